What follows belongs to an exercise in optimizing a design on an open flow for small area; a production flow would make more cautious choices.
Where RTL was checked, it was by simulation tests only, not by an equivalence proof against the original.
The runs stand in the order in which they began. Some may have run side by side, so a run need not build on the results above it, and the first need not be the original design.
The series may have gaps, and a smaller design here may also do less where the tests do not look.
Only the layout flow was run in run 5; the RTL was not checked for function there.
Power and IR drop assume default switching activity.

==> flow/design.v <==
module ROM_16x32(input wire [4:0] g, input wire [4:0] row, input wire [3:0] col, output wire bit_o);
  wire new_n16, new_n17, new_n18, new_n19, new_n20, new_n21, new_n22,
    new_n23, new_n24, new_n25, new_n26, new_n27, new_n28, new_n29, new_n30,
    new_n31, new_n32, new_n33, new_n34, new_n35, new_n36, new_n37, new_n38,
    new_n39, new_n40, new_n41, new_n42, new_n43, new_n44, new_n45, new_n46,
    new_n47, new_n48, new_n49, new_n50, new_n51, new_n52, new_n53, new_n54,
    new_n55, new_n56, new_n57, new_n58, new_n59, new_n60, new_n61, new_n62,
    new_n63, new_n64, new_n65, new_n66, new_n67, new_n68, new_n69, new_n70,
    new_n71, new_n72, new_n73, new_n74, new_n75, new_n76, new_n77, new_n78,
    new_n79, new_n80, new_n81, new_n82, new_n83, new_n84, new_n85, new_n86,
    new_n87, new_n88, new_n89, new_n90, new_n91, new_n92, new_n93, new_n94,
    new_n95, new_n96, new_n97, new_n98, new_n99, new_n100, new_n101,
    new_n102, new_n103, new_n104, new_n105, new_n106, new_n107, new_n108,
    new_n109, new_n110, new_n111, new_n112, new_n113, new_n114, new_n115,
    new_n116, new_n117, new_n118, new_n119, new_n120, new_n121, new_n122,
    new_n123, new_n124, new_n125, new_n126, new_n127, new_n128, new_n129,
    new_n130, new_n131, new_n132, new_n133, new_n134, new_n135, new_n136,
    new_n137, new_n138, new_n139, new_n140, new_n141, new_n142, new_n143,
    new_n144, new_n145, new_n146, new_n147, new_n148, new_n149, new_n150,
    new_n151, new_n152, new_n153, new_n154, new_n155, new_n156, new_n157,
    new_n158, new_n159, new_n160, new_n161, new_n162, new_n163, new_n164,
    new_n165, new_n166, new_n167, new_n168, new_n169, new_n170, new_n171,
    new_n172, new_n173, new_n174, new_n175, new_n176, new_n177, new_n178,
    new_n179, new_n180, new_n181, new_n182, new_n183, new_n184, new_n185,
    new_n186, new_n187, new_n188, new_n189, new_n190, new_n191, new_n192,
    new_n193, new_n194, new_n195, new_n196, new_n197, new_n198, new_n199,
    new_n200, new_n201, new_n202, new_n203, new_n204, new_n205, new_n206,
    new_n207, new_n208, new_n209, new_n210, new_n211, new_n212, new_n213,
    new_n214, new_n215, new_n216, new_n217, new_n218, new_n219, new_n220,
    new_n221, new_n222, new_n223, new_n224, new_n225, new_n226, new_n227,
    new_n228, new_n229, new_n230, new_n231, new_n232, new_n233, new_n234,
    new_n235, new_n236, new_n237, new_n238, new_n239, new_n240, new_n241,
    new_n242, new_n243, new_n244, new_n245, new_n246, new_n247, new_n248,
    new_n249, new_n250, new_n251, new_n252, new_n253, new_n254, new_n255,
    new_n256, new_n257, new_n258, new_n259, new_n260, new_n261, new_n262,
    new_n263, new_n264, new_n265, new_n266, new_n267, new_n268, new_n269,
    new_n270, new_n271, new_n272, new_n273, new_n274, new_n275, new_n276,
    new_n277, new_n278, new_n279, new_n280, new_n281, new_n282, new_n283,
    new_n284, new_n285, new_n286, new_n287, new_n288, new_n289, new_n290,
    new_n291, new_n292, new_n293, new_n294, new_n295, new_n296, new_n297,
    new_n298, new_n299, new_n300, new_n301, new_n302, new_n303, new_n304,
    new_n305, new_n306, new_n307, new_n308, new_n309, new_n310, new_n311,
    new_n312, new_n313, new_n314, new_n315, new_n316, new_n317, new_n318,
    new_n319, new_n320, new_n321, new_n322, new_n323, new_n324, new_n325,
    new_n326, new_n327, new_n328, new_n329, new_n330, new_n331, new_n332,
    new_n333, new_n334, new_n335, new_n336, new_n337, new_n338, new_n339,
    new_n340, new_n341, new_n342, new_n343, new_n344, new_n345, new_n346,
    new_n347, new_n348, new_n349, new_n350, new_n351, new_n352, new_n353,
    new_n354, new_n355, new_n356, new_n357, new_n358, new_n359, new_n360,
    new_n361, new_n362, new_n363, new_n364, new_n365, new_n366, new_n367,
    new_n368, new_n369, new_n370, new_n371, new_n372, new_n373, new_n374,
    new_n375, new_n376, new_n377, new_n378, new_n379, new_n380, new_n381,
    new_n382, new_n383, new_n384, new_n385, new_n386, new_n387, new_n388,
    new_n389, new_n390, new_n391, new_n392, new_n393, new_n394, new_n395,
    new_n396, new_n397, new_n398, new_n399, new_n400, new_n401, new_n402,
    new_n403, new_n404, new_n405, new_n406, new_n407, new_n408, new_n409,
    new_n410, new_n411, new_n412, new_n413, new_n414, new_n415, new_n416,
    new_n417, new_n418, new_n419, new_n420, new_n421, new_n422, new_n423,
    new_n424, new_n425, new_n426, new_n427, new_n428, new_n429, new_n430,
    new_n431, new_n432, new_n433, new_n434, new_n435, new_n436, new_n437,
    new_n438, new_n439, new_n440, new_n441, new_n442, new_n443, new_n444,
    new_n445, new_n446, new_n447, new_n448, new_n449, new_n450, new_n451,
    new_n452, new_n453, new_n454, new_n455, new_n456, new_n457, new_n458,
    new_n459, new_n460, new_n461, new_n462, new_n463, new_n464, new_n465,
    new_n466, new_n467, new_n468, new_n469, new_n470, new_n471, new_n472,
    new_n473, new_n474, new_n475, new_n476, new_n477, new_n478, new_n479,
    new_n480, new_n481, new_n482, new_n483, new_n484, new_n485, new_n486,
    new_n487, new_n488, new_n489, new_n490, new_n491, new_n492, new_n493,
    new_n494, new_n495, new_n496, new_n497, new_n498, new_n499, new_n500,
    new_n501, new_n502, new_n503, new_n504, new_n505, new_n506, new_n507,
    new_n508, new_n509, new_n510, new_n511, new_n512, new_n513, new_n514,
    new_n515, new_n516, new_n517, new_n518;
  assign new_n16 = row[0] & col[0];
  assign new_n17 = ~row[1] & ~new_n16;
  assign new_n18 = row[2] & ~new_n17;
  assign new_n19 = ~row[4] & row[3];
  assign new_n20 = g[1] & new_n19;
  assign new_n21 = ~g[4] & ~g[3];
  assign new_n22 = g[2] & ~g[0];
  assign new_n23 = new_n21 & ~new_n22;
  assign new_n24 = new_n20 & new_n23;
  assign new_n25 = ~new_n18 & new_n24;
  assign new_n26 = g[0] & new_n21;
  assign new_n27 = ~g[4] & ~g[2];
  assign new_n28 = ~g[1] & new_n27;
  assign new_n29 = ~new_n26 & new_n28;
  assign new_n30 = ~g[1] & g[0];
  assign new_n31 = g[1] & ~g[0];
  assign new_n32 = ~new_n30 & ~new_n31;
  assign new_n33 = g[2] & ~new_n32;
  assign new_n34 = new_n21 & new_n33;
  assign new_n35 = ~new_n29 & ~new_n34;
  assign new_n36 = row[4] & ~row[3];
  assign new_n37 = ~row[1] & ~row[0];
  assign new_n38 = ~row[2] & new_n37;
  assign new_n39 = new_n32 & new_n38;
  assign new_n40 = new_n36 & ~new_n39;
  assign new_n41 = ~new_n35 & new_n40;
  assign new_n42 = ~new_n25 & ~new_n41;
  assign new_n43 = ~g[3] & ~g[2];
  assign new_n44 = new_n30 & new_n43;
  assign new_n45 = ~g[0] & new_n19;
  assign new_n46 = g[0] & new_n36;
  assign new_n47 = ~new_n45 & ~new_n46;
  assign new_n48 = ~new_n44 & ~new_n47;
  assign new_n49 = new_n36 & new_n43;
  assign new_n50 = new_n48 & new_n49;
  assign new_n51 = col[1] & ~new_n50;
  assign new_n52 = ~g[3] & new_n27;
  assign new_n53 = new_n35 & ~new_n52;
  assign new_n54 = ~row[4] & row[2];
  assign new_n55 = ~new_n37 & new_n54;
  assign new_n56 = g[1] & ~row[3];
  assign new_n57 = new_n21 & new_n56;
  assign new_n58 = new_n55 & new_n57;
  assign new_n59 = new_n53 & new_n58;
  assign new_n60 = ~row[3] & ~new_n38;
  assign new_n61 = row[1] & row[0];
  assign new_n62 = row[3] & ~row[2];
  assign new_n63 = ~new_n61 & new_n62;
  assign new_n64 = ~new_n60 & ~new_n63;
  assign new_n65 = g[1] & ~new_n64;
  assign new_n66 = new_n55 & ~new_n61;
  assign new_n67 = new_n33 & ~new_n66;
  assign new_n68 = new_n26 & ~new_n67;
  assign new_n69 = ~new_n65 & new_n68;
  assign new_n70 = ~row[2] & ~new_n61;
  assign new_n71 = row[4] & ~new_n37;
  assign new_n72 = new_n70 & new_n71;
  assign new_n73 = row[3] & new_n72;
  assign new_n74 = new_n69 & new_n73;
  assign new_n75 = col[2] & ~new_n74;
  assign new_n76 = ~new_n59 & new_n75;
  assign new_n77 = ~new_n51 & ~new_n76;
  assign new_n78 = new_n42 & ~new_n77;
  assign new_n79 = g[3] & new_n28;
  assign new_n80 = row[2] & row[1];
  assign new_n81 = ~row[0] & ~col[0];
  assign new_n82 = row[0] & ~col[3];
  assign new_n83 = ~new_n81 & ~new_n82;
  assign new_n84 = new_n80 & ~new_n83;
  assign new_n85 = new_n79 & new_n84;
  assign new_n86 = row[2] & new_n37;
  assign new_n87 = ~g[2] & ~col[3];
  assign new_n88 = new_n26 & new_n87;
  assign new_n89 = new_n86 & new_n88;
  assign new_n90 = ~new_n85 & ~new_n89;
  assign new_n91 = new_n19 & ~new_n90;
  assign new_n92 = new_n78 & new_n91;
  assign new_n93 = col[3] & ~new_n78;
  assign new_n94 = col[3] & ~col[0];
  assign new_n95 = row[0] & new_n94;
  assign new_n96 = ~g[4] & ~new_n95;
  assign new_n97 = ~row[2] & ~new_n96;
  assign new_n98 = new_n50 & new_n97;
  assign new_n99 = ~new_n93 & ~new_n98;
  assign new_n100 = ~new_n92 & new_n99;
  assign new_n101 = new_n48 & new_n53;
  assign new_n102 = ~g[2] & ~g[0];
  assign new_n103 = ~g[4] & new_n102;
  assign new_n104 = ~new_n55 & new_n103;
  assign new_n105 = new_n101 & new_n104;
  assign new_n106 = col[0] & new_n37;
  assign new_n107 = new_n105 & ~new_n106;
  assign new_n108 = row[1] & new_n54;
  assign new_n109 = ~row[2] & ~row[1];
  assign new_n110 = row[4] & new_n109;
  assign new_n111 = ~new_n19 & ~new_n36;
  assign new_n112 = ~new_n110 & new_n111;
  assign new_n113 = ~new_n20 & ~new_n112;
  assign new_n114 = ~new_n108 & ~new_n113;
  assign new_n115 = new_n69 & ~new_n114;
  assign new_n116 = ~g[0] & new_n49;
  assign new_n117 = ~g[1] & ~new_n81;
  assign new_n118 = ~row[1] & col[1];
  assign new_n119 = ~new_n16 & ~new_n118;
  assign new_n120 = ~new_n117 & new_n119;
  assign new_n121 = new_n116 & new_n120;
  assign new_n122 = new_n109 & new_n121;
  assign new_n123 = col[2] & col[1];
  assign new_n124 = ~col[2] & ~col[1];
  assign new_n125 = ~new_n123 & ~new_n124;
  assign new_n126 = new_n19 & new_n44;
  assign new_n127 = ~new_n109 & new_n126;
  assign new_n128 = ~new_n125 & ~new_n127;
  assign new_n129 = ~new_n122 & new_n128;
  assign new_n130 = ~new_n115 & new_n129;
  assign new_n131 = ~new_n107 & new_n130;
  assign new_n132 = ~new_n100 & ~new_n131;
  assign new_n133 = ~col[2] & col[1];
  assign new_n134 = col[3] & col[2];
  assign new_n135 = ~col[3] & ~col[2];
  assign new_n136 = ~new_n134 & ~new_n135;
  assign new_n137 = ~col[1] & ~new_n80;
  assign new_n138 = ~new_n136 & new_n137;
  assign new_n139 = ~new_n133 & ~new_n138;
  assign new_n140 = ~new_n19 & ~new_n108;
  assign new_n141 = ~new_n139 & ~new_n140;
  assign new_n142 = ~row[4] & ~col[1];
  assign new_n143 = ~g[2] & ~new_n142;
  assign new_n144 = col[3] & ~col[1];
  assign new_n145 = new_n143 & new_n144;
  assign new_n146 = ~col[2] & ~new_n109;
  assign new_n147 = ~col[2] & col[0];
  assign new_n148 = new_n109 & ~new_n147;
  assign new_n149 = ~new_n146 & ~new_n148;
  assign new_n150 = new_n145 & new_n149;
  assign new_n151 = ~new_n141 & ~new_n150;
  assign new_n152 = new_n56 & ~new_n151;
  assign new_n153 = ~col[1] & ~col[0];
  assign new_n154 = ~col[2] & new_n153;
  assign new_n155 = col[2] & ~new_n153;
  assign new_n156 = ~new_n154 & ~new_n155;
  assign new_n157 = new_n136 & ~new_n156;
  assign new_n158 = ~new_n54 & ~new_n157;
  assign new_n159 = ~new_n64 & ~new_n158;
  assign new_n160 = g[1] & ~new_n159;
  assign new_n161 = g[1] & row[4];
  assign new_n162 = row[0] & new_n80;
  assign new_n163 = ~new_n19 & ~new_n162;
  assign new_n164 = ~col[2] & ~new_n163;
  assign new_n165 = ~new_n66 & ~new_n164;
  assign new_n166 = ~row[3] & ~new_n162;
  assign new_n167 = col[3] & ~new_n166;
  assign new_n168 = col[1] & new_n134;
  assign new_n169 = row[3] & new_n162;
  assign new_n170 = ~new_n168 & ~new_n169;
  assign new_n171 = ~new_n167 & new_n170;
  assign new_n172 = ~new_n165 & new_n171;
  assign new_n173 = ~new_n161 & ~new_n172;
  assign new_n174 = g[2] & ~new_n173;
  assign new_n175 = ~new_n160 & new_n174;
  assign new_n176 = ~new_n152 & ~new_n175;
  assign new_n177 = g[0] & ~new_n176;
  assign new_n178 = row[1] & new_n16;
  assign new_n179 = ~col[1] & ~new_n178;
  assign new_n180 = ~new_n17 & ~new_n179;
  assign new_n181 = new_n54 & new_n180;
  assign new_n182 = ~new_n112 & new_n181;
  assign new_n183 = g[2] & col[3];
  assign new_n184 = ~new_n182 & ~new_n183;
  assign new_n185 = new_n112 & ~new_n181;
  assign new_n186 = ~g[1] & ~g[0];
  assign new_n187 = ~col[2] & new_n186;
  assign new_n188 = ~new_n185 & new_n187;
  assign new_n189 = ~new_n184 & new_n188;
  assign new_n190 = col[1] & ~col[0];
  assign new_n191 = row[2] & new_n190;
  assign new_n192 = col[1] & col[0];
  assign new_n193 = ~col[3] & ~new_n192;
  assign new_n194 = ~row[0] & ~new_n193;
  assign new_n195 = ~new_n191 & ~new_n194;
  assign new_n196 = ~new_n136 & ~new_n153;
  assign new_n197 = ~row[4] & col[2];
  assign new_n198 = g[2] & ~row[3];
  assign new_n199 = ~new_n197 & ~new_n198;
  assign new_n200 = ~new_n44 & new_n199;
  assign new_n201 = ~new_n196 & new_n200;
  assign new_n202 = ~new_n22 & ~new_n55;
  assign new_n203 = ~g[1] & ~row[2];
  assign new_n204 = row[1] & new_n203;
  assign new_n205 = new_n22 & ~new_n204;
  assign new_n206 = ~new_n202 & ~new_n205;
  assign new_n207 = new_n201 & new_n206;
  assign new_n208 = ~new_n195 & new_n207;
  assign new_n209 = ~new_n189 & ~new_n208;
  assign new_n210 = ~new_n177 & new_n209;
  assign new_n211 = new_n21 & ~new_n210;
  assign new_n212 = new_n86 & new_n153;
  assign new_n213 = ~row[0] & col[0];
  assign new_n214 = ~new_n61 & ~new_n213;
  assign new_n215 = col[1] & ~new_n214;
  assign new_n216 = ~row[1] & new_n153;
  assign new_n217 = new_n203 & ~new_n216;
  assign new_n218 = ~new_n215 & new_n217;
  assign new_n219 = ~new_n212 & ~new_n218;
  assign new_n220 = new_n134 & ~new_n219;
  assign new_n221 = ~col[3] & ~new_n118;
  assign new_n222 = new_n86 & ~new_n221;
  assign new_n223 = ~g[0] & row[2];
  assign new_n224 = ~new_n70 & new_n125;
  assign new_n225 = ~new_n223 & ~new_n224;
  assign new_n226 = new_n135 & new_n153;
  assign new_n227 = ~new_n225 & ~new_n226;
  assign new_n228 = ~new_n222 & ~new_n227;
  assign new_n229 = ~g[0] & row[1];
  assign new_n230 = ~new_n16 & new_n229;
  assign new_n231 = col[3] & ~new_n230;
  assign new_n232 = ~new_n223 & new_n231;
  assign new_n233 = ~g[1] & ~new_n232;
  assign new_n234 = ~new_n228 & ~new_n233;
  assign new_n235 = g[0] & ~new_n80;
  assign new_n236 = ~new_n30 & ~new_n235;
  assign new_n237 = row[1] & ~new_n236;
  assign new_n238 = ~new_n234 & ~new_n237;
  assign new_n239 = ~new_n153 & ~new_n192;
  assign new_n240 = new_n37 & ~new_n125;
  assign new_n241 = ~new_n239 & new_n240;
  assign new_n242 = ~new_n238 & ~new_n241;
  assign new_n243 = ~new_n220 & ~new_n242;
  assign new_n244 = col[3] & ~col[2];
  assign new_n245 = ~col[1] & new_n244;
  assign new_n246 = ~new_n192 & ~new_n196;
  assign new_n247 = ~new_n244 & ~new_n246;
  assign new_n248 = ~new_n245 & ~new_n247;
  assign new_n249 = new_n31 & ~new_n248;
  assign new_n250 = row[1] & ~new_n81;
  assign new_n251 = new_n223 & new_n250;
  assign new_n252 = ~row[2] & ~new_n95;
  assign new_n253 = ~col[3] & col[2];
  assign new_n254 = ~g[1] & ~col[1];
  assign new_n255 = ~new_n253 & new_n254;
  assign new_n256 = ~new_n123 & ~new_n255;
  assign new_n257 = ~new_n252 & new_n256;
  assign new_n258 = ~row[0] & ~new_n123;
  assign new_n259 = ~new_n203 & new_n258;
  assign new_n260 = ~col[3] & ~new_n153;
  assign new_n261 = ~new_n259 & new_n260;
  assign new_n262 = ~col[3] & new_n192;
  assign new_n263 = g[1] & ~col[2];
  assign new_n264 = ~new_n82 & new_n263;
  assign new_n265 = ~new_n262 & new_n264;
  assign new_n266 = g[0] & ~new_n265;
  assign new_n267 = ~new_n261 & new_n266;
  assign new_n268 = ~new_n257 & new_n267;
  assign new_n269 = ~new_n251 & ~new_n268;
  assign new_n270 = ~new_n249 & ~new_n269;
  assign new_n271 = new_n19 & ~new_n270;
  assign new_n272 = ~new_n243 & new_n271;
  assign new_n273 = g[0] & new_n37;
  assign new_n274 = ~row[2] & ~new_n178;
  assign new_n275 = ~new_n251 & ~new_n274;
  assign new_n276 = ~new_n273 & ~new_n275;
  assign new_n277 = g[0] & col[2];
  assign new_n278 = new_n153 & new_n277;
  assign new_n279 = ~new_n86 & new_n278;
  assign new_n280 = ~new_n133 & ~new_n279;
  assign new_n281 = ~col[3] & ~new_n280;
  assign new_n282 = ~new_n276 & new_n281;
  assign new_n283 = row[2] & row[0];
  assign new_n284 = ~new_n38 & ~new_n283;
  assign new_n285 = new_n262 & ~new_n284;
  assign new_n286 = col[2] & ~new_n80;
  assign new_n287 = ~new_n168 & ~new_n286;
  assign new_n288 = ~new_n285 & ~new_n287;
  assign new_n289 = ~col[1] & ~new_n16;
  assign new_n290 = ~col[3] & col[0];
  assign new_n291 = new_n80 & ~new_n94;
  assign new_n292 = ~new_n290 & new_n291;
  assign new_n293 = new_n289 & new_n292;
  assign new_n294 = ~col[2] & ~new_n192;
  assign new_n295 = new_n162 & new_n294;
  assign new_n296 = new_n30 & ~new_n295;
  assign new_n297 = ~new_n293 & new_n296;
  assign new_n298 = ~new_n288 & new_n297;
  assign new_n299 = ~new_n282 & ~new_n298;
  assign new_n300 = ~new_n249 & new_n299;
  assign new_n301 = new_n36 & ~new_n300;
  assign new_n302 = ~new_n125 & ~new_n283;
  assign new_n303 = ~row[3] & ~new_n190;
  assign new_n304 = ~col[3] & new_n161;
  assign new_n305 = new_n235 & new_n304;
  assign new_n306 = ~new_n303 & new_n305;
  assign new_n307 = ~new_n302 & new_n306;
  assign new_n308 = ~new_n301 & ~new_n307;
  assign new_n309 = ~new_n272 & new_n308;
  assign new_n310 = g[4] & new_n43;
  assign new_n311 = ~new_n309 & new_n310;
  assign new_n312 = ~row[4] & new_n192;
  assign new_n313 = ~new_n143 & ~new_n312;
  assign new_n314 = new_n162 & ~new_n313;
  assign new_n315 = new_n42 & ~new_n314;
  assign new_n316 = new_n57 & ~new_n315;
  assign new_n317 = new_n36 & new_n103;
  assign new_n318 = ~new_n20 & ~new_n317;
  assign new_n319 = ~new_n35 & ~new_n318;
  assign new_n320 = new_n18 & new_n254;
  assign new_n321 = new_n116 & new_n320;
  assign new_n322 = ~new_n319 & ~new_n321;
  assign new_n323 = ~new_n109 & ~new_n322;
  assign new_n324 = ~new_n316 & ~new_n323;
  assign new_n325 = new_n135 & ~new_n324;
  assign new_n326 = new_n46 & new_n155;
  assign new_n327 = ~g[0] & ~new_n156;
  assign new_n328 = new_n19 & ~new_n277;
  assign new_n329 = ~new_n327 & new_n328;
  assign new_n330 = ~new_n326 & ~new_n329;
  assign new_n331 = ~row[0] & new_n21;
  assign new_n332 = ~new_n330 & new_n331;
  assign new_n333 = new_n53 & ~new_n332;
  assign new_n334 = ~col[2] & new_n181;
  assign new_n335 = col[3] & ~new_n125;
  assign new_n336 = ~col[0] & new_n108;
  assign new_n337 = new_n166 & ~new_n336;
  assign new_n338 = ~new_n335 & ~new_n337;
  assign new_n339 = ~new_n334 & ~new_n338;
  assign new_n340 = row[2] & ~new_n213;
  assign new_n341 = ~col[2] & ~new_n340;
  assign new_n342 = ~col[3] & ~new_n341;
  assign new_n343 = ~row[4] & new_n37;
  assign new_n344 = new_n102 & ~new_n343;
  assign new_n345 = ~new_n342 & new_n344;
  assign new_n346 = new_n65 & new_n345;
  assign new_n347 = ~new_n339 & new_n346;
  assign new_n348 = g[1] & new_n87;
  assign new_n349 = ~new_n183 & ~new_n348;
  assign new_n350 = col[0] & ~new_n349;
  assign new_n351 = col[1] & new_n87;
  assign new_n352 = col[2] & new_n183;
  assign new_n353 = g[0] & ~new_n352;
  assign new_n354 = ~new_n351 & new_n353;
  assign new_n355 = ~new_n350 & new_n354;
  assign new_n356 = ~g[3] & new_n136;
  assign new_n357 = ~row[0] & ~new_n356;
  assign new_n358 = ~g[1] & col[1];
  assign new_n359 = new_n102 & ~new_n358;
  assign new_n360 = ~new_n196 & ~new_n359;
  assign new_n361 = ~new_n44 & ~new_n108;
  assign new_n362 = ~new_n112 & ~new_n361;
  assign new_n363 = new_n360 & new_n362;
  assign new_n364 = ~new_n357 & new_n363;
  assign new_n365 = ~new_n355 & new_n364;
  assign new_n366 = new_n111 & new_n156;
  assign new_n367 = ~g[3] & ~new_n32;
  assign new_n368 = ~new_n284 & ~new_n367;
  assign new_n369 = new_n366 & new_n368;
  assign new_n370 = ~new_n114 & new_n369;
  assign new_n371 = ~new_n365 & ~new_n370;
  assign new_n372 = ~new_n347 & new_n371;
  assign new_n373 = ~new_n333 & ~new_n372;
  assign new_n374 = ~row[1] & col[0];
  assign new_n375 = new_n22 & new_n190;
  assign new_n376 = ~new_n374 & ~new_n375;
  assign new_n377 = col[2] & ~new_n376;
  assign new_n378 = ~col[2] & ~col[0];
  assign new_n379 = g[2] & ~new_n378;
  assign new_n380 = ~new_n133 & ~new_n379;
  assign new_n381 = ~g[0] & ~new_n380;
  assign new_n382 = ~row[1] & ~new_n381;
  assign new_n383 = ~new_n377 & ~new_n382;
  assign new_n384 = new_n58 & ~new_n383;
  assign new_n385 = ~row[4] & new_n16;
  assign new_n386 = ~new_n118 & new_n385;
  assign new_n387 = new_n44 & new_n386;
  assign new_n388 = ~new_n72 & ~new_n387;
  assign new_n389 = row[2] & ~new_n125;
  assign new_n390 = ~new_n62 & ~new_n389;
  assign new_n391 = ~new_n388 & ~new_n390;
  assign new_n392 = ~new_n53 & new_n391;
  assign new_n393 = ~new_n384 & ~new_n392;
  assign new_n394 = new_n136 & ~new_n192;
  assign new_n395 = ~new_n262 & ~new_n394;
  assign new_n396 = ~new_n393 & ~new_n395;
  assign new_n397 = new_n74 & new_n133;
  assign new_n398 = new_n147 & ~new_n162;
  assign new_n399 = ~new_n231 & new_n398;
  assign new_n400 = new_n162 & new_n244;
  assign new_n401 = g[3] & ~new_n277;
  assign new_n402 = ~col[1] & ~new_n253;
  assign new_n403 = ~new_n401 & new_n402;
  assign new_n404 = new_n94 & new_n133;
  assign new_n405 = ~g[3] & ~col[3];
  assign new_n406 = new_n16 & new_n405;
  assign new_n407 = ~new_n404 & ~new_n406;
  assign new_n408 = ~new_n403 & new_n407;
  assign new_n409 = ~new_n400 & new_n408;
  assign new_n410 = ~new_n399 & new_n409;
  assign new_n411 = ~new_n80 & new_n221;
  assign new_n412 = new_n19 & ~new_n274;
  assign new_n413 = ~row[1] & ~col[2];
  assign new_n414 = new_n55 & new_n413;
  assign new_n415 = ~new_n412 & ~new_n414;
  assign new_n416 = ~new_n411 & ~new_n415;
  assign new_n417 = ~new_n410 & new_n416;
  assign new_n418 = ~new_n141 & ~new_n417;
  assign new_n419 = new_n29 & ~new_n418;
  assign new_n420 = ~new_n397 & ~new_n419;
  assign new_n421 = ~new_n396 & new_n420;
  assign new_n422 = ~new_n373 & new_n421;
  assign new_n423 = ~new_n325 & new_n422;
  assign new_n424 = ~new_n311 & new_n423;
  assign new_n425 = ~new_n211 & new_n424;
  assign new_n426 = row[1] & new_n253;
  assign new_n427 = col[1] & ~new_n244;
  assign new_n428 = ~new_n250 & ~new_n427;
  assign new_n429 = ~new_n426 & ~new_n428;
  assign new_n430 = col[2] & ~new_n16;
  assign new_n431 = col[1] & ~new_n430;
  assign new_n432 = ~row[3] & col[2];
  assign new_n433 = ~new_n431 & ~new_n432;
  assign new_n434 = ~new_n429 & ~new_n433;
  assign new_n435 = ~new_n17 & new_n245;
  assign new_n436 = ~new_n434 & ~new_n435;
  assign new_n437 = new_n43 & new_n101;
  assign new_n438 = ~new_n24 & ~new_n437;
  assign new_n439 = ~new_n436 & ~new_n438;
  assign new_n440 = ~new_n245 & ~new_n405;
  assign new_n441 = ~new_n157 & new_n440;
  assign new_n442 = g[1] & new_n317;
  assign new_n443 = ~new_n441 & new_n442;
  assign new_n444 = row[1] & new_n357;
  assign new_n445 = new_n443 & new_n444;
  assign new_n446 = ~new_n109 & ~new_n445;
  assign new_n447 = ~new_n439 & new_n446;
  assign new_n448 = g[4] & g[1];
  assign new_n449 = new_n116 & ~new_n448;
  assign new_n450 = ~new_n126 & ~new_n449;
  assign new_n451 = ~new_n80 & ~new_n450;
  assign new_n452 = ~g[0] & new_n58;
  assign new_n453 = ~new_n451 & ~new_n452;
  assign new_n454 = row[1] & ~col[1];
  assign new_n455 = ~new_n121 & ~new_n454;
  assign new_n456 = ~new_n453 & ~new_n455;
  assign new_n457 = new_n447 & new_n456;
  assign new_n458 = new_n109 & new_n449;
  assign new_n459 = ~new_n105 & ~new_n458;
  assign new_n460 = col[0] & new_n454;
  assign new_n461 = new_n289 & ~new_n460;
  assign new_n462 = ~new_n459 & ~new_n461;
  assign new_n463 = ~row[2] & new_n180;
  assign new_n464 = new_n86 & new_n190;
  assign new_n465 = ~g[0] & ~new_n137;
  assign new_n466 = ~col[1] & ~new_n223;
  assign new_n467 = ~new_n465 & ~new_n466;
  assign new_n468 = ~new_n464 & ~new_n467;
  assign new_n469 = ~new_n463 & new_n468;
  assign new_n470 = new_n21 & ~new_n469;
  assign new_n471 = new_n101 & new_n470;
  assign new_n472 = ~row[3] & new_n66;
  assign new_n473 = g[2] & row[0];
  assign new_n474 = ~new_n44 & ~new_n473;
  assign new_n475 = new_n472 & new_n474;
  assign new_n476 = ~new_n53 & new_n475;
  assign new_n477 = ~new_n471 & ~new_n476;
  assign new_n478 = ~new_n462 & new_n477;
  assign new_n479 = ~new_n457 & new_n478;
  assign new_n480 = new_n253 & ~new_n479;
  assign new_n481 = ~new_n356 & ~new_n460;
  assign new_n482 = new_n443 & new_n481;
  assign new_n483 = ~new_n456 & new_n482;
  assign new_n484 = new_n447 & new_n483;
  assign new_n485 = new_n156 & new_n316;
  assign new_n486 = new_n79 & new_n136;
  assign new_n487 = ~new_n485 & ~new_n486;
  assign new_n488 = ~col[1] & new_n472;
  assign new_n489 = new_n36 & new_n38;
  assign new_n490 = ~new_n488 & ~new_n489;
  assign new_n491 = ~new_n487 & ~new_n490;
  assign new_n492 = new_n332 & new_n348;
  assign new_n493 = row[0] & ~col[1];
  assign new_n494 = ~g[2] & ~row[0];
  assign new_n495 = row[4] & row[3];
  assign new_n496 = ~new_n494 & new_n495;
  assign new_n497 = ~new_n493 & new_n496;
  assign new_n498 = new_n156 & new_n497;
  assign new_n499 = ~new_n53 & new_n498;
  assign new_n500 = ~new_n135 & ~new_n289;
  assign new_n501 = ~new_n253 & new_n289;
  assign new_n502 = ~new_n500 & ~new_n501;
  assign new_n503 = new_n319 & new_n502;
  assign new_n504 = new_n21 & new_n186;
  assign new_n505 = ~new_n335 & new_n504;
  assign new_n506 = new_n133 & new_n213;
  assign new_n507 = new_n79 & new_n506;
  assign new_n508 = ~new_n505 & ~new_n507;
  assign new_n509 = new_n36 & ~new_n508;
  assign new_n510 = ~row[2] & ~new_n509;
  assign new_n511 = ~new_n503 & new_n510;
  assign new_n512 = ~new_n499 & new_n511;
  assign new_n513 = ~new_n492 & new_n512;
  assign new_n514 = ~new_n447 & ~new_n513;
  assign new_n515 = ~new_n491 & ~new_n514;
  assign new_n516 = ~new_n484 & new_n515;
  assign new_n517 = ~new_n480 & new_n516;
  assign new_n518 = new_n425 & new_n517;
  assign bit_o = new_n132 | ~new_n518;
endmodule
`timescale 1ns / 1ps
module Controlador_VGA(
input wire clock, reset,
input wire [7:0] out_seg_hora,out_min_hora,out_hora_hora,
input wire [7:0] out_dia_fecha,out_mes_fecha,out_jahr_fecha,
input wire [7:0] out_seg_timer,out_min_timer,out_hora_timer,
input wire [1:0] out_banderas_config,
input wire AM_PM,
input wire [1:0] config_mode, cursor_location,
output reg alarma_sonora,
output wire hsync, vsync,
output wire [11:0] RGB
);
function ge10(input [9:0] v, input [9:0] k);
	integer i; reg r;
	begin r = 1'b1; for (i = 0; i < 10; i = i + 1) r = k[i] ? (v[i] & r) : (v[i] | r); ge10 = r; end
endfunction
function le10(input [9:0] v, input [9:0] k);
	integer i; reg r;
	begin r = 1'b1; for (i = 0; i < 10; i = i + 1) r = k[i] ? (~v[i] | r) : (~v[i] & r); le10 = r; end
endfunction
reg [1:0] ph;
always @(posedge clock, posedge reset)
	if (reset) ph <= 2'd0; else ph <= ph + 2'd1;
wire tick_fall = ph[1] & ph[0];
reg [9:0] hx, vy;
wire h_end = hx[9] & hx[8] & (&hx[4:0]);    
wire v_end = vy[9] & vy[3] & vy[2];           
always @(posedge clock, posedge reset)
	if (reset) begin hx <= 10'd0; vy <= 10'd0; end
	else if (tick_fall) begin
		hx <= h_end ? 10'd0 : hx + 10'd1;
		if (h_end) vy <= v_end ? 10'd0 : vy + 10'd1;
	end
reg hs_reg, vs_reg;
always @(posedge clock, posedge reset)
	if (reset) begin hs_reg <= 1'b0; vs_reg <= 1'b0; end
	else if (ph != 2'd0) begin
		hs_reg <= (hx >= 10'd656) && (hx <= 10'd751);
		vs_reg <= (vy >= 10'd513) && (vy <= 10'd514);
	end
assign hsync = ~hs_reg;
assign vsync = ~vs_reg;
reg [19:0] al;
reg blink;
wire al_t = (al == 20'b01010100001000100011);
always @(posedge clock, posedge reset)
	if (reset) begin al <= 20'b10101000010001000111; blink <= 1'b0; end
	else begin
		al <= {al[18:0], ~(al[19] ^ al[16]) ^ al_t};
		blink <= blink ^ al_t;
	end
always @* alarma_sonora = out_banderas_config[0] & blink;
reg [9:0] cl;
reg blink_cursor;
wire hl_end = tick_fall & hx[8] & (&hx[3:0]) & ((hx[7] & ~hx[6] & ~hx[5] & ~hx[4]) | (hx[9] & hx[4]));  
wire cl_t = (cl == 10'b0010110000);
always @(posedge clock, posedge reset)
	if (reset) begin cl <= 10'b0101100000; blink_cursor <= 1'b0; end
	else if (hl_end) begin
		cl <= {cl[8:0], ~(cl[9] ^ cl[6]) ^ cl_t};
		blink_cursor <= blink_cursor ^ cl_t;
	end
wire [5:0] xc = hx[9:4];
wire [4:0] yc = vy[9:5];
wire hora_on  = (yc == 5'd3)  && (xc >= 6'd16) && (xc <= 6'd23);
wire fecha_on = (yc == 5'd7)  && (xc >= 6'd5)  && (xc <= 6'd12);
wire timer_on = (yc == 5'd11) && (xc >= 6'd5)  && (xc <= 6'd12);
wire ampm_on  = (yc == 5'd1)  && (xc >= 6'd26) && (xc <= 6'd27);
wire [7:0] d;   
assign d[0] = hx[6:4] == 3'd0; assign d[1] = hx[6:4] == 3'd1;
assign d[2] = hx[6:4] == 3'd2; assign d[3] = hx[6:4] == 3'd3;
assign d[4] = hx[6:4] == 3'd4; assign d[5] = hx[6:4] == 3'd5;
assign d[6] = hx[6:4] == 3'd6; assign d[7] = hx[6:4] == 3'd7;
wire rh = vy[6] & ~vy[7] & ~vy[8];    
wire rf = vy[6] & vy[7];              
wire rt = vy[6] & vy[8];              
wire ra = ~vy[6];                     
wire [3:0] n =
	({4{rh & d[0]}} & out_hora_hora[7:4]) | ({4{rh & d[1]}} & out_hora_hora[3:0]) |
	({4{rh & d[3]}} & out_min_hora[7:4])  | ({4{rh & d[4]}} & out_min_hora[3:0]) |
	({4{rh & d[6]}} & out_seg_hora[7:4])  | ({4{rh & d[7]}} & out_seg_hora[3:0]) |
	({4{rf & d[5]}} & out_dia_fecha[7:4]) | ({4{rf & d[6]}} & out_dia_fecha[3:0]) |
	({4{rf & d[0]}} & out_mes_fecha[7:4]) | ({4{rf & d[1]}} & out_mes_fecha[3:0]) |
	({4{rf & d[3]}} & out_jahr_fecha[7:4]) | ({4{rf & d[4]}} & out_jahr_fecha[3:0]) |
	({4{rt & d[5]}} & out_hora_timer[7:4]) | ({4{rt & d[6]}} & out_hora_timer[3:0]) |
	({4{rt & d[0]}} & out_min_timer[7:4])  | ({4{rt & d[1]}} & out_min_timer[3:0]) |
	({4{rt & d[3]}} & out_seg_timer[7:4])  | ({4{rt & d[4]}} & out_seg_timer[3:0]) |
	({4{(rh & (d[2] | d[5])) | (rt & (d[7] | d[2]))}} & 4'ha) |
	({4{ra}} & {2'b00, hx[4] | AM_PM, ~hx[4]});
wire [4:0] g = {ra | (rf & (d[7] | d[2])), n};
wire fbit;
ROM_16x32 font (.g(g), .row(vy[4:0]), .col(hx[3:0]), .bit_o(fbit));
reg fb;
always @(posedge clock) fb <= fbit;
wire cl2 = cursor_location == 2'd2, cl1 = cursor_location == 2'd1, cl0 = cursor_location == 2'd0;
wire cur_h = (cl2 & (d[0] | d[1])) | (cl1 & (d[3] | d[4])) | (cl0 & (d[6] | d[7]));
wire cur_ft = (cl2 & (d[5] | d[6])) | (cl1 & (d[0] | d[1])) | (cl0 & (d[3] | d[4]));
wire cur_on = blink_cursor & ((hora_on & (config_mode == 2'd1) & cur_h) |
              (((fecha_on & (config_mode == 2'd2)) | (timer_on & (config_mode == 2'd3))) & cur_ft));
wire text_on = hora_on | fecha_on | timer_on;
wire white = text_on & (fb | cur_on);
wire amg = ampm_on & out_banderas_config[1] & fb;
wire [9:0] x = hx, y = vy;
wire xF = ge10(x, 10'd1) && le10(x, 10'd639);
wire xa = ge10(x, 10'd1) && le10(x, 10'd11);
wire xb = ge10(x, 10'd270) && le10(x, 10'd280);
wire xc3 = ge10(x, 10'd281) && le10(x, 10'd290);
wire xd = ge10(x, 10'd628) && le10(x, 10'd638);
wire xL = ge10(x, 10'd1) && le10(x, 10'd280);
wire xR = ge10(x, 10'd281) && le10(x, 10'd639);
wire red = ((ge10(y, 10'd1) && le10(y, 10'd11)) || (ge10(y, 10'd140) && le10(y, 10'd150))) && xF ||
           (ge10(y, 10'd12) && le10(y, 10'd139)) && (xa || xd);
wire blue = ((ge10(y, 10'd151) && le10(y, 10'd160)) || (ge10(y, 10'd270) && le10(y, 10'd280))) && xL ||
            (ge10(y, 10'd161) && le10(y, 10'd269)) && (xa || xb);
wire green = ((ge10(y, 10'd281) && le10(y, 10'd290)) || (ge10(y, 10'd468) && le10(y, 10'd478))) && xL ||
             (ge10(y, 10'd291) && le10(y, 10'd467)) && (xa || xb);
wire cyan = ((ge10(y, 10'd151) && le10(y, 10'd160)) || (ge10(y, 10'd468) && le10(y, 10'd478))) && xR ||
            (ge10(y, 10'd161) && le10(y, 10'd467)) && (xc3 || xd);
wire box = !text_on && !ampm_on;
reg ca, cb, cc;
always @(posedge clock, posedge reset)
	if (reset) {ca, cb, cc} <= 3'd0;
	else if (ph[1]) begin
		ca <= white | amg | (box & (green | cyan));
		cb <= white | (box & (blue | cyan));
		cc <= white | amg | (box & red);
	end
wire r11 = cc & (cb | ~ca);
wire r10 = (~cb & (ca ^ cc)) | (ca & cb & cc);
wire b1 = cb | (ca & cc);
assign RGB = {r11, r10, cc, r11, ca, ca, ca, ca, cb, cb, b1, cb};
endmodule
==> flow/run.sh <==
#!/bin/bash
# synth_recipe.tcl (not shown) runs the flow's synth.tcl, then flattens the netlist and writes it again
# the make line also repeats each setting of config.mk as NAME=value (left out here)
make -C /OpenROAD-flow-scripts/flow DESIGN_CONFIG=/design/flow/config.mk WORK_HOME=/design/flow/orfs CLKGATE_MAP_FILE= SYNTH_SCRIPT=/design/flow/synth_recipe.tcl finish
==> flow/config.mk <==
export PLATFORM = sky130hd
export DESIGN_NAME = Controlador_VGA
export DESIGN_NICKNAME = Controlador_VGA
export VERILOG_FILES = /design/flow/design.v
export SDC_FILE = /design/flow/constraint.sdc
export NUM_CORES = 4
export LEC_CHECK = 0
export CAP_MARGIN = 20
export CORE_MARGIN = 2
export CORE_UTILIZATION = 40
export SLEW_MARGIN = 20
==> flow/constraint.sdc <==
create_clock -name core_clock -period 10.0 [get_ports {clock}]
set_input_delay 2.0000 -clock core_clock [delete_from_list [all_inputs] [get_ports {clock}]]
set_output_delay 2.0000 -clock core_clock [all_outputs]
set_load 0.01 [all_outputs]
==> impl_metrics.ini, run 1 <==
[outcome]
outcome = timing/DRC/antenna clean

[route]
drc = 0
drtAntennaViolNets = 0
vias = 7132
firstDrtPassIters = 6
viasPerCell = 6.56
wl_per_cell_microns = 23.4
wl_met1_mm = 11.0
wl_met2_mm = 11.0
wl_met3_mm = 2.49
drt-initial-drc-count = 937
routed_wirelength_mm = 25.4
highest_layer = met5

[clock_network]
insertion_delay_ns = 0.34
cts_hold_buf = 0
cts_max_path_buffers = 2
cts_resized = 0
cts_buffers = 9
ctsHtreeMaxLevel = 3
cts.clk_slew.worst_paths_ns = 0.07
clock_sinks = 60
cts_tree = built
root_buffer = clkbuf_16
post_cts_buffers = 0

[logic_synthesis]
yosys.cell_types.count = 93
synth_top_cell_by_area = dfrtp_1
syn_inst = 826
ys_ff_latch = 60
yosys-top-cells-area = dfrtp_1, ha_1, dfstp_2
yosysSeqAreaShare_pct = 23.6
synth_top_area_share_pct = 18.8
synth_common_cells = nor2_1, nand2_1, a21oi_1, o21ai_0, dfrtp_1
ys_warn_count = 1
synthFlopType = dfrtp_1
yosysMostFrequentCell = nor2_1
synth_edf_count = 0
syn_avg_cell_area_sq_um = 7.74
synthArstFlopShare_pct = 98.3
syn_area_sq_um = 6390

[cells_and_area]
largest-register = al
final_core_util_pct = 48.0
multiInputGateArea_sq_um = 4330
largest_reg_flops = 20
drive_gt1_share_pct = 7.81
seq_area_sq_um = 1510
diodes = 0
fill_cells = 1617
final_net_count = 979
area_delta_synth_final_pct = 18.3

[sta]
slew_violations = 0
rsz0062_at_grt = false
worstMarginPinSlew_ns = 1.08
slew_headroom_pct = 27.3
hold_ws_ns = 0.348
min_period_over_period_pct = 57.4
setup_ws_ns = 4.26
hold_violations = 0
min_period_ns = 5.74
clock_skew_ns = 0.0166
setup-tns-final_ns = 0
setup_viol_count_final = 0
max_freq_ghz = 0.174

[worst_setup_path]
required_ns = 10.23
cp-end-kind = flip-flop
worst-r2r-cell-count = 13
path_max_fanout = 15
crit_type = primary input to flip-flop
startpoint_type = primary input
arrival_ns = 5.96

[floorplanning]
die_y_microns = 130
dieArea_sq_um = 17000
num_rows = 46
core_sq_um = 15800
start_util_pct = 40.5
die_w_microns = 130
io_pins = 96

[placed_design]
pre_cts_ws_ns = 3.98
gp_congestion = 0.994
portBuffers = 95
dp_hpwl_mm = 18.2

[worst_hold_path]
hold_path.class = flip-flop to flip-flop
whs_path_depth = 0

[global_route]
grt_pass1_wl_mm = 39.6
grt_pass1_vias = 6931
antenna_found_initial = 1
grt_max_degree = 53
grt_usage_pct = 30.3
gr-total-overflow = 0

[job]
maxCapViolCount = 0
[layout by cell type (no fill, tap or decap), types with 11 or more instances in the layout]
cell | synthesis | routed
clkdlybuf4s50_1 | 0 | 95
nor2_1 | 74 | 74
nand2_1 | 72 | 72
o21ai_0 | 56 | 56
a21oi_1 | 56 | 56
dfrtp_1 | 48 | 48
nand3_1 | 33 | 33
ha_1 | 32 | 32
inv_1 | 30 | 29
nor3_1 | 23 | 23
mux2i_1 | 20 | 20
nor4_1 | 18 | 18
and3_1 | 14 | 14
nand4_1 | 13 | 13
o22ai_1 | 13 | 13
nand3b_1 | 11 | 11
dfstp_2 | 11 | 11
[through the flow]
| step | instances | instance area, sq um |
|---|---|---|
| finish | 1087 | 7560 |
| global route | 1087 | 7560 |
| CTS | 1087 | 7560 |
| detailed placement | 1071 | 7260 |
| global placement | 1071 | 7260 |
| floorplan | 826 | 6390 |
[per-layer routing]
metal | track usage (%) | vias up
met4 | 11.1 | 2
met2 | 46.9 | 465
met1 | 41.8 | 3404
met5 | 0 | -
li1 | - | 3175
met3 | 6.51 | 86
[logic make-up (layout without fill, tap and decap cells)]
group,count (synthesis),in the layout,share of synthesized area (%)
AO/OA/AOI/OAI,242,242,25.6
XOR/XNOR,13,13,1.78
multiplexers,31,31,5.13
adder cells (fa/ha/maj),34,34,6.58
AND/OR/NAND/NOR,335,335,28.5
flip-flops,60,60,23.6
buffers and inverters,111,156,8.81
[path summary, 6_finish.rpt]
check | startpoint | to | slack, ns
max | out_seg_hora[5] | fb | 4.26
min | al[1] | al[2] | 0.35
max reg2reg | hx[5] | fb | 4.99
min reg2reg | al[1] | al[2] | 0.35
min in group asynchronous | reset | al[9] | 2.01
max in group asynchronous | reset | cl[8] | 7.10
[critical path: stages]
cell	delay (ns)
clkdlybuf4s50_1	0.40
and4b_1	0.20
o31ai_1	0.24
o221a_1	0.23
nand4_2	0.47
inv_2	0.48
ha_1	0.38
inv_1	0.16
nor3_4	0.32
nand2_2	0.11
a21oi_2	0.15
o21ai_1	0.09
mux2_4	0.30
a2111o_1	0.42
[final cells by class]
cell class	instances	share of cell area, %
well taps	216	3.57
clock inverters	7	0.993
clock buffers	9	2.98
inverters	36	1.79
flip-flops and latches	60	20.0
multi-input cells	655	57.2
repair buffers	104	13.5
Power of run 1 is not shown: the default activity estimate is doubtful for this run.
==> run 2: changes to the inputs <==
==> flow/flow/run.sh (new file) <==
#!/bin/bash
# Own layout flow: the standard ORFS flow (standard.sh) with one change to
# synthesis: ABC maps for area (no delay-driven restructuring, buffering or
# upsizing; the 10 ns clock has ample slack) and Yosys does not extract
# half/full adders, so ABC sees all of the logic. Every other script is ORFS's
# own, unchanged. Each tool's output goes to a log file in this folder.
set -euo pipefail
cp -r "$FLOW_HOME/scripts" scripts_area
cp flow/abc_area_map.script scripts_area/abc_speed.script
bash standard.sh SCRIPTS_DIR="$PWD/scripts_area" ADDER_MAP_FILE= synth > synth.log 2>&1
bash standard.sh SCRIPTS_DIR="$PWD/scripts_area" ADDER_MAP_FILE= finish > layout.log 2>&1
test -s out/final.def
==> flow/flow/abc_area_map.script (new file) <==
strash
&get -n
&st
&dch
&nf -R 1000
&put
topo
stime -c
==> flow/standard.sh (new file) <==
#!/bin/bash
# synth_recipe.tcl (not shown) runs the flow's synth.tcl, then flattens the netlist and writes it again
# the make line also repeats each setting of config.mk as NAME=value (left out here)
make -C /OpenROAD-flow-scripts/flow DESIGN_CONFIG=/design/flow/config.mk WORK_HOME=/design/flow/orfs CLKGATE_MAP_FILE= SYNTH_SCRIPT=/design/flow/synth_recipe.tcl "${@:-finish}"
removed: flow/run.sh
==> impl_metrics.ini, run 2 <==
[sta]
max_freq_ghz = 0.143
setup_ws_ns = 3.00
worstMarginPinSlew_ns = 1.14
hold_violations = 0
clock_skew_ns = 0.00527
min_period_ns = 7.00
rsz0062_at_grt = false
min_period_over_period_pct = 70.0
setup_viol_count_final = 0
setup-tns-final_ns = 0
slew_headroom_pct = 22.9
slew_violations = 0

[clock_network]
clock_sinks = 60
root_buffer = clkbuf_16
cts_hold_buf = 0
cts_buffers = 9
cts_tree = built
ctsHtreeMaxLevel = 3
insertion_delay_ns = 0.32
cts_resized = 0
cts.clk_slew.worst_paths_ns = 0.05
post_cts_buffers = 0
cts_max_path_buffers = 2

[worst_setup_path]
path_max_fanout = 16
required_ns = 10.19
cpMostUsedCell = a221o_1
cp-end-kind = flip-flop
arrival_ns = 7.18
crit_type = primary input to flip-flop
critPathSlowestCell = clkdlybuf4s50_1
startpoint_type = primary input
crit_chain = clkdlybuf4s50_1, a222oi_1, nand3_1, a221o_1, a221o_1, a221o_1, a221o_1, a221o_1, a221o_1, a211oi_1, o21ai_0, buf_4, nor2_1, nand2b_1, nand2_1, o31ai_1, a21o_1, nand2b_1, o31ai_1, o21ai_0, nand2_1, mux2_1, a21oi_1, nand4_1
max_stage_delay_ns = 0.41

[logic_synthesis]
synth_common_cells = nor2_1, nand2_1, o21ai_0
syn_area_sq_um = 4960
ys_warn_count = 1
yosys.cell_types.count = 57
syn_inst = 677
synth_edf_count = 0
yosysMostFrequentCell = nor2_1
synth_top_area_share_pct = 24.2
syn_avg_cell_area_sq_um = 7.33
yosysSeqAreaShare_pct = 30.4
yosys-top-cells-area = dfrtp_1, nor2_1, nand2_1
synth_top_cell_by_area = dfrtp_1
synthArstFlopShare_pct = 98.3
synthFlopType = dfrtp_1
ys_ff_latch = 60

[placed_design]
portBuffers = 95
pre_cts_ws_ns = 2.81
dp_hpwl_mm = 14.9
gp_congestion = 1.01

[floorplanning]
dieArea_sq_um = 13300
num_rows = 40
die_w_microns = 115
die_y_microns = 115
start_util_pct = 41.2
core_sq_um = 12100
io_pins = 96

[route]
wl_per_cell_microns = 21.1
drc = 0
drtAntennaViolNets = 0
viasPerCell = 6.55
drt-initial-drc-count = 985
vias = 6235
firstDrtPassIters = 6
routed_wirelength_mm = 20.1

[worst_hold_path]
hold_path.class = flip-flop to flip-flop

[cells_and_area]
drive_gt1_share_pct = 4.72
final_net_count = 860
area_delta_synth_final_pct = 29.8
fill_cells = 1163
largest-register = al
diodes = 0
final_common_cell = nor2_1
mostFrequentLayoutCells = nor2_1, nand2_1, clkdlybuf4s50_1
largest_reg_flops = 20

[global_route]
grt_pass1_vias = 5876
grt_pass1_wl_mm = 31.4
grt_usage_pct = 30.0
gr-total-overflow = 0
grt_max_degree = 60
antenna_found_initial = 0

[outcome]
outcome = timing/DRC/antenna clean

[job]
maxCapViolCount = 0
run 2: cell count changes in the layout (fill, tap and decap cells not counted), moves of 9 or more:
cell / before / now
mux2_2: 10 / 0
ha_1: 32 / 0
clkinv_1: 3 / 19
inv_1: 29 / 0
mux2_1: 0 / 10
nand2_1: 72 / 95
nor3_1: 23 / 32
a31oi_1: 6 / 15
nand3b_1: 11 / 2
nor2_1: 74 / 97
mux2i_1: 20 / 1
run 2: final timing paths:
path,endpoint,slack [ns],cells after the start,start
max in group asynchronous,hx[6],7.33,3,reset
worst min-delay path,al[2],0.37,0,al[1]
worst min register to register,al[2],0.37,0,al[1]
min in group asynchronous,vs_reg,2.20,3,reset
worst max-delay path,fb,3.00,24,out_hora_hora[5]
worst max register to register,fb,3.81,25,hx[6]
run 2: stage by stage:
step           util (%)  hold slack (ns)  cells  instance area, sq um
5_1_grt            53.4            0.383    952                  6440
3_3_place_gp       50.6            0.356    936                  6100
6_report           53.4            0.373    952                  6440
2_1_floorplan         -            0.347    677                  4960
3_5_place_dp       50.6            0.360    936                  6100
4_1_cts            53.4            0.370    952                  6440
run 2: final cells by class:
cell class	instances	area, sq um	area share, %
inverters	20	75.1	1.17
clock buffers	13	270	4.19
flip-flops and latches	60	1510	23.4
repair buffers	103	1010	15.7
multi-input cells	585	3300	51.2
well taps	168	210	3.26
clock inverters	3	67.6	1.05
run 2: per-layer routing:
metal	part of all wire, %	track usage, %	vias to the layer above
met5	0	0	-
met4	3.2	11.3	0
met3	10	4.86	66
met2	46	48.0	440
met1	41	40.8	2918
li1	-	-	2811
run 2: cells by family after synthesis:
| kind of cell | count (synthesis) | synth area share, % |
|---|---|---|
| buf+inv | 32 | 3.33 |
| mux | 11 | 2.47 |
| simple gates | 335 | 31.7 |
| xor+xnor | 11 | 1.94 |
| flops | 60 | 30.4 |
| compound gates | 228 | 30.1 |
run 2: critical path, delay by kind of cell:
kind,cells,cell delay [ns]
buffers and inverters,2,0.64
multiplexers,1,0.31
AO/OA/AOI/OAI,14,3.21
AND/OR/NAND/NOR,7,1.03
Power of run 2 is not shown: the default activity estimate is doubtful for this run.
==> run 3: changes to the inputs <==
==> flow/flow/run.sh (replaced) <==
#!/bin/bash
# Own layout flow: the standard ORFS flow (standard.sh) with these changes:
#  - synthesis: ABC maps for area (no delay-driven restructuring, buffering or
#    upsizing; the 10 ns clock has ample slack), and Yosys does not extract
#    half/full adders, so ABC sees all of the logic;
#  - every input and output port still gets its own buffer, but the smallest
#    one (buf_1) instead of the clkdlybuf4s50_1 that buffer_ports picks;
#  - clock tree built from clkbuf_4 cells.
# Every ORFS script is used unchanged. Each tool's output goes to a log file
# in this folder.
set -euo pipefail
cp -r "$FLOW_HOME/scripts" scripts_area
cp flow/abc_area_map.script scripts_area/abc_speed.script
KNOBS=(SCRIPTS_DIR="$PWD/scripts_area" ADDER_MAP_FILE=
       "BUFFER_PORTS_ARGS=-buffer_cell sky130_fd_sc_hd__buf_1"
       CTS_BUF_LIST=sky130_fd_sc_hd__clkbuf_4)
bash standard.sh "${KNOBS[@]}" synth > synth.log 2>&1
bash standard.sh "${KNOBS[@]}" finish > layout.log 2>&1
test -s out/final.def
==> impl_metrics.ini, run 3 <==
[outcome]
outcome = timing/DRC/antenna clean

[logic_synthesis]
yosys.cell_types.count = 57
yosysSeqAreaShare_pct = 30.4
ys_ff_latch = 60
synth_common_cells = nor2_1, nand2_1, o21ai_0
syn_inst = 677
syn_avg_cell_area_sq_um = 7.33
synthArstFlopShare_pct = 98.3
yosys-top-cells-area = dfrtp_1, nor2_1, nand2_1
synth_top_cell_by_area = dfrtp_1
synth_edf_count = 0
syn_area_sq_um = 4960
ys_warn_count = 1
synth_top_area_share_pct = 24.2
synthFlopType = dfrtp_1
yosysMostFrequentCell = nor2_1

[route]
drc = 0
routed_wirelength_mm = 19.8
drt-initial-drc-count = 919
wl_per_cell_microns = 20.7
viasPerCell = 6.45
firstDrtPassIters = 5
drtAntennaViolNets = 0
vias = 6171

[floorplanning]
dieArea_sq_um = 13300
core_sq_um = 12100
start_util_pct = 41.2
num_rows = 40
die_w_microns = 115
io_pins = 96
die_y_microns = 115

[placed_design]
dp_hpwl_mm = 14.7
portBuffers = 95
gp_congestion = 1.01

[sta]
hold_violations = 0
slew_headroom_pct = 31.8
max_freq_ghz = 0.155
clock_skew_ns = 0.0105
min_period_ns = 6.46
rsz0062_at_grt = false
setup_viol_count_final = 0
setup-tns-final_ns = 0
slew_violations = 0
min_period_over_period_pct = 64.6
worstMarginPinSlew_ns = 1.02

[clock_network]
clock_sinks = 60
cts.clk_slew.worst_paths_ns = 0.10
insertion_delay_ns = 0.44
cts_resized = 0
cts_max_path_buffers = 2
cts_tree = built
cts_hold_buf = 0
root_buffer = clkbuf_4
ctsHtreeMaxLevel = 3
cts_buffers = 9
post_cts_buffers = 0

[worst_setup_path]
startpoint_type = primary input
cp-end-kind = flip-flop
critPathSlowestCell = o31ai_1
cpMostUsedCell = a221o_1
crit_buf_inv = 2
max_stage_delay_ns = 0.31
crit_type = primary input to flip-flop
arrival_ns = 6.78
required_ns = 10.32
crit_chain = buf_1, a222oi_1, nand3_1, a221o_1, a221o_1, a221o_1, a221o_1, a221o_1, a221o_1, a211oi_1, o21ai_0, buf_4, nor2_1, nand2b_1, nand2_1, o31ai_1, a21o_1, nand2b_1, o31ai_1, o21ai_0, nand2_1, mux2_1, a21oi_1, nand4_1
cpLargestDelayFamily = compound AO/OA/AOI/OAI gates
path_max_fanout = 16

[cells_and_area]
mostFrequentLayoutCells = nor2_1, nand2_1, buf_1
drive_gt1_share_pct = 5.08
area_delta_synth_final_pct = 14.8
largest-register = al
final_common_cell = nor2_1
fill_cells = 1206
largest_reg_flops = 20
final_net_count = 864

[global_route]
grt_pass1_vias = 5676
gr-total-overflow = 0
grt_pass1_wl_mm = 30.3
grt_usage_pct = 29.3
grt_max_degree = 60
antenna_found_initial = 0

[worst_hold_path]
hold_path.class = flip-flop to flip-flop

[job]
maxCapViolCount = 0
==> run 3: cell counts after synthesis <==
Identical to the previous run, type by type.
==> run 3: path summary, 6_finish.rpt <==
| path | cells past startpoint | endpoint | slack [ns] | startpoint |
|---|---|---|---|---|
| worst max register to register | 25 | fb | 3.89 | hx[6] |
| worst min register to register | 0 | al[1] | 0.37 | al[0] |
| worst max-delay path | 24 | fb | 3.54 | out_hora_hora[5] |
| worst min-delay path | 0 | al[1] | 0.37 | al[0] |
| min in group asynchronous | 3 | vy[5] | 1.74 | reset |
| max in group asynchronous | 3 | hx[7] | 7.80 | reset |
==> run 3: through the flow <==
step | util [%] | area [sq um] | instances | hold WS (ns) | worst slack (ns)
after floorplan | - | 4960 | 677 | 0.347 | 3.49
after global placement | 45.9 | 5540 | 940 | 0.353 | 3.28
after detailed placement | 45.9 | 5540 | 940 | 0.360 | 3.17
after CTS | 47.2 | 5700 | 956 | 0.380 | 3.60
after global routing | 47.2 | 5700 | 956 | 0.391 | 3.11
final | 47.2 | 5700 | 957 | 0.375 | 3.54
==> run 3: cell families after synthesis <==
family / synth area share (%)
mux: 2.47
compound gates: 30.1
flops: 30.4
simple gates: 31.7
xor+xnor: 1.94
buf+inv: 3.33
==> run 3: layout make-up <==
cell class / instances / area, sq um / share of cell area [%]
Antenna cell: 1 / 2.50 / 0.0439
Clock buffer: 11 / 82.6 / 1.45
Clock inverter: 5 / 76.3 / 1.34
Inverter: 20 / 75.1 / 1.32
Multi-Input combinational cell: 585 / 3290 / 57.8
Sequential cell: 60 / 1510 / 26.5
Tap cell: 168 / 210 / 3.69
Timing Repair Buffer: 107 / 447 / 7.84
==> run 3: metal layers <==
metal | wire [microns] | part of all wire [%] | vias up | GRT usage, %
met4 | 1080 | 5.5 | 0 | 14.8
met3 | 2000 | 10 | 88 | 5.49
met1 | 8160 | 41 | 2866 | 39.4
met5 | 0 | 0 | - | 0
met2 | 8530 | 43 | 413 | 45.0
li1 | - | - | 2804 | -
Power of run 3 is not shown: the default activity estimate is doubtful for this run.
==> run 4: changes to the inputs <==
--- a/flow/flow/run.sh
+++ b/flow/flow/run.sh
@@ -5,7 +5,8 @@
 #    half/full adders, so ABC sees all of the logic;
 #  - every input and output port still gets its own buffer, but the smallest
 #    one (buf_1) instead of the clkdlybuf4s50_1 that buffer_ports picks;
-#  - clock tree built from clkbuf_4 cells.
+#  - clock tree built from clkbuf_4 cells in clusters of up to 20 registers,
+#    without dummy load cells.
 # Every ORFS script is used unchanged. Each tool's output goes to a log file
 # in this folder.
 set -euo pipefail
@@ -13,7 +14,8 @@
 cp flow/abc_area_map.script scripts_area/abc_speed.script
 KNOBS=(SCRIPTS_DIR="$PWD/scripts_area" ADDER_MAP_FILE=
        "BUFFER_PORTS_ARGS=-buffer_cell sky130_fd_sc_hd__buf_1"
-       CTS_BUF_LIST=sky130_fd_sc_hd__clkbuf_4)
+       CTS_BUF_LIST=sky130_fd_sc_hd__clkbuf_4
+       "CTS_ARGS=-sink_clustering_enable -repair_clock_nets -buf_list sky130_fd_sc_hd__clkbuf_4 -sink_clustering_size 20 -sink_clustering_max_diameter 100 -dont_use_dummy_load")
 bash standard.sh "${KNOBS[@]}" synth > synth.log 2>&1
 bash standard.sh "${KNOBS[@]}" finish > layout.log 2>&1
 test -s out/final.def
==> impl_metrics.ini, run 4 <==
[outcome]
outcome = timing/DRC/antenna clean

[logic_synthesis]
synthFlopType = dfrtp_1
yosysSeqAreaShare_pct = 30.4
yosys.area_share.simple_pct = 31.7
yosys.cell_types.count = 57
synth_edf_count = 0
synth_compound_area_share_pct = 30.1
synthAdderAreaFrac_pct = 0
synth_top_cell_by_area = dfrtp_1
syn_avg_cell_area_sq_um = 7.33
yosys-top-cells-area = dfrtp_1, nor2_1, nand2_1
synthArstFlopShare_pct = 98.3
yosysMostFrequentCell = nor2_1
synth_top_area_share_pct = 24.2
ys_warn_count = 1
syn_inst = 677
synth_top_family_by_area = simple AND/OR/NAND/NOR gates
synthMuxAreaShare_pct = 2.47
ys_ff_latch = 60
synth_common_cells = nor2_1, nand2_1, o21ai_0
synth_xor_area_share_pct = 1.94
syn_area_sq_um = 4960

[cells_and_area]
area_delta_synth_final_pct = 12.9
drive_gt1_share_pct = 4.35
final_common_cell = nor2_1
largest-register = al
mostFrequentLayoutCells = nor2_1, nand2_1, buf_1
largest_reg_flops = 20
final_net_count = 864
fill_cells = 1213

[route]
drtAntennaViolNets = 0
drt-initial-drc-count = 851
drc = 0
routed_wirelength_mm = 19.7
firstDrtPassIters = 7
viasPerCell = 6.51
vias = 6182
wl_per_cell_microns = 20.7

[worst_setup_path]
cp-end-kind = flip-flop
path_max_fanout = 16
startpoint_type = primary input
arrival_ns = 6.81
crit_type = primary input to flip-flop
required_ns = 10.29

[global_route]
grt_use_met2_pct = 44.9
grt_max_degree = 60
use_met3_pct = 5.49
grt_pass1_vias = 5649
grt.busiest_layer = met2
grtUsageMet1_pct = 39.4
grt_pass1_wl_mm = 30.2
antenna_found_initial = 0
grt_usage_pct = 29.2
gr-total-overflow = 0

[clock_network]
insertion_delay_ns = 0.41
cts_buffers = 9
cts.clk_slew.worst_paths_ns = 0.09
cts_max_path_buffers = 2
clock_sinks = 60
ctsHtreeMaxLevel = 3
cts_tree = built
post_cts_buffers = 0
cts_hold_buf = 0
root_buffer = clkbuf_4
cts_resized = 0

[placed_design]
portBuffers = 95
gp_congestion = 1.01
dp_hpwl_mm = 14.7

[sta]
slew_headroom_pct = 31.7
hold_violations = 0
slew_violations = 0
setup-tns-final_ns = 0
min_period_ns = 6.51
setup_viol_count_final = 0
clock_skew_ns = 0.0228
rsz0062_at_grt = false
max_freq_ghz = 0.154
worstMarginPinSlew_ns = 1.02
min_period_over_period_pct = 65.1

[floorplanning]
io_pins = 96
die_y_microns = 115
die_w_microns = 115
dieArea_sq_um = 13300
start_util_pct = 41.2
core_sq_um = 12100
num_rows = 40

[worst_hold_path]
hold_path.class = flip-flop to flip-flop

[job]
maxCapViolCount = 0
## run 4: final timing paths
| kind | from | to | slack, ns | cells after the start |
|---|---|---|---|---|
| setup reg to reg | hx[6] | fb | 3.86 | 25 |
| hold reg to reg | al[7] | al[8] | 0.37 | 0 |
| max in group asynchronous | reset | hx[7] | 7.75 | 3 |
| setup / recovery | out_hora_hora[5] | fb | 3.49 | 24 |
| hold / removal | al[7] | al[8] | 0.37 | 0 |
| min in group asynchronous | reset | vs_reg | 1.77 | 3 |
## run 4: layout make-up
class	count	area (sq um)	area share, %
Clock buffer	9	67.6	1.21
Multi-Input combinational cell	585	3290	58.8
Sequential cell	60	1510	26.9
Antenna cell	1	2.50	0.0446
Inverter	20	75.1	1.34
Timing Repair Buffer	107	447	7.97
Tap cell	168	210	3.75
## run 4: critical path: stages
cell      delay [ns]
buf_1           0.07
a222oi_1        0.30
nand3_1         0.14
a221o_1         0.28
a221o_1         0.27
a221o_1         0.26
a221o_1         0.27
a221o_1         0.26
a221o_1         0.25
a211oi_1        0.21
o21ai_0         0.12
buf_4           0.23
nor2_1          0.24
nand2b_1        0.20
nand2_1         0.09
o31ai_1         0.31
a21o_1          0.25
nand2b_1        0.20
o31ai_1         0.09
o21ai_0         0.14
nand2_1         0.08
mux2_1          0.31
a21oi_1         0.13
nand4_1         0.09
## run 4: per-stage QoR
stage | cell area, sq um | hold WS [ns] | utilization [%] | instances | setup slack, ns
4_1_cts | 5600 | 0.373 | 46.5 | 949 | 3.58
3_5_place_dp | 5540 | 0.360 | 45.9 | 940 | 3.17
6_report | 5610 | 0.366 | 46.5 | 950 | 3.49
5_1_grt | 5600 | 0.385 | 46.5 | 949 | 3.09
2_1_floorplan | 4960 | 0.347 | - | 677 | 3.49
3_3_place_gp | 5540 | 0.353 | 45.9 | 940 | 3.28
## run 4: cell families after synthesis
logic type	Yosys count
simple gates	335
compound gates	228
flops	60
buf+inv	32
xor+xnor	11
mux	11
## run 4: layer usage
| layer | vias up | routed length (microns) |
|---|---|---|
| met5 | - | 0 |
| met4 | 0 | 960 |
| met3 | 77 | 1930 |
| met2 | 464 | 8560 |
| met1 | 2843 | 8230 |
| li1 | 2798 | - |
Power of run 4 is not shown: the default activity estimate is doubtful for this run.
==> run 5: changes to the inputs <==
--- a/flow/design.v
+++ b/flow/design.v
@@ -694,14 +694,13 @@
              (ge10(y, 10'd291) && le10(y, 10'd467)) && (xa || xb);
 wire cyan = ((ge10(y, 10'd151) && le10(y, 10'd160)) || (ge10(y, 10'd468) && le10(y, 10'd478))) && xR ||
             (ge10(y, 10'd161) && le10(y, 10'd467)) && (xc3 || xd);
-wire box = !text_on && !ampm_on;
 reg ca, cb, cc;
 always @(posedge clock, posedge reset)
 	if (reset) {ca, cb, cc} <= 3'd0;
 	else if (ph[1]) begin
-		ca <= white | amg | (box & (green | cyan));
-		cb <= white | (box & (blue | cyan));
-		cc <= white | amg | (box & red);
+		ca <= white | amg | green | cyan;
+		cb <= white | blue | cyan;
+		cc <= white | amg | red;
 	end
 wire r11 = cc & (cb | ~ca);
 wire r10 = (~cb & (ca ^ cc)) | (ca & cb & cc);
--- a/flow/flow/run.sh
+++ b/flow/flow/run.sh
@@ -1,8 +1,5 @@
 #!/bin/bash
 # Own layout flow: the standard ORFS flow (standard.sh) with these changes:
-#  - synthesis: ABC maps for area (no delay-driven restructuring, buffering or
-#    upsizing; the 10 ns clock has ample slack), and Yosys does not extract
-#    half/full adders, so ABC sees all of the logic;
 #  - every input and output port still gets its own buffer, but the smallest
 #    one (buf_1) instead of the clkdlybuf4s50_1 that buffer_ports picks;
 #  - clock tree built from clkbuf_4 cells in clusters of up to 20 registers,
==> flow/flow/abc_area_map.script (replaced) <==
strash
dc2
&get -n
&deepsyn -T 600
&dch
&nf -R 1000 -E 100 -F 10
&put
topo
stime -c
==> impl_metrics.ini, run 5 <==
[clock_network]
ctsHtreeMaxLevel = 3
clock_sinks = 60
cts_tree = built
cts_max_path_buffers = 2
cts_hold_buf = 0
root_buffer = clkbuf_4
cts.clk_slew.worst_paths_ns = 0.11
cts_buffers = 9
cts_resized = 0
post_cts_buffers = 0
insertion_delay_ns = 0.40

[route]
drt-initial-drc-count = 935
drtAntennaViolNets = 0
viasPerCell = 6.69
drc = 0
vias = 5962
firstDrtPassIters = 6
wl_per_cell_microns = 21.9
routed_wirelength_mm = 19.5

[logic_synthesis]
synth_top_area_share_pct = 25.1
synth_edf_count = 0
synthArstFlopShare_pct = 98.3
yosysMostFrequentCell = nand2_1
yosys-top-cells-area = dfrtp_1, nand2_1, nor2_1
ys_ff_latch = 60
synth_common_cells = nand2_1, nor2_1, a21oi_1
yosysSeqAreaShare_pct = 31.6
yosys.cell_types.count = 59
syn_avg_cell_area_sq_um = 7.43
syn_inst = 643
synthFlopType = dfrtp_1
synth_top_cell_by_area = dfrtp_1
syn_area_sq_um = 4780
ys_warn_count = 1

[sta]
hold_violations = 0
worstMarginPinSlew_ns = 0.973
setup_viol_count_final = 0
slew_headroom_pct = 34.9
setup-tns-final_ns = 0
clock_skew_ns = 0.0456
slew_violations = 0
min_period_ns = 5.46
max_freq_ghz = 0.183
min_period_over_period_pct = 54.6
rsz0062_at_grt = false

[cells_and_area]
fill_cells = 1184
final_common_cell = buf_1
final_net_count = 830
drive_gt1_share_pct = 4.42
area_delta_synth_final_pct = 12.7
largest_reg_flops = 20
largest-register = al
mostFrequentLayoutCells = buf_1, nand2_1, nor2_1
final_core_util_pct = 46.8

[worst_setup_path]
arrival_ns = 5.70
cp-end-kind = flip-flop
critPathSlowestCell = a31oi_1
crit_buf_inv = 2
startpoint_type = primary input
cpLargestDelayFamily = compound AO/OA/AOI/OAI gates
max_stage_delay_ns = 0.50
crit_type = primary input to flip-flop
path_max_fanout = 13
required_ns = 10.24
crit_chain = buf_1, a32oi_1, nand3_1, a31oi_1, o22ai_1, a31oi_1, o21ai_0, buf_4, nand3_1, and2_0, o21ai_0, or3_1, a311oi_1, a311oi_1, nor3b_1, o22ai_1, o2111ai_1

[placed_design]
portBuffers = 95
dp_hpwl_mm = 14.0
gp_congestion = 1.07

[floorplanning]
core_sq_um = 11500
die_w_microns = 113
start_util_pct = 41.5
dieArea_sq_um = 12800
io_pins = 96
num_rows = 39
die_y_microns = 113

[job]
maxCapViolCount = 0

[global_route]
grt_pass1_wl_mm = 31.3
grt_pass1_vias = 5717
antenna_found_initial = 1
grt_max_degree = 60
gr-total-overflow = 0
grt_usage_pct = 30.7

[outcome]
outcome = timing/DRC/antenna clean

[power]
powerDensity_nw_per_um2 = 71.8
max-vdd-ir-drop_mv = 0.0427
leakagePower_nw = 1.85

[worst_hold_path]
hold_path.class = flip-flop to flip-flop
-- run 5: cell types whose count changed after synthesis, moves of 8 or more --
cell / previous run / this run
clkinv_1: 20 / 32
o21ai_0: 58 / 45
nand2_1: 95 / 85
a221o_1: 10 / 2
a21oi_1: 52 / 61
nor2_1: 97 / 84
-- run 5: worst paths after layout --
kind                             startpoint  endpoint  slack (ns)  cells after the start
setup / recovery           out_dia_fecha[5]        fb        4.54                     17
hold / removal                        al[0]     al[1]        0.34                      0
setup reg to reg                      hx[5]        fb        4.61                     18
hold reg to reg                       al[0]     al[1]        0.34                      0
max in group asynchronous             reset     cl[7]        7.73                      3
min in group asynchronous             reset    al[13]        1.78                      3
-- run 5: power by group --
| group | switching, mW | total [mW] | internal [mW] |
|---|---|---|---|
| Combinational | 0.0162 | 0.0278 | 0.0116 |
| Sequential | 0 | 0.243 | 0.243 |
| Clock | 0.0742 | 0.116 | 0.0417 |
-- run 5: stage by stage --
step	instances	area, sq um	hold WS [ns]	power, mW	setup WS [ns]
2_1_floorplan	643	4780	0.347	0.258	4.92
3_3_place_gp	881	5320	0.351	0.274	4.23
3_5_place_dp	881	5320	0.363	0.275	4.31
4_1_cts	890	5380	0.337	0.390	4.73
5_1_grt	891	5390	0.339	0.405	4.32
6_report	891	5390	0.335	0.386	4.54
-- run 5: final cells by class --
class | instances | area (sq um) | area share (%)
well taps | 143 | 179 | 3.32
multi-input cells | 539 | 3060 | 56.8
repair buffers | 107 | 447 | 8.29
inverters | 32 | 120 | 2.23
clock buffers | 9 | 67.6 | 1.25
diodes | 1 | 2.50 | 0.0465
flip-flops and latches | 60 | 1510 | 28.0
-- run 5: routing by layer --
| metal | track usage [%] | vias to the layer above | part of all wire [%] |
|---|---|---|---|
| li1 | - | 2681 | - |
| met1 | 43.4 | 2820 | 42 |
| met2 | 46.1 | 387 | 44 |
| met3 | 3.64 | 74 | 9.1 |
| met4 | 16.1 | 0 | 4.3 |
| met5 | 0 | - | 0 |
-- run 5: cells by family (layout without fill, tap and decap cells) --
group / Yosys count / in the layout / synth area share (%)
adder cells (fa/ha/maj): 2 / 2 / 0.419
buffers and inverters: 44 / 148 / 4.40
multiplexers: 9 / 9 / 2.12
AO/OA/AOI/OAI: 233 / 233 / 32.1
XOR/XNOR: 9 / 9 / 1.65
other: 0 / 1 / 0
flip-flops: 60 / 60 / 31.6
AND/OR/NAND/NOR: 286 / 286 / 27.7
==> run 6: changes to the inputs <==
--- a/flow/design.v
+++ b/flow/design.v
@@ -694,13 +694,14 @@
              (ge10(y, 10'd291) && le10(y, 10'd467)) && (xa || xb);
 wire cyan = ((ge10(y, 10'd151) && le10(y, 10'd160)) || (ge10(y, 10'd468) && le10(y, 10'd478))) && xR ||
             (ge10(y, 10'd161) && le10(y, 10'd467)) && (xc3 || xd);
+wire box = !text_on && !ampm_on;
 reg ca, cb, cc;
 always @(posedge clock, posedge reset)
 	if (reset) {ca, cb, cc} <= 3'd0;
 	else if (ph[1]) begin
-		ca <= white | amg | green | cyan;
-		cb <= white | blue | cyan;
-		cc <= white | amg | red;
+		ca <= white | amg | (box & (green | cyan));
+		cb <= white | (box & (blue | cyan));
+		cc <= white | amg | (box & red);
 	end
 wire r11 = cc & (cb | ~ca);
 wire r10 = (~cb & (ca ^ cc)) | (ca & cb & cc);
==> flow/flow/run.sh (replaced) <==
#!/bin/bash
# Own layout flow: the standard ORFS flow (standard.sh) with these changes:
#  - synthesis: ABC maps for area (no delay-driven restructuring, buffering or
#    upsizing; the 10 ns clock has ample slack), and Yosys does not extract
#    half/full adders, so ABC sees all of the logic;
#  - every input and output port still gets its own buffer, but the smallest
#    one (buf_1) instead of the clkdlybuf4s50_1 that buffer_ports picks;
#  - clock tree built from clkbuf_4 cells in clusters of up to 20 registers,
#    without dummy load cells.
# Every ORFS script is used unchanged. Each tool's output goes to a log file
# in this folder.
set -euo pipefail
cp -r "$FLOW_HOME/scripts" scripts_area
cp flow/abc_area_map.script scripts_area/abc_speed.script
KNOBS=(SCRIPTS_DIR="$PWD/scripts_area" ADDER_MAP_FILE=
       "BUFFER_PORTS_ARGS=-buffer_cell sky130_fd_sc_hd__buf_1"
       CTS_BUF_LIST=sky130_fd_sc_hd__clkbuf_8
       "CTS_ARGS=-sink_clustering_enable -repair_clock_nets -buf_list sky130_fd_sc_hd__clkbuf_8 -sink_clustering_size 30 -sink_clustering_max_diameter 200 -dont_use_dummy_load")
bash standard.sh "${KNOBS[@]}" synth > synth.log 2>&1
bash standard.sh "${KNOBS[@]}" finish > layout.log 2>&1
test -s out/final.def
==> flow/flow/abc_area_map.script (replaced) <==
strash
&get -n
&st
&dch
&nf -R 1000
&put
topo
stime -c
==> impl_metrics.ini, run 6 <==
[cells_and_area]
drive_gt1_share_pct = 4.35
fin_cells = 949
largest_reg_flops = 20
final_net_count = 864
mostFrequentLayoutCells = nor2_1, nand2_1, buf_1
diodes = 0
largest-register = al
final_common_cell = nor2_1
area_delta_synth_final_pct = 14.0

[route]
viasPerCell = 6.49
wl_per_cell_microns = 20.8
vias = 6158
routed_wirelength_mm = 19.7
drtAntennaViolNets = 0
drc = 0
firstDrtPassIters = 6
drt-initial-drc-count = 885

[worst_setup_path]
path_max_fanout = 16
max_stage_delay_ns = 0.31
cp-end-kind = flip-flop
cpMostUsedCell = a221o_1
crit_type = primary input to flip-flop
crit_buf_inv = 2
cpLargestDelayFamily = compound AO/OA/AOI/OAI gates
required_ns = 10.21
crit_chain = buf_1, a222oi_1, nand3_1, a221o_1, a221o_1, a221o_1, a221o_1, a221o_1, a221o_1, a211oi_1, o21ai_0, buf_4, nor2_1, nand2b_1, nand2_1, o31ai_1, a21o_1, nand2b_1, o31ai_1, o21ai_0, nand2_1, mux2_1, a21oi_1, nand4_1
critPathSlowestCell = o31ai_1
arrival_ns = 6.81
startpoint_type = primary input

[logic_synthesis]
synth_common_cells = nor2_1, nand2_1, o21ai_0
yosys.cell_types.count = 57
syn_area_sq_um = 4960
syn_inst = 677
synthArstFlopShare_pct = 98.3
synth_xor_area_share_pct = 1.94
synth_top_family_by_area = simple AND/OR/NAND/NOR gates
syn_avg_cell_area_sq_um = 7.33
yosys-top-cells-area = dfrtp_1, nor2_1, nand2_1
ys_warn_count = 1
synth_top_cell_by_area = dfrtp_1
yosysSeqAreaShare_pct = 30.4
synthMuxAreaShare_pct = 2.47
synthAdderAreaFrac_pct = 0
synth_edf_count = 0
yosysMostFrequentCell = nor2_1
yosys.area_share.simple_pct = 31.7
synth_top_area_share_pct = 24.2
synthFlopType = dfrtp_1
synth_compound_area_share_pct = 30.1
ys_ff_latch = 60

[clock_network]
cts_tree = built
cts.clk_slew.worst_paths_ns = 0.06
root_buffer = clkbuf_8
cts_resized = 0
post_cts_buffers = 0
cts_max_path_buffers = 2
cts_hold_buf = 0
ctsHtreeMaxLevel = 3
cts_buffers = 9
clock_sinks = 60
insertion_delay_ns = 0.34

[global_route]
grtUsageMet1_pct = 39.6
grt_use_met2_pct = 44.8
grt_pass1_wl_mm = 30.4
grt_pass1_vias = 5660
gr-total-overflow = 0
grt_max_degree = 60
grt_usage_pct = 29.3
grt.busiest_layer = met2
use_met3_pct = 5.54
antenna_found_initial = 0

[floorplanning]
die_w_microns = 115
dieArea_sq_um = 13300
core_sq_um = 12100
num_rows = 40
start_util_pct = 41.2
die_y_microns = 115
io_pins = 96

[sta]
hold_violations = 0
worstMarginPinSlew_ns = 1.02
slew_headroom_pct = 31.9
setup_viol_count_final = 0
clock_skew_ns = 0.0205
rsz0062_at_grt = false
min_period_over_period_pct = 66.0
setup-tns-final_ns = 0
max_freq_ghz = 0.152
min_period_ns = 6.60
slew_violations = 0

[job]
maxCapViolCount = 0

[outcome]
outcome = timing/DRC/antenna clean

[placed_design]
portBuffers = 95
dp.cells = 940
dp_hpwl_mm = 14.7
gp_congestion = 1.01

[worst_hold_path]
hold_path.class = flip-flop to flip-flop
-- run 6: cell types whose count changed in the layout (fill, tap and decap cells not counted), sizes merged, moves of 8 or more --
cell    previous run  this run
nor2              84        97
o21ai             45        58
clkinv            31        19
nand2             85        95
a21oi             61        52
a221o              2        10
-- run 6: path summary, 6_finish.rpt --
kind                            slack (ns)              from  depth (start not counted)      to
max in group asynchronous             7.68             reset                          3   hx[7]
min in group asynchronous             1.84             reset                          3  vs_reg
worst max-delay path                  3.40  out_hora_hora[5]                         24      fb
worst min-delay path                  0.37             al[7]                          0   al[8]
worst min register to register        0.37             al[7]                          0   al[8]
worst max register to register        3.87             hx[6]                         25      fb
-- run 6: per-layer routing --
| layer | routed length, microns | up-vias |
|---|---|---|
| li1 | - | 2797 |
| met1 | 8100 | 2836 |
| met2 | 8700 | 453 |
| met3 | 2010 | 72 |
| met4 | 926 | 0 |
| met5 | 0 | - |
-- run 6: cell type report --
type / instances / area (sq um)
fill: 1207 / 6400
multi-input combinational: 585 / 3290
sequential: 60 / 1510
timing repair buffer: 107 / 447
tap: 168 / 210
clock buffer: 9 / 124
inverter: 20 / 75.1
-- run 6: worst register-to-register path, delay by kind of cell (launching register included) --
kind,cells,cell delay [ns]
compound gates,14,3.18
buf+inv,1,0.23
flops,1,0.74
mux,1,0.31
simple gates,9,1.56
-- run 6: kinds of logic after synthesis --
kind of cell	count (synthesis)
buffers and inverters	32
AND/OR/NAND/NOR	335
XOR/XNOR	11
AO/OA/AOI/OAI	228
multiplexers	11
flip-flops	60
-- run 6: through the flow --
stage	instance area [sq um]	utilization (%)	setup WS (ns)	hold WS, ns
2_1_floorplan	4960	-	3.49	0.347
3_5_place_dp	5540	45.9	3.17	0.360
5_1_grt	5660	46.9	3.01	0.379
6_report	5660	46.9	3.40	0.369
4_1_cts	5660	46.9	3.50	0.372
3_3_place_gp	5540	45.9	3.28	0.353
Power of run 6 is not shown: the default activity estimate is doubtful for this run.
==> run 7: changes to the inputs <==
--- a/flow/flow/run.sh
+++ b/flow/flow/run.sh
@@ -14,8 +14,8 @@
 cp flow/abc_area_map.script scripts_area/abc_speed.script
 KNOBS=(SCRIPTS_DIR="$PWD/scripts_area" ADDER_MAP_FILE=
        "BUFFER_PORTS_ARGS=-buffer_cell sky130_fd_sc_hd__buf_1"
-       CTS_BUF_LIST=sky130_fd_sc_hd__clkbuf_8
-       "CTS_ARGS=-sink_clustering_enable -repair_clock_nets -buf_list sky130_fd_sc_hd__clkbuf_8 -sink_clustering_size 30 -sink_clustering_max_diameter 200 -dont_use_dummy_load")
+       CTS_BUF_LIST=sky130_fd_sc_hd__clkbuf_16
+       "CTS_ARGS=-sink_clustering_enable -repair_clock_nets -buf_list sky130_fd_sc_hd__clkbuf_16 -sink_clustering_size 60 -sink_clustering_max_diameter 500 -dont_use_dummy_load")
 bash standard.sh "${KNOBS[@]}" synth > synth.log 2>&1
 bash standard.sh "${KNOBS[@]}" finish > layout.log 2>&1
 test -s out/final.def
==> impl_metrics.ini, run 7 <==
[sta]
min_period_over_period_pct = 65.8
slew_headroom_pct = 32.3
setup-tns-final_ns = 0
worstMarginPinSlew_ns = 1.02
setup_viol_count_final = 0
rsz0062_at_grt = false
hold_violations = 0
clock_skew_ns = 0.0140
min_period_ns = 6.58
setup_ws_ns = 3.42
max_freq_ghz = 0.152
slew_violations = 0
hold_ws_ns = 0.368

[worst_hold_path]
hold_path.class = flip-flop to flip-flop
whs_path_depth = 0
holdPathEnd = al[8]
worstHoldStart = al[7]

[logic_synthesis]
syn_avg_cell_area_sq_um = 7.33
synthArstFlopShare_pct = 98.3
yosys.cell_types.count = 57
synth_top_cell_by_area = dfrtp_1
synth_common_cells = nor2_1, nand2_1, o21ai_0
ys_warn_count = 1
ys_ff_latch = 60
synth_top_area_share_pct = 24.2
yosysMostFrequentCell = nor2_1
synthFlopType = dfrtp_1
syn_area_sq_um = 4960
yosys-top-cells-area = dfrtp_1, nor2_1, nand2_1
syn_inst = 677
synth_edf_count = 0
yosysSeqAreaShare_pct = 30.4

[worst_setup_path]
startpoint_type = primary input
cp-end-kind = flip-flop
required_ns = 10.21
r2r_end = fb
crit_type = primary input to flip-flop
rr_startpoint = hx[6]
r2r_slack_ns = 3.87
path_max_fanout = 16
arrival_ns = 6.79
worst-r2r-cell-count = 25

[floorplanning]
io_pins = 96
start_util_pct = 41.2
core_sq_um = 12100
die_w_microns = 115
dieArea_sq_um = 13300
num_rows = 40
die_y_microns = 115

[global_route]
antenna_found_initial = 0
grt_usage_pct = 29.5
use_met3_pct = 6.12
grt_use_met2_pct = 45.1
grt_pass1_wl_mm = 30.5
grtUsageMet1_pct = 39.7
grt_pass1_vias = 5663
gr-total-overflow = 0
grt.busiest_layer = met2
grt_max_degree = 60

[placed_design]
dp_hpwl_mm = 14.7
pre_cts_ws_ns = 3.17
portBuffers = 95
gp_congestion = 1.01

[route]
viasPerCell = 6.50
drc = 0
drt-initial-drc-count = 930
wl_per_cell_microns = 20.9
vias = 6168
routed_wirelength_mm = 19.9
firstDrtPassIters = 6
drtAntennaViolNets = 0

[cells_and_area]
final_net_count = 864
largest-register = al
mostFrequentLayoutCells = nor2_1, nand2_1, buf_1
largest_reg_flops = 20
final_common_cell = nor2_1
fill_cells = 1199
diodes = 0
drive_gt1_share_pct = 4.35
area_delta_synth_final_pct = 16.1
final_core_util_pct = 47.8

[clock_network]
clock_sinks = 60
cts_resized = 0
cts_hold_buf = 0
cts_buffers = 9
root_buffer = clkbuf_16
cts_tree = built
cts.clk_slew.worst_paths_ns = 0.05
cts_max_path_buffers = 2
insertion_delay_ns = 0.33
post_cts_buffers = 0
ctsHtreeMaxLevel = 3

[outcome]
outcome = timing/DRC/antenna clean

[job]
maxCapViolCount = 0
-- run 7: cell counts after synthesis --
No cell type changed its count.
-- run 7: routing by layer --
| layer | share of wire, % | vias up |
|---|---|---|
| met5 | 0 | - |
| met1 | 42 | 2889 |
| li1 | - | 2797 |
| met3 | 9.3 | 69 |
| met4 | 4.6 | 0 |
| met2 | 44 | 413 |
-- run 7: through the flow --
stage / instance area [sq um] / cells
final: 5760 / 949
after global routing: 5760 / 949
after global placement: 5540 / 940
after floorplan: 4960 / 677
after CTS: 5760 / 949
after detailed placement: 5540 / 940
-- run 7: cell families (layout without fill, tap and decap cells) --
group,count (synthesis),after routing,share of synthesized area (%)
and+or+nand+nor,335,335,31.7
AOI/OAI and AO/OA,228,228,30.1
DFF,60,60,30.4
buffers and inverters,32,136,3.33
xor gates and xnor gates,11,11,1.94
muxes,11,11,2.47
-- run 7: layout make-up --
class                           instances  area, sq um  share of cell area (%)
Multi-Input combinational cell        585         3290                    57.2
Sequential cell                        60         1510                    26.2
Timing Repair Buffer                  107          447                    7.75
Clock buffer                            9          225                    3.91
Tap cell                              168          210                    3.65
Inverter                               20         75.1                    1.30
-- run 7: critical path: stages --
cell      delay, ns
buf_1          0.07
a222oi_1       0.30
nand3_1        0.14
a221o_1        0.28
a221o_1        0.27
a221o_1        0.26
a221o_1        0.27
a221o_1        0.26
a221o_1        0.25
a211oi_1       0.21
o21ai_0        0.12
buf_4          0.23
nor2_1         0.23
nand2b_1       0.20
nand2_1        0.09
o31ai_1        0.31
a21o_1         0.24
nand2b_1       0.19
o31ai_1        0.09
o21ai_0        0.14
nand2_1        0.08
mux2_1         0.32
a21oi_1        0.14
nand4_1        0.09
-- run 7: worst max path at each step --
stage | slack (ns) | to | startpoint | depth (start not counted)
floorplan | 3.49 | fb | out_hora_hora[5] | 22
global placement | 3.28 | fb | out_hora_hora[5] | 24
detailed placement | 3.17 | fb | out_hora_hora[5] | 24
CTS | 3.48 | fb | out_hora_hora[5] | 24
global route | 2.99 | fb | out_hora_hora[5] | 24
finish | 3.42 | fb | out_hora_hora[5] | 24
Power of run 7 is not shown: the default activity estimate is doubtful for this run.
==> run 8: changes to the inputs <==
==> flow/design.v (replaced) <==
module ROM_16x32(input wire [4:0] g, input wire [4:0] row, input wire [3:0] col, output wire bit_o);
  wire new_n16, new_n17, new_n18, new_n19, new_n20, new_n21, new_n22,
    new_n23, new_n24, new_n25, new_n26, new_n27, new_n28, new_n29, new_n30,
    new_n31, new_n32, new_n33, new_n34, new_n35, new_n36, new_n37, new_n38,
    new_n39, new_n40, new_n41, new_n42, new_n43, new_n44, new_n45, new_n46,
    new_n47, new_n48, new_n49, new_n50, new_n51, new_n52, new_n53, new_n54,
    new_n55, new_n56, new_n57, new_n58, new_n59, new_n60, new_n61, new_n62,
    new_n63, new_n64, new_n65, new_n66, new_n67, new_n68, new_n69, new_n70,
    new_n71, new_n72, new_n73, new_n74, new_n75, new_n76, new_n77, new_n78,
    new_n79, new_n80, new_n81, new_n82, new_n83, new_n84, new_n85, new_n86,
    new_n87, new_n88, new_n89, new_n90, new_n91, new_n92, new_n93, new_n94,
    new_n95, new_n96, new_n97, new_n98, new_n99, new_n100, new_n101,
    new_n102, new_n103, new_n104, new_n105, new_n106, new_n107, new_n108,
    new_n109, new_n110, new_n111, new_n112, new_n113, new_n114, new_n115,
    new_n116, new_n117, new_n118, new_n119, new_n120, new_n121, new_n122,
    new_n123, new_n124, new_n125, new_n126, new_n127, new_n128, new_n129,
    new_n130, new_n131, new_n132, new_n133, new_n134, new_n135, new_n136,
    new_n137, new_n138, new_n139, new_n140, new_n141, new_n142, new_n143,
    new_n144, new_n145, new_n146, new_n147, new_n148, new_n149, new_n150,
    new_n151, new_n152, new_n153, new_n154, new_n155, new_n156, new_n157,
    new_n158, new_n159, new_n160, new_n161, new_n162, new_n163, new_n164,
    new_n165, new_n166, new_n167, new_n168, new_n169, new_n170, new_n171,
    new_n172, new_n173, new_n174, new_n175, new_n176, new_n177, new_n178,
    new_n179, new_n180, new_n181, new_n182, new_n183, new_n184, new_n185,
    new_n186, new_n187, new_n188, new_n189, new_n190, new_n191, new_n192,
    new_n193, new_n194, new_n195, new_n196, new_n197, new_n198, new_n199,
    new_n200, new_n201, new_n202, new_n203, new_n204, new_n205, new_n206,
    new_n207, new_n208, new_n209, new_n210, new_n211, new_n212, new_n213,
    new_n214, new_n215, new_n216, new_n217, new_n218, new_n219, new_n220,
    new_n221, new_n222, new_n223, new_n224, new_n225, new_n226, new_n227,
    new_n228, new_n229, new_n230, new_n231, new_n232, new_n233, new_n234,
    new_n235, new_n236, new_n237, new_n238, new_n239, new_n240, new_n241,
    new_n242, new_n243, new_n244, new_n245, new_n246, new_n247, new_n248,
    new_n249, new_n250, new_n251, new_n252, new_n253, new_n254, new_n255,
    new_n256, new_n257, new_n258, new_n259, new_n260, new_n261, new_n262,
    new_n263, new_n264, new_n265, new_n266, new_n267, new_n268, new_n269,
    new_n270, new_n271, new_n272, new_n273, new_n274, new_n275, new_n276,
    new_n277, new_n278, new_n279, new_n280, new_n281, new_n282, new_n283,
    new_n284, new_n285, new_n286, new_n287, new_n288, new_n289, new_n290,
    new_n291, new_n292, new_n293, new_n294, new_n295, new_n296, new_n297,
    new_n298, new_n299, new_n300, new_n301, new_n302, new_n303, new_n304,
    new_n305, new_n306, new_n307, new_n308, new_n309, new_n310, new_n311,
    new_n312, new_n313, new_n314, new_n315, new_n316, new_n317, new_n318,
    new_n319, new_n320, new_n321, new_n322, new_n323, new_n324, new_n325,
    new_n326, new_n327, new_n328, new_n329, new_n330, new_n331, new_n332,
    new_n333, new_n334, new_n335, new_n336, new_n337, new_n338, new_n339,
    new_n340, new_n341, new_n342, new_n343, new_n344, new_n345, new_n346,
    new_n347, new_n348, new_n349, new_n350, new_n351, new_n352, new_n353,
    new_n354, new_n355, new_n356, new_n357, new_n358, new_n359, new_n360,
    new_n361, new_n362, new_n363, new_n364, new_n365, new_n366, new_n367,
    new_n368, new_n369, new_n370, new_n371, new_n372, new_n373, new_n374,
    new_n375, new_n376, new_n377, new_n378, new_n379, new_n380, new_n381,
    new_n382, new_n383, new_n384, new_n385, new_n386, new_n387, new_n388,
    new_n389, new_n390, new_n391, new_n392, new_n393, new_n394, new_n395,
    new_n396, new_n397, new_n398, new_n399, new_n400, new_n401, new_n402,
    new_n403, new_n404, new_n405, new_n406, new_n407, new_n408, new_n409,
    new_n410, new_n411, new_n412, new_n413, new_n414, new_n415, new_n416,
    new_n417, new_n418, new_n419, new_n420, new_n421, new_n422, new_n423,
    new_n424, new_n425, new_n426, new_n427, new_n428, new_n429, new_n430,
    new_n431, new_n432, new_n433, new_n434, new_n435, new_n436, new_n437,
    new_n438, new_n439, new_n440, new_n441, new_n442, new_n443, new_n444,
    new_n445, new_n446, new_n447, new_n448, new_n449, new_n450, new_n451,
    new_n452, new_n453, new_n454, new_n455, new_n456, new_n457, new_n458,
    new_n459, new_n460, new_n461, new_n462, new_n463, new_n464;
  assign new_n16 = ~row[4] & row[3];
  assign new_n17 = ~row[2] & col[0];
  assign new_n18 = row[3] & ~row[0];
  assign new_n19 = new_n17 & new_n18;
  assign new_n20 = ~new_n16 & ~new_n19;
  assign new_n21 = col[1] & ~new_n20;
  assign new_n22 = ~col[2] & ~col[1];
  assign new_n23 = col[2] & col[1];
  assign new_n24 = ~new_n22 & ~new_n23;
  assign new_n25 = row[4] & ~row[3];
  assign new_n26 = row[1] & row[0];
  assign new_n27 = ~row[2] & ~new_n26;
  assign new_n28 = new_n25 & ~new_n27;
  assign new_n29 = row[2] & row[1];
  assign new_n30 = row[2] & row[0];
  assign new_n31 = ~new_n29 & ~new_n30;
  assign new_n32 = new_n16 & new_n31;
  assign new_n33 = ~new_n28 & ~new_n32;
  assign new_n34 = col[1] & col[0];
  assign new_n35 = col[3] & col[0];
  assign new_n36 = ~col[3] & col[1];
  assign new_n37 = ~new_n35 & ~new_n36;
  assign new_n38 = ~new_n34 & ~new_n37;
  assign new_n39 = ~new_n33 & new_n38;
  assign new_n40 = ~new_n24 & ~new_n39;
  assign new_n41 = row[2] & ~new_n40;
  assign new_n42 = row[0] & col[0];
  assign new_n43 = ~row[1] & ~new_n42;
  assign new_n44 = ~col[3] & col[2];
  assign new_n45 = new_n43 & ~new_n44;
  assign new_n46 = new_n41 & ~new_n45;
  assign new_n47 = ~row[2] & ~row[1];
  assign new_n48 = ~new_n29 & ~new_n47;
  assign new_n49 = ~new_n42 & ~new_n48;
  assign new_n50 = col[2] & ~new_n49;
  assign new_n51 = ~col[3] & new_n50;
  assign new_n52 = ~row[2] & new_n51;
  assign new_n53 = ~new_n46 & ~new_n52;
  assign new_n54 = new_n21 & ~new_n53;
  assign new_n55 = ~row[0] & new_n47;
  assign new_n56 = row[4] & row[3];
  assign new_n57 = new_n27 & new_n56;
  assign new_n58 = ~new_n55 & new_n57;
  assign new_n59 = ~row[0] & ~col[0];
  assign new_n60 = col[3] & new_n59;
  assign new_n61 = ~col[1] & new_n60;
  assign new_n62 = new_n58 & new_n61;
  assign new_n63 = ~g[0] & ~new_n62;
  assign new_n64 = ~new_n54 & new_n63;
  assign new_n65 = ~row[4] & ~row[3];
  assign new_n66 = ~new_n26 & new_n65;
  assign new_n67 = ~new_n31 & new_n66;
  assign new_n68 = col[3] & ~col[2];
  assign new_n69 = ~new_n44 & ~new_n68;
  assign new_n70 = g[1] & new_n69;
  assign new_n71 = ~g[2] & new_n44;
  assign new_n72 = ~col[1] & ~new_n71;
  assign new_n73 = ~new_n70 & new_n72;
  assign new_n74 = ~new_n67 & ~new_n73;
  assign new_n75 = g[1] & new_n25;
  assign new_n76 = ~col[0] & new_n47;
  assign new_n77 = new_n75 & new_n76;
  assign new_n78 = new_n16 & new_n29;
  assign new_n79 = ~new_n44 & ~new_n78;
  assign new_n80 = ~new_n77 & new_n79;
  assign new_n81 = row[1] & ~new_n17;
  assign new_n82 = ~new_n27 & ~new_n81;
  assign new_n83 = ~g[1] & new_n16;
  assign new_n84 = new_n82 & new_n83;
  assign new_n85 = g[2] & ~new_n84;
  assign new_n86 = ~new_n80 & ~new_n85;
  assign new_n87 = ~new_n74 & new_n86;
  assign new_n88 = new_n64 & new_n87;
  assign new_n89 = ~g[2] & ~g[1];
  assign new_n90 = ~g[3] & g[0];
  assign new_n91 = new_n89 & ~new_n90;
  assign new_n92 = new_n24 & new_n91;
  assign new_n93 = row[2] & ~col[2];
  assign new_n94 = ~row[2] & col[2];
  assign new_n95 = ~new_n93 & ~new_n94;
  assign new_n96 = ~col[1] & ~new_n43;
  assign new_n97 = ~row[0] & col[0];
  assign new_n98 = col[1] & ~new_n26;
  assign new_n99 = ~new_n97 & new_n98;
  assign new_n100 = ~new_n96 & ~new_n99;
  assign new_n101 = ~new_n95 & ~new_n100;
  assign new_n102 = row[2] & ~row[1];
  assign new_n103 = ~col[1] & ~new_n59;
  assign new_n104 = new_n102 & ~new_n103;
  assign new_n105 = ~col[2] & ~new_n26;
  assign new_n106 = new_n17 & ~new_n105;
  assign new_n107 = ~new_n104 & ~new_n106;
  assign new_n108 = new_n24 & ~new_n107;
  assign new_n109 = ~new_n101 & ~new_n108;
  assign new_n110 = g[4] & g[3];
  assign new_n111 = g[1] & g[0];
  assign new_n112 = new_n110 & new_n111;
  assign new_n113 = ~g[2] & new_n112;
  assign new_n114 = ~new_n109 & new_n113;
  assign new_n115 = ~new_n92 & ~new_n114;
  assign new_n116 = col[3] & new_n16;
  assign new_n117 = ~new_n115 & new_n116;
  assign new_n118 = ~new_n88 & new_n117;
  assign new_n119 = col[0] & new_n22;
  assign new_n120 = ~col[1] & col[0];
  assign new_n121 = new_n24 & ~new_n120;
  assign new_n122 = ~new_n119 & ~new_n121;
  assign new_n123 = ~g[3] & g[2];
  assign new_n124 = new_n111 & new_n123;
  assign new_n125 = ~new_n69 & new_n124;
  assign new_n126 = new_n122 & new_n125;
  assign new_n127 = row[4] & new_n126;
  assign new_n128 = ~new_n24 & ~new_n69;
  assign new_n129 = g[2] & g[1];
  assign new_n130 = ~g[3] & ~new_n129;
  assign new_n131 = g[1] & ~g[0];
  assign new_n132 = ~new_n23 & new_n131;
  assign new_n133 = new_n130 & new_n132;
  assign new_n134 = ~new_n128 & new_n133;
  assign new_n135 = ~row[4] & ~row[1];
  assign new_n136 = new_n59 & new_n135;
  assign new_n137 = new_n44 & ~new_n136;
  assign new_n138 = new_n22 & new_n136;
  assign new_n139 = ~new_n137 & ~new_n138;
  assign new_n140 = new_n134 & new_n139;
  assign new_n141 = ~new_n127 & ~new_n140;
  assign new_n142 = new_n27 & ~new_n141;
  assign new_n143 = new_n42 & new_n71;
  assign new_n144 = g[2] & new_n110;
  assign new_n145 = ~g[1] & g[0];
  assign new_n146 = new_n59 & new_n145;
  assign new_n147 = new_n144 & new_n146;
  assign new_n148 = ~new_n143 & ~new_n147;
  assign new_n149 = ~g[1] & row[2];
  assign new_n150 = g[3] & ~g[2];
  assign new_n151 = new_n149 & ~new_n150;
  assign new_n152 = g[4] & g[0];
  assign new_n153 = new_n29 & new_n152;
  assign new_n154 = ~new_n151 & ~new_n153;
  assign new_n155 = ~new_n148 & ~new_n154;
  assign new_n156 = ~col[3] & ~col[2];
  assign new_n157 = new_n131 & new_n156;
  assign new_n158 = new_n123 & new_n157;
  assign new_n159 = ~new_n155 & ~new_n158;
  assign new_n160 = new_n21 & ~new_n159;
  assign new_n161 = ~new_n25 & ~new_n160;
  assign new_n162 = ~new_n142 & new_n161;
  assign new_n163 = ~new_n118 & new_n162;
  assign new_n164 = row[0] & new_n29;
  assign new_n165 = ~g[3] & g[1];
  assign new_n166 = new_n164 & new_n165;
  assign new_n167 = ~col[3] & ~new_n166;
  assign new_n168 = ~col[2] & ~new_n167;
  assign new_n169 = ~col[3] & ~new_n55;
  assign new_n170 = col[0] & new_n165;
  assign new_n171 = ~row[0] & ~col[1];
  assign new_n172 = g[4] & ~col[0];
  assign new_n173 = new_n171 & new_n172;
  assign new_n174 = ~new_n170 & ~new_n173;
  assign new_n175 = g[0] & new_n47;
  assign new_n176 = ~new_n174 & new_n175;
  assign new_n177 = ~new_n169 & ~new_n176;
  assign new_n178 = new_n109 & ~new_n177;
  assign new_n179 = ~g[3] & ~col[3];
  assign new_n180 = g[0] & ~new_n55;
  assign new_n181 = new_n179 & ~new_n180;
  assign new_n182 = ~new_n112 & ~new_n181;
  assign new_n183 = ~new_n178 & ~new_n182;
  assign new_n184 = ~new_n168 & ~new_n183;
  assign new_n185 = col[1] & ~new_n95;
  assign new_n186 = col[2] & ~col[1];
  assign new_n187 = new_n102 & new_n186;
  assign new_n188 = ~new_n185 & ~new_n187;
  assign new_n189 = ~col[3] & ~new_n188;
  assign new_n190 = new_n177 & ~new_n189;
  assign new_n191 = ~new_n184 & ~new_n190;
  assign new_n192 = col[3] & ~new_n186;
  assign new_n193 = ~g[1] & ~g[0];
  assign new_n194 = new_n47 & new_n193;
  assign new_n195 = ~new_n192 & new_n194;
  assign new_n196 = ~new_n122 & ~new_n171;
  assign new_n197 = new_n195 & new_n196;
  assign new_n198 = ~new_n191 & ~new_n197;
  assign new_n199 = ~g[2] & ~new_n198;
  assign new_n200 = new_n126 & ~new_n191;
  assign new_n201 = ~g[3] & new_n195;
  assign new_n202 = ~row[3] & ~new_n158;
  assign new_n203 = ~new_n201 & new_n202;
  assign new_n204 = ~new_n200 & new_n203;
  assign new_n205 = ~new_n199 & new_n204;
  assign new_n206 = ~new_n163 & ~new_n205;
  assign new_n207 = ~g[3] & new_n88;
  assign new_n208 = ~col[2] & ~new_n34;
  assign new_n209 = col[3] & ~new_n208;
  assign new_n210 = ~new_n34 & new_n156;
  assign new_n211 = ~new_n209 & ~new_n210;
  assign new_n212 = g[2] & ~new_n23;
  assign new_n213 = ~new_n211 & ~new_n212;
  assign new_n214 = ~g[3] & ~new_n122;
  assign new_n215 = new_n25 & new_n55;
  assign new_n216 = ~new_n214 & new_n215;
  assign new_n217 = new_n29 & new_n83;
  assign new_n218 = row[0] & new_n217;
  assign new_n219 = ~new_n216 & ~new_n218;
  assign new_n220 = g[2] & new_n122;
  assign new_n221 = ~new_n179 & ~new_n220;
  assign new_n222 = ~new_n219 & new_n221;
  assign new_n223 = new_n30 & new_n65;
  assign new_n224 = new_n70 & new_n223;
  assign new_n225 = ~new_n67 & ~new_n224;
  assign new_n226 = ~new_n222 & new_n225;
  assign new_n227 = ~new_n213 & ~new_n226;
  assign new_n228 = col[3] & new_n24;
  assign new_n229 = new_n25 & new_n228;
  assign new_n230 = row[4] & new_n55;
  assign new_n231 = ~new_n122 & new_n230;
  assign new_n232 = ~new_n229 & ~new_n231;
  assign new_n233 = g[1] & col[0];
  assign new_n234 = row[0] & ~new_n233;
  assign new_n235 = ~row[3] & new_n47;
  assign new_n236 = ~new_n234 & new_n235;
  assign new_n237 = ~new_n232 & ~new_n236;
  assign new_n238 = ~new_n16 & ~new_n164;
  assign new_n239 = row[3] & row[1];
  assign new_n240 = row[2] & new_n239;
  assign new_n241 = new_n156 & ~new_n240;
  assign new_n242 = ~new_n238 & new_n241;
  assign new_n243 = ~new_n229 & ~new_n242;
  assign new_n244 = ~col[2] & new_n55;
  assign new_n245 = ~new_n243 & new_n244;
  assign new_n246 = ~row[4] & new_n29;
  assign new_n247 = ~row[3] & new_n246;
  assign new_n248 = new_n196 & new_n247;
  assign new_n249 = ~g[0] & new_n25;
  assign new_n250 = row[2] & ~col[1];
  assign new_n251 = new_n16 & ~new_n250;
  assign new_n252 = ~new_n249 & ~new_n251;
  assign new_n253 = ~new_n47 & new_n156;
  assign new_n254 = ~new_n252 & new_n253;
  assign new_n255 = ~new_n90 & ~new_n254;
  assign new_n256 = ~g[1] & ~new_n255;
  assign new_n257 = ~new_n248 & ~new_n256;
  assign new_n258 = ~new_n245 & new_n257;
  assign new_n259 = ~new_n237 & new_n258;
  assign new_n260 = ~g[2] & ~new_n259;
  assign new_n261 = ~new_n227 & ~new_n260;
  assign new_n262 = ~col[3] & new_n82;
  assign new_n263 = row[3] & ~new_n262;
  assign new_n264 = ~new_n65 & ~new_n263;
  assign new_n265 = ~new_n40 & new_n264;
  assign new_n266 = ~new_n51 & ~new_n265;
  assign new_n267 = new_n16 & ~new_n30;
  assign new_n268 = ~new_n266 & new_n267;
  assign new_n269 = col[0] & new_n26;
  assign new_n270 = ~new_n96 & ~new_n269;
  assign new_n271 = row[2] & ~new_n270;
  assign new_n272 = new_n65 & ~new_n271;
  assign new_n273 = ~new_n27 & new_n56;
  assign new_n274 = new_n128 & ~new_n273;
  assign new_n275 = ~new_n272 & new_n274;
  assign new_n276 = new_n24 & new_n58;
  assign new_n277 = new_n89 & ~new_n276;
  assign new_n278 = ~new_n275 & new_n277;
  assign new_n279 = ~new_n268 & new_n278;
  assign new_n280 = new_n164 & ~new_n232;
  assign new_n281 = ~g[0] & ~new_n280;
  assign new_n282 = ~g[3] & ~new_n281;
  assign new_n283 = ~new_n279 & new_n282;
  assign new_n284 = ~new_n91 & ~new_n283;
  assign new_n285 = ~new_n261 & ~new_n284;
  assign new_n286 = new_n29 & new_n75;
  assign new_n287 = new_n16 & new_n149;
  assign new_n288 = ~new_n286 & ~new_n287;
  assign new_n289 = ~g[2] & col[0];
  assign new_n290 = new_n239 & new_n289;
  assign new_n291 = ~new_n144 & ~new_n290;
  assign new_n292 = ~new_n288 & ~new_n291;
  assign new_n293 = ~g[2] & ~new_n67;
  assign new_n294 = ~new_n84 & new_n293;
  assign new_n295 = ~col[1] & ~new_n42;
  assign new_n296 = new_n29 & ~new_n295;
  assign new_n297 = ~g[1] & new_n65;
  assign new_n298 = ~new_n296 & new_n297;
  assign new_n299 = new_n130 & ~new_n273;
  assign new_n300 = ~new_n298 & new_n299;
  assign new_n301 = ~new_n294 & new_n300;
  assign new_n302 = ~new_n292 & ~new_n301;
  assign new_n303 = new_n168 & ~new_n302;
  assign new_n304 = ~new_n35 & ~new_n109;
  assign new_n305 = ~col[1] & new_n164;
  assign new_n306 = ~col[1] & ~col[0];
  assign new_n307 = new_n29 & new_n306;
  assign new_n308 = col[2] & ~new_n307;
  assign new_n309 = ~new_n305 & new_n308;
  assign new_n310 = ~new_n304 & ~new_n309;
  assign new_n311 = row[4] & ~new_n42;
  assign new_n312 = ~new_n310 & ~new_n311;
  assign new_n313 = ~new_n189 & ~new_n246;
  assign new_n314 = ~g[2] & new_n165;
  assign new_n315 = ~row[3] & new_n314;
  assign new_n316 = ~new_n313 & new_n315;
  assign new_n317 = ~new_n312 & new_n316;
  assign new_n318 = ~new_n303 & ~new_n317;
  assign new_n319 = ~g[0] & ~new_n318;
  assign new_n320 = ~new_n25 & ~new_n271;
  assign new_n321 = ~new_n128 & ~new_n320;
  assign new_n322 = ~new_n228 & new_n320;
  assign new_n323 = ~new_n124 & ~new_n314;
  assign new_n324 = ~new_n16 & ~new_n215;
  assign new_n325 = ~new_n323 & ~new_n324;
  assign new_n326 = ~new_n322 & new_n325;
  assign new_n327 = ~new_n321 & new_n326;
  assign new_n328 = g[3] & ~new_n89;
  assign new_n329 = ~row[0] & ~new_n211;
  assign new_n330 = ~new_n131 & ~new_n145;
  assign new_n331 = g[2] & new_n330;
  assign new_n332 = ~new_n36 & new_n69;
  assign new_n333 = ~new_n331 & ~new_n332;
  assign new_n334 = new_n58 & new_n333;
  assign new_n335 = ~new_n329 & new_n334;
  assign new_n336 = new_n24 & new_n59;
  assign new_n337 = g[2] & ~col[3];
  assign new_n338 = ~g[3] & ~new_n337;
  assign new_n339 = new_n336 & ~new_n338;
  assign new_n340 = new_n217 & new_n339;
  assign new_n341 = ~new_n335 & ~new_n340;
  assign new_n342 = ~new_n328 & ~new_n341;
  assign new_n343 = new_n91 & new_n156;
  assign new_n344 = ~new_n29 & ~new_n145;
  assign new_n345 = ~new_n31 & new_n123;
  assign new_n346 = ~new_n344 & new_n345;
  assign new_n347 = new_n211 & new_n346;
  assign new_n348 = ~new_n343 & ~new_n347;
  assign new_n349 = ~row[1] & new_n16;
  assign new_n350 = ~new_n348 & new_n349;
  assign new_n351 = ~new_n342 & ~new_n350;
  assign new_n352 = ~new_n327 & new_n351;
  assign new_n353 = ~new_n319 & new_n352;
  assign new_n354 = ~new_n285 & new_n353;
  assign new_n355 = ~new_n207 & new_n354;
  assign new_n356 = ~new_n206 & new_n355;
  assign new_n357 = g[0] & new_n243;
  assign new_n358 = ~g[1] & ~new_n357;
  assign new_n359 = ~new_n64 & new_n358;
  assign new_n360 = new_n55 & new_n359;
  assign new_n361 = ~new_n18 & ~new_n26;
  assign new_n362 = new_n120 & ~new_n239;
  assign new_n363 = ~new_n361 & new_n362;
  assign new_n364 = ~new_n33 & ~new_n363;
  assign new_n365 = new_n44 & ~new_n306;
  assign new_n366 = ~new_n128 & ~new_n365;
  assign new_n367 = new_n131 & ~new_n366;
  assign new_n368 = new_n364 & new_n367;
  assign new_n369 = ~g[1] & ~new_n42;
  assign new_n370 = col[0] & new_n156;
  assign new_n371 = new_n369 & new_n370;
  assign new_n372 = g[3] & ~new_n371;
  assign new_n373 = new_n78 & ~new_n372;
  assign new_n374 = ~new_n368 & ~new_n373;
  assign new_n375 = ~new_n360 & new_n374;
  assign new_n376 = ~g[0] & new_n171;
  assign new_n377 = new_n330 & ~new_n376;
  assign new_n378 = ~new_n366 & new_n377;
  assign new_n379 = ~g[3] & ~new_n378;
  assign new_n380 = ~g[2] & ~new_n379;
  assign new_n381 = ~new_n375 & new_n380;
  assign new_n382 = ~g[0] & row[1];
  assign new_n383 = col[2] & ~new_n196;
  assign new_n384 = ~col[3] & ~new_n59;
  assign new_n385 = g[1] & ~new_n384;
  assign new_n386 = ~new_n383 & new_n385;
  assign new_n387 = ~new_n119 & ~new_n128;
  assign new_n388 = ~new_n386 & new_n387;
  assign new_n389 = ~row[2] & ~new_n388;
  assign new_n390 = ~g[1] & ~new_n22;
  assign new_n391 = ~col[3] & new_n390;
  assign new_n392 = ~new_n60 & new_n208;
  assign new_n393 = col[1] & new_n392;
  assign new_n394 = ~new_n391 & ~new_n393;
  assign new_n395 = ~new_n389 & new_n394;
  assign new_n396 = new_n382 & ~new_n395;
  assign new_n397 = new_n149 & ~new_n364;
  assign new_n398 = ~new_n41 & ~new_n397;
  assign new_n399 = new_n29 & new_n392;
  assign new_n400 = new_n193 & ~new_n399;
  assign new_n401 = ~g[0] & ~new_n369;
  assign new_n402 = ~new_n68 & new_n306;
  assign new_n403 = new_n145 & ~new_n402;
  assign new_n404 = new_n31 & ~new_n55;
  assign new_n405 = ~g[0] & ~col[3];
  assign new_n406 = ~new_n22 & new_n405;
  assign new_n407 = ~new_n404 & new_n406;
  assign new_n408 = ~new_n403 & ~new_n407;
  assign new_n409 = ~g[1] & new_n34;
  assign new_n410 = new_n365 & ~new_n382;
  assign new_n411 = ~new_n409 & new_n410;
  assign new_n412 = col[1] & new_n68;
  assign new_n413 = ~new_n411 & ~new_n412;
  assign new_n414 = ~new_n408 & new_n413;
  assign new_n415 = ~new_n401 & ~new_n414;
  assign new_n416 = ~new_n400 & ~new_n415;
  assign new_n417 = ~new_n398 & new_n416;
  assign new_n418 = ~new_n396 & ~new_n417;
  assign new_n419 = new_n16 & ~new_n418;
  assign new_n420 = ~col[3] & ~new_n29;
  assign new_n421 = new_n56 & new_n420;
  assign new_n422 = ~new_n265 & ~new_n421;
  assign new_n423 = new_n131 & ~new_n422;
  assign new_n424 = g[0] & new_n16;
  assign new_n425 = ~new_n27 & new_n424;
  assign new_n426 = new_n390 & new_n425;
  assign new_n427 = ~new_n423 & ~new_n426;
  assign new_n428 = ~new_n24 & ~new_n30;
  assign new_n429 = ~new_n29 & ~new_n428;
  assign new_n430 = ~new_n336 & ~new_n429;
  assign new_n431 = ~new_n427 & ~new_n430;
  assign new_n432 = ~new_n309 & new_n400;
  assign new_n433 = ~new_n371 & ~new_n414;
  assign new_n434 = ~new_n432 & new_n433;
  assign new_n435 = new_n25 & ~new_n434;
  assign new_n436 = ~new_n431 & ~new_n435;
  assign new_n437 = ~new_n419 & new_n436;
  assign new_n438 = new_n144 & ~new_n437;
  assign new_n439 = col[3] & new_n383;
  assign new_n440 = new_n223 & ~new_n366;
  assign new_n441 = ~new_n275 & new_n440;
  assign new_n442 = ~new_n78 & ~new_n441;
  assign new_n443 = ~new_n439 & ~new_n442;
  assign new_n444 = new_n232 & ~new_n443;
  assign new_n445 = g[0] & ~new_n18;
  assign new_n446 = ~new_n330 & ~new_n445;
  assign new_n447 = ~new_n444 & new_n446;
  assign new_n448 = row[3] & ~col[1];
  assign new_n449 = new_n348 & ~new_n448;
  assign new_n450 = ~col[2] & new_n49;
  assign new_n451 = ~row[4] & new_n405;
  assign new_n452 = ~new_n50 & new_n451;
  assign new_n453 = ~new_n450 & new_n452;
  assign new_n454 = ~new_n400 & new_n453;
  assign new_n455 = ~new_n449 & new_n454;
  assign new_n456 = ~new_n369 & new_n412;
  assign new_n457 = new_n223 & new_n330;
  assign new_n458 = new_n456 & new_n457;
  assign new_n459 = ~new_n455 & ~new_n458;
  assign new_n460 = ~new_n359 & new_n459;
  assign new_n461 = ~new_n447 & new_n460;
  assign new_n462 = new_n123 & ~new_n461;
  assign new_n463 = ~new_n438 & ~new_n462;
  assign new_n464 = ~new_n381 & new_n463;
  assign bit_o = ~new_n356 | ~new_n464;
endmodule
`timescale 1ns / 1ps
module Controlador_VGA(
input wire clock, reset,
input wire [7:0] out_seg_hora,out_min_hora,out_hora_hora,
input wire [7:0] out_dia_fecha,out_mes_fecha,out_jahr_fecha,
input wire [7:0] out_seg_timer,out_min_timer,out_hora_timer,
input wire [1:0] out_banderas_config,
input wire AM_PM,
input wire [1:0] config_mode, cursor_location,
output reg alarma_sonora,
output wire hsync, vsync,
output wire [11:0] RGB
);
function ge10(input [9:0] v, input [9:0] k);
	integer i; reg r;
	begin r = 1'b1; for (i = 0; i < 10; i = i + 1) r = k[i] ? (v[i] & r) : (v[i] | r); ge10 = r; end
endfunction
function le10(input [9:0] v, input [9:0] k);
	integer i; reg r;
	begin r = 1'b1; for (i = 0; i < 10; i = i + 1) r = k[i] ? (~v[i] | r) : (~v[i] & r); le10 = r; end
endfunction
reg [1:0] ph;
always @(posedge clock, posedge reset)
	if (reset) ph <= 2'd0; else ph <= ph + 2'd1;
wire tick_fall = ph[1] & ph[0];
reg [9:0] hx, vy;
wire h_end = hx[9] & hx[8] & (&hx[4:0]);    
wire v_end = vy[9] & vy[3] & vy[2];           
always @(posedge clock, posedge reset)
	if (reset) begin hx <= 10'd0; vy <= 10'd0; end
	else if (tick_fall) begin
		hx <= h_end ? 10'd0 : hx + 10'd1;
		if (h_end) vy <= v_end ? 10'd0 : vy + 10'd1;
	end
reg hs_reg, vs_reg;
always @(posedge clock, posedge reset)
	if (reset) begin hs_reg <= 1'b0; vs_reg <= 1'b0; end
	else if (ph != 2'd0) begin
		hs_reg <= (hx >= 10'd656) && (hx <= 10'd751);
		vs_reg <= (vy >= 10'd513) && (vy <= 10'd514);
	end
assign hsync = ~hs_reg;
assign vsync = ~vs_reg;
reg [19:0] al;
reg blink;
wire al_t = (al == 20'b01010100001000100011);
always @(posedge clock, posedge reset)
	if (reset) begin al <= 20'b10101000010001000111; blink <= 1'b0; end
	else begin
		al <= {al[18:0], ~(al[19] ^ al[16]) ^ al_t};
		blink <= blink ^ al_t;
	end
always @* alarma_sonora = out_banderas_config[0] & blink;
reg [9:0] cl;
reg blink_cursor;
wire hl_end = tick_fall & hx[8] & (&hx[3:0]) & ((hx[7] & ~hx[6] & ~hx[5] & ~hx[4]) | (hx[9] & hx[4]));  
wire cl_t = (cl == 10'b0010110000);
always @(posedge clock, posedge reset)
	if (reset) begin cl <= 10'b0101100000; blink_cursor <= 1'b0; end
	else if (hl_end) begin
		cl <= {cl[8:0], ~(cl[9] ^ cl[6]) ^ cl_t};
		blink_cursor <= blink_cursor ^ cl_t;
	end
wire [5:0] xc = hx[9:4];
wire [4:0] yc = vy[9:5];
wire hora_on  = (yc == 5'd3)  && (xc >= 6'd16) && (xc <= 6'd23);
wire fecha_on = (yc == 5'd7)  && (xc >= 6'd5)  && (xc <= 6'd12);
wire timer_on = (yc == 5'd11) && (xc >= 6'd5)  && (xc <= 6'd12);
wire ampm_on  = (yc == 5'd1)  && (xc >= 6'd26) && (xc <= 6'd27);
wire [7:0] d;   
assign d[0] = hx[6:4] == 3'd0; assign d[1] = hx[6:4] == 3'd1;
assign d[2] = hx[6:4] == 3'd2; assign d[3] = hx[6:4] == 3'd3;
assign d[4] = hx[6:4] == 3'd4; assign d[5] = hx[6:4] == 3'd5;
assign d[6] = hx[6:4] == 3'd6; assign d[7] = hx[6:4] == 3'd7;
wire rh = vy[6] & ~vy[7] & ~vy[8];    
wire rf = vy[6] & vy[7];              
wire rt = vy[6] & vy[8];              
wire ra = ~vy[6];                     
wire colon = (rh & (d[2] | d[5])) | (rt & (d[7] | d[2]));
wire slash = rf & (d[7] | d[2]);
wire [3:0] n =
	({4{rh & d[0]}} & out_hora_hora[7:4]) | ({4{rh & d[1]}} & out_hora_hora[3:0]) |
	({4{rh & d[3]}} & out_min_hora[7:4])  | ({4{rh & d[4]}} & out_min_hora[3:0]) |
	({4{rh & d[6]}} & out_seg_hora[7:4])  | ({4{rh & d[7]}} & out_seg_hora[3:0]) |
	({4{rf & d[5]}} & out_dia_fecha[7:4]) | ({4{rf & d[6]}} & out_dia_fecha[3:0]) |
	({4{rf & d[0]}} & out_mes_fecha[7:4]) | ({4{rf & d[1]}} & out_mes_fecha[3:0]) |
	({4{rf & d[3]}} & out_jahr_fecha[7:4]) | ({4{rf & d[4]}} & out_jahr_fecha[3:0]) |
	({4{rt & d[5]}} & out_hora_timer[7:4]) | ({4{rt & d[6]}} & out_hora_timer[3:0]) |
	({4{rt & d[0]}} & out_min_timer[7:4])  | ({4{rt & d[1]}} & out_min_timer[3:0]) |
	({4{rt & d[3]}} & out_seg_timer[7:4])  | ({4{rt & d[4]}} & out_seg_timer[3:0]) |
	({4{colon | slash}} & 4'ha) | {3'b000, slash} |
	({4{ra}} & {2'b11, ~hx[4] & AM_PM, hx[4]});
wire [4:0] g = {ra | slash, n};
wire fbit;
ROM_16x32 font (.g(g), .row(vy[4:0]), .col(hx[3:0]), .bit_o(fbit));
reg fb;
always @(posedge clock) fb <= fbit;
wire cl2 = cursor_location == 2'd2, cl1 = cursor_location == 2'd1, cl0 = cursor_location == 2'd0;
wire cur_h = (cl2 & (d[0] | d[1])) | (cl1 & (d[3] | d[4])) | (cl0 & (d[6] | d[7]));
wire cur_ft = (cl2 & (d[5] | d[6])) | (cl1 & (d[0] | d[1])) | (cl0 & (d[3] | d[4]));
wire cur_on = blink_cursor & ((hora_on & (config_mode == 2'd1) & cur_h) |
              (((fecha_on & (config_mode == 2'd2)) | (timer_on & (config_mode == 2'd3))) & cur_ft));
wire text_on = hora_on | fecha_on | timer_on;
wire white = text_on & (fb | cur_on);
wire amg = ampm_on & out_banderas_config[1] & fb;
wire [9:0] x = hx, y = vy;
wire xF = ge10(x, 10'd1) && le10(x, 10'd639);
wire xa = ge10(x, 10'd1) && le10(x, 10'd11);
wire xb = ge10(x, 10'd270) && le10(x, 10'd280);
wire xc3 = ge10(x, 10'd281) && le10(x, 10'd290);
wire xd = ge10(x, 10'd628) && le10(x, 10'd638);
wire xL = ge10(x, 10'd1) && le10(x, 10'd280);
wire xR = ge10(x, 10'd281) && le10(x, 10'd639);
wire red = ((ge10(y, 10'd1) && le10(y, 10'd11)) || (ge10(y, 10'd140) && le10(y, 10'd150))) && xF ||
           (ge10(y, 10'd12) && le10(y, 10'd139)) && (xa || xd);
wire blue = ((ge10(y, 10'd151) && le10(y, 10'd160)) || (ge10(y, 10'd270) && le10(y, 10'd280))) && xL ||
            (ge10(y, 10'd161) && le10(y, 10'd269)) && (xa || xb);
wire green = ((ge10(y, 10'd281) && le10(y, 10'd290)) || (ge10(y, 10'd468) && le10(y, 10'd478))) && xL ||
             (ge10(y, 10'd291) && le10(y, 10'd467)) && (xa || xb);
wire cyan = ((ge10(y, 10'd151) && le10(y, 10'd160)) || (ge10(y, 10'd468) && le10(y, 10'd478))) && xR ||
            (ge10(y, 10'd161) && le10(y, 10'd467)) && (xc3 || xd);
reg ca, cb, cc;
always @(posedge clock, posedge reset)
	if (reset) {ca, cb, cc} <= 3'd0;
	else if (ph[1]) begin
		ca <= white | amg | green | cyan;
		cb <= white | blue | cyan;
		cc <= white | amg | red;
	end
wire r11 = cc & (cb | ~ca);
wire r10 = (~cb & (ca ^ cc)) | (ca & cb & cc);
wire b1 = cb | (ca & cc);
assign RGB = {r11, r10, cc, r11, ca, ca, ca, ca, cb, cb, b1, cb};
endmodule
==> flow/flow/run.sh (replaced) <==
#!/bin/bash
# Own layout flow: the standard ORFS flow (standard.sh) with these changes:
#  - every input and output port still gets its own buffer, but the smallest
#    one (buf_1) instead of the clkdlybuf4s50_1 that buffer_ports picks;
#  - clock tree built from clkbuf_4 cells in clusters of up to 20 registers,
#    without dummy load cells.
# Every ORFS script is used unchanged. Each tool's output goes to a log file
# in this folder.
set -euo pipefail
cp -r "$FLOW_HOME/scripts" scripts_area
cp flow/abc_area_map.script scripts_area/abc_speed.script
KNOBS=(SCRIPTS_DIR="$PWD/scripts_area" ADDER_MAP_FILE=
       "BUFFER_PORTS_ARGS=-buffer_cell sky130_fd_sc_hd__buf_1"
       CTS_BUF_LIST=sky130_fd_sc_hd__clkbuf_4
       "CTS_ARGS=-sink_clustering_enable -repair_clock_nets -buf_list sky130_fd_sc_hd__clkbuf_4 -sink_clustering_size 20 -sink_clustering_max_diameter 100 -dont_use_dummy_load")
bash standard.sh "${KNOBS[@]}" synth > synth.log 2>&1
bash standard.sh "${KNOBS[@]}" finish > layout.log 2>&1
test -s out/final.def
==> flow/flow/abc_area_map.script (replaced) <==
strash
dc2
&get -n
&deepsyn -T 600
&dch
&nf -R 1000 -E 100 -F 10
&put
topo
stime -c
==> impl_metrics.ini, run 8 <==
[route]
wl_per_cell_microns = 21.8
drtAntennaViolNets = 0
drt-initial-drc-count = 787
vias = 5652
firstDrtPassIters = 8
drc = 0
viasPerCell = 6.63
routed_wirelength_mm = 18.6

[worst_setup_path]
arrival_ns = 5.35
cp-end-kind = flip-flop
crit_type = primary input to flip-flop
required_ns = 10.28
startpoint_type = primary input
path_max_fanout = 15

[clock_network]
ctsHtreeMaxLevel = 3
cts_resized = 0
post_cts_buffers = 0
clock_sinks = 60
cts_tree = built
cts_max_path_buffers = 2
cts.clk_slew.worst_paths_ns = 0.10
root_buffer = clkbuf_4
insertion_delay_ns = 0.41
cts_hold_buf = 0
cts_buffers = 9

[logic_synthesis]
yosysMostFrequentCell = nor2_1
yosysSeqAreaShare_pct = 32.3
synth_common_cells = nor2_1, nand2_1, a21oi_1
syn_avg_cell_area_sq_um = 7.70
synth_edf_count = 0
synth_top_cell_by_area = dfrtp_1
synthFlopType = dfrtp_1
ys_warn_count = 1
syn_inst = 607
yosys.cell_types.count = 58
syn_area_sq_um = 4670
synthArstFlopShare_pct = 98.3
synth_top_area_share_pct = 25.7
ys_ff_latch = 60
yosys-top-cells-area = dfrtp_1, nor2_1, dfstp_2

[cells_and_area]
largest_reg_flops = 20
area_delta_synth_final_pct = 12.6
final_net_count = 792
diodes = 0
largest-register = al
drive_gt1_share_pct = 4.37
mostFrequentLayoutCells = buf_1, nor2_1, nand2_1
final_common_cell = buf_1
final_core_util_pct = 46.1

[power]
leakagePower_nw = 1.87
max-vdd-ir-drop_mv = 0.0775
powerDensity_nw_per_um2 = 73.5

[global_route]
grt_pass1_wl_mm = 29.6
gr-total-overflow = 0
grt_max_degree = 59
grt_usage_pct = 29.7
antenna_found_initial = 0
grt_pass1_vias = 5423

[job]
maxCapViolCount = 0

[outcome]
outcome = timing/DRC/antenna clean

[floorplanning]
core_sq_um = 11400
num_rows = 39
die_w_microns = 112
dieArea_sq_um = 12600
start_util_pct = 40.9
die_y_microns = 112
io_pins = 96

[sta]
hold_ws_ns = 0.372
slew_headroom_pct = 29.7
setup_viol_count_final = 0
rsz0062_at_grt = false
hold_violations = 0
slew_violations = 0
min_period_over_period_pct = 50.8
setup-tns-final_ns = 0
min_period_ns = 5.08
clock_skew_ns = 0.0353
worstMarginPinSlew_ns = 1.05
max_freq_ghz = 0.197

[placed_design]
portBuffers = 95
gp_congestion = 0.973
dp_hpwl_mm = 13.5

[worst_hold_path]
hold_path.class = flip-flop to flip-flop
==> run 8: changes by cell type in the layout (fill, tap and decap cells not counted), moves of 6 or more <==
cell       before  now
a222oi_1        4   12
nor3_1         32   21
nor4_1         15    5
nor2_1         97   78
nand3_1        30   24
clkbuf_4        0    9
a221o_1        10    1
o21ai_0        58   44
clkbuf_16       9    0
nand2_1        95   71
==> run 8: cell type report <==
cell class                      count  area (sq um)
Clock buffer                        9          67.6
Multi-Input combinational cell    513          2990
Tap cell                          143           179
Fill cell                        1211          6160
Sequential cell                    60          1510
Inverter                           22          82.6
Timing Repair Buffer              105           432
==> run 8: path summary, 6_finish.rpt <==
check / start / end / slack [ns] / depth (start not counted)
setup / recovery: out_hora_hora[0] / fb / 4.92 / 13
hold / removal: al[1] / al[2] / 0.37 / 0
setup reg to reg: hx[4] / fb / 5.26 / 19
hold reg to reg: al[1] / al[2] / 0.37 / 0
max in group asynchronous: reset / hx[1] / 7.71 / 3
min in group asynchronous: reset / blink_cursor / 1.43 / 2
==> run 8: per-layer routing <==
metal | wire, microns | track usage [%]
met1 | 7970 | 43.1
met2 | 8210 | 43.6
met3 | 1830 | 5.51
met4 | 534 | 12.6
met5 | 0 | 0
==> run 8: worst max-delay path: stages <==
cell      delay [ns]
buf_1           0.07
a222oi_1        0.34
o21ai_0         0.12
a311oi_1        0.20
o21ai_0         0.25
nor2_1          0.79
clkinv_1        0.32
a21oi_1         0.34
o32ai_1         0.13
a32oi_1         0.22
a21oi_1         0.09
nor4b_1         0.30
o311ai_0        0.17
==> run 8: cells by family after synthesis <==
family | synth area share (%)
xor+xnor | 1.87
buf+inv | 3.70
compound gates | 34.0
flops | 32.3
simple gates | 26.0
mux | 2.14
==> run 8: through the flow <==
step	cells	worst slack [ns]	power (mW)	cell area [sq um]
floorplan	607	5.33	0.257	4670
global placement	843	4.71	0.272	5190
detailed placement	843	4.53	0.273	5190
CTS	852	4.98	0.392	5260
global route	852	4.60	0.404	5260
finish	852	4.92	0.387	5260
==> run 8: power by group <==
part           internal [mW]  switching [mW]
registers              0.243               0
logic                 0.0114          0.0140
clock network         0.0417          0.0768
total                  0.296          0.0908
==> run 9: changes to the inputs <==
==> flow/design.v (replaced) <==
module ROM_16x32(input wire [4:0] g, input wire [4:0] row, input wire [3:0] col, output wire bit_o);
  wire new_n16, new_n17, new_n18, new_n19, new_n20, new_n21, new_n22,
    new_n23, new_n24, new_n25, new_n26, new_n27, new_n28, new_n29, new_n30,
    new_n31, new_n32, new_n33, new_n34, new_n35, new_n36, new_n37, new_n38,
    new_n39, new_n40, new_n41, new_n42, new_n43, new_n44, new_n45, new_n46,
    new_n47, new_n48, new_n49, new_n50, new_n51, new_n52, new_n53, new_n54,
    new_n55, new_n56, new_n57, new_n58, new_n59, new_n60, new_n61, new_n62,
    new_n63, new_n64, new_n65, new_n66, new_n67, new_n68, new_n69, new_n70,
    new_n71, new_n72, new_n73, new_n74, new_n75, new_n76, new_n77, new_n78,
    new_n79, new_n80, new_n81, new_n82, new_n83, new_n84, new_n85, new_n86,
    new_n87, new_n88, new_n89, new_n90, new_n91, new_n92, new_n93, new_n94,
    new_n95, new_n96, new_n97, new_n98, new_n99, new_n100, new_n101,
    new_n102, new_n103, new_n104, new_n105, new_n106, new_n107, new_n108,
    new_n109, new_n110, new_n111, new_n112, new_n113, new_n114, new_n115,
    new_n116, new_n117, new_n118, new_n119, new_n120, new_n121, new_n122,
    new_n123, new_n124, new_n125, new_n126, new_n127, new_n128, new_n129,
    new_n130, new_n131, new_n132, new_n133, new_n134, new_n135, new_n136,
    new_n137, new_n138, new_n139, new_n140, new_n141, new_n142, new_n143,
    new_n144, new_n145, new_n146, new_n147, new_n148, new_n149, new_n150,
    new_n151, new_n152, new_n153, new_n154, new_n155, new_n156, new_n157,
    new_n158, new_n159, new_n160, new_n161, new_n162, new_n163, new_n164,
    new_n165, new_n166, new_n167, new_n168, new_n169, new_n170, new_n171,
    new_n172, new_n173, new_n174, new_n175, new_n176, new_n177, new_n178,
    new_n179, new_n180, new_n181, new_n182, new_n183, new_n184, new_n185,
    new_n186, new_n187, new_n188, new_n189, new_n190, new_n191, new_n192,
    new_n193, new_n194, new_n195, new_n196, new_n197, new_n198, new_n199,
    new_n200, new_n201, new_n202, new_n203, new_n204, new_n205, new_n206,
    new_n207, new_n208, new_n209, new_n210, new_n211, new_n212, new_n213,
    new_n214, new_n215, new_n216, new_n217, new_n218, new_n219, new_n220,
    new_n221, new_n222, new_n223, new_n224, new_n225, new_n226, new_n227,
    new_n228, new_n229, new_n230, new_n231, new_n232, new_n233, new_n234,
    new_n235, new_n236, new_n237, new_n238, new_n239, new_n240, new_n241,
    new_n242, new_n243, new_n244, new_n245, new_n246, new_n247, new_n248,
    new_n249, new_n250, new_n251, new_n252, new_n253, new_n254, new_n255,
    new_n256, new_n257, new_n258, new_n259, new_n260, new_n261, new_n262,
    new_n263, new_n264, new_n265, new_n266, new_n267, new_n268, new_n269,
    new_n270, new_n271, new_n272, new_n273, new_n274, new_n275, new_n276,
    new_n277, new_n278, new_n279, new_n280, new_n281, new_n282, new_n283,
    new_n284, new_n285, new_n286, new_n287, new_n288, new_n289, new_n290,
    new_n291, new_n292, new_n293, new_n294, new_n295, new_n296, new_n297,
    new_n298, new_n299, new_n300, new_n301, new_n302, new_n303, new_n304,
    new_n305, new_n306, new_n307, new_n308, new_n309, new_n310, new_n311,
    new_n312, new_n313, new_n314, new_n315, new_n316, new_n317, new_n318,
    new_n319, new_n320, new_n321, new_n322, new_n323, new_n324, new_n325,
    new_n326, new_n327, new_n328, new_n329, new_n330, new_n331, new_n332,
    new_n333, new_n334, new_n335, new_n336, new_n337, new_n338, new_n339,
    new_n340, new_n341, new_n342, new_n343, new_n344, new_n345, new_n346,
    new_n347, new_n348, new_n349, new_n350, new_n351, new_n352, new_n353,
    new_n354, new_n355, new_n356, new_n357, new_n358, new_n359, new_n360,
    new_n361, new_n362, new_n363, new_n364, new_n365, new_n366, new_n367,
    new_n368, new_n369, new_n370, new_n371, new_n372, new_n373, new_n374,
    new_n375, new_n376, new_n377, new_n378, new_n379, new_n380, new_n381,
    new_n382, new_n383, new_n384, new_n385, new_n386, new_n387, new_n388,
    new_n389, new_n390, new_n391, new_n392, new_n393, new_n394, new_n395,
    new_n396, new_n397, new_n398, new_n399, new_n400, new_n401, new_n402,
    new_n403, new_n404, new_n405, new_n406, new_n407;
  assign new_n16 = row[1] & row[0];
  assign new_n17 = ~row[2] & ~new_n16;
  assign new_n18 = row[4] & row[3];
  assign new_n19 = ~row[1] & ~row[0];
  assign new_n20 = new_n18 & ~new_n19;
  assign new_n21 = new_n17 & new_n20;
  assign new_n22 = row[4] & ~row[3];
  assign new_n23 = ~col[2] & col[1];
  assign new_n24 = col[2] & ~col[1];
  assign new_n25 = ~new_n23 & ~new_n24;
  assign new_n26 = col[3] & ~new_n25;
  assign new_n27 = new_n22 & new_n26;
  assign new_n28 = ~col[1] & ~col[0];
  assign new_n29 = ~col[2] & ~new_n28;
  assign new_n30 = col[2] & new_n28;
  assign new_n31 = ~new_n29 & ~new_n30;
  assign new_n32 = ~row[2] & ~row[1];
  assign new_n33 = ~row[0] & new_n32;
  assign new_n34 = row[4] & new_n33;
  assign new_n35 = ~new_n31 & new_n34;
  assign new_n36 = ~new_n27 & ~new_n35;
  assign new_n37 = col[3] & col[2];
  assign new_n38 = ~row[0] & ~col[1];
  assign new_n39 = ~new_n31 & ~new_n38;
  assign new_n40 = new_n37 & ~new_n39;
  assign new_n41 = row[2] & row[1];
  assign new_n42 = ~row[4] & row[3];
  assign new_n43 = new_n41 & new_n42;
  assign new_n44 = ~new_n40 & new_n43;
  assign new_n45 = new_n36 & ~new_n44;
  assign new_n46 = g[1] & g[0];
  assign new_n47 = new_n31 & new_n46;
  assign new_n48 = ~new_n45 & new_n47;
  assign new_n49 = ~new_n21 & ~new_n48;
  assign new_n50 = col[1] & col[0];
  assign new_n51 = ~col[3] & ~col[2];
  assign new_n52 = new_n50 & new_n51;
  assign new_n53 = ~new_n37 & ~new_n51;
  assign new_n54 = ~new_n50 & ~new_n51;
  assign new_n55 = new_n29 & ~new_n54;
  assign new_n56 = new_n53 & ~new_n55;
  assign new_n57 = ~new_n52 & ~new_n56;
  assign new_n58 = ~row[1] & new_n23;
  assign new_n59 = new_n57 & ~new_n58;
  assign new_n60 = ~new_n49 & ~new_n59;
  assign new_n61 = row[0] & col[0];
  assign new_n62 = ~new_n32 & ~new_n41;
  assign new_n63 = ~new_n61 & ~new_n62;
  assign new_n64 = col[2] & ~new_n63;
  assign new_n65 = ~new_n41 & ~new_n61;
  assign new_n66 = row[2] & ~new_n65;
  assign new_n67 = ~new_n64 & ~new_n66;
  assign new_n68 = ~row[0] & ~col[0];
  assign new_n69 = ~row[1] & new_n68;
  assign new_n70 = col[2] & ~new_n69;
  assign new_n71 = row[2] & new_n70;
  assign new_n72 = ~new_n67 & ~new_n71;
  assign new_n73 = ~col[1] & new_n72;
  assign new_n74 = new_n41 & ~new_n68;
  assign new_n75 = row[1] & new_n61;
  assign new_n76 = ~row[2] & ~new_n75;
  assign new_n77 = ~new_n74 & ~new_n76;
  assign new_n78 = new_n23 & new_n77;
  assign new_n79 = ~new_n28 & ~new_n50;
  assign new_n80 = ~new_n61 & ~new_n79;
  assign new_n81 = col[2] & new_n17;
  assign new_n82 = ~new_n80 & new_n81;
  assign new_n83 = ~new_n78 & ~new_n82;
  assign new_n84 = ~new_n73 & new_n83;
  assign new_n85 = row[2] & row[0];
  assign new_n86 = ~new_n41 & ~new_n85;
  assign new_n87 = new_n42 & new_n86;
  assign new_n88 = ~col[3] & ~new_n63;
  assign new_n89 = new_n87 & new_n88;
  assign new_n90 = ~new_n84 & new_n89;
  assign new_n91 = new_n21 & ~new_n25;
  assign new_n92 = ~new_n25 & ~new_n89;
  assign new_n93 = ~row[4] & ~row[3];
  assign new_n94 = col[1] & ~new_n75;
  assign new_n95 = new_n66 & ~new_n94;
  assign new_n96 = new_n93 & ~new_n95;
  assign new_n97 = ~new_n17 & new_n18;
  assign new_n98 = new_n53 & ~new_n97;
  assign new_n99 = ~new_n96 & new_n98;
  assign new_n100 = ~new_n92 & new_n99;
  assign new_n101 = ~new_n91 & ~new_n100;
  assign new_n102 = ~new_n90 & new_n101;
  assign new_n103 = row[3] & new_n95;
  assign new_n104 = ~g[0] & ~col[0];
  assign new_n105 = row[0] & ~new_n104;
  assign new_n106 = ~row[3] & new_n32;
  assign new_n107 = ~new_n105 & new_n106;
  assign new_n108 = ~new_n103 & ~new_n107;
  assign new_n109 = ~new_n102 & ~new_n108;
  assign new_n110 = g[1] & ~new_n109;
  assign new_n111 = ~g[1] & ~g[0];
  assign new_n112 = ~col[3] & ~new_n41;
  assign new_n113 = ~col[2] & ~new_n112;
  assign new_n114 = row[2] & new_n113;
  assign new_n115 = new_n111 & ~new_n114;
  assign new_n116 = row[3] & new_n112;
  assign new_n117 = ~new_n23 & ~new_n54;
  assign new_n118 = new_n22 & ~new_n117;
  assign new_n119 = ~new_n116 & ~new_n118;
  assign new_n120 = ~g[0] & ~new_n74;
  assign new_n121 = ~new_n119 & new_n120;
  assign new_n122 = ~new_n42 & ~new_n121;
  assign new_n123 = ~new_n115 & ~new_n122;
  assign new_n124 = ~new_n23 & ~new_n53;
  assign new_n125 = g[1] & new_n41;
  assign new_n126 = ~new_n124 & new_n125;
  assign new_n127 = ~new_n123 & ~new_n126;
  assign new_n128 = ~row[4] & ~new_n127;
  assign new_n129 = new_n26 & ~new_n103;
  assign new_n130 = new_n128 & new_n129;
  assign new_n131 = new_n110 & ~new_n130;
  assign new_n132 = row[2] & col[1];
  assign new_n133 = new_n65 & ~new_n132;
  assign new_n134 = ~col[3] & col[2];
  assign new_n135 = row[4] & new_n134;
  assign new_n136 = new_n133 & new_n135;
  assign new_n137 = ~row[0] & col[0];
  assign new_n138 = row[1] & ~col[1];
  assign new_n139 = ~new_n137 & new_n138;
  assign new_n140 = ~new_n55 & ~new_n139;
  assign new_n141 = ~col[2] & new_n139;
  assign new_n142 = ~new_n140 & ~new_n141;
  assign new_n143 = ~row[4] & ~new_n133;
  assign new_n144 = new_n142 & new_n143;
  assign new_n145 = ~new_n136 & ~new_n144;
  assign new_n146 = new_n84 & ~new_n145;
  assign new_n147 = new_n131 & new_n146;
  assign new_n148 = g[1] & ~new_n53;
  assign new_n149 = new_n16 & ~new_n148;
  assign new_n150 = ~row[4] & ~new_n86;
  assign new_n151 = ~new_n149 & new_n150;
  assign new_n152 = ~new_n34 & ~new_n151;
  assign new_n153 = new_n53 & ~new_n152;
  assign new_n154 = g[0] & col[0];
  assign new_n155 = new_n32 & new_n154;
  assign new_n156 = col[3] & ~new_n155;
  assign new_n157 = new_n113 & ~new_n156;
  assign new_n158 = new_n152 & new_n157;
  assign new_n159 = ~new_n153 & ~new_n158;
  assign new_n160 = ~new_n147 & new_n159;
  assign new_n161 = ~g[2] & ~new_n32;
  assign new_n162 = col[3] & new_n25;
  assign new_n163 = col[3] & col[1];
  assign new_n164 = ~new_n28 & ~new_n163;
  assign new_n165 = ~new_n162 & ~new_n164;
  assign new_n166 = new_n53 & ~new_n165;
  assign new_n167 = ~g[0] & ~new_n166;
  assign new_n168 = col[3] & new_n39;
  assign new_n169 = new_n85 & ~new_n168;
  assign new_n170 = ~new_n167 & new_n169;
  assign new_n171 = ~new_n161 & ~new_n170;
  assign new_n172 = ~row[3] & ~new_n171;
  assign new_n173 = ~new_n160 & new_n172;
  assign new_n174 = ~new_n60 & ~new_n173;
  assign new_n175 = ~g[0] & ~new_n131;
  assign new_n176 = g[0] & new_n131;
  assign new_n177 = ~new_n175 & ~new_n176;
  assign new_n178 = ~new_n174 & new_n177;
  assign new_n179 = ~col[3] & ~new_n84;
  assign new_n180 = ~col[3] & ~col[1];
  assign new_n181 = new_n33 & ~new_n180;
  assign new_n182 = new_n53 & new_n181;
  assign new_n183 = ~new_n179 & ~new_n182;
  assign new_n184 = ~g[3] & g[0];
  assign new_n185 = ~col[1] & col[0];
  assign new_n186 = ~new_n23 & ~new_n185;
  assign new_n187 = new_n33 & ~new_n186;
  assign new_n188 = ~new_n184 & new_n187;
  assign new_n189 = g[4] & g[3];
  assign new_n190 = new_n46 & new_n189;
  assign new_n191 = ~g[3] & ~g[0];
  assign new_n192 = ~new_n190 & ~new_n191;
  assign new_n193 = ~new_n187 & new_n192;
  assign new_n194 = ~new_n188 & ~new_n193;
  assign new_n195 = ~new_n183 & new_n194;
  assign new_n196 = ~g[3] & row[0];
  assign new_n197 = new_n157 & new_n196;
  assign new_n198 = ~row[3] & ~new_n197;
  assign new_n199 = ~new_n195 & new_n198;
  assign new_n200 = g[1] & ~g[0];
  assign new_n201 = ~g[3] & new_n200;
  assign new_n202 = new_n17 & new_n201;
  assign new_n203 = ~new_n134 & new_n202;
  assign new_n204 = ~new_n162 & new_n203;
  assign new_n205 = new_n18 & ~new_n204;
  assign new_n206 = ~new_n199 & ~new_n205;
  assign new_n207 = new_n39 & new_n41;
  assign new_n208 = new_n93 & ~new_n207;
  assign new_n209 = new_n99 & ~new_n208;
  assign new_n210 = new_n47 & new_n209;
  assign new_n211 = ~new_n206 & new_n210;
  assign new_n212 = ~row[4] & ~col[2];
  assign new_n213 = new_n102 & ~new_n212;
  assign new_n214 = row[4] & ~new_n83;
  assign new_n215 = ~row[3] & ~new_n163;
  assign new_n216 = new_n111 & ~new_n180;
  assign new_n217 = ~new_n215 & new_n216;
  assign new_n218 = new_n72 & new_n217;
  assign new_n219 = ~new_n214 & new_n218;
  assign new_n220 = ~new_n213 & new_n219;
  assign new_n221 = row[3] & ~new_n152;
  assign new_n222 = ~g[1] & ~new_n221;
  assign new_n223 = ~new_n45 & ~new_n222;
  assign new_n224 = ~new_n46 & ~new_n111;
  assign new_n225 = new_n223 & new_n224;
  assign new_n226 = ~row[1] & col[1];
  assign new_n227 = new_n63 & ~new_n226;
  assign new_n228 = col[2] & ~new_n227;
  assign new_n229 = ~col[2] & new_n227;
  assign new_n230 = ~g[0] & ~col[3];
  assign new_n231 = ~new_n229 & new_n230;
  assign new_n232 = ~new_n228 & new_n231;
  assign new_n233 = new_n128 & new_n232;
  assign new_n234 = ~new_n225 & ~new_n233;
  assign new_n235 = ~new_n220 & new_n234;
  assign new_n236 = ~new_n211 & new_n235;
  assign new_n237 = g[2] & ~new_n236;
  assign new_n238 = new_n43 & ~new_n162;
  assign new_n239 = new_n111 & ~new_n238;
  assign new_n240 = ~col[3] & new_n41;
  assign new_n241 = ~new_n25 & new_n240;
  assign new_n242 = ~new_n239 & ~new_n241;
  assign new_n243 = g[2] & ~col[2];
  assign new_n244 = row[3] & ~col[1];
  assign new_n245 = new_n77 & new_n244;
  assign new_n246 = ~new_n243 & ~new_n245;
  assign new_n247 = new_n209 & ~new_n246;
  assign new_n248 = g[1] & ~new_n33;
  assign new_n249 = new_n42 & ~new_n248;
  assign new_n250 = ~g[0] & new_n22;
  assign new_n251 = ~new_n32 & new_n250;
  assign new_n252 = ~new_n249 & ~new_n251;
  assign new_n253 = new_n41 & new_n244;
  assign new_n254 = new_n51 & ~new_n253;
  assign new_n255 = ~new_n252 & new_n254;
  assign new_n256 = g[2] & ~new_n46;
  assign new_n257 = ~new_n27 & new_n256;
  assign new_n258 = ~new_n255 & new_n257;
  assign new_n259 = ~col[3] & ~new_n258;
  assign new_n260 = new_n247 & ~new_n259;
  assign new_n261 = ~new_n242 & ~new_n260;
  assign new_n262 = new_n242 & new_n258;
  assign new_n263 = ~new_n261 & ~new_n262;
  assign new_n264 = ~new_n131 & new_n263;
  assign new_n265 = ~new_n237 & ~new_n264;
  assign new_n266 = ~new_n178 & new_n265;
  assign new_n267 = ~g[3] & ~new_n266;
  assign new_n268 = row[2] & new_n196;
  assign new_n269 = new_n50 & new_n268;
  assign new_n270 = g[4] & g[1];
  assign new_n271 = ~col[3] & ~new_n270;
  assign new_n272 = ~new_n269 & new_n271;
  assign new_n273 = ~g[0] & row[1];
  assign new_n274 = row[2] & new_n273;
  assign new_n275 = ~new_n162 & ~new_n274;
  assign new_n276 = ~new_n272 & new_n275;
  assign new_n277 = ~new_n110 & new_n276;
  assign new_n278 = col[3] & new_n190;
  assign new_n279 = ~new_n84 & new_n278;
  assign new_n280 = new_n19 & new_n31;
  assign new_n281 = ~col[3] & ~new_n70;
  assign new_n282 = new_n202 & new_n281;
  assign new_n283 = ~new_n280 & new_n282;
  assign new_n284 = ~row[4] & ~new_n283;
  assign new_n285 = ~new_n279 & new_n284;
  assign new_n286 = ~new_n277 & new_n285;
  assign new_n287 = new_n206 & ~new_n286;
  assign new_n288 = row[2] & col[3];
  assign new_n289 = new_n16 & new_n288;
  assign new_n290 = new_n200 & ~new_n289;
  assign new_n291 = new_n93 & new_n207;
  assign new_n292 = ~new_n33 & ~new_n155;
  assign new_n293 = ~row[3] & ~new_n292;
  assign new_n294 = ~new_n36 & ~new_n293;
  assign new_n295 = ~new_n291 & ~new_n294;
  assign new_n296 = ~new_n255 & new_n295;
  assign new_n297 = ~new_n290 & ~new_n296;
  assign new_n298 = new_n16 & new_n185;
  assign new_n299 = ~new_n17 & new_n22;
  assign new_n300 = ~new_n298 & new_n299;
  assign new_n301 = ~new_n87 & ~new_n300;
  assign new_n302 = ~new_n297 & ~new_n301;
  assign new_n303 = g[3] & g[1];
  assign new_n304 = ~new_n302 & new_n303;
  assign new_n305 = new_n142 & new_n221;
  assign new_n306 = ~row[4] & ~row[0];
  assign new_n307 = ~row[1] & new_n185;
  assign new_n308 = new_n306 & new_n307;
  assign new_n309 = ~new_n27 & ~new_n200;
  assign new_n310 = ~new_n308 & ~new_n309;
  assign new_n311 = ~new_n167 & new_n310;
  assign new_n312 = ~new_n305 & ~new_n311;
  assign new_n313 = g[3] & ~new_n312;
  assign new_n314 = ~new_n60 & ~new_n297;
  assign new_n315 = ~new_n313 & new_n314;
  assign new_n316 = ~new_n304 & ~new_n315;
  assign new_n317 = ~new_n287 & ~new_n316;
  assign new_n318 = ~g[2] & ~new_n317;
  assign new_n319 = new_n28 & new_n51;
  assign new_n320 = ~g[1] & ~new_n319;
  assign new_n321 = ~col[2] & ~new_n41;
  assign new_n322 = ~new_n134 & ~new_n321;
  assign new_n323 = row[0] & ~col[0];
  assign new_n324 = new_n163 & ~new_n323;
  assign new_n325 = ~new_n322 & ~new_n324;
  assign new_n326 = new_n320 & new_n325;
  assign new_n327 = ~new_n24 & ~new_n52;
  assign new_n328 = ~row[0] & ~new_n327;
  assign new_n329 = new_n180 & new_n323;
  assign new_n330 = g[1] & ~row[2];
  assign new_n331 = ~new_n329 & new_n330;
  assign new_n332 = ~new_n328 & new_n331;
  assign new_n333 = ~new_n326 & ~new_n332;
  assign new_n334 = ~new_n220 & new_n333;
  assign new_n335 = ~new_n247 & new_n288;
  assign new_n336 = ~new_n152 & new_n184;
  assign new_n337 = g[2] & new_n189;
  assign new_n338 = new_n273 & new_n337;
  assign new_n339 = ~new_n336 & ~new_n338;
  assign new_n340 = ~new_n335 & new_n339;
  assign new_n341 = ~new_n40 & new_n42;
  assign new_n342 = ~new_n340 & new_n341;
  assign new_n343 = ~new_n334 & new_n342;
  assign new_n344 = ~new_n50 & new_n134;
  assign new_n345 = ~g[1] & ~new_n344;
  assign new_n346 = ~new_n165 & new_n345;
  assign new_n347 = ~new_n126 & ~new_n346;
  assign new_n348 = new_n224 & ~new_n347;
  assign new_n349 = ~new_n142 & new_n322;
  assign new_n350 = ~new_n33 & ~new_n85;
  assign new_n351 = ~new_n79 & ~new_n350;
  assign new_n352 = col[2] & ~new_n41;
  assign new_n353 = ~new_n351 & new_n352;
  assign new_n354 = new_n111 & ~new_n353;
  assign new_n355 = ~new_n349 & new_n354;
  assign new_n356 = ~new_n348 & ~new_n355;
  assign new_n357 = new_n22 & ~new_n356;
  assign new_n358 = ~row[1] & ~new_n79;
  assign new_n359 = new_n306 & ~new_n358;
  assign new_n360 = ~new_n111 & ~new_n359;
  assign new_n361 = ~new_n167 & ~new_n360;
  assign new_n362 = new_n25 & ~new_n85;
  assign new_n363 = ~new_n361 & new_n362;
  assign new_n364 = ~col[0] & new_n162;
  assign new_n365 = ~new_n19 & new_n25;
  assign new_n366 = ~g[0] & row[2];
  assign new_n367 = ~new_n365 & new_n366;
  assign new_n368 = ~row[4] & ~new_n367;
  assign new_n369 = ~new_n364 & ~new_n368;
  assign new_n370 = ~new_n74 & new_n320;
  assign new_n371 = ~new_n346 & ~new_n370;
  assign new_n372 = ~new_n17 & ~new_n371;
  assign new_n373 = ~new_n369 & ~new_n372;
  assign new_n374 = new_n123 & ~new_n373;
  assign new_n375 = ~new_n363 & new_n374;
  assign new_n376 = ~new_n357 & ~new_n375;
  assign new_n377 = new_n337 & ~new_n376;
  assign new_n378 = ~row[3] & ~new_n152;
  assign new_n379 = new_n45 & ~new_n378;
  assign new_n380 = ~g[2] & ~g[1];
  assign new_n381 = ~new_n184 & ~new_n380;
  assign new_n382 = ~g[2] & new_n57;
  assign new_n383 = ~new_n381 & ~new_n382;
  assign new_n384 = ~new_n379 & new_n383;
  assign new_n385 = ~new_n223 & new_n384;
  assign new_n386 = ~new_n377 & ~new_n385;
  assign new_n387 = ~g[2] & ~col[3];
  assign new_n388 = ~new_n39 & new_n387;
  assign new_n389 = row[2] & new_n215;
  assign new_n390 = ~g[3] & ~new_n389;
  assign new_n391 = ~new_n168 & new_n390;
  assign new_n392 = ~new_n388 & new_n391;
  assign new_n393 = ~new_n386 & ~new_n392;
  assign new_n394 = new_n39 & new_n380;
  assign new_n395 = g[1] & ~new_n243;
  assign new_n396 = ~g[3] & ~new_n395;
  assign new_n397 = ~new_n394 & ~new_n396;
  assign new_n398 = ~g[1] & ~new_n32;
  assign new_n399 = new_n250 & ~new_n398;
  assign new_n400 = ~new_n162 & new_n399;
  assign new_n401 = ~new_n397 & new_n400;
  assign new_n402 = ~new_n393 & ~new_n401;
  assign new_n403 = ~new_n343 & new_n402;
  assign new_n404 = ~new_n318 & new_n403;
  assign new_n405 = ~new_n267 & new_n404;
  assign new_n406 = new_n184 & new_n380;
  assign new_n407 = new_n102 & new_n406;
  assign bit_o = ~new_n405 & ~new_n407;
endmodule
`timescale 1ns / 1ps
module Controlador_VGA(
input wire clock, reset,
input wire [7:0] out_seg_hora,out_min_hora,out_hora_hora,
input wire [7:0] out_dia_fecha,out_mes_fecha,out_jahr_fecha,
input wire [7:0] out_seg_timer,out_min_timer,out_hora_timer,
input wire [1:0] out_banderas_config,
input wire AM_PM,
input wire [1:0] config_mode, cursor_location,
output reg alarma_sonora,
output wire hsync, vsync,
output wire [11:0] RGB
);
function ge10(input [9:0] v, input [9:0] k);
	integer i; reg r;
	begin r = 1'b1; for (i = 0; i < 10; i = i + 1) r = k[i] ? (v[i] & r) : (v[i] | r); ge10 = r; end
endfunction
function le10(input [9:0] v, input [9:0] k);
	integer i; reg r;
	begin r = 1'b1; for (i = 0; i < 10; i = i + 1) r = k[i] ? (~v[i] | r) : (~v[i] & r); le10 = r; end
endfunction
reg [1:0] ph;
always @(posedge clock, posedge reset)
	if (reset) ph <= 2'd0; else ph <= ph + 2'd1;
wire tick_fall = ph[1] & ph[0];
reg [9:0] hx, vy;
wire h_end = hx[9] & hx[8] & (&hx[4:0]);    
wire v_end = vy[9] & vy[3] & vy[2];           
wire [9:0] hx_inc = hx + 10'd1;
wire [9:0] vy_inc = vy + 10'd1;
always @(posedge clock, posedge reset)
	if (reset) begin hx <= 10'd0; vy <= 10'd0; end
	else if (tick_fall) begin
		hx <= {hx_inc[9:8] & {2{~h_end}}, hx_inc[7:6], hx_inc[5] & ~h_end, hx_inc[4:0]};
		if (h_end) vy <= {vy_inc[9] & ~v_end, vy_inc[8:4], vy_inc[3:2] & {2{~v_end}}, vy_inc[1], vy_inc[0] & ~v_end};
	end
reg hs_reg, vs_reg;
always @(posedge clock, posedge reset)
	if (reset) begin hs_reg <= 1'b0; vs_reg <= 1'b0; end
	else if (ph != 2'd0) begin
		hs_reg <= (hx >= 10'd656) && (hx <= 10'd751);
		vs_reg <= (vy >= 10'd513) && (vy <= 10'd514);
	end
assign hsync = ~hs_reg;
assign vsync = ~vs_reg;
reg [19:0] al;
reg blink;
wire al_t = (al == 20'b01010100001000100011);
always @(posedge clock, posedge reset)
	if (reset) begin al <= 20'b10101000010001000111; blink <= 1'b0; end
	else begin
		al <= {al[18:0], ~(al[19] ^ al[16]) ^ al_t};
		blink <= blink ^ al_t;
	end
always @* alarma_sonora = out_banderas_config[0] & blink;
reg [9:0] cl;
reg blink_cursor;
wire hl_end = tick_fall & hx[8] & (&hx[3:0]) & ((hx[7] & ~hx[6] & ~hx[5] & ~hx[4]) | (hx[9] & hx[4]));  
wire cl_t = (cl == 10'b0010110000);
always @(posedge clock, posedge reset)
	if (reset) begin cl <= 10'b0101100000; blink_cursor <= 1'b0; end
	else if (hl_end) begin
		cl <= {cl[8:0], ~(cl[9] ^ cl[6]) ^ cl_t};
		blink_cursor <= blink_cursor ^ cl_t;
	end
wire [5:0] xc = hx[9:4];
wire [4:0] yc = vy[9:5];
wire hora_on  = (yc == 5'd3)  && (xc >= 6'd16) && (xc <= 6'd23);
wire fecha_on = (yc == 5'd7)  && (xc >= 6'd5)  && (xc <= 6'd12);
wire timer_on = (yc == 5'd11) && (xc >= 6'd5)  && (xc <= 6'd12);
wire ampm_on  = (yc == 5'd1)  && (xc >= 6'd26) && (xc <= 6'd27);
wire [7:0] d;   
assign d[0] = hx[6:4] == 3'd0; assign d[1] = hx[6:4] == 3'd1;
assign d[2] = hx[6:4] == 3'd2; assign d[3] = hx[6:4] == 3'd3;
assign d[4] = hx[6:4] == 3'd4; assign d[5] = hx[6:4] == 3'd5;
assign d[6] = hx[6:4] == 3'd6; assign d[7] = hx[6:4] == 3'd7;
wire rh = vy[6] & ~vy[7] & ~vy[8];    
wire rf = vy[6] & vy[7];              
wire rt = vy[6] & vy[8];              
wire ra = ~vy[6];                     
wire colon = (rh & (d[2] | d[5])) | (rt & (d[7] | d[2]));
wire slash = rf & (d[7] | d[2]);
wire [3:0] n =
	({4{rh & d[0]}} & out_hora_hora[7:4]) | ({4{rh & d[1]}} & out_hora_hora[3:0]) |
	({4{rh & d[3]}} & out_min_hora[7:4])  | ({4{rh & d[4]}} & out_min_hora[3:0]) |
	({4{rh & d[6]}} & out_seg_hora[7:4])  | ({4{rh & d[7]}} & out_seg_hora[3:0]) |
	({4{rf & d[5]}} & out_dia_fecha[7:4]) | ({4{rf & d[6]}} & out_dia_fecha[3:0]) |
	({4{rf & d[0]}} & out_mes_fecha[7:4]) | ({4{rf & d[1]}} & out_mes_fecha[3:0]) |
	({4{rf & d[3]}} & out_jahr_fecha[7:4]) | ({4{rf & d[4]}} & out_jahr_fecha[3:0]) |
	({4{rt & d[5]}} & out_hora_timer[7:4]) | ({4{rt & d[6]}} & out_hora_timer[3:0]) |
	({4{rt & d[0]}} & out_min_timer[7:4])  | ({4{rt & d[1]}} & out_min_timer[3:0]) |
	({4{rt & d[3]}} & out_seg_timer[7:4])  | ({4{rt & d[4]}} & out_seg_timer[3:0]) |
	({4{colon | slash}} & 4'ha) | {3'b000, slash} |
	({4{ra}} & {2'b11, ~hx[4] & AM_PM, hx[4]});
wire [4:0] g = {ra | slash, n};
wire fbit;
ROM_16x32 font (.g(g), .row(vy[4:0]), .col(hx[3:0]), .bit_o(fbit));
reg fb;
always @(posedge clock) fb <= fbit;
wire cl2 = cursor_location == 2'd2, cl1 = cursor_location == 2'd1, cl0 = cursor_location == 2'd0;
wire cur_h = (cl2 & (d[0] | d[1])) | (cl1 & (d[3] | d[4])) | (cl0 & (d[6] | d[7]));
wire cur_ft = (cl2 & (d[5] | d[6])) | (cl1 & (d[0] | d[1])) | (cl0 & (d[3] | d[4]));
wire cur_on = blink_cursor & ((hora_on & (config_mode == 2'd1) & cur_h) |
              (((fecha_on & (config_mode == 2'd2)) | (timer_on & (config_mode == 2'd3))) & cur_ft));
wire text_on = hora_on | fecha_on | timer_on;
wire white = text_on & (fb | cur_on);
wire amg = ampm_on & out_banderas_config[1] & fb;
wire [9:0] x = hx, y = vy;
wire xF = ge10(x, 10'd1) && le10(x, 10'd639);
wire xa = ge10(x, 10'd1) && le10(x, 10'd11);
wire xb = ge10(x, 10'd270) && le10(x, 10'd280);
wire xc3 = ge10(x, 10'd281) && le10(x, 10'd290);
wire xd = ge10(x, 10'd628) && le10(x, 10'd638);
wire xL = ge10(x, 10'd1) && le10(x, 10'd280);
wire xR = ge10(x, 10'd281) && le10(x, 10'd639);
wire red = ((ge10(y, 10'd1) && le10(y, 10'd11)) || (ge10(y, 10'd140) && le10(y, 10'd150))) && xF ||
           (ge10(y, 10'd12) && le10(y, 10'd139)) && (xa || xd);
wire blue = ((ge10(y, 10'd151) && le10(y, 10'd160)) || (ge10(y, 10'd270) && le10(y, 10'd280))) && xL ||
            (ge10(y, 10'd161) && le10(y, 10'd269)) && (xa || xb);
wire green = ((ge10(y, 10'd281) && le10(y, 10'd290)) || (ge10(y, 10'd468) && le10(y, 10'd478))) && xL ||
             (ge10(y, 10'd291) && le10(y, 10'd467)) && (xa || xb);
wire cyan = ((ge10(y, 10'd151) && le10(y, 10'd160)) || (ge10(y, 10'd468) && le10(y, 10'd478))) && xR ||
            (ge10(y, 10'd161) && le10(y, 10'd467)) && (xc3 || xd);
reg ca, cb, cc;
always @(posedge clock, posedge reset)
	if (reset) {ca, cb, cc} <= 3'd0;
	else if (ph[1]) begin
		ca <= white | amg | green | cyan;
		cb <= white | blue | cyan;
		cc <= white | amg | red;
	end
wire r11 = cc & (cb | ~ca);
wire r10 = (~cb & (ca ^ cc)) | (ca & cb & cc);
wire b1 = cb | (ca & cc);
assign RGB = {r11, r10, cc, r11, ca, ca, ca, ca, cb, cb, b1, cb};
endmodule
==> flow/flow/abc_area_map.script (replaced) <==
strash
dc2
&get -n
&deepsyn -T 1500
&dch -f
&nf -R 1000 -E 100 -F 10
&put
topo
stime -c
==> impl_metrics.ini, run 9 <==
[logic_synthesis]
yosysMostFrequentCell = nand2_1
synthArstFlopShare_pct = 98.3
yosys-top-cells-area = dfrtp_1, dfstp_2, nand2_1
synth_top_cell_by_area = dfrtp_1
syn_avg_cell_area_sq_um = 7.97
ys_warn_count = 1
synth_common_cells = nand2_1, nor2_1, dfrtp_1
yosysSeqAreaShare_pct = 33.0
syn_inst = 574
synth_top_area_share_pct = 26.3
yosys.cell_types.count = 60
syn_area_sq_um = 4570
ys_ff_latch = 60
synthFlopType = dfrtp_1
synth_edf_count = 0

[sta]
clock_skew_ns = 0.0333
min_period_ns = 4.98
hold_ws_ns = 0.343
slew_headroom_pct = 43.7
setup_viol_count_final = 0
max_freq_ghz = 0.201
slew_violations = 0
min_period_over_period_pct = 49.8
rsz0062_at_grt = false
worstMarginPinSlew_ns = 0.844
setup_ws_ns = 5.02
hold_violations = 0
setup-tns-final_ns = 0

[cells_and_area]
final_net_count = 761
final_core_util_pct = 46.1
drive_gt1_share_pct = 5.16
fin_area_sq_um = 5190
largest-register = al
fin_cells = 822
area_delta_synth_final_pct = 13.5
final_common_cell = buf_1
mostFrequentLayoutCells = buf_1, nand2_1, nor2_1
largest_reg_flops = 20

[global_route]
grt_pass1_vias = 4980
grt_max_degree = 60
antenna_found_initial = 1
grt_usage_pct = 26.4
gr-total-overflow = 0
grt_pass1_wl_mm = 26.6

[job]
maxCapViolCount = 0

[power]
leakagePower_nw = 1.85
power_mw = 0.385
max-vdd-ir-drop_mv = 0.0544
powerDensity_nw_per_um2 = 74.2

[worst_hold_path]
whs_path_depth = 0
hold_path.class = flip-flop to flip-flop
worstHoldStart = al[14]
holdPathEnd = al[15]

[placed_design]
dp_hpwl_mm = 12.0
pre_cts_ws_ns = 4.33
gp_congestion = 0.995
portBuffers = 95
placed_area_sq_um = 5120
dp.cells = 812

[clock_network]
insertion_delay_ns = 0.39
cts_buffers = 9
cts_resized = 0
cts_max_path_buffers = 2
post_cts_buffers = 0
cts_tree = built
clock_sinks = 60
ctsHtreeMaxLevel = 3
cts.clk_slew.worst_paths_ns = 0.11
root_buffer = clkbuf_4
cts_hold_buf = 0

[floorplanning]
start_util_pct = 40.6
dieArea_sq_um = 12300
num_rows = 39
core_sq_um = 11300
die_w_microns = 111
die_y_microns = 111
io_pins = 96

[worst_setup_path]
arrival_ns = 5.25
rr_startpoint = vy[7]
cp-end-kind = flip-flop
worst-r2r-cell-count = 19
crit_type = primary input to flip-flop
required_ns = 10.27
startpoint_type = primary input
r2r_end = fb
r2r_slack_ns = 5.47
path_max_fanout = 13

[route]
drt-initial-drc-count = 524
drc = 0
vias = 5283
drtAntennaViolNets = 0
wl_per_cell_microns = 19.9
viasPerCell = 6.43
routed_wirelength_mm = 16.3
firstDrtPassIters = 8

[outcome]
outcome = timing/DRC/antenna clean
run 9: cell types whose count changed in the layout (fill, tap and decap cells not counted), moves of 5 or more:
cell      delta
a222oi_1    -11
nor2_1      -20
nor2b_1      +6
nand4_1      +8
o32ai_1      -6
nand3_1      -6
o41ai_1      -5
or2_0        +5
a221oi_1     +9
a21oi_1     -15
a31oi_1      -6
o31ai_1      +5
run 9: report_power, final:
| part | switching (mW) | internal [mW] | total (mW) |
|---|---|---|---|
| combinational | 0.0136 | 0.0103 | 0.0238 |
| clock | 0.0767 | 0.0418 | 0.119 |
| sequential | 0 | 0.243 | 0.243 |
| total | 0.0902 | 0.295 | 0.385 |
run 9: cells by family (layout without fill, tap and decap cells):
family	count (synthesis)	count (layout)	share of synthesized area (%)
AOI/OAI and AO/OA	214	214	31.7
other	0	1	0
and+or+nand+nor	243	243	26.1
xor gates and xnor gates	16	16	3.06
DFF	60	60	33.0
buffers and inverters	30	134	3.45
muxes	11	11	2.65
run 9: critical path: stages:
cell and delay [ns]:
buf_1 0.07, nand2_1 0.05, nand2_1 0.05, a221oi_1 0.23
o311ai_0 0.16, a31oi_1 0.18, nor4_1 0.07, a21oi_1 0.29
a21boi_2 0.62, and2_0 0.27, o21ai_0 0.11, a21oi_1 0.23
o22ai_1 0.13, a211oi_1 0.27, a31oi_1 0.07, a21oi_1 0.15
o2111ai_1 0.12, o32a_1 0.19
run 9: final cells by class:
class / instances / area (sq um)
antenna: 1 / 2.50
tap: 143 / 179
multi-input combinational: 484 / 2920
timing repair buffer: 107 / 447
clock buffer: 9 / 67.6
sequential: 60 / 1510
inverter: 18 / 67.6
fill: 1146 / 6080
run 9: worst max-delay path by stage:
stage,startpoint,end,slack [ns]
floorplan,out_jahr_fecha[0],fb,4.94
global placement,out_jahr_fecha[0],fb,4.40
detailed placement,out_jahr_fecha[0],fb,4.33
CTS,out_jahr_fecha[0],fb,4.72
global route,out_jahr_fecha[0],fb,4.57
finish,out_jahr_fecha[0],fb,5.02
run 9: metal layers:
layer	share of wire, %	track usage, %	up-vias
li1	-	-	2445
met1	44	37.6	2476
met2	44	40.2	331
met3	9.7	4.98	31
met4	2.1	9.08	0
met5	0	0	-
==> run 10: changes to the inputs <==
--- a/flow/flow/run.sh
+++ b/flow/flow/run.sh
@@ -11,7 +11,7 @@
 cp flow/abc_area_map.script scripts_area/abc_speed.script
 KNOBS=(SCRIPTS_DIR="$PWD/scripts_area" ADDER_MAP_FILE=
        "BUFFER_PORTS_ARGS=-buffer_cell sky130_fd_sc_hd__buf_1"
-       CTS_BUF_LIST=sky130_fd_sc_hd__clkbuf_4
+       CTS_BUF_LIST=sky130_fd_sc_hd__clkbuf_4 SLEW_MARGIN=0 CAP_MARGIN=0 GPL_TIMING_DRIVEN=0
        "CTS_ARGS=-sink_clustering_enable -repair_clock_nets -buf_list sky130_fd_sc_hd__clkbuf_4 -sink_clustering_size 20 -sink_clustering_max_diameter 100 -dont_use_dummy_load")
 bash standard.sh "${KNOBS[@]}" synth > synth.log 2>&1
 bash standard.sh "${KNOBS[@]}" finish > layout.log 2>&1
==> flow/flow/abc_area_map.script (replaced) <==
strash
dc2
&get -n
&deepsyn -T 60
&dch -f
&nf -R 1000 -E 100 -F 10
&put
topo
stime -c
==> impl_metrics.ini, run 10 <==
[worst_setup_path]
crit_buf_inv = 2
crit_chain = buf_1, a222oi_1, o311ai_0, a2111oi_0, nor2_1, clkinv_1, o21ai_0, a222oi_1, nand2b_1, o32ai_1, a211o_1, a22oi_1, nor2_1, nor3_1, a31oi_1
rr_startpoint = hx[4]
max_stage_delay_ns = 0.80
required_ns = 10.27
startpoint_type = primary input
r2r_slack_ns = 4.27
cpLargestDelayFamily = compound AO/OA/AOI/OAI gates
crit_type = primary input to flip-flop
worst-r2r-cell-count = 15
cp-end-kind = flip-flop
path_max_fanout = 11
arrival_ns = 6.16
r2r_end = fb
critPathSlowestCell = a2111oi_0

[global_route]
grt_pass1_vias = 5149
gr-total-overflow = 0
grt_usage_pct = 25.7
grt_max_degree = 42
antenna_found_initial = 1
grt_pass1_wl_mm = 26.1

[sta]
clock_skew_ns = 0.0351
slew_headroom_pct = 14.0
max_freq_ghz = 0.170
slew_violations = 0
setup_viol_count_final = 0
worstMarginPinSlew_ns = 1.28
min_period_over_period_pct = 58.9
min_period_ns = 5.89
hold_violations = 0
setup-tns-final_ns = 0
rsz0062_at_grt = false

[floorplanning]
num_rows = 39
dieArea_sq_um = 12400
start_util_pct = 40.6
die_y_microns = 111
core_sq_um = 11300
die_w_microns = 111
io_pins = 96

[power]
switching_power_mw = 0.0881
intPower_mw = 0.297
power_mw = 0.385
leakagePower_nw = 1.95
p_seq_share_pct = 63.1
switching_share_pct = 22.9
combPwrFrac_pct = 7.1
pwr-share-clk_pct = 29.8
max-vdd-ir-drop_mv = 0.0791
powerDensity_nw_per_um2 = 73.7

[route]
drtAntennaViolNets = 0
viasPerCell = 6.48
drt-initial-drc-count = 633
routed_wirelength_mm = 16.0
drc = 0
wl_per_cell_microns = 19.3
firstDrtPassIters = 6
vias = 5362

[logic_synthesis]
synth_edf_count = 0
syn_inst = 579
syn_avg_cell_area_sq_um = 7.94
ys_warn_count = 1
synth_common_cells = nor2_1, nand2_1, dfrtp_1
ys_ff_latch = 60
synthFlopType = dfrtp_1
yosysMostFrequentCell = nor2_1
synth_top_cell_by_area = dfrtp_1
synth_top_area_share_pct = 26.1
synthArstFlopShare_pct = 98.3
yosys.cell_types.count = 58
syn_area_sq_um = 4600
yosys-top-cells-area = dfrtp_1, dfstp_2, nor2_1
yosysSeqAreaShare_pct = 32.9

[cells_and_area]
seq_area_sq_um = 1510
largest-register = al
fill_cells = 1180
multiInputGateArea_sq_um = 2930
mostFrequentLayoutCells = buf_1, nor2_1, nand2_1
final_common_cell = buf_1
drive_gt1_share_pct = 4.97
area_delta_synth_final_pct = 13.6
final_net_count = 767
largest_reg_flops = 20

[clock_network]
cts_max_path_buffers = 2
insertion_delay_ns = 0.42
cts_buffers = 9
cts.clk_slew.worst_paths_ns = 0.10
cts_hold_buf = 0
cts_resized = 0
post_cts_buffers = 0
clock_sinks = 60
root_buffer = clkbuf_4
cts_tree = built
ctsHtreeMaxLevel = 3

[worst_hold_path]
holdPathEnd = al[2]
worstHoldStart = al[1]
whs_path_depth = 0
hold_path.class = flip-flop to flip-flop

[placed_design]
portBuffers = 95
gp_congestion = 1.01
dp_hpwl_mm = 11.6

[job]
maxCapViolCount = 0

[outcome]
outcome = timing/DRC/antenna clean
[run 10: area by class of cell]
class	count	share of cell area, %
buffer	12	1.72
inverter	17	1.25
multi-input combinational	490	56.1
sequential	60	28.9
tap	143	3.43
timing repair buffer	96	7.21
clock buffer	9	1.29
antenna	1	0.0479
[run 10: through the flow]
step	utilization (%)	hold WS [ns]	instances	worst slack (ns)	cell area (sq um)
after floorplan	-	0.347	579	5.02	4600
after global placement	45.3	0.358	817	3.78	5130
after detailed placement	45.5	0.353	818	3.83	5150
after CTS	46.1	0.358	827	4.30	5220
after global routing	46.1	0.365	828	3.91	5220
final	46.1	0.360	828	4.11	5220
[run 10: how the worst max path moves through the flow]
stage | start | depth (start not counted) | end
5_1_grt | out_min_timer[5] | 18 | fb
3_3_place_gp | out_min_timer[5] | 15 | fb
3_5_place_dp | out_min_timer[5] | 15 | fb
2_1_floorplan | out_min_timer[5] | 17 | fb
6_report | out_seg_timer[5] | 15 | fb
4_1_cts | out_min_timer[5] | 15 | fb
[run 10: cell families (layout without fill, tap and decap cells)]
kind of cell / after synthesis / in the layout / share of synthesized area [%]
multiplexers: 9 / 9 / 2.21
other: 0 / 1 / 0
XOR/XNOR: 16 / 16 / 3.05
AND/OR/NAND/NOR: 250 / 250 / 26.5
flip-flops: 60 / 60 / 32.9
buffers and inverters: 29 / 134 / 3.35
AO/OA/AOI/OAI: 215 / 215 / 32.1
[run 10: per-layer routing]
layer	wire, microns	part of all wire (%)	global-route usage, %
met4	622	3.9	11.8
met5	0	0	0
met3	1490	9.3	4.81
met1	6850	43	35.1
met2	7050	44	39.4
[run 10: power groups by stage]
stage | Combinational [mW] | Clock [mW] | Sequential [mW]
finish | 0.0275 | 0.115 | 0.243
global route | 0.0312 | 0.129 | 0.243
CTS | 0.0277 | 0.121 | 0.243
detailed placement | 0.0277 | 0 | 0.247
global placement | 0.0263 | 0 | 0.247
floorplan | 0.0113 | 0 | 0.247
==> run 11: changes to the inputs <==
--- a/flow/flow/run.sh
+++ b/flow/flow/run.sh
@@ -11,7 +11,7 @@
 cp flow/abc_area_map.script scripts_area/abc_speed.script
 KNOBS=(SCRIPTS_DIR="$PWD/scripts_area" ADDER_MAP_FILE=
        "BUFFER_PORTS_ARGS=-buffer_cell sky130_fd_sc_hd__buf_1"
-       CTS_BUF_LIST=sky130_fd_sc_hd__clkbuf_4 SLEW_MARGIN=0 CAP_MARGIN=0 GPL_TIMING_DRIVEN=0
+       CTS_BUF_LIST=sky130_fd_sc_hd__clkbuf_4 SLEW_MARGIN=0 CAP_MARGIN=0
        "CTS_ARGS=-sink_clustering_enable -repair_clock_nets -buf_list sky130_fd_sc_hd__clkbuf_4 -sink_clustering_size 20 -sink_clustering_max_diameter 100 -dont_use_dummy_load")
 bash standard.sh "${KNOBS[@]}" synth > synth.log 2>&1
 bash standard.sh "${KNOBS[@]}" finish > layout.log 2>&1
==> impl_metrics.ini, run 11 <==
[outcome]
outcome = timing/DRC/antenna clean

[cells_and_area]
area_delta_synth_final_pct = 13.2
fin_area_sq_um = 5200
fill_cells = 1191
final_core_util_pct = 45.9
final_net_count = 766
largest_reg_flops = 20
final_common_cell = buf_1
largest-register = al
drive_gt1_share_pct = 4.83
mostFrequentLayoutCells = buf_1, nor2_1, nand2_1

[placed_design]
placed_area_sq_um = 5130
portBuffers = 95
gp_congestion = 0.954
dp_hpwl_mm = 12.9

[floorplanning]
core_sq_um = 11300
die_y_microns = 111
io_pins = 96
start_util_pct = 40.6
num_rows = 39
die_w_microns = 111
dieArea_sq_um = 12400

[logic_synthesis]
synth_edf_count = 0
synth_top_area_share_pct = 26.1
syn_inst = 579
synthArstFlopShare_pct = 98.3
yosysSeqAreaShare_pct = 32.9
synth_top_cell_by_area = dfrtp_1
yosysMostFrequentCell = nor2_1
synth_common_cells = nor2_1, nand2_1, dfrtp_1
ys_warn_count = 1
syn_area_sq_um = 4600
yosys-top-cells-area = dfrtp_1, dfstp_2, nor2_1
yosys.cell_types.count = 58
synthFlopType = dfrtp_1
ys_ff_latch = 60
syn_avg_cell_area_sq_um = 7.94

[route]
firstDrtPassIters = 8
drt-initial-drc-count = 606
viasPerCell = 6.54
routed_wirelength_mm = 17.3
drtAntennaViolNets = 0
wl_per_cell_microns = 20.9
drc = 0
vias = 5411

[job]
maxCapViolCount = 0

[worst_setup_path]
path_max_fanout = 11
arrival_ns = 5.69
cp-end-kind = flip-flop
crit_type = primary input to flip-flop
required_ns = 10.26
startpoint_type = primary input
worst-r2r-cell-count = 15
r2r_slack_ns = 4.98

[sta]
worstMarginPinSlew_ns = 1.13
hold_ws_ns = 0.371
slew_violations = 0
min_period_over_period_pct = 54.3
max_freq_ghz = 0.184
rsz0062_at_grt = false
setup_viol_count_final = 0
slew_headroom_pct = 23.4
setup-tns-final_ns = 0
hold_violations = 0
min_period_ns = 5.43
clock_skew_ns = 0.0153

[global_route]
grt_max_degree = 60
grt_pass1_vias = 5080
grt_usage_pct = 27.3
gr-total-overflow = 0
antenna_found_initial = 1
grt_pass1_wl_mm = 27.3

[clock_network]
insertion_delay_ns = 0.39
cts_max_path_buffers = 2
post_cts_buffers = 0
root_buffer = clkbuf_4
cts_tree = built
cts_buffers = 9
cts_resized = 0
cts_hold_buf = 0
cts.clk_slew.worst_paths_ns = 0.09
ctsHtreeMaxLevel = 3
clock_sinks = 60

[power]
powerDensity_nw_per_um2 = 74.2
max-vdd-ir-drop_mv = 0.0791
leakagePower_nw = 1.93
power_mw = 0.386

[worst_hold_path]
whs_path_depth = 0
hold_path.class = flip-flop to flip-flop
run 11: cell types whose count changed in the layout (fill, tap and decap cells not counted):
cell | before | now
buf_12 | 1 | 0
inv_2 | 0 | 1
clkinv_2 | 1 | 0
run 11: critical path: stages:
cell and delay (ns):
buf_1 0.07, a222oi_1 0.29, o311ai_0 0.19, a2111oi_0 0.71, nor2_1 0.37, clkinv_1 0.24, o21ai_0 0.10, a222oi_1 0.57
nand2b_1 0.23, o32ai_1 0.10, a211o_1 0.31, a22oi_1 0.16, nor2_1 0.06, nor3_1 0.20, a31oi_1 0.07
run 11: where the power goes:
| group | internal, mW | switching, mW |
|---|---|---|
| Sequential | 0.243 | 0 |
| Clock | 0.0418 | 0.0749 |
| Combinational | 0.0119 | 0.0148 |
run 11: per-stage QoR:
step           instances  setup WS, ns
6_report             827          4.57
5_1_grt              827          4.26
4_1_cts              826          4.67
3_5_place_dp         817          4.24
3_3_place_gp         817          4.31
2_1_floorplan        579          5.02
run 11: cell type report:
| class | instances | area, sq um | area share, % |
|---|---|---|---|
| Tap cell | 143 | 179 | 3.44 |
| Timing Repair Buffer | 107 | 447 | 8.59 |
| Sequential cell | 60 | 1510 | 29.0 |
| Multi-Input combinational cell | 490 | 2930 | 56.4 |
| Antenna cell | 1 | 2.50 | 0.0481 |
| Inverter | 17 | 63.8 | 1.23 |
| Clock buffer | 9 | 67.6 | 1.30 |
run 11: kinds of logic (layout without fill, tap and decap cells):
family | count (synthesis) | count (layout) | synth area share, %
xor+xnor | 16 | 16 | 3.05
buf+inv | 29 | 133 | 3.35
mux | 9 | 9 | 2.21
flops | 60 | 60 | 32.9
other cells | 0 | 1 | 0
compound gates | 215 | 215 | 32.1
simple gates | 250 | 250 | 26.5
run 11: per-layer routing:
| layer | vias to the layer above | part of all wire (%) | track usage (%) |
|---|---|---|---|
| li1 | 2459 | - | - |
| met1 | 2593 | 43 | 37.0 |
| met2 | 307 | 46 | 43.0 |
| met3 | 52 | 7.5 | 3.88 |
| met4 | 0 | 4.0 | 13.2 |
| met5 | - | 0 | 0 |
run 11: final timing paths:
path                             startpoint     to
max in group asynchronous             reset  ph[0]
hold / removal                        al[0]  al[1]
hold reg to reg                       al[0]  al[1]
setup reg to reg                      hx[6]     fb
setup / recovery           out_min_timer[5]     fb
min in group asynchronous             reset  hx[6]
==> run 12: changes to the inputs <==
--- a/flow/flow/run.sh
+++ b/flow/flow/run.sh
@@ -11,7 +11,7 @@
 cp flow/abc_area_map.script scripts_area/abc_speed.script
 KNOBS=(SCRIPTS_DIR="$PWD/scripts_area" ADDER_MAP_FILE=
        "BUFFER_PORTS_ARGS=-buffer_cell sky130_fd_sc_hd__buf_1"
-       CTS_BUF_LIST=sky130_fd_sc_hd__clkbuf_4 SLEW_MARGIN=0 CAP_MARGIN=0
+       CTS_BUF_LIST=sky130_fd_sc_hd__clkbuf_4 SLEW_MARGIN=10 CAP_MARGIN=10 GPL_TIMING_DRIVEN=0 REMOVE_ABC_BUFFERS=1
        "CTS_ARGS=-sink_clustering_enable -repair_clock_nets -buf_list sky130_fd_sc_hd__clkbuf_4 -sink_clustering_size 20 -sink_clustering_max_diameter 100 -dont_use_dummy_load")
 bash standard.sh "${KNOBS[@]}" synth > synth.log 2>&1
 bash standard.sh "${KNOBS[@]}" finish > layout.log 2>&1
==> impl_metrics.ini, run 12 <==
[outcome]
outcome = timing/DRC/antenna clean

[power]
combPwrFrac_pct = 7.3
max-vdd-ir-drop_mv = 0.0848
switching_share_pct = 22.8
leakagePower_nw = 1.88
pwr-share-clk_pct = 29.6
powerDensity_nw_per_um2 = 74.8
p_seq_share_pct = 63.1
intPower_mw = 0.297
switching_power_mw = 0.0878

[logic_synthesis]
syn_inst = 579
synth_top_cell_by_area = dfrtp_1
yosysMostFrequentCell = nor2_1
syn_area_sq_um = 4600
synth_top_area_share_pct = 26.1
synth_edf_count = 0
synthArstFlopShare_pct = 98.3
syn_avg_cell_area_sq_um = 7.94
synthFlopType = dfrtp_1
ys_warn_count = 1
yosys.cell_types.count = 58
yosys-top-cells-area = dfrtp_1, dfstp_2, nor2_1
synth_common_cells = nor2_1, nand2_1, dfrtp_1
ys_ff_latch = 60
yosysSeqAreaShare_pct = 32.9

[route]
wl_per_cell_microns = 21.1
drt-initial-drc-count = 540
vias = 5405
routed_wirelength_mm = 17.2
firstDrtPassIters = 6
drc = 0
drtAntennaViolNets = 0
viasPerCell = 6.63

[global_route]
gr-total-overflow = 0
antenna_found_initial = 0
grt_pass1_wl_mm = 27.7
grt_pass1_vias = 5154
grt_usage_pct = 27.7
grt_max_degree = 36

[floorplanning]
die_w_microns = 111
num_rows = 39
core_sq_um = 11300
dieArea_sq_um = 12400
die_y_microns = 111
io_pins = 96
start_util_pct = 40.6

[sta]
hold_violations = 0
min_period_over_period_pct = 60.5
clock_skew_ns = 0.0417
max_freq_ghz = 0.165
slew_headroom_pct = 26.8
hold_ws_ns = 0.350
worstMarginPinSlew_ns = 1.09
rsz0062_at_grt = false
setup_viol_count_final = 0
setup-tns-final_ns = 0
min_period_ns = 6.05
slew_violations = 0

[clock_network]
insertion_delay_ns = 0.41
cts_buffers = 9
clock_sinks = 60
cts.clk_slew.worst_paths_ns = 0.10
cts_hold_buf = 0
cts_tree = built
post_cts_buffers = 0
cts_resized = 0
cts_max_path_buffers = 2
root_buffer = clkbuf_4
ctsHtreeMaxLevel = 3

[job]
maxCapViolCount = 0

[worst_setup_path]
crit_type = primary input to flip-flop
path_max_fanout = 11
required_ns = 10.27
arrival_ns = 6.31
startpoint_type = primary input
cp-end-kind = flip-flop

[cells_and_area]
mostFrequentLayoutCells = buf_1, nor2_1, nand2_1
final_common_cell = buf_1
final_net_count = 755
diodes = 0
area_delta_synth_final_pct = 11.9
largest-register = al
final_core_util_pct = 45.4
drive_gt1_share_pct = 3.57
fin_cells = 815
largest_reg_flops = 20

[placed_design]
dp_hpwl_mm = 12.5
dp.cells = 806
gp_congestion = 0.952
portBuffers = 95

[worst_hold_path]
hold_path.class = flip-flop to flip-flop
[run 12: changes by cell type in the layout (fill, tap and decap cells not counted)]
cell      previous run  this run
buf_4               12         0
a41oi_1              3         2
a41oi_2              0         1
buf_12               0         1
clkinv_2             0         1
diode_2              1         0
inv_2                1         0
nor3_1              28        27
nor3_2               0         1
[run 12: worst paths after layout]
kind	startpoint	end	slack [ns]	cells after the start
worst min register to register	al[1]	al[2]	0.35	0
worst max-delay path	out_min_timer[5]	fb	3.95	18
worst max register to register	hx[4]	fb	4.15	18
worst min-delay path	al[1]	al[2]	0.35	0
max in group asynchronous	reset	al[1]	7.85	3
min in group asynchronous	reset	vy[8]	1.56	2
[run 12: critical path: stages]
cell,delay [ns]
buf_1,0.09
a222oi_1,0.29
o311ai_0,0.21
a2111oi_0,0.86
nor2_1,0.44
clkinv_1,0.29
nand2_1,0.19
nor2_1,0.17
nor2_1,0.07
a31oi_1,0.25
nor2_1,0.11
a31o_1,0.31
o31a_1,0.31
nor3_1,0.16
o21ai_0,0.11
a21oi_1,0.13
nor3_1,0.07
a31oi_1,0.25
[run 12: stage by stage]
stage	worst slack, ns	cell area, sq um	power, mW
3_3_place_gp	3.61	5040	0.274
4_1_cts	4.10	5130	0.392
2_1_floorplan	5.02	4510	0.259
5_1_grt	3.70	5140	0.405
6_report	3.95	5140	0.384
3_5_place_dp	3.70	5060	0.275
[run 12: final cells by class]
type / count / area, sq um
Tap cell: 143 / 179
Clock buffer: 9 / 67.6
Sequential cell: 60 / 1510
Fill cell: 1148 / 6180
Timing Repair Buffer: 96 / 377
Inverter: 17 / 65.1
Multi-Input combinational cell: 490 / 2940
[run 12: cells by family (layout without fill, tap and decap cells)]
kind of cell | Yosys count | count (layout) | share of synthesized area [%]
AND/OR/NAND/NOR | 250 | 250 | 26.5
AO/OA/AOI/OAI | 215 | 215 | 32.1
flip-flops | 60 | 60 | 32.9
buffers and inverters | 29 | 122 | 3.35
XOR/XNOR | 16 | 16 | 3.05
multiplexers | 9 | 9 | 2.21
[run 12: power groups by stage]
stage	clock network (mW)	registers, mW	logic (mW)
after floorplan	0	0.247	0.0113
after global placement	0	0.247	0.0266
after detailed placement	0	0.247	0.0281
after CTS	0.121	0.243	0.0283
after global routing	0.131	0.243	0.0315
final	0.114	0.243	0.0281
[run 12: routing by layer]
metal / wire length [microns] / GRT usage [%]
met3: 1250 / 4.32
met2: 7900 / 43.9
met1: 7440 / 38.5
met4: 573 / 9.96
met5: 0 / 0
==> run 13: changes to the inputs <==
--- a/flow/flow/run.sh
+++ b/flow/flow/run.sh
@@ -11,7 +11,7 @@
 cp flow/abc_area_map.script scripts_area/abc_speed.script
 KNOBS=(SCRIPTS_DIR="$PWD/scripts_area" ADDER_MAP_FILE=
        "BUFFER_PORTS_ARGS=-buffer_cell sky130_fd_sc_hd__buf_1"
-       CTS_BUF_LIST=sky130_fd_sc_hd__clkbuf_4 SLEW_MARGIN=10 CAP_MARGIN=10 GPL_TIMING_DRIVEN=0 REMOVE_ABC_BUFFERS=1
+       CTS_BUF_LIST=sky130_fd_sc_hd__clkbuf_4 GPL_TIMING_DRIVEN=0 REMOVE_ABC_BUFFERS=1
        "CTS_ARGS=-sink_clustering_enable -repair_clock_nets -buf_list sky130_fd_sc_hd__clkbuf_4 -sink_clustering_size 20 -sink_clustering_max_diameter 100 -dont_use_dummy_load")
 bash standard.sh "${KNOBS[@]}" synth > synth.log 2>&1
 bash standard.sh "${KNOBS[@]}" finish > layout.log 2>&1
==> impl_metrics.ini, run 13 <==
[logic_synthesis]
yosys-top-cells-area = dfrtp_1, dfstp_2, nor2_1
synth_common_cells = nor2_1, nand2_1, dfrtp_1
synthMuxAreaShare_pct = 2.21
synth_compound_area_share_pct = 32.1
ys_ff_latch = 60
synth_xor_area_share_pct = 3.05
synthAdderAreaFrac_pct = 0
yosys.area_share.simple_pct = 26.5
synthFlopType = dfrtp_1
syn_area_sq_um = 4600
yosysMostFrequentCell = nor2_1
synth_top_area_share_pct = 26.1
synth_top_cell_by_area = dfrtp_1
synthArstFlopShare_pct = 98.3
yosysSeqAreaShare_pct = 32.9
synth_top_family_by_area = compound AO/OA/AOI/OAI gates
yosys.cell_types.count = 58
ys_warn_count = 1
syn_avg_cell_area_sq_um = 7.94
synth_edf_count = 0
syn_inst = 579

[route]
drtAntennaViolNets = 0
vias = 5465
drt-initial-drc-count = 505
firstDrtPassIters = 5
routed_wirelength_mm = 17.2
drc = 0
viasPerCell = 6.71
wl_per_cell_microns = 21.1

[global_route]
grt_usage_pct = 28.0
gr-total-overflow = 0
grt_pass1_wl_mm = 27.9
grt_max_degree = 36
antenna_found_initial = 0
grt_pass1_vias = 5152

[clock_network]
post_cts_buffers = 0
ctsHtreeMaxLevel = 3
root_buffer = clkbuf_4
cts_max_path_buffers = 2
clock_sinks = 60
cts_hold_buf = 0
cts_resized = 0
cts_buffers = 9
cts.clk_slew.worst_paths_ns = 0.09
insertion_delay_ns = 0.40
cts_tree = built

[worst_setup_path]
path_max_fanout = 11
startpoint_type = primary input
cpLargestDelayFamily = compound AO/OA/AOI/OAI gates
crit_chain = buf_1, a222oi_1, o311ai_0, a2111oi_0, nor2_1, clkinv_1, o21ai_0, a222oi_1, nand2b_1, a21oi_1, a31oi_1, nand3_1, a22oi_1, a21oi_1, nor3_1, a31oi_1
required_ns = 10.21
critPathSlowestCell = a2111oi_0
rr_startpoint = hx[4]
crit_type = primary input to flip-flop
r2r_end = fb
crit_buf_inv = 2
cp.depth = 16
cp-startpoint = out_min_timer[5]
worst-r2r-cell-count = 19
max_stage_delay_ns = 0.78
r2r_slack_ns = 4.11
arrival_ns = 6.20
endpoint = fb
cp-end-kind = flip-flop

[cells_and_area]
final_net_count = 755
fill_cells = 1179
largest_reg_flops = 20
fin_cells = 815
diodes = 0
mostFrequentLayoutCells = buf_1, nor2_1, nand2_1
final_core_util_pct = 45.4
largest-register = al
drive_gt1_share_pct = 3.57
final_common_cell = buf_1
area_delta_synth_final_pct = 11.9

[sta]
setup_ws_ns = 4.02
worstMarginPinSlew_ns = 1.06
slew_headroom_pct = 29.4
clock_skew_ns = 0.0302
rsz0062_at_grt = false
slew_violations = 0
max_freq_ghz = 0.167
setup_viol_count_final = 0
min_period_ns = 5.98
hold_violations = 0
setup-tns-final_ns = 0
min_period_over_period_pct = 59.8

[placed_design]
dp.cells = 806
dp_hpwl_mm = 12.6
pre_cts_ws_ns = 3.68
portBuffers = 95
gp_congestion = 0.952

[floorplanning]
num_rows = 39
dieArea_sq_um = 12400
die_y_microns = 111
die_w_microns = 111
start_util_pct = 40.6
io_pins = 96
core_sq_um = 11300

[power]
powerDensity_nw_per_um2 = 74.8
max-vdd-ir-drop_mv = 0.0799
leakagePower_nw = 1.88
power_mw = 0.384

[worst_hold_path]
hold_path.class = flip-flop to flip-flop

[outcome]
outcome = timing/DRC/antenna clean

[job]
maxCapViolCount = 0
-- run 13: layer usage --
metal	global-route usage [%]	up-vias	part of all wire (%)
li1	-	2451	-
met1	39.0	2649	43
met2	43.4	308	45
met3	4.81	57	7.8
met4	11.4	0	3.7
met5	0	-	0
-- run 13: final cells by class --
cell class | count | area (sq um) | share of cell area [%]
Inverter | 17 | 65.1 | 1.27
Tap cell | 143 | 179 | 3.48
Sequential cell | 60 | 1510 | 29.4
Multi-Input combinational cell | 490 | 2940 | 57.3
Timing Repair Buffer | 96 | 377 | 7.32
Clock buffer | 9 | 67.6 | 1.31
-- run 13: cell families (layout without fill, tap and decap cells) --
logic type / Yosys count / after routing
simple gates: 250 / 250
xor+xnor: 16 / 16
buf+inv: 29 / 122
flops: 60 / 60
mux: 9 / 9
compound gates: 215 / 215
-- run 13: worst min-delay path by stage --
stage	from	to	slack, ns	cells after the start
after floorplan	al[9]	al[10]	0.35	0
after global placement	al[0]	al[1]	0.36	0
after detailed placement	al[0]	al[1]	0.36	0
after CTS	al[0]	al[1]	0.37	0
after global routing	al[7]	al[8]	0.38	0
final	al[0]	al[1]	0.37	0
-- run 13: report_power, final --
part	leakage, nW	switching, mW	internal, mW
clock network	0.0414	0.0721	0.0416
registers	0.743	0	0.243
logic	1.10	0.0155	0.0125
-- run 13: metrics by stage --
stage	hold WS (ns)	instance area [sq um]
after detailed placement	0.359	5070
after global routing	0.382	5140
final	0.371	5140
after global placement	0.358	5040
after floorplan	0.347	4510
after CTS	0.373	5130
==> run 14: changes to the inputs <==
--- a/flow/flow/run.sh
+++ b/flow/flow/run.sh
@@ -3,7 +3,12 @@
 #  - every input and output port still gets its own buffer, but the smallest
 #    one (buf_1) instead of the clkdlybuf4s50_1 that buffer_ports picks;
 #  - clock tree built from clkbuf_4 cells in clusters of up to 20 registers,
-#    without dummy load cells.
+#    without dummy load cells;
+#  - the buffers synthesis puts on outputs that share a net are removed at
+#    floorplan (REMOVE_ABC_BUFFERS), and global placement is not timing-driven
+#    (its repair_design would buffer high-fanout nets the 10 ns clock does not
+#    need buffered); the ordinary repair_design after placement still fixes
+#    every slew and capacitance limit with ORFS's default margins.
 # Every ORFS script is used unchanged. Each tool's output goes to a log file
 # in this folder.
 set -euo pipefail
==> flow/flow/abc_area_map.script (replaced) <==
strash
dc2
&get -n
&deepsyn -T 600
&dch -f
&nf -R 1000 -E 100 -F 10
&put
topo
stime -c
==> impl_metrics.ini, run 14 <==
[job]
maxCapViolCount = 0

[power]
pwr-share-clk_pct = 30.5
combPwrFrac_pct = 6.3
max-vdd-ir-drop_mv = 0.0608
p_seq_share_pct = 63.3
powerDensity_nw_per_um2 = 74.5
switching_share_pct = 23.1
intPower_mw = 0.295
leakagePower_nw = 1.81
switching_power_mw = 0.0885

[clock_network]
post_cts_buffers = 0
clock_sinks = 60
cts_max_path_buffers = 2
cts_tree = built
ctsHtreeMaxLevel = 3
cts.clk_slew.worst_paths_ns = 0.10
cts_buffers = 9
cts_hold_buf = 0
insertion_delay_ns = 0.39
root_buffer = clkbuf_4
cts_resized = 0

[cells_and_area]
final_common_cell = buf_1
final_net_count = 752
diodes = 0
drive_gt1_share_pct = 4.48
area_delta_synth_final_pct = 12.5
fill_cells = 1145
final_core_util_pct = 45.7
mostFrequentLayoutCells = buf_1, nand2_1, nor2_1
largest_reg_flops = 20
largest-register = al

[worst_setup_path]
cp-end-kind = flip-flop
required_ns = 10.25
crit_type = primary input to flip-flop
max_stage_delay_ns = 0.53
crit_chain = buf_1, nand2_1, nand2_1, a221oi_1, o311ai_0, a31oi_1, nor4_1, a21oi_1, a21boi_1, or2_0, clkinv_1, o21ai_0, or3_1, a31oi_1, a31oi_1, nor3_1, o21ai_0, a21oi_1, o32a_1
path_max_fanout = 6
cpMostUsedCell = a31oi_1
startpoint_type = primary input
critPathSlowestCell = a21boi_1
arrival_ns = 5.67

[route]
drtAntennaViolNets = 0
wl_per_cell_microns = 19.0
drt-initial-drc-count = 756
wl_met3_mm = 1.46
routed_wirelength_mm = 15.4
wl_met1_mm = 6.38
drc = 0
vias = 5304
viasPerCell = 6.53
wl_met2_mm = 7.06
highest_layer = met4
firstDrtPassIters = 6

[logic_synthesis]
synthFlopType = dfrtp_1
ys_warn_count = 1
yosys.cell_types.count = 60
synth_common_cells = nand2_1, nor2_1, dfrtp_1
syn_inst = 574
syn_area_sq_um = 4570
synthArstFlopShare_pct = 98.3
synth_edf_count = 0
yosys-top-cells-area = dfrtp_1, dfstp_2, nand2_1
yosysSeqAreaShare_pct = 33.0
synth_top_area_share_pct = 26.3
ys_ff_latch = 60
syn_avg_cell_area_sq_um = 7.97
yosysMostFrequentCell = nand2_1
synth_top_cell_by_area = dfrtp_1

[floorplanning]
die_y_microns = 111
die_w_microns = 111
core_sq_um = 11300
start_util_pct = 40.6
num_rows = 39
io_pins = 96
dieArea_sq_um = 12300

[global_route]
grt_pass1_wl_mm = 25.5
antenna_found_initial = 0
grt_usage_pct = 24.9
grt_max_degree = 39
grt_pass1_vias = 5092
gr-total-overflow = 0

[sta]
min_period_over_period_pct = 54.2
max_freq_ghz = 0.185
slew_headroom_pct = 29.8
setup-tns-final_ns = 0
setup_viol_count_final = 0
hold_violations = 0
min_period_ns = 5.42
rsz0062_at_grt = false
slew_violations = 0
clock_skew_ns = 0.0306
worstMarginPinSlew_ns = 1.04

[outcome]
outcome = timing/DRC/antenna clean

[placed_design]
portBuffers = 95
dp_hpwl_mm = 11.1
gp_congestion = 0.991

[worst_hold_path]
hold_path.class = flip-flop to flip-flop
[run 14: cell types whose count changed in the layout (fill, tap and decap cells not counted), sizes merged, moves of 7 or more]
cell    previous run  this run
a31oi             24        13
nor3              28        20
and2              11         3
nand4              3        14
nor2b              9        16
o21ai             35        45
nor2              67        58
a221oi             4        14
a22oi             17         7
nand2             59        68
[run 14: area by class of cell]
class | instances | area (sq um) | share of cell area, %
clock buffer | 9 | 67.6 | 1.31
inverter | 18 | 68.8 | 1.34
multi-input combinational | 484 | 2930 | 56.9
sequential | 60 | 1510 | 29.4
tap | 143 | 179 | 3.48
timing repair buffer | 98 | 392 | 7.61
[run 14: path summary, 6_finish.rpt]
kind                            slack [ns]  cells after the start              start  endpoint
worst max-delay path                  4.58                     19  out_jahr_fecha[0]        fb
worst min-delay path                  0.37                      0              al[7]     al[8]
worst max register to register        5.13                     18              hx[6]        fb
worst min register to register        0.37                      0              al[7]     al[8]
max in group asynchronous             7.86                      3              reset     cl[5]
min in group asynchronous             1.56                      2              reset     al[9]
[run 14: through the flow]
step	power (mW)	setup slack (ns)	cells	instance area (sq um)	hold slack (ns)
finish	0.384	4.58	812	5150	0.367
global route	0.403	4.33	812	5150	0.371
CTS	0.392	4.59	812	5140	0.370
detailed placement	0.271	4.26	803	5070	0.358
global placement	0.270	3.23	800	5020	0.358
floorplan	0.256	4.94	562	4480	0.347
[run 14: worst max-delay path, delay by kind of cell]
| kind | cells | cell delay (ns) |
|---|---|---|
| buf+inv | 2 | 0.15 |
| simple gates | 6 | 0.73 |
| compound gates | 11 | 2.79 |
[run 14: kinds of logic after synthesis]
group                  Yosys count  synth area share [%]
AO/OA/AOI/OAI                  214                  31.7
XOR/XNOR                        16                  3.06
buffers and inverters           30                  3.45
flip-flops                      60                  33.0
multiplexers                    11                  2.65
AND/OR/NAND/NOR                243                  26.1
[run 14: routing by layer]
metal,GRT usage [%],up-vias
li1,-,2416
met1,33.0,2474
met2,40.4,363
met3,4.76,51
met4,9.58,0
met5,0,-
[run 14: power by group through the flow]
stage                     clock network (mW)  registers [mW]  logic (mW)
after floorplan                            0           0.247     0.00868
after global placement                     0           0.247      0.0228
after detailed placement                   0           0.247      0.0242
after CTS                              0.125           0.243      0.0242
after global routing                   0.133           0.243      0.0274
final                                  0.117           0.243      0.0241
==> run 15: changes to the inputs <==
==> flow/design.v (replaced) <==
module ROM_16x32(input wire [4:0] g, input wire [4:0] row, input wire [3:0] col, output wire bit_o);
  wire new_n16, new_n17, new_n18, new_n19, new_n20, new_n21, new_n22,
    new_n23, new_n24, new_n25, new_n26, new_n27, new_n28, new_n29, new_n30,
    new_n31, new_n32, new_n33, new_n34, new_n35, new_n36, new_n37, new_n38,
    new_n39, new_n40, new_n41, new_n42, new_n43, new_n44, new_n45, new_n46,
    new_n47, new_n48, new_n49, new_n50, new_n51, new_n52, new_n53, new_n54,
    new_n55, new_n56, new_n57, new_n58, new_n59, new_n60, new_n61, new_n62,
    new_n63, new_n64, new_n65, new_n66, new_n67, new_n68, new_n69, new_n70,
    new_n71, new_n72, new_n73, new_n74, new_n75, new_n76, new_n77, new_n78,
    new_n79, new_n80, new_n81, new_n82, new_n83, new_n84, new_n85, new_n86,
    new_n87, new_n88, new_n89, new_n90, new_n91, new_n92, new_n93, new_n94,
    new_n95, new_n96, new_n97, new_n98, new_n99, new_n100, new_n101,
    new_n102, new_n103, new_n104, new_n105, new_n106, new_n107, new_n108,
    new_n109, new_n110, new_n111, new_n112, new_n113, new_n114, new_n115,
    new_n116, new_n117, new_n118, new_n119, new_n120, new_n121, new_n122,
    new_n123, new_n124, new_n125, new_n126, new_n127, new_n128, new_n129,
    new_n130, new_n131, new_n132, new_n133, new_n134, new_n135, new_n136,
    new_n137, new_n138, new_n139, new_n140, new_n141, new_n142, new_n143,
    new_n144, new_n145, new_n146, new_n147, new_n148, new_n149, new_n150,
    new_n151, new_n152, new_n153, new_n154, new_n155, new_n156, new_n157,
    new_n158, new_n159, new_n160, new_n161, new_n162, new_n163, new_n164,
    new_n165, new_n166, new_n167, new_n168, new_n169, new_n170, new_n171,
    new_n172, new_n173, new_n174, new_n175, new_n176, new_n177, new_n178,
    new_n179, new_n180, new_n181, new_n182, new_n183, new_n184, new_n185,
    new_n186, new_n187, new_n188, new_n189, new_n190, new_n191, new_n192,
    new_n193, new_n194, new_n195, new_n196, new_n197, new_n198, new_n199,
    new_n200, new_n201, new_n202, new_n203, new_n204, new_n205, new_n206,
    new_n207, new_n208, new_n209, new_n210, new_n211, new_n212, new_n213,
    new_n214, new_n215, new_n216, new_n217, new_n218, new_n219, new_n220,
    new_n221, new_n222, new_n223, new_n224, new_n225, new_n226, new_n227,
    new_n228, new_n229, new_n230, new_n231, new_n232, new_n233, new_n234,
    new_n235, new_n236, new_n237, new_n238, new_n239, new_n240, new_n241,
    new_n242, new_n243, new_n244, new_n245, new_n246, new_n247, new_n248,
    new_n249, new_n250, new_n251, new_n252, new_n253, new_n254, new_n255,
    new_n256, new_n257, new_n258, new_n259, new_n260, new_n261, new_n262,
    new_n263, new_n264, new_n265, new_n266, new_n267, new_n268, new_n269,
    new_n270, new_n271, new_n272, new_n273, new_n274, new_n275, new_n276,
    new_n277, new_n278, new_n279, new_n280, new_n281, new_n282, new_n283,
    new_n284, new_n285, new_n286, new_n287, new_n288, new_n289, new_n290,
    new_n291, new_n292, new_n293, new_n294, new_n295, new_n296, new_n297,
    new_n298, new_n299, new_n300, new_n301, new_n302, new_n303, new_n304,
    new_n305, new_n306, new_n307, new_n308, new_n309, new_n310, new_n311,
    new_n312, new_n313, new_n314, new_n315, new_n316, new_n317, new_n318,
    new_n319, new_n320, new_n321, new_n322, new_n323, new_n324, new_n325,
    new_n326, new_n327, new_n328, new_n329, new_n330, new_n331, new_n332,
    new_n333, new_n334, new_n335, new_n336, new_n337, new_n338, new_n339,
    new_n340, new_n341, new_n342, new_n343, new_n344, new_n345, new_n346,
    new_n347, new_n348, new_n349, new_n350, new_n351, new_n352, new_n353,
    new_n354, new_n355, new_n356, new_n357, new_n358, new_n359, new_n360,
    new_n361, new_n362, new_n363, new_n364, new_n365, new_n366, new_n367,
    new_n368, new_n369, new_n370, new_n371, new_n372, new_n373, new_n374,
    new_n375, new_n376, new_n377, new_n378, new_n379, new_n380, new_n381,
    new_n382, new_n383, new_n384, new_n385, new_n386, new_n387, new_n388,
    new_n389, new_n390, new_n391, new_n392, new_n393, new_n394, new_n395,
    new_n396, new_n397, new_n398, new_n399, new_n400, new_n401, new_n402;
  assign new_n16 = row[2] & row[1];
  assign new_n17 = ~col[3] & ~col[2];
  assign new_n18 = ~row[4] & row[3];
  assign new_n19 = ~row[2] & ~row[1];
  assign new_n20 = ~row[0] & new_n19;
  assign new_n21 = g[1] & ~new_n20;
  assign new_n22 = new_n18 & ~new_n21;
  assign new_n23 = row[4] & ~row[3];
  assign new_n24 = ~g[0] & new_n23;
  assign new_n25 = ~new_n19 & new_n24;
  assign new_n26 = ~new_n22 & ~new_n25;
  assign new_n27 = new_n17 & ~new_n26;
  assign new_n28 = ~new_n16 & new_n27;
  assign new_n29 = ~g[1] & ~g[0];
  assign new_n30 = g[1] & g[0];
  assign new_n31 = ~new_n29 & ~new_n30;
  assign new_n32 = ~col[2] & col[1];
  assign new_n33 = col[2] & ~col[1];
  assign new_n34 = ~new_n32 & ~new_n33;
  assign new_n35 = col[3] & ~new_n34;
  assign new_n36 = new_n23 & new_n35;
  assign new_n37 = new_n31 & ~new_n36;
  assign new_n38 = ~new_n28 & new_n37;
  assign new_n39 = new_n16 & new_n18;
  assign new_n40 = ~col[1] & ~col[0];
  assign new_n41 = col[2] & ~new_n40;
  assign new_n42 = ~col[2] & new_n40;
  assign new_n43 = ~new_n41 & ~new_n42;
  assign new_n44 = new_n30 & ~new_n43;
  assign new_n45 = new_n39 & new_n44;
  assign new_n46 = row[1] & row[0];
  assign new_n47 = ~row[2] & ~new_n46;
  assign new_n48 = row[4] & row[3];
  assign new_n49 = ~row[1] & ~row[0];
  assign new_n50 = new_n48 & ~new_n49;
  assign new_n51 = new_n47 & new_n50;
  assign new_n52 = ~new_n45 & ~new_n51;
  assign new_n53 = ~row[0] & ~col[1];
  assign new_n54 = col[1] & col[0];
  assign new_n55 = ~new_n40 & ~new_n54;
  assign new_n56 = ~row[1] & new_n55;
  assign new_n57 = new_n53 & new_n56;
  assign new_n58 = new_n19 & new_n32;
  assign new_n59 = ~new_n57 & ~new_n58;
  assign new_n60 = ~col[3] & col[2];
  assign new_n61 = col[3] & ~col[2];
  assign new_n62 = ~new_n60 & ~new_n61;
  assign new_n63 = ~col[2] & new_n54;
  assign new_n64 = ~new_n62 & ~new_n63;
  assign new_n65 = new_n17 & new_n54;
  assign new_n66 = ~new_n64 & ~new_n65;
  assign new_n67 = new_n59 & new_n66;
  assign new_n68 = ~new_n52 & ~new_n67;
  assign new_n69 = ~row[4] & ~new_n16;
  assign new_n70 = row[0] & col[0];
  assign new_n71 = ~row[1] & ~new_n70;
  assign new_n72 = row[2] & ~new_n71;
  assign new_n73 = ~col[2] & new_n72;
  assign new_n74 = ~col[1] & new_n73;
  assign new_n75 = row[1] & new_n70;
  assign new_n76 = ~row[2] & ~new_n75;
  assign new_n77 = row[2] & new_n46;
  assign new_n78 = col[0] & new_n16;
  assign new_n79 = ~new_n77 & ~new_n78;
  assign new_n80 = ~new_n76 & new_n79;
  assign new_n81 = new_n32 & new_n80;
  assign new_n82 = new_n40 & new_n49;
  assign new_n83 = row[2] & col[2];
  assign new_n84 = new_n82 & new_n83;
  assign new_n85 = ~new_n40 & ~new_n46;
  assign new_n86 = row[1] & ~col[1];
  assign new_n87 = ~new_n85 & ~new_n86;
  assign new_n88 = ~row[2] & col[2];
  assign new_n89 = ~row[0] & new_n54;
  assign new_n90 = new_n88 & ~new_n89;
  assign new_n91 = ~new_n87 & new_n90;
  assign new_n92 = ~new_n84 & ~new_n91;
  assign new_n93 = ~new_n81 & new_n92;
  assign new_n94 = ~new_n74 & new_n93;
  assign new_n95 = ~col[3] & ~new_n94;
  assign new_n96 = new_n20 & ~new_n33;
  assign new_n97 = ~new_n62 & new_n96;
  assign new_n98 = ~new_n95 & ~new_n97;
  assign new_n99 = ~new_n85 & new_n86;
  assign new_n100 = col[3] & ~new_n63;
  assign new_n101 = ~new_n99 & new_n100;
  assign new_n102 = ~g[0] & ~new_n101;
  assign new_n103 = ~new_n16 & ~new_n70;
  assign new_n104 = row[4] & ~new_n103;
  assign new_n105 = new_n34 & ~new_n88;
  assign new_n106 = ~new_n104 & ~new_n105;
  assign new_n107 = new_n102 & new_n106;
  assign new_n108 = new_n98 & new_n107;
  assign new_n109 = ~new_n69 & new_n108;
  assign new_n110 = row[4] & new_n20;
  assign new_n111 = row[2] & ~new_n49;
  assign new_n112 = g[1] & new_n62;
  assign new_n113 = new_n46 & ~new_n112;
  assign new_n114 = new_n111 & ~new_n113;
  assign new_n115 = ~row[4] & new_n114;
  assign new_n116 = ~new_n110 & ~new_n115;
  assign new_n117 = ~new_n62 & ~new_n116;
  assign new_n118 = new_n16 & new_n17;
  assign new_n119 = new_n116 & new_n118;
  assign new_n120 = ~new_n117 & ~new_n119;
  assign new_n121 = ~new_n109 & new_n120;
  assign new_n122 = g[0] & row[0];
  assign new_n123 = ~row[2] & ~new_n122;
  assign new_n124 = new_n71 & new_n123;
  assign new_n125 = ~row[3] & ~new_n124;
  assign new_n126 = ~row[4] & ~row[3];
  assign new_n127 = col[1] & ~new_n75;
  assign new_n128 = new_n72 & ~new_n127;
  assign new_n129 = new_n126 & ~new_n128;
  assign new_n130 = ~new_n47 & new_n48;
  assign new_n131 = ~new_n62 & ~new_n130;
  assign new_n132 = new_n34 & ~new_n131;
  assign new_n133 = col[2] & ~new_n71;
  assign new_n134 = ~new_n80 & ~new_n133;
  assign new_n135 = ~row[4] & ~col[3];
  assign new_n136 = ~new_n111 & new_n135;
  assign new_n137 = ~new_n134 & new_n136;
  assign new_n138 = ~new_n51 & ~new_n137;
  assign new_n139 = ~new_n34 & new_n138;
  assign new_n140 = ~new_n132 & ~new_n139;
  assign new_n141 = ~new_n129 & new_n140;
  assign new_n142 = col[3] & new_n34;
  assign new_n143 = ~col[3] & ~new_n40;
  assign new_n144 = ~new_n41 & ~new_n143;
  assign new_n145 = ~new_n142 & new_n144;
  assign new_n146 = ~new_n62 & ~new_n145;
  assign new_n147 = ~g[0] & ~new_n146;
  assign new_n148 = row[0] & ~new_n147;
  assign new_n149 = ~new_n141 & new_n148;
  assign new_n150 = g[2] & ~new_n149;
  assign new_n151 = new_n125 & ~new_n150;
  assign new_n152 = ~new_n121 & new_n151;
  assign new_n153 = ~new_n68 & ~new_n152;
  assign new_n154 = new_n38 & ~new_n153;
  assign new_n155 = g[2] & new_n38;
  assign new_n156 = ~new_n23 & ~new_n128;
  assign new_n157 = ~new_n125 & ~new_n156;
  assign new_n158 = new_n140 & new_n157;
  assign new_n159 = new_n43 & ~new_n53;
  assign new_n160 = new_n16 & new_n159;
  assign new_n161 = new_n126 & new_n160;
  assign new_n162 = new_n18 & ~new_n128;
  assign new_n163 = ~new_n161 & ~new_n162;
  assign new_n164 = new_n35 & ~new_n163;
  assign new_n165 = g[1] & ~new_n164;
  assign new_n166 = ~new_n158 & new_n165;
  assign new_n167 = ~new_n155 & ~new_n166;
  assign new_n168 = ~new_n154 & ~new_n167;
  assign new_n169 = new_n126 & ~new_n160;
  assign new_n170 = new_n131 & ~new_n169;
  assign new_n171 = g[2] & ~col[2];
  assign new_n172 = ~g[2] & col[2];
  assign new_n173 = row[3] & ~col[1];
  assign new_n174 = ~new_n172 & new_n173;
  assign new_n175 = new_n80 & new_n174;
  assign new_n176 = ~new_n171 & ~new_n175;
  assign new_n177 = new_n170 & ~new_n176;
  assign new_n178 = ~col[3] & ~new_n34;
  assign new_n179 = new_n39 & ~new_n142;
  assign new_n180 = ~new_n178 & new_n179;
  assign new_n181 = ~g[2] & new_n180;
  assign new_n182 = new_n29 & ~new_n181;
  assign new_n183 = ~new_n177 & new_n182;
  assign new_n184 = ~new_n168 & ~new_n183;
  assign new_n185 = ~new_n60 & new_n94;
  assign new_n186 = ~new_n159 & new_n185;
  assign new_n187 = new_n39 & ~new_n186;
  assign new_n188 = new_n43 & new_n110;
  assign new_n189 = ~new_n36 & ~new_n188;
  assign new_n190 = ~new_n187 & new_n189;
  assign new_n191 = new_n116 & new_n190;
  assign new_n192 = row[3] & ~new_n116;
  assign new_n193 = g[1] & ~new_n190;
  assign new_n194 = ~new_n192 & ~new_n193;
  assign new_n195 = ~new_n191 & new_n194;
  assign new_n196 = new_n31 & ~new_n190;
  assign new_n197 = ~new_n195 & new_n196;
  assign new_n198 = g[4] & g[3];
  assign new_n199 = new_n30 & new_n198;
  assign new_n200 = ~g[3] & ~g[0];
  assign new_n201 = ~new_n199 & ~new_n200;
  assign new_n202 = new_n59 & new_n201;
  assign new_n203 = ~g[3] & g[0];
  assign new_n204 = ~new_n59 & ~new_n203;
  assign new_n205 = ~new_n202 & ~new_n204;
  assign new_n206 = ~new_n98 & new_n205;
  assign new_n207 = g[0] & col[0];
  assign new_n208 = new_n19 & new_n207;
  assign new_n209 = new_n61 & new_n208;
  assign new_n210 = ~col[2] & new_n16;
  assign new_n211 = row[0] & ~col[3];
  assign new_n212 = new_n210 & new_n211;
  assign new_n213 = ~new_n209 & ~new_n212;
  assign new_n214 = ~g[3] & ~new_n213;
  assign new_n215 = ~row[3] & ~new_n214;
  assign new_n216 = ~new_n206 & new_n215;
  assign new_n217 = g[1] & ~g[0];
  assign new_n218 = ~g[3] & new_n217;
  assign new_n219 = new_n47 & new_n218;
  assign new_n220 = ~new_n60 & ~new_n142;
  assign new_n221 = new_n219 & new_n220;
  assign new_n222 = new_n48 & ~new_n221;
  assign new_n223 = ~new_n216 & ~new_n222;
  assign new_n224 = new_n44 & new_n170;
  assign new_n225 = ~new_n223 & new_n224;
  assign new_n226 = col[2] & ~new_n138;
  assign new_n227 = ~new_n73 & ~new_n226;
  assign new_n228 = ~new_n18 & ~new_n108;
  assign new_n229 = row[3] & col[1];
  assign new_n230 = ~col[3] & ~new_n229;
  assign new_n231 = col[0] & new_n83;
  assign new_n232 = new_n29 & ~new_n231;
  assign new_n233 = ~new_n230 & new_n232;
  assign new_n234 = ~new_n228 & new_n233;
  assign new_n235 = ~new_n227 & new_n234;
  assign new_n236 = ~new_n32 & new_n62;
  assign new_n237 = ~g[0] & new_n16;
  assign new_n238 = g[1] & new_n237;
  assign new_n239 = ~new_n236 & new_n238;
  assign new_n240 = ~row[4] & new_n239;
  assign new_n241 = row[2] & new_n61;
  assign new_n242 = new_n29 & ~new_n210;
  assign new_n243 = ~new_n241 & new_n242;
  assign new_n244 = new_n18 & ~new_n243;
  assign new_n245 = ~new_n240 & ~new_n244;
  assign new_n246 = ~col[1] & new_n19;
  assign new_n247 = ~new_n16 & ~new_n246;
  assign new_n248 = ~new_n70 & ~new_n247;
  assign new_n249 = ~new_n60 & new_n248;
  assign new_n250 = ~new_n17 & ~new_n248;
  assign new_n251 = ~g[0] & ~new_n250;
  assign new_n252 = ~new_n249 & new_n251;
  assign new_n253 = ~new_n245 & new_n252;
  assign new_n254 = ~new_n235 & ~new_n253;
  assign new_n255 = ~new_n225 & new_n254;
  assign new_n256 = ~new_n197 & new_n255;
  assign new_n257 = g[2] & ~new_n256;
  assign new_n258 = ~new_n184 & ~new_n257;
  assign new_n259 = ~g[3] & ~new_n258;
  assign new_n260 = ~new_n36 & ~new_n217;
  assign new_n261 = ~new_n147 & ~new_n260;
  assign new_n262 = row[1] & new_n43;
  assign new_n263 = new_n192 & new_n262;
  assign new_n264 = ~new_n140 & new_n263;
  assign new_n265 = ~new_n261 & ~new_n264;
  assign new_n266 = ~row[4] & ~new_n59;
  assign new_n267 = g[3] & ~new_n266;
  assign new_n268 = ~new_n265 & new_n267;
  assign new_n269 = new_n27 & ~new_n180;
  assign new_n270 = new_n189 & ~new_n269;
  assign new_n271 = ~new_n20 & ~new_n208;
  assign new_n272 = ~row[3] & ~new_n271;
  assign new_n273 = ~new_n270 & ~new_n272;
  assign new_n274 = ~new_n161 & ~new_n273;
  assign new_n275 = col[3] & new_n77;
  assign new_n276 = new_n217 & ~new_n275;
  assign new_n277 = ~new_n274 & ~new_n276;
  assign new_n278 = ~new_n68 & ~new_n277;
  assign new_n279 = ~new_n268 & new_n278;
  assign new_n280 = new_n18 & ~new_n111;
  assign new_n281 = ~col[1] & new_n75;
  assign new_n282 = new_n23 & ~new_n47;
  assign new_n283 = ~new_n281 & new_n282;
  assign new_n284 = ~new_n280 & ~new_n283;
  assign new_n285 = ~new_n277 & ~new_n284;
  assign new_n286 = g[3] & g[1];
  assign new_n287 = ~new_n285 & new_n286;
  assign new_n288 = ~new_n279 & ~new_n287;
  assign new_n289 = new_n78 & new_n234;
  assign new_n290 = ~new_n185 & new_n199;
  assign new_n291 = ~g[1] & ~new_n237;
  assign new_n292 = ~new_n142 & new_n291;
  assign new_n293 = ~new_n290 & ~new_n292;
  assign new_n294 = row[2] & row[0];
  assign new_n295 = g[3] & ~row[1];
  assign new_n296 = new_n54 & ~new_n295;
  assign new_n297 = new_n294 & new_n296;
  assign new_n298 = ~col[3] & ~new_n297;
  assign new_n299 = ~new_n293 & ~new_n298;
  assign new_n300 = ~new_n17 & ~new_n82;
  assign new_n301 = ~new_n60 & new_n82;
  assign new_n302 = new_n219 & ~new_n301;
  assign new_n303 = ~new_n300 & new_n302;
  assign new_n304 = ~row[4] & ~new_n303;
  assign new_n305 = ~new_n299 & new_n304;
  assign new_n306 = new_n223 & ~new_n305;
  assign new_n307 = ~new_n289 & ~new_n306;
  assign new_n308 = ~new_n288 & new_n307;
  assign new_n309 = ~g[2] & ~new_n308;
  assign new_n310 = col[3] & col[1];
  assign new_n311 = ~row[3] & ~new_n310;
  assign new_n312 = ~g[2] & ~new_n159;
  assign new_n313 = ~new_n311 & ~new_n312;
  assign new_n314 = row[2] & ~new_n313;
  assign new_n315 = col[3] & new_n159;
  assign new_n316 = ~g[3] & ~new_n315;
  assign new_n317 = ~new_n314 & new_n316;
  assign new_n318 = ~g[2] & new_n66;
  assign new_n319 = ~g[2] & ~g[1];
  assign new_n320 = ~new_n203 & ~new_n319;
  assign new_n321 = ~new_n318 & ~new_n320;
  assign new_n322 = ~new_n317 & new_n321;
  assign new_n323 = new_n195 & new_n322;
  assign new_n324 = ~row[1] & ~new_n55;
  assign new_n325 = ~row[4] & ~row[0];
  assign new_n326 = ~new_n324 & new_n325;
  assign new_n327 = ~new_n29 & ~new_n326;
  assign new_n328 = ~new_n147 & ~new_n327;
  assign new_n329 = row[4] & col[3];
  assign new_n330 = ~col[0] & new_n329;
  assign new_n331 = new_n294 & ~new_n330;
  assign new_n332 = new_n34 & ~new_n331;
  assign new_n333 = ~new_n328 & new_n332;
  assign new_n334 = ~col[1] & new_n17;
  assign new_n335 = new_n79 & ~new_n334;
  assign new_n336 = g[1] & ~new_n54;
  assign new_n337 = col[2] & ~new_n336;
  assign new_n338 = new_n24 & ~new_n337;
  assign new_n339 = new_n335 & new_n338;
  assign new_n340 = row[3] & ~col[3];
  assign new_n341 = ~new_n16 & new_n340;
  assign new_n342 = new_n217 & new_n341;
  assign new_n343 = ~new_n244 & ~new_n342;
  assign new_n344 = ~new_n339 & new_n343;
  assign new_n345 = ~new_n333 & ~new_n344;
  assign new_n346 = ~new_n54 & new_n60;
  assign new_n347 = ~new_n145 & ~new_n346;
  assign new_n348 = g[0] & new_n347;
  assign new_n349 = ~new_n20 & ~new_n111;
  assign new_n350 = ~new_n56 & ~new_n349;
  assign new_n351 = col[2] & ~new_n350;
  assign new_n352 = new_n99 & new_n210;
  assign new_n353 = new_n102 & ~new_n352;
  assign new_n354 = ~new_n351 & new_n353;
  assign new_n355 = ~new_n348 & ~new_n354;
  assign new_n356 = ~g[1] & ~new_n355;
  assign new_n357 = ~new_n239 & ~new_n356;
  assign new_n358 = new_n23 & ~new_n357;
  assign new_n359 = ~new_n345 & ~new_n358;
  assign new_n360 = g[2] & new_n198;
  assign new_n361 = ~new_n335 & ~new_n347;
  assign new_n362 = ~g[1] & ~new_n47;
  assign new_n363 = ~new_n361 & new_n362;
  assign new_n364 = new_n34 & ~new_n49;
  assign new_n365 = ~g[0] & row[2];
  assign new_n366 = ~new_n364 & new_n365;
  assign new_n367 = ~row[4] & ~new_n366;
  assign new_n368 = ~new_n363 & new_n367;
  assign new_n369 = new_n360 & ~new_n368;
  assign new_n370 = ~new_n359 & new_n369;
  assign new_n371 = new_n159 & new_n319;
  assign new_n372 = g[1] & ~new_n171;
  assign new_n373 = ~g[3] & ~new_n372;
  assign new_n374 = ~new_n371 & ~new_n373;
  assign new_n375 = ~g[1] & ~new_n19;
  assign new_n376 = new_n24 & ~new_n375;
  assign new_n377 = ~new_n142 & new_n376;
  assign new_n378 = ~new_n374 & new_n377;
  assign new_n379 = new_n114 & new_n203;
  assign new_n380 = ~g[0] & row[1];
  assign new_n381 = new_n360 & new_n380;
  assign new_n382 = ~new_n379 & ~new_n381;
  assign new_n383 = ~new_n33 & ~new_n65;
  assign new_n384 = ~row[0] & ~new_n383;
  assign new_n385 = g[1] & ~new_n211;
  assign new_n386 = ~new_n41 & new_n385;
  assign new_n387 = ~new_n143 & ~new_n386;
  assign new_n388 = ~row[2] & ~new_n387;
  assign new_n389 = ~new_n384 & new_n388;
  assign new_n390 = ~row[0] & new_n310;
  assign new_n391 = ~g[1] & ~new_n390;
  assign new_n392 = ~new_n66 & new_n391;
  assign new_n393 = ~new_n389 & ~new_n392;
  assign new_n394 = new_n18 & ~new_n393;
  assign new_n395 = ~new_n382 & new_n394;
  assign new_n396 = ~new_n378 & ~new_n395;
  assign new_n397 = ~new_n370 & new_n396;
  assign new_n398 = ~new_n323 & new_n397;
  assign new_n399 = ~new_n309 & new_n398;
  assign new_n400 = ~new_n259 & new_n399;
  assign new_n401 = new_n203 & new_n319;
  assign new_n402 = ~new_n141 & new_n401;
  assign bit_o = ~new_n400 & ~new_n402;
endmodule
`timescale 1ns / 1ps
module Controlador_VGA(
input wire clock, reset,
input wire [7:0] out_seg_hora,out_min_hora,out_hora_hora,
input wire [7:0] out_dia_fecha,out_mes_fecha,out_jahr_fecha,
input wire [7:0] out_seg_timer,out_min_timer,out_hora_timer,
input wire [1:0] out_banderas_config,
input wire AM_PM,
input wire [1:0] config_mode, cursor_location,
output reg alarma_sonora,
output wire hsync, vsync,
output wire [11:0] RGB
);
function ge10(input [9:0] v, input [9:0] k);
	integer i; reg r;
	begin r = 1'b1; for (i = 0; i < 10; i = i + 1) r = k[i] ? (v[i] & r) : (v[i] | r); ge10 = r; end
endfunction
function le10(input [9:0] v, input [9:0] k);
	integer i; reg r;
	begin r = 1'b1; for (i = 0; i < 10; i = i + 1) r = k[i] ? (~v[i] | r) : (~v[i] & r); le10 = r; end
endfunction
reg [1:0] ph;
always @(posedge clock, posedge reset)
	if (reset) ph <= 2'd0; else ph <= ph + 2'd1;
wire tick_fall = ph[1] & ph[0];
reg [9:0] hx, vy;
wire h_end = hx[9] & hx[8] & (&hx[4:0]);    
wire v_end = vy[9] & vy[3] & vy[2];           
wire [9:0] hx_inc = hx + 10'd1;
wire [9:0] vy_inc = vy + 10'd1;
always @(posedge clock, posedge reset)
	if (reset) begin hx <= 10'd0; vy <= 10'd0; end
	else if (tick_fall) begin
		hx <= {hx_inc[9:8] & {2{~h_end}}, hx_inc[7:6], hx_inc[5] & ~h_end, hx_inc[4:0]};
		if (h_end) vy <= {vy_inc[9] & ~v_end, vy_inc[8:4], vy_inc[3:2] & {2{~v_end}}, vy_inc[1], vy_inc[0] & ~v_end};
	end
reg hs_reg, vs_reg;
always @(posedge clock, posedge reset)
	if (reset) begin hs_reg <= 1'b0; vs_reg <= 1'b0; end
	else if (ph != 2'd0) begin
		hs_reg <= (hx >= 10'd656) && (hx <= 10'd751);
		vs_reg <= (vy >= 10'd513) && (vy <= 10'd514);
	end
assign hsync = ~hs_reg;
assign vsync = ~vs_reg;
reg [19:0] al;
reg blink;
wire al_t = (al == 20'b10100001000100011000);
always @(posedge clock, posedge reset)
	if (reset) begin al <= 20'b01000010001000111000; blink <= 1'b0; end
	else begin
		al <= {al[18:4], al[3], al[2] ^ al_t, al[1:0], ~(al[19] ^ al[16])};
		blink <= blink ^ al_t;
	end
always @* alarma_sonora = out_banderas_config[0] & blink;
reg [9:0] cl;
reg blink_cursor;
wire hl_end = tick_fall & hx[8] & (&hx[3:0]) & ((hx[7] & ~hx[6] & ~hx[5] & ~hx[4]) | (hx[9] & hx[4]));  
wire cl_t = (cl == 10'b1000010110);
always @(posedge clock, posedge reset)
	if (reset) begin cl <= 10'b0000001100; blink_cursor <= 1'b0; end
	else if (hl_end) begin
		cl <= {cl[8:5], cl[4] ^ cl_t, cl[3:0], ~(cl[9] ^ cl[6])};
		blink_cursor <= blink_cursor ^ cl_t;
	end
wire [5:0] xc = hx[9:4];
wire [4:0] yc = vy[9:5];
wire hora_on  = (yc == 5'd3)  && (xc >= 6'd16) && (xc <= 6'd23);
wire fecha_on = (yc == 5'd7)  && (xc >= 6'd5)  && (xc <= 6'd12);
wire timer_on = (yc == 5'd11) && (xc >= 6'd5)  && (xc <= 6'd12);
wire ampm_on  = (yc == 5'd1)  && (xc >= 6'd26) && (xc <= 6'd27);
wire [7:0] d;   
assign d[0] = hx[6:4] == 3'd0; assign d[1] = hx[6:4] == 3'd1;
assign d[2] = hx[6:4] == 3'd2; assign d[3] = hx[6:4] == 3'd3;
assign d[4] = hx[6:4] == 3'd4; assign d[5] = hx[6:4] == 3'd5;
assign d[6] = hx[6:4] == 3'd6; assign d[7] = hx[6:4] == 3'd7;
wire rh = vy[6] & ~vy[7] & ~vy[8];    
wire rf = vy[6] & vy[7];              
wire rt = vy[6] & vy[8];              
wire ra = ~vy[6];                     
wire colon = (rh & (d[2] | d[5])) | (rt & (d[7] | d[2]));
wire slash = rf & (d[7] | d[2]);
wire [3:0] n =
	({4{rh & d[0]}} & out_hora_hora[7:4]) | ({4{rh & d[1]}} & out_hora_hora[3:0]) |
	({4{rh & d[3]}} & out_min_hora[7:4])  | ({4{rh & d[4]}} & out_min_hora[3:0]) |
	({4{rh & d[6]}} & out_seg_hora[7:4])  | ({4{rh & d[7]}} & out_seg_hora[3:0]) |
	({4{rf & d[5]}} & out_dia_fecha[7:4]) | ({4{rf & d[6]}} & out_dia_fecha[3:0]) |
	({4{rf & d[0]}} & out_mes_fecha[7:4]) | ({4{rf & d[1]}} & out_mes_fecha[3:0]) |
	({4{rf & d[3]}} & out_jahr_fecha[7:4]) | ({4{rf & d[4]}} & out_jahr_fecha[3:0]) |
	({4{rt & d[5]}} & out_hora_timer[7:4]) | ({4{rt & d[6]}} & out_hora_timer[3:0]) |
	({4{rt & d[0]}} & out_min_timer[7:4])  | ({4{rt & d[1]}} & out_min_timer[3:0]) |
	({4{rt & d[3]}} & out_seg_timer[7:4])  | ({4{rt & d[4]}} & out_seg_timer[3:0]) |
	({4{colon | slash}} & 4'ha) | {3'b000, slash} |
	({4{ra}} & {2'b11, ~hx[4] & AM_PM, hx[4]});
wire [4:0] g = {ra | slash, n};
wire fbit;
ROM_16x32 font (.g(g), .row(vy[4:0]), .col(hx[3:0]), .bit_o(fbit));
reg fb;
always @(posedge clock) fb <= fbit;
wire cl2 = cursor_location == 2'd2, cl1 = cursor_location == 2'd1, cl0 = cursor_location == 2'd0;
wire cur_h = (cl2 & (d[0] | d[1])) | (cl1 & (d[3] | d[4])) | (cl0 & (d[6] | d[7]));
wire cur_ft = (cl2 & (d[5] | d[6])) | (cl1 & (d[0] | d[1])) | (cl0 & (d[3] | d[4]));
wire cur_on = blink_cursor & ((hora_on & (config_mode == 2'd1) & cur_h) |
              (((fecha_on & (config_mode == 2'd2)) | (timer_on & (config_mode == 2'd3))) & cur_ft));
wire text_on = hora_on | fecha_on | timer_on;
wire white = text_on & (fb | cur_on);
wire amg = ampm_on & out_banderas_config[1] & fb;
wire [9:0] x = hx, y = vy;
wire xF = ge10(x, 10'd1) && le10(x, 10'd639);
wire xa = ge10(x, 10'd1) && le10(x, 10'd11);
wire xb = ge10(x, 10'd270) && le10(x, 10'd280);
wire xc3 = ge10(x, 10'd281) && le10(x, 10'd290);
wire xd = ge10(x, 10'd628) && le10(x, 10'd638);
wire xL = ge10(x, 10'd1) && le10(x, 10'd280);
wire xR = ge10(x, 10'd281) && le10(x, 10'd639);
wire red = ((ge10(y, 10'd1) && le10(y, 10'd11)) || (ge10(y, 10'd140) && le10(y, 10'd150))) && xF ||
           (ge10(y, 10'd12) && le10(y, 10'd139)) && (xa || xd);
wire blue = ((ge10(y, 10'd151) && le10(y, 10'd160)) || (ge10(y, 10'd270) && le10(y, 10'd280))) && xL ||
            (ge10(y, 10'd161) && le10(y, 10'd269)) && (xa || xb);
wire green = ((ge10(y, 10'd281) && le10(y, 10'd290)) || (ge10(y, 10'd468) && le10(y, 10'd478))) && xL ||
             (ge10(y, 10'd291) && le10(y, 10'd467)) && (xa || xb);
wire cyan = ((ge10(y, 10'd151) && le10(y, 10'd160)) || (ge10(y, 10'd468) && le10(y, 10'd478))) && xR ||
            (ge10(y, 10'd161) && le10(y, 10'd467)) && (xc3 || xd);
reg ca, cb, cc;
always @(posedge clock, posedge reset)
	if (reset) {ca, cb, cc} <= 3'd0;
	else if (ph[1]) begin
		ca <= white | amg | green | cyan;
		cb <= white | blue | cyan;
		cc <= white | amg | red;
	end
wire r11 = cc & (cb | ~ca);
wire r10 = (~cb & (ca ^ cc)) | (ca & cb & cc);
wire b1 = cb | (ca & cc);
assign RGB = {r11, r10, cc, r11, ca, ca, ca, ca, cb, cb, b1, cb};
endmodule
==> impl_metrics.ini, run 15 <==
[clock_network]
root_buffer = clkbuf_4
cts_buffers = 9
cts_resized = 0
post_cts_buffers = 0
insertion_delay_ns = 0.40
cts_max_path_buffers = 2
clock_sinks = 60
cts.clk_slew.worst_paths_ns = 0.09
cts_hold_buf = 0
ctsHtreeMaxLevel = 3
cts_tree = built

[cells_and_area]
largest-register = al
diodes = 0
mostFrequentLayoutCells = nand2_1, buf_1, nor2_1
fill_cells = 1146
largest_reg_flops = 20
drive_gt1_share_pct = 3.03
fin_area_sq_um = 5120
final_common_cell = nand2_1
final_core_util_pct = 45.4
area_delta_synth_final_pct = 11.9
final_net_count = 777
fin_cells = 837

[global_route]
antenna_found_initial = 0
gr-total-overflow = 0
grt_pass1_wl_mm = 26.8
grt_usage_pct = 26.6
grt_pass1_vias = 5087
grt_max_degree = 40

[route]
vias = 5340
drtAntennaViolNets = 0
routed_wirelength_mm = 16.4
firstDrtPassIters = 5
drc = 0
viasPerCell = 6.38
wl_per_cell_microns = 19.6
drt-initial-drc-count = 658

[worst_hold_path]
hold_path.class = flip-flop to flip-flop

[power]
max-vdd-ir-drop_mv = 0.0856
powerDensity_nw_per_um2 = 75.7
leakagePower_nw = 1.92

[logic_synthesis]
synth_edf_count = 0
yosys-top-cells-area = dfrtp_1, nand2_1, nor2_1
synthFlopType = dfrtp_1
yosys.cell_types.count = 59
synthArstFlopShare_pct = 98.3
ys_ff_latch = 60
yosysMostFrequentCell = nand2_1
syn_area_sq_um = 4580
synth_top_cell_by_area = dfrtp_1
synth_top_area_share_pct = 27.9
syn_inst = 601
syn_avg_cell_area_sq_um = 7.61
synth_common_cells = nand2_1, nor2_1, dfrtp_1
yosysSeqAreaShare_pct = 32.9
ys_warn_count = 1

[sta]
max_freq_ghz = 0.162
rsz0062_at_grt = false
setup_viol_count_final = 0
hold_violations = 0
min_period_ns = 6.16
slew_violations = 0
clock_skew_ns = 0.0243
worstMarginPinSlew_ns = 1.09
setup-tns-final_ns = 0
hold_ws_ns = 0.373
slew_headroom_pct = 27.4
min_period_over_period_pct = 61.6

[placed_design]
gp_congestion = 0.984
portBuffers = 95
dp.cells = 828
placed_area_sq_um = 5050
dp_hpwl_mm = 11.8

[floorplanning]
start_util_pct = 40.6
num_rows = 39
dieArea_sq_um = 12300
io_pins = 96
die_y_microns = 111
core_sq_um = 11300
die_w_microns = 111

[worst_setup_path]
arrival_ns = 6.40
critPathSlowestCell = nand2b_1
path_max_fanout = 14
cp-end-kind = flip-flop
startpoint_type = primary input
crit_chain = buf_1, and3_1, a221oi_1, a21oi_1, a2111oi_0, o21ai_0, nand2b_1, nor2_1, o21ai_0, a21oi_1, o22ai_1, a221o_1, a221o_1, a211oi_1, nor2_1, nor4_1, a31oi_1
max_stage_delay_ns = 0.51
crit_type = primary input to flip-flop
required_ns = 10.24

[job]
maxCapViolCount = 0

[outcome]
outcome = timing/DRC/antenna clean
-- run 15: per-stage QoR --
step,power [mW],worst slack [ns]
final,0.388,3.84
after global routing,0.407,3.53
after CTS,0.392,3.93
after detailed placement,0.274,3.52
after global placement,0.272,3.56
after floorplan,0.258,4.87
-- run 15: area by class of cell --
type	instances	area [sq um]	share of cell area, %
Clock buffer	9	67.6	1.32
Sequential cell	60	1510	29.4
Inverter	19	72.6	1.42
Timing Repair Buffer	96	377	7.36
Multi-Input combinational cell	510	2920	57.0
Tap cell	143	179	3.49
-- run 15: worst max-delay path, delay by kind of cell --
| kind | cells | cell delay, ns |
|---|---|---|
| AND/OR/NAND/NOR | 5 | 1.58 |
| AO/OA/AOI/OAI | 11 | 2.75 |
| buffers and inverters | 1 | 0.06 |
-- run 15: cells by family (layout without fill, tap and decap cells) --
family / count (synthesis) / in the layout / share of synthesized area, %
AOI/OAI and AO/OA: 211 / 211 / 30.8
buffers and inverters: 31 / 124 / 3.53
and+or+nand+nor: 279 / 279 / 28.8
muxes: 3 / 3 / 0.656
adders and majority gates: 1 / 1 / 0.219
xor gates and xnor gates: 16 / 16 / 3.06
DFF: 60 / 60 / 32.9
-- run 15: where the power goes --
group,leakage (nW),internal (mW),switching [mW]
combinational,1.13,0.0119,0.0147
sequential,0.739,0.243,0
clock,0.0414,0.0417,0.0766
-- run 15: path summary, 6_finish.rpt --
kind | startpoint | end | slack (ns) | cells after the start
worst min register to register | al[3] | al[4] | 0.37 | 0
worst min-delay path | al[3] | al[4] | 0.37 | 0
worst max register to register | hx[4] | fb | 4.18 | 17
worst max-delay path | out_seg_hora[4] | fb | 3.84 | 17
min in group asynchronous | reset | vy[7] | 1.54 | 2
max in group asynchronous | reset | al[3] | 7.88 | 3
-- run 15: per-layer routing --
| layer | routed length (microns) | track usage (%) | vias to the layer above | part of all wire, % |
|---|---|---|---|---|
| met5 | 0 | 0 | - | 0 |
| met4 | 510 | 11.2 | 0 | 3.1 |
| met3 | 1280 | 3.99 | 39 | 7.8 |
| met2 | 7360 | 40.3 | 311 | 45 |
| met1 | 7240 | 38.1 | 2505 | 44 |
| li1 | - | - | 2485 | - |
==> run 16: changes to the inputs <==
==> flow/design.v (replaced) <==
module Controlador_VGA(clock, reset, out_seg_hora, out_min_hora, out_hora_hora, out_dia_fecha, out_mes_fecha, out_jahr_fecha, out_seg_timer, out_min_timer, out_hora_timer, out_banderas_config, AM_PM, config_mode, cursor_location, alarma_sonora, hsync, vsync, RGB);
  input clock;
  wire clock;
  input reset;
  wire reset;
  input [7:0] out_seg_hora;
  wire [7:0] out_seg_hora;
  input [7:0] out_min_hora;
  wire [7:0] out_min_hora;
  input [7:0] out_hora_hora;
  wire [7:0] out_hora_hora;
  input [7:0] out_dia_fecha;
  wire [7:0] out_dia_fecha;
  input [7:0] out_mes_fecha;
  wire [7:0] out_mes_fecha;
  input [7:0] out_jahr_fecha;
  wire [7:0] out_jahr_fecha;
  input [7:0] out_seg_timer;
  wire [7:0] out_seg_timer;
  input [7:0] out_min_timer;
  wire [7:0] out_min_timer;
  input [7:0] out_hora_timer;
  wire [7:0] out_hora_timer;
  input [1:0] out_banderas_config;
  wire [1:0] out_banderas_config;
  input AM_PM;
  wire AM_PM;
  input [1:0] config_mode;
  wire [1:0] config_mode;
  input [1:0] cursor_location;
  wire [1:0] cursor_location;
  output alarma_sonora;
  wire alarma_sonora;
  output hsync;
  wire hsync;
  output vsync;
  wire vsync;
  output [11:0] RGB;
  wire [11:0] RGB;
  wire [19:0] n0000;
  wire n0001;
  wire n0002;
  wire n0003;
  wire n0004;
  wire n0005;
  wire n0006;
  wire n0007;
  wire n0008;
  wire n0009;
  wire n0010;
  wire n0011;
  wire n0012;
  wire n0013;
  wire n0014;
  wire n0015;
  wire n0016;
  wire n0017;
  wire n0018;
  wire n0019;
  wire n0020;
  wire n0021;
  wire n0022;
  wire n0023;
  wire n0024;
  wire n0025;
  wire n0026;
  wire n0027;
  wire n0028;
  wire n0029;
  wire n0030;
  wire n0031;
  wire n0032;
  wire n0033;
  wire n0034;
  wire n0035;
  wire n0036;
  wire n0037;
  wire n0038;
  wire n0039;
  wire n0040;
  wire n0041;
  wire n0042;
  wire n0043;
  wire n0044;
  wire n0045;
  wire n0046;
  wire n0047;
  wire n0048;
  wire n0049;
  wire n0050;
  wire n0051;
  wire n0052;
  wire n0053;
  wire n0054;
  wire n0055;
  wire n0056;
  wire n0057;
  wire n0058;
  wire n0059;
  wire n0060;
  wire n0061;
  wire n0062;
  wire n0063;
  wire n0064;
  wire n0065;
  wire n0066;
  wire n0067;
  wire n0068;
  wire n0069;
  wire n0070;
  wire n0071;
  wire n0072;
  wire n0073;
  wire n0074;
  wire n0075;
  wire n0076;
  wire n0077;
  wire n0078;
  wire n0079;
  wire n0080;
  wire n0081;
  wire n0082;
  wire n0083;
  wire n0084;
  wire n0085;
  wire n0086;
  wire n0087;
  wire n0088;
  wire n0089;
  wire n0090;
  wire n0091;
  wire n0092;
  wire n0093;
  wire n0094;
  wire n0095;
  wire n0096;
  wire n0097;
  wire n0098;
  wire n0099;
  wire n0100;
  wire n0101;
  wire n0102;
  wire n0103;
  wire n0104;
  wire n0105;
  wire n0106;
  wire n0107;
  wire n0108;
  wire n0109;
  wire n0110;
  wire n0111;
  wire n0112;
  wire n0113;
  wire n0114;
  wire n0115;
  wire n0116;
  wire n0117;
  wire n0118;
  wire n0119;
  wire n0120;
  wire n0121;
  wire n0122;
  wire n0123;
  wire n0124;
  wire n0125;
  wire n0126;
  wire n0127;
  wire n0128;
  wire n0129;
  wire n0130;
  wire n0131;
  wire n0132;
  wire n0133;
  wire n0134;
  wire n0135;
  wire n0136;
  wire n0137;
  wire n0138;
  wire n0139;
  wire n0140;
  wire n0141;
  wire n0142;
  wire n0143;
  wire n0144;
  wire n0145;
  wire n0146;
  wire n0147;
  wire n0148;
  wire n0149;
  wire n0150;
  wire n0151;
  wire n0152;
  wire n0153;
  wire n0154;
  wire n0155;
  wire n0156;
  wire n0157;
  wire n0158;
  wire n0159;
  wire n0160;
  wire n0161;
  wire n0162;
  wire n0163;
  wire n0164;
  wire n0165;
  wire n0166;
  wire n0167;
  wire n0168;
  wire n0169;
  wire n0170;
  wire n0171;
  wire n0172;
  wire n0173;
  wire n0174;
  wire n0175;
  wire n0176;
  wire n0177;
  wire n0178;
  wire n0179;
  wire n0180;
  wire n0181;
  wire n0182;
  wire n0183;
  wire n0184;
  wire n0185;
  wire n0186;
  wire n0187;
  wire n0188;
  wire n0189;
  wire n0190;
  wire n0191;
  wire n0192;
  wire n0193;
  wire n0194;
  wire n0195;
  wire n0196;
  wire n0197;
  wire n0198;
  wire n0199;
  wire n0200;
  wire n0201;
  wire n0202;
  wire n0203;
  wire n0204;
  wire n0205;
  wire n0206;
  wire n0207;
  wire n0208;
  wire n0209;
  wire n0210;
  wire n0211;
  wire n0212;
  wire n0213;
  wire n0214;
  wire n0215;
  wire n0216;
  wire n0217;
  wire n0218;
  wire n0219;
  wire n0220;
  wire n0221;
  wire n0222;
  wire n0223;
  wire n0224;
  wire n0225;
  wire n0226;
  wire n0227;
  wire n0228;
  wire n0229;
  wire n0230;
  wire n0231;
  wire n0232;
  wire n0233;
  wire n0234;
  wire n0235;
  wire n0236;
  wire n0237;
  wire n0238;
  wire n0239;
  wire n0240;
  wire n0241;
  wire n0242;
  wire n0243;
  wire n0244;
  wire n0245;
  wire n0246;
  wire n0247;
  wire n0248;
  wire n0249;
  wire n0250;
  wire n0251;
  wire n0252;
  wire n0253;
  wire n0254;
  wire n0255;
  wire n0256;
  wire n0257;
  wire n0258;
  wire n0259;
  wire n0260;
  wire n0261;
  wire n0262;
  wire n0263;
  wire n0264;
  wire n0265;
  wire n0266;
  wire n0267;
  wire n0268;
  wire n0269;
  wire n0270;
  wire n0271;
  wire n0272;
  wire n0273;
  wire n0274;
  wire n0275;
  wire n0276;
  wire n0277;
  wire n0278;
  wire n0279;
  wire n0280;
  wire n0281;
  wire n0282;
  wire n0283;
  wire n0284;
  wire n0285;
  wire n0286;
  wire n0287;
  wire n0288;
  wire n0289;
  wire n0290;
  wire n0291;
  wire n0292;
  wire n0293;
  wire n0294;
  wire n0295;
  wire n0296;
  wire n0297;
  wire n0298;
  wire n0299;
  wire n0300;
  wire n0301;
  wire n0302;
  wire n0303;
  wire n0304;
  wire n0305;
  wire n0306;
  wire n0307;
  wire n0308;
  wire n0309;
  wire n0310;
  wire n0311;
  wire n0312;
  wire n0313;
  wire n0314;
  wire n0315;
  wire n0316;
  wire n0317;
  wire n0318;
  wire n0319;
  wire n0320;
  wire n0321;
  wire n0322;
  wire n0323;
  wire n0324;
  wire n0325;
  wire n0326;
  wire n0327;
  wire n0328;
  wire n0329;
  wire n0330;
  wire n0331;
  wire n0332;
  wire n0333;
  wire n0334;
  wire n0335;
  wire n0336;
  wire n0337;
  wire n0338;
  wire n0339;
  wire n0340;
  wire n0341;
  wire n0342;
  wire n0343;
  wire n0344;
  wire n0345;
  wire n0346;
  wire n0347;
  wire n0348;
  wire n0349;
  wire n0350;
  wire n0351;
  wire n0352;
  wire n0353;
  wire n0354;
  wire n0355;
  wire n0356;
  wire n0357;
  wire n0358;
  wire n0359;
  wire n0360;
  wire n0361;
  wire n0362;
  wire n0363;
  wire n0364;
  wire n0365;
  wire n0366;
  wire n0367;
  wire n0368;
  wire n0369;
  wire n0370;
  wire n0371;
  wire n0372;
  wire n0373;
  wire n0374;
  wire n0375;
  wire n0376;
  wire n0377;
  wire n0378;
  wire n0379;
  wire n0380;
  wire n0381;
  wire n0382;
  wire n0383;
  wire n0384;
  wire n0385;
  wire n0386;
  wire n0387;
  wire n0388;
  wire n0389;
  wire n0390;
  wire n0391;
  wire n0392;
  wire n0393;
  wire n0394;
  wire n0395;
  wire n0396;
  wire n0397;
  wire n0398;
  wire n0399;
  wire n0400;
  wire n0401;
  wire n0402;
  wire n0403;
  wire n0404;
  wire n0405;
  wire n0406;
  wire n0407;
  wire n0408;
  wire n0409;
  wire n0410;
  wire n0411;
  wire n0412;
  wire n0413;
  wire n0414;
  wire n0415;
  wire n0416;
  wire n0417;
  wire n0418;
  wire n0419;
  wire n0420;
  wire n0421;
  wire n0422;
  wire n0423;
  wire n0424;
  wire n0425;
  wire n0426;
  wire n0427;
  wire n0428;
  wire n0429;
  wire n0430;
  wire n0431;
  wire n0432;
  wire n0433;
  wire n0434;
  wire n0435;
  wire n0436;
  wire n0437;
  wire n0438;
  wire n0439;
  wire n0440;
  wire n0441;
  wire n0442;
  wire n0443;
  wire n0444;
  wire n0445;
  wire n0446;
  wire n0447;
  wire n0448;
  wire n0449;
  wire n0450;
  wire n0451;
  wire n0452;
  wire n0453;
  wire n0454;
  wire n0455;
  wire n0456;
  wire n0457;
  wire n0458;
  wire n0459;
  wire n0460;
  wire n0461;
  wire n0462;
  wire n0463;
  wire n0464;
  wire n0465;
  wire n0466;
  wire n0467;
  wire n0468;
  wire n0469;
  wire n0470;
  wire n0471;
  wire n0472;
  wire n0473;
  wire n0474;
  wire n0475;
  wire n0476;
  wire n0477;
  wire n0478;
  wire n0479;
  wire n0480;
  wire n0481;
  wire n0482;
  wire n0483;
  wire n0484;
  wire n0485;
  wire n0486;
  wire n0487;
  wire n0488;
  wire n0489;
  wire n0490;
  wire n0491;
  wire n0492;
  wire n0493;
  wire n0494;
  wire n0495;
  wire n0496;
  wire n0497;
  wire n0498;
  wire n0499;
  wire n0500;
  wire n0501;
  wire n0502;
  wire n0503;
  wire n0504;
  wire n0505;
  wire n0506;
  wire n0507;
  wire n0508;
  wire n0509;
  wire n0510;
  wire n0511;
  wire n0512;
  wire n0513;
  wire n0514;
  wire n0515;
  wire n0516;
  wire n0517;
  wire n0518;
  wire n0519;
  wire n0520;
  wire n0521;
  wire n0522;
  wire n0523;
  wire n0524;
  wire n0525;
  wire n0526;
  wire n0527;
  wire n0528;
  wire n0529;
  wire n0530;
  wire n0531;
  wire n0532;
  wire n0533;
  wire n0534;
  wire n0535;
  wire n0536;
  wire n0537;
  wire n0538;
  wire n0539;
  wire n0540;
  wire n0541;
  wire n0542;
  wire n0543;
  wire n0544;
  wire n0545;
  wire n0546;
  wire n0547;
  wire n0548;
  wire n0549;
  wire n0550;
  wire n0551;
  wire n0552;
  wire n0553;
  wire n0554;
  wire n0555;
  wire n0556;
  wire n0557;
  wire n0558;
  wire n0559;
  wire n0560;
  wire n0561;
  wire n0562;
  wire n0563;
  wire n0564;
  wire n0565;
  wire n0566;
  wire n0567;
  wire n0568;
  wire n0569;
  wire n0570;
  wire n0571;
  wire n0572;
  wire n0573;
  wire n0574;
  wire n0575;
  wire n0576;
  wire n0577;
  wire n0578;
  wire n0579;
  wire n0580;
  wire n0581;
  wire n0582;
  wire n0583;
  wire n0584;
  wire n0585;
  wire n0586;
  wire n0587;
  wire n0588;
  wire n0589;
  wire n0590;
  wire n0591;
  wire n0592;
  wire n0593;
  wire n0594;
  wire n0595;
  wire n0596;
  wire n0597;
  wire n0598;
  wire n0599;
  wire n0600;
  wire n0601;
  wire n0602;
  wire n0603;
  wire n0604;
  wire n0605;
  wire n0606;
  wire n0607;
  wire n0608;
  wire n0609;
  wire n0610;
  wire n0611;
  wire n0612;
  wire n0613;
  wire n0614;
  wire n0615;
  wire n0616;
  wire n0617;
  wire n0618;
  wire n0619;
  wire n0620;
  wire n0621;
  wire n0622;
  wire n0623;
  wire n0624;
  wire n0625;
  wire n0626;
  wire n0627;
  wire n0628;
  wire n0629;
  wire n0630;
  wire n0631;
  wire n0632;
  wire n0633;
  wire n0634;
  wire n0635;
  wire n0636;
  wire n0637;
  wire n0638;
  wire n0639;
  wire n0640;
  wire n0641;
  wire n0642;
  wire n0643;
  wire n0644;
  wire n0645;
  wire n0646;
  wire n0647;
  wire n0648;
  wire n0649;
  wire n0650;
  wire n0651;
  wire n0652;
  wire n0653;
  wire n0654;
  wire n0655;
  wire n0656;
  wire n0657;
  wire n0658;
  wire n0659;
  wire n0660;
  wire n0661;
  wire n0662;
  wire n0663;
  wire n0664;
  wire n0665;
  wire n0666;
  wire n0667;
  wire n0668;
  wire n0669;
  wire n0670;
  wire n0671;
  wire n0672;
  wire n0673;
  wire n0674;
  wire n0675;
  wire n0676;
  wire n0677;
  wire n0678;
  wire n0679;
  wire n0680;
  wire n0681;
  wire n0682;
  wire n0683;
  wire n0684;
  wire n0685;
  wire n0686;
  wire n0687;
  wire n0688;
  wire n0689;
  wire n0690;
  wire n0691;
  wire n0692;
  wire n0693;
  wire n0694;
  wire n0695;
  wire n0696;
  wire n0697;
  wire n0698;
  wire n0699;
  wire n0700;
  wire n0701;
  wire n0702;
  wire n0703;
  wire n0704;
  wire n0705;
  wire n0706;
  wire n0707;
  wire n0708;
  wire n0709;
  wire n0710;
  wire n0711;
  wire n0712;
  wire n0713;
  wire n0714;
  wire n0715;
  wire n0716;
  wire n0717;
  wire n0718;
  wire n0719;
  wire n0720;
  wire n0721;
  wire n0722;
  wire n0723;
  wire n0724;
  wire n0725;
  wire n0726;
  wire n0727;
  wire n0728;
  wire n0729;
  wire n0730;
  wire n0731;
  wire n0732;
  wire n0733;
  wire n0734;
  wire n0735;
  wire n0736;
  wire n0737;
  wire n0738;
  wire n0739;
  wire n0740;
  wire n0741;
  wire n0742;
  wire n0743;
  wire n0744;
  wire n0745;
  wire n0746;
  wire n0747;
  wire n0748;
  wire n0749;
  wire n0750;
  wire n0751;
  wire n0752;
  wire n0753;
  wire n0754;
  wire n0755;
  wire n0756;
  wire n0757;
  wire n0758;
  wire n0759;
  wire n0760;
  wire n0761;
  wire n0762;
  wire n0763;
  wire n0764;
  wire n0765;
  wire n0766;
  wire n0767;
  wire n0768;
  wire n0769;
  wire n0770;
  wire n0771;
  wire n0772;
  wire n0773;
  wire n0774;
  wire n0775;
  wire n0776;
  wire n0777;
  wire n0778;
  wire n0779;
  wire n0780;
  wire n0781;
  wire n0782;
  wire n0783;
  wire n0784;
  wire n0785;
  wire n0786;
  wire n0787;
  wire n0788;
  wire n0789;
  wire n0790;
  wire n0791;
  wire n0792;
  wire n0793;
  wire n0794;
  wire n0795;
  wire n0796;
  wire n0797;
  wire n0798;
  wire n0799;
  wire n0800;
  wire n0801;
  wire n0802;
  wire n0803;
  wire n0804;
  wire n0805;
  wire n0806;
  wire n0807;
  wire n0808;
  wire n0809;
  wire n0810;
  wire n0811;
  wire n0812;
  wire n0813;
  wire n0814;
  wire n0815;
  wire n0816;
  wire n0817;
  wire n0818;
  wire n0819;
  wire n0820;
  wire n0821;
  wire n0822;
  wire [1:0] n0823;
  wire [1:0] n0824;
  reg [19:0] al;
  wire b1;
  reg blink;
  reg blink_cursor;
  reg ca;
  reg cb;
  reg cc;
  reg [9:0] cl;
  reg fb;
  wire fbit;
  reg [3:0] \font.col ;
  reg [4:0] \font.row ;
  wire hl_end;
  reg hs_reg;
  wire [9:0] hx;
  wire [9:0] hx_inc;
  reg [1:0] ph;
  wire r10;
  wire r11;
  wire tick_fall;
  reg vs_reg;
  wire [9:0] vy;
  wire [9:0] vy_inc;
  assign n0036 = 4'h8 >> { \font.row [0], \font.row [1] };
  assign n0037 = 4'h1 >> { n0036, \font.row [2] };
  assign n0038 = 4'h8 >> \font.row [3:2];
  assign n0039 = 4'h8 >> { n0038, vy[9] };
  assign n0040 = 4'h8 >> { \font.row [1], \font.row [2] };
  assign n0041 = 4'h8 >> { n0040, \font.row [0] };
  assign n0042 = 4'h1 >> { n0041, n0039 };
  assign n0006 = 4'h4 >> { n0042, n0037 };
  assign n0043 = 4'h8 >> { hx[4], hx[6] };
  assign n0044 = 4'h8 >> { n0043, hx[5] };
  assign n0045 = 4'h8 >> { \font.col [0], \font.col [1] };
  assign n0046 = 4'h8 >> \font.col [3:2];
  assign n0047 = 4'h8 >> { n0046, n0045 };
  assign n0048 = 4'h8 >> { n0047, n0044 };
  assign n0049 = 4'h8 >> { n0048, hx[7] };
  assign n0050 = 4'h1 >> { n0049, hx[8] };
  assign n0051 = 4'h8 >> hx[8:7];
  assign n0052 = 4'h8 >> { n0051, n0047 };
  assign n0053 = 4'h8 >> { n0052, n0044 };
  assign n0054 = 4'h8 >> { n0047, hx[4] };
  assign n0055 = 4'h8 >> hx[9:8];
  assign n0056 = 4'h8 >> { n0055, n0054 };
  assign n0057 = 4'h1 >> { n0056, n0053 };
  assign n0003 = 4'h4 >> { n0057, n0050 };
  assign n0058 = 4'h8 >> { \font.row [3], \font.row [4] };
  assign n0059 = 4'h8 >> { n0058, n0041 };
  assign n0060 = 4'h1 >> { n0059, vy[5] };
  assign n0061 = 4'h8 >> { n0059, vy[5] };
  assign vy_inc[5] = 4'h1 >> { n0061, n0060 };
  assign n0062 = 4'h8 >> { n0061, vy[6] };
  assign n0063 = 4'h8 >> { n0062, vy[7] };
  assign n0064 = 4'h1 >> { n0063, vy[8] };
  assign n0065 = 4'h8 >> { n0063, vy[8] };
  assign vy_inc[8] = 4'h1 >> { n0065, n0064 };
  assign n0012 = 4'he >> ph;
  assign tick_fall = 4'h8 >> ph;
  assign n0824[1] = 4'h2 >> { tick_fall, n0012 };
  assign n0066 = 4'h1 >> { \font.row [0], \font.row [1] };
  assign vy_inc[1] = 4'h1 >> { n0066, n0036 };
  assign n0067 = 4'h1 >> \font.col [3:2];
  assign n0068 = 4'h1 >> { n0067, n0047 };
  assign n0069 = 4'h2 >> \font.col [3:2];
  assign n0070 = 4'h4 >> { n0069, n0045 };
  assign hx_inc[3] = 4'h2 >> { n0070, n0068 };
  assign n0071 = 4'h1 >> { \font.col [0], \font.col [1] };
  assign hx_inc[1] = 4'h1 >> { n0071, n0045 };
  assign n0072 = 4'h1 >> { n0062, vy[7] };
  assign vy_inc[7] = 4'h1 >> { n0072, n0063 };
  assign n0073 = 4'h1 >> { n0047, hx[4] };
  assign hx_inc[4] = 4'h1 >> { n0073, n0054 };
  assign n0074 = 4'h1 >> { n0048, hx[7] };
  assign hx_inc[7] = 4'h1 >> { n0074, n0049 };
  assign n0075 = 4'h1 >> { n0061, vy[6] };
  assign vy_inc[6] = 4'h1 >> { n0075, n0062 };
  assign n0076 = 4'h8 >> { hx[4], hx[5] };
  assign n0077 = 4'h8 >> { n0076, n0047 };
  assign n0078 = 4'h1 >> { n0077, hx[6] };
  assign hx_inc[6] = 4'h1 >> { n0078, n0048 };
  assign n0079 = 4'h2 >> { hx[4], hx[5] };
  assign n0080 = 4'h8 >> { n0079, out_dia_fecha[3] };
  assign n0081 = 4'h8 >> { n0076, out_jahr_fecha[7] };
  assign n0082 = 4'h1 >> { n0081, n0080 };
  assign n0083 = 4'h1 >> { hx[4], hx[6] };
  assign n0084 = 4'h8 >> { n0083, out_mes_fecha[7] };
  assign n0085 = 4'h8 >> { n0043, out_dia_fecha[7] };
  assign n0086 = 4'h1 >> { n0085, n0084 };
  assign n0087 = 4'h8 >> { n0086, n0082 };
  assign n0088 = 4'h1 >> { hx[5], hx[6] };
  assign n0089 = 4'h8 >> { n0088, hx[4] };
  assign n0090 = 4'h8 >> { n0089, out_mes_fecha[3] };
  assign n0091 = 4'h1 >> { hx[4], hx[5] };
  assign n0092 = 4'h8 >> { n0091, hx[6] };
  assign n0093 = 4'h8 >> { n0092, out_jahr_fecha[3] };
  assign n0094 = 4'h1 >> { n0093, n0090 };
  assign n0095 = 4'h8 >> { n0094, n0087 };
  assign n0096 = 4'h2 >> { n0095, vy[7] };
  assign n0097 = 4'h1 >> vy[8:7];
  assign n0098 = 4'h4 >> { n0097, out_seg_hora[3] };
  assign n0099 = 4'h2 >> { n0098, n0044 };
  assign n0100 = 4'h4 >> { hx[5], hx[6] };
  assign n0101 = 4'h4 >> { n0100, hx[4] };
  assign n0102 = 4'h2 >> { n0101, vy[6] };
  assign n0103 = 4'h4 >> { n0102, n0099 };
  assign n0104 = 4'h4 >> { n0103, n0096 };
  assign n0105 = 4'h8 >> { n0079, out_seg_hora[7] };
  assign n0106 = 4'h8 >> { n0083, out_hora_hora[7] };
  assign n0107 = 4'h4 >> { hx[4], hx[5] };
  assign n0108 = 4'h8 >> { n0107, out_hora_hora[3] };
  assign n0109 = 4'h1 >> { n0108, n0106 };
  assign n0110 = 4'h4 >> { n0109, n0105 };
  assign n0111 = 4'h8 >> { n0092, out_min_hora[3] };
  assign n0112 = 4'h4 >> { n0043, hx[5] };
  assign n0113 = 4'h8 >> { n0100, out_min_hora[7] };
  assign n0114 = 4'h1 >> { n0113, n0112 };
  assign n0115 = 4'h4 >> { n0114, n0111 };
  assign n0116 = 4'h8 >> { n0115, n0110 };
  assign n0117 = 4'h2 >> { n0116, n0097 };
  assign n0118 = 4'h8 >> { n0107, out_min_timer[3] };
  assign n0119 = 4'h8 >> { out_seg_timer[7], hx[5] };
  assign n0120 = 4'h4 >> { out_min_timer[7], hx[4] };
  assign n0121 = 4'h1 >> { n0120, hx[6] };
  assign n0122 = 4'h4 >> { n0121, n0119 };
  assign n0123 = 4'h4 >> { n0122, n0118 };
  assign n0124 = 4'h4 >> { n0092, out_seg_timer[3] };
  assign n0125 = 4'h4 >> { n0043, out_hora_timer[7] };
  assign n0126 = 4'h8 >> { hx[5], hx[6] };
  assign n0127 = 4'h4 >> { n0126, out_hora_timer[3] };
  assign n0128 = 4'h2 >> { n0127, vy[8] };
  assign n0129 = 4'h4 >> { n0128, n0125 };
  assign n0130 = 4'h4 >> { n0129, n0124 };
  assign n0131 = 4'h4 >> { n0130, n0123 };
  assign n0132 = 4'h1 >> { n0131, n0117 };
  assign n0133 = 4'h8 >> { n0132, n0104 };
  assign n0134 = 4'h1 >> { vy[6], hx[4] };
  assign n0135 = 4'h8 >> { n0092, out_jahr_fecha[0] };
  assign n0136 = 4'h8 >> { n0079, out_dia_fecha[0] };
  assign n0137 = 4'h8 >> { n0043, out_dia_fecha[4] };
  assign n0138 = 4'h8 >> { n0076, out_jahr_fecha[4] };
  assign n0139 = 4'h1 >> { n0138, n0137 };
  assign n0140 = 4'h4 >> { n0139, n0136 };
  assign n0141 = 4'h4 >> { n0140, n0135 };
  assign n0142 = 4'h2 >> { n0141, vy[7] };
  assign n0143 = 4'h8 >> { n0097, out_seg_hora[4] };
  assign n0144 = 4'h8 >> { out_hora_timer[0], vy[8] };
  assign n0145 = 4'h1 >> { n0144, n0143 };
  assign n0146 = 4'h8 >> { n0079, hx[6] };
  assign n0147 = 4'h4 >> { n0146, n0145 };
  assign n0148 = 4'h1 >> { n0147, n0142 };
  assign n0149 = 4'h2 >> { out_seg_hora[0], hx[6] };
  assign n0150 = 4'h1 >> { out_min_hora[4], hx[6] };
  assign n0151 = 4'h2 >> { n0150, n0076 };
  assign n0152 = 4'h4 >> { n0151, n0149 };
  assign n0153 = 4'h8 >> { n0092, out_min_hora[0] };
  assign n0154 = 4'h8 >> { n0089, out_hora_hora[0] };
  assign n0155 = 4'h1 >> { n0154, n0153 };
  assign n0156 = 4'h4 >> { n0155, n0152 };
  assign n0157 = 4'h2 >> { n0156, n0097 };
  assign n0158 = 4'h8 >> { out_mes_fecha[0], vy[7] };
  assign n0159 = 4'h8 >> { out_min_timer[0], vy[8] };
  assign n0160 = 4'h2 >> { n0159, hx[4] };
  assign n0161 = 4'h4 >> { n0160, n0158 };
  assign n0162 = 4'h2 >> { n0161, n0088 };
  assign n0163 = 4'h2 >> { n0162, vy[6] };
  assign n0164 = 4'h8 >> { n0097, out_hora_hora[4] };
  assign n0165 = 4'h8 >> { out_min_timer[4], vy[8] };
  assign n0166 = 4'h8 >> { out_mes_fecha[4], vy[7] };
  assign n0167 = 4'h1 >> { n0166, hx[4] };
  assign n0168 = 4'h4 >> { n0167, n0165 };
  assign n0169 = 4'h4 >> { n0168, n0164 };
  assign n0170 = 4'h1 >> { n0169, n0163 };
  assign n0171 = 4'h8 >> { n0112, out_hora_timer[4] };
  assign n0172 = 4'h8 >> { n0100, hx[4] };
  assign n0173 = 4'h8 >> { n0172, out_seg_timer[4] };
  assign n0174 = 4'h8 >> { n0092, out_seg_timer[0] };
  assign n0175 = 4'h1 >> { n0174, n0173 };
  assign n0176 = 4'h4 >> { n0175, n0171 };
  assign n0177 = 4'h2 >> { n0176, vy[8] };
  assign n0178 = 4'h1 >> { n0177, n0170 };
  assign n0179 = 4'h4 >> { n0178, n0157 };
  assign n0180 = 4'h8 >> { n0179, n0148 };
  assign n0181 = 4'h1 >> { n0180, n0134 };
  assign n0182 = 4'h1 >> { n0101, n0044 };
  assign n0183 = 4'h2 >> { n0182, vy[7] };
  assign n0184 = 4'h8 >> { n0183, vy[6] };
  assign n0185 = 4'h1 >> { n0184, n0181 };
  assign n0186 = 4'h4 >> { n0097, out_seg_hora[1] };
  assign n0187 = 4'h2 >> { n0186, n0044 };
  assign n0188 = 4'h4 >> { out_min_hora[1], hx[5] };
  assign n0189 = 4'h8 >> { n0188, n0097 };
  assign n0190 = 4'h1 >> { n0189, n0083 };
  assign n0191 = 4'h4 >> { n0190, n0187 };
  assign n0192 = 4'h8 >> { out_min_timer[5], vy[8] };
  assign n0193 = 4'h8 >> { out_mes_fecha[5], vy[7] };
  assign n0194 = 4'h2 >> { n0193, n0088 };
  assign n0195 = 4'h4 >> { n0194, n0192 };
  assign n0196 = 4'h1 >> { n0195, n0191 };
  assign n0197 = 4'h8 >> { n0100, out_min_hora[5] };
  assign n0198 = 4'h8 >> { n0079, out_seg_hora[5] };
  assign n0199 = 4'h1 >> { n0198, n0197 };
  assign n0200 = 4'h1 >> { out_hora_hora[1], hx[6] };
  assign n0201 = 4'h2 >> { n0200, n0107 };
  assign n0202 = 4'h8 >> { n0083, out_hora_hora[5] };
  assign n0203 = 4'h1 >> { n0202, n0201 };
  assign n0204 = 4'h8 >> { n0203, n0199 };
  assign n0205 = 4'h2 >> { n0204, n0097 };
  assign n0206 = 4'h8 >> { out_hora_timer[5], vy[8] };
  assign n0207 = 4'h8 >> { out_dia_fecha[5], vy[7] };
  assign n0208 = 4'h1 >> { n0207, n0206 };
  assign n0209 = 4'h2 >> { n0208, n0043 };
  assign n0210 = 4'h2 >> { n0209, vy[6] };
  assign n0211 = 4'h4 >> { n0210, n0205 };
  assign n0212 = 4'h4 >> { n0211, n0196 };
  assign n0213 = 4'h8 >> { n0092, out_jahr_fecha[1] };
  assign n0214 = 4'h8 >> { n0089, out_mes_fecha[1] };
  assign n0215 = 4'h8 >> { n0076, out_jahr_fecha[5] };
  assign n0216 = 4'h8 >> { n0079, out_dia_fecha[1] };
  assign n0217 = 4'h1 >> { n0216, n0215 };
  assign n0218 = 4'h4 >> { n0217, n0214 };
  assign n0219 = 4'h4 >> { n0218, n0213 };
  assign n0220 = 4'h2 >> { n0219, vy[7] };
  assign n0221 = 4'h8 >> { n0089, out_min_timer[1] };
  assign n0222 = 4'h8 >> { n0092, out_seg_timer[1] };
  assign n0223 = 4'h8 >> { n0076, out_seg_timer[5] };
  assign n0224 = 4'h8 >> { n0079, out_hora_timer[1] };
  assign n0225 = 4'h1 >> { n0224, n0223 };
  assign n0226 = 4'h4 >> { n0225, n0222 };
  assign n0227 = 4'h4 >> { n0226, n0221 };
  assign n0228 = 4'h2 >> { n0227, vy[8] };
  assign n0229 = 4'h1 >> { n0228, n0220 };
  assign n0230 = 4'h8 >> { n0229, n0212 };
  assign n0231 = 4'h4 >> { AM_PM, hx[4] };
  assign n0232 = 4'h1 >> { n0231, vy[6] };
  assign n0233 = 4'h1 >> { n0232, n0230 };
  assign n0234 = 4'h1 >> { \font.row [3], \font.row [4] };
  assign n0235 = 4'h8 >> { \font.row [0], \font.col [0] };
  assign n0236 = 4'h1 >> { n0235, \font.row [1] };
  assign n0237 = 4'h8 >> { n0036, \font.col [0] };
  assign n0238 = 4'h2 >> { n0237, \font.col [1] };
  assign n0239 = 4'h1 >> { n0238, n0236 };
  assign n0240 = 4'h8 >> { n0239, \font.row [2] };
  assign n0241 = 4'h2 >> { n0240, n0234 };
  assign n0242 = 4'h1 >> { n0067, n0046 };
  assign n0243 = 4'h4 >> { n0058, n0037 };
  assign n0244 = 4'h2 >> { n0243, n0242 };
  assign n0245 = 4'h4 >> { n0244, n0241 };
  assign n0246 = 4'h2 >> { \font.col [2], \font.row [2] };
  assign n0247 = 4'h4 >> { \font.col [2], \font.row [2] };
  assign n0248 = 4'h1 >> { n0247, n0246 };
  assign n0249 = 4'h1 >> { n0248, n0236 };
  assign n0250 = 4'h2 >> { n0040, \font.col [2] };
  assign n0251 = 4'h1 >> { \font.row [0], \font.col [0] };
  assign n0252 = 4'h8 >> { n0251, \font.row [2] };
  assign n0253 = 4'h8 >> { n0252, n0250 };
  assign n0254 = 4'h1 >> { n0253, n0249 };
  assign n0255 = 4'h1 >> { n0254, \font.col [1] };
  assign n0256 = 4'h2 >> { n0251, n0040 };
  assign n0257 = 4'h1 >> { n0237, \font.row [2] };
  assign n0258 = 4'h1 >> { n0257, n0256 };
  assign n0259 = 4'h2 >> \font.col [2:1];
  assign n0260 = 4'h8 >> { n0259, n0258 };
  assign n0261 = 4'h4 >> { n0045, \font.row [0] };
  assign n0262 = 4'h2 >> { n0071, \font.col [2] };
  assign n0263 = 4'h8 >> { n0262, n0037 };
  assign n0264 = 4'h4 >> { n0263, n0261 };
  assign n0265 = 4'h1 >> { n0264, n0260 };
  assign n0266 = 4'h4 >> { n0265, n0255 };
  assign n0267 = 4'h4 >> { n0266, n0245 };
  assign n0268 = 4'h1 >> { \font.row [1], \font.row [2] };
  assign n0269 = 4'h4 >> { n0268, \font.col [1] };
  assign n0270 = 4'h1 >> { n0269, n0040 };
  assign n0271 = 4'h1 >> { n0270, n0235 };
  assign n0272 = 4'h8 >> { \font.row [0], \font.row [2] };
  assign n0273 = 4'h4 >> { \font.row [3], \font.row [4] };
  assign n0274 = 4'h4 >> { n0273, n0040 };
  assign n0275 = 4'h4 >> { n0274, n0272 };
  assign n0276 = 4'h4 >> { n0275, \font.col [3] };
  assign n0277 = 4'h4 >> { n0276, n0271 };
  assign n0278 = 4'h4 >> { n0277, n0267 };
  assign n0279 = 4'h4 >> \font.col [2:1];
  assign n0280 = 4'h1 >> { n0279, n0259 };
  assign n0281 = 4'h2 >> { n0066, n0058 };
  assign n0282 = 4'h8 >> { n0281, n0037 };
  assign n0283 = 4'h4 >> { n0282, n0280 };
  assign n0284 = 4'h8 >> { n0280, n0245 };
  assign n0285 = 4'h1 >> { n0284, n0283 };
  assign n0286 = 4'h4 >> { n0285, n0278 };
  assign n0287 = 4'h4 >> { n0181, n0066 };
  assign n0288 = 4'h1 >> \font.row [3:2];
  assign n0289 = 4'h4 >> { n0288, n0239 };
  assign n0290 = 4'h4 >> { n0289, n0287 };
  assign n0291 = 4'h8 >> { n0239, n0038 };
  assign n0292 = 4'h1 >> { n0291, n0290 };
  assign n0293 = 4'h1 >> { n0292, n0286 };
  assign n0294 = 4'h2 >> { n0293, n0233 };
  assign n0295 = 4'h4 >> { n0067, \font.col [1] };
  assign n0296 = 4'h2 >> { n0046, n0040 };
  assign n0297 = 4'h4 >> { n0296, n0295 };
  assign n0298 = 4'h8 >> { n0297, n0233 };
  assign n0299 = 4'h8 >> { n0045, \font.col [2] };
  assign n0300 = 4'h2 >> { n0295, \font.row [4] };
  assign n0301 = 4'h4 >> { n0300, n0299 };
  assign n0302 = 4'h4 >> { n0301, n0256 };
  assign n0303 = 4'h1 >> { n0302, \font.row [3] };
  assign n0304 = 4'h2 >> { n0233, n0185 };
  assign n0305 = 4'h1 >> { n0040, \font.col [3] };
  assign n0306 = 4'h2 >> { n0305, n0246 };
  assign n0307 = 4'h2 >> { n0306, n0304 };
  assign n0308 = 4'h1 >> { n0307, n0303 };
  assign n0309 = 4'h1 >> { n0308, n0298 };
  assign n0310 = 4'h1 >> { n0309, \font.row [4] };
  assign n0311 = 4'h2 >> { n0280, \font.col [3] };
  assign n0312 = 4'h8 >> { n0311, n0292 };
  assign n0313 = 4'h8 >> { n0312, n0310 };
  assign n0314 = 4'h2 >> { n0313, n0294 };
  assign n0315 = 4'h2 >> { n0314, n0185 };
  assign n0316 = 4'h2 >> { \font.row [3], \font.row [4] };
  assign n0317 = 4'h8 >> { n0316, n0311 };
  assign n0318 = 4'h4 >> { n0071, \font.col [2] };
  assign n0319 = 4'h1 >> { n0318, n0262 };
  assign n0320 = 4'h4 >> { n0268, \font.row [0] };
  assign n0321 = 4'h8 >> { n0320, \font.row [4] };
  assign n0322 = 4'h8 >> { n0321, n0319 };
  assign n0323 = 4'h1 >> { n0322, n0317 };
  assign n0324 = 4'h1 >> { \font.row [0], \font.col [1] };
  assign n0325 = 4'h2 >> { n0324, n0319 };
  assign n0326 = 4'h2 >> { n0325, n0046 };
  assign n0327 = 4'h2 >> { n0326, n0273 };
  assign n0328 = 4'h8 >> { n0327, n0040 };
  assign n0329 = 4'h2 >> { n0328, n0323 };
  assign n0330 = 4'h4 >> { n0233, n0185 };
  assign n0331 = 4'h4 >> { n0330, n0319 };
  assign n0332 = 4'h4 >> { n0331, n0329 };
  assign n0333 = 4'h1 >> { n0332, n0282 };
  assign n0334 = 4'h1 >> { n0045, \font.col [2] };
  assign n0335 = 4'h2 >> { n0334, \font.col [3] };
  assign n0336 = 4'h4 >> { n0334, \font.col [3] };
  assign n0337 = 4'h1 >> { n0336, n0335 };
  assign n0338 = 4'h4 >> { n0259, \font.row [1] };
  assign n0339 = 4'h1 >> { n0338, n0337 };
  assign n0340 = 4'h1 >> { n0339, n0333 };
  assign n0341 = 4'h2 >> { n0242, n0233 };
  assign n0342 = 4'h2 >> { n0341, n0036 };
  assign n0343 = 4'h1 >> { n0066, \font.row [4] };
  assign n0344 = 4'h1 >> { n0343, n0320 };
  assign n0345 = 4'h1 >> { n0344, n0342 };
  assign n0346 = 4'h4 >> { n0040, \font.col [3] };
  assign n0347 = 4'h8 >> { n0346, n0246 };
  assign n0348 = 4'h4 >> { n0347, n0345 };
  assign n0349 = 4'h8 >> { n0345, n0242 };
  assign n0350 = 4'h1 >> { \font.col [3], \font.col [1] };
  assign n0351 = 4'h8 >> { n0350, n0236 };
  assign n0352 = 4'h2 >> { n0351, n0301 };
  assign n0353 = 4'h2 >> { \font.row [0], \font.col [0] };
  assign n0354 = 4'h1 >> { n0353, \font.col [1] };
  assign n0355 = 4'h4 >> { n0354, \font.col [2] };
  assign n0356 = 4'h1 >> { n0354, n0067 };
  assign n0357 = 4'h2 >> { n0356, \font.row [1] };
  assign n0358 = 4'h4 >> { n0357, n0355 };
  assign n0359 = 4'h1 >> { n0358, n0301 };
  assign n0360 = 4'h1 >> { n0359, n0352 };
  assign n0361 = 4'h8 >> { n0360, n0266 };
  assign n0362 = 4'h8 >> { n0361, n0185 };
  assign n0363 = 4'h1 >> { n0362, n0349 };
  assign n0364 = 4'h4 >> { n0363, n0348 };
  assign n0365 = 4'h8 >> { n0097, out_hora_hora[6] };
  assign n0366 = 4'h8 >> { out_min_timer[6], vy[8] };
  assign n0367 = 4'h8 >> { out_mes_fecha[6], vy[7] };
  assign n0368 = 4'h2 >> { n0367, n0083 };
  assign n0369 = 4'h4 >> { n0368, n0366 };
  assign n0370 = 4'h4 >> { n0369, n0365 };
  assign n0371 = 4'h8 >> { n0097, out_min_hora[2] };
  assign n0372 = 4'h8 >> { out_seg_timer[2], vy[8] };
  assign n0373 = 4'h8 >> { out_jahr_fecha[2], vy[7] };
  assign n0374 = 4'h1 >> { n0373, n0372 };
  assign n0375 = 4'h8 >> { n0374, n0092 };
  assign n0376 = 4'h4 >> { n0375, n0371 };
  assign n0377 = 4'h8 >> { n0097, out_hora_hora[2] };
  assign n0378 = 4'h8 >> { out_min_timer[2], vy[8] };
  assign n0379 = 4'h8 >> { out_mes_fecha[2], vy[7] };
  assign n0380 = 4'h1 >> { n0379, n0378 };
  assign n0381 = 4'h8 >> { n0380, n0089 };
  assign n0382 = 4'h4 >> { n0381, n0377 };
  assign n0383 = 4'h1 >> { n0382, n0376 };
  assign n0384 = 4'h4 >> { n0383, n0370 };
  assign n0385 = 4'h8 >> { out_hora_timer[6], vy[8] };
  assign n0386 = 4'h8 >> { out_dia_fecha[6], vy[7] };
  assign n0387 = 4'h1 >> { n0386, n0385 };
  assign n0388 = 4'h8 >> { n0387, n0112 };
  assign n0389 = 4'h8 >> { n0097, out_seg_hora[2] };
  assign n0390 = 4'h2 >> { n0389, n0044 };
  assign n0391 = 4'h1 >> { n0390, n0101 };
  assign n0392 = 4'h4 >> { n0391, n0388 };
  assign n0393 = 4'h8 >> { n0097, out_min_hora[6] };
  assign n0394 = 4'h8 >> { out_seg_timer[6], vy[8] };
  assign n0395 = 4'h8 >> { out_jahr_fecha[6], vy[7] };
  assign n0396 = 4'h2 >> { n0395, n0100 };
  assign n0397 = 4'h4 >> { n0396, n0394 };
  assign n0398 = 4'h4 >> { n0397, n0393 };
  assign n0399 = 4'h8 >> { n0097, out_seg_hora[6] };
  assign n0400 = 4'h8 >> { out_dia_fecha[2], vy[7] };
  assign n0401 = 4'h8 >> { out_hora_timer[2], vy[8] };
  assign n0402 = 4'h2 >> { n0401, n0079 };
  assign n0403 = 4'h4 >> { n0402, n0400 };
  assign n0404 = 4'h4 >> { n0403, n0399 };
  assign n0405 = 4'h1 >> { n0404, n0398 };
  assign n0406 = 4'h8 >> { n0405, n0392 };
  assign n0407 = 4'h8 >> { n0406, n0384 };
  assign n0408 = 4'h2 >> { n0407, vy[6] };
  assign n0409 = 4'h8 >> { n0280, \font.col [3] };
  assign n0410 = 4'h8 >> { \font.col [3], \font.col [1] };
  assign n0411 = 4'h1 >> { n0410, n0071 };
  assign n0412 = 4'h1 >> { n0411, n0409 };
  assign n0413 = 4'h2 >> { n0412, n0242 };
  assign n0414 = 4'h2 >> { n0413, n0185 };
  assign n0415 = 4'h8 >> { \font.col [3], \font.col [0] };
  assign n0416 = 4'h2 >> { n0415, \font.row [0] };
  assign n0417 = 4'h4 >> { n0416, n0414 };
  assign n0418 = 4'h1 >> { n0417, n0408 };
  assign n0419 = 4'h2 >> \font.row [3:2];
  assign n0420 = 4'h4 >> { n0419, n0418 };
  assign n0421 = 4'h4 >> { n0420, n0364 };
  assign n0422 = 4'h1 >> { n0421, n0340 };
  assign n0423 = 4'h4 >> { n0314, n0185 };
  assign n0424 = 4'h1 >> { n0423, n0422 };
  assign n0425 = 4'h4 >> { n0424, n0315 };
  assign n0426 = 4'h8 >> { n0273, n0040 };
  assign n0427 = 4'h4 >> { n0426, n0409 };
  assign n0428 = 4'h2 >> { n0427, n0304 };
  assign n0429 = 4'h4 >> { n0346, n0280 };
  assign n0430 = 4'h1 >> { n0429, n0428 };
  assign n0431 = 4'h2 >> { n0320, n0233 };
  assign n0432 = 4'h2 >> { n0431, n0273 };
  assign n0433 = 4'h4 >> { n0316, n0268 };
  assign n0434 = 4'h8 >> { n0433, n0185 };
  assign n0435 = 4'h1 >> { n0434, n0432 };
  assign n0436 = 4'h4 >> { \font.row [3], \font.col [1] };
  assign n0437 = 4'h8 >> { n0436, n0040 };
  assign n0438 = 4'h2 >> { n0437, n0067 };
  assign n0439 = 4'h4 >> { n0438, n0435 };
  assign n0440 = 4'h1 >> { n0408, n0317 };
  assign n0441 = 4'h4 >> { n0440, n0330 };
  assign n0442 = 4'h4 >> { n0441, n0439 };
  assign n0443 = 4'h8 >> { n0442, n0430 };
  assign n0444 = 4'h8 >> { n0325, n0040 };
  assign n0445 = 4'h2 >> { n0444, n0234 };
  assign n0446 = 4'h2 >> { n0445, n0245 };
  assign n0447 = 4'h1 >> { n0408, \font.col [2] };
  assign n0448 = 4'h8 >> { n0436, n0258 };
  assign n0449 = 4'h1 >> { n0448, n0447 };
  assign n0450 = 4'h2 >> { n0449, n0446 };
  assign n0451 = 4'h2 >> { n0441, \font.col [2] };
  assign n0452 = 4'h2 >> { n0451, n0450 };
  assign n0453 = 4'h1 >> { n0452, n0430 };
  assign n0454 = 4'h1 >> { n0453, n0443 };
  assign n0455 = 4'h4 >> { n0454, n0314 };
  assign n0456 = 4'h1 >> { \font.row [4], \font.col [2] };
  assign n0457 = 4'h2 >> { n0456, n0286 };
  assign n0458 = 4'h2 >> { n0265, \font.row [4] };
  assign n0459 = 4'h1 >> { n0410, \font.row [3] };
  assign n0460 = 4'h1 >> { n0459, n0350 };
  assign n0461 = 4'h4 >> { n0460, n0254 };
  assign n0462 = 4'h4 >> { n0461, n0458 };
  assign n0463 = 4'h4 >> { n0462, n0457 };
  assign n0464 = 4'h8 >> { n0463, n0304 };
  assign n0465 = 4'h8 >> { n0233, n0185 };
  assign n0466 = 4'h8 >> { n0133, n0037 };
  assign n0467 = 4'h8 >> { n0466, n0465 };
  assign n0468 = 4'h1 >> { n0409, n0069 };
  assign n0469 = 4'h8 >> { n0468, n0467 };
  assign n0470 = 4'h2 >> { n0469, n0058 };
  assign n0471 = 4'h2 >> { n0185, n0133 };
  assign n0472 = 4'h1 >> { n0183, n0133 };
  assign n0473 = 4'h1 >> { n0353, \font.col [3] };
  assign n0474 = 4'h4 >> { \font.row [0], \font.col [0] };
  assign n0475 = 4'h2 >> { n0474, n0268 };
  assign n0476 = 4'h8 >> { n0475, n0242 };
  assign n0477 = 4'h4 >> { n0476, n0473 };
  assign n0478 = 4'h1 >> { n0266, \font.col [3] };
  assign n0479 = 4'h1 >> { n0478, n0477 };
  assign n0480 = 4'h4 >> { n0477, n0266 };
  assign n0481 = 4'h2 >> { n0318, \font.col [3] };
  assign n0482 = 4'h1 >> { n0481, n0480 };
  assign n0483 = 4'h4 >> { n0482, n0479 };
  assign n0484 = 4'h4 >> { n0483, n0472 };
  assign n0485 = 4'h4 >> { n0484, n0471 };
  assign n0486 = 4'h8 >> { n0067, n0041 };
  assign n0487 = 4'h1 >> { n0486, n0477 };
  assign n0488 = 4'h2 >> { n0487, n0471 };
  assign n0489 = 4'h1 >> { n0488, \font.row [3] };
  assign n0490 = 4'h4 >> { n0489, n0485 };
  assign n0491 = 4'h1 >> { n0490, n0470 };
  assign n0492 = 4'h8 >> { n0446, n0331 };
  assign n0493 = 4'h4 >> { n0492, n0491 };
  assign n0494 = 4'h1 >> { n0493, n0464 };
  assign n0495 = 4'h4 >> { n0271, n0069 };
  assign n0496 = 4'h1 >> { n0271, n0067 };
  assign n0497 = 4'h1 >> { n0496, n0495 };
  assign n0498 = 4'h4 >> { n0497, n0181 };
  assign n0499 = 4'h8 >> { n0498, n0310 };
  assign n0500 = 4'h1 >> { \font.row [4], \font.row [2] };
  assign n0501 = 4'h2 >> { n0500, n0345 };
  assign n0502 = 4'h8 >> { n0501, \font.row [3] };
  assign n0503 = 4'h4 >> { n0502, n0233 };
  assign n0504 = 4'h1 >> { n0503, n0185 };
  assign n0505 = 4'h1 >> { n0329, n0304 };
  assign n0506 = 4'h4 >> { n0505, n0504 };
  assign n0507 = 4'h1 >> { n0506, n0499 };
  assign n0508 = 4'h8 >> { n0507, n0494 };
  assign n0509 = 4'h2 >> { n0508, n0407 };
  assign n0510 = 4'h1 >> { n0509, n0455 };
  assign n0511 = 4'h4 >> { n0510, n0425 };
  assign n0512 = 4'h2 >> { n0511, n0133 };
  assign n0513 = 4'h8 >> { n0185, n0040 };
  assign n0514 = 4'h8 >> { n0272, n0045 };
  assign n0515 = 4'h4 >> { n0514, n0472 };
  assign n0516 = 4'h1 >> { n0515, \font.col [3] };
  assign n0517 = 4'h1 >> { n0516, n0409 };
  assign n0518 = 4'h4 >> { n0517, n0513 };
  assign n0519 = 4'h4 >> { n0518, n0294 };
  assign n0520 = 4'h1 >> { n0320, n0272 };
  assign n0521 = 4'h1 >> { n0520, hx_inc[1] };
  assign n0522 = 4'h8 >> { n0521, n0280 };
  assign n0523 = 4'h1 >> { n0521, n0067 };
  assign n0524 = 4'h1 >> { n0523, n0522 };
  assign n0525 = 4'h8 >> { n0524, n0467 };
  assign n0526 = 4'h8 >> { n0183, \font.col [3] };
  assign n0527 = 4'h4 >> { n0526, n0266 };
  assign n0528 = 4'h1 >> { n0527, \font.row [4] };
  assign n0529 = 4'h4 >> { n0528, n0525 };
  assign n0530 = 4'h4 >> { n0529, n0519 };
  assign n0531 = 4'h2 >> { n0530, n0491 };
  assign n0532 = 4'h8 >> { n0041, \font.col [3] };
  assign n0533 = 4'h2 >> { n0532, n0465 };
  assign n0534 = 4'h8 >> { n0185, \font.row [0] };
  assign n0535 = 4'h4 >> { n0475, \font.row [3] };
  assign n0536 = 4'h4 >> { n0535, n0534 };
  assign n0537 = 4'h1 >> { n0536, n0323 };
  assign n0538 = 4'h8 >> { n0444, n0234 };
  assign n0539 = 4'h1 >> { n0538, n0439 };
  assign n0540 = 4'h4 >> { n0539, n0537 };
  assign n0541 = 4'h1 >> { n0540, n0533 };
  assign n0542 = 4'h4 >> { n0237, \font.col [1] };
  assign n0543 = 4'h4 >> { n0316, n0037 };
  assign n0544 = 4'h4 >> { n0543, n0542 };
  assign n0545 = 4'h1 >> { n0544, n0275 };
  assign n0546 = 4'h1 >> { n0545, n0541 };
  assign n0547 = 4'h4 >> { n0233, n0133 };
  assign n0548 = 4'h4 >> { n0547, n0546 };
  assign n0549 = 4'h1 >> { \font.row [0], \font.row [4] };
  assign n0550 = 4'h1 >> { hx_inc[1], \font.row [1] };
  assign n0551 = 4'h2 >> { n0550, n0549 };
  assign n0552 = 4'h1 >> { \font.row [1], \font.col [1] };
  assign n0553 = 4'h8 >> { n0552, n0551 };
  assign n0554 = 4'h2 >> { n0553, n0465 };
  assign n0555 = 4'h1 >> { n0554, n0317 };
  assign n0556 = 4'h1 >> { n0555, n0414 };
  assign n0557 = 4'h8 >> { n0502, n0358 };
  assign n0558 = 4'h1 >> { n0557, n0556 };
  assign n0559 = 4'h1 >> { n0558, n0133 };
  assign n0560 = 4'h1 >> { n0541, n0340 };
  assign n0561 = 4'h4 >> { n0560, n0559 };
  assign n0562 = 4'h1 >> { n0561, n0548 };
  assign n0563 = 4'h1 >> { n0562, n0531 };
  assign n0564 = 4'h2 >> { n0563, n0408 };
  assign n0565 = 4'h2 >> { n0521, n0250 };
  assign n0566 = 4'h8 >> { n0334, n0040 };
  assign n0567 = 4'h1 >> { n0566, n0046 };
  assign n0568 = 4'h1 >> { n0567, n0358 };
  assign n0569 = 4'h1 >> { n0568, n0565 };
  assign n0570 = 4'h8 >> { n0569, n0304 };
  assign n0571 = 4'h1 >> { n0412, n0070 };
  assign n0572 = 4'h4 >> { n0571, n0185 };
  assign n0573 = 4'h1 >> { n0572, n0298 };
  assign n0574 = 4'h4 >> { n0573, n0570 };
  assign n0575 = 4'h2 >> { n0574, n0316 };
  assign n0576 = 4'h1 >> { n0551, n0304 };
  assign n0577 = 4'h1 >> { n0576, n0414 };
  assign n0578 = 4'h4 >> { n0280, n0272 };
  assign n0579 = 4'h4 >> { n0578, n0577 };
  assign n0580 = 4'h4 >> { \font.col [3], \font.col [0] };
  assign n0581 = 4'h1 >> { n0580, n0343 };
  assign n0582 = 4'h2 >> { n0581, n0280 };
  assign n0583 = 4'h1 >> { n0582, n0500 };
  assign n0584 = 4'h2 >> { n0583, n0233 };
  assign n0585 = 4'h2 >> { n0571, n0256 };
  assign n0586 = 4'h1 >> { n0037, \font.row [4] };
  assign n0587 = 4'h4 >> { n0586, n0585 };
  assign n0588 = 4'h2 >> { n0587, hx[4] };
  assign n0589 = 4'h8 >> { n0071, n0067 };
  assign n0590 = 4'h4 >> { n0589, n0058 };
  assign n0591 = 4'h2 >> { n0305, n0058 };
  assign n0592 = 4'h1 >> { n0591, n0590 };
  assign n0593 = 4'h4 >> { n0592, n0588 };
  assign n0594 = 4'h4 >> { n0593, n0584 };
  assign n0595 = 4'h8 >> { n0594, n0308 };
  assign n0596 = 4'h4 >> { n0595, n0579 };
  assign n0597 = 4'h1 >> { n0596, n0575 };
  assign n0598 = 4'h1 >> { n0597, vy[6] };
  assign n0599 = 4'h8 >> { n0408, n0337 };
  assign n0600 = 4'h1 >> { n0599, n0471 };
  assign n0601 = 4'h1 >> { n0600, n0233 };
  assign n0602 = 4'h4 >> { n0408, n0337 };
  assign n0603 = 4'h2 >> { n0602, n0329 };
  assign n0604 = 4'h8 >> { n0603, n0471 };
  assign n0605 = 4'h1 >> { n0604, n0601 };
  assign n0606 = 4'h2 >> { n0501, n0329 };
  assign n0607 = 4'h1 >> { n0606, n0502 };
  assign n0608 = 4'h4 >> { n0607, n0605 };
  assign n0609 = 4'h1 >> { n0608, n0598 };
  assign n0610 = 4'h1 >> { n0325, \font.col [3] };
  assign n0611 = 4'h4 >> { n0610, n0407 };
  assign n0612 = 4'h8 >> { n0459, \font.row [2] };
  assign n0613 = 4'h8 >> { n0325, \font.col [3] };
  assign n0614 = 4'h1 >> { n0613, n0612 };
  assign n0615 = 4'h8 >> { n0614, n0133 };
  assign n0616 = 4'h4 >> { n0615, n0611 };
  assign n0617 = 4'h1 >> { n0616, n0609 };
  assign n0618 = 4'h8 >> { n0134, \font.row [1] };
  assign n0619 = 4'h2 >> { n0450, \font.col [3] };
  assign n0620 = 4'h8 >> { n0471, n0345 };
  assign n0621 = 4'h1 >> { n0620, n0619 };
  assign n0622 = 4'h2 >> { n0621, \font.row [2] };
  assign n0623 = 4'h1 >> { n0622, n0618 };
  assign n0624 = 4'h1 >> { n0410, n0246 };
  assign n0625 = 4'h1 >> { n0624, \font.row [0] };
  assign n0626 = 4'h1 >> { n0625, n0589 };
  assign n0627 = 4'h4 >> { n0626, n0335 };
  assign n0628 = 4'h4 >> { n0627, n0233 };
  assign n0629 = 4'h2 >> { n0334, n0067 };
  assign n0630 = 4'h1 >> { n0629, n0279 };
  assign n0631 = 4'h1 >> { n0630, \font.row [0] };
  assign n0632 = 4'h8 >> { n0474, n0350 };
  assign n0633 = 4'h1 >> { n0632, \font.row [2] };
  assign n0634 = 4'h4 >> { n0633, n0631 };
  assign n0635 = 4'h8 >> { n0634, n0233 };
  assign n0636 = 4'h1 >> { n0635, n0628 };
  assign n0637 = 4'h4 >> { n0636, n0464 };
  assign n0638 = 4'h2 >> { n0637, n0327 };
  assign n0639 = 4'h4 >> { n0638, n0623 };
  assign n0640 = 4'h8 >> { n0465, n0447 };
  assign n0641 = 4'h8 >> { n0304, n0268 };
  assign n0642 = 4'h1 >> { n0641, n0640 };
  assign n0643 = 4'h8 >> { n0408, n0325 };
  assign n0644 = 4'h1 >> { n0643, n0133 };
  assign n0645 = 4'h2 >> { n0409, n0316 };
  assign n0646 = 4'h4 >> { n0645, n0644 };
  assign n0647 = 4'h4 >> { n0646, n0642 };
  assign n0648 = 4'h1 >> { n0647, n0639 };
  assign n0649 = 4'h4 >> { n0648, n0617 };
  assign n0650 = 4'h4 >> { n0649, n0564 };
  assign n0651 = 4'h4 >> { n0650, n0512 };
  assign n0652 = 4'h8 >> { n0408, n0230 };
  assign n0653 = 4'h8 >> { n0652, n0286 };
  assign n0654 = 4'h8 >> { n0653, n0471 };
  assign fbit = 4'h1 >> { n0654, n0651 };
  assign hx_inc[2] = 4'h1 >> { n0334, n0299 };
  assign n0009 = 4'h8 >> { tick_fall, n0056 };
  assign n0655 = 4'h8 >> { ca, cc };
  assign b1 = 4'he >> { n0655, cb };
  assign n0656 = 4'h8 >> { n0655, cb };
  assign n0657 = 4'h1 >> { ca, cc };
  assign n0658 = 4'h1 >> { n0657, b1 };
  assign r10 = 4'he >> { n0658, n0656 };
  assign n0659 = 4'h2 >> { cb, ca };
  assign r11 = 4'h2 >> { n0659, cc };
  assign n0660 = 4'h1 >> { n0172, n0092 };
  assign n0661 = 4'h1 >> { n0660, cursor_location[1] };
  assign n0662 = 4'h2 >> { n0091, hx[6] };
  assign n0663 = 4'h2 >> { n0044, cursor_location[1] };
  assign n0664 = 4'h8 >> { n0663, n0662 };
  assign n0665 = 4'h1 >> { n0664, n0661 };
  assign n0666 = 4'h1 >> { n0665, cursor_location[0] };
  assign n0667 = 4'h8 >> { config_mode[0], hx[8] };
  assign n0668 = 4'h4 >> { n0667, config_mode[1] };
  assign n0669 = 4'h2 >> cursor_location;
  assign n0670 = 4'h8 >> { n0669, n0088 };
  assign n0671 = 4'h1 >> { n0670, n0668 };
  assign n0672 = 4'h4 >> { n0671, n0666 };
  assign n0673 = 4'h8 >> { n0661, cursor_location[0] };
  assign n0674 = 4'h2 >> { config_mode[0], vy[7] };
  assign n0675 = 4'h4 >> { config_mode[0], vy[7] };
  assign n0676 = 4'h1 >> { n0675, n0674 };
  assign n0677 = 4'h4 >> { config_mode[1], hx[8] };
  assign n0678 = 4'h4 >> { n0677, n0676 };
  assign n0679 = 4'h2 >> { n0088, cursor_location[1] };
  assign n0680 = 4'h1 >> { n0126, cursor_location[1] };
  assign n0681 = 4'h1 >> { n0680, cursor_location[0] };
  assign n0682 = 4'h4 >> { n0681, n0679 };
  assign n0683 = 4'h1 >> { n0682, n0678 };
  assign n0684 = 4'h4 >> { n0683, n0673 };
  assign n0685 = 4'h2 >> { n0684, blink_cursor };
  assign n0686 = 4'h4 >> { n0685, n0672 };
  assign n0687 = 4'h1 >> { n0686, fb };
  assign n0688 = 4'h4 >> hx[8:7];
  assign n0689 = 4'h8 >> { n0662, hx[7] };
  assign n0690 = 4'h1 >> { n0662, hx[7] };
  assign n0691 = 4'h1 >> { n0690, n0097 };
  assign n0692 = 4'h4 >> { n0691, n0689 };
  assign n0693 = 4'h1 >> { n0692, n0688 };
  assign n0694 = 4'h8 >> vy[8:7];
  assign n0695 = 4'h1 >> { vy[9], hx[9] };
  assign n0696 = 4'h8 >> { n0695, vy[5] };
  assign n0697 = 4'h4 >> { n0696, n0694 };
  assign n0698 = 4'h2 >> { n0097, hx[8] };
  assign n0699 = 4'h2 >> { n0698, vy[6] };
  assign n0700 = 4'h8 >> { n0699, n0697 };
  assign n0701 = 4'h4 >> { n0700, n0693 };
  assign n0702 = 4'h4 >> { n0701, n0687 };
  assign n0703 = 4'h4 >> { n0088, hx[7] };
  assign n0704 = 4'h1 >> { n0046, hx[4] };
  assign n0705 = 4'h4 >> { n0704, hx[8] };
  assign n0706 = 4'h8 >> { n0705, n0703 };
  assign n0707 = 4'h8 >> { n0706, n0589 };
  assign n0708 = 4'h2 >> { n0707, n0695 };
  assign n0709 = 4'h4 >> hx[9:8];
  assign n0710 = 4'h1 >> { vy[9], hx[7] };
  assign n0711 = 4'h8 >> { n0710, n0709 };
  assign n0712 = 4'h1 >> { n0711, n0708 };
  assign n0713 = 4'h4 >> { n0706, hx[9] };
  assign n0714 = 4'h8 >> { n0044, hx[9] };
  assign n0715 = 4'h8 >> { n0714, n0068 };
  assign n0716 = 4'h1 >> { n0038, \font.row [4] };
  assign n0717 = 4'h1 >> { vy[6], vy[7] };
  assign n0718 = 4'h4 >> { n0717, vy[5] };
  assign n0719 = 4'h8 >> { n0718, n0716 };
  assign n0720 = 4'h2 >> { n0716, vy[7] };
  assign n0721 = 4'h1 >> { n0720, n0719 };
  assign n0722 = 4'h4 >> { n0721, n0715 };
  assign n0723 = 4'h4 >> { n0722, n0713 };
  assign n0724 = 4'h1 >> { n0041, \font.row [3] };
  assign n0725 = 4'h2 >> { n0724, \font.row [4] };
  assign n0726 = 4'h1 >> { n0725, vy[5] };
  assign n0727 = 4'h2 >> { n0726, vy[7] };
  assign n0728 = 4'h8 >> { n0320, n0234 };
  assign n0729 = 4'h8 >> { n0728, n0718 };
  assign n0730 = 4'h1 >> { vy[8], vy[5] };
  assign n0731 = 4'h4 >> { n0730, vy[6] };
  assign n0732 = 4'h1 >> { n0731, n0097 };
  assign n0733 = 4'h1 >> { n0732, n0729 };
  assign n0734 = 4'h4 >> { n0733, n0727 };
  assign n0735 = 4'h4 >> { n0734, n0723 };
  assign n0736 = 4'h4 >> { n0735, n0712 };
  assign n0737 = 4'h4 >> { fb, vy[8] };
  assign n0738 = 4'h8 >> { n0737, out_banderas_config[1] };
  assign n0739 = 4'h8 >> { n0100, n0051 };
  assign n0740 = 4'h8 >> { n0739, n0717 };
  assign n0741 = 4'h8 >> { n0740, n0738 };
  assign n0742 = 4'h8 >> { n0741, n0697 };
  assign n0743 = 4'h1 >> { n0742, n0736 };
  assign n0016 = 4'hb >> { n0743, n0702 };
  assign n0744 = 4'h2 >> { n0320, n0058 };
  assign n0745 = 4'h2 >> { n0744, n0718 };
  assign n0746 = 4'h2 >> { n0745, vy[8] };
  assign n0747 = 4'h8 >> { vy[6], vy[7] };
  assign n0748 = 4'h4 >> { n0747, n0060 };
  assign n0749 = 4'h2 >> { n0748, n0746 };
  assign n0750 = 4'h2 >> { n0728, vy[5] };
  assign n0751 = 4'h1 >> { n0750, vy[6] };
  assign n0752 = 4'h8 >> { n0751, n0727 };
  assign n0753 = 4'h4 >> { n0752, n0749 };
  assign n0754 = 4'h2 >> { n0288, \font.row [4] };
  assign n0755 = 4'h1 >> { n0754, vy[5] };
  assign n0756 = 4'h2 >> { n0755, n0747 };
  assign n0757 = 4'h8 >> { n0756, vy[8] };
  assign n0758 = 4'h2 >> { n0757, n0732 };
  assign n0759 = 4'h8 >> { n0336, n0083 };
  assign n0760 = 4'h1 >> { n0759, n0088 };
  assign n0761 = 4'h2 >> { n0760, n0688 };
  assign n0762 = 4'h1 >> { n0761, n0715 };
  assign n0763 = 4'h2 >> { n0762, n0758 };
  assign n0764 = 4'h2 >> { n0758, n0749 };
  assign n0765 = 4'h1 >> { n0764, n0763 };
  assign n0766 = 4'h4 >> { n0765, n0753 };
  assign n0767 = 4'h8 >> { n0481, hx[4] };
  assign n0768 = 4'h2 >> { n0767, n0703 };
  assign n0769 = 4'h2 >> { n0768, hx[8] };
  assign n0770 = 4'h2 >> { n0769, n0708 };
  assign n0771 = 4'h1 >> { n0770, n0712 };
  assign n0772 = 4'h4 >> { n0771, n0766 };
  assign n0773 = 4'h1 >> { n0772, n0702 };
  assign n0774 = 4'h2 >> { n0704, hx[8] };
  assign n0775 = 4'h1 >> { n0774, n0706 };
  assign n0776 = 4'h4 >> { n0046, \font.col [1] };
  assign n0777 = 4'h1 >> { n0776, n0775 };
  assign n0778 = 4'h8 >> { n0777, n0732 };
  assign n0779 = 4'h1 >> { n0426, \font.row [4] };
  assign n0780 = 4'h2 >> { n0779, vy[8] };
  assign n0781 = 4'h1 >> { n0780, n0752 };
  assign n0782 = 4'h4 >> { n0781, n0778 };
  assign n0783 = 4'h4 >> { n0770, n0746 };
  assign n0784 = 4'h4 >> { n0783, n0782 };
  assign n0015 = 4'hd >> { n0784, n0773 };
  assign n0785 = 4'h8 >> { n0717, n0234 };
  assign n0786 = 4'h8 >> { n0785, n0037 };
  assign n0787 = 4'h1 >> { n0786, n0718 };
  assign n0788 = 4'h4 >> { n0787, n0756 };
  assign n0789 = 4'h4 >> { n0788, n0777 };
  assign n0790 = 4'h8 >> { n0770, n0749 };
  assign n0791 = 4'h4 >> { n0790, n0789 };
  assign n0792 = 4'h1 >> { n0791, n0742 };
  assign n0014 = 4'h7 >> { n0792, n0773 };
  assign n0793 = 4'h4 >> { cl[4], cl[5] };
  assign n0794 = 4'h1 >> cl[8:7];
  assign n0795 = 4'h8 >> { n0794, n0793 };
  assign n0796 = 4'h4 >> { cl[9], cl[6] };
  assign n0797 = 4'h2 >> { cl[0], cl[1] };
  assign n0798 = 4'h4 >> { cl[2], cl[3] };
  assign n0799 = 4'h8 >> { n0798, n0797 };
  assign n0800 = 4'h8 >> { n0799, n0796 };
  assign n0801 = 4'h8 >> { n0800, n0795 };
  assign n0802 = 4'h1 >> { n0801, blink_cursor };
  assign n0803 = 4'h8 >> { n0801, blink_cursor };
  assign n0018 = 4'h1 >> { n0803, n0802 };
  assign n0017 = 4'h2 >> { n0801, cl[4] };
  assign n0804 = 4'h2 >> { cl[9], cl[6] };
  assign n0013 = 4'h1 >> { n0804, n0796 };
  assign n0805 = 4'h4 >> { n0088, hx[4] };
  assign n0806 = 4'h8 >> { n0805, n0052 };
  assign n0807 = 4'h1 >> { n0806, n0056 };
  assign hl_end = 4'h2 >> { n0807, tick_fall };
  assign alarma_sonora = 4'h8 >> { out_banderas_config[0], blink };
  assign n0808 = 4'h4 >> al[3:2];
  assign n0809 = 4'h4 >> { al[4], al[5] };
  assign n0810 = 4'h8 >> { n0809, n0808 };
  assign n0811 = 4'h4 >> { al[19], al[16] };
  assign n0812 = 4'h1 >> { al[0], al[1] };
  assign n0813 = 4'h8 >> { n0812, n0811 };
  assign n0814 = 4'h8 >> { n0813, n0810 };
  assign n0815 = 4'h1 >> { al[14], al[15] };
  assign n0816 = 4'h2 >> al[18:17];
  assign n0817 = 4'h8 >> { n0816, n0815 };
  assign n0818 = 4'h1 >> { al[10], al[11] };
  assign n0819 = 4'h4 >> { al[12], al[13] };
  assign n0820 = 4'h8 >> { n0819, n0818 };
  assign n0821 = 4'h1 >> { al[6], al[7] };
  assign n0822 = 4'h4 >> { al[8], al[9] };
  assign n0019 = 4'h8 >> { n0822, n0821 };
  assign n0020 = 4'h8 >> { n0019, n0820 };
  assign n0021 = 4'h8 >> { n0020, n0817 };
  assign n0022 = 4'h8 >> { n0021, n0814 };
  assign n0023 = 4'h1 >> { n0022, blink };
  assign n0024 = 4'h8 >> { n0022, blink };
  assign n0001 = 4'h1 >> { n0024, n0023 };
  assign n0000[3] = 4'he >> { n0022, al[2] };
  assign n0025 = 4'h2 >> { al[19], al[16] };
  assign n0000[0] = 4'h1 >> { n0025, n0811 };
  assign n0026 = 4'h1 >> { n0549, n0059 };
  assign vy_inc[4] = 4'h4 >> { n0026, n0779 };
  assign n0027 = 4'h2 >> { n0066, vy[9] };
  assign n0028 = 4'h8 >> { n0027, n0730 };
  assign n0011 = 4'h8 >> { n0028, n0786 };
  assign n0029 = 4'h8 >> { n0709, hx[7] };
  assign n0030 = 4'h4 >> { n0029, n0044 };
  assign n0010 = 4'h4 >> { n0030, n0805 };
  assign n0031 = 4'h1 >> { n0065, vy[9] };
  assign n0008 = 4'h1 >> { n0031, n0039 };
  assign n0032 = 4'h2 >> { n0042, \font.row [3] };
  assign n0007 = 4'h1 >> { n0032, n0724 };
  assign n0005 = 4'h1 >> { n0039, \font.row [0] };
  assign n0033 = 4'h1 >> { n0053, hx[9] };
  assign n0004 = 4'h1 >> { n0033, n0056 };
  assign n0034 = 4'h2 >> { n0055, n0054 };
  assign n0035 = 4'h1 >> { n0034, hx[5] };
  assign n0002 = 4'h1 >> { n0035, n0077 };
  assign hx_inc[0] = 2'h1 >> \font.col [0];
  assign n0823[0] = 2'h1 >> ph[0];
  assign vsync = 2'h1 >> vs_reg;
  assign hsync = 2'h1 >> hs_reg;
  always @(posedge clock, posedge reset)
    if (reset) \font.row [0] <= 1'h0;
    else if (n0009) \font.row [0] <= n0005;
  always @(posedge clock, posedge reset)
    if (reset) \font.row [1] <= 1'h0;
    else if (n0009) \font.row [1] <= vy_inc[1];
  always @(posedge clock, posedge reset)
    if (reset) \font.row [2] <= 1'h0;
    else if (n0009) \font.row [2] <= n0006;
  always @(posedge clock, posedge reset)
    if (reset) \font.row [3] <= 1'h0;
    else if (n0009) \font.row [3] <= n0007;
  always @(posedge clock, posedge reset)
    if (reset) \font.row [4] <= 1'h0;
    else if (n0009) \font.row [4] <= vy_inc[4];
  reg \vy_reg[5] ;
  always @(posedge clock, posedge reset)
    if (reset) \vy_reg[5]  <= 1'h0;
    else if (n0009) \vy_reg[5]  <= vy_inc[5];
  assign vy[5] = \vy_reg[5] ;
  reg \vy_reg[6] ;
  always @(posedge clock, posedge reset)
    if (reset) \vy_reg[6]  <= 1'h0;
    else if (n0009) \vy_reg[6]  <= vy_inc[6];
  assign vy[6] = \vy_reg[6] ;
  reg \vy_reg[7] ;
  always @(posedge clock, posedge reset)
    if (reset) \vy_reg[7]  <= 1'h0;
    else if (n0009) \vy_reg[7]  <= vy_inc[7];
  assign vy[7] = \vy_reg[7] ;
  reg \vy_reg[8] ;
  always @(posedge clock, posedge reset)
    if (reset) \vy_reg[8]  <= 1'h0;
    else if (n0009) \vy_reg[8]  <= vy_inc[8];
  assign vy[8] = \vy_reg[8] ;
  reg \vy_reg[9] ;
  always @(posedge clock, posedge reset)
    if (reset) \vy_reg[9]  <= 1'h0;
    else if (n0009) \vy_reg[9]  <= n0008;
  assign vy[9] = \vy_reg[9] ;
  always @(posedge clock, posedge reset)
    if (reset) ca <= 1'h0;
    else if (ph[1]) ca <= n0014;
  always @(posedge clock, posedge reset)
    if (reset) cb <= 1'h0;
    else if (ph[1]) cb <= n0015;
  always @(posedge clock, posedge reset)
    if (reset) \font.col [0] <= 1'h0;
    else if (tick_fall) \font.col [0] <= hx_inc[0];
  always @(posedge clock, posedge reset)
    if (reset) \font.col [1] <= 1'h0;
    else if (tick_fall) \font.col [1] <= hx_inc[1];
  always @(posedge clock, posedge reset)
    if (reset) \font.col [2] <= 1'h0;
    else if (tick_fall) \font.col [2] <= hx_inc[2];
  always @(posedge clock, posedge reset)
    if (reset) \font.col [3] <= 1'h0;
    else if (tick_fall) \font.col [3] <= hx_inc[3];
  reg \hx_reg[4] ;
  always @(posedge clock, posedge reset)
    if (reset) \hx_reg[4]  <= 1'h0;
    else if (tick_fall) \hx_reg[4]  <= hx_inc[4];
  assign hx[4] = \hx_reg[4] ;
  reg \hx_reg[5] ;
  always @(posedge clock, posedge reset)
    if (reset) \hx_reg[5]  <= 1'h0;
    else if (tick_fall) \hx_reg[5]  <= n0002;
  assign hx[5] = \hx_reg[5] ;
  reg \hx_reg[6] ;
  always @(posedge clock, posedge reset)
    if (reset) \hx_reg[6]  <= 1'h0;
    else if (tick_fall) \hx_reg[6]  <= hx_inc[6];
  assign hx[6] = \hx_reg[6] ;
  reg \hx_reg[7] ;
  always @(posedge clock, posedge reset)
    if (reset) \hx_reg[7]  <= 1'h0;
    else if (tick_fall) \hx_reg[7]  <= hx_inc[7];
  assign hx[7] = \hx_reg[7] ;
  reg \hx_reg[8] ;
  always @(posedge clock, posedge reset)
    if (reset) \hx_reg[8]  <= 1'h0;
    else if (tick_fall) \hx_reg[8]  <= n0003;
  assign hx[8] = \hx_reg[8] ;
  reg \hx_reg[9] ;
  always @(posedge clock, posedge reset)
    if (reset) \hx_reg[9]  <= 1'h0;
    else if (tick_fall) \hx_reg[9]  <= n0004;
  assign hx[9] = \hx_reg[9] ;
  always @(posedge clock, posedge reset)
    if (reset) cc <= 1'h0;
    else if (ph[1]) cc <= n0016;
  always @(posedge clock, posedge reset)
    if (reset) hs_reg <= 1'h0;
    else if (n0012) hs_reg <= n0010;
  always @(posedge clock, posedge reset)
    if (reset) cl[0] <= 1'h0;
    else if (hl_end) cl[0] <= n0013;
  always @(posedge clock, posedge reset)
    if (reset) cl[1] <= 1'h0;
    else if (hl_end) cl[1] <= cl[0];
  always @(posedge clock, posedge reset)
    if (reset) cl[2] <= 1'h1;
    else if (hl_end) cl[2] <= cl[1];
  always @(posedge clock, posedge reset)
    if (reset) cl[3] <= 1'h1;
    else if (hl_end) cl[3] <= cl[2];
  always @(posedge clock, posedge reset)
    if (reset) cl[4] <= 1'h0;
    else if (hl_end) cl[4] <= cl[3];
  always @(posedge clock, posedge reset)
    if (reset) cl[5] <= 1'h0;
    else if (hl_end) cl[5] <= n0017;
  always @(posedge clock, posedge reset)
    if (reset) cl[6] <= 1'h0;
    else if (hl_end) cl[6] <= cl[5];
  always @(posedge clock, posedge reset)
    if (reset) cl[7] <= 1'h0;
    else if (hl_end) cl[7] <= cl[6];
  always @(posedge clock, posedge reset)
    if (reset) cl[8] <= 1'h0;
    else if (hl_end) cl[8] <= cl[7];
  always @(posedge clock, posedge reset)
    if (reset) cl[9] <= 1'h0;
    else if (hl_end) cl[9] <= cl[8];
  always @(posedge clock, posedge reset)
    if (reset) blink_cursor <= 1'h0;
    else if (hl_end) blink_cursor <= n0018;
  always @(posedge clock, posedge reset)
    if (reset) vs_reg <= 1'h0;
    else if (n0012) vs_reg <= n0011;
  always @(posedge clock)
    fb <= fbit;
  always @(posedge clock, posedge reset)
    if (reset) al[0] <= 1'h0;
    else al[0] <= n0000[0];
  always @(posedge clock, posedge reset)
    if (reset) al[1] <= 1'h0;
    else al[1] <= al[0];
  always @(posedge clock, posedge reset)
    if (reset) al[2] <= 1'h0;
    else al[2] <= al[1];
  always @(posedge clock, posedge reset)
    if (reset) al[3] <= 1'h1;
    else al[3] <= n0000[3];
  always @(posedge clock, posedge reset)
    if (reset) al[4] <= 1'h1;
    else al[4] <= al[3];
  always @(posedge clock, posedge reset)
    if (reset) al[5] <= 1'h1;
    else al[5] <= al[4];
  always @(posedge clock, posedge reset)
    if (reset) al[6] <= 1'h0;
    else al[6] <= al[5];
  always @(posedge clock, posedge reset)
    if (reset) al[7] <= 1'h0;
    else al[7] <= al[6];
  always @(posedge clock, posedge reset)
    if (reset) al[8] <= 1'h0;
    else al[8] <= al[7];
  always @(posedge clock, posedge reset)
    if (reset) al[9] <= 1'h1;
    else al[9] <= al[8];
  always @(posedge clock, posedge reset)
    if (reset) al[10] <= 1'h0;
    else al[10] <= al[9];
  always @(posedge clock, posedge reset)
    if (reset) al[11] <= 1'h0;
    else al[11] <= al[10];
  always @(posedge clock, posedge reset)
    if (reset) al[12] <= 1'h0;
    else al[12] <= al[11];
  always @(posedge clock, posedge reset)
    if (reset) al[13] <= 1'h1;
    else al[13] <= al[12];
  always @(posedge clock, posedge reset)
    if (reset) al[14] <= 1'h0;
    else al[14] <= al[13];
  always @(posedge clock, posedge reset)
    if (reset) al[15] <= 1'h0;
    else al[15] <= al[14];
  always @(posedge clock, posedge reset)
    if (reset) al[16] <= 1'h0;
    else al[16] <= al[15];
  always @(posedge clock, posedge reset)
    if (reset) al[17] <= 1'h0;
    else al[17] <= al[16];
  always @(posedge clock, posedge reset)
    if (reset) al[18] <= 1'h1;
    else al[18] <= al[17];
  always @(posedge clock, posedge reset)
    if (reset) al[19] <= 1'h0;
    else al[19] <= al[18];
  always @(posedge clock, posedge reset)
    if (reset) blink <= 1'h0;
    else blink <= n0001;
  always @(posedge clock, posedge reset)
    if (reset) ph[0] <= 1'h0;
    else ph[0] <= n0823[0];
  always @(posedge clock, posedge reset)
    if (reset) ph[1] <= 1'h0;
    else ph[1] <= n0824[1];
  assign { n0000[19:4], n0000[2:1] } = { al[18:3], al[1:0] };
  assign n0823[1] = ph[1];
  assign n0824[0] = n0823[0];
  assign { vy_inc[9], vy_inc[3:2], vy_inc[0] } = 4'hx;
  assign { hx_inc[9:8], hx_inc[5] } = 3'hx;
  assign vy[4:0] = \font.row ;
  assign hx[3:0] = \font.col ;
  assign RGB = { r11, r10, cc, r11, ca, ca, ca, ca, cb, cb, b1, cb };
endmodule
==> flow/flow/abc_area_map.script (replaced) <==
strash
dc2
&get -n
&deepsyn -T 60
&dch -f
&nf -R 1000 -E 100 -F 10
&put
topo
stime -c
==> impl_metrics.ini, run 16 <==
[cells_and_area]
final_core_util_pct = 46.3
diodes = 0
fin_cells = 816
seq_area_sq_um = 1510
area_delta_synth_final_pct = 12.1
fill_cells = 1130
final_common_cell = buf_1
mostFrequentLayoutCells = buf_1, nand2_1, nor2_1
drive_gt1_share_pct = 3.25
largest_reg_flops = 20
multiInputGateArea_sq_um = 2800
final_net_count = 759

[clock_network]
root_buffer = clkbuf_4
cts.clk_slew.worst_paths_ns = 0.10
cts_max_path_buffers = 2
ctsHtreeMaxLevel = 3
cts_tree = built
cts_buffers = 9
post_cts_buffers = 0
clock_sinks = 60
insertion_delay_ns = 0.39
cts_hold_buf = 0
cts_resized = 0

[placed_design]
dp.cells = 807
pre_cts_ws_ns = 3.20
dp_hpwl_mm = 12.1
portBuffers = 95
gp_congestion = 0.954

[logic_synthesis]
syn_inst = 583
synth_edf_count = 0
syn_area_sq_um = 4490
synthAdderAreaFrac_pct = 0
synth_compound_area_share_pct = 31.2
ys_ff_latch = 60
synth_common_cells = nand2_1, nor2_1, a21oi_1
ys_warn_count = 1
syn_avg_cell_area_sq_um = 7.70
synthMuxAreaShare_pct = 2.67
synth_xor_area_share_pct = 3.51
yosys.cell_types.count = 57
synthArstFlopShare_pct = 98.3
yosysMostFrequentCell = nand2_1
synthFlopType = dfrtp_1
synth_top_area_share_pct = 28.4
yosys-top-cells-area = dfrtp_1, nand2_1, nor2_1
synth_top_family_by_area = compound AO/OA/AOI/OAI gates
yosys.area_share.simple_pct = 24.7
yosysSeqAreaShare_pct = 33.5
synth_top_cell_by_area = dfrtp_1

[floorplanning]
io_pins = 96
die_y_microns = 110
dieArea_sq_um = 12100
start_util_pct = 41.2
die_w_microns = 110
core_sq_um = 10900
num_rows = 38

[power]
switching_power_mw = 0.0866
leakagePower_nw = 1.78
pwr-share-clk_pct = 29.8
intPower_mw = 0.295
powerDensity_nw_per_um2 = 75.8
switching_share_pct = 22.7
max-vdd-ir-drop_mv = 0.0722
combPwrFrac_pct = 6.6
p_seq_share_pct = 63.5

[worst_setup_path]
startpoint_type = flip-flop
max_stage_delay_ns = 0.88
required_ns = 10.23
critPathSlowestCell = dfrtp_1
crit_type = flip-flop to flip-flop
cp-end-kind = flip-flop
r2r_slack_ns = 3.13
arrival_ns = 7.11
crit_chain = clkinv_1, and3_1, a221o_1, a2111oi_0, o21ai_0, o21ai_0, a21boi_1, clkinv_1, nor2_1, a21o_1, a2bb2oi_1, nor2_1, a31oi_1, a31oi_1, a2111oi_0, a21oi_1
path_max_fanout = 20

[sta]
setup_ws_ns = 3.13
min_period_ns = 6.87
setup-tns-final_ns = 0
hold_violations = 0
worstMarginPinSlew_ns = 1.03
slew_violations = 0
slew_headroom_pct = 30.9
hold_ws_ns = 0.360
setup_viol_count_final = 0
min_period_over_period_pct = 68.7
clock_skew_ns = 0.0291
max_freq_ghz = 0.146
rsz0062_at_grt = false

[global_route]
grt_pass1_wl_mm = 25.6
gr-total-overflow = 0
grt_usage_pct = 27.8
antenna_found_initial = 0
grt_pass1_vias = 4831
grt_max_degree = 33

[route]
firstDrtPassIters = 5
drt-initial-drc-count = 586
wl_per_cell_microns = 20.6
drtAntennaViolNets = 0
viasPerCell = 6.47
routed_wirelength_mm = 16.8
drc = 0
vias = 5278

[outcome]
outcome = timing/DRC/antenna clean

[job]
maxCapViolCount = 0

[worst_hold_path]
hold_path.class = flip-flop to flip-flop
## run 16: changes by cell type after synthesis, moves of 7 or more
cell,before,now
mux2_1,0,8
nor2_1,66,78
nand2_1,101,79
clkinv_1,19,28
a221oi_1,4,11
a211oi_1,9,2
nand2b_1,11,1
## run 16: final timing paths
kind / end / cells past startpoint / from
max: fb / 16 / hx_reg[4]
min: al[4] / 0 / al[3]
max reg2reg: fb / 16 / hx_reg[4]
min reg2reg: al[4] / 0 / al[3]
max in group asynchronous: al[3] / 3 / reset
min in group asynchronous: cl[9] / 2 / reset
## run 16: metrics by stage
stage / total power [mW] / cell area, sq um
2_1_floorplan: 0.256 / 4400
3_3_place_gp: 0.271 / 4930
3_5_place_dp: 0.273 / 4960
4_1_cts: 0.388 / 5030
5_1_grt: 0.405 / 5040
6_report: 0.382 / 5040
## run 16: per-layer routing
metal  up-vias  track usage, %  part of all wire [%]
met5         -               0                     0
met1      2464            37.9                    43
met3        54            7.23                    11
met2       363            42.0                    44
met4         0            10.8                   3.1
li1       2397               -                     -
## run 16: area by class of cell
type | instances | area share, %
clock buffers | 9 | 1.34
inverters | 28 | 2.11
well taps | 140 | 3.48
flip-flops and latches | 60 | 29.9
repair buffers | 96 | 7.48
multi-input cells | 483 | 55.7
## run 16: worst max-delay path, delay by kind of cell (launching register included)
family | cells | cell delay (ns)
and+or+nand+nor | 3 | 1.17
DFF | 1 | 0.88
buffers and inverters | 2 | 1.10
AOI/OAI and AO/OA | 11 | 3.57
## run 16: power groups by stage
stage / logic [mW] / clock network [mW] / registers (mW)
after floorplan: 0.00925 / 0 / 0.247
after global placement: 0.0242 / 0 / 0.247
after detailed placement: 0.0253 / 0 / 0.247
after CTS: 0.0256 / 0.120 / 0.243
after global routing: 0.0285 / 0.134 / 0.243
final: 0.0254 / 0.114 / 0.243
## run 16: cells by family (layout without fill, tap and decap cells)
family | after synthesis | in the layout
XOR/XNOR | 18 | 18
buffers and inverters | 40 | 133
AND/OR/NAND/NOR | 241 | 241
multiplexers | 11 | 11
flip-flops | 60 | 60
AO/OA/AOI/OAI | 213 | 213

[what the ideal ports hide]
Ports are ideal in the flow. The routed layouts listed here were re-timed in OpenROAD.
Step 1 (the two cells are an assumption about what drives the block):
set clk [get_ports {clock}]
set_driving_cell -lib_cell sky130_fd_sc_hd__clkbuf_16 $clk
set_driving_cell -lib_cell sky130_fd_sc_hd__buf_2 [delete_from_list [all_inputs] $clk]
Step 2 also shifts input and output timing later by t, the mid clock arrival at the registers, as if the neighbouring blocks saw the same clock.
Three values: no drivers, after step 1, after step 2; two values: the first two.
| run | t, ns | setup WS [ns] | worst setup path after step 2 |
|---|---|---|---|
| run 1 | 0.374 | 4.265 / 4.278 / 3.904 | input to register |
| run 2 | 0.358 | 3.001 / 3.012 / 2.653 | input to register |
| run 3 | 0.465 | 3.544 / 3.553 / 3.088 | input to register |
| run 4 | 0.426 | 3.487 / 3.497 / 3.071 | input to register |
| run 5 | 0.405 | 4.542 / 4.549 / 4.143 | input to register |
| run 6 | 0.360 | 3.403 / 3.414 / 3.054 | input to register |
| run 7 | 0.362 | 3.415 / 3.430 / 3.068 | input to register |
| run 8 | 0.427 | 4.925 / 4.938 / 4.510 | input to register |
| run 9 | 0.410 | 5.019 / 5.034 / 4.623 | input to register |
| run 10 | 0.422 | 4.112 / 4.119 / 3.697 | input to register |
| run 11 | 0.412 | 4.567 / 4.577 / 4.165 | input to register |
| run 12 | 0.418 | 3.952 / 3.950 / 3.532 | input to register |
| run 13 | 0.413 | 4.016 / 4.016 / 3.603 | input to register |
| run 14 | 0.398 | 4.580 / 4.589 / 4.190 | input to register |
| run 15 | 0.418 | 3.838 / 3.848 / 3.430 | input to register |
| run 16 | 0.408 | 3.128 / 3.128 / 3.001 | input to register |
After both steps every run listed still meets setup and hold. The setup slack of run 3, which loses most, moves by +0.009 ns with the drivers and by -0.456 ns with both steps.
